What follows belongs to an exercise in optimizing a design on an open flow for a short achievable clock period and few clock cycles; a production flow would make more cautious choices.
At most, simulation tests tie the RTL to the original design; equivalence was not proved.
Runs are listed by start time; runs that overlapped did not see each other's results, and the first one shown may already differ from the original design.
Some runs may be left out. An edit can pass the tests and still lose a function that they never use.
For runs 1 to 18, 22, 23, 26, 29, 30, 33, 36 and 43 to 46, only the layout was checked, not whether the RTL still works.
In runs 11 to 46 the design's own scripts or RTL, not TritonCTS, make the clock network.
No driver is modelled on the clock port, so clock power and skew are understated where the tree is cut down; a real chip needs a root buffer or a tree.

File: flow/design.v
`timescale 1ns / 1ps
module prio_support_2(
    input clk,
    input [5:0] initial_count,   
    input init,                  
    input setup,                 
    input sel,                   
    output reg [5:0] addr,       
    output reg has_dat,          
    output reg valid             
);
reg [5:0] item_cntr;
wire not_zero, count_en;
assign not_zero = (item_cntr[5:0] != 6'b000000) ? 1'b1 : 1'b0;
assign count_en = ~setup & not_zero & sel;
always @ (posedge clk) begin
    if (init) begin                     
        item_cntr[5:0] <= initial_count;
    end
    else if (count_en) begin        
        item_cntr[5:0] <= item_cntr[5:0] - 1'b000001;
    end
end
always @ (posedge clk) begin
    has_dat <= not_zero;
    valid <= count_en;
end
always @ (posedge clk) begin
    if (init)                      
        addr[5:0] <= 6'b000000;
    else if (count_en)             
        addr[5:0] <= addr[5:0] + 1'b000001;
end
endmodule
`timescale 1ns / 1ps
module prio_encoder_2(
    input clk,
    input first_dat,
    input has_dat00,
    input has_dat01,
    input has_dat02,
    input has_dat03,
    input has_dat04,
    input has_dat05,
    input has_dat06,
    input has_dat07,
    input has_dat08,
    input has_dat09,
    input has_dat10,
    input has_dat11,
    output reg sel00,
    output reg sel01,
    output reg sel02,
    output reg sel03,
    output reg sel04,
    output reg sel05,
    output reg sel06,
    output reg sel07,
    output reg sel08,
    output reg sel09,
    output reg sel10,
    output reg sel11,
    output reg [3:0] sel,    
    output reg none
);
reg first;
always @ (posedge clk) begin
    if (first_dat) begin
        first <= 1'b1;
        sel00 <= 1'b0;
        sel01 <= 1'b0;
        sel02 <= 1'b0;
        sel03 <= 1'b0;
        sel04 <= 1'b0;
        sel05 <= 1'b0;
        sel06 <= 1'b0;
        sel07 <= 1'b0;
        sel08 <= 1'b0;
        sel09 <= 1'b0;
        sel10 <= 1'b0;
        sel11 <= 1'b0;
        none <= 1'b0;
    end
    else begin
        first <= 1'b0;
        sel00 <= has_dat00;
        sel01 <= has_dat01 & !has_dat00;
        sel02 <= has_dat02 & !has_dat00 & !has_dat01;
        sel03 <= has_dat03 & !has_dat00 & !has_dat01 & !has_dat02;
        sel04 <= has_dat04 & !has_dat00 & !has_dat01 & !has_dat02 & !has_dat03;
        sel05 <= has_dat05 & !has_dat00 & !has_dat01 & !has_dat02 & !has_dat03 & !has_dat04;
        sel06 <= has_dat06 & !has_dat00 & !has_dat01 & !has_dat02 & !has_dat03 & !has_dat04 & !has_dat05;
        sel07 <= has_dat07 & !has_dat00 & !has_dat01 & !has_dat02 & !has_dat03 & !has_dat04 & !has_dat05 & !has_dat06;
        sel08 <= has_dat08 & !has_dat00 & !has_dat01 & !has_dat02 & !has_dat03 & !has_dat04 & !has_dat05 & !has_dat06 & !has_dat07;
        sel09 <= has_dat09 & !has_dat00 & !has_dat01 & !has_dat02 & !has_dat03 & !has_dat04 & !has_dat05 & !has_dat06 & !has_dat07 & !has_dat08;
        sel10 <= has_dat10 & !has_dat00 & !has_dat01 & !has_dat02 & !has_dat03 & !has_dat04 & !has_dat05 & !has_dat06 & !has_dat07 & !has_dat08 & !has_dat09;
        sel11 <= has_dat11 & !has_dat00 & !has_dat01 & !has_dat02 & !has_dat03 & !has_dat04 & !has_dat05 & !has_dat06 & !has_dat07 & !has_dat08 & !has_dat09 & !has_dat10;
        none <= !has_dat00 & !has_dat01 & !has_dat02 & !has_dat03 & !has_dat04 & !has_dat05 & !has_dat06 & !has_dat07 & !has_dat08 & !has_dat09 & !has_dat10 &!has_dat11;
    end
end 
always @ (posedge clk) begin
    if (first) sel <= 4'b1111;
    if (sel00) sel <= 4'b0001;
    if (sel01) sel <= 4'b0010;
    if (sel02) sel <= 4'b0011;
    if (sel03) sel <= 4'b0100;
    if (sel04) sel <= 4'b0101;
    if (sel05) sel <= 4'b0110;
    if (sel06) sel <= 4'b0111;
    if (sel07) sel <= 4'b1000;
    if (sel08) sel <= 4'b1001;
    if (sel09) sel <= 4'b1010;
    if (sel10) sel <= 4'b1011;
    if (sel11) sel <= 4'b1100;
end
endmodule
`timescale 1ns / 1ps
module mem_mux_2(
    input clk,
    input [2:0] BX,
    input [3:0] sel,    
    input [43:0] mem_dat00,
    input [43:0] mem_dat01,
    input [43:0] mem_dat02,
    input [43:0] mem_dat03,
    input [43:0] mem_dat04,
    input [43:0] mem_dat05,
    input [43:0] mem_dat06,
    input [43:0] mem_dat07,
    input [43:0] mem_dat08,
    input [43:0] mem_dat09,
    input [43:0] mem_dat10,
    input [43:0] mem_dat11,
    output reg [47:0] mem_dat_stream                     
);
always @ (posedge clk) begin
    case (sel[3:0])
        4'b1111: mem_dat_stream <= {sel,BX,41'b0};
        4'b0001: mem_dat_stream <= {sel,mem_dat00};
        4'b0010: mem_dat_stream <= {sel,mem_dat01};
        4'b0011: mem_dat_stream <= {sel,mem_dat02};
        4'b0100: mem_dat_stream <= {sel,mem_dat03};
        4'b0101: mem_dat_stream <= {sel,mem_dat04};
        4'b0110: mem_dat_stream <= {sel,mem_dat05};
        4'b0111: mem_dat_stream <= {sel,mem_dat06};
        4'b1000: mem_dat_stream <= {sel,mem_dat07};
        4'b1001: mem_dat_stream <= {sel,mem_dat08};
        4'b1010: mem_dat_stream <= {sel,mem_dat09};
        4'b1011: mem_dat_stream <= {sel,mem_dat10};
        4'b1100: mem_dat_stream <= {sel,mem_dat11};
        default  mem_dat_stream <= 48'b0;
    endcase
end
endmodule
`timescale 1ns / 1ps
module mem_readout_top_2(
    input clk,                      
    input reset,                    
    input wire [2:0] BX,            
    input [6:0] clk_cnt,            
    input [2:0] BX_pipe,            
    input [5:0] number_in1,           
    output [5:0] read_add1,           
    input [43:0] input_L1L2_1,        
    input [5:0] number_in2,           
    output [5:0] read_add2,           
    input [43:0] input_L1L2_2,        
    input [5:0] number_in3,           
    output [5:0] read_add3,           
    input [43:0] input_L1L2_3,        
    input [5:0] number_in4,           
    output [5:0] read_add4,           
    input [43:0] input_L1L2_4,        
    input [5:0] number_in5,           
    output [5:0] read_add5,           
    input [43:0] input_L3L4_1,        
    input [5:0] number_in6,           
    output [5:0] read_add6,           
    input [43:0] input_L3L4_2,        
    input [5:0] number_in7,           
    output [5:0] read_add7,           
    input [43:0] input_L3L4_3,        
    input [5:0] number_in8,           
    output [5:0] read_add8,           
    input [43:0] input_L3L4_4,        
    input [5:0] number_in9,           
    output [5:0] read_add9,           
    input [43:0] input_L5L6_1,        
    input [5:0] number_in10,           
    output [5:0] read_add10,           
    input [43:0] input_L5L6_2,        
    input [5:0] number_in11,           
    output [5:0] read_add11,           
    input [43:0] input_L5L6_3,        
    input [5:0] number_in12,           
    output [5:0] read_add12,           
    input [43:0] input_L5L6_4,        
    output [47:0] mem_dat_stream,  
    output reg valid,              
    output reg send_BX,            
    output none                    
);
wire has_dat00, has_dat01, has_dat02, has_dat03, has_dat04, has_dat05, has_dat06, has_dat07, has_dat08, has_dat09, has_dat10, has_dat11;
wire valid00, valid01, valid02, valid03, valid04, valid05, valid06, valid07, valid08, valid09, valid10, valid11;
wire [3:0] sel;
wire sel00, sel01, sel02, sel03, sel04, sel05, sel06, sel07, sel08, sel09, sel10, sel11;
wire setup;
reg hdr_done;                
reg new_event_dly1, new_event_dly2;
always @(posedge clk) begin
    new_event_dly1 <= reset;
    new_event_dly2 <= new_event_dly1;
end
assign setup = reset | new_event_dly1 | new_event_dly2;
prio_support_2 prio_support00(.clk(clk), .initial_count(number_in1), .init(reset), .sel(sel00), 
    .setup(setup), .addr(read_add1[5:0]), .has_dat(has_dat00), .valid(valid00));
prio_support_2 prio_support01(.clk(clk), .initial_count(number_in2), .init(reset), .sel(sel01), 
    .setup(setup), .addr(read_add2[5:0]), .has_dat(has_dat01), .valid(valid01));
prio_support_2 prio_support02(.clk(clk), .initial_count(number_in3), .init(reset), .sel(sel02), 
    .setup(setup), .addr(read_add3[5:0]), .has_dat(has_dat02), .valid(valid02));
prio_support_2 prio_support03(.clk(clk), .initial_count(number_in4), .init(reset), .sel(sel03), 
    .setup(setup), .addr(read_add4[5:0]), .has_dat(has_dat03), .valid(valid03));
prio_support_2 prio_support04(.clk(clk), .initial_count(number_in5), .init(reset), .sel(sel04), 
    .setup(setup), .addr(read_add5[5:0]), .has_dat(has_dat04), .valid(valid04));
prio_support_2 prio_support05(.clk(clk), .initial_count(number_in6), .init(reset), .sel(sel05), 
    .setup(setup), .addr(read_add6[5:0]), .has_dat(has_dat05), .valid(valid05));
prio_support_2 prio_support06(.clk(clk), .initial_count(number_in7), .init(reset), .sel(sel06), 
    .setup(setup), .addr(read_add7[5:0]), .has_dat(has_dat06), .valid(valid06));
prio_support_2 prio_support07(.clk(clk), .initial_count(number_in8), .init(reset), .sel(sel07), 
    .setup(setup), .addr(read_add8[5:0]), .has_dat(has_dat07), .valid(valid07));
prio_support_2 prio_support08(.clk(clk), .initial_count(number_in9), .init(reset), .sel(sel08), 
    .setup(setup), .addr(read_add9[5:0]), .has_dat(has_dat08), .valid(valid08));
prio_support_2 prio_support09(.clk(clk), .initial_count(number_in10), .init(reset), .sel(sel09), 
    .setup(setup), .addr(read_add10[5:0]), .has_dat(has_dat09), .valid(valid09));
prio_support_2 prio_support10(.clk(clk), .initial_count(number_in11), .init(reset), .sel(sel10), 
    .setup(setup), .addr(read_add11[5:0]), .has_dat(has_dat10), .valid(valid10));
prio_support_2 prio_support11(.clk(clk), .initial_count(number_in12), .init(reset), .sel(sel11), 
    .setup(setup), .addr(read_add12[5:0]), .has_dat(has_dat11), .valid(valid11));
prio_encoder_2 prio_encoder(
    .clk(clk),
    .first_dat(setup),
    .has_dat00(has_dat00),
    .has_dat01(has_dat01),
    .has_dat02(has_dat02),
    .has_dat03(has_dat03),
    .has_dat04(has_dat04),
    .has_dat05(has_dat05),
    .has_dat06(has_dat06),
    .has_dat07(has_dat07),
    .has_dat08(has_dat08),
    .has_dat09(has_dat09),
    .has_dat10(has_dat10),
    .has_dat11(has_dat11),
    .sel00(sel00),
    .sel01(sel01),
    .sel02(sel02),
    .sel03(sel03),
    .sel04(sel04),
    .sel05(sel05),
    .sel06(sel06),
    .sel07(sel07),
    .sel08(sel08),
    .sel09(sel09),
    .sel10(sel10),
    .sel11(sel11),
    .sel(sel[3:0]),    
    .none(none)        
);
mem_mux_2 mem_mux(
    .clk(clk),
    .BX(BX),
    .sel(sel[3:0]),    
    .mem_dat00(input_L1L2_1[43:0]),
    .mem_dat01(input_L1L2_2[43:0]),
    .mem_dat02(input_L1L2_3[43:0]),
    .mem_dat03(input_L1L2_4[43:0]),
    .mem_dat04(input_L3L4_1[43:0]),
    .mem_dat05(input_L3L4_2[43:0]),
    .mem_dat06(input_L3L4_3[43:0]),
    .mem_dat07(input_L3L4_4[43:0]),
    .mem_dat08(input_L5L6_1[43:0]),
    .mem_dat09(input_L5L6_2[43:0]),
    .mem_dat10(input_L5L6_3[43:0]),
    .mem_dat11(input_L5L6_4[43:0]),
    .mem_dat_stream(mem_dat_stream)
);
always @ (posedge clk) begin
    valid <= !setup & (valid00 | valid01 | valid02 | valid03 | valid04 | valid05 | valid06 | valid07 | valid08 | valid09 | valid10 | valid11);
    send_BX <= (!setup & !hdr_done & sel[3:0]==4'b1111)? 1'b1 : 1'b0;
    hdr_done <= setup ? 1'b0 : (hdr_done | (sel[3:0]==4'b1111));
end
endmodule
File: flow/run.sh
#!/bin/bash
# synth_recipe.tcl (not shown) runs the flow's synth.tcl, then flattens the netlist and writes it again
# the make line also repeats each setting of config.mk as NAME=value (left out here)
make -C /OpenROAD-flow-scripts/flow DESIGN_CONFIG=/design/flow/config.mk WORK_HOME=/design/flow/orfs CLKGATE_MAP_FILE= SYNTH_SCRIPT=/design/flow/synth_recipe.tcl finish
File: flow/constraint.sdc
create_clock -name core_clock -period 3.0 [get_ports {clk}]
set_input_delay 0.6000 -clock core_clock [delete_from_list [all_inputs] [get_ports {clk}]]
set_output_delay 0.6000 -clock core_clock [all_outputs]
set_load 0.01 [all_outputs]
File: flow/config.mk
export PLATFORM = sky130hd
export DESIGN_NAME = mem_readout_top_2
export DESIGN_NICKNAME = mem_readout_top_2
export VERILOG_FILES = /design/flow/design.v
export SDC_FILE = /design/flow/constraint.sdc
export NUM_CORES = 4
export LEC_CHECK = 0
export CAP_MARGIN = 20
export CORE_AREA = 10 10 290 290
export DIE_AREA = 0 0 300 300
export PLACE_DENSITY = 0.6
export SLEW_MARGIN = 20
==> out/metrics.yaml, run 1 <==
placement:
  portBuffers: 727
  place.gp.congestion: 0.9779
  dp_hpwl_mm: 77.08
  post-place-ws_ns: 0.5951
critical_path:
  cpPeakStageDelay_ns: 0.90
  cp.required_ns: 2.40
  r2r_slack_ns: 0.71
  r2r-start: "prio_support09.item_cntr[3]"
  critical_path.top_delay_family: "buffers and inverters"
  cpMaxStageDelayCell: "clkdlybuf4s50_1"
  path_max_fanout: 1
  reg2regPathDepth: 3
  crit_type: "reg -> out"
  cp.arrival_ns: 1.80
  worstPathCellList: "clkdlybuf4s50_1"
  path_buf_inv: 1
  start_kind: "flop"
  r2r_end: "prio_support09.item_cntr[0]"
  critPathCaptureType: "output pin"
floorplanning:
  die_y_microns: 300
  ioPinCount: 738
  die_w_microns: 300
  coreArea_sq_um: 77590
  dieArea_sq_um: 90000
  core.rowCount: 102
  initial_core_util: 0.1636
timing:
  worst_hold_slack_ns: 0.4193
  max_slew_margin: 0.4284
  rsz0062_at_grt: "no"
  finClkSkew_ns: 0.01044
  max_freq_ghz: 0.4164
  fin_crit_ns: 2.401
  max_slew.worst_pin.slew_ns: 0.8503
  fin_ws_ns: 0.5987
  setup_violations: 0
  setup_tns_ns: 0
  slew_viol_final: 0
  finalCritPeriodShare: 0.8004
  hold_viol: 0
cts:
  cts_tree: "done"
  cts_max_path_buffers: 3
  cts_hold_buf: 0
  root_buffer: "clkbuf_16"
  cts.sinks: 239
  cts_made_buffers: 31
  htree_num_levels: 1
  post_cts_buffers: 0
  insertion_delay_ns: 0.59
  cts_resized: 0
  path_clk_slew_ns: 0.06
grt:
  grt_antenna_before_repair: 56
  grt_pass1_wl_mm: 122.2
  grt_pass1_vias: 14500
  grt_start_max_net_pins: 198
  grt_use_total: 0.1926
  grt_overflow: 0
logic_synthesis:
  synth-compound-area-share: 0.2652
  synth_xor_area_frac: 0.05312
  muxShareOfSynthArea: 0.01035
  synth-async-reset-ratio: 0
  yosys-top-cells-area: "dfxtp_1 (26%), edfxtp_1 (17%), a221oi_1 (8.7%)"
  synthAdderAreaFrac: 0.03548
  synth_area_sq_um: 12690
  syn_nets: 1992
  ys_seq_elements: 239
  yosysSeqAreaShare: 0.4337
  yosys.area.top_type_share: 0.2634
  yosys.area.top_type: "dfxtp_1"
  synth_simple_gate_area_frac: 0.1569
  synthFlopType: "dfxtp_1"
  synth_cells: 1341
  synth_top_family_by_area: "compound AO/OA/AOI/OAI gates"
  ys_types: 62
  avgSynthCellArea_sq_um: 9.467
  synth_edf_count: 72
  synth-warning-count: 4
job:
  maxCapViolations: 0
route:
  drc: 0
  detail_route.wl_per_cell_microns: 29.26
  firstDrtPassIters: 5
  dr.first_iter.drc_count: 902
  via_per_inst: 4.610
  ant_nets: 0
  vias: 14540
  drt-total-wl_mm: 92.32
final_layout:
  most-common-layout-cells: "clkdlybuf4s50_1 (726), dfxtp_1 (167), nand2_1 (138), a221oi_1 (126), a22o_1 (125)"
  regMostFlops: "mem_mux.mem_dat_stream"
  area_growth_pct: 77.98
  largest_reg_flops: 48
  nNetsFinal: 2707
  layout.filler_cells: 8282
  final_common_cell: "clkdlybuf4s50_1"
  final_layout_size_suffix_gt1_frac: 0.06202
worst_hold_path:
  hold_class: "reg -> reg"
  min_to: "new_event_dly2"
  hp-start: "new_event_dly1"
  min_delay_path_depth: 0
run_status:
  status: "no timing/DRC/antenna violations"
per-layer routing:
metal,global-route usage,wire (microns),up-vias
met3,0.09701,11600,168
met5,0,226,-
met4,0.09859,4211,32
met1,0.2046,33260,6934
li1,-,-,6654
met2,0.3119,43020,755
Yosys cell counts (6+ instances only):
cell type  count
o211ai_1      20
or4_1          6
xor2_1        32
or2_2         12
nand3_1       55
mux2i_1       12
o31ai_1       12
nand4_1       12
a21oi_1       23
and4_1         7
clkbuf_1      68
edfxtp_1      72
ha_1          36
or3_1         14
nor4_1        10
nor3_1        26
a22o_1       125
o21ai_0       79
a221oi_1     126
xnor2_1       45
nand2_1      138
dfxtp_1      167
nor2b_1        6
inv_1         50
buf_2         21
a211oi_1       9
o41ai_1        6
nand2b_1       7
nor2_1        65
final cells by class:
type / count / area, sq um / area share
Antenna cell: 35 / 87.58 / 0.003876
Clock buffer: 42 / 847.1 / 0.03749
Clock inverter: 15 / 150.1 / 0.006645
Inverter: 52 / 195.2 / 0.008639
Multi-Input combinational cell: 956 / 6740 / 0.2983
Sequential cell: 239 / 5505 / 0.2437
Tap cell: 1040 / 1301 / 0.05759
Timing Repair Buffer: 776 / 7767 / 0.3438
cells by family after synthesis:
logic type / count (synthesis)
AOI/OAI and AO/OA: 435
and+or+nand+nor: 395
DFF: 239
buffers and inverters: 146
xor gates and xnor gates: 77
adders and majority gates: 36
muxes: 13
how the worst max path moves through the flow:
stage	start	endpoint	slack (ns)	cells past startpoint
floorplan	reset	prio_support05.addr[5]	0.97	5
finish	mem_mux.mem_dat_stream[36]	mem_dat_stream[36]	0.60	1
global route	mem_mux.mem_dat_stream[37]	mem_dat_stream[37]	0.47	1
global placement	reset	prio_support11.addr[5]	0.63	6
CTS	mem_mux.mem_dat_stream[39]	mem_dat_stream[39]	0.54	1
detailed placement	reset	prio_support11.addr[5]	0.60	6
through the flow:
stage / area, sq um / utilization / instances
finish: 22590 / 0.2912 / 3155
global route: 22570 / 0.2909 / 3145
CTS: 22510 / 0.2901 / 3120
detailed placement: 21510 / 0.2772 / 3063
global placement: 21510 / 0.2772 / 3063
floorplan: 12690 / - / 1341
Power of run 1 is not shown: the default activity estimate is doubtful for this run.
==> inputs of run 2 (changes only) <==
==> flow/design.v (replaced) <==
`timescale 1ns / 1ps
module mem_readout_top_2(
    input clk,
    input reset,
    input wire [2:0] BX,
    input [6:0] clk_cnt,
    input [2:0] BX_pipe,
    input [5:0] number_in1,
    output [5:0] read_add1,
    input [43:0] input_L1L2_1,
    input [5:0] number_in2,
    output [5:0] read_add2,
    input [43:0] input_L1L2_2,
    input [5:0] number_in3,
    output [5:0] read_add3,
    input [43:0] input_L1L2_3,
    input [5:0] number_in4,
    output [5:0] read_add4,
    input [43:0] input_L1L2_4,
    input [5:0] number_in5,
    output [5:0] read_add5,
    input [43:0] input_L3L4_1,
    input [5:0] number_in6,
    output [5:0] read_add6,
    input [43:0] input_L3L4_2,
    input [5:0] number_in7,
    output [5:0] read_add7,
    input [43:0] input_L3L4_3,
    input [5:0] number_in8,
    output [5:0] read_add8,
    input [43:0] input_L3L4_4,
    input [5:0] number_in9,
    output [5:0] read_add9,
    input [43:0] input_L5L6_1,
    input [5:0] number_in10,
    output [5:0] read_add10,
    input [43:0] input_L5L6_2,
    input [5:0] number_in11,
    output [5:0] read_add11,
    input [43:0] input_L5L6_3,
    input [5:0] number_in12,
    output [5:0] read_add12,
    input [43:0] input_L5L6_4,
    output reg [47:0] mem_dat_stream,
    output reg valid,
    output reg send_BX,
    output reg none
);
wire [5:0] num [0:11];
assign num[0] = number_in1;   assign num[1] = number_in2;
assign num[2] = number_in3;   assign num[3] = number_in4;
assign num[4] = number_in5;   assign num[5] = number_in6;
assign num[6] = number_in7;   assign num[7] = number_in8;
assign num[8] = number_in9;   assign num[9] = number_in10;
assign num[10] = number_in11; assign num[11] = number_in12;
wire [43:0] dat [0:11];
assign dat[0] = input_L1L2_1;  assign dat[1] = input_L1L2_2;
assign dat[2] = input_L1L2_3;  assign dat[3] = input_L1L2_4;
assign dat[4] = input_L3L4_1;  assign dat[5] = input_L3L4_2;
assign dat[6] = input_L3L4_3;  assign dat[7] = input_L3L4_4;
assign dat[8] = input_L5L6_1;  assign dat[9] = input_L5L6_2;
assign dat[10] = input_L5L6_3; assign dat[11] = input_L5L6_4;
reg [5:0] addr [0:11];           
assign read_add1 = addr[0];   assign read_add2 = addr[1];
assign read_add3 = addr[2];   assign read_add4 = addr[3];
assign read_add5 = addr[4];   assign read_add6 = addr[5];
assign read_add7 = addr[6];   assign read_add8 = addr[7];
assign read_add9 = addr[8];   assign read_add10 = addr[9];
assign read_add11 = addr[10]; assign read_add12 = addr[11];
function [11:0] lowest;
    input [11:0] m;
    integer j;
    reg seen;
    begin
        seen = 1'b0;
        for (j = 0; j < 12; j = j + 1) begin
            lowest[j] = m[j] & ~seen;
            seen = seen | m[j];
        end
    end
endfunction
function [3:0] code;
    input [11:0] s;
    integer j;
    begin
        code = 4'd0;
        for (j = 0; j < 12; j = j + 1)
            code = code | ({4{s[j]}} & (j[3:0] + 4'd1));
    end
endfunction
reg [11:0] act, pend;
reg [5:0]  rem [0:11];           
reg [11:0] last;                 
reg        idle;                 
wire [11:0] ne_in;
genvar g;
generate
    for (g = 0; g < 12; g = g + 1) begin : g_ne
        assign ne_in[g] = |num[g];
    end
endgenerate
wire        sw = |(act & last);              
wire [11:0] nxt = lowest(pend & ~act);       
integer n;
always @(posedge clk) begin
    if (reset) begin
        act  <= lowest(ne_in);
        pend <= ne_in;
        idle <= ~|ne_in;
    end else if (sw) begin
        act  <= nxt;
        pend <= pend & ~act;
        idle <= ~|nxt;
    end
    for (n = 0; n < 12; n = n + 1) begin
        if (reset) begin
            addr[n] <= 6'd0;
            rem[n]  <= num[n];
            last[n] <= (num[n] == 6'd1);
        end else if (act[n]) begin
            addr[n] <= addr[n] + 6'd1;
            rem[n]  <= rem[n] - 6'd1;
            last[n] <= (rem[n] == 6'd2);
        end
    end
end
reg [11:0] sel;                  
reg [3:0]  sel_code;             
reg [2:0]  hdr_bx;               
reg        dvalid;               
reg        hdr;                  
reg [43:0] mux;
integer k;
always @(*) begin
    mux = 44'd0;
    for (k = 0; k < 12; k = k + 1)
        mux = mux | ({44{sel[k]}} & dat[k]);
end
always @(posedge clk) begin
    sel      <= reset ? 12'd0 : act;
    sel_code <= reset ? 4'hF : code(act);
    hdr_bx   <= reset ? BX : 3'd0;
    hdr      <= reset;
    dvalid   <= ~reset & ~idle;
    mem_dat_stream <= {sel_code, mux[43:41] | hdr_bx, mux[40:0]};
    valid   <= ~reset & dvalid;
    send_BX <= ~reset & hdr;
    none    <= ~reset & ~hdr & idle;
end
endmodule
==> run 2 against run 1 <==
  * Via count increased by 2.0%
  * Flip-flop and latch count increased by 13
  * Critical path type is now in -> reg
  * Wire length grew 5.2%
  * Critical endpoint is now idle
==> out/metrics.yaml, run 2 <==
floorplanning:
  die_y_microns: 300  # unchanged
  coreArea_sq_um: 77590  # unchanged
  dieArea_sq_um: 90000  # unchanged
  ioPinCount: 738  # unchanged
  initial_core_util: 0.1724  # +0.008756
  die_w_microns: 300  # unchanged
  core.rowCount: 102  # unchanged
run_status:
  status: "no timing/DRC/antenna violations"
placement:
  placed_area_sq_um: 21940  # +2.0%
  dp_hpwl_mm: 81.50  # +5.7%
  place.gp.congestion: 0.9928  # +1.5%
  portBuffers: 727  # unchanged
  dp.cells: 3087  # +0.78%
logic_synthesis:
  ys_seq_elements: 252  # +5.4%
  yosysSeqAreaShare: 0.4580  # +0.02437
  synth_cells: 1380  # +2.9%
  synth-async-reset-ratio: 0  # unchanged
  yosys-top-cells-area: "edfxtp_1 (24%), dfxtp_1 (22%), a221oi_1 (8.6%)"
  syn_nets: 2031  # +2.0%
  synth_area_sq_um: 13370  # +5.4%
  ys_types: 45  # -27%
  synth-warning-count: 3  # -1
  synthFlopType: "dfxtp_1"
  yosys.area.top_type_share: 0.2425  # -0.02086
  yosys.area.top_type: "edfxtp_1"
  synth_edf_count: 108  # +50%
  yosys-top-cells-count: "dfxtp_1 (144), nand2_1 (137), a221oi_1 (131), a22o_1 (128), edfxtp_1 (108)"
  synth.most_common_cell: "dfxtp_1"
  avgSynthCellArea_sq_um: 9.691  # +2.4%
grt:
  grt_pass1_wl_mm: 128.8  # +5.4%
  grt_use_total: 0.2049  # +0.01229
  grt_antenna_before_repair: 69  # +23%
  grt_overflow: 0  # unchanged
  grt_start_max_net_pins: 112  # -43%
  grt_pass1_vias: 15050  # +3.8%
critical_path:
  cpPeakStageDelay_ns: 0.58  # -0.32 ns
  worstPathCellList: "clkdlybuf4s50_1, or4_4, or4_4, nor3_2, nand2_1, o41ai_1"
  worst_path_most_repeated_cell: "or4_4"
  crit_type: "in -> reg"
  critical_path.top_delay_family: "simple AND/OR/NAND/NOR gates"
  critPathCaptureType: "flop"
  cpMaxStageDelayCell: "or4_4"
  cp.required_ns: 3.34  # +0.94 ns
  cp.arrival_ns: 2.67  # +0.87 ns
  path_max_fanout: 3  # +2
  path_buf_inv: 1  # unchanged
  start_kind: "input pin"
route:
  detail_route.wl_per_cell_microns: 30.58  # +4.5%
  dr.first_iter.drc_count: 1036  # +15%
  ant_nets: 0  # unchanged
  via_per_inst: 4.670  # +1.3%
  drc: 0  # unchanged
  drt-total-wl_mm: 97.15  # +5.2%
  firstDrtPassIters: 5  # unchanged
  vias: 14840  # +2.0%
job:
  maxCapViolations: 0  # unchanged
timing:
  fin_crit_ns: 2.333  # -0.06855 ns
  setup_violations: 0  # unchanged
  max_slew.worst_pin.slew_ns: 1.198  # +0.3475 ns
  finClkSkew_ns: 0.01535  # +0.004912 ns
  hold_viol: 0  # unchanged
  rsz0062_at_grt: "no"
  max_slew_margin: 0.2015  # -0.2269
  worst_hold_slack_ns: 0.3282  # -0.09111 ns
  finalCritPeriodShare: 0.7776  # -0.02285
  max_freq_ghz: 0.4287  # +2.9%
  slew_viol_final: 0  # unchanged
  setup_tns_ns: 0  # unchanged
cts:
  cts_tree: "done"
  cts.sinks: 252  # +5.4%
  cts_max_path_buffers: 3  # unchanged
  cts_resized: 0  # unchanged
  insertion_delay_ns: 0.55  # -0.04 ns
  path_clk_slew_ns: 0.06  # about the same
  post_cts_buffers: 0  # unchanged
  cts_made_buffers: 35  # +13%
  cts_hold_buf: 0  # unchanged
  root_buffer: "clkbuf_16"
  htree_num_levels: 2  # +1
final_layout:
  finalInstanceArea_sq_um: 23130  # +2.4%
  nNetsFinal: 2735  # +1.0%
  instances_no_fill: 3177  # +0.70%
  largest_registers: "addr x72, rem x72, mem_dat_stream x48"
  final_layout_size_suffix_gt1_frac: 0.06632  # +0.004300
  final_common_cell: "clkdlybuf4s50_1"
  layout.filler_cells: 8221  # -0.74%
  most-common-layout-cells: "clkdlybuf4s50_1 (726), nand2_1 (137), dfxtp_1 (132), a221oi_1 (131), a22o_1 (128)"
  area_growth_pct: 72.98
worst_hold_path:
  hold_class: "reg -> reg"
## run 2: cell count changes after synthesis, moves of 20 or more
cell      before  now
edfxtp_1      72  108
clkbuf_1      68   89
o211ai_1      20    0
xor2_1        32   56
buf_2         21    0
nor2_1        65   99
dfxtp_1      167  144
## run 2: logic make-up after synthesis
| group | after synthesis | share of synthesized area |
|---|---|---|
| AOI/OAI and AO/OA | 378 | 0.2183 |
| DFF | 252 | 0.4580 |
| xor gates and xnor gates | 96 | 0.06287 |
| adders and majority gates | 36 | 0.03368 |
| and+or+nand+nor | 442 | 0.1594 |
| muxes | 35 | 0.02741 |
| buffers and inverters | 141 | 0.04032 |
## run 2: per-stage QoR
stage | utilization | setup WS, ns
after floorplan | - | 0.6023
after global placement | 0.2828 | 0.1679
after detailed placement | 0.2828 | 0.1203
after CTS | 0.2973 | 0.6107
after global routing | 0.2980 | 0.5655
final | 0.2981 | 0.6673
## run 2: layout make-up
cell class,count,area [sq um],share of cell area
tap,1040,1301,0.05625
clock buffer,47,960.9,0.04154
sequential,252,6141,0.2654
multi-input combinational,987,6709,0.2900
clock inverter,17,165.2,0.007139
antenna,26,65.06,0.002812
inverter,39,146.4,0.006328
timing repair buffer,769,7646,0.3305
## run 2: path summary, 6_finish.rpt
check	from	end	slack, ns	depth (start not counted)
min reg2reg	sel_code[0]	mem_dat_stream[44]	0.33	0
min	sel_code[0]	mem_dat_stream[44]	0.33	0
max reg2reg	sel[3]	mem_dat_stream[26]	0.97	4
max	number_in1[1]	idle	0.67	6
## run 2: per-layer routing
layer | vias up | global-route usage | wire length (microns)
met1 | 7100 | 0.2159 | 34640
met4 | 26 | 0.09205 | 4825
met3 | 215 | 0.08717 | 10670
met5 | - | 0 | 161
li1 | 6681 | - | -
met2 | 814 | 0.3519 | 46850
Power of run 2 is not shown: the default activity estimate is doubtful for this run.
==> inputs of run 3 (changes only) <==
--- a/flow/config.mk
+++ b/flow/config.mk
@@ -5,8 +5,10 @@
 export SDC_FILE = /design/flow/constraint.sdc
 export NUM_CORES = 4
 export LEC_CHECK = 0
+export ABC_CLOCK_PERIOD_IN_PS = 1400
 export CAP_MARGIN = 20
 export CORE_AREA = 10 10 290 290
 export DIE_AREA = 0 0 300 300
 export PLACE_DENSITY = 0.6
+export SETUP_SLACK_MARGIN = 1.6
 export SLEW_MARGIN = 20
==> run 3 against run 2 <==
  * Still clean on timing, DRC and antenna
  * Worst hold slack got worse by 0.0073 ns
  * Wire length increased by 12%
  * Register-to-register slack better by 0.34 ns
  * Synthesized cell count unchanged
  * Die area unchanged
  * Clock skew is 0.0043 ns higher
  * Cell area up 20%
  * Area after synthesis unchanged
  * Flip-flop and latch count did not move
  * Worst setup slack gained 0.44 ns
  * Largest cell class unchanged
==> out/metrics.yaml, run 3 <==
final_layout:
  final_util: 0.3567  # +0.05850
  layout.filler_cells: 7846  # -4.6%
  most-common-layout-cells: "clkdlybuf4s50_1 (558), buf_4 (173), buf_6 (158), nand2_1 (126), a22o_1 (117)"
  area_growth_pct: 106.9
  nNetsFinal: 2975  # +8.8%
  final_common_cell: "clkdlybuf4s50_1"
  seqCellArea_sq_um: 6359  # +3.5%
  finalInstanceArea_sq_um: 27670  # +20%
  largest_registers: "addr x72, rem x72, mem_dat_stream x48"
  multi_input_area_sq_um: 8170  # +22%
  final_layout_size_suffix_gt1_frac: 0.3579  # +0.2916
route:
  wl_met2_mm: 52.58  # +12%
  drc: 0  # unchanged
  vias: 16110  # +8.6%
  drt-total-wl_mm: 108.9  # +12%
  firstDrtPassIters: 5  # unchanged
  met1_length_mm: 37.52  # +8.3%
  routed-wl-met3_mm: 11.49  # +7.6%
  ant_nets: 0  # unchanged
  detail_route.wl_per_cell_microns: 31.77  # +3.9%
  routed.top_layer: "met5"
  via_per_inst: 4.700  # +0.64%
  dr.first_iter.drc_count: 1008  # -2.7%
logic_synthesis:
  synth_cells: 1380  # unchanged
  syn_nets: 2031  # unchanged
  ys_types: 45  # unchanged
  synth-warning-count: 3  # unchanged
  synth.most_common_cell: "dfxtp_1"
  yosys.area.top_type: "edfxtp_1"
  avgSynthCellArea_sq_um: 9.691  # unchanged
  yosys.area.top_type_share: 0.2425  # unchanged
  yosys-top-cells-area: "edfxtp_1 (24%), dfxtp_1 (22%), a221oi_1 (8.6%)"
  synth_area_sq_um: 13370  # unchanged
  yosysSeqAreaShare: 0.4580  # unchanged
  synthFlopType: "dfxtp_1"
  synth-async-reset-ratio: 0  # unchanged
  ys_seq_elements: 252  # unchanged
  synth_edf_count: 108  # unchanged
  yosys-top-cells-count: "dfxtp_1 (144), nand2_1 (137), a221oi_1 (131), a22o_1 (128), edfxtp_1 (108)"
timing:
  fin_crit_ns: 1.893  # -0.4395 ns
  max_freq_ghz: 0.5282  # +23%
  setup_tns_ns: 0  # unchanged
  hold_viol: 0  # unchanged
  finalCritPeriodShare: 0.6311  # -0.1465
  slew_viol_final: 0  # unchanged
  max_slew.worst_pin.slew_ns: 0.5947  # -0.6031 ns
  max_slew_margin: 0.6036  # +0.4021
  rsz0062_at_grt: "yes"
  setup_violations: 0  # unchanged
  fin_ws_ns: 1.107  # +0.4395 ns
  finClkSkew_ns: 0.01967  # +0.004319 ns
critical_path:
  cp.arrival_ns: 2.27  # -0.40 ns
  start_kind: "input pin"
  critPathCaptureType: "flop"
  cp.required_ns: 3.38  # +0.04 ns
  crit_type: "in -> reg"
  path_max_fanout: 3  # unchanged
placement:
  placed_area_sq_um: 22120  # +0.79%
  portBuffers: 727  # unchanged
  dp_hpwl_mm: 82.89  # +1.7%
  post-place-ws_ns: 0.1300  # +0.009653 ns
  place.gp.congestion: 0.9557  # -3.7%
cts:
  root_buffer: "clkbuf_16"
  path_clk_slew_ns: 0.06  # about the same
  cts_made_buffers: 35  # unchanged
  cts_max_path_buffers: 3  # unchanged
  insertion_delay_ns: 0.56  # about the same
  htree_num_levels: 2  # unchanged
  cts.sinks: 252  # unchanged
  cts_tree: "done"
floorplanning:
  initial_core_util: 0.1724  # unchanged
  coreArea_sq_um: 77590  # unchanged
  die_y_microns: 300  # unchanged
  core.rowCount: 102  # unchanged
  dieArea_sq_um: 90000  # unchanged
  ioPinCount: 738  # unchanged
  die_w_microns: 300  # unchanged
grt:
  grt_pass1_wl_mm: 140.1  # +8.8%
  grt_overflow: 0  # unchanged
  grt_start_max_net_pins: 86  # -23%
  grt_pass1_vias: 16340  # +8.6%
  grt_antenna_before_repair: 79  # +14%
  grt_use_total: 0.2261  # +0.02124
worst_hold_path:
  hold_class: "reg -> reg"
run_status:
  status: "no timing/DRC/antenna violations"
job:
  maxCapViolations: 0  # unchanged
## run 3: cell counts after synthesis
Identical to the previous run, type by type.
## run 3: final timing paths
kind,from,end,slack (ns),cells after the start
max,number_in1[5],idle,1.11,6
min,sel_code[1],mem_dat_stream[45],0.32,0
max reg2reg,act[8],act[11],1.31,6
min reg2reg,sel_code[1],mem_dat_stream[45],0.32,0
## run 3: critical path, cell delays in order
cell and delay [ns]:
buf_6 0.09, or4_4 0.55, or4_4 0.49, nor3_4 0.15, nand2_2 0.11, o41ai_2 0.27
## run 3: kinds of logic after synthesis
kind of cell,synth area share
flip-flops,0.4580
adder cells (fa/ha/maj),0.03368
multiplexers,0.02741
XOR/XNOR,0.06287
buffers and inverters,0.04032
AO/OA/AOI/OAI,0.2183
AND/OR/NAND/NOR,0.1594
## run 3: what timing repair did
action / 4_1_cts / 5_1_grt
cloned: 9 / 3
hold buffers: 0 / 0
endpoints found under the setup margin: 339 / 258
setup buffers: 155 / 73
pin swaps: 72 / 87
gates resized for setup: 1151 / 182
## run 3: area by class of cell
| type | instances | share of cell area |
|---|---|---|
| inverter | 39 | 0.005290 |
| clock inverter | 11 | 0.005199 |
| sequential | 252 | 0.2298 |
| clock buffer | 52 | 0.03653 |
| antenna | 38 | 0.003436 |
| tap | 1040 | 0.04702 |
| timing repair buffer | 1007 | 0.3775 |
| multi-input combinational | 989 | 0.2952 |
## run 3: per-layer routing
metal  track usage  up-vias
met4        0.1374       28
met5             0        -
met1        0.2258     7767
met2        0.3828      832
li1              -     7207
met3        0.1026      277
## run 3: per-stage QoR
step                instances  hold slack, ns
floorplan                1380          0.3096
global placement         3087          0.3117
detailed placement       3087          0.3164
CTS                      3314          0.2921
global route             3416          0.3239
finish                   3428          0.3209
Power of run 3 is not shown: the default activity estimate is doubtful for this run.
==> inputs of run 4 (changes only) <==
--- a/flow/config.mk
+++ b/flow/config.mk
@@ -7,8 +7,8 @@
 export LEC_CHECK = 0
 export ABC_CLOCK_PERIOD_IN_PS = 1400
 export CAP_MARGIN = 20
-export CORE_AREA = 10 10 290 290
-export DIE_AREA = 0 0 300 300
+export CORE_AREA = 8 8 192 192
+export DIE_AREA = 0 0 200 200
 export PLACE_DENSITY = 0.6
 export SETUP_SLACK_MARGIN = 1.6
 export SLEW_MARGIN = 20
==> run 4 against run 3 <==
  * The run now fails in 3_2_place_iop
  * Area after synthesis unchanged
  * Synthesized cell count unchanged
==> out/metrics.yaml, run 4 <==
logic_synthesis:
  ys_types: 45  # unchanged
  synth.most_common_cell: "dfxtp_1"
  yosys.area.top_type_share: 0.2425  # unchanged
  synth_area_sq_um: 13370  # unchanged
  synthFlopType: "dfxtp_1"
  ys_seq_elements: 252  # unchanged
  avgSynthCellArea_sq_um: 9.691  # unchanged
  synth_edf_count: 108  # unchanged
  yosysSeqAreaShare: 0.4580  # unchanged
  synth-warning-count: 3  # unchanged
  yosys.area.top_type: "edfxtp_1"
  yosys-top-cells-area: "edfxtp_1 (24%), dfxtp_1 (22%), a221oi_1 (8.6%)"
  synth_cells: 1380  # unchanged
  syn_nets: 2031  # unchanged
  yosys-top-cells-count: "dfxtp_1 (144), nand2_1 (137), a221oi_1 (131), a22o_1 (128), edfxtp_1 (108)"
  synth-async-reset-ratio: 0  # unchanged
run_status:
  toolErrorMsg: "[ERROR PPL-0024] Number of IO pins (738) exceeds maximum number of available positions (718). Increase the die perimeter from 800.00um to 1003.68um."
  haltStage: "3_2_place_iop"
  status: "aborted with a tool error"
floorplanning:
  initial_core_util: 0.3998  # +0.2275
  die_w_microns: 200  # -33%
  die_y_microns: 200  # -33%
  core.rowCount: 67  # -34%
-- run 4: cell counts after synthesis --
No cell type changed its count.
-- run 4: kinds of logic after synthesis --
kind of cell	Yosys count	share of synthesized area
compound gates	378	0.2183
xor+xnor	96	0.06287
flops	252	0.4580
mux	35	0.02741
buf+inv	141	0.04032
fa+ha+maj	36	0.03368
simple gates	442	0.1594
==> inputs of run 5 (changes only) <==
--- a/flow/design.v
+++ b/flow/design.v
@@ -88,39 +88,20 @@
             code = code | ({4{s[j]}} & (j[3:0] + 4'd1));
     end
 endfunction
-reg [11:0] act, pend;
-reg [5:0]  rem [0:11];           
+reg [11:0] pend;
 reg [11:0] last;                 
-reg        idle;                 
-wire [11:0] ne_in;
-genvar g;
-generate
-    for (g = 0; g < 12; g = g + 1) begin : g_ne
-        assign ne_in[g] = |num[g];
-    end
-endgenerate
-wire        sw = |(act & last);              
-wire [11:0] nxt = lowest(pend & ~act);       
+wire [11:0] act = lowest(pend);
 integer n;
 always @(posedge clk) begin
-    if (reset) begin
-        act  <= lowest(ne_in);
-        pend <= ne_in;
-        idle <= ~|ne_in;
-    end else if (sw) begin
-        act  <= nxt;
-        pend <= pend & ~act;
-        idle <= ~|nxt;
-    end
     for (n = 0; n < 12; n = n + 1) begin
         if (reset) begin
+            pend[n] <= |num[n];
             addr[n] <= 6'd0;
-            rem[n]  <= num[n];
             last[n] <= (num[n] == 6'd1);
         end else if (act[n]) begin
+            pend[n] <= ~last[n];
             addr[n] <= addr[n] + 6'd1;
-            rem[n]  <= rem[n] - 6'd1;
-            last[n] <= (rem[n] == 6'd2);
+            last[n] <= (addr[n] + 6'd2 == num[n]);
         end
     end
 end
@@ -141,10 +122,10 @@
     sel_code <= reset ? 4'hF : code(act);
     hdr_bx   <= reset ? BX : 3'd0;
     hdr      <= reset;
-    dvalid   <= ~reset & ~idle;
+    dvalid   <= ~reset & |pend;
     mem_dat_stream <= {sel_code, mux[43:41] | hdr_bx, mux[40:0]};
     valid   <= ~reset & dvalid;
     send_BX <= ~reset & hdr;
-    none    <= ~reset & ~hdr & idle;
+    none    <= ~reset & ~|pend;
 end
 endmodule
==> flow/config.mk (replaced) <==
export PLATFORM = sky130hd
export DESIGN_NAME = mem_readout_top_2
export DESIGN_NICKNAME = mem_readout_top_2
export VERILOG_FILES = /design/flow/design.v
export SDC_FILE = /design/flow/constraint.sdc
export NUM_CORES = 4
export LEC_CHECK = 0
export ABC_CLOCK_PERIOD_IN_PS = 1200
export CAP_MARGIN = 20
export CORE_AREA = 6 6 256 256
export CTS_CLUSTER_DIAMETER = 120
export CTS_CLUSTER_SIZE = 30
export DIE_AREA = 0 0 262 262
export PLACE_DENSITY = 0.6
export SETUP_SLACK_MARGIN = 1.8
export SLEW_MARGIN = 20
==> run 5 against run 4 <==
  * The run now finishes clean
  * Area after synthesis is 20% lower
  * Synthesized cell count is 13% lower
==> out/metrics.yaml, run 5 <==
logic_synthesis:
  synth_simple_gate_area_frac: 0.1913  # +0.03192
  synth_top_family_by_area: "compound AO/OA/AOI/OAI gates"
  yosys.area.top_type: "dfxtp_1"
  avgSynthCellArea_sq_um: 8.865  # -8.5%
  yosys-top-cells-area: "dfxtp_1 (27%), a22o_1 (11%), a221oi_1 (11%)"
  yosys.area.top_type_share: 0.2715  # +0.02901
  yosys-top-cells-count: "dfxtp_1 (145), a22o_1 (130), a221oi_1 (129), nor2_1 (119), xor2_1 (102)"
  synth_cells: 1206  # -13%
  muxShareOfSynthArea: 0.02715  # -0.0002610
  synth-async-reset-ratio: 0  # unchanged
  synthFlopType: "dfxtp_1"
  yosysSeqAreaShare: 0.3361  # -0.1219
  ys_seq_elements: 168  # -33%
  synth_area_sq_um: 10690  # -20%
  synth-compound-area-share: 0.2660  # +0.04774
  syn_nets: 1845  # -9.2%
  synth-warning-count: 2  # -1
  synth.most_common_cell: "dfxtp_1"
  synth_xor_area_frac: 0.1136  # +0.05077
  ys_types: 50  # +11%
  synth_edf_count: 23  # -79%
  synthAdderAreaFrac: 0.02809  # -0.005593
critical_path:
  critPathCaptureType: "flop"
  cp.arrival_ns: 2.34
  critical_path.top_delay_family: "simple AND/OR/NAND/NOR gates"
  start_kind: "flop"
  cpMaxStageDelayCell: "edfxtp_1"
  path_buf_inv: 3
  path_max_fanout: 5
  cpPeakStageDelay_ns: 0.49
  crit_type: "reg -> reg"
  worstPathCellList: "buf_6, nor4_4, buf_6, and2_4, buf_6, nand4_1, xor2_1, nor2_1"
  cp.required_ns: 3.38
  worst_path_most_repeated_cell: "buf_6"
final_layout:
  nNetsFinal: 2783
  multi_input_area_sq_um: 8956
  regMostFlops: "addr"
  most-common-layout-cells: "clkdlybuf4s50_1 (550), buf_6 (196), buf_4 (157), a22o_1 (125), a221oi_2 (119)"
  largest_registers: "addr x72, mem_dat_stream x48"
  layout.filler_cells: 5953
  area_growth_pct: 138.2
  finalInstanceArea_sq_um: 25470
  final_common_cell: "clkdlybuf4s50_1"
  largest_reg_flops: 72
  seqCellArea_sq_um: 3948
  final_layout_size_suffix_gt1_frac: 0.4358
run_status:
  status: "no timing/DRC/antenna violations"
placement:
  dp_hpwl_mm: 77.34
  portBuffers: 727
  placed_area_sq_um: 20060
  place.gp.congestion: 0.9558
  post-place-ws_ns: 0.6039
cts:
  path_clk_slew_ns: 0.08
  cts.sinks: 168
  insertion_delay_ns: 0.49
  cts_max_path_buffers: 2
  cts_tree: "done"
  htree_num_levels: 4
  cts_made_buffers: 17
  root_buffer: "clkbuf_16"
grt:
  use_met1: 0.3141
  grt_most_used_layer: "met2"
  grt_pass1_vias: 15610
  grt_antenna_before_repair: 96
  grt_pass1_wl_mm: 137.7
  grtUsageMet2: 0.4609
  grt_start_max_net_pins: 50
  grt_use_met3: 0.1655
  grt_use_total: 0.2964
  grt_overflow: 0
floorplanning:
  ioPinCount: 738
  initial_core_util: 0.1732  # -0.2266
  dieArea_sq_um: 68640
  coreArea_sq_um: 61710
  core.rowCount: 91  # +36%
  die_w_microns: 262  # +31%
  die_y_microns: 262  # +31%
timing:
  finClkSkew_ns: 0.01408
  hold_viol: 0
  fin_crit_ns: 1.958
  finalCritPeriodShare: 0.6526
  rsz0062_at_grt: "yes"
  setup_tns_ns: 0
  slew_viol_final: 0
  setup_violations: 0
  fin_ws_ns: 1.042
  max_slew.worst_pin.slew_ns: 0.9149
  max_slew_margin: 0.3900
  max_freq_ghz: 0.5107
worst_hold_path:
  hold_class: "reg -> reg"
route:
  firstDrtPassIters: 7
  ant_nets: 0
  drt-total-wl_mm: 107.8
  dr.first_iter.drc_count: 1187
  detail_route.wl_per_cell_microns: 35.36
  vias: 15340
  via_per_inst: 5.032
  drc: 0
job:
  maxCapViolations: 0
[run 5: cell count changes after synthesis, sizes merged, moves of 29 or more]
cell	change
edfxtp	-85
xor2	+46
nand2	-101
inv	-29
o21ai	-58
nand3	+40
[run 5: cell type report]
class,instances,area share
repair buffers,1015,0.4218
multi-input cells,932,0.3516
flip-flops and latches,168,0.1550
well taps,837,0.04112
clock buffers,17,0.01670
clock inverters,15,0.006926
diodes,54,0.005305
inverters,10,0.001572
[run 5: stage by stage]
stage / instances / util / hold slack (ns)
floorplan: 1206 / - / 0.3096
global placement: 2702 / 0.3251 / 0.3149
detailed placement: 2702 / 0.3251 / 0.3154
CTS: 2944 / 0.3948 / 0.3319
global route: 3031 / 0.4120 / 0.3330
finish: 3048 / 0.4127 / 0.3314
[run 5: kinds of logic after synthesis]
logic type,Yosys count
buffers and inverters,106
adders and majority gates,24
AOI/OAI and AO/OA,348
xor gates and xnor gates,134
muxes,29
and+or+nand+nor,397
DFF,168
[run 5: worst paths after layout]
kind	start	endpoint	slack (ns)	cells after the start
worst max register to register	pend[1]	addr[11][2]	1.04	8
worst max-delay path	pend[1]	addr[11][2]	1.04	8
worst min register to register	sel_code[1]	mem_dat_stream[45]	0.33	0
worst min-delay path	sel_code[1]	mem_dat_stream[45]	0.33	0
[run 5: layer usage]
| metal | part of all wire | wire length (microns) | vias up |
|---|---|---|---|
| met5 | 0.0032 | 346 | - |
| met4 | 0.061 | 6568 | 52 |
| met3 | 0.12 | 13100 | 291 |
| met2 | 0.46 | 49560 | 883 |
| met1 | 0.35 | 38210 | 7439 |
| li1 | - | - | 6673 |
[run 5: timing repair]
item / in CTS / in global routing
pin swaps: 143 / 107
hold buffers: 0 / 0
buffers inserted: 200 / 50
setup endpoints to repair: 298 / 297
resized for setup: 1302 / 137
cloned: 10 / 0
Power of run 5 is not shown: the default activity estimate is doubtful for this run.
==> inputs of run 6 (changes only) <==
--- a/flow/config.mk
+++ b/flow/config.mk
@@ -7,10 +7,8 @@
 export LEC_CHECK = 0
 export ABC_CLOCK_PERIOD_IN_PS = 1200
 export CAP_MARGIN = 20
-export CORE_AREA = 6 6 256 256
-export CTS_CLUSTER_DIAMETER = 120
-export CTS_CLUSTER_SIZE = 30
-export DIE_AREA = 0 0 262 262
+export CORE_AREA = 10 10 290 290
+export DIE_AREA = 0 0 300 300
 export PLACE_DENSITY = 0.6
 export SETUP_SLACK_MARGIN = 1.8
 export SLEW_MARGIN = 20
==> run 6 against run 5 <==
  * Wire length up 1.6%
  * Count of clock-buffer cells in the layout increased by 3
  * Critical path depth fell by 2
  * Cell area rose by 2.0%
  * Worst setup slack lost 0.039 ns
  * Die area grew 31%
  * Register-to-register slack lost 0.04 ns
  * Sequential share of layout area decreased by 0.31 points
  * First-iteration DRC count is 8.3% lower
  * Via count decreased by 1.1%
  * Clock skew up 0.015 ns
  * Critical endpoint is now addr[6][4]
==> out/metrics.yaml, run 6 <==
critical_path:
  crit_type: "reg -> reg"
  cp.arrival_ns: 2.41  # +0.07 ns
  cp.required_ns: 3.42  # +0.04 ns
  r2r_slack_ns: 1.00  # -0.04 ns
  r2r-start: "pend[3]"
  critPathCaptureType: "flop"
  path_max_fanout: 7  # +2
  start_kind: "flop"
  crit_start: "pend[3]"
placement:
  place.gp.congestion: 0.9541  # -0.18%
  dp_hpwl_mm: 76.55  # -1.0%
  portBuffers: 727  # unchanged
run_status:
  status: "no timing/DRC/antenna violations"
logic_synthesis:
  ys_seq_elements: 168  # unchanged
  yosys.area.top_type_share: 0.2715  # unchanged
  synth-async-reset-ratio: 0  # unchanged
  yosys.area.top_type: "dfxtp_1"
  avgSynthCellArea_sq_um: 8.865  # unchanged
  yosys-top-cells-count: "dfxtp_1 (145), a22o_1 (130), a221oi_1 (129), nor2_1 (119), xor2_1 (102)"
  synth_cells: 1206  # unchanged
  synth_area_sq_um: 10690  # unchanged
  synth_edf_count: 23  # unchanged
  yosysSeqAreaShare: 0.3361  # unchanged
  ys_types: 50  # unchanged
  synth-warning-count: 2  # unchanged
  synth.most_common_cell: "dfxtp_1"
  yosys-top-cells-area: "dfxtp_1 (27%), a22o_1 (11%), a221oi_1 (11%)"
  synthFlopType: "dfxtp_1"
  syn_nets: 1845  # unchanged
timing:
  setup_violations: 0  # unchanged
  max_slew_margin: 0.4449  # +0.05485
  finClkSkew_ns: 0.02869  # +0.01461 ns
  hold_viol: 0  # unchanged
  rsz0062_at_grt: "yes"
  setup_tns_ns: 0  # unchanged
  max_slew.worst_pin.slew_ns: 0.8327  # -0.08227 ns
  fin_crit_ns: 1.997  # +0.03878 ns
  max_freq_ghz: 0.5008  # -1.9%
  finalCritPeriodShare: 0.6656  # +0.01293
  slew_viol_final: 0  # unchanged
final_layout:
  largest_reg_flops: 72  # unchanged
  nNetsFinal: 2793  # +0.36%
  final_layout_size_suffix_gt1_frac: 0.4407  # +0.004911
  area_growth_pct: 142.9
  most-common-layout-cells: "clkdlybuf4s50_1 (549), buf_6 (183), buf_4 (167), a22o_1 (123), a221oi_2 (116)"
  final_common_cell: "clkdlybuf4s50_1"
  regMostFlops: "addr"
  largest_registers: "addr x72, mem_dat_stream x48"
cts:
  path_clk_slew_ns: 0.07  # about the same
  root_buffer: "clkbuf_16"
  insertion_delay_ns: 0.51  # +0.02 ns
  cts.sinks: 168  # unchanged
  cts_hold_buf: 0  # unchanged
  cts_tree: "done"
  cts_made_buffers: 17  # unchanged
  htree_num_levels: 4  # unchanged
  cts_max_path_buffers: 2  # unchanged
grt:
  grt_start_max_net_pins: 56  # +12%
  grt_use_total: 0.2291  # -0.06730
  grt_pass1_wl_mm: 139.9  # +1.6%
  grt_antenna_before_repair: 75  # -22%
  grt_overflow: 0  # unchanged
  grt_pass1_vias: 15410  # -1.3%
job:
  maxCapViolations: 0  # unchanged
worst_hold_path:
  hp-start: "sel_code[2]"
  hold_class: "reg -> reg"
route:
  firstDrtPassIters: 5  # -2
  via_per_inst: 4.673  # -7.1%
  drc: 0  # unchanged
  vias: 15170  # -1.1%
  dr.first_iter.drc_count: 1089  # -8.3%
  detail_route.wl_per_cell_microns: 33.75  # -4.6%
  drt-total-wl_mm: 109.6  # +1.6%
  ant_nets: 0  # unchanged
floorplanning:
  coreArea_sq_um: 77590  # +26%
  ioPinCount: 738  # unchanged
  die_w_microns: 300  # +15%
  initial_core_util: 0.1378  # -0.03546
  dieArea_sq_um: 90000  # +31%
  die_y_microns: 300  # +15%
  core.rowCount: 102  # +12%
-- run 6: kinds of logic (layout without fill, tap and decap cells) --
kind of cell / count (synthesis) / count (layout) / synth area share
and+or+nand+nor: 397 / 398 / 0.1913
AOI/OAI and AO/OA: 348 / 348 / 0.2660
DFF: 168 / 168 / 0.3361
xor gates and xnor gates: 134 / 134 / 0.1136
buffers and inverters: 106 / 1066 / 0.03768
muxes: 29 / 29 / 0.02715
adders and majority gates: 24 / 24 / 0.02809
other: 0 / 39 / 0
-- run 6: layout make-up --
type	instances	area, sq um
flip-flops and latches	168	3945
inverters	10	40.04
well taps	1040	1301
fillers	7933	51620
clock buffers	20	446.7
multi-input cells	933	9109
repair buffers	1024	10880
diodes	39	97.59
clock inverters	12	155.1
-- run 6: through the flow --
step           cell area [sq um]  hold slack [ns]  instances  setup slack, ns  utilization
2_1_floorplan              12290           0.3096       1206            1.064            -
3_3_place_gp               20400           0.3130       2909           0.6054       0.2629
3_5_place_dp               20400           0.3146       2909           0.5962       0.2629
4_1_cts                    24790           0.3282       3148            1.011       0.3195
5_1_grt                    25950           0.3395       3237           0.9312       0.3344
6_report                   25970           0.3262       3246            1.003       0.3347
-- run 6: worst paths after layout --
kind / endpoint / depth (start not counted)
max: addr[6][4] / 6
min: mem_dat_stream[46] / 0
max reg2reg: addr[6][4] / 6
min reg2reg: mem_dat_stream[46] / 0
-- run 6: metal layers --
layer / track usage / wire (microns) / up-vias / share of wire
li1: - / - / 6655 / -
met1: 0.2433 / 39160 / 7328 / 0.36
met2: 0.3791 / 52260 / 900 / 0.48
met3: 0.09996 / 11960 / 246 / 0.11
met4: 0.1256 / 5944 / 38 / 0.054
met5: 0 / 233 / - / 0.0021
-- run 6: critical path, cell delays in order (launching register included) --
cell and delay [ns]:
edfxtp_1 0.46, or4_4 0.62, nor4b_4 0.30, buf_6 0.17, nand4_1 0.10, xor2_1 0.16
nor2_1 0.13
-- run 6: what timing repair did --
item | CTS | global route
pin swaps | 165 | 126
cloned | 9 | 4
resized for setup | 1290 | 135
endpoints found under the setup margin | 300 | 295
setup buffers | 198 | 55
Power of run 6 is not shown: the default activity estimate is doubtful for this run.
==> inputs of run 7 (changes only) <==
--- a/flow/design.v
+++ b/flow/design.v
@@ -67,18 +67,6 @@
 assign read_add7 = addr[6];   assign read_add8 = addr[7];
 assign read_add9 = addr[8];   assign read_add10 = addr[9];
 assign read_add11 = addr[10]; assign read_add12 = addr[11];
-function [11:0] lowest;
-    input [11:0] m;
-    integer j;
-    reg seen;
-    begin
-        seen = 1'b0;
-        for (j = 0; j < 12; j = j + 1) begin
-            lowest[j] = m[j] & ~seen;
-            seen = seen | m[j];
-        end
-    end
-endfunction
 function [3:0] code;
     input [11:0] s;
     integer j;
@@ -88,18 +76,53 @@
             code = code | ({4{s[j]}} & (j[3:0] + 4'd1));
     end
 endfunction
-reg [11:0] pend;
+wire [11:0] ne_in;               
+genvar g;
+generate
+    for (g = 0; g < 12; g = g + 1) begin : g_ne
+        assign ne_in[g] = |num[g];
+    end
+endgenerate
+reg [11:0] act;
 reg [11:0] last;                 
-wire [11:0] act = lowest(pend);
+reg [11:0] succ [0:11];
+wire [11:0] leave = act & last;  
+integer i, j;
+reg [11:0] act_nxt;
+always @(*) begin
+    for (j = 0; j < 12; j = j + 1) begin
+        act_nxt[j] = act[j] & ~last[j];
+        for (i = 0; i < j; i = i + 1)
+            act_nxt[j] = act_nxt[j] | (leave[i] & succ[i][j]);
+    end
+end
+reg [11:0] first_in;             
+reg [11:0] succ_in [0:11];
+reg        seen;
+always @(*) begin
+    seen = 1'b0;
+    for (j = 0; j < 12; j = j + 1) begin
+        first_in[j] = ne_in[j] & ~seen;
+        seen = seen | ne_in[j];
+    end
+    for (i = 0; i < 12; i = i + 1) begin
+        seen = 1'b0;
+        for (j = 0; j < 12; j = j + 1) begin
+            succ_in[i][j] = (j > i) & ne_in[j] & ~seen;
+            if (j > i) seen = seen | ne_in[j];
+        end
+    end
+end
 integer n;
 always @(posedge clk) begin
+    act <= reset ? first_in : act_nxt;
     for (n = 0; n < 12; n = n + 1) begin
+        if (reset)
+            succ[n] <= succ_in[n];
         if (reset) begin
-            pend[n] <= |num[n];
             addr[n] <= 6'd0;
             last[n] <= (num[n] == 6'd1);
         end else if (act[n]) begin
-            pend[n] <= ~last[n];
             addr[n] <= addr[n] + 6'd1;
             last[n] <= (addr[n] + 6'd2 == num[n]);
         end
@@ -122,10 +145,10 @@
     sel_code <= reset ? 4'hF : code(act);
     hdr_bx   <= reset ? BX : 3'd0;
     hdr      <= reset;
-    dvalid   <= ~reset & |pend;
+    dvalid   <= ~reset & |act;
     mem_dat_stream <= {sel_code, mux[43:41] | hdr_bx, mux[40:0]};
     valid   <= ~reset & dvalid;
     send_BX <= ~reset & hdr;
-    none    <= ~reset & ~|pend;
+    none    <= ~reset & ~|act;
 end
 endmodule
--- a/flow/config.mk
+++ b/flow/config.mk
@@ -5,10 +5,10 @@
 export SDC_FILE = /design/flow/constraint.sdc
 export NUM_CORES = 4
 export LEC_CHECK = 0
-export ABC_CLOCK_PERIOD_IN_PS = 1200
+export ABC_CLOCK_PERIOD_IN_PS = 1300
 export CAP_MARGIN = 20
 export CORE_AREA = 10 10 290 290
 export DIE_AREA = 0 0 300 300
 export PLACE_DENSITY = 0.6
-export SETUP_SLACK_MARGIN = 1.8
+export SETUP_SLACK_MARGIN = 1.6
 export SLEW_MARGIN = 20
==> run 7 against run 6 <==
  * Global-route usage increased by 1.8 points
  * Cell area rose by 10%
  * Synthesized cell count increased by 18%
  * Clock skew shrank 0.00095 ns
  * Die area did not move
  * Sequential share of layout area grew 5.2 points
  * Count of clock-buffer cells in the layout increased by 27
  * Highest routed layer unchanged
  * Wire length increased by 7.4%
  * Still clean
  * Largest cell class unchanged
  * Utilization up 3.5 points
==> out/metrics.yaml, run 7 <==
logic_synthesis:
  synthFlopType: "dfxtp_1"
  synth-async-reset-ratio: 0  # unchanged
  avgSynthCellArea_sq_um: 9.373  # +5.7%
  syn_nets: 2067  # +12%
  synth_area_sq_um: 13380  # +25%
  yosys-top-cells-area: "dfxtp_1 (23%), edfxtp_1 (18%), a221oi_1 (8.8%)"
  yosysSeqAreaShare: 0.4083  # +0.07224
  yosys.area.top_type: "dfxtp_1"
  yosys.area.top_type_share: 0.2333  # -0.03817
  synth-warning-count: 4  # +2
  ys_types: 61  # +22%
  yosys-top-cells-count: "dfxtp_1 (156), nor2_1 (142), a221oi_1 (135), a22o_1 (135), xor2_1 (101)"
  synth.most_common_cell: "dfxtp_1"
  ys_seq_elements: 234  # +39%
  synth_edf_count: 78  # +240%
  synth_cells: 1428  # +18%
critical_path:
  path_max_fanout: 4  # -3
  cpMaxStageDelayCell: "dfxtp_4"
  critPathCaptureType: "output pin"
  start_kind: "flop"
  cp.required_ns: 2.40  # -1.02 ns
  worstPathCellList: "buf_6, buf_6"
  worst_path_most_repeated_cell: "buf_6"
  cpPeakStageDelay_ns: 0.37  # -0.25 ns
  cp.arrival_ns: 1.14  # -1.27 ns
  crit_type: "reg -> out"
route:
  via_per_inst: 4.834  # +3.5%
  drt-total-wl_mm: 117.7  # +7.4%
  dr.first_iter.drc_count: 1307  # +20%
  detail_route.wl_per_cell_microns: 33.63  # -0.37%
  vias: 16920  # +12%
  drc: 0  # unchanged
  ant_nets: 0  # unchanged
  firstDrtPassIters: 5  # unchanged
cts:
  cts_max_path_buffers: 3  # +1
  cts.sinks: 234  # +39%
  insertion_delay_ns: 0.56  # +0.05 ns
  cts_tree: "done"
  cts_made_buffers: 34  # +17
  path_clk_slew_ns: 0.06  # about the same
  root_buffer: "clkbuf_16"
  htree_num_levels: 2  # -2
  cts_hold_buf: 0  # unchanged
grt:
  grt_use_total: 0.2473  # +0.01812
  grt_overflow: 0  # unchanged
  grt_antenna_before_repair: 85  # +13%
  grt_pass1_wl_mm: 152.4  # +8.9%
  grt_pass1_vias: 16890  # +9.6%
  grt_start_max_net_pins: 60  # +7.1%
timing:
  max_slew_margin: 0.6556  # +0.2108
  max_slew.worst_pin.slew_ns: 0.5158  # -0.3168 ns
  finClkSkew_ns: 0.02773  # -0.0009548 ns
  setup_violations: 0  # unchanged
  setup_tns_ns: 0  # unchanged
  fin_crit_ns: 1.738  # -0.2591 ns
  hold_viol: 0  # unchanged
  finalCritPeriodShare: 0.5792  # -0.08637
  rsz0062_at_grt: "yes"
  max_freq_ghz: 0.5755  # +15%
  slew_viol_final: 0  # unchanged
final_layout:
  nNetsFinal: 3020  # +8.1%
  regMostFlops: "addr"
  layout.filler_cells: 7761  # -2.2%
  most-common-layout-cells: "clkdlybuf4s50_1 (531), buf_4 (213), buf_6 (140), a22o_1 (123), nor2_1 (114)"
  final_common_cell: "clkdlybuf4s50_1"
  largest_reg_flops: 72  # unchanged
  largest_registers: "addr x72, succ x66, mem_dat_stream x48"
  final_layout_size_suffix_gt1_frac: 0.4038  # -0.03688
  area_growth_pct: 114.4
floorplanning:
  core.rowCount: 102  # unchanged
  die_y_microns: 300  # unchanged
  coreArea_sq_um: 77590  # unchanged
  dieArea_sq_um: 90000  # unchanged
  initial_core_util: 0.1725  # +0.03470
  ioPinCount: 738  # unchanged
  die_w_microns: 300  # unchanged
worst_hold_path:
  hold_class: "reg -> reg"
placement:
  place.gp.congestion: 1.062  # +11%
  portBuffers: 727  # unchanged
  dp_hpwl_mm: 88.09  # +15%
run_status:
  status: "no timing/DRC/antenna violations"
job:
  maxCapViolations: 0  # unchanged
## run 7: changes by cell type after synthesis, moves of 14 or more
cell	delta
edfxtp_1	+55
a21oi_1	+14
a32oi_1	+18
inv_1	+27
nor2_1	+23
nand2_1	+26
## run 7: area by class of cell
class	count	area, sq um	area share
Inverter	39	181.4	0.006322
Multi-Input combinational cell	1047	9497	0.3309
Antenna cell	53	132.6	0.004622
Sequential cell	234	5861	0.2042
Tap cell	1040	1301	0.04535
Clock buffer	47	991.0	0.03453
Clock inverter	15	257.7	0.008982
Timing Repair Buffer	1025	10470	0.3650
## run 7: metrics by stage
stage	instance area, sq um	util	hold slack [ns]	setup slack, ns	std cells
after CTS	27490	0.3543	0.3280	1.198	3402
final	28700	0.3698	0.3268	1.262	3500
after floorplan	14020	-	0.3096	1.142	1428
after global routing	28670	0.3695	0.3349	1.214	3489
after global placement	22440	0.2891	0.3125	0.2652	3129
after detailed placement	22440	0.2891	0.3153	0.2579	3129
## run 7: cell families after synthesis
| kind of cell | Yosys count | synth area share |
|---|---|---|
| and+or+nand+nor | 463 | 0.1779 |
| AOI/OAI and AO/OA | 407 | 0.2440 |
| DFF | 234 | 0.4083 |
| buffers and inverters | 147 | 0.04300 |
| xor gates and xnor gates | 130 | 0.08713 |
| adders and majority gates | 24 | 0.02244 |
| muxes | 23 | 0.01720 |
## run 7: what timing repair did
action                                   CTS  global route
resized for setup                       1356           212
gates cloned                               8             1
endpoints found under the setup margin   275           224
buffers inserted                         203            44
pin swaps                                125           116
## run 7: final timing paths
path	startpoint	endpoint	slack, ns	cells past startpoint
worst max-delay path	addr[7][1]	read_add8[1]	1.26	2
worst min-delay path	sel_code[3]	mem_dat_stream[47]	0.33	0
worst max register to register	addr[7][4]	last[7]	1.27	4
worst min register to register	sel_code[3]	mem_dat_stream[47]	0.33	0
## run 7: routing by layer
metal | up-vias | part of all wire | global-route usage | wire length, microns
li1 | 7493 | - | - | -
met3 | 252 | 0.096 | 0.09105 | 11320
met2 | 903 | 0.50 | 0.4264 | 58610
met1 | 8258 | 0.34 | 0.2510 | 40220
met5 | - | 0.00078 | 0 | 92
met4 | 14 | 0.063 | 0.1571 | 7445
## run 7: critical path: cells and delay by family, from the launching register on
family | cells | cell delay, ns
buffers and inverters | 2 | 0.23
DFF | 1 | 0.37
Power of run 7 is not shown: the default activity estimate is doubtful for this run.
==> inputs of run 8 (changes only) <==
--- a/flow/design.v
+++ b/flow/design.v
@@ -85,6 +85,7 @@
 endgenerate
 reg [11:0] act;
 reg [11:0] last;                 
+reg [5:0]  rem [0:11];           
 reg [11:0] succ [0:11];
 wire [11:0] leave = act & last;  
 integer i, j;
@@ -121,10 +122,12 @@
             succ[n] <= succ_in[n];
         if (reset) begin
             addr[n] <= 6'd0;
+            rem[n]  <= num[n];
             last[n] <= (num[n] == 6'd1);
         end else if (act[n]) begin
             addr[n] <= addr[n] + 6'd1;
-            last[n] <= (addr[n] + 6'd2 == num[n]);
+            rem[n]  <= rem[n] - 6'd1;
+            last[n] <= (rem[n] == 6'd2);
         end
     end
 end
--- a/flow/config.mk
+++ b/flow/config.mk
@@ -7,8 +7,10 @@
 export LEC_CHECK = 0
 export ABC_CLOCK_PERIOD_IN_PS = 1300
 export CAP_MARGIN = 20
-export CORE_AREA = 10 10 290 290
-export DIE_AREA = 0 0 300 300
+export CORE_AREA = 6 6 264 264
+export CTS_CLUSTER_DIAMETER = 80
+export CTS_CLUSTER_SIZE = 20
+export DIE_AREA = 0 0 270 270
 export PLACE_DENSITY = 0.6
 export SETUP_SLACK_MARGIN = 1.6
 export SLEW_MARGIN = 20
==> run 8 against run 7 <==
  * Clock skew shrank 0.0040 ns
  * Worst hold slack got worse by 0.041 ns
  * Still clean
  * Critical path depth up 11
  * Area after synthesis grew 15%
  * Via count up 5.8%
  * Count of clock-buffer cells in the layout decreased by 11
==> out/metrics.yaml, run 8 <==
run_status:
  status: "no timing/DRC/antenna violations"
logic_synthesis:
  synthAdderAreaFrac: 0.02938  # +0.006944
  synth_xor_area_frac: 0.05484  # -0.03228
  yosys-top-cells-count: "dfxtp_1 (156), edfxtp_1 (150), nand2_1 (140), a221oi_1 (134), nor2_1 (131)"
  synth_simple_gate_area_frac: 0.1547  # -0.02316
  synth_edf_count: 150  # +92%
  synth_cells: 1523  # +6.7%
  yosys-top-cells-area: "edfxtp_1 (29%), dfxtp_1 (20%), a221oi_1 (7.7%)"
  muxShareOfSynthArea: 0.01241  # -0.004796
  ys_types: 56  # -8.2%
  synth-compound-area-share: 0.2107  # -0.03327
  synth.most_common_cell: "dfxtp_1"
  synth_top_family_by_area: "compound AO/OA/AOI/OAI gates"
  yosysSeqAreaShare: 0.4975  # +0.08917
  yosys.area.top_type_share: 0.2938  # +0.06047
  synthFlopType: "dfxtp_1"
  synth-warning-count: 5  # +1
  yosys.area.top_type: "edfxtp_1"
  ys_seq_elements: 306  # +31%
  syn_nets: 2174  # +5.2%
  synth-async-reset-ratio: 0  # unchanged
  synth_area_sq_um: 15330  # +15%
  avgSynthCellArea_sq_um: 10.07  # +7.4%
job:
  maxCapViolations: 0  # unchanged
timing:
  max_freq_ghz: 0.4715  # -18%
  max_slew.worst_pin.slew_ns: 0.4441  # -0.07177 ns
  slew_viol_final: 0  # unchanged
  max_slew_margin: 0.7040  # +0.04832
  finClkSkew_ns: 0.02373  # -0.004003 ns
  finalCritPeriodShare: 0.7069  # +0.1277
  setup_violations: 0  # unchanged
  rsz0062_at_grt: "yes"
  fin_crit_ns: 2.121  # +0.3831 ns
  hold_viol: 0  # unchanged
worst_hold_path:
  hold_class: "in -> reg"
route:
  dr.first_iter.drc_count: 1428  # +9.3%
  via_per_inst: 5.260  # +8.8%
  drc: 0  # unchanged
  vias: 17900  # +5.8%
  drt-total-wl_mm: 120.6  # +2.4%
  ant_nets: 0  # unchanged
  detail_route.wl_per_cell_microns: 35.43  # +5.4%
  firstDrtPassIters: 5  # unchanged
grt:
  grt_use_total: 0.3075  # +0.06028
  grt_antenna_before_repair: 116  # +36%
  grt_overflow: 0  # unchanged
  grt_start_max_net_pins: 100  # +67%
  grt_pass1_wl_mm: 156.6  # +2.8%
  grt_pass1_vias: 18240  # +7.9%
placement:
  place.gp.congestion: 0.9748  # -8.2%
  portBuffers: 727  # unchanged
  dp_hpwl_mm: 94.33  # +7.1%
  dp.cells: 3063  # -2.1%
cts:
  cts_hold_buf: 0  # unchanged
  root_buffer: "clkbuf_16"
  htree_num_levels: 1  # -1
  cts_made_buffers: 27  # -21%
  insertion_delay_ns: 0.58  # +0.02 ns
  cts_tree: "done"
  cts_max_path_buffers: 3  # unchanged
  cts.sinks: 306  # +31%
  path_clk_slew_ns: 0.09  # +0.03 ns
floorplanning:
  initial_core_util: 0.2332  # +0.06070
  core.rowCount: 94  # -7.8%
  dieArea_sq_um: 72900  # -19%
  coreArea_sq_um: 65750  # -15%
  ioPinCount: 738  # unchanged
  die_y_microns: 270  # -10%
  die_w_microns: 270  # -10%
final_layout:
  nNetsFinal: 3104  # +2.8%
  area_growth_pct: 92.52
  final_common_cell: "clkdlybuf4s50_1"
  final_layout_size_suffix_gt1_frac: 0.3684  # -0.03544
  most-common-layout-cells: "clkdlybuf4s50_1 (548), buf_6 (187), buf_4 (162), edfxtp_1 (150), nand2_1 (122)"
  instances_no_fill: 3403  # -2.8%
  largest_registers: "addr x72, rem x72, succ x66"
critical_path:
  cp.required_ns: 3.35  # +0.95 ns
  cp.arrival_ns: 2.47  # +1.33 ns
  crit_type: "in -> reg"
  path_max_fanout: 3  # -1
  critPathCaptureType: "flop"
  start_kind: "input pin"
run 8: cell count changes after synthesis, sizes merged, moves of 17 or more:
cell / previous run / this run
a21oi: 39 / 22
edfxtp: 78 / 150
nand2: 61 / 143
nand3: 100 / 54
o21ai: 37 / 86
xor2: 101 / 58
run 8: worst max-delay path: stages:
cell and delay [ns]:
buf_6 0.09, or4_4 0.55, nor3_4 0.23, clkinv_2 0.10, buf_6 0.12, buf_6 0.10, buf_6 0.10, buf_6 0.10
buf_6 0.10, buf_8 0.11, nand3_4 0.09, buf_6 0.11, nor2_1 0.04
run 8: what timing repair did:
item / in CTS / in global routing
cloned: 4 / 2
gates resized for setup: 1287 / 166
setup endpoints to repair: 329 / 295
setup buffers: 175 / 44
pin swaps: 88 / 77
run 8: cells by family after synthesis:
group | Yosys count
mux | 19
fa+ha+maj | 36
xor+xnor | 96
simple gates | 484
buf+inv | 163
compound gates | 419
flops | 306
run 8: final timing paths:
kind / slack [ns] / endpoint / start / cells past startpoint
worst max-delay path: 0.88 / succ[1][6] / number_in7[3] / 13
worst min-delay path: 0.29 / rem[5][3] / number_in6[3] / 3
worst max register to register: 1.22 / act[8] / last[5] / 5
worst min register to register: 0.33 / mem_dat_stream[47] / sel_code[3] / 0
run 8: per-stage QoR:
stage | hold WS, ns | setup TNS, ns | setup slack (ns) | instance area [sq um] | utilization
2_1_floorplan | 0.3096 | 0 | 0.4358 | 15900 | -
3_3_place_gp | 0.3186 | -0.02803 | -0.007981 | 24110 | 0.3667
3_5_place_dp | 0.3168 | -0.07476 | -0.02194 | 24110 | 0.3667
4_1_cts | 0.2652 | 0 | 0.8304 | 28250 | 0.4296
5_1_grt | 0.2752 | 0 | 0.8718 | 29460 | 0.4482
6_report | 0.2853 | 0 | 0.8793 | 29510 | 0.4489
run 8: per-layer routing:
layer	routed length [microns]	vias to the layer above	track usage
met5	246	-	0
met4	8661	38	0.1872
met3	14190	314	0.1412
met2	55970	1008	0.4955
met1	41500	8778	0.3290
li1	-	7762	-
run 8: layout make-up:
type | instances | area [sq um]
Sequential cell | 306 | 7884
Clock inverter | 13 | 190.2
Timing Repair Buffer | 1010 | 10510
Multi-Input combinational cell | 1054 | 8726
Clock buffer | 36 | 744.5
Fill cell | 6181 | 36230
Tap cell | 864 | 1081
Antenna cell | 66 | 165.2
Inverter | 54 | 214.0
Power of run 8 is not shown: the default activity estimate is doubtful for this run.
==> inputs of run 9 (changes only) <==
--- a/flow/config.mk
+++ b/flow/config.mk
@@ -8,8 +8,8 @@
 export ABC_CLOCK_PERIOD_IN_PS = 1300
 export CAP_MARGIN = 20
 export CORE_AREA = 6 6 264 264
-export CTS_CLUSTER_DIAMETER = 80
-export CTS_CLUSTER_SIZE = 20
+export CTS_CLUSTER_DIAMETER = 60
+export CTS_CLUSTER_SIZE = 28
 export DIE_AREA = 0 0 270 270
 export PLACE_DENSITY = 0.6
 export SETUP_SLACK_MARGIN = 1.6
==> run 9 against run 8 <==
  * Final cell count rose by 1.2%
  * First-iteration DRC count shrank 0.98%
  * Worst setup slack improved by 0.031 ns
  * Global-route usage about the same
  * Wire length rose by 0.70%
  * Clock skew increased by 0.016 ns
  * Critical path type unchanged
==> out/metrics.yaml, run 9 <==
final_layout:
  most-common-layout-cells: "clkdlybuf4s50_1 (548), buf_4 (180), buf_6 (171), edfxtp_1 (150), nand2_1 (121)"
  final_common_cell: "clkdlybuf4s50_1"
  largest_registers: "addr x72, rem x72, succ x66"
  area_growth_pct: 96.96
  finalInstanceArea_sq_um: 30200  # +2.3%
  nNetsFinal: 3125  # +0.68%
  layout.filler_cells: 6124  # -0.92%
  final_layout_size_suffix_gt1_frac: 0.3799  # +0.01151
timing:
  setup_tns_ns: 0  # unchanged
  hold_viol: 0  # unchanged
  max_slew_margin: 0.6150  # -0.08893
  setup_violations: 0  # unchanged
  max_freq_ghz: 0.4786  # +1.5%
  fin_ws_ns: 0.9104  # +0.03112 ns
  fin_crit_ns: 2.090  # -0.03112 ns
  slew_viol_final: 0  # unchanged
  max_slew.worst_pin.slew_ns: 0.5775  # +0.1334 ns
  finClkSkew_ns: 0.03928  # +0.01554 ns
  rsz0062_at_grt: "yes"
  finalCritPeriodShare: 0.6965  # -0.01037
placement:
  place.gp.congestion: 0.9748  # unchanged
  placed_area_sq_um: 24110  # unchanged
  post-place-ws_ns: -0.02194  # unchanged
  portBuffers: 727  # unchanged
  dp_hpwl_mm: 94.33  # unchanged
route:
  firstDrtPassIters: 7  # +2
  ant_nets: 0  # unchanged
  drc: 0  # unchanged
  dr.first_iter.drc_count: 1414  # -0.98%
  via_per_inst: 5.227  # -0.62%
  detail_route.wl_per_cell_microns: 35.26  # -0.47%
  drt-total-wl_mm: 121.4  # +0.70%
  vias: 18000  # +0.55%
floorplanning:
  ioPinCount: 738  # unchanged
  die_y_microns: 270  # unchanged
  coreArea_sq_um: 65750  # unchanged
  initial_core_util: 0.2332  # unchanged
  core.rowCount: 94  # unchanged
  dieArea_sq_um: 72900  # unchanged
  die_w_microns: 270  # unchanged
cts:
  cts_max_path_buffers: 3  # unchanged
  insertion_delay_ns: 0.60  # +0.02 ns
  root_buffer: "clkbuf_16"
  htree_num_levels: 2  # +1
  cts_tree: "done"
  cts.sinks: 306  # unchanged
  cts_made_buffers: 40  # +48%
  path_clk_slew_ns: 0.08  # about the same
critical_path:
  worstPathCellList: "buf_6, or4_4, nor3_4, clkinv_2, or4_4, or3_4, nor2_2"
  r2r_slack_ns: 1.21  # about the same
  cpPeakStageDelay_ns: 0.55  # about the same
  critPathCaptureType: "flop"
  cp.arrival_ns: 2.55  # +0.08 ns
  path_max_fanout: 4  # +1
  critical_path.top_delay_family: "simple AND/OR/NAND/NOR gates"
  crit_start: "number_in7[1]"
  crit_type: "in -> reg"
  cp.required_ns: 3.47  # +0.12 ns
  path_buf_inv: 2  # -7
  reg2regPathDepth: 5  # unchanged
  cpMaxStageDelayCell: "or4_4"
  worst_path_most_repeated_cell: "or4_4"
  cp.depth: 7  # -6
  start_kind: "input pin"
  r2r-start: "last[4]"
logic_synthesis:
  yosys.area.top_type: "edfxtp_1"
  yosysSeqAreaShare: 0.4975  # unchanged
  synthFlopType: "dfxtp_1"
  synth_cells: 1523  # unchanged
  synth-async-reset-ratio: 0  # unchanged
  ys_seq_elements: 306  # unchanged
  ys_types: 56  # unchanged
  synth.most_common_cell: "dfxtp_1"
  yosys.area.top_type_share: 0.2938  # unchanged
  yosys-top-cells-area: "edfxtp_1 (29%), dfxtp_1 (20%), a221oi_1 (7.7%)"
  syn_nets: 2174  # unchanged
  avgSynthCellArea_sq_um: 10.07  # unchanged
  synth_edf_count: 150  # unchanged
  yosys-top-cells-count: "dfxtp_1 (156), edfxtp_1 (150), nand2_1 (140), a221oi_1 (134), nor2_1 (131)"
  synth_area_sq_um: 15330  # unchanged
  synth-warning-count: 5  # unchanged
grt:
  grt_overflow: 0  # unchanged
  grt_antenna_before_repair: 127  # +9.5%
  grt_pass1_vias: 18060  # -0.98%
  grt_pass1_wl_mm: 156.0  # -0.41%
  grt_start_max_net_pins: 100  # unchanged
  grt_use_total: 0.3078  # about the same
worst_hold_path:
  hold_class: "in -> reg"
  hp-start: "number_in6[3]"
  min_delay_path_depth: 3  # unchanged
run_status:
  status: "no timing/DRC/antenna violations"
job:
  maxCapViolations: 0  # unchanged
-- run 9: area by class of cell --
type / instances / area [sq um] / share of cell area
repair buffers: 1018 / 10610 / 0.3512
multi-input cells: 1054 / 8787 / 0.2910
flip-flops and latches: 306 / 7881 / 0.2610
clock buffers: 49 / 1117 / 0.03700
well taps: 864 / 1081 / 0.03580
clock inverters: 25 / 329.1 / 0.01090
inverters: 54 / 211.5 / 0.007003
diodes: 73 / 182.7 / 0.006050
-- run 9: worst min-delay path: cells and delay by family --
| family | cells | cell delay, ns |
|---|---|---|
| simple gates | 1 | 0.04 |
| compound gates | 1 | 0.06 |
| buf+inv | 1 | 0.07 |
-- run 9: kinds of logic after synthesis --
group                    share of synthesized area
XOR/XNOR                                   0.05484
adder cells (fa/ha/maj)                    0.02938
buffers and inverters                      0.04040
AND/OR/NAND/NOR                             0.1547
multiplexers                               0.01240
AO/OA/AOI/OAI                               0.2107
flip-flops                                  0.4975
-- run 9: per-layer routing --
layer,wire length [microns],GRT usage
met4,9250,0.1853
met1,40910,0.3220
met2,56350,0.5013
met5,277,0
met3,14620,0.1472
-- run 9: final timing paths --
check | to
hold reg to reg | mem_dat_stream[47]
setup / recovery | succ[0][8]
hold / removal | rem[5][3]
setup reg to reg | act[8]
-- run 9: through the flow --
step / utilization / cells / hold slack [ns]
floorplan: - / 1523 / 0.3096
global placement: 0.3667 / 3063 / 0.3186
detailed placement: 0.3667 / 3063 / 0.3168
CTS: 0.4329 / 3285 / 0.2403
global route: 0.4582 / 3415 / 0.2808
finish: 0.4593 / 3443 / 0.2864
-- run 9: timing repair --
item	in CTS	in global routing
buffers inserted	141	81
setup endpoints to repair	325	300
resized for setup	1207	216
cloned	7	4
hold buffers	0	0
pin swaps	78	80
Power of run 9 is not shown: the default activity estimate is doubtful for this run.
==> inputs of run 10 (changes only) <==
==> flow/flow/run.sh (new file) <==
#!/bin/bash
# Standard layout; every tool's output goes to standard.log.
bash standard.sh > standard.log 2>&1
==> flow/standard.sh (new file) <==
#!/bin/bash
# synth_recipe.tcl (not shown) runs the flow's synth.tcl, then flattens the netlist and writes it again
# the make line also repeats each setting of config.mk as NAME=value (left out here)
make -C /OpenROAD-flow-scripts/flow DESIGN_CONFIG=/design/flow/config.mk WORK_HOME=/design/flow/orfs CLKGATE_MAP_FILE= SYNTH_SCRIPT=/design/flow/synth_recipe.tcl "${@:-finish}"
--- a/flow/config.mk
+++ b/flow/config.mk
@@ -8,9 +8,7 @@
 export ABC_CLOCK_PERIOD_IN_PS = 1300
 export CAP_MARGIN = 20
 export CORE_AREA = 6 6 264 264
-export CTS_CLUSTER_DIAMETER = 60
-export CTS_CLUSTER_SIZE = 28
 export DIE_AREA = 0 0 270 270
 export PLACE_DENSITY = 0.6
-export SETUP_SLACK_MARGIN = 1.6
+export SETUP_SLACK_MARGIN = 1.3
 export SLEW_MARGIN = 20
removed: flow/run.sh
==> run 10 against run 9 <==
  * Sequential share of layout area increased by 3.7 points
  * Worst hold slack improved by 0.039 ns
  * Largest cell class unchanged
  * Critical endpoint is now succ[0][7]
  * Still clean on timing, DRC and antenna
  * Cell area decreased by 13%
==> out/metrics.yaml, run 10 <==
critical_path:
  critPathCaptureType: "flop"
  worst_path_most_repeated_cell: "or4_4"
  worstPathCellList: "buf_6, or4_4, nor3_4, buf_12, inv_6, or4_4, or3_4, nor2_2"
  cp.arrival_ns: 2.55  # about the same
  cpMaxStageDelayCell: "or4_4"
  start_kind: "input pin"
  cp.required_ns: 3.44  # -0.03 ns
  cpPeakStageDelay_ns: 0.54  # about the same
  crit_type: "in -> reg"
  path_max_fanout: 4  # unchanged
run_status:
  status: "no timing/DRC/antenna violations"
route:
  dr.first_iter.drc_count: 1487  # +5.2%
  drc: 0  # unchanged
  firstDrtPassIters: 7  # unchanged
  vias: 17070  # -5.2%
  detail_route.wl_per_cell_microns: 34.80  # -1.3%
  via_per_inst: 5.220  # -0.14%
  ant_nets: 0  # unchanged
  drt-total-wl_mm: 113.8  # -6.3%
floorplanning:
  die_y_microns: 270  # unchanged
  coreArea_sq_um: 65750  # unchanged
  initial_core_util: 0.2332  # unchanged
  die_w_microns: 270  # unchanged
  dieArea_sq_um: 72900  # unchanged
  ioPinCount: 738  # unchanged
  core.rowCount: 94  # unchanged
final_layout:
  final_common_cell: "clkdlybuf4s50_1"
  largest_registers: "addr x72, rem x72, succ x66"
  most-common-layout-cells: "clkdlybuf4s50_1 (563), edfxtp_1 (150), nand2_1 (134), buf_4 (127), a22o_1 (126)"
  area_growth_pct: 71.39
  nNetsFinal: 2968  # -5.0%
  final_util: 0.3997  # -0.05962
  multi_input_area_sq_um: 7546  # -14%
  final_layout_size_suffix_gt1_frac: 0.2372  # -0.1427
  seqCellArea_sq_um: 7830  # -0.65%
  instances_no_fill: 3269  # -5.1%
  layout.filler_cells: 6438  # +5.1%
cts:
  cts_tree: "done"
  cts_made_buffers: 39  # -2.5%
  root_buffer: "clkbuf_16"
  cts_max_path_buffers: 3  # unchanged
  insertion_delay_ns: 0.57  # -0.03 ns
  htree_num_levels: 2  # unchanged
  cts_hold_buf: 0  # unchanged
  cts.sinks: 306  # unchanged
  path_clk_slew_ns: 0.06  # -0.02 ns
worst_hold_path:
  hold_class: "in -> reg"
logic_synthesis:
  synth_simple_gate_area_frac: 0.1547  # unchanged
  muxShareOfSynthArea: 0.01241  # unchanged
  yosys.area.top_type: "edfxtp_1"
  yosys-top-cells-area: "edfxtp_1 (29%), dfxtp_1 (20%), a221oi_1 (7.7%)"
  synth_cells: 1523  # unchanged
  synth-compound-area-share: 0.2107  # unchanged
  avgSynthCellArea_sq_um: 10.07  # unchanged
  ys_types: 56  # unchanged
  synthAdderAreaFrac: 0.02938  # unchanged
  synth-warning-count: 5  # unchanged
  yosysSeqAreaShare: 0.4975  # unchanged
  synthFlopType: "dfxtp_1"
  yosys.area.top_type_share: 0.2938  # unchanged
  synth-async-reset-ratio: 0  # unchanged
  synth_edf_count: 150  # unchanged
  yosys-top-cells-count: "dfxtp_1 (156), edfxtp_1 (150), nand2_1 (140), a221oi_1 (134), nor2_1 (131)"
  syn_nets: 2174  # unchanged
  synth.most_common_cell: "dfxtp_1"
  synth_area_sq_um: 15330  # unchanged
  synth_top_family_by_area: "compound AO/OA/AOI/OAI gates"
  synth_xor_area_frac: 0.05484  # unchanged
  ys_seq_elements: 306  # unchanged
placement:
  portBuffers: 727  # unchanged
  place.gp.congestion: 0.9958  # +2.2%
  dp_hpwl_mm: 93.11  # -1.3%
  dp.cells: 3060  # -0.098%
grt:
  grt_use_total: 0.2927  # -0.01505
  grt_start_max_net_pins: 97  # -3.0%
  grt_antenna_before_repair: 124  # -2.4%
  grt_pass1_vias: 17120  # -5.2%
  grt_overflow: 0  # unchanged
  grt_pass1_wl_mm: 148.9  # -4.5%
timing:
  fin_crit_ns: 2.119  # +0.02917 ns
  setup_violations: 0  # unchanged
  hold_viol: 0  # unchanged
  rsz0062_at_grt: "yes"
  finalCritPeriodShare: 0.7063  # +0.009722
  max_slew.worst_pin.slew_ns: 0.8151  # +0.2377 ns
  max_slew_margin: 0.4566  # -0.1584
  max_freq_ghz: 0.4720  # -1.4%
  slew_viol_final: 0  # unchanged
  finClkSkew_ns: 0.02341  # -0.01587 ns
job:
  maxCapViolations: 0  # unchanged
-- run 10: metal layers --
metal / GRT usage / share of wire
met5: 0 / 0.0021
met4: 0.1270 / 0.054
met3: 0.1352 / 0.12
met2: 0.4869 / 0.47
met1: 0.3210 / 0.35
-- run 10: final timing paths --
kind                      start                 end  slack [ns]  cells past startpoint
setup / recovery  number_in6[3]          succ[0][7]        0.88                      8
hold / removal    number_in9[3]           rem[8][3]        0.33                      3
setup reg to reg         act[2]              act[8]        1.16                      6
hold reg to reg     sel_code[2]  mem_dat_stream[46]        0.33                      0
-- run 10: timing repair --
item                       4_1_cts  5_1_grt
setup endpoints to repair      230      107
setup buffers                   54       26
gates resized for setup        862       97
pin swaps                       35       38
-- run 10: layout make-up --
type / instances / area share
antenna: 57 / 0.005429
clock buffer: 55 / 0.04138
clock inverter: 17 / 0.008333
inverter: 54 / 0.008048
multi-input combinational: 1054 / 0.2872
sequential: 306 / 0.2980
tap: 864 / 0.04114
timing repair buffer: 862 / 0.3105
-- run 10: per-stage QoR --
stage	setup WS, ns	hold slack, ns	instance area, sq um	TNS (ns)
detailed placement	-0.06672	0.3143	23880	-0.2481
CTS	0.7500	0.3048	25660	0
finish	0.8812	0.3256	26280	0
global route	0.8467	0.3170	26210	0
floorplan	0.4355	0.3096	15500	0
global placement	-0.04459	0.3161	23880	-0.1713
-- run 10: worst max-delay path, delay by kind of cell --
kind                   cells  cell delay (ns)
buffers and inverters      3             0.26
and+or+nand+nor            5             1.68
-- run 10: cells by family (layout without fill, tap and decap cells) --
kind of cell	after synthesis	in the layout
and+or+nand+nor	484	484
AOI/OAI and AO/OA	419	419
DFF	306	306
buffers and inverters	163	988
xor gates and xnor gates	96	96
adders and majority gates	36	36
muxes	19	19
other	0	57
Power of run 10 is not shown: the default activity estimate is doubtful for this run.
==> inputs of run 11 (changes only) <==
--- a/flow/design.v
+++ b/flow/design.v
@@ -77,57 +77,71 @@
     end
 endfunction
 wire [11:0] ne_in;               
+wire [11:0] pre_in;              
 genvar g;
 generate
     for (g = 0; g < 12; g = g + 1) begin : g_ne
         assign ne_in[g] = |num[g];
+        if (g == 0) begin : g_p0
+            assign pre_in[g] = 1'b0;
+        end else begin : g_pn
+            assign pre_in[g] = |ne_in[g-1:0];
+        end
     end
 endgenerate
-reg [11:0] act;
+reg [11:0] ne;                   
+reg [11:0] act, mask;
+reg        first;                
+reg        ghost;                
 reg [11:0] last;                 
 reg [5:0]  rem [0:11];           
 reg [11:0] succ [0:11];
-wire [11:0] leave = act & last;  
+wire [11:0] cur = act & ~mask;   
+wire [11:0] leave = act & (last | {12{ghost}});
 integer i, j;
 reg [11:0] act_nxt;
 always @(*) begin
     for (j = 0; j < 12; j = j + 1) begin
-        act_nxt[j] = act[j] & ~last[j];
+        act_nxt[j] = act[j] & ~last[j] & ~ghost;
         for (i = 0; i < j; i = i + 1)
             act_nxt[j] = act_nxt[j] | (leave[i] & succ[i][j]);
     end
 end
-reg [11:0] first_in;             
-reg [11:0] succ_in [0:11];
+reg [11:0] succ_nxt [0:11];
 reg        seen;
 always @(*) begin
-    seen = 1'b0;
-    for (j = 0; j < 12; j = j + 1) begin
-        first_in[j] = ne_in[j] & ~seen;
-        seen = seen | ne_in[j];
-    end
     for (i = 0; i < 12; i = i + 1) begin
         seen = 1'b0;
         for (j = 0; j < 12; j = j + 1) begin
-            succ_in[i][j] = (j > i) & ne_in[j] & ~seen;
-            if (j > i) seen = seen | ne_in[j];
+            succ_nxt[i][j] = (j > i) & ne[j] & ~seen;
+            if (j > i) seen = seen | ne[j];
         end
     end
 end
 integer n;
 always @(posedge clk) begin
-    act <= reset ? first_in : act_nxt;
+    if (reset) begin
+        ne    <= ne_in;
+        act   <= ne_in;
+        mask  <= pre_in;
+        first <= 1'b1;
+        ghost <= 1'b0;
+    end else begin
+        act   <= first ? cur : act_nxt;
+        mask  <= 12'd0;
+        first <= 1'b0;
+        ghost <= first & |(cur & last);
+    end
     for (n = 0; n < 12; n = n + 1) begin
-        if (reset)
-            succ[n] <= succ_in[n];
+        succ[n] <= succ_nxt[n];
         if (reset) begin
             addr[n] <= 6'd0;
             rem[n]  <= num[n];
             last[n] <= (num[n] == 6'd1);
-        end else if (act[n]) begin
+        end else if (cur[n]) begin
             addr[n] <= addr[n] + 6'd1;
             rem[n]  <= rem[n] - 6'd1;
-            last[n] <= (rem[n] == 6'd2);
+            last[n] <= (rem[n] == 6'd2) | (first & last[n]);
         end
     end
 end
@@ -144,11 +158,11 @@
         mux = mux | ({44{sel[k]}} & dat[k]);
 end
 always @(posedge clk) begin
-    sel      <= reset ? 12'd0 : act;
-    sel_code <= reset ? 4'hF : code(act);
+    sel      <= reset ? 12'd0 : cur;
+    sel_code <= reset ? 4'hF : code(cur);
     hdr_bx   <= reset ? BX : 3'd0;
     hdr      <= reset;
-    dvalid   <= ~reset & |act;
+    dvalid   <= ~reset & ~ghost & |act;
     mem_dat_stream <= {sel_code, mux[43:41] | hdr_bx, mux[40:0]};
     valid   <= ~reset & dvalid;
     send_BX <= ~reset & hdr;
==> flow/flow/run.sh (replaced) <==
#!/bin/bash
# Standard ORFS layout with two changes: the ports get plain buffers that
# the resizer may size freely (instead of delay cells of a fixed footprint),
# and the clock tree is built by flow/mytree.tcl, hooked in before ORFS's CTS
# step. Tool output goes to standard.log.
bash standard.sh PRE_CTS_TCL="$PWD/flow/pre_cts.tcl" \
  BUFFER_PORTS_ARGS="-buffer_cell sky130_fd_sc_hd__buf_4" \
  MATCH_CELL_FOOTPRINT=0 finish > standard.log 2>&1
==> flow/flow/mytree.tcl (new file) <==
# Two-level clock tree: the clock port drives NROOT root buffers, each root
# drives the leaf buffers of its part of the die, each leaf a cluster of
# nearby flip-flops. Sinks are split into equal clusters by k-means.
proc mt_env {name default} {
  if {[info exists ::env($name)] && $::env($name) ne ""} { return $::env($name) }
  return $default
}
set mt_nroot [mt_env MT_NROOT 4]
set mt_nleaf [mt_env MT_NLEAF 12]
set mt_buf   [mt_env MT_BUF sky130_fd_sc_hd__clkbuf_16]
set mt_rbuf  [mt_env MT_RBUF sky130_fd_sc_hd__clkbuf_16]

set block [ord::get_db_block]
set db [ord::get_db]
set clk_port [$block findBTerm clk]
set clk_net [$clk_port getNet]
set bmaster [$db findMaster $mt_buf]
set rmaster [$db findMaster $mt_rbuf]

set sinks {}
foreach it [$clk_net getITerms] {
  set inst [$it getInst]
  set box [$inst getBBox]
  set x [expr {([$box xMin] + [$box xMax]) / 2.0}]
  set y [expr {([$box yMin] + [$box yMax]) / 2.0}]
  lappend sinks [list $it $x $y]
}
set n [llength $sinks]
puts "mytree: $n sinks, $mt_nroot roots, $mt_nleaf leaves"

# balanced k-means: assign points to centers with a capacity limit
proc mt_kmeans {pts k iters} {
  set n [llength $pts]
  set cap [expr {int(ceil(double($n) / $k))}]
  # initial centers: sort by angle around the centroid
  set cx 0; set cy 0
  foreach p $pts { set cx [expr {$cx + [lindex $p 1]}]; set cy [expr {$cy + [lindex $p 2]}] }
  set cx [expr {$cx / $n}]; set cy [expr {$cy / $n}]
  set ang {}
  set i 0
  foreach p $pts { lappend ang [list $i [expr {atan2([lindex $p 2]-$cy, [lindex $p 1]-$cx)}]]; incr i }
  set ang [lsort -real -index 1 $ang]
  set centers {}
  for {set c 0} {$c < $k} {incr c} {
    set sx 0; set sy 0; set m 0
    for {set j [expr {$c * $n / $k}]} {$j < ($c + 1) * $n / $k} {incr j} {
      set p [lindex $pts [lindex $ang $j 0]]
      set sx [expr {$sx + [lindex $p 1]}]; set sy [expr {$sy + [lindex $p 2]}]; incr m
    }
    lappend centers [list [expr {$sx / $m}] [expr {$sy / $m}]]
  }
  for {set it 0} {$it < $iters} {incr it} {
    # all (point, center) distances, greedy by distance with capacity
    set pairs {}
    set i 0
    foreach p $pts {
      set c 0
      foreach ctr $centers {
        lappend pairs [list $i $c [expr {abs([lindex $p 1]-[lindex $ctr 0]) + abs([lindex $p 2]-[lindex $ctr 1])}]]
        incr c
      }
      incr i
    }
    set pairs [lsort -real -index 2 $pairs]
    set assign [lrepeat $n -1]
    set count [lrepeat $k 0]
    foreach pr $pairs {
      lassign $pr i c d
      if {[lindex $assign $i] >= 0} continue
      if {[lindex $count $c] >= $cap} continue
      lset assign $i $c
      lset count $c [expr {[lindex $count $c] + 1}]
    }
    set sums {}
    for {set c 0} {$c < $k} {incr c} { lappend sums [list 0 0 0] }
    set i 0
    foreach p $pts {
      set c [lindex $assign $i]
      lassign [lindex $sums $c] sx sy m
      lset sums $c [list [expr {$sx + [lindex $p 1]}] [expr {$sy + [lindex $p 2]}] [expr {$m + 1}]]
      incr i
    }
    set centers {}
    foreach s $sums {
      lassign $s sx sy m
      if {$m == 0} { set m 1 }
      lappend centers [list [expr {$sx / $m}] [expr {$sy / $m}]]
    }
  }
  return [list $assign $centers]
}

lassign [mt_kmeans $sinks $mt_nleaf 12] assign lcenters
set lpts {}
set c 0
foreach ctr $lcenters { lappend lpts [list $c [lindex $ctr 0] [lindex $ctr 1]]; incr c }
lassign [mt_kmeans $lpts $mt_nroot 12] rassign rcenters

proc mt_place {inst x y} {
  set m [$inst getMaster]
  set w [$m getWidth]; set h [$m getHeight]
  $inst setLocation [expr {int($x - $w / 2)}] [expr {int($y - $h / 2)}]
  $inst setPlacementStatus PLACED
}

# root buffers on the clock port's net
set rnets {}
for {set r 0} {$r < $mt_nroot} {incr r} {
  set inst [odb::dbInst_create $block $rmaster "mt_root_$r"]
  mt_place $inst [lindex $rcenters $r 0] [lindex $rcenters $r 1]
  set net [odb::dbNet_create $block "mt_rootnet_$r"]
  $net setSigType CLOCK
  [$inst findITerm A] connect $clk_net
  [$inst findITerm X] connect $net
  lappend rnets $net
}
set lnets {}
for {set l 0} {$l < $mt_nleaf} {incr l} {
  set inst [odb::dbInst_create $block $bmaster "mt_leaf_$l"]
  mt_place $inst [lindex $lcenters $l 0] [lindex $lcenters $l 1]
  set net [odb::dbNet_create $block "mt_leafnet_$l"]
  $net setSigType CLOCK
  [$inst findITerm A] connect [lindex $rnets [lindex $rassign $l]]
  [$inst findITerm X] connect $net
  lappend lnets $net
}
set i 0
foreach s $sinks {
  set it [lindex $s 0]
  $it disconnect
  $it connect [lindex $lnets [lindex $assign $i]]
  incr i
}
$clk_net setSigType CLOCK
puts "mytree: done"
==> flow/flow/pre_cts.tcl (new file) <==
# Replaces ORFS's clock tree synthesis with the two-level tree of mytree.tcl:
# clock port -> 4 root buffers -> 24 leaf buffers -> flip-flops.
set ::env(MT_NROOT) 4
set ::env(MT_NLEAF) 24
source [file join [file dirname [info script]] mytree.tcl]
proc clock_tree_synthesis {args} {
  puts "clock_tree_synthesis skipped: the tree was built by mytree.tcl"
}
set_propagated_clock [all_clocks]
==> run 11 against run 10 <==
  * Area after synthesis grew 1.8%
  * Utilization is 3.9 points lower
  * Global-route usage is 0.91 points higher
  * Via count grew 1.9%
  * Final cell count shrank 0.28%
==> out/metrics.yaml, run 11 <==
route:
  firstDrtPassIters: 6  # -1
  dr.first_iter.drc_count: 1643  # +10%
  drt-total-wl_mm: 118.4  # +4.1%
  ant_nets: 0  # unchanged
  via_per_inst: 5.335  # +2.2%
  detail_route.wl_per_cell_microns: 36.31  # +4.3%
  vias: 17390  # +1.9%
  drc: 0  # unchanged
floorplanning:
  initial_core_util: 0.2374  # +0.004263
  dieArea_sq_um: 72900  # unchanged
  coreArea_sq_um: 65750  # unchanged
  die_y_microns: 270  # unchanged
  ioPinCount: 738  # unchanged
  die_w_microns: 270  # unchanged
  core.rowCount: 94  # unchanged
placement:
  placed_area_sq_um: 22130  # -7.3%
  place.gp.congestion: 0.9723  # -2.4%
  dp_hpwl_mm: 98.73  # +6.0%
  portBuffers: 727  # unchanged
grt:
  grt_use_total: 0.3018  # +0.009062
  grt_pass1_wl_mm: 154.5  # +3.7%
  grt_pass1_vias: 17100  # -0.12%
  grt_antenna_before_repair: 102  # -18%
  grt_overflow: 0  # unchanged
  grt_start_max_net_pins: 81  # -16%
logic_synthesis:
  synthAdderAreaFrac: 0.02885  # -0.0005275
  yosys-top-cells-area: "dfxtp_1 (30%), edfxtp_1 (18%), a221oi_1 (8.9%)"
  synth_area_sq_um: 15610  # +1.8%
  synth_simple_gate_area_frac: 0.1527  # -0.002057
  avgSynthCellArea_sq_um: 9.702  # -3.6%
  muxShareOfSynthArea: 0.01250  # +0.00009788
  synth_top_family_by_area: "compound AO/OA/AOI/OAI gates"
  syn_nets: 2260  # +4.0%
  synth-async-reset-ratio: 0  # unchanged
  ys_types: 52  # -7.1%
  yosys-top-cells-count: "dfxtp_1 (233), a221oi_1 (159), nand2_1 (142), nor2_1 (141), a22o_1 (133)"
  ys_seq_elements: 329  # +7.5%
  synth_cells: 1609  # +5.6%
  yosysSeqAreaShare: 0.4834  # -0.01406
  synth-warning-count: 5  # unchanged
  yosys.area.top_type_share: 0.2988  # +0.004984
  yosys.area.top_type: "dfxtp_1"
  synth_xor_area_frac: 0.05386  # -0.0009846
  synth_edf_count: 96  # -36%
  synth.most_common_cell: "dfxtp_1"
  synth-compound-area-share: 0.2285  # +0.01778
  synthFlopType: "dfxtp_1"
critical_path:
  reg2regPathDepth: 6  # unchanged
  crit_type: "in -> reg"
  r2r-start: "ghost"
  r2r_end: "act[4]"
  cp.required_ns: 3.21  # -0.23 ns
  r2r_slack_ns: 1.17  # about the same
  start_kind: "input pin"
  path_max_fanout: 4  # unchanged
  cp.arrival_ns: 2.40  # -0.15 ns
  critPathCaptureType: "flop"
timing:
  max_freq_ghz: 0.4568  # -3.2%
  rsz0062_at_grt: "yes"
  max_slew_margin: 0.5871  # +0.1305
  setup_tns_ns: 0  # unchanged
  max_slew.worst_pin.slew_ns: 0.6193  # -0.1958 ns
  slew_viol_final: 0  # unchanged
  setup_violations: 0  # unchanged
  fin_crit_ns: 2.189  # +0.07037 ns
  finClkSkew_ns: 0.04266  # +0.01926 ns
  hold_viol: 0  # unchanged
  finalCritPeriodShare: 0.7297  # +0.02346
final_layout:
  final_layout_size_suffix_gt1_frac: 0.3920  # +0.1548
  most-common-layout-cells: "buf_4 (791), dfxtp_1 (215), a221oi_1 (148), nand2_1 (142), nor2_1 (141)"
  largest_registers: "addr x72, rem x72, succ x66"
  final_common_cell: "buf_4"
  finalInstanceArea_sq_um: 23700  # -9.8%
  nNetsFinal: 2987  # +0.64%
  area_growth_pct: 51.80
cts:
  insertion_delay_ns: 0.36  # -0.21 ns
  path_clk_slew_ns: 0.07  # about the same
  cts_hold_buf: 0  # unchanged
run_status:
  status: "no timing/DRC/antenna violations"
job:
  maxCapViolations: 0  # unchanged
worst_hold_path:
  hold_class: "reg -> reg"
  hp-start: "sel_code[2]"
  min_delay_path_depth: 0  # -3
  min_to: "mem_dat_stream[46]"
[run 11: cell count changes after synthesis, moves of 8 or more]
cell,change
dfxtp_1,+77
edfxtp_1,-54
a221oi_1,+25
nand2b_1,+19
a21oi_1,+16
o21ai_0,-14
nor4b_1,-12
o21a_1,+12
nor2_1,+10
nor4_1,+10
o31ai_1,-10
nor2b_1,+9
a22oi_1,+8
[run 11: cell type report]
class | count | area [sq um]
inverters | 54 | 202.7
diodes | 62 | 155.1
plain buffers | 28 | 700.7
fillers | 6733 | 42050
flip-flops and latches | 329 | 7595
repair buffers | 810 | 6262
multi-input cells | 1113 | 7701
well taps | 864 | 1081
[run 11: layer usage]
layer	up-vias	track usage	routed length (microns)
met1	8463	0.3477	43370
met2	1106	0.5008	55260
met4	10	0.1574	8053
met5	-	0	62
met3	260	0.09630	11620
li1	7554	-	-
[run 11: repair_timing]
action | CTS | global route
setup buffers | 15 | 25
cloned | 1 | 1
setup endpoints to repair | 103 | 32
pin swaps | 7 | 18
resized for setup | 42 | 42
[run 11: per-stage QoR]
| step | util | setup slack [ns] | cells | hold WS (ns) |
|---|---|---|---|---|
| after floorplan | - | 0.7175 | 1609 | 0.3096 |
| after global placement | 0.3366 | 0.3278 | 3128 | 0.3181 |
| after CTS | 0.3517 | 0.8346 | 3172 | 0.3302 |
| after global routing | 0.3595 | 0.7623 | 3236 | 0.3365 |
| final | 0.3604 | 0.8109 | 3260 | 0.3331 |
| after detailed placement | 0.3366 | 0.3221 | 3128 | 0.3200 |
[run 11: cells by family after synthesis]
logic type                 after synthesis
buffers and inverters                  167
adders and majority gates               36
DFF                                    329
xor gates and xnor gates                96
and+or+nand+nor                        504
AOI/OAI and AO/OA                      458
muxes                                   19
[run 11: worst max-delay path by stage]
| stage | to | from | depth (start not counted) |
|---|---|---|---|
| after detailed placement | mask[11] | number_in3[1] | 6 |
| after CTS | mask[7] | number_in4[2] | 7 |
| after global routing | mask[7] | number_in4[2] | 7 |
| final | mask[7] | number_in4[2] | 7 |
| after global placement | mask[11] | number_in3[1] | 6 |
| after floorplan | mask[7] | number_in3[1] | 5 |
[run 11: worst max-delay path: stages]
cell and delay, ns:
buf_6 0.09, or4_4 0.54, or3_4 0.37, nor4_4 0.28, buf_6 0.17, nand3_4 0.08
o31a_1 0.25
Power of run 11 is not shown: the default activity estimate is doubtful for this run.
==> inputs of run 12 (changes only) <==
--- a/flow/config.mk
+++ b/flow/config.mk
@@ -10,5 +10,5 @@
 export CORE_AREA = 6 6 264 264
 export DIE_AREA = 0 0 270 270
 export PLACE_DENSITY = 0.6
-export SETUP_SLACK_MARGIN = 1.3
+export SETUP_SLACK_MARGIN = 1.0
 export SLEW_MARGIN = 20
==> run 12 against run 11 <==
  * Critical path depth unchanged
  * First-iteration DRC count shrank 8.8%
  * Area after synthesis did not move
  * Cell area is 2.5% lower
  * Global-route usage shrank 1.1 points
  * Die area unchanged
  * Sequential share of layout area increased by 0.68 points
  * Worst setup slack worse by 0.035 ns
  * Critical path type unchanged
==> out/metrics.yaml, run 12 <==
route:
  via_per_inst: 5.355  # +0.36%
  ant_nets: 0  # unchanged
  firstDrtPassIters: 5  # -1
  drc: 0  # unchanged
  dr.first_iter.drc_count: 1498  # -8.8%
  vias: 17230  # -0.96%
  drt-total-wl_mm: 113.5  # -4.1%
  detail_route.wl_per_cell_microns: 35.29  # -2.8%
worst_hold_path:
  min_delay_path_depth: 0  # unchanged
  hold_class: "reg -> reg"
  min_to: "mem_dat_stream[46]"
  hp-start: "sel_code[2]"
grt:
  grt_overflow: 0  # unchanged
  grt_antenna_before_repair: 91  # -11%
  grt_pass1_wl_mm: 150.1  # -2.8%
  grt_start_max_net_pins: 104  # +28%
  grt_pass1_vias: 17000  # -0.58%
  grtUsageMet2: 0.4755  # -0.02533
  grt_most_used_layer: "met2"
  grt_use_met3: 0.08294  # -0.01337
  grt_use_total: 0.2909  # -0.01088
  use_met1: 0.3439  # -0.003728
critical_path:
  cp.arrival_ns: 2.46  # +0.06 ns
  r2r_end: "mem_dat_stream[25]"
  cp.required_ns: 3.24  # +0.03 ns
  crit_type: "in -> reg"
  r2r_slack_ns: 1.01  # -0.16 ns
  start_kind: "input pin"
  r2r-start: "sel[1]"
  reg2regPathDepth: 3  # -3
  critPathCaptureType: "flop"
  path_max_fanout: 4  # unchanged
floorplanning:
  coreArea_sq_um: 65750  # unchanged
  ioPinCount: 738  # unchanged
  dieArea_sq_um: 72900  # unchanged
  die_w_microns: 270  # unchanged
  die_y_microns: 270  # unchanged
  core.rowCount: 94  # unchanged
  initial_core_util: 0.2374  # unchanged
cts:
  cts_hold_buf: 0  # unchanged
  insertion_delay_ns: 0.36  # about the same
  path_clk_slew_ns: 0.06  # about the same
logic_synthesis:
  yosys.area.top_type_share: 0.2988  # unchanged
  yosys.area.top_type: "dfxtp_1"
  synth_area_sq_um: 15610  # unchanged
  yosysSeqAreaShare: 0.4834  # unchanged
  synth-warning-count: 5  # unchanged
  synthFlopType: "dfxtp_1"
  synth_edf_count: 96  # unchanged
  yosys-top-cells-area: "dfxtp_1 (30%), edfxtp_1 (18%), a221oi_1 (8.9%)"
  yosys-top-cells-count: "dfxtp_1 (233), a221oi_1 (159), nand2_1 (142), nor2_1 (141), a22o_1 (133)"
  syn_nets: 2260  # unchanged
  synth.most_common_cell: "dfxtp_1"
  avgSynthCellArea_sq_um: 9.702  # unchanged
  synth-async-reset-ratio: 0  # unchanged
  ys_types: 52  # unchanged
  synth_cells: 1609  # unchanged
  ys_seq_elements: 329  # unchanged
timing:
  slew_viol_final: 0  # unchanged
  setup_violations: 0  # unchanged
  max_freq_ghz: 0.4496  # -1.6%
  fin_crit_ns: 2.224  # +0.03487 ns
  hold_viol: 0  # unchanged
  rsz0062_at_grt: "yes"
  finalCritPeriodShare: 0.7413  # +0.01162
  max_slew.worst_pin.slew_ns: 1.138  # +0.5183 ns
  finClkSkew_ns: 0.03519  # -0.007472 ns
  setup_tns_ns: 0  # unchanged
  max_slew_margin: 0.2416  # -0.3455
placement:
  place.gp.congestion: 1.055  # +8.5%
  portBuffers: 727  # unchanged
  dp_hpwl_mm: 96.14  # -2.6%
final_layout:
  nNetsFinal: 2954  # -1.1%
  most-common-layout-cells: "buf_4 (766), dfxtp_1 (221), a221oi_1 (158), nand2_1 (142), nor2_1 (141)"
  largest_registers: "addr x72, rem x72, succ x66"
  final_layout_size_suffix_gt1_frac: 0.3698  # -0.02219
  area_growth_pct: 48.02
  final_common_cell: "buf_4"
run_status:
  status: "no timing/DRC/antenna violations"
job:
  maxCapViolations: 0  # unchanged
run 12: cell counts after synthesis:
No cell type changed its count.
run 12: how the worst max path moves through the flow:
stage	startpoint	to	slack, ns	cells after the start
final	number_in3[1]	mask[7]	0.78	7
after global routing	number_in3[1]	mask[7]	0.73	7
after CTS	number_in1[3]	mask[7]	0.75	7
after detailed placement	number_in1[3]	mask[7]	0.33	6
after global placement	number_in1[3]	mask[7]	0.35	6
after floorplan	number_in3[1]	mask[7]	0.72	5
run 12: cell type report:
class	count	area [sq um]
Tap cell	864	1081
Inverter	54	202.7
Antenna cell	52	130.1
Timing Repair Buffer	777	5903
Multi-Input combinational cell	1113	7527
Sequential cell	329	7562
Fill cell	6789	42640
Buffer	28	700.7
run 12: what timing repair did:
item                       4_1_cts  5_1_grt
resized for setup               12       16
setup endpoints to repair        9       18
setup buffers                    4        1
pin swaps                        6        3
run 12: per-layer routing:
metal,routed length [microns],up-vias
li1,-,7470
met1,43240,8451
met2,52420,1056
met3,10250,239
met4,7555,10
met5,69,-
run 12: critical path, cell delays in order:
cell     delay [ns]
buf_6          0.09
or4_4          0.52
or3_4          0.39
nor4_4         0.31
buf_4          0.17
nand3_4        0.09
o31a_1         0.30
run 12: stage by stage:
stage | instances | utilization | setup slack, ns | hold slack [ns] | instance area (sq um)
after CTS | 3164 | 0.3485 | 0.7501 | 0.3316 | 22910
after floorplan | 1609 | - | 0.7171 | 0.3096 | 15620
final | 3217 | 0.3515 | 0.7760 | 0.3297 | 23110
after global routing | 3207 | 0.3511 | 0.7329 | 0.3373 | 23080
after global placement | 3132 | 0.3366 | 0.3499 | 0.3126 | 22130
after detailed placement | 3132 | 0.3366 | 0.3310 | 0.3171 | 22130
run 12: cell families (layout without fill, tap and decap cells):
| group | count (synthesis) | in the layout | share of synthesized area |
|---|---|---|---|
| adders and majority gates | 36 | 36 | 0.02885 |
| buffers and inverters | 167 | 859 | 0.04015 |
| AOI/OAI and AO/OA | 458 | 458 | 0.2285 |
| muxes | 19 | 19 | 0.01250 |
| xor gates and xnor gates | 96 | 96 | 0.05386 |
| and+or+nand+nor | 504 | 504 | 0.1527 |
| other | 0 | 52 | 0 |
| DFF | 329 | 329 | 0.4834 |
Power of run 12 is not shown: the default activity estimate is doubtful for this run.
==> inputs of run 13 (changes only) <==
--- a/flow/config.mk
+++ b/flow/config.mk
@@ -5,10 +5,10 @@
 export SDC_FILE = /design/flow/constraint.sdc
 export NUM_CORES = 4
 export LEC_CHECK = 0
-export ABC_CLOCK_PERIOD_IN_PS = 1300
+export ABC_CLOCK_PERIOD_IN_PS = 600
 export CAP_MARGIN = 20
 export CORE_AREA = 6 6 264 264
 export DIE_AREA = 0 0 270 270
 export PLACE_DENSITY = 0.6
-export SETUP_SLACK_MARGIN = 1.0
+export SETUP_SLACK_MARGIN = 1.8
 export SLEW_MARGIN = 20
==> run 13 against run 12 <==
  * Register-to-register slack gained 0.28 ns
  * Die area is the same
  * Synthesized cell count is the same
  * Clock skew grew 0.027 ns
  * Critical path type unchanged
  * Largest cell class is now non-clock buffers
  * Highest routed layer unchanged
==> out/metrics.yaml, run 13 <==
logic_synthesis:
  synthFlopType: "dfxtp_1"
  ys_types: 52  # unchanged
  synth_simple_gate_area_frac: 0.1527  # unchanged
  yosys-top-cells-count: "dfxtp_1 (233), a221oi_1 (159), nand2_1 (142), nor2_1 (141), a22o_1 (133)"
  synth_xor_area_frac: 0.05386  # unchanged
  synth_top_family_by_area: "compound AO/OA/AOI/OAI gates"
  yosys-top-cells-area: "dfxtp_1 (30%), edfxtp_1 (18%), a221oi_1 (8.9%)"
  synth_cells: 1609  # unchanged
  synth.most_common_cell: "dfxtp_1"
  synth-warning-count: 5  # unchanged
  synth-async-reset-ratio: 0  # unchanged
  yosysSeqAreaShare: 0.4834  # unchanged
  synth_edf_count: 96  # unchanged
  syn_nets: 2260  # unchanged
  synthAdderAreaFrac: 0.02885  # unchanged
  yosys.area.top_type: "dfxtp_1"
  muxShareOfSynthArea: 0.01250  # unchanged
  yosys.area.top_type_share: 0.2988  # unchanged
  avgSynthCellArea_sq_um: 9.702  # unchanged
  ys_seq_elements: 329  # unchanged
  synth-compound-area-share: 0.2285  # unchanged
  synth_area_sq_um: 15610  # unchanged
route:
  dr.first_iter.drc_count: 1616  # +7.9%
  drc: 0  # unchanged
  vias: 19010  # +10%
  drt-total-wl_mm: 128.2  # +13%
  via_per_inst: 5.365  # +0.19%
  ant_nets: 0  # unchanged
  firstDrtPassIters: 7  # +2
  detail_route.wl_per_cell_microns: 36.19  # +2.5%
floorplanning:
  die_y_microns: 270  # unchanged
  ioPinCount: 738  # unchanged
  die_w_microns: 270  # unchanged
  coreArea_sq_um: 65750  # unchanged
  dieArea_sq_um: 72900  # unchanged
  initial_core_util: 0.2374  # unchanged
  core.rowCount: 94  # unchanged
worst_hold_path:
  min_to: "mem_dat_stream[47]"
  min_delay_path_depth: 0  # unchanged
  hold_class: "reg -> reg"
  hp-start: "sel_code[3]"
grt:
  grt_use_total: 0.3227  # +0.03176
  grt_overflow: 0  # unchanged
  grt_start_max_net_pins: 45  # -57%
  grt_pass1_wl_mm: 165.6  # +10%
  grt_pass1_vias: 18600  # +9.4%
  grt_antenna_before_repair: 68  # -25%
timing:
  slew_viol_final: 0  # unchanged
  rsz0062_at_grt: "yes"
  hold_viol: 0  # unchanged
  setup_tns_ns: 0  # unchanged
  max_slew.worst_pin.slew_ns: 0.6171  # -0.5206 ns
  max_slew_margin: 0.5886  # +0.3470
  max_freq_ghz: 0.4306  # -4.2%
  finClkSkew_ns: 0.06242  # +0.02722 ns
  finalCritPeriodShare: 0.7742  # +0.03286
  setup_violations: 0  # unchanged
  fin_crit_ns: 2.323  # +0.09857 ns
critical_path:
  path_max_fanout: 4  # unchanged
  worstPathCellList: "buf_6, or4_4, or3_4, nor4_4, nand3_2, o31a_1"
  r2r-start: "last[6]"
  cpMaxStageDelayCell: "or4_4"
  r2r_slack_ns: 1.29  # +0.28 ns
  start_kind: "input pin"
  reg2regPathDepth: 5  # +2
  cp.required_ns: 3.21  # -0.03 ns
  cpPeakStageDelay_ns: 0.55  # +0.03 ns
  critPathCaptureType: "flop"
  crit_type: "in -> reg"
  cp.arrival_ns: 2.53  # +0.07 ns
  r2r_end: "act[7]"
cts:
  path_clk_slew_ns: 0.07  # about the same
  cts_hold_buf: 0  # unchanged
  insertion_delay_ns: 0.38  # +0.02 ns
placement:
  portBuffers: 727  # unchanged
  place.gp.congestion: 0.9923  # -6.0%
  dp_hpwl_mm: 96.57  # +0.44%
final_layout:
  area_growth_pct: 91.24
  largest_registers: "addr x72, rem x72, succ x66"
  most-common-layout-cells: "buf_4 (831), buf_6 (205), a22o_1 (129), a221oi_2 (127), nand2_1 (120)"
  final_layout_size_suffix_gt1_frac: 0.6407  # +0.2708
  nNetsFinal: 3283  # +11%
  final_common_cell: "buf_4"
job:
  maxCapViolations: 0  # unchanged
run_status:
  status: "no timing/DRC/antenna violations"
[run 13: routing by layer]
layer,up-vias,part of all wire,global-route usage,routed length (microns)
met3,265,0.081,0.08984,10400
met4,20,0.055,0.1391,7010
met1,9467,0.38,0.3785,48730
met5,-,0.0010,0,132
met2,1073,0.48,0.5514,61930
li1,8182,-,-,-
[run 13: worst max-delay path by stage]
stage,depth (start not counted),endpoint,start
3_5_place_dp,6,mask[11],number_in3[1]
3_3_place_gp,6,mask[11],number_in3[1]
2_1_floorplan,5,mask[11],number_in3[1]
5_1_grt,6,mask[11],number_in4[2]
6_report,6,mask[11],number_in4[2]
4_1_cts,6,mask[11],number_in3[1]
[run 13: final cells by class]
type	count	area (sq um)
Antenna cell	49	122.6
Buffer	28	700.7
Fill cell	6120	35890
Inverter	54	210.2
Multi-Input combinational cell	1115	9945
Sequential cell	329	7838
Tap cell	864	1081
Timing Repair Buffer	1104	9958
[run 13: critical path: cells and delay by family]
family                 cells  cell delay, ns
buffers and inverters      1            0.09
AOI/OAI and AO/OA          1            0.30
and+or+nand+nor            4            1.55
[run 13: cell families (layout without fill, tap and decap cells)]
| family | count (synthesis) | after routing |
|---|---|---|
| AND/OR/NAND/NOR | 504 | 505 |
| AO/OA/AOI/OAI | 458 | 459 |
| flip-flops | 329 | 329 |
| buffers and inverters | 167 | 1186 |
| XOR/XNOR | 96 | 96 |
| adder cells (fa/ha/maj) | 36 | 36 |
| multiplexers | 19 | 19 |
| other | 0 | 49 |
[run 13: per-stage QoR]
stage          instances  hold WS, ns  setup slack (ns)  area, sq um  utilization
6_report            3543       0.3321            0.6774        29850       0.4541
5_1_grt             3531       0.3417            0.6598        29820       0.4536
4_1_cts             3393       0.3330            0.7753        27940       0.4249
3_5_place_dp        3127       0.3168            0.3408        23220       0.3533
3_3_place_gp        3127       0.3174            0.3810        23220       0.3533
2_1_floorplan       1609       0.3096            0.7233        17100            -
[run 13: repair_timing]
item / 4_1_cts / 5_1_grt
endpoints found under the setup margin: 478 / 367
setup buffers: 221 / 98
gates resized for setup: 528 / 210
gates cloned: 17 / 3
pin swaps: 124 / 150
Power of run 13 is not shown: the default activity estimate is doubtful for this run.
==> inputs of run 14 (changes only) <==
--- a/flow/config.mk
+++ b/flow/config.mk
@@ -10,5 +10,5 @@
 export CORE_AREA = 6 6 264 264
 export DIE_AREA = 0 0 270 270
 export PLACE_DENSITY = 0.6
-export SETUP_SLACK_MARGIN = 1.8
+export SETUP_SLACK_MARGIN = 1.6
 export SLEW_MARGIN = 20
==> run 14 against run 13 <==
  * First-iteration DRC count is 15% lower
  * Critical endpoint is now mask[7]
  * Maximum frequency is 6.6% higher
  * Still clean
  * Cell area is 8.9% lower
  * Area after synthesis stayed put
  * Synthesized cell count stayed put
  * Die area stayed put
  * Critical path depth is 1 higher
  * Clock skew is 0.0062 ns lower
==> out/metrics.yaml, run 14 <==
final_layout:
  final_common_cell: "buf_4"
  final_util: 0.4136  # -0.04054
  layout.filler_cells: 6424  # +5.0%
  largest_registers: "addr x72, rem x72, succ x66"
  area_growth_pct: 74.17
  nNetsFinal: 3172  # -3.4%
  final_layout_size_suffix_gt1_frac: 0.5510  # -0.08967
  most-common-layout-cells: "buf_4 (801), buf_6 (150), nand2_1 (142), nor2_1 (134), a22o_1 (127)"
placement:
  post-place-ws_ns: 0.2874  # -0.05339 ns
  place.gp.congestion: 0.9451  # -4.8%
  dp_hpwl_mm: 97.09  # +0.53%
  portBuffers: 727  # unchanged
logic_synthesis:
  yosys-top-cells-area: "dfxtp_1 (30%), edfxtp_1 (18%), a221oi_1 (8.9%)"
  synth_edf_count: 96  # unchanged
  synth_area_sq_um: 15610  # unchanged
  synth_xor_area_frac: 0.05386  # unchanged
  synth_cells: 1609  # unchanged
  yosys-top-cells-count: "dfxtp_1 (233), a221oi_1 (159), nand2_1 (142), nor2_1 (141), a22o_1 (133)"
  synth_simple_gate_area_frac: 0.1527  # unchanged
  synth-compound-area-share: 0.2285  # unchanged
  ys_types: 52  # unchanged
  yosys.area.top_type_share: 0.2988  # unchanged
  synth_top_family_by_area: "compound AO/OA/AOI/OAI gates"
  synth.most_common_cell: "dfxtp_1"
  synthFlopType: "dfxtp_1"
  synth-async-reset-ratio: 0  # unchanged
  synth-warning-count: 5  # unchanged
  avgSynthCellArea_sq_um: 9.702  # unchanged
  synthAdderAreaFrac: 0.02885  # unchanged
  yosys.area.top_type: "dfxtp_1"
  yosysSeqAreaShare: 0.4834  # unchanged
  syn_nets: 2260  # unchanged
  muxShareOfSynthArea: 0.01250  # unchanged
  ys_seq_elements: 329  # unchanged
critical_path:
  cp.required_ns: 3.22  # about the same
  critPathCaptureType: "flop"
  crit_type: "in -> reg"
  path_max_fanout: 4  # unchanged
  start_kind: "input pin"
  cp.arrival_ns: 2.40  # -0.13 ns
route:
  drc: 0  # unchanged
  drt-total-wl_mm: 124.2  # -3.1%
  via_per_inst: 5.275  # -1.7%
  dr.first_iter.drc_count: 1378  # -15%
  vias: 18150  # -4.5%
  detail_route.wl_per_cell_microns: 36.10  # -0.25%
  ant_nets: 0  # unchanged
  firstDrtPassIters: 5  # -2
timing:
  fin_ws_ns: 0.8214  # +0.1440 ns
  max_slew_margin: 0.5296  # -0.05900
  setup_tns_ns: 0  # unchanged
  rsz0062_at_grt: "yes"
  finClkSkew_ns: 0.05618  # -0.006238 ns
  max_slew.worst_pin.slew_ns: 0.7056  # +0.08850 ns
  hold_viol: 0  # unchanged
  setup_violations: 0  # unchanged
  slew_viol_final: 0  # unchanged
  finalCritPeriodShare: 0.7262  # -0.04799
  max_freq_ghz: 0.4590  # +6.6%
  fin_crit_ns: 2.179  # -0.1440 ns
cts:
  cts_hold_buf: 0  # unchanged
  insertion_delay_ns: 0.38  # about the same
  path_clk_slew_ns: 0.07  # about the same
floorplanning:
  dieArea_sq_um: 72900  # unchanged
  ioPinCount: 738  # unchanged
  core.rowCount: 94  # unchanged
  initial_core_util: 0.2374  # unchanged
  die_w_microns: 270  # unchanged
  coreArea_sq_um: 65750  # unchanged
  die_y_microns: 270  # unchanged
grt:
  grt_use_met3: 0.1414  # +0.05160
  use_met1: 0.3458  # -0.03274
  grt_use_total: 0.3149  # -0.007783
  grt_antenna_before_repair: 116  # +71%
  grt_pass1_wl_mm: 160.9  # -2.9%
  grtUsageMet2: 0.5085  # -0.04292
  grt_start_max_net_pins: 50  # +11%
  grt_pass1_vias: 18410  # -1.0%
  grt_most_used_layer: "met2"
  grt_overflow: 0  # unchanged
worst_hold_path:
  hold_class: "reg -> reg"
run_status:
  status: "no timing/DRC/antenna violations"
job:
  maxCapViolations: 0  # unchanged
run 14: cell counts after synthesis:
No cell type changed its count.
run 14: final timing paths:
kind | startpoint | end | slack [ns] | cells past startpoint
max reg2reg | ghost | act[10] | 1.31 | 6
min | sel_code[3] | mem_dat_stream[47] | 0.33 | 0
min reg2reg | sel_code[3] | mem_dat_stream[47] | 0.33 | 0
max | number_in4[2] | mask[7] | 0.82 | 7
run 14: final cells by class:
| type | instances | area [sq um] | area share |
|---|---|---|---|
| Buffer | 28 | 700.7 | 0.02577 |
| Antenna cell | 57 | 142.6 | 0.005246 |
| Inverter | 54 | 202.7 | 0.007455 |
| Timing Repair Buffer | 994 | 8523 | 0.3135 |
| Tap cell | 864 | 1081 | 0.03976 |
| Sequential cell | 329 | 7825 | 0.2878 |
| Multi-Input combinational cell | 1114 | 8715 | 0.3205 |
run 14: kinds of logic (layout without fill, tap and decap cells):
| logic type | Yosys count | in the layout |
|---|---|---|
| other | 0 | 57 |
| XOR/XNOR | 96 | 96 |
| buffers and inverters | 167 | 1076 |
| flip-flops | 329 | 329 |
| AO/OA/AOI/OAI | 458 | 458 |
| multiplexers | 19 | 19 |
| AND/OR/NAND/NOR | 504 | 505 |
| adder cells (fa/ha/maj) | 36 | 36 |
run 14: timing repair:
item,4_1_cts,5_1_grt
pin swaps,51,66
cloned,4,1
buffers inserted,151,71
gates resized for setup,423,145
setup endpoints to repair,359,239
run 14: through the flow:
step,cells,hold slack [ns],instance area [sq um]
final,3440,0.3334,27190
after global routing,3422,0.3391,27140
after CTS,3311,0.3314,25780
after detailed placement,3128,0.3143,22250
after global placement,3128,0.3174,22250
after floorplan,1609,0.3096,15880
run 14: metal layers:
layer,wire length [microns],up-vias
met5,210,-
met4,8588,30
met3,14780,297
met2,56530,1018
met1,44050,8881
li1,-,7921
run 14: worst max-delay path: stages:
cell	delay, ns
buf_6	0.09
or4_4	0.52
or3_4	0.38
nor4_4	0.29
buf_6	0.17
nand3_4	0.09
o31a_1	0.25
Power of run 14 is not shown: the default activity estimate is doubtful for this run.
==> inputs of run 15 (changes only) <==
--- a/flow/design.v
+++ b/flow/design.v
@@ -67,6 +67,18 @@
 assign read_add7 = addr[6];   assign read_add8 = addr[7];
 assign read_add9 = addr[8];   assign read_add10 = addr[9];
 assign read_add11 = addr[10]; assign read_add12 = addr[11];
+function [11:0] lowest;
+    input [11:0] m;
+    integer j;
+    reg seen;
+    begin
+        seen = 1'b0;
+        for (j = 0; j < 12; j = j + 1) begin
+            lowest[j] = m[j] & ~seen;
+            seen = seen | m[j];
+        end
+    end
+endfunction
 function [3:0] code;
     input [11:0] s;
     integer j;
@@ -76,27 +88,15 @@
             code = code | ({4{s[j]}} & (j[3:0] + 4'd1));
     end
 endfunction
-wire [11:0] ne_in;               
-wire [11:0] pre_in;              
-genvar g;
-generate
-    for (g = 0; g < 12; g = g + 1) begin : g_ne
-        assign ne_in[g] = |num[g];
-        if (g == 0) begin : g_p0
-            assign pre_in[g] = 1'b0;
-        end else begin : g_pn
-            assign pre_in[g] = |ne_in[g-1:0];
-        end
-    end
-endgenerate
 reg [11:0] ne;                   
-reg [11:0] act, mask;
 reg        first;                
 reg        ghost;                
+reg [11:0] act;
 reg [11:0] last;                 
-reg [5:0]  rem [0:11];           
+reg [5:0]  nm2 [0:11];           
 reg [11:0] succ [0:11];
-wire [11:0] cur = act & ~mask;   
+wire [11:0] fst = lowest(ne);    
+wire [11:0] cur = first ? fst : act;    
 wire [11:0] leave = act & (last | {12{ghost}});
 integer i, j;
 reg [11:0] act_nxt;
@@ -121,27 +121,27 @@
 integer n;
 always @(posedge clk) begin
     if (reset) begin
-        ne    <= ne_in;
-        act   <= ne_in;
-        mask  <= pre_in;
         first <= 1'b1;
         ghost <= 1'b0;
     end else begin
-        act   <= first ? cur : act_nxt;
-        mask  <= 12'd0;
+        act   <= first ? fst : act_nxt;
         first <= 1'b0;
-        ghost <= first & |(cur & last);
+        ghost <= first & |(fst & last);
     end
     for (n = 0; n < 12; n = n + 1) begin
         succ[n] <= succ_nxt[n];
         if (reset) begin
+            ne[n]   <= |num[n];
+            nm2[n]  <= num[n] - 6'd2;
             addr[n] <= 6'd0;
-            rem[n]  <= num[n];
             last[n] <= (num[n] == 6'd1);
-        end else if (cur[n]) begin
+        end else if (first) begin
+            addr[n] <= {5'd0, fst[n]};
+            if (fst[n])
+                last[n] <= last[n] | (nm2[n] == 6'd0);
+        end else if (act[n]) begin
             addr[n] <= addr[n] + 6'd1;
-            rem[n]  <= rem[n] - 6'd1;
-            last[n] <= (rem[n] == 6'd2) | (first & last[n]);
+            last[n] <= (addr[n] == nm2[n]);
         end
     end
 end
@@ -162,10 +162,10 @@
     sel_code <= reset ? 4'hF : code(cur);
     hdr_bx   <= reset ? BX : 3'd0;
     hdr      <= reset;
-    dvalid   <= ~reset & ~ghost & |act;
+    dvalid   <= ~reset & (first ? |ne : ~ghost & |act);
     mem_dat_stream <= {sel_code, mux[43:41] | hdr_bx, mux[40:0]};
     valid   <= ~reset & dvalid;
     send_BX <= ~reset & hdr;
-    none    <= ~reset & ~|act;
+    none    <= ~reset & (first ? ~|ne : ~|act);
 end
 endmodule
--- a/flow/config.mk
+++ b/flow/config.mk
@@ -5,10 +5,10 @@
 export SDC_FILE = /design/flow/constraint.sdc
 export NUM_CORES = 4
 export LEC_CHECK = 0
-export ABC_CLOCK_PERIOD_IN_PS = 600
+export ABC_CLOCK_PERIOD_IN_PS = 1300
 export CAP_MARGIN = 20
 export CORE_AREA = 6 6 264 264
 export DIE_AREA = 0 0 270 270
 export PLACE_DENSITY = 0.6
-export SETUP_SLACK_MARGIN = 1.6
+export SETUP_SLACK_MARGIN = 1.8
 export SLEW_MARGIN = 20
==> run 15 against run 14 <==
  * Cell area up 10%
  * Wire length up 2.4%
  * Register-to-register slack lost 0.04 ns
  * Die area unchanged
  * Maximum frequency up 26%
  * First-iteration DRC count fell by 11%
  * Worst hold slack better by 0.025 ns
  * Utilization up 4.2 points
  * Global-route usage up 1.0 points
  * Critical path depth fell by 1
  * Final cell count rose by 0.23%
==> out/metrics.yaml, run 15 <==
floorplanning:
  ioPinCount: 738  # unchanged
  core.rowCount: 94  # unchanged
  die_y_microns: 270  # unchanged
  dieArea_sq_um: 72900  # unchanged
  initial_core_util: 0.2350  # -0.002474
  coreArea_sq_um: 65750  # unchanged
  die_w_microns: 270  # unchanged
grt:
  grt_use_total: 0.3251  # +0.01017
  grt_pass1_vias: 19140  # +3.9%
  grt_pass1_wl_mm: 166.3  # +3.4%
  grt_antenna_before_repair: 96  # -17%
  grt_start_max_net_pins: 52  # +4.0%
  grt_overflow: 0  # unchanged
placement:
  post-place-ws_ns: 0.6678  # +0.3804 ns
  dp_hpwl_mm: 91.33  # -5.9%
  place.gp.congestion: 1.017  # +7.6%
  portBuffers: 727  # unchanged
route:
  detail_route.wl_per_cell_microns: 36.86  # +2.1%
  dr.first_iter.drc_count: 1227  # -11%
  via_per_inst: 5.339  # +1.2%
  vias: 18410  # +1.4%
  drc: 0  # unchanged
  drt-total-wl_mm: 127.1  # +2.4%
  ant_nets: 0  # unchanged
  firstDrtPassIters: 7  # +2
final_layout:
  layout.filler_cells: 6107  # -4.9%
  seqCellArea_sq_um: 7816  # -0.11%
  most-common-layout-cells: "buf_4 (773), buf_6 (205), a221oi_2 (130), a22o_1 (113), edfxtp_1 (108)"
  nNetsFinal: 3175  # +0.095%
  largest_registers: "addr x72, nm2 x72, succ x66"
  final_layout_size_suffix_gt1_frac: 0.6504  # +0.09934
  multi_input_area_sq_um: 9874  # +13%
  area_growth_pct: 94.09
  final_common_cell: "buf_4"
timing:
  fin_ws_ns: 1.273  # +0.4520 ns
  max_freq_ghz: 0.5792  # +26%
  fin_crit_ns: 1.727  # -0.4520 ns
  setup_violations: 0  # unchanged
  max_slew.worst_pin.slew_ns: 0.4781  # -0.2275 ns
  slew_viol_final: 0  # unchanged
  setup_tns_ns: 0  # unchanged
  finalCritPeriodShare: 0.5755  # -0.1507
  max_slew_margin: 0.6812  # +0.1516
  hold_viol: 0  # unchanged
  worst_hold_slack_ns: 0.3581  # +0.02472 ns
  finClkSkew_ns: 0.03938  # -0.01680 ns
  rsz0062_at_grt: "yes"
run_status:
  status: "no timing/DRC/antenna violations"
logic_synthesis:
  yosys.area.top_type: "dfxtp_1"
  synth.most_common_cell: "dfxtp_1"
  synth-async-reset-ratio: 0  # unchanged
  synth_area_sq_um: 15450  # -1.0%
  ys_seq_elements: 319  # -3.0%
  yosys.area.top_type_share: 0.2734  # -0.02536
  synth_cells: 1526  # -5.2%
  yosys-top-cells-area: "dfxtp_1 (27%), edfxtp_1 (21%), a221oi_1 (8.0%)"
  syn_nets: 2165  # -4.2%
  synthFlopType: "dfxtp_1"
  synth-warning-count: 5  # unchanged
  avgSynthCellArea_sq_um: 10.12  # +4.3%
  synth_edf_count: 108  # +13%
  yosysSeqAreaShare: 0.4834  # about the same
  yosys-top-cells-count: "dfxtp_1 (211), a221oi_1 (141), a22o_1 (135), nor2_1 (122), edfxtp_1 (108)"
  ys_types: 64  # +23%
worst_hold_path:
  hold_class: "reg -> reg"
critical_path:
  r2r_slack_ns: 1.27  # -0.04 ns
  crit_type: "reg -> reg"
  path_max_fanout: 7  # +3
  cp.arrival_ns: 1.79  # -0.61 ns
  start_kind: "flop"
  cp.required_ns: 3.06  # -0.16 ns
  critPathCaptureType: "flop"
cts:
  path_clk_slew_ns: 0.07  # about the same
  insertion_delay_ns: 0.35  # -0.03 ns
  cts_hold_buf: 0  # unchanged
job:
  maxCapViolations: 0  # unchanged
-- run 15: cell types whose count changed after synthesis, sizes merged, moves of 16 or more --
cell,delta
a221oi,-18
nand4,+17
dfxtp,-22
o21ai,-38
nand2b,-16
clkbuf,-20
nand2,-59
or4,+19
nor2,-19
xor2,+35
-- run 15: area by class of cell --
cell class / instances / area share
inverters: 53 / 0.007845
plain buffers: 28 / 0.02337
flip-flops and latches: 319 / 0.2607
well taps: 864 / 0.03605
multi-input cells: 1052 / 0.3293
diodes: 50 / 0.004173
repair buffers: 1082 / 0.3385
-- run 15: timing repair --
action,CTS,global route
pin swaps,127,86
hold endpoints to repair,0,0
setup buffers,269,31
cloned,24,2
endpoints found under the setup margin,443,349
resized for setup,626,161
-- run 15: per-layer routing --
layer | vias up | part of all wire | GRT usage
li1 | 7947 | - | -
met1 | 9017 | 0.35 | 0.3481
met2 | 1062 | 0.46 | 0.5245
met3 | 332 | 0.13 | 0.1722
met4 | 52 | 0.060 | 0.1606
met5 | - | 0.0027 | 0
-- run 15: through the flow --
stage,utilization,std cells,cell area (sq um)
3_5_place_dp,0.3517,3044,23120
4_1_cts,0.4401,3365,28930
2_1_floorplan,-,1526,16990
3_3_place_gp,0.3517,3044,23120
6_report,0.4561,3448,29980
5_1_grt,0.4553,3429,29940
-- run 15: kinds of logic after synthesis --
group,synth area share
AO/OA/AOI/OAI,0.2167
XOR/XNOR,0.08277
adder cells (fa/ha/maj),0.01944
buffers and inverters,0.04147
flip-flops,0.4834
multiplexers,0.007775
AND/OR/NAND/NOR,0.1485
-- run 15: path summary, 6_finish.rpt --
kind,from,end,cells after the start
hold reg to reg,sel_code[1],mem_dat_stream[45],0
setup reg to reg,ne[1],last[6],6
hold / removal,sel_code[1],mem_dat_stream[45],0
setup / recovery,ne[1],last[6],6
-- run 15: worst max-delay path, cell delays in order, from the launching register on --
cell and delay (ns):
edfxtp_1 0.51, nor4_4 0.28, buf_4 0.19, buf_12 0.16, a311oi_4 0.10, buf_4 0.17, inv_2 0.04
Power of run 15 is not shown: the default activity estimate is doubtful for this run.
==> inputs of run 16 (changes only) <==
--- a/flow/config.mk
+++ b/flow/config.mk
@@ -10,5 +10,5 @@
 export CORE_AREA = 6 6 264 264
 export DIE_AREA = 0 0 270 270
 export PLACE_DENSITY = 0.6
-export SETUP_SLACK_MARGIN = 1.8
+export SETUP_SLACK_MARGIN = 1.6
 export SLEW_MARGIN = 20
==> run 16 against run 15 <==
  * Via count increased by 1.8%
  * Wire length increased by 1.5%
  * Cell area decreased by 3.7%
  * Worst setup slack got worse by 0.020 ns
  * Worst hold slack improved by 0.017 ns
  * Die area unchanged
  * Critical path depth unchanged
  * Register-to-register slack got worse by 0.02 ns
  * Global-route usage increased by 0.28 points
  * Synthesized cell count unchanged
  * First-iteration DRC count increased by 20%
  * Critical path type unchanged
  * Largest cell class unchanged
==> out/metrics.yaml, run 16 <==
final_layout:
  final_common_cell: "buf_4"
  layout.filler_cells: 6290  # +3.0%
  seqCellArea_sq_um: 7843  # +0.34%
  final_util: 0.4392  # -0.01682
  final_layout_size_suffix_gt1_frac: 0.6134  # -0.03692
  most-common-layout-cells: "buf_4 (823), buf_6 (189), a22o_1 (122), edfxtp_1 (108), xor2_1 (94)"
  finalInstanceArea_sq_um: 28880  # -3.7%
  area_growth_pct: 86.93
  instances_no_fill: 3467  # +0.55%
  nNetsFinal: 3171  # -0.13%
  largest_registers: "addr x72, nm2 x72, succ x66"
  multi_input_area_sq_um: 9238  # -6.4%
logic_synthesis:
  synth-warning-count: 5  # unchanged
  synth-async-reset-ratio: 0  # unchanged
  yosys-top-cells-area: "dfxtp_1 (27%), edfxtp_1 (21%), a221oi_1 (8.0%)"
  synth_area_sq_um: 15450  # unchanged
  yosys-top-cells-count: "dfxtp_1 (211), a221oi_1 (141), a22o_1 (135), nor2_1 (122), edfxtp_1 (108)"
  synthFlopType: "dfxtp_1"
  ys_types: 64  # unchanged
  yosys.area.top_type: "dfxtp_1"
  avgSynthCellArea_sq_um: 10.12  # unchanged
  yosys.area.top_type_share: 0.2734  # unchanged
  syn_nets: 2165  # unchanged
  synth.most_common_cell: "dfxtp_1"
  yosysSeqAreaShare: 0.4834  # unchanged
  synth_cells: 1526  # unchanged
  synth_edf_count: 108  # unchanged
  ys_seq_elements: 319  # unchanged
floorplanning:
  die_y_microns: 270  # unchanged
  dieArea_sq_um: 72900  # unchanged
  core.rowCount: 94  # unchanged
  ioPinCount: 738  # unchanged
  initial_core_util: 0.2350  # unchanged
  coreArea_sq_um: 65750  # unchanged
  die_w_microns: 270  # unchanged
critical_path:
  path_max_fanout: 8  # +1
  r2r_slack_ns: 1.25  # -0.02 ns
  crit_type: "reg -> reg"
  cp.required_ns: 3.05  # about the same
  start_kind: "flop"
  cp.arrival_ns: 1.80  # about the same
  crit_start: "ne[5]"
  critPathCaptureType: "flop"
  r2r-start: "ne[5]"
placement:
  dp_hpwl_mm: 100.1  # +9.6%
  place.gp.congestion: 1.003  # -1.4%
  placed_area_sq_um: 22200  # -4.0%
  portBuffers: 727  # unchanged
  dp.cells: 3058  # +0.46%
route:
  vias: 18730  # +1.8%
  firstDrtPassIters: 5  # -2
  drt-total-wl_mm: 129.0  # +1.5%
  ant_nets: 0  # unchanged
  via_per_inst: 5.403  # +1.2%
  dr.first_iter.drc_count: 1471  # +20%
  drc: 0  # unchanged
  detail_route.wl_per_cell_microns: 37.22  # +0.96%
cts:
  insertion_delay_ns: 0.37  # +0.02 ns
  path_clk_slew_ns: 0.07  # about the same
  cts_hold_buf: 0  # unchanged
grt:
  grt_antenna_before_repair: 130  # +35%
  grt_pass1_wl_mm: 166.6  # +0.15%
  grt_start_max_net_pins: 57  # +9.6%
  grt_pass1_vias: 18910  # -1.2%
  grt_overflow: 0  # unchanged
  grt_use_total: 0.3278  # +0.002753
timing:
  hold_viol: 0  # unchanged
  setup_tns_ns: 0  # unchanged
  max_freq_ghz: 0.5726  # -1.1%
  max_slew_margin: 0.4473  # -0.2340
  finClkSkew_ns: 0.03750  # -0.001883 ns
  setup_violations: 0  # unchanged
  max_slew.worst_pin.slew_ns: 0.8291  # +0.3509 ns
  slew_viol_final: 0  # unchanged
  rsz0062_at_grt: "yes"
  fin_crit_ns: 1.747  # +0.01995 ns
  finalCritPeriodShare: 0.5822  # +0.006650
run_status:
  status: "no timing/DRC/antenna violations"
worst_hold_path:
  hold_class: "reg -> reg"
  hp-start: "sel_code[2]"
job:
  maxCapViolations: 0  # unchanged
-- run 16: area by class of cell --
| class | instances | share of cell area |
|---|---|---|
| multi-input cells | 1048 | 0.3199 |
| flip-flops and latches | 319 | 0.2716 |
| diodes | 73 | 0.006326 |
| plain buffers | 28 | 0.02426 |
| repair buffers | 1082 | 0.3329 |
| inverters | 53 | 0.007582 |
| well taps | 864 | 0.03744 |
-- run 16: routing by layer --
metal	part of all wire	track usage
met3	0.12	0.1511
met1	0.33	0.3431
met4	0.065	0.1843
met2	0.48	0.5445
met5	0.00099	0
-- run 16: final timing paths --
check / to / cells after the start
setup / recovery: last[9] / 6
hold / removal: mem_dat_stream[46] / 0
setup reg to reg: last[9] / 6
hold reg to reg: mem_dat_stream[46] / 0
-- run 16: stage by stage --
step / setup slack, ns / hold slack (ns)
floorplan: 1.288 / 0.3096
finish: 1.253 / 0.3751
global route: 1.242 / 0.3702
CTS: 1.253 / 0.3664
global placement: 0.8149 / 0.3689
detailed placement: 0.8051 / 0.3742
-- run 16: worst max-delay path, stage by stage (launching register included) --
cell       delay, ns
edfxtp_1        0.48
buf_6           0.18
nor4_4          0.26
buf_6           0.24
nand2_8         0.08
a2bb2oi_4       0.15
nand2_1         0.08
-- run 16: kinds of logic after synthesis --
group,Yosys count,share of synthesized area
buf+inv,160,0.04147
fa+ha+maj,24,0.01944
flops,319,0.4834
xor+xnor,146,0.08277
mux,12,0.007775
simple gates,453,0.1485
compound gates,412,0.2167
-- run 16: repair_timing --
| item | CTS | global route |
|---|---|---|
| gates resized for setup | 585 | 230 |
| cloned | 5 | 1 |
| pin swaps | 96 | 111 |
| endpoints found under the setup margin | 372 | 261 |
| buffers inserted | 234 | 68 |
Power of run 16 is not shown: the default activity estimate is doubtful for this run.
==> inputs of run 17 (changes only) <==
--- a/flow/design.v
+++ b/flow/design.v
@@ -67,18 +67,6 @@
 assign read_add7 = addr[6];   assign read_add8 = addr[7];
 assign read_add9 = addr[8];   assign read_add10 = addr[9];
 assign read_add11 = addr[10]; assign read_add12 = addr[11];
-function [11:0] lowest;
-    input [11:0] m;
-    integer j;
-    reg seen;
-    begin
-        seen = 1'b0;
-        for (j = 0; j < 12; j = j + 1) begin
-            lowest[j] = m[j] & ~seen;
-            seen = seen | m[j];
-        end
-    end
-endfunction
 function [3:0] code;
     input [11:0] s;
     integer j;
@@ -89,14 +77,33 @@
     end
 endfunction
 reg [11:0] ne;                   
+reg [12:0] none_before;          
+reg [11:0] one, two;             
+reg [5:0]  nm2 [0:11];           
+reg [12:0] nb_in;                
+integer m;
+always @(*) begin
+    nb_in[0] = 1'b1;
+    for (m = 0; m < 12; m = m + 1)
+        nb_in[m+1] = nb_in[m] & ~|num[m];
+end
+integer n;
+always @(posedge clk) begin
+    for (n = 0; n < 12; n = n + 1) begin
+        ne[n]  <= |num[n];
+        one[n] <= (num[n] == 6'd1);
+        two[n] <= (num[n] == 6'd2);
+        nm2[n] <= num[n] - 6'd2;
+    end
+    none_before <= nb_in;
+end
 reg        first;                
 reg        ghost;                
 reg [11:0] act;
 reg [11:0] last;                 
-reg [5:0]  nm2 [0:11];           
 reg [11:0] succ [0:11];
-wire [11:0] fst = lowest(ne);    
-wire [11:0] cur = first ? fst : act;    
+wire [11:0] fst = ne & none_before[11:0];   
+wire [11:0] cur = first ? fst : act;        
 wire [11:0] leave = act & (last | {12{ghost}});
 integer i, j;
 reg [11:0] act_nxt;
@@ -118,7 +125,6 @@
         end
     end
 end
-integer n;
 always @(posedge clk) begin
     if (reset) begin
         first <= 1'b1;
@@ -126,23 +132,20 @@
     end else begin
         act   <= first ? fst : act_nxt;
         first <= 1'b0;
-        ghost <= first & |(fst & last);
+        ghost <= first & |(fst & one);
     end
     for (n = 0; n < 12; n = n + 1) begin
         succ[n] <= succ_nxt[n];
-        if (reset) begin
-            ne[n]   <= |num[n];
-            nm2[n]  <= num[n] - 6'd2;
+        if (first)
+            last[n] <= one[n] | (fst[n] & two[n]);
+        else if (act[n])
+            last[n] <= (addr[n] == nm2[n]);
+        if (reset)
             addr[n] <= 6'd0;
-            last[n] <= (num[n] == 6'd1);
-        end else if (first) begin
+        else if (first)
             addr[n] <= {5'd0, fst[n]};
-            if (fst[n])
-                last[n] <= last[n] | (nm2[n] == 6'd0);
-        end else if (act[n]) begin
+        else if (act[n])
             addr[n] <= addr[n] + 6'd1;
-            last[n] <= (addr[n] == nm2[n]);
-        end
     end
 end
 reg [11:0] sel;                  
@@ -162,10 +165,10 @@
     sel_code <= reset ? 4'hF : code(cur);
     hdr_bx   <= reset ? BX : 3'd0;
     hdr      <= reset;
-    dvalid   <= ~reset & (first ? |ne : ~ghost & |act);
+    dvalid   <= ~reset & (first ? ~none_before[12] : ~ghost & |act);
     mem_dat_stream <= {sel_code, mux[43:41] | hdr_bx, mux[40:0]};
     valid   <= ~reset & dvalid;
     send_BX <= ~reset & hdr;
-    none    <= ~reset & (first ? ~|ne : ~|act);
+    none    <= ~reset & (first ? none_before[12] : ~|act);
 end
 endmodule
==> run 17 against run 16 <==
  * Global-route usage is 3.7 points lower
  * Critical endpoint is now none_before[11]
  * Area after synthesis is 0.79% lower
  * Still clean on timing, DRC and antenna
  * Flip-flop and latch count is 36 higher
  * Worst setup slack worse by 0.26 ns
  * Clock skew is 0.0016 ns higher
  * Utilization is 2.9 points lower
  * Cell area is 6.6% lower
  * First-iteration DRC count is 18% lower
  * Worst hold slack worse by 0.034 ns
  * Sequential share of layout area is 1.4 points higher
  * Final cell count is 2.6% lower
  * Maximum frequency is 13% lower
==> out/metrics.yaml, run 17 <==
run_status:
  status: "no timing/DRC/antenna violations"
timing:
  hold_viol: 0  # unchanged
  fin_crit_ns: 2.009  # +0.2625 ns
  setup_violations: 0  # unchanged
  rsz0062_at_grt: "yes"
  max_slew.worst_pin.slew_ns: 0.6458  # -0.1833 ns
  finClkSkew_ns: 0.03912  # +0.001623 ns
  setup_tns_ns: 0  # unchanged
  fin_ws_ns: 0.9909  # -0.2625 ns
  max_slew_margin: 0.5695  # +0.1222
  slew_viol_final: 0  # unchanged
  max_freq_ghz: 0.4977  # -13%
  finalCritPeriodShare: 0.6697  # +0.08751
logic_synthesis:
  synth_edf_count: 24  # -78%
  synth_xor_area_frac: 0.08914  # +0.006370
  synth_simple_gate_area_frac: 0.1509  # +0.002319
  synth_cells: 1566  # +2.6%
  synth_area_sq_um: 15330  # -0.79%
  yosys.area.top_type: "dfxtp_1"
  syn_nets: 2205  # +1.8%
  synth-compound-area-share: 0.2133  # -0.003346
  yosys.area.top_type_share: 0.4323  # +0.1589
  synth.most_common_cell: "dfxtp_1"
  yosysSeqAreaShare: 0.4793  # -0.004009
  synthFlopType: "dfxtp_1"
  synth_top_family_by_area: "compound AO/OA/AOI/OAI gates"
  synth-async-reset-ratio: 0  # unchanged
  yosys-top-cells-area: "dfxtp_1 (43%), a221oi_1 (8.1%), a22o_1 (7.4%)"
  avgSynthCellArea_sq_um: 9.787  # -3.3%
  muxShareOfSynthArea: 0.007837  # +0.00006157
  ys_seq_elements: 355  # +11%
  yosys-top-cells-count: "dfxtp_1 (331), a221oi_1 (141), a22o_1 (129), nor2_1 (127), clkbuf_1 (96)"
  synthAdderAreaFrac: 0.01959  # +0.0001539
  synth-warning-count: 5  # unchanged
  ys_types: 55  # -14%
route:
  dr.first_iter.drc_count: 1212  # -18%
  via_per_inst: 5.203  # -3.7%
  drt-total-wl_mm: 116.0  # -10%
  ant_nets: 0  # unchanged
  drc: 0  # unchanged
  detail_route.wl_per_cell_microns: 34.35  # -7.7%
  vias: 17570  # -6.2%
  firstDrtPassIters: 7  # +2
floorplanning:
  coreArea_sq_um: 65750  # unchanged
  ioPinCount: 738  # unchanged
  die_y_microns: 270  # unchanged
  dieArea_sq_um: 72900  # unchanged
  die_w_microns: 270  # unchanged
  initial_core_util: 0.2331  # -0.001846
  core.rowCount: 94  # unchanged
final_layout:
  layout.filler_cells: 6383  # +1.5%
  final_layout_size_suffix_gt1_frac: 0.5497  # -0.06378
  most-common-layout-cells: "buf_4 (771), dfxtp_1 (194), buf_6 (143), a22o_1 (122), nor2_1 (93)"
  finalInstanceArea_sq_um: 26980  # -6.6%
  final_common_cell: "buf_4"
  nNetsFinal: 3108  # -2.0%
  area_growth_pct: 76.06
  largest_registers: "addr x72, nm2 x72, succ x66"
critical_path:
  cp.arrival_ns: 2.26  # +0.46 ns
  critPathCaptureType: "flop"
  path_max_fanout: 6  # -2
  start_kind: "input pin"
  cp.required_ns: 3.25  # +0.20 ns
  crit_type: "in -> reg"
worst_hold_path:
  hold_class: "reg -> reg"
grt:
  grt_use_total: 0.2909  # -0.03693
  grt_pass1_wl_mm: 150.7  # -9.5%
  grt_start_max_net_pins: 41  # -28%
  grt_overflow: 0  # unchanged
  grt_pass1_vias: 17850  # -5.6%
  grt_antenna_before_repair: 83  # -36%
cts:
  path_clk_slew_ns: 0.07  # about the same
  insertion_delay_ns: 0.37  # about the same
placement:
  portBuffers: 727  # unchanged
  place.gp.congestion: 0.9859  # -1.7%
  placed_area_sq_um: 21920  # -1.3%
  post-place-ws_ns: 0.6323  # -0.1728 ns
  dp_hpwl_mm: 88.67  # -11%
job:
  maxCapViolations: 0  # unchanged
## run 17: cell count changes after synthesis, sizes merged, moves of 18 or more
cell,before,now
xor2,94,65
dfxtp,211,331
edfxtp,108,24
o21ai,31,13
nor3,19,42
xnor2,52,91
## run 17: cells by family after synthesis
family | Yosys count
AO/OA/AOI/OAI | 407
buffers and inverters | 162
XOR/XNOR | 156
adder cells (fa/ha/maj) | 24
multiplexers | 12
AND/OR/NAND/NOR | 450
flip-flops | 355
## run 17: path summary, 6_finish.rpt
| kind | cells after the start | start | endpoint | slack [ns] |
|---|---|---|---|---|
| setup / recovery | 6 | number_in1[0] | none_before[11] | 0.99 |
| setup reg to reg | 6 | ghost | act[6] | 1.36 |
| hold reg to reg | 0 | sel_code[3] | mem_dat_stream[47] | 0.34 |
| hold / removal | 0 | sel_code[3] | mem_dat_stream[47] | 0.34 |
## run 17: repair_timing
action                     in CTS  in global routing
cloned                          6                 12
pin swaps                      49                 79
buffers inserted              165                 34
gates resized for setup       465                159
hold buffers                    0                  0
setup endpoints to repair     314                254
## run 17: metrics by stage
step	instances	util	hold WS, ns
after floorplan	1566	-	0.3096
after global placement	3086	0.3334	0.3174
after detailed placement	3086	0.3334	0.3229
after CTS	3285	0.3891	0.3309
after global routing	3359	0.4098	0.3408
final	3376	0.4104	0.3412
## run 17: worst max-delay path: stages
cell,delay (ns)
buf_6,0.09
or4_4,0.57
nor4_4,0.37
nand4_4,0.26
buf_4,0.22
nor4_2,0.14
## run 17: per-layer routing
layer / share of wire / track usage
met5: 0.0026 / 0
met4: 0.041 / 0.1019
met3: 0.13 / 0.1529
met2: 0.47 / 0.4869
met1: 0.35 / 0.3148
## run 17: layout make-up
type,count,area (sq um),share of cell area
diodes,45,112.6,0.004173
plain buffers,28,700.7,0.02597
well taps,864,1081,0.04006
flip-flops and latches,355,7711,0.2858
multi-input cells,1052,8578,0.3179
repair buffers,977,8587,0.3182
inverters,55,214.0,0.007929
Power of run 17 is not shown: the default activity estimate is doubtful for this run.
==> inputs of run 18 (changes only) <==
--- a/flow/config.mk
+++ b/flow/config.mk
@@ -10,5 +10,5 @@
 export CORE_AREA = 6 6 264 264
 export DIE_AREA = 0 0 270 270
 export PLACE_DENSITY = 0.6
-export SETUP_SLACK_MARGIN = 1.6
+export SETUP_SLACK_MARGIN = 1.8
 export SLEW_MARGIN = 20
==> run 18 against run 17 <==
  * Still clean
  * Cell area grew 11%
  * Critical path depth is the same
  * Maximum frequency shrank 2.1%
  * First-iteration DRC count grew 29%
  * Worst hold slack lost 0.014 ns
  * Final cell count grew 3.2%
  * Sequential share of layout area shrank 2.9 points
  * Register-to-register slack gained 0.05 ns
  * Via count grew 5.9%
  * Wire length grew 11%
  * Area after synthesis is the same
  * Clock skew grew 0.025 ns
  * Critical path type unchanged
==> out/metrics.yaml, run 18 <==
final_layout:
  nNetsFinal: 3211  # +3.3%
  multi_input_area_sq_um: 9853  # +15%
  instances_no_fill: 3485  # +3.2%
  final_util: 0.4576  # +0.04720
  area_growth_pct: 96.30
  final_layout_size_suffix_gt1_frac: 0.6455  # +0.09587
  final_common_cell: "buf_4"
  finalInstanceArea_sq_um: 30090  # +11%
  largest_registers: "addr x72, nm2 x72, succ x66"
  layout.filler_cells: 6046  # -5.3%
  seqCellArea_sq_um: 7734  # +0.29%
  most-common-layout-cells: "buf_4 (759), buf_6 (199), dfxtp_1 (184), a221oi_2 (123), a22o_1 (116)"
timing:
  max_freq_ghz: 0.4874  # -2.1%
  max_slew_margin: 0.4896  # -0.07985
  finalCritPeriodShare: 0.6839  # +0.01422
  slew_viol_final: 0  # unchanged
  max_slew.worst_pin.slew_ns: 0.7656  # +0.1198 ns
  setup_violations: 0  # unchanged
  rsz0062_at_grt: "yes"
  hold_viol: 0  # unchanged
  finClkSkew_ns: 0.06405  # +0.02493 ns
  setup_tns_ns: 0  # unchanged
  fin_crit_ns: 2.052  # +0.04265 ns
floorplanning:
  die_w_microns: 270  # unchanged
  core.rowCount: 94  # unchanged
  coreArea_sq_um: 65750  # unchanged
  initial_core_util: 0.2331  # unchanged
  ioPinCount: 738  # unchanged
  dieArea_sq_um: 72900  # unchanged
  die_y_microns: 270  # unchanged
route:
  via_per_inst: 5.339  # +2.6%
  dr.first_iter.drc_count: 1564  # +29%
  drt-total-wl_mm: 128.8  # +11%
  vias: 18610  # +5.9%
  ant_nets: 0  # unchanged
  detail_route.wl_per_cell_microns: 36.96  # +7.6%
  firstDrtPassIters: 7  # unchanged
  drc: 0  # unchanged
critical_path:
  path_max_fanout: 6  # unchanged
  crit_start: "number_in2[4]"
  r2r_end: "act[10]"
  crit_path_end: "none_before[11]"
  cp.required_ns: 3.22  # -0.03 ns
  crit_type: "in -> reg"
  start_kind: "input pin"
  r2r_slack_ns: 1.41  # +0.05 ns
  r2r-start: "ghost"
  reg2regPathDepth: 5  # -1
  critPathCaptureType: "flop"
  cp.arrival_ns: 2.27  # about the same
logic_synthesis:
  yosys.area.top_type_share: 0.4323  # unchanged
  syn_nets: 2205  # unchanged
  synth.most_common_cell: "dfxtp_1"
  synth-async-reset-ratio: 0  # unchanged
  synth_cells: 1566  # unchanged
  avgSynthCellArea_sq_um: 9.787  # unchanged
  yosys-top-cells-area: "dfxtp_1 (43%), a221oi_1 (8.1%), a22o_1 (7.4%)"
  synthFlopType: "dfxtp_1"
  ys_types: 55  # unchanged
  synth-warning-count: 5  # unchanged
  synth_area_sq_um: 15330  # unchanged
  ys_seq_elements: 355  # unchanged
  synth_edf_count: 24  # unchanged
  yosys.area.top_type: "dfxtp_1"
  yosys-top-cells-count: "dfxtp_1 (331), a221oi_1 (141), a22o_1 (129), nor2_1 (127), clkbuf_1 (96)"
  yosysSeqAreaShare: 0.4793  # unchanged
grt:
  grt_start_max_net_pins: 32  # -22%
  grt_antenna_before_repair: 91  # +9.6%
  grt_overflow: 0  # unchanged
  grt_pass1_vias: 19180  # +7.4%
  grt_pass1_wl_mm: 167.3  # +11%
  grt_use_total: 0.3263  # +0.03544
job:
  maxCapViolations: 0  # unchanged
cts:
  insertion_delay_ns: 0.39  # +0.02 ns
  cts_hold_buf: 0  # unchanged
  path_clk_slew_ns: 0.07  # about the same
placement:
  place.gp.congestion: 0.9583  # -2.8%
  portBuffers: 727  # unchanged
  dp.cells: 3067  # -0.62%
  dp_hpwl_mm: 88.83  # +0.18%
  placed_area_sq_um: 22680  # +3.5%
worst_hold_path:
  hold_class: "reg -> reg"
  hp-start: "sel_code[0]"
run_status:
  status: "no timing/DRC/antenna violations"
run 18: cell counts after synthesis:
Identical to the previous run, type by type.
run 18: worst min path at each step:
stage	to	slack, ns	cells past startpoint
6_report	mem_dat_stream[44]	0.33	0
5_1_grt	nm2[8][0]	0.33	1
4_1_cts	mem_dat_stream[44]	0.33	0
3_5_place_dp	mem_dat_stream[44]	0.31	0
3_3_place_gp	mem_dat_stream[45]	0.32	0
2_1_floorplan	mem_dat_stream[44]	0.31	0
run 18: metal layers:
layer	share of wire	global-route usage
met3	0.13	0.1657
met1	0.35	0.3549
met2	0.46	0.5322
met4	0.058	0.1472
met5	0.0020	0
run 18: repair_timing:
item / 4_1_cts / 5_1_grt
gates cloned: 33 / 4
setup endpoints to repair: 357 / 352
pin swaps: 132 / 81
buffers inserted: 256 / 46
resized for setup: 633 / 177
run 18: logic make-up (layout without fill, tap and decap cells):
kind of cell,after synthesis,in the layout,share of synthesized area
buffers and inverters,162,1163,0.03992
adders and majority gates,24,24,0.01959
xor gates and xnor gates,156,156,0.08914
muxes,12,12,0.007837
AOI/OAI and AO/OA,407,408,0.2133
other,0,51,0
DFF,355,355,0.4793
and+or+nand+nor,450,452,0.1509
run 18: cell type report:
class | count | area share
timing repair buffer | 1080 | 0.3448
multi-input combinational | 1052 | 0.3275
sequential | 355 | 0.2570
tap | 864 | 0.03593
buffer | 28 | 0.02329
inverter | 55 | 0.007236
antenna | 51 | 0.004242
run 18: stage by stage:
step | setup slack (ns) | hold slack [ns]
after floorplan | 0.9138 | 0.3096
after global routing | 0.9114 | 0.3288
final | 0.9483 | 0.3273
after CTS | 1.042 | 0.3286
after detailed placement | 0.4012 | 0.3146
after global placement | 0.4266 | 0.3185
run 18: critical path: stages:
cell     delay, ns
buf_6         0.11
or4_4         0.53
nor4_4        0.29
buf_6         0.17
nand4_4       0.20
nor4_2        0.37
Power of run 18 is not shown: the default activity estimate is doubtful for this run.
==> inputs of run 19 (changes only) <==
--- a/flow/design.v
+++ b/flow/design.v
@@ -67,6 +67,18 @@
 assign read_add7 = addr[6];   assign read_add8 = addr[7];
 assign read_add9 = addr[8];   assign read_add10 = addr[9];
 assign read_add11 = addr[10]; assign read_add12 = addr[11];
+function [11:0] lowest;
+    input [11:0] m;
+    integer j;
+    reg seen;
+    begin
+        seen = 1'b0;
+        for (j = 0; j < 12; j = j + 1) begin
+            lowest[j] = m[j] & ~seen;
+            seen = seen | m[j];
+        end
+    end
+endfunction
 function [3:0] code;
     input [11:0] s;
     integer j;
@@ -77,16 +89,8 @@
     end
 endfunction
 reg [11:0] ne;                   
-reg [12:0] none_before;          
 reg [11:0] one, two;             
 reg [5:0]  nm2 [0:11];           
-reg [12:0] nb_in;                
-integer m;
-always @(*) begin
-    nb_in[0] = 1'b1;
-    for (m = 0; m < 12; m = m + 1)
-        nb_in[m+1] = nb_in[m] & ~|num[m];
-end
 integer n;
 always @(posedge clk) begin
     for (n = 0; n < 12; n = n + 1) begin
@@ -95,21 +99,18 @@
         two[n] <= (num[n] == 6'd2);
         nm2[n] <= num[n] - 6'd2;
     end
-    none_before <= nb_in;
 end
-reg        first;                
-reg        ghost;                
+reg        first, second;
 reg [11:0] act;
 reg [11:0] last;                 
 reg [11:0] succ [0:11];
-wire [11:0] fst = ne & none_before[11:0];   
-wire [11:0] cur = first ? fst : act;        
-wire [11:0] leave = act & (last | {12{ghost}});
+wire [11:0] fst = lowest(ne);
+wire [11:0] leave = act & last;
 integer i, j;
 reg [11:0] act_nxt;
 always @(*) begin
     for (j = 0; j < 12; j = j + 1) begin
-        act_nxt[j] = act[j] & ~last[j] & ~ghost;
+        act_nxt[j] = act[j] & ~last[j];
         for (i = 0; i < j; i = i + 1)
             act_nxt[j] = act_nxt[j] | (leave[i] & succ[i][j]);
     end
@@ -126,33 +127,34 @@
     end
 end
 always @(posedge clk) begin
-    if (reset) begin
-        first <= 1'b1;
-        ghost <= 1'b0;
-    end else begin
-        act   <= first ? fst : act_nxt;
-        first <= 1'b0;
-        ghost <= first & |(fst & one);
-    end
+    first  <= reset;
+    second <= ~reset & first;
+    if (first)
+        act <= fst;
+    else
+        act <= act_nxt;
     for (n = 0; n < 12; n = n + 1) begin
         succ[n] <= succ_nxt[n];
         if (first)
-            last[n] <= one[n] | (fst[n] & two[n]);
+            last[n] <= one[n] | two[n];
         else if (act[n])
             last[n] <= (addr[n] == nm2[n]);
+        else if (second)
+            last[n] <= one[n];
         if (reset)
             addr[n] <= 6'd0;
         else if (first)
-            addr[n] <= {5'd0, fst[n]};
+            addr[n] <= 6'd1;
         else if (act[n])
             addr[n] <= addr[n] + 6'd1;
+        else if (second)
+            addr[n] <= 6'd0;
     end
 end
 reg [11:0] sel;                  
 reg [3:0]  sel_code;             
 reg [2:0]  hdr_bx;               
 reg        dvalid;               
-reg        hdr;                  
 reg [43:0] mux;
 integer k;
 always @(*) begin
@@ -161,14 +163,13 @@
         mux = mux | ({44{sel[k]}} & dat[k]);
 end
 always @(posedge clk) begin
-    sel      <= reset ? 12'd0 : cur;
-    sel_code <= reset ? 4'hF : code(cur);
+    sel      <= reset ? 12'd0 : first ? fst : act;
+    sel_code <= reset ? 4'hF : first ? code(fst) : code(act);
     hdr_bx   <= reset ? BX : 3'd0;
-    hdr      <= reset;
-    dvalid   <= ~reset & (first ? ~none_before[12] : ~ghost & |act);
+    dvalid   <= ~reset & (first ? |ne : |act & ~(second & |(act & one)));
     mem_dat_stream <= {sel_code, mux[43:41] | hdr_bx, mux[40:0]};
     valid   <= ~reset & dvalid;
-    send_BX <= ~reset & hdr;
-    none    <= ~reset & (first ? none_before[12] : ~|act);
+    send_BX <= ~reset & first;
+    none    <= ~reset & (first ? ~|ne : ~|act);
 end
 endmodule
--- a/flow/config.mk
+++ b/flow/config.mk
@@ -10,5 +10,5 @@
 export CORE_AREA = 6 6 264 264
 export DIE_AREA = 0 0 270 270
 export PLACE_DENSITY = 0.6
-export SETUP_SLACK_MARGIN = 1.8
+export SETUP_SLACK_MARGIN = 1.6
 export SLEW_MARGIN = 20
==> run 19 against run 18 <==
  * Still clean on timing, DRC and antenna
  * First-iteration DRC count rose by 0.77%
  * Worst hold slack improved by 0.0015 ns
  * Synthesized cell count increased by 6.1%
  * Final cell count down 0.92%
  * Wire length shrank 4.4%
  * Area after synthesis grew 1.4%
  * Highest routed layer unchanged
==> out/metrics.yaml, run 19 <==
critical_path:
  cpMaxStageDelayCell: "or4_4"
  r2r-start: "act[3]"
  r2r_slack_ns: 1.39  # -0.02 ns
  crit_type: "reg -> reg"
  r2r_end: "none"
  path_max_fanout: 5  # -1
  reg2regPathDepth: 5  # unchanged
  critPathCaptureType: "flop"
  start_kind: "flop"
  cpPeakStageDelay_ns: 0.55  # +0.02 ns
  path_buf_inv: 1  # -1
  cp.arrival_ns: 1.89  # -0.38 ns
  worstPathCellList: "buf_12, or4_4, nor4_4, a41o_1, and2b_1"
  critical_path.top_delay_family: "simple AND/OR/NAND/NOR gates"
  cp.required_ns: 3.28  # +0.06 ns
logic_synthesis:
  synth_edf_count: 12  # -50%
  synth-async-reset-ratio: 0  # unchanged
  synthAdderAreaFrac: 0.01933  # -0.0002635
  yosysSeqAreaShare: 0.4484  # -0.03093
  yosys-top-cells-area: "dfxtp_1 (43%), a221oi_1 (7.4%), a22o_1 (7.3%)"
  synthFlopType: "dfxtp_1"
  synth.most_common_cell: "dfxtp_1"
  synth_xor_area_frac: 0.06145  # -0.02769
  ys_seq_elements: 342  # -3.7%
  avgSynthCellArea_sq_um: 9.348  # -4.5%
  synth_cells: 1662  # +6.1%
  synth_simple_gate_area_frac: 0.1742  # +0.02334
  syn_nets: 2301  # +4.4%
  synth-warning-count: 5  # unchanged
  muxShareOfSynthArea: 0  # -0.007837
  synth_area_sq_um: 15540  # +1.4%
  yosys.area.top_type: "dfxtp_1"
  synth_top_family_by_area: "compound AO/OA/AOI/OAI gates"
  ys_types: 61  # +11%
  synth-compound-area-share: 0.2509  # +0.03756
  yosys.area.top_type_share: 0.4252  # -0.007103
  yosys-top-cells-count: "dfxtp_1 (330), a221oi_1 (132), a22o_1 (130), clkbuf_1 (106), nand3_1 (96)"
timing:
  setup_violations: 0  # unchanged
  finalCritPeriodShare: 0.5361  # -0.1478
  finClkSkew_ns: 0.06001  # -0.004040 ns
  worst_hold_slack_ns: 0.3288  # +0.001465 ns
  slew_viol_final: 0  # unchanged
  max_freq_ghz: 0.6218  # +28%
  hold_viol: 0  # unchanged
  max_slew.worst_pin.slew_ns: 0.7793  # +0.01376 ns
  rsz0062_at_grt: "yes"
  max_slew_margin: 0.4804  # -0.009174
  setup_tns_ns: 0  # unchanged
  fin_crit_ns: 1.608  # -0.4434 ns
floorplanning:
  initial_core_util: 0.2363  # +0.003178
  die_y_microns: 270  # unchanged
  ioPinCount: 738  # unchanged
  die_w_microns: 270  # unchanged
  coreArea_sq_um: 65750  # unchanged
  dieArea_sq_um: 72900  # unchanged
  core.rowCount: 94  # unchanged
placement:
  dp_hpwl_mm: 93.80  # +5.6%
  portBuffers: 727  # unchanged
  dp.cells: 3169  # +3.3%
  place.gp.congestion: 0.9908  # +3.4%
final_layout:
  seqCellArea_sq_um: 7396  # -4.4%
  instances_no_fill: 3453  # -0.92%
  final_common_cell: "buf_4"
  most-common-layout-cells: "buf_4 (773), dfxtp_1 (173), buf_6 (140), a22o_1 (122), dfxtp_4 (93)"
  layout.filler_cells: 6505  # +7.6%
  multi_input_area_sq_um: 8867  # -10%
  area_growth_pct: 72.76
  final_layout_size_suffix_gt1_frac: 0.5296  # -0.1160
  largest_registers: "addr x72, nm2 x72, succ x66"
  nNetsFinal: 3177  # -1.1%
cts:
  insertion_delay_ns: 0.39  # about the same
  cts_hold_buf: 0  # unchanged
  path_clk_slew_ns: 0.07  # about the same
grt:
  grt_use_total: 0.3080  # -0.01830
  grt_use_met3: 0.1774  # +0.01168
  grt_most_used_layer: "met2"
  grt_start_max_net_pins: 30  # -6.3%
  use_met1: 0.3255  # -0.02933
  grtUsageMet2: 0.4914  # -0.04080
  grt_overflow: 0  # unchanged
  grt_pass1_vias: 18600  # -3.0%
  grt_pass1_wl_mm: 158.9  # -5.0%
  grt_antenna_before_repair: 111  # +22%
worst_hold_path:
  min_to: "mem_dat_stream[44]"
  min_delay_path_depth: 0  # unchanged
  hold_class: "reg -> reg"
  hp-start: "sel_code[0]"
route:
  drt-total-wl_mm: 123.1  # -4.4%
  drc: 0  # unchanged
  detail_route.wl_per_cell_microns: 35.66  # -3.5%
  dr.first_iter.drc_count: 1576  # +0.77%
  ant_nets: 0  # unchanged
  vias: 18660  # +0.30%
  firstDrtPassIters: 5  # -2
  via_per_inst: 5.404  # +1.2%
run_status:
  status: "no timing/DRC/antenna violations"
job:
  maxCapViolations: 0  # unchanged
-- run 19: per-stage QoR --
step           cell area, sq um  worst slack [ns]  utilization
2_1_floorplan             15620             1.456            -
3_3_place_gp              21960            0.9668       0.3340
3_5_place_dp              21960            0.9293       0.3340
4_1_cts                   25390             1.389       0.3861
5_1_grt                   26800             1.344       0.4076
6_report                  26840             1.392       0.4083
-- run 19: worst max-delay path by stage --
| stage | start | to | slack [ns] | cells past startpoint |
|---|---|---|---|---|
| 2_1_floorplan | number_in11[2] | ne[10] | 1.46 | 2 |
| 3_3_place_gp | reset | addr[8][4] | 0.97 | 4 |
| 3_5_place_dp | reset | addr[0][5] | 0.93 | 4 |
| 4_1_cts | act[3] | none | 1.39 | 5 |
| 5_1_grt | act[3] | none | 1.34 | 5 |
| 6_report | act[3] | none | 1.39 | 5 |
-- run 19: kinds of logic after synthesis --
family	Yosys count
and+or+nand+nor	507
AOI/OAI and AO/OA	498
adders and majority gates	24
xor gates and xnor gates	109
DFF	342
buffers and inverters	182
-- run 19: area by class of cell --
class,count,area share
well taps,864,0.04028
repair buffers,971,0.3145
flip-flops and latches,342,0.2755
inverters,56,0.008298
multi-input cells,1139,0.3304
plain buffers,28,0.02610
diodes,53,0.004941
-- run 19: worst register-to-register path, stage by stage (launching register included) --
cell	delay, ns
dfxtp_4	0.35
buf_12	0.13
or4_4	0.55
nor4_4	0.23
a41o_1	0.17
and2b_1	0.13
-- run 19: routing by layer --
layer | up-vias | share of wire
met3 | 299 | 0.14
met5 | - | 0.0036
li1 | 8115 | -
met4 | 66 | 0.053
met1 | 9116 | 0.35
met2 | 1064 | 0.46
-- run 19: timing repair --
action	CTS	global route
gates resized for setup	460	166
setup buffers	152	42
pin swaps	33	57
endpoints found under the hold margin	0	0
cloned	2	7
endpoints found under the setup margin	308	251
Testbench counts for the RTL of run 19, summed over its fixed seeds: cycles 29,813.
Power of run 19 is not shown: the default activity estimate is doubtful for this run.
==> inputs of run 20 (changes only) <==
--- a/flow/config.mk
+++ b/flow/config.mk
@@ -10,5 +10,5 @@
 export CORE_AREA = 6 6 264 264
 export DIE_AREA = 0 0 270 270
 export PLACE_DENSITY = 0.6
-export SETUP_SLACK_MARGIN = 1.6
+export SETUP_SLACK_MARGIN = 1.8
 export SLEW_MARGIN = 20
==> run 20 against run 19 <==
  * Sequential share of layout area decreased by 2.3 points
  * Cell area rose by 9.6%
  * Via count up 2.0%
  * Largest cell class unchanged
  * Clock skew decreased by 0.023 ns
==> out/metrics.yaml, run 20 <==
run_status:
  status: "no timing/DRC/antenna violations"
timing:
  worst_hold_slack_ns: 0.3507  # +0.02192 ns
  setup_violations: 0  # unchanged
  fin_ws_ns: 1.421  # +0.02979 ns
  setup_tns_ns: 0  # unchanged
  finClkSkew_ns: 0.03674  # -0.02327 ns
  fin_crit_ns: 1.579  # -0.02979 ns
  max_freq_ghz: 0.6335  # +1.9%
  slew_viol_final: 0  # unchanged
  max_slew.worst_pin.slew_ns: 0.6044  # -0.1749 ns
  hold_viol: 0  # unchanged
  rsz0062_at_grt: "yes"
  max_slew_margin: 0.5920  # +0.1115
  finalCritPeriodShare: 0.5262  # -0.009930
grt:
  grt_start_max_net_pins: 27  # -10%
  grt_antenna_before_repair: 116  # +4.5%
  grt_overflow: 0  # unchanged
  grt_use_total: 0.3241  # +0.01606
  grt_pass1_vias: 19030  # +2.3%
  grt_pass1_wl_mm: 166.1  # +4.5%
placement:
  post-place-ws_ns: 0.9764  # +0.04708 ns
  place.gp.congestion: 0.9688  # -2.2%
  portBuffers: 727  # unchanged
  dp.cells: 3156  # -0.41%
  dp_hpwl_mm: 93.92  # +0.14%
critical_path:
  path_max_fanout: 7  # +2
  cp.arrival_ns: 1.85  # -0.04 ns
  cp.required_ns: 3.27  # about the same
  crit_type: "reg -> reg"
  worstPathCellList: "or4_4, nor4_4, a41o_1, and2b_1"
  cpMaxStageDelayCell: "or4_4"
  cpPeakStageDelay_ns: 0.56  # about the same
  critPathCaptureType: "flop"
  start_kind: "flop"
route:
  via_per_inst: 5.389  # -0.28%
  dr.first_iter.drc_count: 1677  # +6.4%
  ant_nets: 0  # unchanged
  firstDrtPassIters: 8  # +3
  detail_route.wl_per_cell_microns: 36.33  # +1.9%
  vias: 19030  # +2.0%
  drt-total-wl_mm: 128.3  # +4.2%
  drc: 0  # unchanged
floorplanning:
  dieArea_sq_um: 72900  # unchanged
  coreArea_sq_um: 65750  # unchanged
  die_w_microns: 270  # unchanged
  ioPinCount: 738  # unchanged
  die_y_microns: 270  # unchanged
  initial_core_util: 0.2363  # unchanged
  core.rowCount: 94  # unchanged
final_layout:
  final_common_cell: "buf_4"
  layout.filler_cells: 6196  # -4.8%
  instances_no_fill: 3532  # +2.3%
  seqCellArea_sq_um: 7420  # +0.32%
  multi_input_area_sq_um: 10170  # +15%
  nNetsFinal: 3253  # +2.4%
  largest_registers: "addr x72, nm2 x72, succ x66"
  final_layout_size_suffix_gt1_frac: 0.6179  # +0.08834
  most-common-layout-cells: "buf_4 (771), buf_6 (176), dfxtp_1 (172), a221oi_2 (119), a22o_1 (114)"
  area_growth_pct: 89.27
worst_hold_path:
  hold_class: "reg -> reg"
cts:
  insertion_delay_ns: 0.37  # -0.02 ns
  path_clk_slew_ns: 0.06  # about the same
  cts_hold_buf: 0  # unchanged
logic_synthesis:
  yosysSeqAreaShare: 0.4484  # unchanged
  yosys-top-cells-area: "dfxtp_1 (43%), a221oi_1 (7.4%), a22o_1 (7.3%)"
  synth-warning-count: 5  # unchanged
  synth_cells: 1662  # unchanged
  synth.most_common_cell: "dfxtp_1"
  synth_edf_count: 12  # unchanged
  synth-async-reset-ratio: 0  # unchanged
  syn_nets: 2301  # unchanged
  ys_seq_elements: 342  # unchanged
  ys_types: 61  # unchanged
  yosys.area.top_type_share: 0.4252  # unchanged
  avgSynthCellArea_sq_um: 9.348  # unchanged
  yosys-top-cells-count: "dfxtp_1 (330), a221oi_1 (132), a22o_1 (130), clkbuf_1 (106), nand3_1 (96)"
  synthFlopType: "dfxtp_1"
  synth_area_sq_um: 15540  # unchanged
  yosys.area.top_type: "dfxtp_1"
job:
  maxCapViolations: 0  # unchanged
[run 20: layout make-up]
| type | instances | area share |
|---|---|---|
| timing repair buffer | 1043 | 0.3281 |
| buffer | 28 | 0.02383 |
| sequential | 342 | 0.2523 |
| multi-input combinational | 1141 | 0.3458 |
| inverter | 56 | 0.007574 |
| timing repair inverter | 2 | 0.0008510 |
| antenna | 56 | 0.004766 |
| tap | 864 | 0.03676 |
[run 20: cell families (layout without fill, tap and decap cells)]
| family | Yosys count | after routing | synth area share |
|---|---|---|---|
| fa+ha+maj | 24 | 24 | 0.01933 |
| buf+inv | 182 | 1129 | 0.04574 |
| simple gates | 507 | 510 | 0.1742 |
| compound gates | 498 | 498 | 0.2509 |
| other cells | 0 | 56 | 0 |
| xor+xnor | 109 | 109 | 0.06145 |
| flops | 342 | 342 | 0.4484 |
[run 20: timing repair]
item                       4_1_cts  5_1_grt
setup endpoints to repair      331      322
gates cloned                    19        3
gates resized for setup        562      233
pin swaps                      105      115
buffers inserted               209       61
[run 20: worst max-delay path: cells and delay by family, from the launching register on]
| family | cells | cell delay (ns) |
|---|---|---|
| AO/OA/AOI/OAI | 1 | 0.15 |
| AND/OR/NAND/NOR | 3 | 0.97 |
| flip-flops | 1 | 0.38 |
[run 20: final timing paths]
| check | start | end | slack [ns] | cells past startpoint |
|---|---|---|---|---|
| setup / recovery | act[2] | none | 1.42 | 4 |
| hold / removal | sel_code[3] | mem_dat_stream[47] | 0.35 | 0 |
| setup reg to reg | act[2] | none | 1.42 | 4 |
| hold reg to reg | sel_code[3] | mem_dat_stream[47] | 0.35 | 0 |
[run 20: stage by stage]
stage	util	cell area, sq um
floorplan	-	16830
global placement	0.3482	22890
detailed placement	0.3482	22890
CTS	0.4212	27690
global route	0.4466	29360
finish	0.4473	29410
[run 20: layer usage]
| metal | up-vias | global-route usage | wire, microns |
|---|---|---|---|
| met1 | 9268 | 0.3424 | 44130 |
| met3 | 340 | 0.1653 | 16480 |
| met5 | - | 0 | 313 |
| li1 | 8288 | - | - |
| met4 | 50 | 0.1457 | 7115 |
| met2 | 1087 | 0.5403 | 60290 |
Power of run 20 is not shown: the default activity estimate is doubtful for this run.
==> inputs of run 21 (changes only) <==
==> flow/flow/run.sh (replaced) <==
#!/bin/bash
# Standard ORFS layout with three changes:
# - synthesis and the resizer do not use the slow 3- and 4-input OR and
#   4-input NOR cells (added to the platform's don't-use list);
# - the ports get plain buffers that the resizer may size freely (instead
#   of delay cells of a fixed footprint);
# - the clock tree is built by flow/mytree.tcl, hooked in before ORFS's CTS
#   step.
# Tool output goes to standard.log.
DONT_USE="$(cat flow/dont_use.txt)"
bash standard.sh PRE_CTS_TCL="$PWD/flow/pre_cts.tcl" \
  BUFFER_PORTS_ARGS="-buffer_cell sky130_fd_sc_hd__buf_4" \
  MATCH_CELL_FOOTPRINT=0 DONT_USE_CELLS="$DONT_USE" finish > standard.log 2>&1
==> flow/flow/dont_use.txt (new file) <==
sky130_fd_sc_hd__probe_p_8 sky130_fd_sc_hd__probec_p_8 sky130_fd_sc_hd__lpflow_bleeder_1 sky130_fd_sc_hd__lpflow_clkbufkapwr_1 sky130_fd_sc_hd__lpflow_clkbufkapwr_16 sky130_fd_sc_hd__lpflow_clkbufkapwr_2 sky130_fd_sc_hd__lpflow_clkbufkapwr_4 sky130_fd_sc_hd__lpflow_clkbufkapwr_8 sky130_fd_sc_hd__lpflow_clkinvkapwr_1 sky130_fd_sc_hd__lpflow_clkinvkapwr_16 sky130_fd_sc_hd__lpflow_clkinvkapwr_2 sky130_fd_sc_hd__lpflow_clkinvkapwr_4 sky130_fd_sc_hd__lpflow_clkinvkapwr_8 sky130_fd_sc_hd__lpflow_decapkapwr_12 sky130_fd_sc_hd__lpflow_decapkapwr_3 sky130_fd_sc_hd__lpflow_decapkapwr_4 sky130_fd_sc_hd__lpflow_decapkapwr_6 sky130_fd_sc_hd__lpflow_decapkapwr_8 sky130_fd_sc_hd__lpflow_inputiso0n_1 sky130_fd_sc_hd__lpflow_inputiso0p_1 sky130_fd_sc_hd__lpflow_inputiso1n_1 sky130_fd_sc_hd__lpflow_inputiso1p_1 sky130_fd_sc_hd__lpflow_inputisolatch_1 sky130_fd_sc_hd__lpflow_isobufsrc_1 sky130_fd_sc_hd__lpflow_isobufsrc_16 sky130_fd_sc_hd__lpflow_isobufsrc_2 sky130_fd_sc_hd__lpflow_isobufsrc_4 sky130_fd_sc_hd__lpflow_isobufsrc_8 sky130_fd_sc_hd__lpflow_isobufsrckapwr_16 sky130_fd_sc_hd__lpflow_lsbuf_lh_hl_isowell_tap_1 sky130_fd_sc_hd__lpflow_lsbuf_lh_hl_isowell_tap_2 sky130_fd_sc_hd__lpflow_lsbuf_lh_hl_isowell_tap_4 sky130_fd_sc_hd__lpflow_lsbuf_lh_isowell_4 sky130_fd_sc_hd__lpflow_lsbuf_lh_isowell_tap_1 sky130_fd_sc_hd__lpflow_lsbuf_lh_isowell_tap_2 sky130_fd_sc_hd__lpflow_lsbuf_lh_isowell_tap_4 sky130_fd_sc_hd__nor4_1 sky130_fd_sc_hd__nor4_2 sky130_fd_sc_hd__nor4_4 sky130_fd_sc_hd__nor4b_1 sky130_fd_sc_hd__nor4b_2 sky130_fd_sc_hd__nor4b_4 sky130_fd_sc_hd__nor4bb_1 sky130_fd_sc_hd__nor4bb_2 sky130_fd_sc_hd__nor4bb_4 sky130_fd_sc_hd__or3_1 sky130_fd_sc_hd__or3_2 sky130_fd_sc_hd__or3_4 sky130_fd_sc_hd__or3b_1 sky130_fd_sc_hd__or3b_2 sky130_fd_sc_hd__or3b_4 sky130_fd_sc_hd__or4_1 sky130_fd_sc_hd__or4_2 sky130_fd_sc_hd__or4_4 sky130_fd_sc_hd__or4b_1 sky130_fd_sc_hd__or4b_2 sky130_fd_sc_hd__or4b_4 sky130_fd_sc_hd__or4bb_1 sky130_fd_sc_hd__or4bb_2 sky130_fd_sc_hd__or4bb_4
==> run 21 against run 20 <==
  * Still clean on timing, DRC and antenna
  * Utilization increased by 0.36 points
  * Clock skew increased by 0.013 ns
  * Via count rose by 1.2%
  * Sequential share of layout area fell by 0.21 points
  * Cell area grew 0.81%
  * First-iteration DRC count rose by 6.3%
  * Critical path depth is 2 lower
  * Flip-flop and latch count unchanged
  * Area after synthesis grew 0.41%
  * Register-to-register slack improved by 0.06 ns
  * Largest cell class unchanged
  * Highest routed layer unchanged
==> out/metrics.yaml, run 21 <==
cts:
  path_clk_slew_ns: 0.07  # about the same
  insertion_delay_ns: 0.37  # about the same
  cts_hold_buf: 0  # unchanged
grt:
  grt_antenna_before_repair: 94  # -19%
  grt_start_max_net_pins: 36  # +33%
  grt_overflow: 0  # unchanged
  grt_use_total: 0.3267  # +0.002618
  grt_pass1_wl_mm: 167.7  # +1.0%
  grt_pass1_vias: 19210  # +0.94%
final_layout:
  most-common-layout-cells: "buf_4 (767), dfxtp_1 (173), buf_6 (168), a221oi_2 (121), a22o_1 (111)"
  final_layout_size_suffix_gt1_frac: 0.6093  # -0.008626
  multi_input_area_sq_um: 10300  # +1.3%
  area_growth_pct: 90.02
  layout.filler_cells: 6098  # -1.6%
  seqCellArea_sq_um: 7418  # about the same
  largest_registers: "addr x72, nm2 x72, succ x66"
  finalInstanceArea_sq_um: 29640  # +0.81%
  final_common_cell: "buf_4"
  nNetsFinal: 3267  # +0.43%
route:
  firstDrtPassIters: 5  # -3
  drc: 0  # unchanged
  detail_route.wl_per_cell_microns: 36.74  # +1.1%
  vias: 19250  # +1.2%
  dr.first_iter.drc_count: 1783  # +6.3%
  via_per_inst: 5.439  # +0.93%
  ant_nets: 0  # unchanged
  drt-total-wl_mm: 130.1  # +1.3%
timing:
  finClkSkew_ns: 0.04970  # +0.01296 ns
  hold_viol: 0  # unchanged
  finalCritPeriodShare: 0.5230  # -0.003177
  setup_tns_ns: 0  # unchanged
  rsz0062_at_grt: "yes"
  setup_violations: 0  # unchanged
  max_slew.worst_pin.slew_ns: 0.7264  # +0.1220 ns
  max_freq_ghz: 0.6373  # +0.61%
  fin_crit_ns: 1.569  # -0.009530 ns
  max_slew_margin: 0.5157  # -0.07623
  slew_viol_final: 0  # unchanged
floorplanning:
  die_y_microns: 270  # unchanged
  ioPinCount: 738  # unchanged
  core.rowCount: 94  # unchanged
  initial_core_util: 0.2373  # +0.0009706
  coreArea_sq_um: 65750  # unchanged
  dieArea_sq_um: 72900  # unchanged
  die_w_microns: 270  # unchanged
critical_path:
  cp.required_ns: 2.40  # -0.87 ns
  r2r-start: "sel[5]"
  crit_type: "reg -> out"
  critPathCaptureType: "output pin"
  start_kind: "flop"
  cp.arrival_ns: 0.97  # -0.88 ns
  path_max_fanout: 2  # -5
  reg2regPathDepth: 6  # +2
  r2r_end: "mem_dat_stream[25]"
  r2r_slack_ns: 1.48  # +0.06 ns
worst_hold_path:
  min_delay_path_depth: 0  # unchanged
  hold_class: "reg -> reg"
  hp-start: "sel_code[0]"
  min_to: "mem_dat_stream[44]"
logic_synthesis:
  synth-warning-count: 5  # unchanged
  synth-async-reset-ratio: 0  # unchanged
  yosys.area.top_type: "dfxtp_1"
  yosys-top-cells-count: "dfxtp_1 (330), a221oi_1 (132), a22o_1 (130), nor2_1 (107), clkbuf_1 (88)"
  synthFlopType: "dfxtp_1"
  yosysSeqAreaShare: 0.4466  # -0.001834
  syn_nets: 2314  # +0.56%
  ys_seq_elements: 342  # unchanged
  synth.most_common_cell: "dfxtp_1"
  synth_cells: 1675  # +0.78%
  ys_types: 58  # -4.9%
  synth_area_sq_um: 15600  # +0.41%
  yosys-top-cells-area: "dfxtp_1 (42%), a221oi_1 (7.4%), a22o_1 (7.3%)"
  synth_edf_count: 12  # unchanged
  avgSynthCellArea_sq_um: 9.313  # -0.37%
  yosys.area.top_type_share: 0.4235  # -0.001739
placement:
  place.gp.congestion: 0.9592  # -0.99%
  placed_area_sq_um: 22720  # -0.73%
  portBuffers: 727  # unchanged
  dp_hpwl_mm: 91.25  # -2.8%
run_status:
  status: "no timing/DRC/antenna violations"
job:
  maxCapViolations: 0  # unchanged
## run 21: changes by cell type in the layout (fill, tap and decap cells not counted), moves of 10 or more
cell	change
and3_1	+17
nand2_2	-13
xnor2_1	+13
nand2b_4	+11
or3_1	-11
nor2b_1	+10
or3_4	-10
## run 21: worst max-delay path by stage
| stage | start | end | slack (ns) | cells past startpoint |
|---|---|---|---|---|
| floorplan | reset | addr[10][4] | 1.53 | 5 |
| global placement | first | last[6] | 0.77 | 3 |
| finish | send_BX | send_BX | 1.43 | 2 |
| detailed placement | reset | addr[0][4] | 0.90 | 4 |
| CTS | send_BX | send_BX | 1.43 | 2 |
| global route | send_BX | send_BX | 1.42 | 2 |
## run 21: through the flow
step	instances	setup slack (ns)	hold WS (ns)	utilization
5_1_grt	3520	1.421	0.3480	0.4501
2_1_floorplan	1675	1.527	0.3096	-
4_1_cts	3440	1.433	0.3407	0.4285
3_3_place_gp	3172	0.7681	0.3197	0.3456
3_5_place_dp	3172	0.9035	0.3153	0.3456
6_report	3540	1.431	0.3396	0.4509
## run 21: kinds of logic (layout without fill, tap and decap cells)
kind of cell,Yosys count,in the layout,share of synthesized area
other,0,50,0
AO/OA/AOI/OAI,501,501,0.2511
flip-flops,342,342,0.4466
buffers and inverters,176,1123,0.04764
adder cells (fa/ha/maj),24,24,0.01925
AND/OR/NAND/NOR,523,527,0.1742
XOR/XNOR,109,109,0.06120
## run 21: timing repair
action	4_1_cts	5_1_grt
buffers inserted	214	47
pin swaps	129	124
resized for setup	663	195
gates cloned	26	3
setup endpoints to repair	311	310
## run 21: critical path, cell delays in order, from the launching register on
cell,delay (ns)
dfxtp_4,0.36
buf_12,0.13
buf_6,0.11
## run 21: layer usage
layer / track usage / share of wire / up-vias
li1: - / - / 8288
met1: 0.3530 / 0.35 / 9465
met2: 0.5407 / 0.46 / 1123
met3: 0.1573 / 0.13 / 336
met4: 0.1497 / 0.059 / 42
met5: 0 / 0.0021 / -
## run 21: final cells by class
class                           instances  share of cell area
Buffer                                 28             0.02364
Antenna cell                           50            0.004221
Multi-Input combinational cell       1161              0.3474
Timing Repair Buffer                 1044              0.3314
Inverter                               51            0.006669
Sequential cell                       342              0.2503
Tap cell                              864             0.03647
Power of run 21 is not shown: the default activity estimate is doubtful for this run.
==> inputs of run 22 (changes only) <==
--- a/flow/design.v
+++ b/flow/design.v
@@ -104,10 +104,13 @@
 reg [11:0] act;
 reg [11:0] last;                 
 reg [11:0] succ [0:11];
+reg [11:0] nosucc;               
+reg        busy;                 
 wire [11:0] fst = lowest(ne);
 wire [11:0] leave = act & last;
 integer i, j;
 reg [11:0] act_nxt;
+reg [11:0] nosucc_nxt;
 always @(*) begin
     for (j = 0; j < 12; j = j + 1) begin
         act_nxt[j] = act[j] & ~last[j];
@@ -124,15 +127,20 @@
             succ_nxt[i][j] = (j > i) & ne[j] & ~seen;
             if (j > i) seen = seen | ne[j];
         end
+        nosucc_nxt[i] = ~seen;
     end
 end
 always @(posedge clk) begin
     first  <= reset;
     second <= ~reset & first;
-    if (first)
-        act <= fst;
-    else
-        act <= act_nxt;
+    nosucc <= nosucc_nxt;
+    if (first) begin
+        act  <= fst;
+        busy <= |ne;
+    end else begin
+        act  <= act_nxt;
+        busy <= busy & ~|(leave & nosucc);
+    end
     for (n = 0; n < 12; n = n + 1) begin
         succ[n] <= succ_nxt[n];
         if (first)
@@ -166,10 +174,10 @@
     sel      <= reset ? 12'd0 : first ? fst : act;
     sel_code <= reset ? 4'hF : first ? code(fst) : code(act);
     hdr_bx   <= reset ? BX : 3'd0;
-    dvalid   <= ~reset & (first ? |ne : |act & ~(second & |(act & one)));
+    dvalid   <= ~reset & (first ? |ne : busy & ~(second & |(act & one)));
     mem_dat_stream <= {sel_code, mux[43:41] | hdr_bx, mux[40:0]};
     valid   <= ~reset & dvalid;
     send_BX <= ~reset & first;
-    none    <= ~reset & (first ? ~|ne : ~|act);
+    none    <= ~reset & (first ? ~|ne : ~busy);
 end
 endmodule
==> run 22 against run 21 <==
  * Still clean on timing, DRC and antenna
  * First-iteration DRC count down 8.9%
  * Worst hold slack got worse by 0.012 ns
  * Clock skew increased by 0.0070 ns
  * Sequential share of layout area rose by 0.34 points
  * Maximum frequency increased by 2.6%
  * Area after synthesis grew 2.5%
  * Critical path type unchanged
  * Critical endpoint unchanged
  * Highest routed layer unchanged
==> out/metrics.yaml, run 22 <==
critical_path:
  cp.arrival_ns: 0.93  # -0.04 ns
  critPathCaptureType: "output pin"
  cp.required_ns: 2.40  # about the same
  start_kind: "flop"
  crit_type: "reg -> out"
  path_max_fanout: 2  # unchanged
floorplanning:
  ioPinCount: 738  # unchanged
  core.rowCount: 94  # unchanged
  die_y_microns: 270  # unchanged
  die_w_microns: 270  # unchanged
  coreArea_sq_um: 65750  # unchanged
  initial_core_util: 0.2432  # +0.005919
  dieArea_sq_um: 72900  # unchanged
route:
  firstDrtPassIters: 5  # unchanged
  drc: 0  # unchanged
  dr.first_iter.drc_count: 1625  # -8.9%
  detail_route.wl_per_cell_microns: 35.07  # -4.5%
  vias: 19370  # +0.60%
  via_per_inst: 5.355  # -1.5%
  ant_nets: 0  # unchanged
  drt-total-wl_mm: 126.8  # -2.5%
worst_hold_path:
  hold_class: "reg -> reg"
cts:
  path_clk_slew_ns: 0.07  # about the same
  cts_hold_buf: 0  # unchanged
  insertion_delay_ns: 0.38  # about the same
logic_synthesis:
  yosys-top-cells-count: "dfxtp_1 (342), a221oi_1 (132), a22o_1 (129), nor2_1 (122), clkbuf_1 (100)"
  synth_cells: 1737  # +3.7%
  synth-async-reset-ratio: 0  # unchanged
  yosys-top-cells-area: "dfxtp_1 (43%), a221oi_1 (7.2%), a22o_1 (7.1%)"
  ys_types: 49  # -16%
  synth.most_common_cell: "dfxtp_1"
  synthFlopType: "dfxtp_1"
  synth_area_sq_um: 15990  # +2.5%
  yosysSeqAreaShare: 0.4507  # +0.004156
  avgSynthCellArea_sq_um: 9.205  # -1.2%
  synth-warning-count: 5  # unchanged
  yosys.area.top_type_share: 0.4282  # +0.004718
  syn_nets: 2376  # +2.7%
  ys_seq_elements: 354  # +3.5%
  yosys.area.top_type: "dfxtp_1"
  synth_edf_count: 12  # unchanged
timing:
  finClkSkew_ns: 0.05674  # +0.007040 ns
  fin_crit_ns: 1.529  # -0.03966 ns
  setup_tns_ns: 0  # unchanged
  finalCritPeriodShare: 0.5098  # -0.01322
  setup_violations: 0  # unchanged
  max_slew.worst_pin.slew_ns: 0.5055  # -0.2209 ns
  slew_viol_final: 0  # unchanged
  hold_viol: 0  # unchanged
  max_freq_ghz: 0.6539  # +2.6%
  rsz0062_at_grt: "yes"
  max_slew_margin: 0.6630  # +0.1473
final_layout:
  nNetsFinal: 3340  # +2.2%
  largest_registers: "addr x72, nm2 x72, succ x66"
  final_layout_size_suffix_gt1_frac: 0.5987  # -0.01055
  layout.filler_cells: 6092  # -0.098%
  final_common_cell: "buf_4"
  multi_input_area_sq_um: 10480  # +1.8%
  most-common-layout-cells: "buf_4 (777), dfxtp_1 (183), buf_6 (175), a221oi_2 (118), a22o_1 (113)"
  area_growth_pct: 88.69
  seqCellArea_sq_um: 7654  # +3.2%
placement:
  portBuffers: 727  # unchanged
  dp_hpwl_mm: 90.25  # -1.1%
  place.gp.congestion: 0.9921  # +3.4%
job:
  maxCapViolations: 0  # unchanged
grt:
  grt_overflow: 0  # unchanged
  grt_pass1_wl_mm: 166.2  # -0.91%
  grt_start_max_net_pins: 26  # -28%
  grt_antenna_before_repair: 92  # -2.1%
  grt_use_total: 0.3216  # -0.005070
  grt_pass1_vias: 19440  # +1.2%
run_status:
  status: "no timing/DRC/antenna violations"
[run 22: routing by layer]
layer	up-vias	global-route usage	part of all wire	routed length [microns]
met3	304	0.1730	0.13	16690
met1	9488	0.3481	0.35	44570
met2	1058	0.5234	0.46	58600
met5	-	0	0.0025	323
li1	8468	-	-	-
met4	52	0.1367	0.052	6654
[run 22: critical path, cell delays in order, from the launching register on]
cell and delay, ns:
dfxtp_4 0.36, buf_12 0.13, buf_6 0.11
[run 22: area by class of cell]
| cell class | instances | share of cell area |
|---|---|---|
| buffer | 28 | 0.02322 |
| tap | 864 | 0.03583 |
| timing repair buffer | 1059 | 0.3270 |
| antenna | 54 | 0.004479 |
| multi-input combinational | 1199 | 0.3474 |
| sequential | 354 | 0.2537 |
| inverter | 59 | 0.008377 |
[run 22: logic make-up after synthesis]
kind of cell / after synthesis / share of synthesized area
flip-flops: 354 / 0.4507
AO/OA/AOI/OAI: 513 / 0.2393
AND/OR/NAND/NOR: 540 / 0.1791
XOR/XNOR: 120 / 0.06573
buffers and inverters: 186 / 0.04633
adder cells (fa/ha/maj): 24 / 0.01878
[run 22: per-stage QoR]
| stage | cells | utilization | instance area (sq um) | setup slack (ns) | hold slack [ns] |
|---|---|---|---|---|---|
| 2_1_floorplan | 1737 | - | 17230 | 1.650 | 0.3096 |
| 3_3_place_gp | 3232 | 0.3549 | 23330 | 1.092 | 0.3195 |
| 3_5_place_dp | 3232 | 0.3549 | 23330 | 1.052 | 0.3136 |
| 4_1_cts | 3511 | 0.4370 | 28730 | 1.473 | 0.3263 |
| 5_1_grt | 3598 | 0.4582 | 30120 | 1.451 | 0.3410 |
| 6_report | 3617 | 0.4589 | 30170 | 1.471 | 0.3273 |
[run 22: worst paths after layout]
kind	startpoint	end	slack (ns)	cells past startpoint
worst max register to register	sel[5]	mem_dat_stream[18]	1.52	5
worst min-delay path	sel_code[3]	mem_dat_stream[47]	0.33	0
worst min register to register	sel_code[3]	mem_dat_stream[47]	0.33	0
worst max-delay path	send_BX	send_BX	1.47	2
[run 22: repair_timing]
item | 4_1_cts | 5_1_grt
resized for setup | 629 | 200
buffers inserted | 224 | 52
cloned | 27 | 0
endpoints found under the setup margin | 335 | 306
pin swaps | 143 | 114
Power of run 22 is not shown: the default activity estimate is doubtful for this run.
==> inputs of run 23 (changes only) <==
--- a/flow/config.mk
+++ b/flow/config.mk
@@ -10,5 +10,5 @@
 export CORE_AREA = 6 6 264 264
 export DIE_AREA = 0 0 270 270
 export PLACE_DENSITY = 0.6
-export SETUP_SLACK_MARGIN = 1.8
+export SETUP_SLACK_MARGIN = 2.0
 export SLEW_MARGIN = 20
==> run 23 against run 22 <==
  * Still clean
  * Die area unchanged
  * Utilization rose by 1.3 points
  * Area after synthesis did not move
  * Synthesized cell count unchanged
  * First-iteration DRC count fell by 2.8%
  * Sequential share of layout area decreased by 0.69 points
  * Flip-flop and latch count unchanged
  * Via count shrank 0.39%
  * Register-to-register slack worse by 0.03 ns
  * Worst hold slack gained 0.0035 ns
  * Critical endpoint is now act[8]
  * Largest cell class is now multi-input gates
==> out/metrics.yaml, run 23 <==
logic_synthesis:
  synth.most_common_cell: "dfxtp_1"
  synth_cells: 1737  # unchanged
  synth_edf_count: 12  # unchanged
  syn_nets: 2376  # unchanged
  avgSynthCellArea_sq_um: 9.205  # unchanged
  yosys.area.top_type: "dfxtp_1"
  yosys.area.top_type_share: 0.4282  # unchanged
  yosysSeqAreaShare: 0.4507  # unchanged
  yosys-top-cells-count: "dfxtp_1 (342), a221oi_1 (132), a22o_1 (129), nor2_1 (122), clkbuf_1 (100)"
  ys_types: 49  # unchanged
  synth-warning-count: 5  # unchanged
  synth-async-reset-ratio: 0  # unchanged
  synthFlopType: "dfxtp_1"
  synth_area_sq_um: 15990  # unchanged
  yosys-top-cells-area: "dfxtp_1 (43%), a221oi_1 (7.2%), a22o_1 (7.1%)"
  ys_seq_elements: 354  # unchanged
floorplanning:
  core.rowCount: 94  # unchanged
  die_y_microns: 270  # unchanged
  ioPinCount: 738  # unchanged
  initial_core_util: 0.2432  # unchanged
  coreArea_sq_um: 65750  # unchanged
  die_w_microns: 270  # unchanged
  dieArea_sq_um: 72900  # unchanged
timing:
  max_freq_ghz: 0.6610  # +1.1%
  fin_crit_ns: 1.513  # -0.01646 ns
  setup_violations: 0  # unchanged
  finClkSkew_ns: 0.05672  # -0.00001930 ns
  slew_viol_final: 0  # unchanged
  max_slew_margin: 0.4927  # -0.1703
  hold_viol: 0  # unchanged
  finalCritPeriodShare: 0.5043  # -0.005487
  rsz0062_at_grt: "yes"
  setup_tns_ns: 0  # unchanged
  max_slew.worst_pin.slew_ns: 0.7610  # +0.2555 ns
critical_path:
  cp.required_ns: 3.24  # +0.84 ns
  path_max_fanout: 4  # +2
  cp.arrival_ns: 1.75  # +0.82 ns
  start_kind: "flop"
  r2r_slack_ns: 1.49  # -0.03 ns
  crit_path_end: "act[8]"
  crit_start: "last[7]"
  critPathCaptureType: "flop"
  crit_type: "reg -> reg"
  r2r-start: "last[7]"
  reg2regPathDepth: 4  # -1
  r2r_end: "act[8]"
cts:
  cts_hold_buf: 0  # unchanged
  path_clk_slew_ns: 0.07  # about the same
  insertion_delay_ns: 0.38  # about the same
route:
  drt-total-wl_mm: 128.6  # +1.4%
  firstDrtPassIters: 5  # unchanged
  routed.top_layer: "met5"
  ant_nets: 0  # unchanged
  vias: 19290  # -0.39%
  detail_route.wl_per_cell_microns: 35.98  # +2.6%
  dr.first_iter.drc_count: 1580  # -2.8%
  via_per_inst: 5.400  # +0.83%
  wl_met2_mm: 61.12  # +4.3%
  drc: 0  # unchanged
  routed-wl-met3_mm: 17.92  # +7.4%
  met1_length_mm: 43.77  # -1.8%
grt:
  grt_overflow: 0  # unchanged
  grt_use_total: 0.3239  # +0.002288
  grt_start_max_net_pins: 33  # +27%
  grt_antenna_before_repair: 90  # -2.2%
  grt_pass1_wl_mm: 167.1  # +0.54%
  grt_pass1_vias: 19750  # +1.6%
placement:
  portBuffers: 727  # unchanged
  dp_hpwl_mm: 89.65  # -0.66%
  place.gp.congestion: 0.9770  # -1.5%
final_layout:
  final_layout_size_suffix_gt1_frac: 0.6489  # +0.05012
  multi_input_area_sq_um: 11140  # +6.3%
  nNetsFinal: 3318  # -0.66%
  seqCellArea_sq_um: 7652  # about the same
  area_growth_pct: 93.92
  final_common_cell: "buf_4"
  most-common-layout-cells: "buf_4 (755), dfxtp_1 (182), buf_6 (172), a221oi_2 (125), a22o_1 (123)"
  layout.filler_cells: 6006  # -1.4%
  largest_registers: "addr x72, nm2 x72, succ x66"
worst_hold_path:
  hp-start: "sel_code[3]"
  hold_class: "reg -> reg"
job:
  maxCapViolations: 0  # unchanged
run_status:
  status: "no timing/DRC/antenna violations"
[run 23: cell counts after synthesis]
Identical to the previous run, type by type.
[run 23: cells by family (layout without fill, tap and decap cells)]
family	after synthesis	after routing	share of synthesized area
and+or+nand+nor	540	544	0.1791
AOI/OAI and AO/OA	513	513	0.2393
DFF	354	354	0.4507
buffers and inverters	186	1122	0.04633
xor gates and xnor gates	120	120	0.06573
adders and majority gates	24	24	0.01878
other	0	32	0
[run 23: worst max-delay path: stages (launching register included)]
cell,delay (ns)
edfxtp_1,0.52
and3_4,0.24
a2111oi_4,0.29
nand3_1,0.15
a32o_1,0.23
[run 23: worst min-delay path by stage]
stage	end	slack [ns]	depth (start not counted)
2_1_floorplan	mem_dat_stream[44]	0.31	0
3_3_place_gp	mem_dat_stream[47]	0.32	0
3_5_place_dp	mem_dat_stream[46]	0.31	0
4_1_cts	mem_dat_stream[47]	0.33	0
5_1_grt	mem_dat_stream[47]	0.33	0
6_report	mem_dat_stream[47]	0.33	0
[run 23: timing repair]
action | CTS | global route
setup endpoints to repair | 341 | 339
endpoints found under the hold margin | 0 | 0
pin swaps | 152 | 123
gates resized for setup | 634 | 238
gates cloned | 29 | 7
buffers inserted | 201 | 46
[run 23: final cells by class]
cell class                      count  share of cell area
Multi-Input combinational cell   1201              0.3593
Timing Repair Buffer             1035              0.3155
Sequential cell                   354              0.2468
Tap cell                          864             0.03487
Buffer                             28             0.02260
Inverter                           59             0.01836
Antenna cell                       32            0.002583
[run 23: metal layers]
metal	global-route usage	up-vias
met2	0.5444	1024
met1	0.3411	9448
met4	0.1045	88
met3	0.1884	326
met5	0	-
li1	-	8408
[run 23: stage by stage]
step	std cells	hold WS, ns	setup slack, ns	utilization	instance area, sq um
2_1_floorplan	1737	0.3096	1.650	-	18350
3_3_place_gp	3230	0.3165	1.034	0.3674	24160
3_5_place_dp	3230	0.3147	0.9900	0.3674	24160
4_1_cts	3488	0.3285	1.489	0.4468	29380
5_1_grt	3560	0.3348	1.434	0.4711	30970
6_report	3573	0.3308	1.487	0.4716	31010
Power of run 23 is not shown: the default activity estimate is doubtful for this run.
==> inputs of run 24 (changes only) <==
--- a/flow/design.v
+++ b/flow/design.v
@@ -100,7 +100,8 @@
         nm2[n] <= num[n] - 6'd2;
     end
 end
-reg        first, second;
+reg        first;
+reg [11:0] first_m, second_m;
 reg [11:0] act;
 reg [11:0] last;                 
 reg [11:0] succ [0:11];
@@ -132,7 +133,6 @@
 end
 always @(posedge clk) begin
     first  <= reset;
-    second <= ~reset & first;
     nosucc <= nosucc_nxt;
     if (first) begin
         act  <= fst;
@@ -143,19 +143,21 @@
     end
     for (n = 0; n < 12; n = n + 1) begin
         succ[n] <= succ_nxt[n];
-        if (first)
+        first_m[n]  <= reset & |num[n];
+        second_m[n] <= ~reset & first_m[n];
+        if (first_m[n])
             last[n] <= one[n] | two[n];
         else if (act[n])
             last[n] <= (addr[n] == nm2[n]);
-        else if (second)
+        else if (second_m[n])
             last[n] <= one[n];
         if (reset)
             addr[n] <= 6'd0;
-        else if (first)
+        else if (first_m[n])
             addr[n] <= 6'd1;
         else if (act[n])
             addr[n] <= addr[n] + 6'd1;
-        else if (second)
+        else if (second_m[n])
             addr[n] <= 6'd0;
     end
 end
@@ -174,7 +176,7 @@
     sel      <= reset ? 12'd0 : first ? fst : act;
     sel_code <= reset ? 4'hF : first ? code(fst) : code(act);
     hdr_bx   <= reset ? BX : 3'd0;
-    dvalid   <= ~reset & (first ? |ne : busy & ~(second & |(act & one)));
+    dvalid   <= ~reset & (first ? |ne : busy & ~|(act & one & second_m));
     mem_dat_stream <= {sel_code, mux[43:41] | hdr_bx, mux[40:0]};
     valid   <= ~reset & dvalid;
     send_BX <= ~reset & first;
--- a/flow/config.mk
+++ b/flow/config.mk
@@ -7,8 +7,8 @@
 export LEC_CHECK = 0
 export ABC_CLOCK_PERIOD_IN_PS = 1300
 export CAP_MARGIN = 20
-export CORE_AREA = 6 6 264 264
-export DIE_AREA = 0 0 270 270
+export CORE_AREA = 6 6 250 250
+export DIE_AREA = 0 0 256 256
 export PLACE_DENSITY = 0.6
-export SETUP_SLACK_MARGIN = 2.0
+export SETUP_SLACK_MARGIN = 1.8
 export SLEW_MARGIN = 20
==> run 24 against run 23 <==
  * Critical path depth down 2
  * Maximum frequency down 2.8%
  * Utilization up 6.5 points
  * Final cell count up 0.84%
  * Area after synthesis up 5.0%
  * Synthesized cell count up 4.0%
  * Highest routed layer unchanged
  * Die area down 10%
  * Worst hold slack better by 0.0032 ns
  * Register-to-register slack worse by 0.04 ns
==> out/metrics.yaml, run 24 <==
logic_synthesis:
  syn_nets: 2445  # +2.9%
  synthFlopType: "dfxtp_1"
  synth-warning-count: 5  # unchanged
  synth_area_sq_um: 16780  # +5.0%
  yosys-top-cells-count: "dfxtp_1 (366), a221oi_1 (133), a22o_1 (126), nor2_1 (126), nand3_1 (115)"
  synth_edf_count: 12  # unchanged
  synth.most_common_cell: "dfxtp_1"
  ys_types: 53  # +8.2%
  synth-async-reset-ratio: 0  # unchanged
  yosys.area.top_type: "dfxtp_1"
  yosys-top-cells-area: "dfxtp_1 (44%), a221oi_1 (6.9%), a22o_1 (6.6%)"
  synth_cells: 1806  # +4.0%
  yosysSeqAreaShare: 0.4581  # +0.007358
  avgSynthCellArea_sq_um: 9.292  # +0.94%
  yosys.area.top_type_share: 0.4366  # +0.008421
  ys_seq_elements: 378  # +6.8%
floorplanning:
  core.rowCount: 88  # -6.4%
  die_y_microns: 256  # -5.2%
  ioPinCount: 738  # unchanged
  die_w_microns: 256  # -5.2%
  dieArea_sq_um: 65540  # -10%
  coreArea_sq_um: 58250  # -11%
  initial_core_util: 0.2881  # +0.04491
final_layout:
  most-common-layout-cells: "buf_4 (746), buf_6 (243), dfxtp_1 (210), a221oi_2 (118), a22o_1 (108)"
  final_layout_size_suffix_gt1_frac: 0.6024  # -0.04642
  nNetsFinal: 3423  # +3.2%
  area_growth_pct: 86.41
  finalInstanceArea_sq_um: 31280  # +0.89%
  final_common_cell: "buf_4"
  largest_registers: "addr x72, nm2 x72, succ x66"
grt:
  grt_use_total: 0.3641  # +0.04013
  grt_pass1_wl_mm: 168.5  # +0.85%
  grt_pass1_vias: 19820  # +0.31%
  grt_start_max_net_pins: 53  # +61%
  grt_antenna_before_repair: 97  # +7.8%
  grt_overflow: 0  # unchanged
route:
  vias: 20230  # +4.8%
  ant_nets: 0  # unchanged
  drc: 0  # unchanged
  drt-total-wl_mm: 130.8  # +1.8%
  firstDrtPassIters: 5  # unchanged
  via_per_inst: 5.614  # +4.0%
  dr.first_iter.drc_count: 1862  # +18%
  detail_route.wl_per_cell_microns: 36.32  # +0.93%
critical_path:
  r2r_slack_ns: 1.44  # -0.04 ns
  path_max_fanout: 5  # +1
  crit_start: "sel[0]"
  cp.arrival_ns: 1.76  # about the same
  cp.required_ns: 3.20  # -0.04 ns
  critPathCaptureType: "flop"
  r2r-start: "sel[0]"
  crit_type: "reg -> reg"
  start_kind: "flop"
worst_hold_path:
  hold_class: "reg -> reg"
  hp-start: "sel_code[0]"
placement:
  portBuffers: 727  # unchanged
  place.gp.congestion: 1.014  # +3.8%
  placed_area_sq_um: 23960  # -0.81%
  dp_hpwl_mm: 92.29  # +2.9%
  post-place-ws_ns: 0.8962  # -0.09378 ns
timing:
  worst_hold_slack_ns: 0.3340  # +0.003193 ns
  rsz0062_at_grt: "yes"
  finClkSkew_ns: 0.03323  # -0.02349 ns
  finalCritPeriodShare: 0.5187  # +0.01439
  slew_viol_final: 0  # unchanged
  hold_viol: 0  # unchanged
  setup_tns_ns: 0  # unchanged
  setup_violations: 0  # unchanged
  max_freq_ghz: 0.6426  # -2.8%
  fin_crit_ns: 1.556  # +0.04318 ns
  max_slew.worst_pin.slew_ns: 0.9135  # +0.1525 ns
  fin_ws_ns: 1.444  # -0.04318 ns
  max_slew_margin: 0.3910  # -0.1017
cts:
  insertion_delay_ns: 0.36  # -0.02 ns
  path_clk_slew_ns: 0.09  # +0.02 ns
run_status:
  status: "no timing/DRC/antenna violations"
job:
  maxCapViolations: 0  # unchanged
[run 24: cell families after synthesis]
| kind of cell | Yosys count | share of synthesized area |
|---|---|---|
| AO/OA/AOI/OAI | 482 | 0.2272 |
| XOR/XNOR | 115 | 0.06002 |
| buffers and inverters | 198 | 0.04817 |
| AND/OR/NAND/NOR | 609 | 0.1886 |
| adder cells (fa/ha/maj) | 24 | 0.01789 |
| flip-flops | 378 | 0.4581 |
[run 24: area by class of cell]
cell class | instances | area, sq um
Sequential cell | 378 | 8128
Multi-Input combinational cell | 1231 | 10970
Buffer | 28 | 700.7
Timing Repair Buffer | 1078 | 10120
Timing Repair inverter | 1 | 7.507
Tap cell | 765 | 957.2
Antenna cell | 56 | 140.1
Fill cell | 5120 | 26960
Inverter | 66 | 260.3
[run 24: repair_timing]
| item | CTS | global route |
|---|---|---|
| setup endpoints to repair | 341 | 275 |
| gates resized for setup | 600 | 236 |
| cloned | 9 | 5 |
| hold buffers | 0 | 0 |
| pin swaps | 184 | 150 |
| buffers inserted | 241 | 72 |
[run 24: final timing paths]
path | end | cells after the start
min reg2reg | mem_dat_stream[44] | 0
max | mem_dat_stream[42] | 2
max reg2reg | mem_dat_stream[42] | 2
min | mem_dat_stream[44] | 0
[run 24: per-stage QoR]
step / cells / utilization
6_report: 3603 / 0.5371
5_1_grt: 3590 / 0.5365
4_1_cts: 3470 / 0.5024
3_5_place_dp: 3192 / 0.4114
3_3_place_gp: 3192 / 0.4114
2_1_floorplan: 1806 / -
[run 24: layer usage]
metal	share of wire	wire length [microns]	global-route usage
met2	0.45	58890	0.5764
met1	0.34	44600	0.3888
met4	0.074	9676	0.2087
met5	0.0028	366	0
met3	0.13	17310	0.1905
[run 24: worst max-delay path: stages (launching register included)]
cell	delay [ns]
dfxtp_4	0.42
a222oi_1	0.83
nand3_1	0.16
Testbench counts for the RTL of run 24, summed over its fixed seeds: cycles 29,813.
Power of run 24 is not shown: the default activity estimate is doubtful for this run.
==> inputs of run 25 (changes only) <==
--- a/flow/config.mk
+++ b/flow/config.mk
@@ -7,8 +7,8 @@
 export LEC_CHECK = 0
 export ABC_CLOCK_PERIOD_IN_PS = 1300
 export CAP_MARGIN = 20
-export CORE_AREA = 6 6 250 250
-export DIE_AREA = 0 0 256 256
+export CORE_AREA = 6 6 264 264
+export DIE_AREA = 0 0 270 270
 export PLACE_DENSITY = 0.6
 export SETUP_SLACK_MARGIN = 1.8
 export SLEW_MARGIN = 20
==> run 25 against run 24 <==
  * Still clean on timing, DRC and antenna
  * Wire length rose by 1.8%
  * Sequential share of layout area shrank 0.20 points
  * Maximum frequency increased by 2.7%
  * Clock skew rose by 0.030 ns
  * Via count barely moved
  * Critical path depth shrank 1
  * Worst hold slack lost 0.0060 ns
  * Die area rose by 11%
  * Global-route usage fell by 2.9 points
  * First-iteration DRC count shrank 12%
  * Cell area grew 0.80%
  * Largest cell class unchanged
  * Highest routed layer unchanged
==> out/metrics.yaml, run 25 <==
run_status:
  status: "no timing/DRC/antenna violations"
logic_synthesis:
  synth_cells: 1806  # unchanged
  yosysSeqAreaShare: 0.4581  # unchanged
  synth_top_family_by_area: "compound AO/OA/AOI/OAI gates"
  yosys.area.top_type_share: 0.4366  # unchanged
  yosys-top-cells-area: "dfxtp_1 (44%), a221oi_1 (6.9%), a22o_1 (6.6%)"
  syn_nets: 2445  # unchanged
  synth_edf_count: 12  # unchanged
  synth.most_common_cell: "dfxtp_1"
  synth-warning-count: 5  # unchanged
  avgSynthCellArea_sq_um: 9.292  # unchanged
  synth-async-reset-ratio: 0  # unchanged
  synth_simple_gate_area_frac: 0.1886  # unchanged
  muxShareOfSynthArea: 0  # unchanged
  yosys.area.top_type: "dfxtp_1"
  synth-compound-area-share: 0.2272  # unchanged
  synthFlopType: "dfxtp_1"
  yosys-top-cells-count: "dfxtp_1 (366), a221oi_1 (133), a22o_1 (126), nor2_1 (126), nand3_1 (115)"
  ys_types: 53  # unchanged
  synthAdderAreaFrac: 0.01789  # unchanged
  ys_seq_elements: 378  # unchanged
  synth_area_sq_um: 16780  # unchanged
  synth_xor_area_frac: 0.06002  # unchanged
floorplanning:
  coreArea_sq_um: 65750  # +13%
  core.rowCount: 94  # +6.8%
  ioPinCount: 738  # unchanged
  initial_core_util: 0.2552  # -0.03286
  die_y_microns: 270  # +5.5%
  die_w_microns: 270  # +5.5%
  dieArea_sq_um: 72900  # +11%
route:
  firstDrtPassIters: 6  # +1
  via_per_inst: 5.453  # -2.9%
  ant_nets: 0  # unchanged
  dr.first_iter.drc_count: 1632  # -12%
  drt-total-wl_mm: 133.3  # +1.8%
  vias: 20210  # -0.084%
  detail_route.wl_per_cell_microns: 35.96  # -0.98%
  drc: 0  # unchanged
final_layout:
  largest_registers: "addr x72, nm2 x72, succ x66"
  nNetsFinal: 3438  # +0.44%
  final_layout_size_suffix_gt1_frac: 0.6117  # +0.009283
  most-common-layout-cells: "buf_4 (785), dfxtp_1 (209), buf_6 (209), a221oi_2 (127), a22o_1 (112)"
  seqCellArea_sq_um: 8129  # about the same
  multi_input_area_sq_um: 10970  # about the same
  final_common_cell: "buf_4"
  layout.filler_cells: 6002  # +17%
  area_growth_pct: 87.90
grt:
  grt_use_total: 0.3350  # -0.02902
  grt_antenna_before_repair: 96  # -1.0%
  grt_start_max_net_pins: 34  # -36%
  grt_pass1_vias: 20200  # +2.0%
  grt_pass1_wl_mm: 172.4  # +2.3%
  grt_overflow: 0  # unchanged
critical_path:
  critPathCaptureType: "output pin"
  cp.depth: 1  # -1
  crit_type: "reg -> out"
  r2r_slack_ns: 1.58  # +0.14 ns
  cpMaxStageDelayCell: "dfxtp_2"
  worstPathCellList: "buf_8"
  crit_path_end: "mem_dat_stream[26]"
  reg2regPathDepth: 4  # +2
  r2r_end: "act[5]"
  path_buf_inv: 1  # +1
  cpPeakStageDelay_ns: 0.37  # -0.46 ns
  cp.arrival_ns: 0.91  # -0.85 ns
  cp.required_ns: 2.40  # -0.80 ns
  path_max_fanout: 1  # -4
  r2r-start: "last[3]"
  critical_path.top_delay_family: "flip-flops"
  crit_start: "mem_dat_stream[26]"
  start_kind: "flop"
timing:
  fin_crit_ns: 1.515  # -0.04147 ns
  hold_viol: 0  # unchanged
  worst_hold_slack_ns: 0.3279  # -0.006045 ns
  setup_tns_ns: 0  # unchanged
  setup_violations: 0  # unchanged
  max_slew.worst_pin.slew_ns: 0.5933  # -0.3201 ns
  finalCritPeriodShare: 0.5049  # -0.01382
  max_slew_margin: 0.6045  # +0.2134
  finClkSkew_ns: 0.06306  # +0.02983 ns
  rsz0062_at_grt: "yes"
  max_freq_ghz: 0.6602  # +2.7%
  slew_viol_final: 0  # unchanged
placement:
  portBuffers: 727  # unchanged
  place.gp.congestion: 0.9840  # -3.0%
  dp_hpwl_mm: 92.74  # +0.49%
cts:
  cts_hold_buf: 0  # unchanged
  path_clk_slew_ns: 0.09  # about the same
  insertion_delay_ns: 0.39  # +0.03 ns
worst_hold_path:
  hold_class: "reg -> reg"
job:
  maxCapViolations: 0  # unchanged
-- run 25: cell counts after synthesis --
No cell type changed its count.
-- run 25: worst min-delay path by stage --
| stage | slack [ns] | depth (start not counted) | startpoint | end |
|---|---|---|---|---|
| 2_1_floorplan | 0.31 | 0 | sel_code[0] | mem_dat_stream[44] |
| 3_3_place_gp | 0.31 | 0 | sel_code[0] | mem_dat_stream[44] |
| 3_5_place_dp | 0.32 | 0 | sel_code[0] | mem_dat_stream[44] |
| 4_1_cts | 0.33 | 0 | sel_code[0] | mem_dat_stream[44] |
| 5_1_grt | 0.34 | 1 | number_in6[0] | nm2[5][0] |
| 6_report | 0.33 | 0 | sel_code[2] | mem_dat_stream[46] |
-- run 25: cell type report --
type | instances | share of cell area
diodes | 45 | 0.003571
flip-flops and latches | 378 | 0.2578
repair buffers | 1094 | 0.3256
well taps | 864 | 0.03428
multi-input cells | 1230 | 0.3480
inverters | 66 | 0.008254
plain buffers | 28 | 0.02222
repair inverters | 1 | 0.0002381
-- run 25: timing repair --
action / in CTS / in global routing
pin swaps: 154 / 178
buffers inserted: 250 / 76
resized for setup: 574 / 244
gates cloned: 13 / 3
endpoints found under the hold margin: 0 / 0
endpoints found under the setup margin: 328 / 282
-- run 25: per-layer routing --
layer | up-vias | part of all wire | track usage | routed length [microns]
met4 | 48 | 0.057 | 0.1507 | 7659
met5 | - | 0.0023 | 0 | 310
li1 | 8740 | - | - | -
met2 | 1114 | 0.47 | 0.5574 | 62630
met1 | 9988 | 0.35 | 0.3643 | 46400
met3 | 319 | 0.12 | 0.1559 | 16270
-- run 25: through the flow --
step | utilization | area [sq um] | worst slack [ns] | cells
2_1_floorplan | - | 18160 | 1.556 | 1806
3_3_place_gp | 0.3668 | 24110 | 1.087 | 3291
3_5_place_dp | 0.3668 | 24110 | 1.051 | 3291
4_1_cts | 0.4492 | 29530 | 1.465 | 3582
5_1_grt | 0.4790 | 31490 | 1.461 | 3691
6_report | 0.4796 | 31530 | 1.485 | 3706
-- run 25: logic make-up after synthesis --
family | count (synthesis)
XOR/XNOR | 115
AND/OR/NAND/NOR | 609
AO/OA/AOI/OAI | 482
buffers and inverters | 198
adder cells (fa/ha/maj) | 24
flip-flops | 378
Power of run 25 is not shown: the default activity estimate is doubtful for this run.
==> inputs of run 26 (changes only) <==
--- a/flow/design.v
+++ b/flow/design.v
@@ -90,20 +90,24 @@
 endfunction
 reg [11:0] ne;                   
 reg [11:0] one, two;             
-reg [5:0]  nm2 [0:11];           
+reg [5:0]  nm1 [0:11];           
 integer n;
+always @(*) begin
+    for (n = 0; n < 12; n = n + 1) begin
+        one[n] = (num[n] == 6'd1);
+        two[n] = (num[n] == 6'd2);
+        nm1[n] = num[n] - 6'd1;
+    end
+end
 always @(posedge clk) begin
-    for (n = 0; n < 12; n = n + 1) begin
-        ne[n]  <= |num[n];
-        one[n] <= (num[n] == 6'd1);
-        two[n] <= (num[n] == 6'd2);
-        nm2[n] <= num[n] - 6'd2;
-    end
+    for (n = 0; n < 12; n = n + 1)
+        ne[n] <= |num[n];
 end
 reg        first;
 reg [11:0] first_m, second_m;
 reg [11:0] act;
 reg [11:0] last;                 
+reg [5:0]  ap1 [0:11];           
 reg [11:0] succ [0:11];
 reg [11:0] nosucc;               
 reg        busy;                 
@@ -148,17 +152,19 @@
         if (first_m[n])
             last[n] <= one[n] | two[n];
         else if (act[n])
-            last[n] <= (addr[n] == nm2[n]);
+            last[n] <= (ap1[n] == nm1[n]);
         else if (second_m[n])
             last[n] <= one[n];
-        if (reset)
+        if (reset) begin
             addr[n] <= 6'd0;
-        else if (first_m[n])
-            addr[n] <= 6'd1;
-        else if (act[n])
-            addr[n] <= addr[n] + 6'd1;
-        else if (second_m[n])
+            ap1[n]  <= 6'd1;
+        end else if (first_m[n] | act[n]) begin
+            addr[n] <= ap1[n];
+            ap1[n]  <= ap1[n] + 6'd1;
+        end else if (second_m[n]) begin
             addr[n] <= 6'd0;
+            ap1[n]  <= 6'd1;
+        end
     end
 end
 reg [11:0] sel;                  
==> run 26 against run 25 <==
  * Flip-flop and latch count is 24 lower
  * Wire length is 4.3% lower
  * Critical path depth is 5 higher
  * Via count is 4.6% higher
  * Clock skew is 0.00079 ns higher
  * Sequential share of layout area is 1.7 points lower
  * Register-to-register slack worse by 0.08 ns
  * Maximum frequency is 6.8% lower
  * Synthesized cell count is 12% higher
  * Die area stayed put
  * Cell area is 0.72% higher
  * Utilization is 0.34 points higher
  * Critical path type is now in -> reg
==> out/metrics.yaml, run 26 <==
floorplanning:
  initial_core_util: 0.2678  # +0.01252
  die_y_microns: 270  # unchanged
  ioPinCount: 738  # unchanged
  dieArea_sq_um: 72900  # unchanged
  core.rowCount: 94  # unchanged
  coreArea_sq_um: 65750  # unchanged
  die_w_microns: 270  # unchanged
route:
  drc: 0  # unchanged
  dr.first_iter.drc_count: 1581  # -3.1%
  firstDrtPassIters: 7  # +1
  via_per_inst: 5.498  # +0.83%
  vias: 21140  # +4.6%
  detail_route.wl_per_cell_microns: 33.17  # -7.7%
  drt-total-wl_mm: 127.6  # -4.3%
  ant_nets: 0  # unchanged
grt:
  grt_pass1_vias: 21040  # +4.1%
  grt_antenna_before_repair: 63  # -34%
  grt_overflow: 0  # unchanged
  grt_start_max_net_pins: 58  # +71%
  grt_use_total: 0.3185  # -0.01659
  grt_pass1_wl_mm: 168.1  # -2.5%
timing:
  worst_hold_slack_ns: 0.3357  # +0.007795 ns
  fin_crit_ns: 1.626  # +0.1109 ns
  setup_tns_ns: 0  # unchanged
  hold_viol: 0  # unchanged
  rsz0062_at_grt: "yes"
  finClkSkew_ns: 0.06384  # +0.0007857 ns
  max_slew.worst_pin.slew_ns: 0.4850  # -0.1083 ns
  max_freq_ghz: 0.6152  # -6.8%
  setup_violations: 0  # unchanged
  finalCritPeriodShare: 0.5418  # +0.03697
  fin_ws_ns: 1.374  # -0.1109 ns
  slew_viol_final: 0  # unchanged
  max_slew_margin: 0.6766  # +0.07219
critical_path:
  path_max_fanout: 3  # +2
  cpPeakStageDelay_ns: 0.38  # about the same
  r2r_slack_ns: 1.50  # -0.08 ns
  cp.required_ns: 3.21  # +0.81 ns
  cpMaxStageDelayCell: "nand4_1"
  critPathCaptureType: "flop"
  crit_type: "in -> reg"
  path_buf_inv: 1  # unchanged
  r2r-start: "last[1]"
  start_kind: "input pin"
  r2r_end: "act[2]"
  critical_path.top_delay_family: "simple AND/OR/NAND/NOR gates"
  reg2regPathDepth: 6  # +2
  cp.arrival_ns: 1.84  # +0.93 ns
  worst_path_most_repeated_cell: "nand4_1"
  worstPathCellList: "buf_8, or2_4, nor3_4, nand4_1, nand4_1, o32ai_1"
final_layout:
  most-common-layout-cells: "buf_4 (757), nand2_1 (167), buf_6 (159), dfxtp_2 (145), a22o_1 (129)"
  final_layout_size_suffix_gt1_frac: 0.5883  # -0.02339
  final_common_cell: "buf_4"
  nNetsFinal: 3614  # +5.1%
  layout.filler_cells: 6074  # +1.2%
  area_growth_pct: 80.40
  largest_registers: "addr x72, ap1 x72, succ x66"
placement:
  place.gp.congestion: 0.9976  # +1.4%
  post-place-ws_ns: 0.8668  # -0.1840 ns
  portBuffers: 727  # unchanged
  dp_hpwl_mm: 91.78  # -1.0%
logic_synthesis:
  synth-warning-count: 6  # +1
  syn_nets: 2693  # +10%
  synth_edf_count: 12  # unchanged
  yosys-top-cells-area: "dfxtp_1 (39%), a22o_1 (6.7%), a221oi_1 (6.5%)"
  yosys-top-cells-count: "dfxtp_1 (342), nand2_1 (190), nor2_1 (163), a22o_1 (134), a21oi_1 (132)"
  yosysSeqAreaShare: 0.4094  # -0.04872
  ys_types: 59  # +11%
  yosys.area.top_type: "dfxtp_1"
  synthFlopType: "dfxtp_1"
  synth-async-reset-ratio: 0  # unchanged
  synth.most_common_cell: "dfxtp_1"
  synth_area_sq_um: 17600  # +4.9%
  yosys.area.top_type_share: 0.3889  # -0.04771
  ys_seq_elements: 354  # -6.3%
  synth_cells: 2030  # +12%
  avgSynthCellArea_sq_um: 8.672  # -6.7%
worst_hold_path:
  hold_class: "reg -> reg"
  min_delay_path_depth: 0  # unchanged
  min_to: "mem_dat_stream[44]"
  hp-start: "sel_code[0]"
cts:
  insertion_delay_ns: 0.38  # about the same
  path_clk_slew_ns: 0.07  # -0.02 ns
job:
  maxCapViolations: 0  # unchanged
run_status:
  status: "no timing/DRC/antenna violations"
-- run 26: changes by cell type after synthesis, sizes merged, moves of 21 or more --
| cell | delta |
|---|---|
| nand2 | +119 |
| a21oi | +64 |
| nand3b | +64 |
| xor2 | -51 |
| nor3 | -46 |
| o21ai | +39 |
| nor2 | +33 |
| nor2b | -33 |
| nand2b | +30 |
| xnor2 | +27 |
| dfxtp | -24 |
| ha | +24 |
| nand3 | -21 |
-- run 26: final cells by class --
| cell class | instances | area, sq um | area share |
|---|---|---|---|
| Buffer | 28 | 700.7 | 0.02206 |
| Tap cell | 864 | 1081 | 0.03404 |
| Sequential cell | 354 | 7651 | 0.2409 |
| Inverter | 71 | 491.7 | 0.01548 |
| Antenna cell | 32 | 80.08 | 0.002521 |
| Timing Repair Buffer | 1026 | 9603 | 0.3024 |
| Multi-Input combinational cell | 1470 | 12150 | 0.3826 |
-- run 26: cells by family (layout without fill, tap and decap cells) --
logic type,Yosys count,after routing,synth area share
AND/OR/NAND/NOR,747,751,0.2138
AO/OA/AOI/OAI,578,578,0.2476
flip-flops,354,354,0.4094
buffers and inverters,210,1125,0.04876
XOR/XNOR,91,91,0.04527
adder cells (fa/ha/maj),48,48,0.03412
multiplexers,2,2,0.001137
other,0,32,0
-- run 26: worst register-to-register path: stages (launching register included) --
cell	delay (ns)
edfxtp_1	0.41
buf_6	0.14
and2_4	0.17
buf_4	0.15
buf_6	0.11
a222oi_1	0.31
o21ai_1	0.10
-- run 26: metal layers --
| metal | up-vias | share of wire | global-route usage |
|---|---|---|---|
| met5 | - | 0.0023 | 0 |
| met4 | 44 | 0.046 | 0.1162 |
| met3 | 287 | 0.12 | 0.1584 |
| met2 | 1009 | 0.46 | 0.5217 |
| met1 | 10440 | 0.37 | 0.3574 |
| li1 | 9357 | - | - |
-- run 26: timing repair --
item	CTS	global route
pin swaps	152	161
setup endpoints to repair	417	323
hold buffers	0	0
cloned	12	6
gates resized for setup	629	249
setup buffers	173	86
-- run 26: how the worst max path moves through the flow --
stage                    to  depth (start not counted)  slack [ns]          start
detailed placement   dvalid                          6        0.87  number_in8[3]
finish               dvalid                          6        1.37  number_in8[2]
global placement    last[8]                          8        0.88  number_in9[0]
global route        last[6]                          8        1.40  number_in7[1]
floorplan           last[0]                          6        1.29  number_in1[1]
CTS                  dvalid                          6        1.30  number_in8[2]
-- run 26: stage by stage --
stage / util / cell area [sq um] / std cells
floorplan: - / 19250 / 2030
global placement: 0.3840 / 25250 / 3508
detailed placement: 0.3840 / 25250 / 3508
CTS: 0.4542 / 29860 / 3721
global route: 0.4826 / 31730 / 3833
finish: 0.4830 / 31760 / 3845
Power of run 26 is not shown: the default activity estimate is doubtful for this run.
==> inputs of run 27 (changes only) <==
--- a/flow/design.v
+++ b/flow/design.v
@@ -90,24 +90,20 @@
 endfunction
 reg [11:0] ne;                   
 reg [11:0] one, two;             
-reg [5:0]  nm1 [0:11];           
+reg [5:0]  nm2 [0:11];           
 integer n;
-always @(*) begin
+always @(posedge clk) begin
     for (n = 0; n < 12; n = n + 1) begin
-        one[n] = (num[n] == 6'd1);
-        two[n] = (num[n] == 6'd2);
-        nm1[n] = num[n] - 6'd1;
+        ne[n]  <= |num[n];
+        one[n] <= (num[n] == 6'd1);
+        two[n] <= (num[n] == 6'd2);
+        nm2[n] <= num[n] - 6'd2;
     end
-end
-always @(posedge clk) begin
-    for (n = 0; n < 12; n = n + 1)
-        ne[n] <= |num[n];
 end
 reg        first;
 reg [11:0] first_m, second_m;
 reg [11:0] act;
 reg [11:0] last;                 
-reg [5:0]  ap1 [0:11];           
 reg [11:0] succ [0:11];
 reg [11:0] nosucc;               
 reg        busy;                 
@@ -152,19 +148,17 @@
         if (first_m[n])
             last[n] <= one[n] | two[n];
         else if (act[n])
-            last[n] <= (ap1[n] == nm1[n]);
+            last[n] <= (addr[n] == nm2[n]);
         else if (second_m[n])
             last[n] <= one[n];
-        if (reset) begin
+        if (reset)
             addr[n] <= 6'd0;
-            ap1[n]  <= 6'd1;
-        end else if (first_m[n] | act[n]) begin
-            addr[n] <= ap1[n];
-            ap1[n]  <= ap1[n] + 6'd1;
-        end else if (second_m[n]) begin
+        else if (first_m[n])
+            addr[n] <= 6'd1;
+        else if (act[n])
+            addr[n] <= addr[n] + 6'd1;
+        else if (second_m[n])
             addr[n] <= 6'd0;
-            ap1[n]  <= 6'd1;
-        end
     end
 end
 reg [11:0] sel;                  
--- a/flow/config.mk
+++ b/flow/config.mk
@@ -9,6 +9,6 @@
 export CAP_MARGIN = 20
 export CORE_AREA = 6 6 264 264
 export DIE_AREA = 0 0 270 270
-export PLACE_DENSITY = 0.6
+export PLACE_DENSITY = 0.8
 export SETUP_SLACK_MARGIN = 1.8
 export SLEW_MARGIN = 20
==> run 27 against run 26 <==
  * Sequential share of layout area rose by 1.8 points
  * Flip-flop and latch count rose by 24
  * Final cell count fell by 4.0%
  * First-iteration DRC count rose by 27%
  * Maximum frequency rose by 7.8%
  * Critical path depth fell by 5
  * Worst setup slack improved by 0.12 ns
==> out/metrics.yaml, run 27 <==
critical_path:
  cp.required_ns: 2.40  # -0.81 ns
  start_kind: "flop"
  path_max_fanout: 1  # -2
  crit_type: "reg -> out"
  path_buf_inv: 1  # unchanged
  cpMaxStageDelayCell: "dfxtp_2"
  cp.depth: 1  # -5
  critPathCaptureType: "output pin"
  cp.arrival_ns: 0.91  # -0.93 ns
  critical_path.top_delay_family: "flip-flops"
  worstPathCellList: "buf_8"
  reg2regPathDepth: 4  # -2
  cpPeakStageDelay_ns: 0.35  # -0.03 ns
logic_synthesis:
  yosys-top-cells-area: "dfxtp_1 (44%), a221oi_1 (6.9%), a22o_1 (6.6%)"
  avgSynthCellArea_sq_um: 9.292  # +7.1%
  yosysSeqAreaShare: 0.4581  # +0.04872
  synth-warning-count: 5  # -1
  synth_area_sq_um: 16780  # -4.7%
  yosys-top-cells-count: "dfxtp_1 (366), a221oi_1 (133), a22o_1 (126), nor2_1 (126), nand3_1 (115)"
  syn_nets: 2445  # -9.2%
  yosys.area.top_type: "dfxtp_1"
  yosys.area.top_type_share: 0.4366  # +0.04771
  ys_types: 53  # -10%
  ys_seq_elements: 378  # +6.8%
  synth.most_common_cell: "dfxtp_1"
  synth_cells: 1806  # -11%
  synth-async-reset-ratio: 0  # unchanged
  synth_edf_count: 12  # unchanged
  synthFlopType: "dfxtp_1"
timing:
  rsz0062_at_grt: "yes"
  setup_violations: 0  # unchanged
  max_slew_margin: 0.6142  # -0.06245
  finClkSkew_ns: 0.05452  # -0.009318 ns
  worst_hold_slack_ns: 0.3308  # -0.004904 ns
  max_slew.worst_pin.slew_ns: 0.5787  # +0.09368 ns
  setup_tns_ns: 0  # unchanged
  hold_viol: 0  # unchanged
  fin_crit_ns: 1.509  # -0.1170 ns
  finalCritPeriodShare: 0.5028  # -0.03899
  slew_viol_final: 0  # unchanged
  max_freq_ghz: 0.6629  # +7.8%
final_layout:
  final_layout_size_suffix_gt1_frac: 0.6046  # +0.01622
  final_common_cell: "buf_4"
  largest_registers: "addr x72, nm2 x72, succ x66"
  finalInstanceArea_sq_um: 31410  # -1.1%
  nNetsFinal: 3410  # -5.6%
  most-common-layout-cells: "buf_4 (762), dfxtp_1 (205), buf_6 (205), a221oi_2 (120), a22o_1 (102)"
  area_growth_pct: 87.18
  final_util: 0.4778  # -0.005290
route:
  drt-total-wl_mm: 137.8  # +8.0%
  ant_nets: 0  # unchanged
  dr.first_iter.drc_count: 2013  # +27%
  via_per_inst: 5.620  # +2.2%
  drc: 0  # unchanged
  detail_route.wl_per_cell_microns: 37.33  # +13%
  firstDrtPassIters: 6  # -1
  vias: 20740  # -1.9%
cts:
  cts_hold_buf: 0  # unchanged
  path_clk_slew_ns: 0.11  # +0.04 ns
  insertion_delay_ns: 0.40  # +0.02 ns
grt:
  grt_pass1_wl_mm: 173.8  # +3.4%
  grt_antenna_before_repair: 106  # +68%
  grt_use_total: 0.3404  # +0.02190
  grt_pass1_vias: 20150  # -4.2%
  grt_start_max_net_pins: 63  # +8.6%
  grt_overflow: 0  # unchanged
floorplanning:
  dieArea_sq_um: 72900  # unchanged
  die_w_microns: 270  # unchanged
  die_y_microns: 270  # unchanged
  initial_core_util: 0.2552  # -0.01252
  ioPinCount: 738  # unchanged
  coreArea_sq_um: 65750  # unchanged
  core.rowCount: 94  # unchanged
placement:
  placed_area_sq_um: 24070  # -4.7%
  dp_hpwl_mm: 92.47  # +0.75%
  portBuffers: 727  # unchanged
  place.gp.congestion: 0.9796  # -1.8%
job:
  maxCapViolations: 0  # unchanged
run_status:
  status: "no timing/DRC/antenna violations"
worst_hold_path:
  hold_class: "reg -> reg"
  min_delay_path_depth: 0  # unchanged
run 27: changes by cell type in the layout (fill, tap and decap cells not counted), moves of 27 or more:
cell / before / now
a21oi_1: 116 / 53
a22o_1: 129 / 102
buf_6: 159 / 205
dfxtp_1: 127 / 205
dfxtp_2: 145 / 62
dfxtp_4: 70 / 99
inv_1: 22 / 59
nand2_1: 167 / 61
nand3b_1: 79 / 15
nor2b_1: 25 / 62
nor3_1: 17 / 55
xor2_1: 39 / 68
run 27: layout make-up:
type	count	area [sq um]
Tap cell	864	1081
Timing Repair Buffer	1065	10010
Sequential cell	378	8137
Fill cell	5771	34340
Timing Repair inverter	2	15.01
Inverter	66	261.5
Buffer	28	700.7
Antenna cell	58	145.1
Multi-Input combinational cell	1230	11060
run 27: layer usage:
layer	GRT usage	vias to the layer above	part of all wire
met5	0	-	0.0034
met1	0.3628	10130	0.34
li1	-	8721	-
met3	0.1768	498	0.13
met2	0.5488	1336	0.45
met4	0.1783	58	0.073
run 27: path summary, 6_finish.rpt:
| check | end | start | slack (ns) |
|---|---|---|---|
| min reg2reg | mem_dat_stream[44] | sel_code[0] | 0.33 |
| max | mem_dat_stream[38] | mem_dat_stream[38] | 1.49 |
| max reg2reg | act[4] | last[0] | 1.50 |
| min | mem_dat_stream[44] | sel_code[0] | 0.33 |
run 27: metrics by stage:
step	cells	worst slack [ns]
3_3_place_gp	3287	1.088
5_1_grt	3671	1.430
6_report	3691	1.491
2_1_floorplan	1806	1.556
4_1_cts	3572	1.476
3_5_place_dp	3287	1.068
run 27: what timing repair did:
action | in CTS | in global routing
setup endpoints to repair | 341 | 266
buffers inserted | 235 | 58
gates cloned | 22 | 3
pin swaps | 143 | 169
gates resized for setup | 596 | 237
run 27: cells by family after synthesis:
logic type	count (synthesis)	synth area share
AOI/OAI and AO/OA	482	0.2272
xor gates and xnor gates	115	0.06002
adders and majority gates	24	0.01789
buffers and inverters	198	0.04817
DFF	378	0.4581
and+or+nand+nor	609	0.1886
Testbench counts for the RTL of run 27, summed over its fixed seeds: cycles 29,813.
Power of run 27 is not shown: the default activity estimate is doubtful for this run.
==> inputs of run 28 (changes only) <==
--- a/flow/config.mk
+++ b/flow/config.mk
@@ -9,6 +9,6 @@
 export CAP_MARGIN = 20
 export CORE_AREA = 6 6 264 264
 export DIE_AREA = 0 0 270 270
-export PLACE_DENSITY = 0.8
+export PLACE_DENSITY = 0.45
 export SETUP_SLACK_MARGIN = 1.8
 export SLEW_MARGIN = 20
==> run 28 against run 27 <==
  * Still clean on timing, DRC and antenna
  * Utilization shrank 0.13 points
  * Worst hold slack got worse by 0.0031 ns
  * Cell area decreased by 0.26%
  * Largest cell class is now non-clock buffers
==> out/metrics.yaml, run 28 <==
floorplanning:
  dieArea_sq_um: 72900  # unchanged
  coreArea_sq_um: 65750  # unchanged
  die_w_microns: 270  # unchanged
  ioPinCount: 738  # unchanged
  core.rowCount: 94  # unchanged
  die_y_microns: 270  # unchanged
  initial_core_util: 0.2552  # unchanged
grt:
  grt_most_used_layer: "met2"
  use_met1: 0.3770  # +0.01427
  grt_overflow: 0  # unchanged
  grt_use_total: 0.3202  # -0.02014
  grtUsageMet2: 0.5240  # -0.02480
  grt_start_max_net_pins: 26  # -59%
  grt_pass1_vias: 19910  # -1.2%
  grt_pass1_wl_mm: 167.0  # -3.9%
  grt_antenna_before_repair: 70  # -34%
  grt_use_met3: 0.1244  # -0.05240
final_layout:
  final_common_cell: "buf_4"
  final_layout_size_suffix_gt1_frac: 0.6019  # -0.002605
  area_growth_pct: 86.68
  largest_registers: "addr x72, nm2 x72, succ x66"
  most-common-layout-cells: "buf_4 (746), buf_6 (221), dfxtp_1 (206), a221oi_2 (128), a22o_1 (119)"
  nNetsFinal: 3417  # +0.21%
  layout.filler_cells: 6213  # +7.7%
timing:
  max_slew.worst_pin.slew_ns: 0.5460  # -0.03267 ns
  slew_viol_final: 0  # unchanged
  max_slew_margin: 0.6360  # +0.02178
  hold_viol: 0  # unchanged
  worst_hold_slack_ns: 0.3278  # -0.003054 ns
  rsz0062_at_grt: "yes"
  setup_violations: 0  # unchanged
  fin_crit_ns: 1.520  # +0.01110 ns
  setup_tns_ns: 0  # unchanged
  max_freq_ghz: 0.6581  # -0.73%
  finalCritPeriodShare: 0.5065  # +0.003700
  finClkSkew_ns: 0.05940  # +0.004878 ns
job:
  maxCapViolations: 0  # unchanged
critical_path:
  cp.arrival_ns: 0.92  # about the same
  cp.required_ns: 2.40  # about the same
  start_kind: "flop"
  path_max_fanout: 1  # unchanged
  critPathCaptureType: "output pin"
  cpPeakStageDelay_ns: 0.41  # +0.06 ns
  critical_path.top_delay_family: "flip-flops"
  crit_type: "reg -> out"
  worstPathCellList: "buf_6"
  cpMaxStageDelayCell: "dfxtp_4"
  path_buf_inv: 1  # unchanged
cts:
  insertion_delay_ns: 0.39  # about the same
  cts_hold_buf: 0  # unchanged
  path_clk_slew_ns: 0.09  # -0.02 ns
route:
  detail_route.wl_per_cell_microns: 34.19  # -8.4%
  ant_nets: 0  # unchanged
  drt-total-wl_mm: 126.0  # -8.6%
  drc: 0  # unchanged
  dr.first_iter.drc_count: 1608  # -20%
  firstDrtPassIters: 5  # -1
  via_per_inst: 5.350  # -4.8%
  vias: 19710  # -5.0%
placement:
  dp_hpwl_mm: 87.88  # -5.0%
  portBuffers: 727  # unchanged
  place.gp.congestion: 0.9446  # -3.6%
run_status:
  status: "no timing/DRC/antenna violations"
logic_synthesis:
  ys_types: 53  # unchanged
  synth.most_common_cell: "dfxtp_1"
  synth-warning-count: 5  # unchanged
  yosysSeqAreaShare: 0.4581  # unchanged
  synthFlopType: "dfxtp_1"
  yosys.area.top_type: "dfxtp_1"
  synth-async-reset-ratio: 0  # unchanged
  synth_edf_count: 12  # unchanged
  yosys.area.top_type_share: 0.4366  # unchanged
  syn_nets: 2445  # unchanged
  synth_cells: 1806  # unchanged
  yosys-top-cells-area: "dfxtp_1 (44%), a221oi_1 (6.9%), a22o_1 (6.6%)"
  avgSynthCellArea_sq_um: 9.292  # unchanged
  ys_seq_elements: 378  # unchanged
  yosys-top-cells-count: "dfxtp_1 (366), a221oi_1 (133), a22o_1 (126), nor2_1 (126), nand3_1 (115)"
  synth_area_sq_um: 16780  # unchanged
worst_hold_path:
  hold_class: "reg -> reg"
==> run 28: cell counts after synthesis <==
No cell type changed its count.
==> run 28: layout make-up <==
type	count	area (sq um)	share of cell area
well taps	864	1081	0.03451
inverters	66	257.7	0.008227
repair buffers	1074	10240	0.3270
diodes	44	110.1	0.003515
plain buffers	28	700.7	0.02237
flip-flops and latches	378	8160	0.2605
multi-input cells	1230	10770	0.3439
==> run 28: what timing repair did <==
item                                    4_1_cts  5_1_grt
endpoints found under the setup margin      341      285
resized for setup                           597      223
cloned                                       19        2
buffers inserted                            236       66
pin swaps                                   157      168
==> run 28: final timing paths <==
path | from | endpoint | slack [ns] | cells after the start
max | mem_dat_stream[29] | mem_dat_stream[29] | 1.48 | 1
min | sel_code[0] | mem_dat_stream[44] | 0.33 | 0
max reg2reg | last[4] | act[11] | 1.57 | 4
min reg2reg | sel_code[0] | mem_dat_stream[44] | 0.33 | 0
==> run 28: kinds of logic (layout without fill, tap and decap cells) <==
family,Yosys count,count (layout),share of synthesized area
other,0,44,0
and+or+nand+nor,609,609,0.1886
xor gates and xnor gates,115,115,0.06002
AOI/OAI and AO/OA,482,482,0.2272
DFF,378,378,0.4581
buffers and inverters,198,1168,0.04817
adders and majority gates,24,24,0.01789
==> run 28: routing by layer <==
layer  up-vias  wire length, microns
met5         -                   161
met4        26                  5720
met3       239                 13710
met2       965                 59070
met1      9778                 47290
li1       8702                     -
==> run 28: worst register-to-register path, cell delays in order, from the launching register on <==
cell and delay (ns):
edfxtp_1 0.54, and3_1 0.28, a2111oi_4 0.19, nand4_1 0.14, a21o_1 0.17
==> run 28: per-stage QoR <==
step                      instance area [sq um]  std cells    util  setup slack (ns)
after floorplan                           18160       1806       -             1.556
after global routing                      31290       3667  0.4759             1.480
final                                     31330       3684  0.4765             1.480
after detailed placement                  24070       3289  0.3661             1.002
after CTS                                 29570       3572  0.4498             1.487
after global placement                    24070       3289  0.3661            0.9526
Power of run 28 is not shown: the default activity estimate is doubtful for this run.
==> inputs of run 29 (changes only) <==
--- a/flow/design.v
+++ b/flow/design.v
@@ -88,30 +88,62 @@
             code = code | ({4{s[j]}} & (j[3:0] + 4'd1));
     end
 endfunction
-reg [11:0] ne;                   
-reg [11:0] one, two;             
+wire [11:0] ne_in;               
+wire [11:0] one_in, two_in;      
+reg  [11:0] succ_in [0:11];      
+reg  [11:0] nosucc_in;           
+wire [11:0] fst_in = lowest(ne_in);      
+genvar g;
+generate
+    for (g = 0; g < 12; g = g + 1) begin : g_cnt
+        assign ne_in[g]  = |num[g];
+        assign one_in[g] = (num[g] == 6'd1);
+        assign two_in[g] = (num[g] == 6'd2);
+    end
+endgenerate
+integer i, j;
+reg seen;
+always @(*) begin
+    for (i = 0; i < 12; i = i + 1) begin
+        seen = 1'b0;
+        for (j = 0; j < 12; j = j + 1) begin
+            succ_in[i][j] = (j > i) & ne_in[j] & ~seen;
+            if (j > i) seen = seen | ne_in[j];
+        end
+        nosucc_in[i] = ~seen;
+    end
+end
+reg [11:0] one, two;
 reg [5:0]  nm2 [0:11];           
+reg [11:0] succ [0:11];
+reg [11:0] nosucc;
 integer n;
 always @(posedge clk) begin
+    one    <= one_in;
+    two    <= two_in;
+    nosucc <= nosucc_in;
     for (n = 0; n < 12; n = n + 1) begin
-        ne[n]  <= |num[n];
-        one[n] <= (num[n] == 6'd1);
-        two[n] <= (num[n] == 6'd2);
-        nm2[n] <= num[n] - 6'd2;
-    end
-end
-reg        first;
+        nm2[n]  <= num[n] - 6'd2;
+        succ[n] <= succ_in[n];
+    end
+end
+reg        idle;                 
+reg        fchk;                 
+reg        trust;                
+reg        retry;                
+reg        first;                
+reg        hdr_slow;             
 reg [11:0] first_m, second_m;
 reg [11:0] act;
+reg        busy;
 reg [11:0] last;                 
-reg [11:0] succ [0:11];
-reg [11:0] nosucc;               
-reg        busy;                 
-wire [11:0] fst = lowest(ne);
+reg [11:0] sel;                  
+reg [3:0]  sel_code;             
+reg [2:0]  hdr_bx;               
+wire fast = reset & idle & ~|sel & ~|sel_code & ~|hdr_bx;
+wire rst  = reset | retry;       
 wire [11:0] leave = act & last;
-integer i, j;
 reg [11:0] act_nxt;
-reg [11:0] nosucc_nxt;
 always @(*) begin
     for (j = 0; j < 12; j = j + 1) begin
         act_nxt[j] = act[j] & ~last[j];
@@ -119,67 +151,66 @@
             act_nxt[j] = act_nxt[j] | (leave[i] & succ[i][j]);
     end
 end
-reg [11:0] succ_nxt [0:11];
-reg        seen;
-always @(*) begin
-    for (i = 0; i < 12; i = i + 1) begin
-        seen = 1'b0;
-        for (j = 0; j < 12; j = j + 1) begin
-            succ_nxt[i][j] = (j > i) & ne[j] & ~seen;
-            if (j > i) seen = seen | ne[j];
-        end
-        nosucc_nxt[i] = ~seen;
-    end
+reg served;
+integer k;
+always @(*) begin
+    served = 1'b0;
+    for (k = 0; k < 12; k = k + 1)
+        served = served | (|dat[k][3:0]);
 end
 always @(posedge clk) begin
-    first  <= reset;
-    nosucc <= nosucc_nxt;
-    if (first) begin
-        act  <= fst;
-        busy <= |ne;
-    end else begin
+    idle     <= ~rst & ~first & ~busy;
+    fchk     <= reset;
+    trust    <= fast;
+    retry    <= ~reset & fchk & busy & ~(trust & served);
+    first    <= retry;
+    hdr_slow <= reset & ~fast;
+    if (rst) begin
+        act  <= fst_in;
+        busy <= |ne_in;
+    end else if (~first) begin
         act  <= act_nxt;
         busy <= busy & ~|(leave & nosucc);
     end
     for (n = 0; n < 12; n = n + 1) begin
-        succ[n] <= succ_nxt[n];
-        first_m[n]  <= reset & |num[n];
-        second_m[n] <= ~reset & first_m[n];
-        if (first_m[n])
+        first_m[n]  <= retry & ne_in[n];
+        second_m[n] <= (fast & ne_in[n]) | (~rst & first_m[n]);
+        if (rst)
+            last[n] <= one_in[n] | two_in[n];
+        else if (first_m[n])
             last[n] <= one[n] | two[n];
         else if (act[n])
             last[n] <= (addr[n] == nm2[n]);
         else if (second_m[n])
             last[n] <= one[n];
-        if (reset)
-            addr[n] <= 6'd0;
+        if (rst)
+            addr[n] <= {5'd0, fast & ne_in[n]};
         else if (first_m[n])
             addr[n] <= 6'd1;
         else if (act[n])
-            addr[n] <= addr[n] + 6'd1;
+            addr[n] <= last[n] ? 6'd0 : addr[n] + 6'd1;
         else if (second_m[n])
             addr[n] <= 6'd0;
     end
 end
-reg [11:0] sel;                  
-reg [3:0]  sel_code;             
-reg [2:0]  hdr_bx;               
 reg        dvalid;               
 reg [43:0] mux;
-integer k;
 always @(*) begin
     mux = 44'd0;
     for (k = 0; k < 12; k = k + 1)
         mux = mux | ({44{sel[k]}} & dat[k]);
 end
 always @(posedge clk) begin
-    sel      <= reset ? 12'd0 : first ? fst : act;
-    sel_code <= reset ? 4'hF : first ? code(fst) : code(act);
-    hdr_bx   <= reset ? BX : 3'd0;
-    dvalid   <= ~reset & (first ? |ne : busy & ~|(act & one & second_m));
-    mem_dat_stream <= {sel_code, mux[43:41] | hdr_bx, mux[40:0]};
-    valid   <= ~reset & dvalid;
-    send_BX <= ~reset & first;
-    none    <= ~reset & (first ? ~|ne : ~busy);
+    sel      <= rst ? (fast ? fst_in : 12'd0) : act;
+    sel_code <= rst ? (fast ? code(fst_in) : {4{reset}}) : code(act);
+    hdr_bx   <= (reset & ~fast) ? BX : 3'd0;
+    dvalid   <= rst ? fast & |ne_in
+                    : (first ? busy : busy & ~|(act & one & second_m));
+    mem_dat_stream <= {sel_code | {4{fast}},
+                       mux[43:41] | hdr_bx | (BX & {3{fast}}),
+                       mux[40:0]};
+    valid   <= ~rst & dvalid & (~fchk | (trust & served));
+    send_BX <= fast | hdr_slow;
+    none    <= ~rst & ~busy;
 end
 endmodule
--- a/flow/config.mk
+++ b/flow/config.mk
@@ -9,6 +9,6 @@
 export CAP_MARGIN = 20
 export CORE_AREA = 6 6 264 264
 export DIE_AREA = 0 0 270 270
-export PLACE_DENSITY = 0.45
-export SETUP_SLACK_MARGIN = 1.8
+export PLACE_DENSITY = 0.6
+export SETUP_SLACK_MARGIN = 2.0
 export SLEW_MARGIN = 20
==> run 29 against run 28 <==
  * Global-route usage up 2.1 points
  * Critical path depth up 6
  * Clock skew down 0.033 ns
  * Still clean on timing, DRC and antenna
  * Final cell count up 5.8%
  * Wire length up 7.6%
  * Via count up 8.2%
==> out/metrics.yaml, run 29 <==
run_status:
  status: "no timing/DRC/antenna violations"
critical_path:
  path_buf_inv: 2  # +1
  cp.arrival_ns: 2.05  # +1.13 ns
  critPathCaptureType: "flop"
  cpMaxStageDelayCell: "o31ai_1"
  r2r_slack_ns: 1.22  # -0.35 ns
  start_kind: "input pin"
  cp.required_ns: 3.14  # +0.74 ns
  crit_type: "in -> reg"
  cpPeakStageDelay_ns: 0.30  # -0.11 ns
  path_max_fanout: 4  # +3
  critical_path.top_delay_family: "simple AND/OR/NAND/NOR gates"
  worstPathCellList: "buf_8, nor2_4, and3_4, clkinvlp_4, nor2_2, nand2_1, o31ai_1"
final_layout:
  nNetsFinal: 3615  # +5.8%
  largest_registers: "addr x72, nm2 x72, succ x66"
  final_util: 0.5181  # +0.04164
  most-common-layout-cells: "buf_4 (766), buf_6 (262), dfxtp_1 (208), nor2_1 (128), a22o_1 (119)"
  final_layout_size_suffix_gt1_frac: 0.6436  # +0.04163
  area_growth_pct: 100.0
  instances_no_fill: 3899  # +5.8%
  final_common_cell: "buf_4"
timing:
  fin_crit_ns: 1.908  # +0.3883 ns
  setup_tns_ns: 0  # unchanged
  worst_hold_slack_ns: 0.3708  # +0.04306 ns
  setup_violations: 0  # unchanged
  rsz0062_at_grt: "yes"
  finClkSkew_ns: 0.02625  # -0.03315 ns
  max_slew_margin: 0.6788  # +0.04280
  max_slew.worst_pin.slew_ns: 0.4819  # -0.06419 ns
  slew_viol_final: 0  # unchanged
  max_freq_ghz: 0.5241  # -20%
  finalCritPeriodShare: 0.6360  # +0.1294
  hold_viol: 0  # unchanged
route:
  drt-total-wl_mm: 135.5  # +7.6%
  dr.first_iter.drc_count: 1771  # +10%
  via_per_inst: 5.471  # +2.3%
  firstDrtPassIters: 5  # unchanged
  vias: 21330  # +8.2%
  drc: 0  # unchanged
  detail_route.wl_per_cell_microns: 34.76  # +1.7%
  ant_nets: 0  # unchanged
floorplanning:
  core.rowCount: 94  # unchanged
  die_y_microns: 270  # unchanged
  dieArea_sq_um: 72900  # unchanged
  initial_core_util: 0.2590  # +0.003787
  die_w_microns: 270  # unchanged
  coreArea_sq_um: 65750  # unchanged
  ioPinCount: 738  # unchanged
logic_synthesis:
  yosys-top-cells-area: "dfxtp_1 (39%), a22o_1 (6.8%), a221oi_1 (6.6%)"
  synth_simple_gate_area_frac: 0.1868  # -0.001803
  yosys-top-cells-count: "dfxtp_1 (334), nor2_1 (201), a22o_1 (132), a221oi_1 (128), nand2_1 (122)"
  synth.most_common_cell: "dfxtp_1"
  synth_edf_count: 37  # +25
  synth_xor_area_frac: 0.06120  # +0.001180
  yosys.area.top_type_share: 0.3926  # -0.04400
  synthFlopType: "dfxtp_1"
  ys_seq_elements: 371  # -1.9%
  synth-async-reset-ratio: 0  # unchanged
  muxShareOfSynthArea: 0.0005878  # +0.0005878
  ys_types: 58  # +9.4%
  synth-warning-count: 5  # unchanged
  syn_nets: 2532  # +3.6%
  synth_area_sq_um: 17030  # +1.5%
  avgSynthCellArea_sq_um: 8.996  # -3.2%
  synth_top_family_by_area: "compound AO/OA/AOI/OAI gates"
  synth-compound-area-share: 0.2326  # +0.005421
  yosysSeqAreaShare: 0.4579  # about the same
  synthAdderAreaFrac: 0.01763  # -0.0002616
  synth_cells: 1893  # +4.8%
  yosys.area.top_type: "dfxtp_1"
cts:
  path_clk_slew_ns: 0.07  # -0.02 ns
  cts_hold_buf: 0  # unchanged
  insertion_delay_ns: 0.35  # -0.04 ns
grt:
  grt_start_max_net_pins: 45  # +73%
  grt_pass1_wl_mm: 177.4  # +6.2%
  grt_use_total: 0.3414  # +0.02120
  use_met1: 0.3610  # -0.01604
  grt_most_used_layer: "met2"
  grt_use_met3: 0.1621  # +0.03771
  grt_overflow: 0  # unchanged
  grt_antenna_before_repair: 123  # +76%
  grtUsageMet2: 0.5712  # +0.04715
  grt_pass1_vias: 21220  # +6.6%
placement:
  dp.cells: 3415  # +3.8%
  dp_hpwl_mm: 101.1  # +15%
  place.gp.congestion: 0.9896  # +4.8%
  portBuffers: 727  # unchanged
worst_hold_path:
  hold_class: "in -> reg"
job:
  maxCapViolations: 0  # unchanged
[run 29: cell count changes after synthesis, sizes merged, moves of 31 or more]
cell,delta
xnor2,+73
nor2b,-60
dfxtp,-32
xor2,-69
o21ai,+91
nand2,+53
a311oi,-31
nor2,+73
[run 29: final timing paths]
path | startpoint | to | cells after the start
setup / recovery | number_in3[4] | act[6] | 7
hold / removal | number_in10[0] | nm2[9][0] | 1
setup reg to reg | act[0] | act[10] | 5
hold reg to reg | dvalid | valid | 2
[run 29: cell type report]
type | instances | area, sq um
repair buffers | 1158 | 11230
diodes | 61 | 152.6
inverters | 86 | 698.2
multi-input cells | 1331 | 12070
plain buffers | 28 | 700.7
well taps | 864 | 1081
fillers | 5783 | 31680
flip-flops and latches | 371 | 8133
[run 29: through the flow]
stage / setup WS, ns / instance area (sq um)
after global placement: 0.5678 / 25670
after detailed placement: 0.5225 / 25670
after floorplan: 1.059 / 19630
final: 1.092 / 34070
after CTS: 1.161 / 31500
after global routing: 1.106 / 34010
[run 29: cells by family after synthesis]
group / count (synthesis)
adders and majority gates: 24
muxes: 1
xor gates and xnor gates: 119
DFF: 371
and+or+nand+nor: 652
AOI/OAI and AO/OA: 534
buffers and inverters: 192
[run 29: routing by layer]
layer  share of wire  up-vias
li1                -     9285
met5          0.0027        -
met2            0.47     1191
met3            0.13      399
met4           0.064       54
met1            0.33    10400
[run 29: repair_timing]
item	CTS	global route
pin swaps	188	187
gates resized for setup	679	342
gates cloned	24	8
setup buffers	257	106
endpoints found under the setup margin	433	443
[run 29: worst reg2reg max path, delay by kind of cell, from the launching register on]
| family | cells | cell delay (ns) |
|---|---|---|
| buffers and inverters | 1 | 0.19 |
| AOI/OAI and AO/OA | 2 | 0.44 |
| and+or+nand+nor | 2 | 0.46 |
| DFF | 1 | 0.41 |
Power of run 29 is not shown: the default activity estimate is doubtful for this run.
==> inputs of run 30 (changes only) <==
--- a/flow/config.mk
+++ b/flow/config.mk
@@ -10,5 +10,5 @@
 export CORE_AREA = 6 6 264 264
 export DIE_AREA = 0 0 270 270
 export PLACE_DENSITY = 0.6
-export SETUP_SLACK_MARGIN = 2.0
+export SETUP_SLACK_MARGIN = 1.8
 export SLEW_MARGIN = 20
==> run 30 against run 29 <==
  * Still clean
  * Sequential share of layout area is 0.50 points higher
  * Final cell count hardly changed
  * Global-route usage is 0.38 points higher
  * Critical path depth is 1 higher
  * Wire length is 1.8% higher
  * Clock skew is 0.010 ns higher
  * Maximum frequency is 6.8% higher
  * Utilization is 0.99 points lower
  * Die area stayed put
  * Flip-flop and latch count stayed put
  * Critical endpoint is now busy
==> out/metrics.yaml, run 30 <==
run_status:
  status: "no timing/DRC/antenna violations"
floorplanning:
  core.rowCount: 94  # unchanged
  die_y_microns: 270  # unchanged
  ioPinCount: 738  # unchanged
  coreArea_sq_um: 65750  # unchanged
  initial_core_util: 0.2590  # unchanged
  die_w_microns: 270  # unchanged
  dieArea_sq_um: 72900  # unchanged
route:
  ant_nets: 0  # unchanged
  firstDrtPassIters: 6  # +1
  dr.first_iter.drc_count: 1839  # +3.8%
  vias: 21830  # +2.3%
  via_per_inst: 5.596  # +2.3%
  detail_route.wl_per_cell_microns: 35.38  # +1.8%
  drc: 0  # unchanged
  drt-total-wl_mm: 138.0  # +1.8%
critical_path:
  r2r_slack_ns: 1.29  # +0.07 ns
  path_max_fanout: 9  # +5
  critPathCaptureType: "flop"
  path_buf_inv: 3  # +1
  cpPeakStageDelay_ns: 0.26  # -0.04 ns
  critical_path.top_delay_family: "simple AND/OR/NAND/NOR gates"
  cp.arrival_ns: 1.90  # -0.15 ns
  worstPathCellList: "buf_4, nor2_4, and3_4, inv_6, nor3_4, buf_12, and4_4, a21oi_2"
  cpMaxStageDelayCell: "nor3_4"
  start_kind: "input pin"
  crit_type: "in -> reg"
  cp.required_ns: 3.11  # -0.03 ns
timing:
  setup_violations: 0  # unchanged
  slew_viol_final: 0  # unchanged
  max_slew_margin: 0.6549  # -0.02387
  hold_viol: 0  # unchanged
  rsz0062_at_grt: "yes"
  max_slew.worst_pin.slew_ns: 0.5170  # +0.03510 ns
  setup_tns_ns: 0  # unchanged
  fin_crit_ns: 1.786  # -0.1215 ns
  max_freq_ghz: 0.5598  # +6.8%
  finClkSkew_ns: 0.03658  # +0.01033 ns
  finalCritPeriodShare: 0.5955  # -0.04049
final_layout:
  nNetsFinal: 3624  # +0.25%
  final_layout_size_suffix_gt1_frac: 0.6185  # -0.02507
  final_common_cell: "buf_4"
  area_growth_pct: 96.22
  seqCellArea_sq_um: 8145  # +0.15%
  multi_input_area_sq_um: 11620  # -3.7%
  largest_registers: "addr x72, nm2 x72, succ x66"
  layout.filler_cells: 5865  # +1.4%
  most-common-layout-cells: "buf_4 (776), buf_6 (245), dfxtp_1 (206), nor2_1 (128), a22o_1 (125)"
logic_synthesis:
  synth_edf_count: 37  # unchanged
  synth_cells: 1893  # unchanged
  yosys-top-cells-count: "dfxtp_1 (334), nor2_1 (201), a22o_1 (132), a221oi_1 (128), nand2_1 (122)"
  yosysSeqAreaShare: 0.4579  # unchanged
  ys_seq_elements: 371  # unchanged
  synth-async-reset-ratio: 0  # unchanged
  synth.most_common_cell: "dfxtp_1"
  ys_types: 58  # unchanged
  syn_nets: 2532  # unchanged
  synthFlopType: "dfxtp_1"
  yosys.area.top_type: "dfxtp_1"
  synth_area_sq_um: 17030  # unchanged
  yosys.area.top_type_share: 0.3926  # unchanged
  yosys-top-cells-area: "dfxtp_1 (39%), a22o_1 (6.8%), a221oi_1 (6.6%)"
  avgSynthCellArea_sq_um: 8.996  # unchanged
  synth-warning-count: 5  # unchanged
placement:
  place.gp.congestion: 1.036  # +4.7%
  dp_hpwl_mm: 98.41  # -2.6%
  portBuffers: 727  # unchanged
cts:
  path_clk_slew_ns: 0.08  # about the same
  insertion_delay_ns: 0.36  # about the same
  cts_hold_buf: 0  # unchanged
grt:
  grtUsageMet2: 0.5664  # -0.004762
  grt_pass1_wl_mm: 178.9  # +0.82%
  grt_overflow: 0  # unchanged
  grt_start_max_net_pins: 26  # -42%
  grt_use_total: 0.3452  # +0.003828
  grt_pass1_vias: 21780  # +2.6%
  grt_antenna_before_repair: 92  # -25%
  grt_most_used_layer: "met2"
  grt_use_met3: 0.1649  # +0.002832
  use_met1: 0.3655  # +0.004520
worst_hold_path:
  hold_class: "in -> reg"
job:
  maxCapViolations: 0  # unchanged
==> run 30: cell counts after synthesis <==
Identical to the previous run, type by type.
==> run 30: path summary, 6_finish.rpt <==
| path | start | to | depth (start not counted) |
|---|---|---|---|
| min | number_in2[0] | nm2[1][0] | 1 |
| max reg2reg | last[1] | act[8] | 5 |
| max | number_in6[3] | busy | 8 |
| min reg2reg | retry | first | 0 |
==> run 30: what timing repair did <==
action | 4_1_cts | 5_1_grt
endpoints found under the setup margin | 413 | 421
cloned | 35 | 7
buffers inserted | 272 | 93
gates resized for setup | 741 | 280
pin swaps | 155 | 141
==> run 30: per-layer routing <==
| layer | routed length, microns | up-vias |
|---|---|---|
| met2 | 63950 | 1379 |
| met4 | 9474 | 54 |
| li1 | - | 9297 |
| met1 | 46830 | 10660 |
| met5 | 343 | - |
| met3 | 17390 | 437 |
==> run 30: logic make-up after synthesis <==
kind of cell               Yosys count  share of synthesized area
muxes                                1                  0.0005878
buffers and inverters              192                    0.04327
AOI/OAI and AO/OA                  534                     0.2326
DFF                                371                     0.4579
adders and majority gates           24                    0.01763
and+or+nand+nor                    652                     0.1868
xor gates and xnor gates           119                    0.06120
==> run 30: layout make-up <==
class / count / share of cell area
Inverter: 86 / 0.01198
Multi-Input combinational cell: 1336 / 0.3479
Tap cell: 864 / 0.03235
Timing Repair Buffer: 1162 / 0.3391
Antenna cell: 53 / 0.003969
Sequential cell: 371 / 0.2437
Buffer: 28 / 0.02097
==> run 30: through the flow <==
step / cell area [sq um] / std cells / worst slack, ns / hold slack [ns] / util
3_3_place_gp: 25020 / 3412 / 0.5263 / 0.4530 / 0.3806
4_1_cts: 31180 / 3747 / 1.146 / 0.3441 / 0.4742
2_1_floorplan: 18910 / 1893 / 1.059 / 0.3863 / -
5_1_grt: 33380 / 3884 / 1.198 / 0.3486 / 0.5077
6_report: 33420 / 3900 / 1.214 / 0.3493 / 0.5083
3_5_place_dp: 25020 / 3412 / 0.4938 / 0.4321 / 0.3806
==> run 30: worst register-to-register path, delay by kind of cell, from the launching register on <==
kind | cells | cell delay (ns)
AO/OA/AOI/OAI | 3 | 0.65
buffers and inverters | 1 | 0.18
flip-flops | 1 | 0.42
AND/OR/NAND/NOR | 1 | 0.21
Power of run 30 is not shown: the default activity estimate is doubtful for this run.
==> inputs of run 31 (changes only) <==
==> flow/design.v: back to that of run 24 <==
==> flow/flow/pre_cts.tcl (replaced) <==
# Replaces ORFS's clock tree synthesis with the two-level tree of mytree.tcl:
# clock port -> 4 root buffers -> 30 leaf buffers -> flip-flops.
set ::env(MT_NROOT) 4
set ::env(MT_NLEAF) 30
source [file join [file dirname [info script]] mytree.tcl]
proc clock_tree_synthesis {args} {
  puts "clock_tree_synthesis skipped: the tree was built by mytree.tcl"
}
set_propagated_clock [all_clocks]
==> run 31 against run 30 <==
  * Synthesized cell count is 4.6% lower
  * First-iteration DRC count fell by 15%
  * Flip-flop and latch count is 7 higher
  * Still clean on timing, DRC and antenna
  * Highest routed layer unchanged
  * Global-route usage fell by 1.6 points
==> out/metrics.yaml, run 31 <==
timing:
  hold_viol: 0  # unchanged
  rsz0062_at_grt: "yes"
  setup_violations: 0  # unchanged
  finClkSkew_ns: 0.05302  # +0.01644 ns
  max_freq_ghz: 0.6529  # +17%
  max_slew_margin: 0.5382  # -0.1167
  slew_viol_final: 0  # unchanged
  finalCritPeriodShare: 0.5105  # -0.08498
  fin_crit_ns: 1.532  # -0.2549 ns
  max_slew.worst_pin.slew_ns: 0.6927  # +0.1757 ns
  setup_tns_ns: 0  # unchanged
critical_path:
  worstPathCellList: "buf_8"
  r2r_slack_ns: 1.48  # +0.19 ns
  start_kind: "flop"
  r2r-start: "last[7]"
  path_max_fanout: 1  # -8
  reg2regPathDepth: 4  # -1
  path_buf_inv: 1  # -2
  critical_path.top_delay_family: "flip-flops"
  cpMaxStageDelayCell: "dfxtp_2"
  crit_type: "reg -> out"
  cpPeakStageDelay_ns: 0.37  # +0.11 ns
  r2r_end: "act[11]"
  cp.required_ns: 2.40  # -0.71 ns
  critPathCaptureType: "output pin"
  cp.arrival_ns: 0.93  # -0.97 ns
logic_synthesis:
  yosys-top-cells-count: "dfxtp_1 (366), a221oi_1 (133), a22o_1 (126), nor2_1 (126), nand3_1 (115)"
  synth.most_common_cell: "dfxtp_1"
  synthAdderAreaFrac: 0.01789  # +0.0002616
  avgSynthCellArea_sq_um: 9.292  # +3.3%
  synth_edf_count: 12  # -68%
  ys_types: 53  # -8.6%
  synth_area_sq_um: 16780  # -1.5%
  ys_seq_elements: 378  # +1.9%
  synth_simple_gate_area_frac: 0.1886  # +0.001803
  synth_top_family_by_area: "compound AO/OA/AOI/OAI gates"
  synth_cells: 1806  # -4.6%
  synthFlopType: "dfxtp_1"
  yosys-top-cells-area: "dfxtp_1 (44%), a221oi_1 (6.9%), a22o_1 (6.6%)"
  synth-warning-count: 5  # unchanged
  syn_nets: 2445  # -3.4%
  yosys.area.top_type: "dfxtp_1"
  synth-compound-area-share: 0.2272  # -0.005421
  synth_xor_area_frac: 0.06002  # -0.001180
  synth-async-reset-ratio: 0  # unchanged
  yosysSeqAreaShare: 0.4581  # about the same
  muxShareOfSynthArea: 0  # -0.0005878
  yosys.area.top_type_share: 0.4366  # +0.04400
final_layout:
  final_common_cell: "buf_4"
  most-common-layout-cells: "buf_4 (799), buf_6 (219), dfxtp_1 (206), a221oi_2 (125), a22o_1 (107)"
  largest_registers: "addr x72, nm2 x72, succ x66"
  area_growth_pct: 88.20
  final_util: 0.4804  # -0.02790
  instances_no_fill: 3729  # -4.4%
  nNetsFinal: 3461  # -4.5%
  final_layout_size_suffix_gt1_frac: 0.6067  # -0.01177
  finalInstanceArea_sq_um: 31580  # -5.5%
worst_hold_path:
  min_delay_path_depth: 0  # -1
  hp-start: "sel_code[1]"
  hold_class: "reg -> reg"
  min_to: "mem_dat_stream[45]"
run_status:
  status: "no timing/DRC/antenna violations"
route:
  firstDrtPassIters: 6  # unchanged
  ant_nets: 0  # unchanged
  drt-total-wl_mm: 131.6  # -4.7%
  drc: 0  # unchanged
  vias: 20210  # -7.4%
  detail_route.wl_per_cell_microns: 35.28  # -0.28%
  via_per_inst: 5.419  # -3.2%
  dr.first_iter.drc_count: 1564  # -15%
cts:
  cts_hold_buf: 0  # unchanged
  path_clk_slew_ns: 0.08  # about the same
  insertion_delay_ns: 0.39  # +0.03 ns
placement:
  portBuffers: 727  # unchanged
  place.gp.congestion: 0.9840  # -5.0%
  dp.cells: 3291  # -3.5%
  placed_area_sq_um: 24110  # -3.6%
  dp_hpwl_mm: 92.74  # -5.8%
floorplanning:
  core.rowCount: 94  # unchanged
  initial_core_util: 0.2552  # -0.003787
  die_w_microns: 270  # unchanged
  coreArea_sq_um: 65750  # unchanged
  die_y_microns: 270  # unchanged
  ioPinCount: 738  # unchanged
  dieArea_sq_um: 72900  # unchanged
job:
  maxCapViolations: 0  # unchanged
grt:
  grt_most_used_layer: "met2"
  grt_use_met3: 0.1529  # -0.01195
  use_met1: 0.3588  # -0.006758
  grt_use_total: 0.3295  # -0.01579
  grt_pass1_wl_mm: 170.2  # -4.9%
  grt_overflow: 0  # unchanged
  grt_start_max_net_pins: 44  # +69%
  grt_pass1_vias: 20250  # -7.0%
  grt_antenna_before_repair: 98  # +6.5%
  grtUsageMet2: 0.5524  # -0.01402
[run 31: cell count changes after synthesis, moves of 32 or more]
cell / change
xor2_1: +69
nor2_1: -75
xnor2_1: -73
nor2b_1: +60
nand2_1: -50
o21ai_0: -90
dfxtp_1: +32
[run 31: how the worst max path moves through the flow]
stage                            start            endpoint  slack [ns]  cells past startpoint
floorplan                        ne[3]              dvalid        1.56                      7
global placement                act[2]              act[8]        1.09                      4
detailed placement              act[2]              act[8]        1.05                      4
CTS                 mem_dat_stream[28]  mem_dat_stream[28]        1.47                      1
global route                   last[7]             act[11]        1.42                      4
finish              mem_dat_stream[28]  mem_dat_stream[28]        1.47                      1
[run 31: cells by family after synthesis]
family	Yosys count
AND/OR/NAND/NOR	609
AO/OA/AOI/OAI	482
flip-flops	378
buffers and inverters	198
XOR/XNOR	115
adder cells (fa/ha/maj)	24
[run 31: timing repair]
action | CTS | global route
pin swaps | 184 | 176
gates cloned | 8 | 3
setup endpoints to repair | 333 | 281
endpoints found under the hold margin | 0 | 0
buffers inserted | 245 | 103
resized for setup | 602 | 207
[run 31: area by class of cell]
type                    instances  area, sq um
fillers                      6023        34160
flip-flops and latches        378         8135
well taps                     864         1081
repair inverters                1        7.507
repair buffers               1111        10290
diodes                         45        112.6
inverters                      66        256.5
plain buffers                  34        850.8
multi-input cells            1230        10850
[run 31: metal layers]
metal / vias up / part of all wire
met5: - / 0.0022
met4: 46 / 0.056
met3: 337 / 0.12
met2: 1092 / 0.47
met1: 9934 / 0.36
li1: 8798 / -
[run 31: through the flow]
stage / worst slack [ns] / hold slack (ns)
after floorplan: 1.556 / 0.3096
after global placement: 1.087 / 0.3141
after detailed placement: 1.051 / 0.3184
after CTS: 1.467 / 0.3157
after global routing: 1.416 / 0.3322
final: 1.468 / 0.3212
Testbench counts for the RTL of run 31, summed over its fixed seeds: cycles 29,813.
Power of run 31 is not shown: the default activity estimate is doubtful for this run.
==> inputs of run 32 (changes only) <==
==> flow/flow/run.sh (replaced) <==
#!/bin/bash
# Standard ORFS layout with four changes:
# - synthesis and the resizer do not use the slow 3- and 4-input OR and
#   4-input NOR cells (added to the platform's don't-use list);
# - the ports get plain buffers that the resizer may size freely (instead
#   of delay cells of a fixed footprint);
# - the output word's pins are kept together on the top edge
#   (flow/pre_io.tcl, hooked in before ORFS's pin placement);
# - the clock tree is built by flow/mytree.tcl, hooked in before ORFS's CTS
#   step.
# Tool output goes to standard.log.
DONT_USE="$(cat flow/dont_use.txt)"
bash standard.sh PRE_CTS_TCL="$PWD/flow/pre_cts.tcl" \
  PRE_IO_PLACEMENT_TCL="$PWD/flow/pre_io.tcl" \
  BUFFER_PORTS_ARGS="-buffer_cell sky130_fd_sc_hd__buf_4" \
  MATCH_CELL_FOOTPRINT=0 DONT_USE_CELLS="$DONT_USE" finish > standard.log 2>&1
==> flow/flow/pre_cts.tcl (replaced) <==
# Replaces ORFS's clock tree synthesis with the two-level tree of mytree.tcl:
# clock port -> 4 root buffers -> 24 leaf buffers -> flip-flops.
set ::env(MT_NROOT) 4
set ::env(MT_NLEAF) 24
source [file join [file dirname [info script]] mytree.tcl]
proc clock_tree_synthesis {args} {
  puts "clock_tree_synthesis skipped: the tree was built by mytree.tcl"
}
set_propagated_clock [all_clocks]
==> flow/flow/pre_io.tcl (new file) <==
# Keeps the output word's pins together on the top edge, so that the output
# registers and their port buffers sit next to their pins.
set names {valid none send_BX}
for {set b 0} {$b < 48} {incr b} { lappend names "mem_dat_stream\[$b\]" }
set_io_pin_constraint -pin_names $names -region top:40-230
==> run 32 against run 31 <==
  * Still clean on timing, DRC and antenna
  * Utilization grew 0.082 points
  * Flip-flop and latch count is the same
  * Sequential share of layout area is essentially flat
  * Synthesized cell count is the same
  * Area after synthesis is the same
  * First-iteration DRC count grew 15%
  * Worst hold slack lost 0.025 ns
  * Die area is the same
  * Maximum frequency grew 3.4%
  * Critical path type unchanged
==> out/metrics.yaml, run 32 <==
logic_synthesis:
  synth_xor_area_frac: 0.06002  # unchanged
  yosys.area.top_type: "dfxtp_1"
  synth-async-reset-ratio: 0  # unchanged
  ys_seq_elements: 378  # unchanged
  synth_cells: 1806  # unchanged
  synth-compound-area-share: 0.2272  # unchanged
  synthFlopType: "dfxtp_1"
  avgSynthCellArea_sq_um: 9.292  # unchanged
  yosys-top-cells-area: "dfxtp_1 (44%), a221oi_1 (6.9%), a22o_1 (6.6%)"
  yosys.area.top_type_share: 0.4366  # unchanged
  synthAdderAreaFrac: 0.01789  # unchanged
  synth-warning-count: 5  # unchanged
  ys_types: 53  # unchanged
  synth_top_family_by_area: "compound AO/OA/AOI/OAI gates"
  synth.most_common_cell: "dfxtp_1"
  synth_area_sq_um: 16780  # unchanged
  yosys-top-cells-count: "dfxtp_1 (366), a221oi_1 (133), a22o_1 (126), nor2_1 (126), nand3_1 (115)"
  yosysSeqAreaShare: 0.4581  # unchanged
  synth_edf_count: 12  # unchanged
  muxShareOfSynthArea: 0  # unchanged
  synth_simple_gate_area_frac: 0.1886  # unchanged
  syn_nets: 2445  # unchanged
final_layout:
  area_growth_pct: 88.53
  layout.filler_cells: 5978  # -0.75%
  nNetsFinal: 3432  # -0.84%
  largest_registers: "addr x72, nm2 x72, succ x66"
  seqCellArea_sq_um: 8140  # about the same
  final_common_cell: "buf_4"
  most-common-layout-cells: "buf_4 (767), buf_6 (231), dfxtp_1 (206), a221oi_2 (123), nor2_1 (109)"
  multi_input_area_sq_um: 11080  # +2.1%
  final_layout_size_suffix_gt1_frac: 0.6084  # +0.001647
floorplanning:
  die_y_microns: 270  # unchanged
  ioPinCount: 738  # unchanged
  coreArea_sq_um: 65750  # unchanged
  die_w_microns: 270  # unchanged
  initial_core_util: 0.2552  # unchanged
  core.rowCount: 94  # unchanged
  dieArea_sq_um: 72900  # unchanged
critical_path:
  worstPathCellList: "buf_6"
  cp.arrival_ns: 0.88  # -0.05 ns
  path_max_fanout: 1  # unchanged
  path_buf_inv: 1  # unchanged
  cpPeakStageDelay_ns: 0.35  # -0.02 ns
  crit_type: "reg -> out"
  start_kind: "flop"
  cp.required_ns: 2.40  # about the same
  cpMaxStageDelayCell: "dfxtp_2"
  critical_path.top_delay_family: "flip-flops"
  critPathCaptureType: "output pin"
cts:
  cts_hold_buf: 0  # unchanged
  insertion_delay_ns: 0.40  # about the same
  path_clk_slew_ns: 0.11  # +0.03 ns
timing:
  finalCritPeriodShare: 0.4939  # -0.01658
  max_freq_ghz: 0.6749  # +3.4%
  fin_crit_ns: 1.482  # -0.04974 ns
  max_slew.worst_pin.slew_ns: 0.6725  # -0.02017 ns
  setup_violations: 0  # unchanged
  slew_viol_final: 0  # unchanged
  setup_tns_ns: 0  # unchanged
  hold_viol: 0  # unchanged
  finClkSkew_ns: 0.07434  # +0.02132 ns
  rsz0062_at_grt: "yes"
  max_slew_margin: 0.5517  # +0.01344
route:
  detail_route.wl_per_cell_microns: 35.76  # +1.4%
  vias: 20200  # -0.035%
  firstDrtPassIters: 6  # unchanged
  drt-total-wl_mm: 132.3  # +0.55%
  ant_nets: 0  # unchanged
  dr.first_iter.drc_count: 1798  # +15%
  drc: 0  # unchanged
  via_per_inst: 5.461  # +0.78%
job:
  maxCapViolations: 0  # unchanged
grt:
  grt_overflow: 0  # unchanged
  grt_pass1_vias: 20380  # +0.63%
  grt_antenna_before_repair: 99  # +1.0%
  grt_start_max_net_pins: 31  # -30%
  grt_use_total: 0.3349  # +0.005462
  grt_pass1_wl_mm: 173.2  # +1.7%
placement:
  place.gp.congestion: 1.013  # +3.0%
  portBuffers: 727  # unchanged
  dp_hpwl_mm: 93.20  # +0.50%
worst_hold_path:
  hold_class: "reg -> reg"
run_status:
  status: "no timing/DRC/antenna violations"
[run 32: cell types whose count changed in the layout (fill, tap and decap cells not counted), moves of 6 or more]
| cell | previous run | this run |
|---|---|---|
| buf_6 | 219 | 231 |
| nor2_1 | 103 | 109 |
| nor2_4 | 18 | 9 |
| a311oi_2 | 14 | 23 |
| buf_4 | 799 | 767 |
| nand3_4 | 5 | 13 |
| buf_8 | 26 | 11 |
| a311oi_1 | 18 | 9 |
[run 32: through the flow]
stage | cells | instance area, sq um | utilization | hold WS, ns | setup slack, ns
floorplan | 1806 | 18160 | - | 0.3096 | 1.556
global placement | 3294 | 24140 | 0.3672 | 0.3164 | 1.023
detailed placement | 3294 | 24140 | 0.3672 | 0.3128 | 0.9747
CTS | 3577 | 29760 | 0.4527 | 0.2897 | 1.505
global route | 3675 | 31580 | 0.4803 | 0.3039 | 1.499
finish | 3699 | 31640 | 0.4812 | 0.2960 | 1.518
[run 32: metal layers]
layer | GRT usage | vias to the layer above | part of all wire
li1 | - | 8754 | -
met3 | 0.1459 | 330 | 0.12
met5 | 0 | - | 0.0027
met1 | 0.3721 | 9917 | 0.35
met2 | 0.5550 | 1145 | 0.46
met4 | 0.1505 | 54 | 0.061
[run 32: path summary, 6_finish.rpt]
kind / endpoint / from / slack, ns / depth (start not counted)
hold reg to reg: mem_dat_stream[47] / sel_code[3] / 0.30 / 0
hold / removal: mem_dat_stream[47] / sel_code[3] / 0.30 / 0
setup reg to reg: sel[10] / ne[3] / 1.54 / 6
setup / recovery: mem_dat_stream[38] / mem_dat_stream[38] / 1.52 / 1
[run 32: logic make-up after synthesis]
family / count (synthesis)
buffers and inverters: 198
flip-flops: 378
AO/OA/AOI/OAI: 482
AND/OR/NAND/NOR: 609
XOR/XNOR: 115
adder cells (fa/ha/maj): 24
[run 32: cell type report]
cell class	count	area share
antenna	44	0.003480
buffer	28	0.02215
inverter	66	0.008028
multi-input combinational	1230	0.3501
sequential	378	0.2573
tap	864	0.03417
timing repair buffer	1089	0.3248
[run 32: timing repair]
item	CTS	global route
gates cloned	16	2
buffers inserted	239	76
endpoints found under the setup margin	339	268
gates resized for setup	608	216
pin swaps	171	186
Power of run 32 is not shown: the default activity estimate is doubtful for this run.
==> inputs of run 33 (changes only) <==
--- a/flow/design.v
+++ b/flow/design.v
@@ -89,12 +89,23 @@
     end
 endfunction
 reg [11:0] ne;                   
+reg [11:0] fst;                  
+reg        any;                  
 reg [11:0] one, two;             
 reg [5:0]  nm2 [0:11];           
+wire [11:0] ne_in;
+genvar g;
+generate
+    for (g = 0; g < 12; g = g + 1) begin : g_ne
+        assign ne_in[g] = |num[g];
+    end
+endgenerate
 integer n;
 always @(posedge clk) begin
+    fst <= lowest(ne_in);
+    any <= |ne_in;
     for (n = 0; n < 12; n = n + 1) begin
-        ne[n]  <= |num[n];
+        ne[n]  <= ne_in[n];
         one[n] <= (num[n] == 6'd1);
         two[n] <= (num[n] == 6'd2);
         nm2[n] <= num[n] - 6'd2;
@@ -107,7 +118,6 @@
 reg [11:0] succ [0:11];
 reg [11:0] nosucc;               
 reg        busy;                 
-wire [11:0] fst = lowest(ne);
 wire [11:0] leave = act & last;
 integer i, j;
 reg [11:0] act_nxt;
@@ -136,7 +146,7 @@
     nosucc <= nosucc_nxt;
     if (first) begin
         act  <= fst;
-        busy <= |ne;
+        busy <= any;
     end else begin
         act  <= act_nxt;
         busy <= busy & ~|(leave & nosucc);
@@ -176,10 +186,10 @@
     sel      <= reset ? 12'd0 : first ? fst : act;
     sel_code <= reset ? 4'hF : first ? code(fst) : code(act);
     hdr_bx   <= reset ? BX : 3'd0;
-    dvalid   <= ~reset & (first ? |ne : busy & ~|(act & one & second_m));
+    dvalid   <= ~reset & (first ? any : busy & ~|(act & one & second_m));
     mem_dat_stream <= {sel_code, mux[43:41] | hdr_bx, mux[40:0]};
     valid   <= ~reset & dvalid;
     send_BX <= ~reset & first;
-    none    <= ~reset & (first ? ~|ne : ~busy);
+    none    <= ~reset & (first ? ~any : ~busy);
 end
 endmodule
--- a/flow/config.mk
+++ b/flow/config.mk
@@ -10,5 +10,5 @@
 export CORE_AREA = 6 6 264 264
 export DIE_AREA = 0 0 270 270
 export PLACE_DENSITY = 0.6
-export SETUP_SLACK_MARGIN = 1.8
+export SETUP_SLACK_MARGIN = 2.0
 export SLEW_MARGIN = 20
==> run 33 against run 32 <==
  * Maximum frequency down 3.4%
  * Worst setup slack worse by 0.053 ns
  * Global-route usage grew 0.88 points
  * Critical path depth is 4 higher
  * First-iteration DRC count shrank 15%
  * Still clean
  * Wire length grew 3.3%
  * Register-to-register slack worse by 0.07 ns
  * Area after synthesis up 1.9%
  * Worst hold slack better by 0.013 ns
  * Critical path type is now reg -> reg
  * Via count is 1.8% higher
  * Cell area up 9.5%
==> out/metrics.yaml, run 33 <==
worst_hold_path:
  hp-start: "sel_code[1]"
  min_delay_path_depth: 0  # unchanged
  hold_class: "reg -> reg"
  min_to: "mem_dat_stream[45]"
logic_synthesis:
  synth_cells: 1809  # +0.17%
  synth_edf_count: 12  # unchanged
  syn_nets: 2448  # +0.12%
  ys_types: 54  # +1.9%
  yosys.area.top_type: "dfxtp_1"
  yosys-top-cells-area: "dfxtp_1 (44%), a221oi_1 (7.0%), a22o_1 (6.6%)"
  synth_area_sq_um: 17110  # +1.9%
  synthFlopType: "dfxtp_1"
  synth-async-reset-ratio: 0  # unchanged
  ys_seq_elements: 390  # +3.2%
  synth-warning-count: 5  # unchanged
  yosysSeqAreaShare: 0.4635  # +0.005366
  avgSynthCellArea_sq_um: 9.456  # +1.8%
  yosys.area.top_type_share: 0.4424  # +0.005772
  yosys-top-cells-count: "dfxtp_1 (378), nor2_1 (153), a221oi_1 (137), a22o_1 (128), nand3_1 (102)"
  synth.most_common_cell: "dfxtp_1"
route:
  ant_nets: 0  # unchanged
  drt-total-wl_mm: 136.7  # +3.3%
  drc: 0  # unchanged
  dr.first_iter.drc_count: 1529  # -15%
  firstDrtPassIters: 5  # -1
  vias: 20560  # +1.8%
  detail_route.wl_per_cell_microns: 36.17  # +1.1%
  via_per_inst: 5.440  # -0.38%
timing:
  fin_ws_ns: 1.466  # -0.05255 ns
  setup_tns_ns: 0  # unchanged
  max_freq_ghz: 0.6517  # -3.4%
  slew_viol_final: 0  # unchanged
  setup_violations: 0  # unchanged
  rsz0062_at_grt: "yes"
  finClkSkew_ns: 0.03851  # -0.03583 ns
  max_slew.worst_pin.slew_ns: 0.5701  # -0.1024 ns
  fin_crit_ns: 1.534  # +0.05255 ns
  hold_viol: 0  # unchanged
  max_slew_margin: 0.6200  # +0.06828
  finalCritPeriodShare: 0.5115  # +0.01752
  worst_hold_slack_ns: 0.3087  # +0.01269 ns
floorplanning:
  die_y_microns: 270  # unchanged
  ioPinCount: 738  # unchanged
  die_w_microns: 270  # unchanged
  initial_core_util: 0.2602  # +0.004929
  core.rowCount: 94  # unchanged
  coreArea_sq_um: 65750  # unchanged
  dieArea_sq_um: 72900  # unchanged
final_layout:
  instances_no_fill: 3780  # +2.2%
  final_layout_size_suffix_gt1_frac: 0.6965  # +0.08809
  area_growth_pct: 102.5
  nNetsFinal: 3504  # +2.1%
  largest_registers: "addr x72, nm2 x72, succ x66"
  most-common-layout-cells: "buf_4 (763), buf_6 (265), dfxtp_1 (209), a221oi_2 (118), a22o_1 (116)"
  final_common_cell: "buf_4"
cts:
  cts_hold_buf: 0  # unchanged
  path_clk_slew_ns: 0.08  # -0.03 ns
  insertion_delay_ns: 0.36  # -0.04 ns
placement:
  dp.cells: 3303  # +0.27%
  portBuffers: 727  # unchanged
  post-place-ws_ns: 1.110  # +0.1356 ns
  place.gp.congestion: 1.020  # +0.64%
  dp_hpwl_mm: 99.49  # +6.7%
critical_path:
  path_max_fanout: 3  # +2
  r2r-start: "last[6]"
  critPathCaptureType: "flop"
  r2r_end: "act[11]"
  start_kind: "flop"
  cp.arrival_ns: 1.78  # +0.90 ns
  cp.required_ns: 3.24  # +0.84 ns
  r2r_slack_ns: 1.47  # -0.07 ns
  crit_type: "reg -> reg"
  reg2regPathDepth: 5  # -1
grt:
  grt_use_total: 0.3437  # +0.008772
  grt_pass1_wl_mm: 177.6  # +2.6%
  grt_start_max_net_pins: 25  # -19%
  grt_antenna_before_repair: 77  # -22%
  grt_overflow: 0  # unchanged
  grt_pass1_vias: 20390  # +0.079%
run_status:
  status: "no timing/DRC/antenna violations"
job:
  maxCapViolations: 0  # unchanged
[run 33: cell count changes after synthesis, sizes merged, moves of 12 or more]
| cell | change |
|---|---|
| a311oi | -24 |
| a41oi | -15 |
| and3 | -16 |
| dfxtp | +12 |
| nand2 | -17 |
| nand3 | -15 |
| nor2 | +25 |
| nor3b | +12 |
| xnor2 | +58 |
| xor2 | -55 |
[run 33: cells by family (layout without fill, tap and decap cells)]
logic type	Yosys count	count (layout)	share of synthesized area
AO/OA/AOI/OAI	467	467	0.2160
XOR/XNOR	118	118	0.06042
adder cells (fa/ha/maj)	24	24	0.01756
buffers and inverters	195	1249	0.04733
flip-flops	390	390	0.4635
multiplexers	15	15	0.009070
other	0	53	0
AND/OR/NAND/NOR	600	600	0.1862
[run 33: worst max-delay path by stage]
| stage | cells past startpoint | to | startpoint | slack (ns) |
|---|---|---|---|---|
| 4_1_cts | 5 | act[11] | last[6] | 1.45 |
| 6_report | 5 | act[11] | last[6] | 1.47 |
| 5_1_grt | 5 | act[11] | last[6] | 1.42 |
| 3_5_place_dp | 6 | any | number_in2[1] | 1.11 |
| 2_1_floorplan | 5 | any | number_in3[1] | 1.44 |
| 3_3_place_gp | 6 | any | number_in3[1] | 1.12 |
[run 33: layout make-up]
cell class / count / area, sq um
Fill cell: 5615 / 31110
Sequential cell: 390 / 8379
Timing Repair Buffer: 1152 / 11150
Multi-Input combinational cell: 1224 / 12620
Inverter: 69 / 569.3
Buffer: 28 / 700.7
Antenna cell: 53 / 132.6
Tap cell: 864 / 1081
[run 33: metrics by stage]
stage | util | cell area [sq um]
after detailed placement | 0.3900 | 25640
after global routing | 0.5262 | 34590
after CTS | 0.4912 | 32290
final | 0.5268 | 34640
after global placement | 0.3900 | 25640
after floorplan | - | 19900
[run 33: metal layers]
layer,global-route usage,vias up,share of wire
met5,0,-,0.00097
met4,0.1815,20,0.069
met3,0.08665,331,0.079
met2,0.5908,1128,0.49
met1,0.3922,10190,0.36
li1,-,8891,-
[run 33: timing repair]
| item | CTS | global route |
|---|---|---|
| gates resized for setup | 767 | 283 |
| endpoints found under the setup margin | 381 | 360 |
| pin swaps | 297 | 237 |
| gates cloned | 21 | 1 |
| buffers inserted | 273 | 101 |
[run 33: worst max-delay path, stage by stage (launching register included)]
cell,delay [ns]
edfxtp_1,0.44
and2_4,0.19
a221o_1,0.30
a221oi_2,0.17
and4_1,0.23
a32oi_1,0.09
Power of run 33 is not shown: the default activity estimate is doubtful for this run.
==> inputs of run 34 (changes only) <==
--- a/flow/design.v
+++ b/flow/design.v
@@ -89,23 +89,12 @@
     end
 endfunction
 reg [11:0] ne;                   
-reg [11:0] fst;                  
-reg        any;                  
 reg [11:0] one, two;             
 reg [5:0]  nm2 [0:11];           
-wire [11:0] ne_in;
-genvar g;
-generate
-    for (g = 0; g < 12; g = g + 1) begin : g_ne
-        assign ne_in[g] = |num[g];
-    end
-endgenerate
 integer n;
 always @(posedge clk) begin
-    fst <= lowest(ne_in);
-    any <= |ne_in;
     for (n = 0; n < 12; n = n + 1) begin
-        ne[n]  <= ne_in[n];
+        ne[n]  <= |num[n];
         one[n] <= (num[n] == 6'd1);
         two[n] <= (num[n] == 6'd2);
         nm2[n] <= num[n] - 6'd2;
@@ -118,6 +107,7 @@
 reg [11:0] succ [0:11];
 reg [11:0] nosucc;               
 reg        busy;                 
+wire [11:0] fst = lowest(ne);
 wire [11:0] leave = act & last;
 integer i, j;
 reg [11:0] act_nxt;
@@ -146,7 +136,7 @@
     nosucc <= nosucc_nxt;
     if (first) begin
         act  <= fst;
-        busy <= any;
+        busy <= |ne;
     end else begin
         act  <= act_nxt;
         busy <= busy & ~|(leave & nosucc);
@@ -186,10 +176,10 @@
     sel      <= reset ? 12'd0 : first ? fst : act;
     sel_code <= reset ? 4'hF : first ? code(fst) : code(act);
     hdr_bx   <= reset ? BX : 3'd0;
-    dvalid   <= ~reset & (first ? any : busy & ~|(act & one & second_m));
+    dvalid   <= ~reset & (first ? |ne : busy & ~|(act & one & second_m));
     mem_dat_stream <= {sel_code, mux[43:41] | hdr_bx, mux[40:0]};
     valid   <= ~reset & dvalid;
     send_BX <= ~reset & first;
-    none    <= ~reset & (first ? ~any : ~busy);
+    none    <= ~reset & (first ? ~|ne : ~busy);
 end
 endmodule
==> run 34 against run 33 <==
  * Clock skew rose by 0.0056 ns
  * Global-route usage down 1.5 points
  * Critical path depth shrank 4
  * Via count is 1.2% lower
  * Final cell count fell by 1.2%
  * Largest cell class unchanged
  * Area after synthesis is 1.9% lower
  * Synthesized cell count decreased by 0.17%
  * Cell area down 3.8%
  * Utilization shrank 2.0 points
  * Still clean on timing, DRC and antenna
  * Highest routed layer unchanged
==> out/metrics.yaml, run 34 <==
placement:
  place.gp.congestion: 1.028  # +0.75%
  dp_hpwl_mm: 90.87  # -8.7%
  portBuffers: 727  # unchanged
worst_hold_path:
  hold_class: "reg -> reg"
  min_delay_path_depth: 0  # unchanged
logic_synthesis:
  avgSynthCellArea_sq_um: 9.292  # -1.7%
  synth_xor_area_frac: 0.06002  # -0.0003990
  ys_types: 53  # -1.9%
  synth_edf_count: 12  # unchanged
  yosys-top-cells-area: "dfxtp_1 (44%), a221oi_1 (6.9%), a22o_1 (6.6%)"
  yosysSeqAreaShare: 0.4581  # -0.005366
  yosys.area.top_type_share: 0.4366  # -0.005772
  synth_area_sq_um: 16780  # -1.9%
  ys_seq_elements: 378  # -3.1%
  syn_nets: 2445  # -0.12%
  synthFlopType: "dfxtp_1"
  yosys.area.top_type: "dfxtp_1"
  synth-compound-area-share: 0.2272  # +0.01118
  synth_cells: 1806  # -0.17%
  synthAdderAreaFrac: 0.01789  # +0.0003390
  muxShareOfSynthArea: 0  # -0.009070
  yosys-top-cells-count: "dfxtp_1 (366), a221oi_1 (133), a22o_1 (126), nor2_1 (126), nand3_1 (115)"
  synth-async-reset-ratio: 0  # unchanged
  synth-warning-count: 5  # unchanged
  synth_top_family_by_area: "compound AO/OA/AOI/OAI gates"
  synth.most_common_cell: "dfxtp_1"
  synth_simple_gate_area_frac: 0.1886  # +0.002477
timing:
  setup_tns_ns: 0  # unchanged
  finalCritPeriodShare: 0.4854  # -0.02609
  max_slew.worst_pin.slew_ns: 0.4822  # -0.08783 ns
  worst_hold_slack_ns: 0.3148  # +0.006126 ns
  setup_violations: 0  # unchanged
  slew_viol_final: 0  # unchanged
  finClkSkew_ns: 0.04414  # +0.005631 ns
  max_slew_margin: 0.6785  # +0.05856
  fin_crit_ns: 1.456  # -0.07826 ns
  max_freq_ghz: 0.6868  # +5.4%
  rsz0062_at_grt: "yes"
  hold_viol: 0  # unchanged
critical_path:
  cp.arrival_ns: 0.86  # -0.92 ns
  critical_path.top_delay_family: "flip-flops"
  crit_type: "reg -> out"
  cpMaxStageDelayCell: "dfxtp_2"
  critPathCaptureType: "output pin"
  cp.depth: 1  # -4
  worstPathCellList: "buf_6"
  path_buf_inv: 1  # +1
  start_kind: "flop"
  reg2regPathDepth: 4  # -1
  path_max_fanout: 1  # -2
  cpPeakStageDelay_ns: 0.38  # -0.06 ns
  cp.required_ns: 2.40  # -0.84 ns
grt:
  grt_antenna_before_repair: 94  # +22%
  grt_overflow: 0  # unchanged
  grt_use_total: 0.3289  # -0.01476
  grt_pass1_vias: 20700  # +1.5%
  grt_start_max_net_pins: 26  # +4.0%
  grt_pass1_wl_mm: 171.4  # -3.5%
floorplanning:
  die_w_microns: 270  # unchanged
  die_y_microns: 270  # unchanged
  dieArea_sq_um: 72900  # unchanged
  coreArea_sq_um: 65750  # unchanged
  ioPinCount: 738  # unchanged
  initial_core_util: 0.2552  # -0.004929
  core.rowCount: 94  # unchanged
final_layout:
  largest_registers: "addr x72, nm2 x72, succ x66"
  final_layout_size_suffix_gt1_frac: 0.6799  # -0.01661
  most-common-layout-cells: "buf_4 (764), buf_6 (265), dfxtp_1 (194), a221oi_2 (121), a22o_1 (111)"
  final_common_cell: "buf_4"
  nNetsFinal: 3471  # -0.94%
  area_growth_pct: 98.53
route:
  vias: 20330  # -1.2%
  dr.first_iter.drc_count: 1575  # +3.0%
  ant_nets: 0  # unchanged
  via_per_inst: 5.442  # about the same
  drc: 0  # unchanged
  firstDrtPassIters: 6  # +1
  detail_route.wl_per_cell_microns: 34.65  # -4.2%
  drt-total-wl_mm: 129.4  # -5.3%
cts:
  insertion_delay_ns: 0.38  # +0.02 ns
  path_clk_slew_ns: 0.10  # +0.02 ns
job:
  maxCapViolations: 0  # unchanged
run_status:
  status: "no timing/DRC/antenna violations"
## run 34: cell count changes after synthesis, sizes merged, moves of 16 or more
| cell | delta |
|---|---|
| xor2 | +55 |
| xnor2 | -58 |
| nor2 | -25 |
| and3 | +16 |
| nand2 | +17 |
| a311oi | +24 |
## run 34: per-stage QoR
| step | cells | setup WS (ns) | util | cell area, sq um |
|---|---|---|---|---|
| floorplan | 1806 | 1.556 | - | 19560 |
| detailed placement | 3286 | 0.9769 | 0.3830 | 25180 |
| global placement | 3286 | 0.9777 | 0.3830 | 25180 |
| CTS | 3626 | 1.526 | 0.4792 | 31510 |
| finish | 3735 | 1.544 | 0.5067 | 33320 |
| global route | 3714 | 1.517 | 0.5059 | 33260 |
## run 34: final timing paths
path,start,endpoint,slack (ns)
worst min register to register,sel_code[1],mem_dat_stream[45],0.31
worst max-delay path,mem_dat_stream[7],mem_dat_stream[7],1.54
worst max register to register,last[4],act[11],1.55
worst min-delay path,sel_code[1],mem_dat_stream[45],0.31
## run 34: timing repair
| action | in CTS | in global routing |
|---|---|---|
| hold endpoints to repair | 0 | 0 |
| cloned | 18 | 2 |
| buffers inserted | 294 | 66 |
| pin swaps | 250 | 263 |
| hold buffers | 0 | 0 |
| setup endpoints to repair | 373 | 347 |
| gates resized for setup | 661 | 242 |
## run 34: cell families after synthesis
| family | Yosys count |
|---|---|
| compound gates | 482 |
| xor+xnor | 115 |
| fa+ha+maj | 24 |
| buf+inv | 198 |
| flops | 378 |
| simple gates | 609 |
## run 34: layout make-up
class | count | area (sq um)
Antenna cell | 41 | 102.6
Sequential cell | 378 | 8160
Timing Repair Buffer | 1127 | 10690
Fill cell | 5761 | 32430
Multi-Input combinational cell | 1230 | 12010
Tap cell | 864 | 1081
Buffer | 28 | 700.7
Inverter | 66 | 568.0
Timing Repair inverter | 1 | 7.507
## run 34: per-layer routing
metal	part of all wire	vias to the layer above	track usage
li1	-	8833	-
met1	0.35	9928	0.3638
met2	0.45	1130	0.5298
met3	0.13	360	0.1677
met4	0.063	74	0.1457
met5	0.0038	-	0
Testbench counts for the RTL of run 34, summed over its fixed seeds: cycles 29,813.
Power of run 34 is not shown: the default activity estimate is doubtful for this run.
==> inputs of run 35 (changes only) <==
--- a/flow/config.mk
+++ b/flow/config.mk
@@ -10,5 +10,5 @@
 export CORE_AREA = 6 6 264 264
 export DIE_AREA = 0 0 270 270
 export PLACE_DENSITY = 0.6
-export SETUP_SLACK_MARGIN = 2.0
+export SETUP_SLACK_MARGIN = 2.2
 export SLEW_MARGIN = 20
==> run 35 against run 34 <==
  * Still clean on timing, DRC and antenna
  * Wire length increased by 4.3%
  * Die area unchanged
  * Clock skew rose by 0.010 ns
  * Worst setup slack worse by 0.041 ns
  * Cell area is 6.5% higher
  * Via count grew 4.6%
  * Utilization grew 3.3 points
  * Critical path depth stayed put
  * Sequential share of layout area shrank 1.4 points
  * Flip-flop and latch count unchanged
  * Maximum frequency down 2.7%
  * Area after synthesis did not move
  * Critical endpoint is now mem_dat_stream[26]
  * Largest cell class is now non-clock buffers
  * Highest routed layer unchanged
==> out/metrics.yaml, run 35 <==
run_status:
  status: "no timing/DRC/antenna violations"
cts:
  path_clk_slew_ns: 0.11  # about the same
  insertion_delay_ns: 0.39  # about the same
  cts_hold_buf: 0  # unchanged
timing:
  fin_crit_ns: 1.497  # +0.04099 ns
  hold_viol: 0  # unchanged
  finalCritPeriodShare: 0.4990  # +0.01366
  setup_violations: 0  # unchanged
  finClkSkew_ns: 0.05456  # +0.01042 ns
  rsz0062_at_grt: "yes"
  max_freq_ghz: 0.6680  # -2.7%
  setup_tns_ns: 0  # unchanged
  slew_viol_final: 0  # unchanged
  max_slew.worst_pin.slew_ns: 0.4790  # -0.003258 ns
  max_slew_margin: 0.6807  # +0.002172
final_layout:
  final_common_cell: "buf_4"
  nNetsFinal: 3582  # +3.2%
  seqCellArea_sq_um: 8189  # +0.35%
  area_growth_pct: 111.4
  multi_input_area_sq_um: 12540  # +4.5%
  most-common-layout-cells: "buf_4 (770), buf_6 (322), dfxtp_1 (193), a221oi_2 (125), dfxtp_4 (114)"
  layout.filler_cells: 5522  # -4.1%
  final_layout_size_suffix_gt1_frac: 0.7239  # +0.04404
  largest_registers: "addr x72, nm2 x72, succ x66"
placement:
  place.gp.congestion: 1.032  # +0.41%
  dp_hpwl_mm: 91.66  # +0.88%
  portBuffers: 727  # unchanged
job:
  maxCapViolations: 0  # unchanged
floorplanning:
  ioPinCount: 738  # unchanged
  die_y_microns: 270  # unchanged
  die_w_microns: 270  # unchanged
  core.rowCount: 94  # unchanged
  initial_core_util: 0.2552  # unchanged
  coreArea_sq_um: 65750  # unchanged
  dieArea_sq_um: 72900  # unchanged
critical_path:
  crit_start: "mem_dat_stream[26]"
  r2r_slack_ns: 1.53  # -0.02 ns
  worstPathCellList: "buf_6"
  crit_type: "reg -> out"
  cpMaxStageDelayCell: "dfxtp_4"
  path_max_fanout: 1  # unchanged
  path_buf_inv: 1  # unchanged
  critical_path.top_delay_family: "flip-flops"
  r2r-start: "last[4]"
  start_kind: "flop"
  cpPeakStageDelay_ns: 0.40  # +0.02 ns
  cp.arrival_ns: 0.90  # +0.04 ns
  critPathCaptureType: "output pin"
  cp.required_ns: 2.40  # about the same
logic_synthesis:
  ys_types: 53  # unchanged
  yosys-top-cells-count: "dfxtp_1 (366), a221oi_1 (133), a22o_1 (126), nor2_1 (126), nand3_1 (115)"
  synth_edf_count: 12  # unchanged
  synth-async-reset-ratio: 0  # unchanged
  ys_seq_elements: 378  # unchanged
  synth_area_sq_um: 16780  # unchanged
  yosys-top-cells-area: "dfxtp_1 (44%), a221oi_1 (6.9%), a22o_1 (6.6%)"
  synthFlopType: "dfxtp_1"
  synth.most_common_cell: "dfxtp_1"
  yosys.area.top_type: "dfxtp_1"
  synth_cells: 1806  # unchanged
  yosysSeqAreaShare: 0.4581  # unchanged
  avgSynthCellArea_sq_um: 9.292  # unchanged
  synth-warning-count: 5  # unchanged
  syn_nets: 2445  # unchanged
  yosys.area.top_type_share: 0.4366  # unchanged
route:
  vias: 21260  # +4.6%
  dr.first_iter.drc_count: 1790  # +14%
  drt-total-wl_mm: 134.9  # +4.3%
  ant_nets: 0  # unchanged
  detail_route.wl_per_cell_microns: 34.99  # +1.0%
  firstDrtPassIters: 6  # unchanged
  via_per_inst: 5.513  # +1.3%
  drc: 0  # unchanged
grt:
  grt_pass1_vias: 21170  # +2.3%
  grt_start_max_net_pins: 27  # +3.8%
  grt_antenna_before_repair: 90  # -4.3%
  grt_overflow: 0  # unchanged
  grt_use_total: 0.3338  # +0.004904
  grt_pass1_wl_mm: 174.5  # +1.8%
worst_hold_path:
  hp-start: "sel_code[0]"
  hold_class: "reg -> reg"
run 35: cell counts after synthesis:
Identical to the previous run, type by type.
run 35: path summary, 6_finish.rpt:
check	to	cells after the start
worst min register to register	mem_dat_stream[44]	0
worst max register to register	act[8]	4
worst min-delay path	mem_dat_stream[44]	0
worst max-delay path	mem_dat_stream[26]	1
run 35: cells by family (layout without fill, tap and decap cells):
logic type      Yosys count  after routing  share of synthesized area
flops                   378            378                     0.4581
xor+xnor                115            115                    0.06002
fa+ha+maj                24             24                    0.01789
simple gates            609            609                     0.1886
compound gates          482            482                     0.2272
other cells               0             51                          0
buf+inv                 198           1333                    0.04817
run 35: timing repair:
action,CTS,global route
gates cloned,30,1
setup buffers,340,116
resized for setup,756,361
pin swaps,353,303
setup endpoints to repair,468,438
run 35: per-layer routing:
metal	share of wire	track usage	up-vias
li1	-	-	9073
met1	0.35	0.3671	10410
met2	0.46	0.5444	1286
met3	0.13	0.1644	416
met4	0.062	0.1483	68
met5	0.0031	0	-
run 35: through the flow:
step	cell area, sq um	instances	util	setup WS (ns)	hold WS (ns)
final	35480	3856	0.5396	1.503	0.3346
after global routing	35410	3828	0.5385	1.489	0.3467
after CTS	32740	3688	0.4980	1.501	0.3370
after detailed placement	25520	3290	0.3882	1.129	0.3179
after global placement	25520	3290	0.3882	1.152	0.3172
after floorplan	19920	1806	-	1.557	0.3095
run 35: layout make-up:
type,instances,share of cell area
Multi-Input combinational cell,1230,0.3536
Timing Repair Buffer,1238,0.3456
Sequential cell,378,0.2308
Tap cell,864,0.03047
Buffer,28,0.01975
Inverter,66,0.01598
Antenna cell,51,0.003597
Timing Repair inverter,1,0.0002116
Power of run 35 is not shown: the default activity estimate is doubtful for this run.
==> inputs of run 36 (changes only) <==
--- a/flow/design.v
+++ b/flow/design.v
@@ -88,26 +88,43 @@
             code = code | ({4{s[j]}} & (j[3:0] + 4'd1));
     end
 endfunction
+wire [11:0] ne_in;               
+genvar g;
+generate
+    for (g = 0; g < 12; g = g + 1) begin : g_ne
+        assign ne_in[g] = |num[g];
+    end
+endgenerate
+wire [11:0] fst_in = lowest(ne_in);      
 reg [11:0] ne;                   
 reg [11:0] one, two;             
 reg [5:0]  nm2 [0:11];           
 integer n;
 always @(posedge clk) begin
     for (n = 0; n < 12; n = n + 1) begin
-        ne[n]  <= |num[n];
+        ne[n]  <= ne_in[n];
         one[n] <= (num[n] == 6'd1);
         two[n] <= (num[n] == 6'd2);
         nm2[n] <= num[n] - 6'd2;
     end
 end
-reg        first;
+reg        idle;                 
+reg        fchk;                 
+reg        trust;                
+reg        retry;                
+reg        first;                
+reg        hdr_slow;             
+reg        ghost;                
 reg [11:0] first_m, second_m;
 reg [11:0] act;
 reg [11:0] last;                 
 reg [11:0] succ [0:11];
 reg [11:0] nosucc;               
 reg        busy;                 
-wire [11:0] fst = lowest(ne);
+reg [11:0] sel;                  
+reg        dvalid;               
+wire fast = reset & idle & ~|sel;
+wire rst  = reset | retry;       
 wire [11:0] leave = act & last;
 integer i, j;
 reg [11:0] act_nxt;
@@ -131,55 +148,68 @@
         nosucc_nxt[i] = ~seen;
     end
 end
+reg served;
+integer k;
+always @(*) begin
+    served = 1'b0;
+    for (k = 0; k < 12; k = k + 1)
+        served = served | (|dat[k][3:0]);
+end
 always @(posedge clk) begin
-    first  <= reset;
-    nosucc <= nosucc_nxt;
-    if (first) begin
-        act  <= fst;
-        busy <= |ne;
-    end else begin
+    idle     <= ~rst & ~first & ~busy;
+    fchk     <= reset;
+    trust    <= fast;
+    retry    <= ~reset & fchk & busy & ~(trust & served);
+    first    <= retry;
+    hdr_slow <= reset & ~fast;
+    ghost    <= ~rst & fchk & |(act & (one | two));
+    nosucc   <= nosucc_nxt;
+    if (rst) begin
+        act  <= fst_in;
+        busy <= |ne_in;
+    end else if (~first) begin
         act  <= act_nxt;
         busy <= busy & ~|(leave & nosucc);
     end
     for (n = 0; n < 12; n = n + 1) begin
-        succ[n] <= succ_nxt[n];
-        first_m[n]  <= reset & |num[n];
-        second_m[n] <= ~reset & first_m[n];
-        if (first_m[n])
+        succ[n]     <= succ_nxt[n];
+        first_m[n]  <= retry & ne[n];
+        second_m[n] <= (fast & ne_in[n]) | (~rst & first_m[n]);
+        if (rst)
+            last[n] <= 1'b0;
+        else if (first_m[n])
             last[n] <= one[n] | two[n];
         else if (act[n])
-            last[n] <= (addr[n] == nm2[n]);
+            last[n] <= (addr[n] == nm2[n]) | (fchk & (one[n] | two[n]));
         else if (second_m[n])
             last[n] <= one[n];
-        if (reset)
-            addr[n] <= 6'd0;
+        if (rst)
+            addr[n] <= {5'd0, fast & ne_in[n]};
         else if (first_m[n])
             addr[n] <= 6'd1;
         else if (act[n])
-            addr[n] <= addr[n] + 6'd1;
+            addr[n] <= last[n] ? 6'd0 : addr[n] + 6'd1;
         else if (second_m[n])
             addr[n] <= 6'd0;
     end
 end
-reg [11:0] sel;                  
-reg [3:0]  sel_code;             
-reg [2:0]  hdr_bx;               
-reg        dvalid;               
 reg [43:0] mux;
-integer k;
 always @(*) begin
     mux = 44'd0;
     for (k = 0; k < 12; k = k + 1)
         mux = mux | ({44{sel[k]}} & dat[k]);
 end
+wire hdr = fast | hdr_slow;
 always @(posedge clk) begin
-    sel      <= reset ? 12'd0 : first ? fst : act;
-    sel_code <= reset ? 4'hF : first ? code(fst) : code(act);
-    hdr_bx   <= reset ? BX : 3'd0;
-    dvalid   <= ~reset & (first ? |ne : busy & ~|(act & one & second_m));
-    mem_dat_stream <= {sel_code, mux[43:41] | hdr_bx, mux[40:0]};
-    valid   <= ~reset & dvalid;
-    send_BX <= ~reset & first;
-    none    <= ~reset & (first ? ~|ne : ~busy);
+    sel    <= rst ? (fast ? fst_in : 12'd0) : act;
+    dvalid <= rst ? fast & |ne_in
+                  : (first ? busy
+                           : busy & ~ghost & ~|(act & one & second_m));
+    mem_dat_stream <= {code(sel) | {4{hdr}},
+                       mux[43:41] | (BX & {3{hdr}}),
+                       mux[40:0]};
+    valid   <= ~rst & dvalid & (~fchk | (trust & served));
+    send_BX <= hdr;
+    none    <= ~rst & ~busy;
 end
 endmodule
--- a/flow/config.mk
+++ b/flow/config.mk
@@ -10,5 +10,5 @@
 export CORE_AREA = 6 6 264 264
 export DIE_AREA = 0 0 270 270
 export PLACE_DENSITY = 0.6
-export SETUP_SLACK_MARGIN = 2.2
+export SETUP_SLACK_MARGIN = 2.0
 export SLEW_MARGIN = 20
==> run 36 against run 35 <==
  * Synthesized cell count grew 5.1%
  * Worst setup slack lost 0.34 ns
  * Die area is the same
  * Wire length shrank 4.3%
  * Register-to-register slack lost 0.30 ns
  * Highest routed layer unchanged
==> out/metrics.yaml, run 36 <==
final_layout:
  layout.filler_cells: 5983  # +8.3%
  largest_registers: "addr x72, nm2 x72, succ x66"
  multi_input_area_sq_um: 11590  # -7.6%
  nNetsFinal: 3553  # -0.81%
  final_util: 0.4944  # -0.04514
  area_growth_pct: 89.82
  seqCellArea_sq_um: 8154  # -0.43%
  final_layout_size_suffix_gt1_frac: 0.6137  # -0.1102
  most-common-layout-cells: "buf_4 (758), buf_6 (247), dfxtp_1 (219), a221oi_2 (121), a22o_1 (120)"
  final_common_cell: "buf_4"
  finalInstanceArea_sq_um: 32510  # -8.4%
floorplanning:
  die_w_microns: 270  # unchanged
  die_y_microns: 270  # unchanged
  core.rowCount: 94  # unchanged
  dieArea_sq_um: 72900  # unchanged
  coreArea_sq_um: 65750  # unchanged
  ioPinCount: 738  # unchanged
  initial_core_util: 0.2605  # +0.005234
route:
  ant_nets: 0  # unchanged
  via_per_inst: 5.399  # -2.1%
  dr.first_iter.drc_count: 1620  # -9.5%
  vias: 20640  # -2.9%
  drt-total-wl_mm: 129.2  # -4.3%
  drc: 0  # unchanged
  firstDrtPassIters: 6  # unchanged
  detail_route.wl_per_cell_microns: 33.79  # -3.5%
logic_synthesis:
  synth-async-reset-ratio: 0  # unchanged
  synth_edf_count: 25  # +13
  ys_types: 62  # +17%
  synth_area_sq_um: 17130  # +2.1%
  yosys-top-cells-count: "dfxtp_1 (352), nor2_1 (180), nand2_1 (138), a221oi_1 (129), a22o_1 (127)"
  yosys-top-cells-area: "dfxtp_1 (41%), a221oi_1 (6.6%), a22o_1 (6.5%)"
  synthFlopType: "dfxtp_1"
  yosys.area.top_type_share: 0.4115  # -0.02514
  syn_nets: 2537  # +3.8%
  yosysSeqAreaShare: 0.4553  # -0.002775
  ys_seq_elements: 377  # -0.26%
  yosys.area.top_type: "dfxtp_1"
  synth_cells: 1898  # +5.1%
  synth.most_common_cell: "dfxtp_1"
  avgSynthCellArea_sq_um: 9.023  # -2.9%
  synth-warning-count: 5  # unchanged
grt:
  grt_start_max_net_pins: 46  # +70%
  grt_antenna_before_repair: 99  # +10%
  grt_pass1_vias: 20660  # -2.4%
  grt_pass1_wl_mm: 169.5  # -2.9%
  grt_use_total: 0.3238  # -0.01005
  grt_overflow: 0  # unchanged
timing:
  slew_viol_final: 0  # unchanged
  max_freq_ghz: 0.5455  # -18%
  finalCritPeriodShare: 0.6111  # +0.1121
  rsz0062_at_grt: "yes"
  fin_ws_ns: 1.167  # -0.3362 ns
  setup_violations: 0  # unchanged
  max_slew_margin: 0.6224  # -0.05831
  setup_tns_ns: 0  # unchanged
  fin_crit_ns: 1.833  # +0.3362 ns
  hold_viol: 0  # unchanged
  finClkSkew_ns: 0.05458  # +0.00002280 ns
  max_slew.worst_pin.slew_ns: 0.5605  # +0.08154 ns
critical_path:
  cp.required_ns: 3.09  # +0.69 ns
  reg2regPathDepth: 6  # +2
  cpMaxStageDelayCell: "and3_4"
  start_kind: "input pin"
  cpPeakStageDelay_ns: 0.27  # -0.13 ns
  critical_path.top_delay_family: "simple AND/OR/NAND/NOR gates"
  worst_path_most_repeated_cell: "and3_4"
  path_buf_inv: 2  # +1
  cp.depth: 8  # +7
  path_max_fanout: 6  # +5
  crit_type: "in -> reg"
  critPathCaptureType: "flop"
  cp.arrival_ns: 1.93  # +1.03 ns
  worstPathCellList: "buf_4, nor2_4, and3_4, nand4_4, nor3_4, buf_12, and3_4, a21oi_2"
cts:
  insertion_delay_ns: 0.38  # about the same
  path_clk_slew_ns: 0.09  # -0.02 ns
  cts_hold_buf: 0  # unchanged
placement:
  placed_area_sq_um: 25610  # +0.34%
  dp_hpwl_mm: 94.96  # +3.6%
  portBuffers: 727  # unchanged
  post-place-ws_ns: 0.6408  # -0.4882 ns
  place.gp.congestion: 0.9894  # -4.1%
job:
  maxCapViolations: 0  # unchanged
worst_hold_path:
  hold_class: "in -> reg"
  min_delay_path_depth: 1  # +1
run_status:
  status: "no timing/DRC/antenna violations"
run 36: logic make-up after synthesis:
| kind of cell | share of synthesized area |
|---|---|
| adder cells (fa/ha/maj) | 0.01754 |
| flip-flops | 0.4553 |
| XOR/XNOR | 0.06137 |
| AND/OR/NAND/NOR | 0.1895 |
| AO/OA/AOI/OAI | 0.2334 |
| buffers and inverters | 0.04289 |
run 36: path summary, 6_finish.rpt:
path                 to     startpoint  slack, ns
max                busy  number_in2[3]       1.17
min           nm2[0][0]  number_in1[0]       0.35
max reg2reg     act[10]         act[3]       1.23
min reg2reg  succ[5][6]          ne[6]       0.41
run 36: through the flow:
stage | std cells | hold slack, ns
floorplan | 1898 | 0.3421
global placement | 3416 | 0.4055
detailed placement | 3416 | 0.4080
CTS | 3696 | 0.3208
global route | 3799 | 0.3445
finish | 3823 | 0.3540
run 36: layout make-up:
type | instances | area share
Multi-Input combinational cell | 1332 | 0.3566
Timing Repair Buffer | 1091 | 0.3145
Antenna cell | 47 | 0.003618
Inverter | 84 | 0.01959
Buffer | 28 | 0.02155
Tap cell | 864 | 0.03326
Sequential cell | 377 | 0.2508
run 36: what timing repair did:
item,in CTS,in global routing
cloned,24,7
pin swaps,180,146
resized for setup,600,234
endpoints found under the setup margin,380,383
setup buffers,228,73
run 36: worst reg2reg max path, cell delays in order (launching register included):
cell and delay [ns]:
edfxtp_1 0.46, and2_4 0.20, a32o_1 0.21, a221oi_2 0.22, nand4_1 0.18, o21ai_2 0.18, o31ai_2 0.09
run 36: per-layer routing:
layer / global-route usage / share of wire / vias to the layer above
li1: - / - / 9134
met1: 0.3516 / 0.35 / 10070
met2: 0.5283 / 0.46 / 1061
met3: 0.1629 / 0.13 / 314
met4: 0.1492 / 0.058 / 58
met5: 0 / 0.0030 / -
Power of run 36 is not shown: the default activity estimate is doubtful for this run.
==> inputs of run 37 (changes only) <==
==> flow/design.v: back to that of run 24 <==
==> flow/flow/pre_io.tcl (replaced) <==
# Keeps the output word's pins together on the top edge, so that the output
# registers and their port buffers sit next to their pins.
set names {valid none send_BX}
for {set b 0} {$b < 48} {incr b} { lappend names "mem_dat_stream\[$b\]" }
set_io_pin_constraint -pin_names $names -region top:35-225
--- a/flow/config.mk
+++ b/flow/config.mk
@@ -7,8 +7,8 @@
 export LEC_CHECK = 0
 export ABC_CLOCK_PERIOD_IN_PS = 1300
 export CAP_MARGIN = 20
-export CORE_AREA = 6 6 264 264
-export DIE_AREA = 0 0 270 270
+export CORE_AREA = 6 6 254 254
+export DIE_AREA = 0 0 260 260
 export PLACE_DENSITY = 0.6
 export SETUP_SLACK_MARGIN = 2.0
 export SLEW_MARGIN = 20
==> run 37 against run 36 <==
  * Still clean
  * Highest routed layer unchanged
  * Via count increased by 0.44%
  * Final cell count decreased by 4.1%
  * Utilization increased by 6.1 points
==> out/metrics.yaml, run 37 <==
route:
  dr.first_iter.drc_count: 1700  # +4.9%
  vias: 20730  # +0.44%
  firstDrtPassIters: 7  # +1
  ant_nets: 0  # unchanged
  via_per_inst: 5.653  # +4.7%
  drc: 0  # unchanged
  detail_route.wl_per_cell_microns: 35.60  # +5.4%
  drt-total-wl_mm: 130.5  # +1.1%
logic_synthesis:
  synthFlopType: "dfxtp_1"
  ys_types: 53  # -15%
  syn_nets: 2445  # -3.6%
  yosysSeqAreaShare: 0.4581  # +0.002775
  avgSynthCellArea_sq_um: 9.292  # +3.0%
  yosys.area.top_type: "dfxtp_1"
  yosys-top-cells-count: "dfxtp_1 (366), a221oi_1 (133), a22o_1 (126), nor2_1 (126), nand3_1 (115)"
  ys_seq_elements: 378  # +0.27%
  synth_edf_count: 12  # -52%
  synth-warning-count: 5  # unchanged
  synth-async-reset-ratio: 0  # unchanged
  synth_area_sq_um: 16780  # -2.0%
  synth.most_common_cell: "dfxtp_1"
  yosys-top-cells-area: "dfxtp_1 (44%), a221oi_1 (6.9%), a22o_1 (6.6%)"
  synth_cells: 1806  # -4.8%
  yosys.area.top_type_share: 0.4366  # +0.02514
floorplanning:
  ioPinCount: 738  # unchanged
  dieArea_sq_um: 67600  # -7.3%
  coreArea_sq_um: 60580  # -7.9%
  core.rowCount: 90  # -4.3%
  die_w_microns: 260  # -3.7%
  initial_core_util: 0.2770  # +0.01652
  die_y_microns: 260  # -3.7%
critical_path:
  reg2regPathDepth: 4  # -2
  cpMaxStageDelayCell: "edfxtp_1"
  path_buf_inv: 0  # -2
  critPathCaptureType: "flop"
  path_max_fanout: 2  # -4
  r2r-start: "last[9]"
  critical_path.top_delay_family: "flip-flops"
  cpPeakStageDelay_ns: 0.52  # +0.25 ns
  cp.arrival_ns: 1.74  # -0.19 ns
  crit_start: "last[9]"
  start_kind: "flop"
  worstPathCellList: "and3_4, a2111oi_4, nand4_1, a21o_1"
  cp.required_ns: 3.23  # +0.14 ns
  cp.depth: 4  # -4
  crit_type: "reg -> reg"
grt:
  grt_start_max_net_pins: 24  # -48%
  grt_use_total: 0.3504  # +0.02658
  grt_overflow: 0  # unchanged
  grt_antenna_before_repair: 104  # +5.1%
  grt_pass1_vias: 20440  # -1.0%
  grt_pass1_wl_mm: 166.8  # -1.6%
placement:
  place.gp.congestion: 1.018  # +2.9%
  portBuffers: 727  # unchanged
  dp.cells: 3208  # -6.1%
  dp_hpwl_mm: 91.29  # -3.9%
  post-place-ws_ns: 1.112  # +0.4716 ns
timing:
  finalCritPeriodShare: 0.5010  # -0.1100
  fin_ws_ns: 1.497  # +0.3301 ns
  finClkSkew_ns: 0.06881  # +0.01422 ns
  fin_crit_ns: 1.503  # -0.3301 ns
  hold_viol: 0  # unchanged
  slew_viol_final: 0  # unchanged
  max_freq_ghz: 0.6653  # +22%
  max_slew_margin: 0.7165  # +0.09410
  rsz0062_at_grt: "yes"
  max_slew.worst_pin.slew_ns: 0.4253  # -0.1352 ns
  setup_tns_ns: 0  # unchanged
  setup_violations: 0  # unchanged
final_layout:
  seqCellArea_sq_um: 8158  # about the same
  multi_input_area_sq_um: 12190  # +5.2%
  largest_registers: "addr x72, nm2 x72, succ x66"
  nNetsFinal: 3481  # -2.0%
  most-common-layout-cells: "buf_4 (752), buf_6 (290), dfxtp_1 (196), a221oi_2 (126), a22o_1 (108)"
  instances_no_fill: 3667  # -4.1%
  final_layout_size_suffix_gt1_frac: 0.6908  # +0.07718
  layout.filler_cells: 5052  # -16%
  area_growth_pct: 100.4
  final_util: 0.5551  # +0.06062
  final_common_cell: "buf_4"
worst_hold_path:
  hold_class: "reg -> reg"
  hp-start: "sel_code[3]"
  min_delay_path_depth: 0  # -1
cts:
  path_clk_slew_ns: 0.07  # -0.02 ns
  cts_hold_buf: 0  # unchanged
  insertion_delay_ns: 0.39  # about the same
run_status:
  status: "no timing/DRC/antenna violations"
job:
  maxCapViolations: 0  # unchanged
==> run 37: cell types whose count changed in the layout (fill, tap and decap cells not counted), moves of 26 or more <==
cell | before | now
nand2_1 | 94 | 36
xnor2_1 | 71 | 18
buf_6 | 247 | 290
nor2_1 | 115 | 84
nor2b_1 | 22 | 53
o21ai_0 | 34 | 3
dfxtp_4 | 76 | 103
o21ai_1 | 41 | 15
o21ai_2 | 33 | 7
==> run 37: through the flow <==
stage	area [sq um]	hold slack, ns
finish	33630	0.3282
global route	33560	0.3415
CTS	31230	0.3292
detailed placement	25130	0.3147
global placement	25130	0.3183
floorplan	19560	0.3096
==> run 37: cells by family (layout without fill, tap and decap cells) <==
group,after synthesis,after routing,share of synthesized area
AOI/OAI and AO/OA,482,482,0.2272
buffers and inverters,198,1232,0.04817
adders and majority gates,24,24,0.01789
DFF,378,378,0.4581
and+or+nand+nor,609,609,0.1886
xor gates and xnor gates,115,115,0.06002
other,0,45,0
==> run 37: worst paths after layout <==
check                             to  slack, ns
setup / recovery             act[11]       1.50
hold / removal    mem_dat_stream[47]       0.33
setup reg to reg             act[11]       1.50
hold reg to reg   mem_dat_stream[47]       0.33
==> run 37: timing repair <==
item                                    4_1_cts  5_1_grt
gates cloned                                 21        6
endpoints found under the setup margin      371      351
pin swaps                                   293      266
gates resized for setup                     656      311
setup buffers                               261       98
==> run 37: final cells by class <==
| class | count | area share |
|---|---|---|
| Multi-Input combinational cell | 1230 | 0.3626 |
| Inverter | 66 | 0.01700 |
| Antenna cell | 45 | 0.003349 |
| Timing Repair Buffer | 1138 | 0.3246 |
| Buffer | 28 | 0.02084 |
| Sequential cell | 378 | 0.2426 |
| Tap cell | 782 | 0.02910 |
==> run 37: per-layer routing <==
metal  global-route usage  vias to the layer above  part of all wire
li1                     -                     8871                 -
met4               0.1575                       80             0.053
met3               0.2051                      393              0.15
met1               0.3885                    10130              0.35
met5                    0                        -            0.0040
met2               0.5425                     1257              0.44
Testbench counts for the RTL of run 37, summed over its fixed seeds: cycles 29,813.
Power of run 37 is not shown: the default activity estimate is doubtful for this run.
==> inputs of run 38 (changes only) <==
==> flow/flow/pre_io.tcl (replaced) <==
# Keeps the output word's pins together on the top edge, so that the output
# registers and their port buffers sit next to their pins.
set names {valid none send_BX}
for {set b 0} {$b < 48} {incr b} { lappend names "mem_dat_stream\[$b\]" }
set_io_pin_constraint -pin_names $names -region top:40-230
--- a/flow/config.mk
+++ b/flow/config.mk
@@ -7,8 +7,8 @@
 export LEC_CHECK = 0
 export ABC_CLOCK_PERIOD_IN_PS = 1300
 export CAP_MARGIN = 20
-export CORE_AREA = 6 6 254 254
-export DIE_AREA = 0 0 260 260
-export PLACE_DENSITY = 0.6
+export CORE_AREA = 6 6 264 264
+export DIE_AREA = 0 0 270 270
+export PLACE_DENSITY = 0.7
 export SETUP_SLACK_MARGIN = 2.0
 export SLEW_MARGIN = 20
==> run 38 against run 37 <==
  * Synthesized cell count unchanged
  * Critical path type unchanged
  * Largest cell class unchanged
  * Clock skew decreased by 0.0010 ns
  * Area after synthesis unchanged
  * First-iteration DRC count increased by 28%
  * Die area increased by 7.8%
  * Critical path depth increased by 2
  * Worst hold slack got worse by 0.018 ns
  * Maximum frequency decreased by 2.6%
  * Worst setup slack got worse by 0.040 ns
  * Still clean on timing, DRC and antenna
  * Via count increased by 3.5%
  * Cell area increased by 0.61%
  * Register-to-register slack got worse by 0.04 ns
==> out/metrics.yaml, run 38 <==
final_layout:
  largest_registers: "addr x72, nm2 x72, succ x66"
  most-common-layout-cells: "buf_4 (756), buf_6 (301), dfxtp_1 (196), a221oi_2 (126), a22o_1 (109)"
  final_common_cell: "buf_4"
  nNetsFinal: 3498  # +0.49%
  final_layout_size_suffix_gt1_frac: 0.6895  # -0.001311
  area_growth_pct: 101.6
  instances_no_fill: 3796  # +3.5%
  layout.filler_cells: 5613  # +11%
  finalInstanceArea_sq_um: 33830  # +0.61%
logic_synthesis:
  synth-warning-count: 5  # unchanged
  avgSynthCellArea_sq_um: 9.292  # unchanged
  synth_xor_area_frac: 0.06002  # unchanged
  synthAdderAreaFrac: 0.01789  # unchanged
  ys_types: 53  # unchanged
  synth_area_sq_um: 16780  # unchanged
  synthFlopType: "dfxtp_1"
  ys_seq_elements: 378  # unchanged
  synth.most_common_cell: "dfxtp_1"
  yosysSeqAreaShare: 0.4581  # unchanged
  yosys.area.top_type_share: 0.4366  # unchanged
  muxShareOfSynthArea: 0  # unchanged
  yosys-top-cells-area: "dfxtp_1 (44%), a221oi_1 (6.9%), a22o_1 (6.6%)"
  synth_top_family_by_area: "compound AO/OA/AOI/OAI gates"
  synth-compound-area-share: 0.2272  # unchanged
  syn_nets: 2445  # unchanged
  yosys-top-cells-count: "dfxtp_1 (366), a221oi_1 (133), a22o_1 (126), nor2_1 (126), nand3_1 (115)"
  synth_edf_count: 12  # unchanged
  synth_cells: 1806  # unchanged
  synth_simple_gate_area_frac: 0.1886  # unchanged
  synth-async-reset-ratio: 0  # unchanged
  yosys.area.top_type: "dfxtp_1"
floorplanning:
  die_y_microns: 270  # +3.8%
  initial_core_util: 0.2552  # -0.02175
  die_w_microns: 270  # +3.8%
  core.rowCount: 94  # +4.4%
  coreArea_sq_um: 65750  # +8.5%
  dieArea_sq_um: 72900  # +7.8%
  ioPinCount: 738  # unchanged
critical_path:
  path_max_fanout: 5  # +3
  critPathCaptureType: "flop"
  cp.arrival_ns: 1.76  # +0.02 ns
  cpMaxStageDelayCell: "dfxtp_4"
  path_buf_inv: 2  # +2
  critical_path.top_delay_family: "flip-flops"
  cp.required_ns: 3.22  # about the same
  worstPathCellList: "nor2_4, buf_6, nand4_4, inv_2, a21oi_2, a211oi_2"
  crit_type: "reg -> reg"
  start_kind: "flop"
  cpPeakStageDelay_ns: 0.41  # -0.11 ns
timing:
  rsz0062_at_grt: "yes"
  max_slew.worst_pin.slew_ns: 0.5318  # +0.1065 ns
  slew_viol_final: 0  # unchanged
  fin_crit_ns: 1.543  # +0.04018 ns
  setup_tns_ns: 0  # unchanged
  finalCritPeriodShare: 0.5144  # +0.01339
  finClkSkew_ns: 0.06780  # -0.001006 ns
  hold_viol: 0  # unchanged
  max_slew_margin: 0.6455  # -0.07101
  max_freq_ghz: 0.6480  # -2.6%
  setup_violations: 0  # unchanged
placement:
  dp_hpwl_mm: 94.08  # +3.1%
  place.gp.congestion: 0.9755  # -4.2%
  dp.cells: 3286  # +2.4%
  placed_area_sq_um: 25180  # +0.17%
  portBuffers: 727  # unchanged
route:
  detail_route.wl_per_cell_microns: 37.61  # +5.6%
  vias: 21450  # +3.5%
  via_per_inst: 5.651  # about the same
  ant_nets: 0  # unchanged
  drt-total-wl_mm: 142.7  # +9.4%
  dr.first_iter.drc_count: 2169  # +28%
  drc: 0  # unchanged
  firstDrtPassIters: 7  # unchanged
run_status:
  status: "no timing/DRC/antenna violations"
cts:
  path_clk_slew_ns: 0.09  # +0.02 ns
  cts_hold_buf: 0  # unchanged
  insertion_delay_ns: 0.40  # about the same
grt:
  grt_pass1_vias: 20660  # +1.0%
  grt_use_total: 0.3463  # -0.004024
  grt_pass1_wl_mm: 176.9  # +6.0%
  grt_antenna_before_repair: 131  # +26%
  grt_start_max_net_pins: 31  # +29%
  grt_overflow: 0  # unchanged
worst_hold_path:
  hold_class: "reg -> reg"
job:
  maxCapViolations: 0  # unchanged
[run 38: cell types whose count changed in the layout (fill, tap and decap cells not counted), sizes merged]
cell	change
buf	+20
clkbuf	-3
clkinv	-1
clkinvlp	-1
diode	+30
inv	+2
[run 38: cell families (layout without fill, tap and decap cells)]
logic type | Yosys count | after routing
flip-flops | 378 | 378
AND/OR/NAND/NOR | 609 | 609
adder cells (fa/ha/maj) | 24 | 24
AO/OA/AOI/OAI | 482 | 482
XOR/XNOR | 115 | 115
other | 0 | 75
buffers and inverters | 198 | 1249
[run 38: path summary, 6_finish.rpt]
kind | slack (ns) | cells after the start | to | startpoint
setup reg to reg | 1.46 | 6 | none | ne[4]
hold / removal | 0.31 | 0 | mem_dat_stream[45] | sel_code[1]
setup / recovery | 1.46 | 6 | none | ne[4]
hold reg to reg | 0.31 | 0 | mem_dat_stream[45] | sel_code[1]
[run 38: layer usage]
| layer | routed length, microns | part of all wire | track usage |
|---|---|---|---|
| met5 | 634 | 0.0044 | 0 |
| met4 | 10870 | 0.076 | 0.1762 |
| met3 | 21020 | 0.15 | 0.2052 |
| met2 | 63160 | 0.44 | 0.5501 |
| met1 | 47060 | 0.33 | 0.3626 |
[run 38: area by class of cell]
type,count,area [sq um],area share
plain buffers,28,700.7,0.02071
diodes,75,187.7,0.005547
repair buffers,1155,11040,0.3263
multi-input cells,1230,12110,0.3578
well taps,864,1081,0.03195
flip-flops and latches,378,8155,0.2411
inverters,66,563.0,0.01664
[run 38: repair_timing]
action                                  CTS  global route
gates cloned                             15             7
gates resized for setup                 630           332
endpoints found under the setup margin  374           349
pin swaps                               284           244
buffers inserted                        294            91
[run 38: per-stage QoR]
step / setup WS [ns] / hold slack, ns / utilization
6_report: 1.457 / 0.3104 / 0.5146
5_1_grt: 1.491 / 0.3266 / 0.5130
4_1_cts: 1.500 / 0.3097 / 0.4754
3_5_place_dp: 1.098 / 0.3132 / 0.3829
3_3_place_gp: 1.056 / 0.3127 / 0.3829
2_1_floorplan: 1.556 / 0.3096 / -
[run 38: worst register-to-register path, cell delays in order (launching register included)]
cell	delay (ns)
dfxtp_4	0.41
nor2_4	0.24
buf_6	0.16
nand4_4	0.11
inv_2	0.12
a21oi_2	0.07
a211oi_2	0.30
Power of run 38 is not shown: the default activity estimate is doubtful for this run.
==> inputs of run 39 (changes only) <==
==> flow/flow/run.sh (replaced) <==
#!/bin/bash
# Standard ORFS layout with five changes:
# - synthesis and the resizer do not use the slow 3- and 4-input OR and
#   4-input NOR cells (added to the platform's don't-use list);
# - the ports get plain buffers that the resizer may size freely (instead
#   of delay cells of a fixed footprint);
# - the output word's pins are kept together on the top edge
#   (flow/pre_io.tcl, hooked in before ORFS's pin placement);
# - registers that drive only an output port's buffer are moved next to it
#   before detailed placement (flow/pre_dpl.tcl);
# - the clock tree is built by flow/mytree.tcl, hooked in before ORFS's CTS
#   step.
# Tool output goes to standard.log.
DONT_USE="$(cat flow/dont_use.txt)"
bash standard.sh PRE_CTS_TCL="$PWD/flow/pre_cts.tcl" \
  PRE_IO_PLACEMENT_TCL="$PWD/flow/pre_io.tcl" \
  PRE_DETAIL_PLACE_TCL="$PWD/flow/pre_dpl.tcl" \
  BUFFER_PORTS_ARGS="-buffer_cell sky130_fd_sc_hd__buf_4" \
  MATCH_CELL_FOOTPRINT=0 DONT_USE_CELLS="$DONT_USE" finish > standard.log 2>&1
==> flow/flow/pre_dpl.tcl (new file) <==
# Moves each register that drives only an output port's buffer next to
# that buffer (detailed placement then legalizes it).
set block [ord::get_db_block]
set moved 0
foreach bt [$block getBTerms] {
  if {[$bt getIoType] != "OUTPUT"} continue
  set net [$bt getNet]
  set buf ""
  foreach it [$net getITerms] { if {[$it isOutputSignal]} { set buf [$it getInst] } }
  if {$buf eq ""} continue
  set a [$buf findITerm A]
  if {$a eq "NULL"} continue
  set n2 [$a getNet]
  if {$n2 eq "NULL" || [llength [$n2 getITerms]] != 2} continue
  set ff ""
  foreach it [$n2 getITerms] { if {[$it isOutputSignal]} { set ff [$it getInst] } }
  if {$ff eq "" || ![[$ff getMaster] isSequential]} continue
  lassign [$buf getLocation] bx by
  $ff setLocation $bx $by
  incr moved
}
puts "pre_dpl: moved $moved output registers next to their port buffers"
--- a/flow/config.mk
+++ b/flow/config.mk
@@ -9,6 +9,6 @@
 export CAP_MARGIN = 20
 export CORE_AREA = 6 6 264 264
 export DIE_AREA = 0 0 270 270
-export PLACE_DENSITY = 0.7
+export PLACE_DENSITY = 0.6
 export SETUP_SLACK_MARGIN = 2.0
 export SLEW_MARGIN = 20
==> run 39 against run 38 <==
  * Global-route usage decreased by 1.7 points
  * Maximum frequency rose by 4.9%
  * Worst setup slack improved by 0.072 ns
  * Clock skew about the same
  * Worst hold slack better by 0.0088 ns
==> out/metrics.yaml, run 39 <==
logic_synthesis:
  yosys-top-cells-count: "dfxtp_1 (366), a221oi_1 (133), a22o_1 (126), nor2_1 (126), nand3_1 (115)"
  muxShareOfSynthArea: 0  # unchanged
  synthFlopType: "dfxtp_1"
  synth_edf_count: 12  # unchanged
  ys_seq_elements: 378  # unchanged
  avgSynthCellArea_sq_um: 9.292  # unchanged
  synth_xor_area_frac: 0.06002  # unchanged
  synth-warning-count: 5  # unchanged
  yosysSeqAreaShare: 0.4581  # unchanged
  yosys.area.top_type_share: 0.4366  # unchanged
  yosys.area.top_type: "dfxtp_1"
  synth.most_common_cell: "dfxtp_1"
  synth_area_sq_um: 16780  # unchanged
  ys_types: 53  # unchanged
  synth-compound-area-share: 0.2272  # unchanged
  synthAdderAreaFrac: 0.01789  # unchanged
  synth-async-reset-ratio: 0  # unchanged
  syn_nets: 2445  # unchanged
  synth_simple_gate_area_frac: 0.1886  # unchanged
  synth_top_family_by_area: "compound AO/OA/AOI/OAI gates"
  synth_cells: 1806  # unchanged
  yosys-top-cells-area: "dfxtp_1 (44%), a221oi_1 (6.9%), a22o_1 (6.6%)"
placement:
  dp_hpwl_mm: 90.84  # -3.4%
  placed_area_sq_um: 25180  # about the same
  post-place-ws_ns: 0.9448  # -0.1528 ns
  portBuffers: 727  # unchanged
  dp.cells: 3286  # unchanged
  place.gp.congestion: 1.028  # +5.3%
timing:
  finalCritPeriodShare: 0.4906  # -0.02387
  setup_violations: 0  # unchanged
  rsz0062_at_grt: "yes"
  fin_crit_ns: 1.472  # -0.07160 ns
  fin_ws_ns: 1.528  # +0.07160 ns
  finClkSkew_ns: 0.06785  # +0.00004640 ns
  setup_tns_ns: 0  # unchanged
  max_freq_ghz: 0.6795  # +4.9%
  max_slew.worst_pin.slew_ns: 0.4459  # -0.08589 ns
  max_slew_margin: 0.7027  # +0.05726
  slew_viol_final: 0  # unchanged
  hold_viol: 0  # unchanged
final_layout:
  finalInstanceArea_sq_um: 33580  # -0.76%
  nNetsFinal: 3495  # -0.086%
  largest_registers: "addr x72, nm2 x72, succ x66"
  final_common_cell: "buf_4"
  instances_no_fill: 3777  # -0.50%
  area_growth_pct: 100.1
  most-common-layout-cells: "buf_4 (788), buf_6 (268), dfxtp_1 (197), a221oi_2 (125), a22o_1 (110)"
  final_layout_size_suffix_gt1_frac: 0.6875  # -0.002078
critical_path:
  crit_path_end: "read_add8[5]"
  reg2regPathDepth: 5  # -1
  cpPeakStageDelay_ns: 0.38  # -0.03 ns
  r2r-start: "act[11]"
  cp.depth: 1  # -5
  path_buf_inv: 1  # -1
  cpMaxStageDelayCell: "dfxtp_4"
  r2r_slack_ns: 1.56  # +0.10 ns
  critPathCaptureType: "output pin"
  cp.required_ns: 2.40  # -0.82 ns
  r2r_end: "act[11]"
  critical_path.top_delay_family: "flip-flops"
  crit_type: "reg -> out"
  crit_start: "addr[7][5]"
  start_kind: "flop"
  path_max_fanout: 4  # -1
  cp.arrival_ns: 0.87  # -0.89 ns
  worstPathCellList: "buf_6"
route:
  drc: 0  # unchanged
  drt-total-wl_mm: 130.0  # -9.0%
  dr.first_iter.drc_count: 1599  # -26%
  via_per_inst: 5.434  # -3.8%
  firstDrtPassIters: 5  # -2
  detail_route.wl_per_cell_microns: 34.41  # -8.5%
  vias: 20520  # -4.3%
  ant_nets: 0  # unchanged
floorplanning:
  initial_core_util: 0.2552  # unchanged
  die_y_microns: 270  # unchanged
  die_w_microns: 270  # unchanged
  dieArea_sq_um: 72900  # unchanged
  core.rowCount: 94  # unchanged
  coreArea_sq_um: 65750  # unchanged
  ioPinCount: 738  # unchanged
cts:
  path_clk_slew_ns: 0.10  # about the same
  insertion_delay_ns: 0.39  # about the same
grt:
  grt_overflow: 0  # unchanged
  grt_antenna_before_repair: 95  # -27%
  grt_pass1_wl_mm: 172.0  # -2.8%
  grt_start_max_net_pins: 26  # -16%
  grt_pass1_vias: 20840  # +0.87%
  grt_use_total: 0.3297  # -0.01659
worst_hold_path:
  hold_class: "reg -> reg"
job:
  maxCapViolations: 0  # unchanged
run_status:
  status: "no timing/DRC/antenna violations"
[run 39: cell counts after synthesis]
Identical to the previous run, type by type.
[run 39: cells by family after synthesis]
kind of cell / Yosys count
AOI/OAI and AO/OA: 482
DFF: 378
buffers and inverters: 198
and+or+nand+nor: 609
adders and majority gates: 24
xor gates and xnor gates: 115
[run 39: worst min-delay path by stage]
stage	from	cells after the start	endpoint
2_1_floorplan	sel_code[0]	0	mem_dat_stream[44]
3_3_place_gp	sel_code[2]	0	mem_dat_stream[46]
3_5_place_dp	sel_code[3]	0	mem_dat_stream[47]
4_1_cts	sel_code[1]	0	mem_dat_stream[45]
5_1_grt	sel_code[1]	0	mem_dat_stream[45]
6_report	sel_code[1]	0	mem_dat_stream[45]
[run 39: metrics by stage]
stage / hold slack (ns) / util
4_1_cts: 0.3184 / 0.4777
3_5_place_dp: 0.3230 / 0.3830
6_report: 0.3192 / 0.5107
3_3_place_gp: 0.3174 / 0.3830
2_1_floorplan: 0.3096 / -
5_1_grt: 0.3300 / 0.5093
[run 39: timing repair]
action                                  CTS  global route
pin swaps                               254           268
gates resized for setup                 650           268
endpoints found under the setup margin  373           338
setup buffers                           284            98
hold buffers                              0             0
cloned                                   22             0
[run 39: routing by layer]
| metal | part of all wire | vias to the layer above | GRT usage |
|---|---|---|---|
| met2 | 0.45 | 1180 | 0.5195 |
| met1 | 0.35 | 10050 | 0.3659 |
| met5 | 0.0023 | - | 0 |
| met3 | 0.13 | 347 | 0.1684 |
| met4 | 0.063 | 48 | 0.1662 |
| li1 | - | 8903 | - |
[run 39: cell type report]
type | count | area, sq um
repair inverters | 1 | 7.507
multi-input cells | 1230 | 12060
flip-flops and latches | 378 | 8154
diodes | 59 | 147.6
well taps | 864 | 1081
fillers | 5736 | 32170
plain buffers | 28 | 700.7
inverters | 66 | 564.3
repair buffers | 1151 | 10860
Power of run 39 is not shown: the default activity estimate is doubtful for this run.
==> inputs of run 40 (changes only) <==
--- a/flow/flow/run.sh
+++ b/flow/flow/run.sh
@@ -6,14 +6,16 @@
 #   of delay cells of a fixed footprint);
 # - the output word's pins are kept together on the top edge
 #   (flow/pre_io.tcl, hooked in before ORFS's pin placement);
-# - registers that drive only an output port's buffer are moved next to it
-#   before detailed placement (flow/pre_dpl.tcl);
+# - registers that drive only an output port are placed at its pin before
+#   global placement and released before detailed placement
+#   (flow/pre_gpl.tcl, flow/pre_dpl.tcl);
 # - the clock tree is built by flow/mytree.tcl, hooked in before ORFS's CTS
 #   step.
 # Tool output goes to standard.log.
 DONT_USE="$(cat flow/dont_use.txt)"
 bash standard.sh PRE_CTS_TCL="$PWD/flow/pre_cts.tcl" \
   PRE_IO_PLACEMENT_TCL="$PWD/flow/pre_io.tcl" \
+  PRE_GLOBAL_PLACE_TCL="$PWD/flow/pre_gpl.tcl" \
   PRE_DETAIL_PLACE_TCL="$PWD/flow/pre_dpl.tcl" \
   BUFFER_PORTS_ARGS="-buffer_cell sky130_fd_sc_hd__buf_4" \
   MATCH_CELL_FOOTPRINT=0 DONT_USE_CELLS="$DONT_USE" finish > standard.log 2>&1
==> flow/flow/pre_dpl.tcl (replaced) <==
# Lets detailed placement legalize the output registers that
# flow/pre_gpl.tcl kept in place during global placement.
set n 0
foreach inst [[ord::get_db_block] getInsts] {
  if {[$inst getPlacementStatus] eq "FIRM" && [[$inst getMaster] isSequential]} {
    $inst setPlacementStatus PLACED
    incr n
  }
}
puts "pre_dpl: released $n output registers"
==> flow/flow/pre_gpl.tcl (new file) <==
# Places each register that drives only an output port next to that port's
# pin and keeps it there during global placement, so that the register, its
# port buffer and the pin are close together.
set block [ord::get_db_block]
set core [$block getCoreArea]
set cx0 [$core xMin]; set cy0 [$core yMin]; set cx1 [$core xMax]; set cy1 [$core yMax]
set moved 0
foreach bt [$block getBTerms] {
  if {[$bt getIoType] != "OUTPUT"} continue
  set net [$bt getNet]
  if {$net eq "NULL" || [llength [$net getITerms]] != 1} continue
  set it [lindex [$net getITerms] 0]
  set ff [$it getInst]
  if {![[$ff getMaster] isSequential]} continue
  set bb [$bt getBBox]
  set px [expr {([$bb xMin] + [$bb xMax]) / 2}]
  set py [expr {([$bb yMin] + [$bb yMax]) / 2}]
  set w [[$ff getMaster] getWidth]; set h [[$ff getMaster] getHeight]
  set x [expr {min(max($px - $w / 2, $cx0), $cx1 - $w)}]
  set y [expr {min(max($py - $h / 2, $cy0), $cy1 - $h)}]
  $ff setLocation $x $y
  $ff setPlacementStatus FIRM
  incr moved
}
puts "pre_gpl: placed $moved output registers at their pins"
==> run 40 against run 39 <==
  * Still clean
  * Worst setup slack got worse by 0.065 ns
  * Worst hold slack improved by 0.038 ns
  * Final cell count fell by 0.69%
  * Cell area fell by 0.16%
  * Maximum frequency fell by 4.2%
  * Utilization fell by 0.084 points
  * Area after synthesis did not move
  * First-iteration DRC count fell by 3.8%
  * Clock skew fell by 0.032 ns
==> out/metrics.yaml, run 40 <==
route:
  vias: 20590  # +0.30%
  drc: 0  # unchanged
  detail_route.wl_per_cell_microns: 35.03  # +1.8%
  drt-total-wl_mm: 131.4  # +1.1%
  firstDrtPassIters: 5  # unchanged
  ant_nets: 0  # unchanged
  dr.first_iter.drc_count: 1539  # -3.8%
  via_per_inst: 5.488  # +0.99%
logic_synthesis:
  synth_edf_count: 12  # unchanged
  yosys.area.top_type_share: 0.4366  # unchanged
  synth-warning-count: 5  # unchanged
  ys_seq_elements: 378  # unchanged
  synth-async-reset-ratio: 0  # unchanged
  ys_types: 53  # unchanged
  avgSynthCellArea_sq_um: 9.292  # unchanged
  yosys-top-cells-area: "dfxtp_1 (44%), a221oi_1 (6.9%), a22o_1 (6.6%)"
  synth_area_sq_um: 16780  # unchanged
  synth.most_common_cell: "dfxtp_1"
  yosys.area.top_type: "dfxtp_1"
  yosys-top-cells-count: "dfxtp_1 (366), a221oi_1 (133), a22o_1 (126), nor2_1 (126), nand3_1 (115)"
  yosysSeqAreaShare: 0.4581  # unchanged
  synthFlopType: "dfxtp_1"
  syn_nets: 2445  # unchanged
  synth_cells: 1806  # unchanged
grt:
  grt_start_max_net_pins: 23  # -12%
  grt_antenna_before_repair: 87  # -8.4%
  grt_pass1_wl_mm: 171.3  # -0.45%
  grt_use_total: 0.3286  # -0.001173
  grt_pass1_vias: 20480  # -1.7%
  grt_overflow: 0  # unchanged
timing:
  hold_viol: 0  # unchanged
  max_slew.worst_pin.slew_ns: 0.4677  # +0.02174 ns
  slew_viol_final: 0  # unchanged
  setup_violations: 0  # unchanged
  rsz0062_at_grt: "yes"
  max_slew_margin: 0.6882  # -0.01449
  setup_tns_ns: 0  # unchanged
  finalCritPeriodShare: 0.5123  # +0.02168
  max_freq_ghz: 0.6507  # -4.2%
  finClkSkew_ns: 0.03563  # -0.03222 ns
  fin_crit_ns: 1.537  # +0.06504 ns
floorplanning:
  initial_core_util: 0.2552  # unchanged
  coreArea_sq_um: 65750  # unchanged
  ioPinCount: 738  # unchanged
  die_w_microns: 270  # unchanged
  core.rowCount: 94  # unchanged
  dieArea_sq_um: 72900  # unchanged
  die_y_microns: 270  # unchanged
final_layout:
  area_growth_pct: 99.75
  final_common_cell: "buf_4"
  largest_registers: "addr x72, nm2 x72, succ x66"
  nNetsFinal: 3483  # -0.34%
  layout.filler_cells: 5685  # -0.89%
  most-common-layout-cells: "buf_4 (790), buf_6 (256), dfxtp_1 (196), a221oi_2 (116), a22o_1 (111)"
  final_layout_size_suffix_gt1_frac: 0.6914  # +0.003958
placement:
  place.gp.congestion: 1.005  # -2.2%
  portBuffers: 727  # unchanged
  dp_hpwl_mm: 92.13  # +1.4%
worst_hold_path:
  hold_class: "reg -> reg"
job:
  maxCapViolations: 0  # unchanged
cts:
  cts_hold_buf: 0  # unchanged
  insertion_delay_ns: 0.36  # -0.03 ns
  path_clk_slew_ns: 0.08  # -0.02 ns
run_status:
  status: "no timing/DRC/antenna violations"
critical_path:
  r2r_slack_ns: 1.46  # -0.10 ns
  crit_type: "reg -> reg"
  cp.required_ns: 3.16  # +0.76 ns
  start_kind: "flop"
  path_max_fanout: 8  # +4
  cp.arrival_ns: 1.69  # +0.82 ns
  critPathCaptureType: "flop"
==> run 40: per-stage QoR <==
step	setup WS (ns)	instance area (sq um)	utilization	hold WS, ns	instances
3_5_place_dp	0.8560	25170	0.3829	0.3903	3285
2_1_floorplan	1.556	19560	-	0.3096	1806
6_report	1.463	33520	0.5099	0.3568	3751
3_3_place_gp	0.9017	25170	0.3829	0.4042	3285
5_1_grt	1.441	33450	0.5088	0.3574	3724
4_1_cts	1.455	31300	0.4761	0.3627	3614
==> run 40: layer usage <==
layer	up-vias	track usage	wire length (microns)
met5	-	0	408
met4	58	0.1385	7658
met3	359	0.1620	17190
met2	1159	0.5347	60190
met1	10140	0.3652	45930
li1	8869	-	-
==> run 40: cell type report <==
type	instances	area (sq um)	area share
Buffer	28	700.7	0.02090
Antenna cell	45	112.6	0.003359
Inverter	66	564.3	0.01683
Tap cell	864	1081	0.03225
Sequential cell	378	8155	0.2433
Timing Repair Buffer	1139	10720	0.3198
Multi-Input combinational cell	1231	12190	0.3636
==> run 40: cell families (layout without fill, tap and decap cells) <==
group,after synthesis,in the layout,synth area share
other,0,45,0
AO/OA/AOI/OAI,482,482,0.2272
XOR/XNOR,115,115,0.06002
adder cells (fa/ha/maj),24,24,0.01789
flip-flops,378,378,0.4581
buffers and inverters,198,1233,0.04817
AND/OR/NAND/NOR,609,610,0.1886
==> run 40: critical path, stage by stage (launching register included) <==
cell       delay (ns)
dfxtp_4          0.43
clkbuf_16        0.21
a22o_4           0.27
a221oi_2         0.19
nand3_2          0.24
==> run 40: what timing repair did <==
item	in CTS	in global routing
cloned	14	5
gates resized for setup	664	276
setup endpoints to repair	376	351
setup buffers	287	87
pin swaps	241	241
==> run 40: worst paths after layout <==
| kind | endpoint | cells past startpoint | startpoint |
|---|---|---|---|
| worst min-delay path | mem_dat_stream[47] | 0 | sel_code[3] |
| worst max register to register | mem_dat_stream[23] | 4 | sel[5] |
| worst min register to register | mem_dat_stream[47] | 0 | sel_code[3] |
| worst max-delay path | mem_dat_stream[23] | 4 | sel[5] |
Power of run 40 is not shown: the default activity estimate is doubtful for this run.
==> inputs of run 41 (changes only) <==
==> flow/flow/run.sh (replaced) <==
#!/bin/bash
# Standard ORFS layout with four changes:
# - synthesis and the resizer do not use the slow 3- and 4-input OR and
#   4-input NOR cells (added to the platform's don't-use list);
# - the ports get plain buffers that the resizer may size freely (instead
#   of delay cells of a fixed footprint);
# - the output word's pins are kept together on the top edge
#   (flow/pre_io.tcl, hooked in before ORFS's pin placement);
# - the clock tree is built by flow/mytree.tcl, hooked in before ORFS's CTS
#   step.
# Tool output goes to standard.log.
DONT_USE="$(cat flow/dont_use.txt)"
bash standard.sh PRE_CTS_TCL="$PWD/flow/pre_cts.tcl" \
  PRE_IO_PLACEMENT_TCL="$PWD/flow/pre_io.tcl" \
  BUFFER_PORTS_ARGS="-buffer_cell sky130_fd_sc_hd__buf_4" \
  MATCH_CELL_FOOTPRINT=0 DONT_USE_CELLS="$DONT_USE" finish > standard.log 2>&1
--- a/flow/config.mk
+++ b/flow/config.mk
@@ -5,7 +5,7 @@
 export SDC_FILE = /design/flow/constraint.sdc
 export NUM_CORES = 4
 export LEC_CHECK = 0
-export ABC_CLOCK_PERIOD_IN_PS = 1300
+export ABC_CLOCK_PERIOD_IN_PS = 1000
 export CAP_MARGIN = 20
 export CORE_AREA = 6 6 264 264
 export DIE_AREA = 0 0 270 270
removed: flow/flow/pre_dpl.tcl
removed: flow/flow/pre_gpl.tcl
==> run 41 against run 40 <==
  * Area after synthesis unchanged
  * Clock skew is 0.0085 ns higher
  * Synthesized cell count did not move
  * Maximum frequency grew 5.5%
  * Via count is 1.3% lower
  * Sequential share of layout area up 0.16 points
  * Critical path type is now reg -> out
==> out/metrics.yaml, run 41 <==
critical_path:
  start_kind: "flop"
  cp.required_ns: 2.40  # -0.76 ns
  crit_type: "reg -> out"
  path_buf_inv: 1  # unchanged
  cpPeakStageDelay_ns: 0.38  # -0.05 ns
  critPathCaptureType: "output pin"
  critical_path.top_delay_family: "flip-flops"
  cpMaxStageDelayCell: "dfxtp_2"
  path_max_fanout: 1  # -7
  worstPathCellList: "buf_6"
  cp.arrival_ns: 0.86  # -0.83 ns
timing:
  slew_viol_final: 0  # unchanged
  max_slew.worst_pin.slew_ns: 0.4822  # +0.01458 ns
  max_freq_ghz: 0.6868  # +5.5%
  max_slew_margin: 0.6785  # -0.009720
  setup_violations: 0  # unchanged
  finalCritPeriodShare: 0.4854  # -0.02688
  hold_viol: 0  # unchanged
  finClkSkew_ns: 0.04414  # +0.008512 ns
  fin_crit_ns: 1.456  # -0.08065 ns
  rsz0062_at_grt: "yes"
  setup_tns_ns: 0  # unchanged
route:
  detail_route.wl_per_cell_microns: 34.65  # -1.1%
  dr.first_iter.drc_count: 1575  # +2.3%
  drc: 0  # unchanged
  firstDrtPassIters: 6  # +1
  vias: 20330  # -1.3%
  ant_nets: 0  # unchanged
  via_per_inst: 5.442  # -0.84%
  drt-total-wl_mm: 129.4  # -1.5%
placement:
  dp.cells: 3286  # +0.030%
  portBuffers: 727  # unchanged
  place.gp.congestion: 1.028  # +2.3%
  dp_hpwl_mm: 90.87  # -1.4%
final_layout:
  area_growth_pct: 98.53
  final_layout_size_suffix_gt1_frac: 0.6799  # -0.01156
  most-common-layout-cells: "buf_4 (764), buf_6 (265), dfxtp_1 (194), a221oi_2 (121), a22o_1 (111)"
  nNetsFinal: 3471  # -0.34%
  largest_registers: "addr x72, nm2 x72, succ x66"
  final_common_cell: "buf_4"
  instances_no_fill: 3735  # -0.43%
logic_synthesis:
  synth_cells: 1806  # unchanged
  synth_area_sq_um: 16780  # unchanged
  ys_seq_elements: 378  # unchanged
  yosys-top-cells-area: "dfxtp_1 (44%), a221oi_1 (6.9%), a22o_1 (6.6%)"
  avgSynthCellArea_sq_um: 9.292  # unchanged
  synth_edf_count: 12  # unchanged
  yosys.area.top_type: "dfxtp_1"
  synth-async-reset-ratio: 0  # unchanged
  yosysSeqAreaShare: 0.4581  # unchanged
  synth-warning-count: 5  # unchanged
  synthFlopType: "dfxtp_1"
  ys_types: 53  # unchanged
  syn_nets: 2445  # unchanged
  yosys-top-cells-count: "dfxtp_1 (366), a221oi_1 (133), a22o_1 (126), nor2_1 (126), nand3_1 (115)"
  synth.most_common_cell: "dfxtp_1"
  yosys.area.top_type_share: 0.4366  # unchanged
floorplanning:
  ioPinCount: 738  # unchanged
  die_w_microns: 270  # unchanged
  coreArea_sq_um: 65750  # unchanged
  core.rowCount: 94  # unchanged
  die_y_microns: 270  # unchanged
  dieArea_sq_um: 72900  # unchanged
  initial_core_util: 0.2552  # unchanged
grt:
  grt_pass1_vias: 20700  # +1.1%
  grt_overflow: 0  # unchanged
  grt_use_total: 0.3289  # +0.0003535
  grt_pass1_wl_mm: 171.4  # +0.11%
  grt_start_max_net_pins: 26  # +13%
  grt_antenna_before_repair: 94  # +8.0%
worst_hold_path:
  hold_class: "reg -> reg"
run_status:
  status: "no timing/DRC/antenna violations"
cts:
  path_clk_slew_ns: 0.10  # +0.02 ns
  insertion_delay_ns: 0.38  # +0.02 ns
  cts_hold_buf: 0  # unchanged
job:
  maxCapViolations: 0  # unchanged
-- run 41: changes by cell type in the layout (fill, tap and decap cells not counted), moves of 5 or more --
cell,previous run,this run
a221oi_2,116,121
nor2_1,84,89
buf_4,790,764
nand3_2,57,30
buf_12,47,54
nor2_2,17,10
buf_6,256,265
nand3_1,49,77
-- run 41: layer usage --
metal,vias to the layer above,global-route usage,part of all wire
li1,8833,-,-
met1,9928,0.3638,0.35
met2,1130,0.5298,0.45
met3,360,0.1677,0.13
met4,74,0.1457,0.063
met5,-,0,0.0038
-- run 41: cell type report --
type                       instances  area [sq um]
fill                            5761         32430
multi-input combinational       1230         12010
timing repair buffer            1127         10690
sequential                       378          8160
tap                              864          1081
buffer                            28         700.7
inverter                          66         568.0
antenna                           41         102.6
timing repair inverter             1         7.507
-- run 41: repair_timing --
action / in CTS / in global routing
pin swaps: 250 / 263
buffers inserted: 294 / 66
gates resized for setup: 661 / 242
gates cloned: 18 / 2
setup endpoints to repair: 373 / 347
-- run 41: worst register-to-register path, cell delays in order, from the launching register on --
cell and delay (ns):
edfxtp_1 0.53, and3_4 0.25, a2111oi_4 0.20, nand4_1 0.15, a21o_1 0.19
-- run 41: logic make-up (layout without fill, tap and decap cells) --
logic type | count (synthesis) | after routing | share of synthesized area
simple gates | 609 | 609 | 0.1886
compound gates | 482 | 482 | 0.2272
flops | 378 | 378 | 0.4581
buf+inv | 198 | 1222 | 0.04817
xor+xnor | 115 | 115 | 0.06002
fa+ha+maj | 24 | 24 | 0.01789
other cells | 0 | 41 | 0
-- run 41: stage by stage --
stage | cell area [sq um] | setup WS [ns] | hold WS, ns | util
CTS | 31510 | 1.526 | 0.3011 | 0.4792
detailed placement | 25180 | 0.9769 | 0.3150 | 0.3830
global route | 33260 | 1.517 | 0.3132 | 0.5059
floorplan | 19560 | 1.556 | 0.3096 | -
global placement | 25180 | 0.9777 | 0.3174 | 0.3830
finish | 33320 | 1.544 | 0.3148 | 0.5067
-- run 41: worst paths after layout --
check	from	end	cells past startpoint	slack, ns
worst min register to register	sel_code[1]	mem_dat_stream[45]	0	0.31
worst min-delay path	sel_code[1]	mem_dat_stream[45]	0	0.31
worst max-delay path	mem_dat_stream[7]	mem_dat_stream[7]	1	1.54
worst max register to register	last[4]	act[11]	4	1.55
Power of run 41 is not shown: the default activity estimate is doubtful for this run.
==> inputs of run 42 (changes only) <==
==> flow/flow/pre_cts.tcl (replaced) <==
# Replaces ORFS's clock tree synthesis with the two-level tree of mytree.tcl:
# clock port -> 4 root buffers (buf_16) -> 24 leaf buffers -> flip-flops.
set ::env(MT_NROOT) 4
set ::env(MT_NLEAF) 24
set ::env(MT_RBUF) sky130_fd_sc_hd__buf_16
source [file join [file dirname [info script]] mytree.tcl]
proc clock_tree_synthesis {args} {
  puts "clock_tree_synthesis skipped: the tree was built by mytree.tcl"
}
set_propagated_clock [all_clocks]
--- a/flow/config.mk
+++ b/flow/config.mk
@@ -5,7 +5,7 @@
 export SDC_FILE = /design/flow/constraint.sdc
 export NUM_CORES = 4
 export LEC_CHECK = 0
-export ABC_CLOCK_PERIOD_IN_PS = 1000
+export ABC_CLOCK_PERIOD_IN_PS = 1300
 export CAP_MARGIN = 20
 export CORE_AREA = 6 6 264 264
 export DIE_AREA = 0 0 270 270
==> run 42 against run 41 <==
  * Area after synthesis did not move
  * Highest routed layer unchanged
  * First-iteration DRC count up 7.0%
  * Via count up 1.4%
  * Wire length is 1.1% higher
  * Critical path depth rose by 5
==> out/metrics.yaml, run 42 <==
run_status:
  status: "no timing/DRC/antenna violations"
critical_path:
  crit_type: "reg -> reg"
  cp.required_ns: 3.24  # +0.84 ns
  crit_start: "ne[5]"
  reg2regPathDepth: 6  # +2
  start_kind: "flop"
  critPathCaptureType: "flop"
  crit_path_end: "sel_code[0]"
  r2r-start: "ne[5]"
  r2r_end: "sel_code[0]"
  cp.arrival_ns: 1.71  # +0.85 ns
  r2r_slack_ns: 1.54  # about the same
  path_max_fanout: 5  # +4
logic_synthesis:
  synth_edf_count: 12  # unchanged
  ys_seq_elements: 378  # unchanged
  yosysSeqAreaShare: 0.4581  # unchanged
  synth.most_common_cell: "dfxtp_1"
  yosys-top-cells-count: "dfxtp_1 (366), a221oi_1 (133), a22o_1 (126), nor2_1 (126), nand3_1 (115)"
  ys_types: 53  # unchanged
  yosys.area.top_type_share: 0.4366  # unchanged
  synthFlopType: "dfxtp_1"
  synth_area_sq_um: 16780  # unchanged
  synth-warning-count: 5  # unchanged
  syn_nets: 2445  # unchanged
  synth-async-reset-ratio: 0  # unchanged
  avgSynthCellArea_sq_um: 9.292  # unchanged
  yosys.area.top_type: "dfxtp_1"
  synth_cells: 1806  # unchanged
  yosys-top-cells-area: "dfxtp_1 (44%), a221oi_1 (6.9%), a22o_1 (6.6%)"
timing:
  setup_tns_ns: 0  # unchanged
  rsz0062_at_grt: "yes"
  hold_viol: 0  # unchanged
  finalCritPeriodShare: 0.4876  # +0.002260
  finClkSkew_ns: 0.04411  # -0.00002880 ns
  fin_crit_ns: 1.463  # +0.006780 ns
  max_freq_ghz: 0.6836  # -0.46%
  slew_viol_final: 0  # unchanged
  max_slew.worst_pin.slew_ns: 0.4700  # -0.01222 ns
  max_slew_margin: 0.6867  # +0.008145
  setup_violations: 0  # unchanged
grt:
  grt_use_total: 0.3313  # +0.002346
  grt_start_max_net_pins: 26  # unchanged
  grt_antenna_before_repair: 92  # -2.1%
  grt_overflow: 0  # unchanged
  grt_pass1_wl_mm: 172.6  # +0.67%
  grt_pass1_vias: 20840  # +0.68%
placement:
  portBuffers: 727  # unchanged
  dp_hpwl_mm: 90.87  # unchanged
  place.gp.congestion: 1.028  # unchanged
cts:
  insertion_delay_ns: 0.35  # -0.03 ns
  path_clk_slew_ns: 0.10  # about the same
route:
  firstDrtPassIters: 8  # +2
  ant_nets: 0  # unchanged
  vias: 20610  # +1.4%
  dr.first_iter.drc_count: 1685  # +7.0%
  drt-total-wl_mm: 130.8  # +1.1%
  drc: 0  # unchanged
  via_per_inst: 5.461  # +0.36%
  detail_route.wl_per_cell_microns: 34.68  # about the same
floorplanning:
  die_y_microns: 270  # unchanged
  core.rowCount: 94  # unchanged
  coreArea_sq_um: 65750  # unchanged
  ioPinCount: 738  # unchanged
  initial_core_util: 0.2552  # unchanged
  die_w_microns: 270  # unchanged
  dieArea_sq_um: 72900  # unchanged
final_layout:
  area_growth_pct: 101.3
  most-common-layout-cells: "buf_4 (761), buf_6 (294), dfxtp_1 (194), a221oi_2 (123), a22o_1 (110)"
  final_layout_size_suffix_gt1_frac: 0.6900  # +0.01011
  final_common_cell: "buf_4"
  layout.filler_cells: 5706  # -0.95%
  nNetsFinal: 3502  # +0.89%
  largest_registers: "addr x72, nm2 x72, succ x66"
job:
  maxCapViolations: 0  # unchanged
worst_hold_path:
  hold_class: "reg -> reg"
  min_delay_path_depth: 0  # unchanged
[run 42: cell counts after synthesis]
No cell type changed its count.
[run 42: stage by stage]
step	cells	utilization	hold slack, ns	worst slack, ns	area [sq um]
5_1_grt	3745	0.5128	0.3135	1.512	33710
3_5_place_dp	3286	0.3830	0.3150	0.9769	25180
4_1_cts	3642	0.4814	0.3012	1.552	31650
2_1_floorplan	1806	-	0.3096	1.556	19560
6_report	3773	0.5138	0.3087	1.537	33780
3_3_place_gp	3286	0.3830	0.3174	0.9777	25180
[run 42: worst min-delay path by stage]
stage | startpoint | endpoint | slack (ns)
after floorplan | sel_code[0] | mem_dat_stream[44] | 0.31
after global placement | sel_code[2] | mem_dat_stream[46] | 0.32
after detailed placement | sel_code[3] | mem_dat_stream[47] | 0.31
after CTS | sel_code[1] | mem_dat_stream[45] | 0.30
after global routing | sel_code[1] | mem_dat_stream[45] | 0.31
final | sel_code[1] | mem_dat_stream[45] | 0.31
[run 42: cell families (layout without fill, tap and decap cells)]
kind of cell / Yosys count / count (layout) / share of synthesized area
and+or+nand+nor: 609 / 609 / 0.1886
AOI/OAI and AO/OA: 482 / 482 / 0.2272
DFF: 378 / 378 / 0.4581
buffers and inverters: 198 / 1253 / 0.04817
xor gates and xnor gates: 115 / 115 / 0.06002
adders and majority gates: 24 / 24 / 0.01789
other: 0 / 48 / 0
[run 42: worst max-delay path, stage by stage (launching register included)]
cell,delay [ns]
dfxtp_4,0.39
nor2_4,0.24
buf_6,0.15
buf_12,0.09
nand3_4,0.12
a31oi_1,0.19
a211o_1,0.19
[run 42: layer usage]
metal | vias up | wire (microns) | global-route usage
li1 | 8905 | - | -
met1 | 10070 | 45910 | 0.3671
met2 | 1200 | 59270 | 0.5310
met3 | 367 | 17030 | 0.1664
met4 | 62 | 8197 | 0.1540
met5 | - | 421 | 0
[run 42: area by class of cell]
cell class / instances / area, sq um / share of cell area
buffer: 28 / 710.7 / 0.02104
tap: 864 / 1081 / 0.03200
inverter: 66 / 568.0 / 0.01682
sequential: 378 / 8158 / 0.2415
multi-input combinational: 1230 / 12060 / 0.3570
timing repair inverter: 1 / 7.507 / 0.0002222
antenna: 48 / 120.1 / 0.003556
timing repair buffer: 1158 / 11080 / 0.3279
[run 42: repair_timing]
item	in CTS	in global routing
hold buffers	0	0
setup endpoints to repair	375	351
gates resized for setup	675	296
gates cloned	19	0
buffers inserted	309	83
pin swaps	263	286
Power of run 42 is not shown: the default activity estimate is doubtful for this run.
==> inputs of run 43 (changes only) <==
--- a/flow/design.v
+++ b/flow/design.v
@@ -89,12 +89,23 @@
     end
 endfunction
 reg [11:0] ne;                   
+reg [11:0] fst;                  
+reg        any;                  
 reg [11:0] one, two;             
 reg [5:0]  nm2 [0:11];           
+wire [11:0] ne_in;
+genvar g;
+generate
+    for (g = 0; g < 12; g = g + 1) begin : g_ne
+        assign ne_in[g] = |num[g];
+    end
+endgenerate
 integer n;
 always @(posedge clk) begin
+    fst <= lowest(ne_in);
+    any <= |ne_in;
     for (n = 0; n < 12; n = n + 1) begin
-        ne[n]  <= |num[n];
+        ne[n]  <= ne_in[n];
         one[n] <= (num[n] == 6'd1);
         two[n] <= (num[n] == 6'd2);
         nm2[n] <= num[n] - 6'd2;
@@ -107,7 +118,7 @@
 reg [11:0] succ [0:11];
 reg [11:0] nosucc;               
 reg        busy;                 
-wire [11:0] fst = lowest(ne);
+reg        ghost;                
 wire [11:0] leave = act & last;
 integer i, j;
 reg [11:0] act_nxt;
@@ -133,10 +144,11 @@
 end
 always @(posedge clk) begin
     first  <= reset;
+    ghost  <= first & |(fst & one);
     nosucc <= nosucc_nxt;
     if (first) begin
         act  <= fst;
-        busy <= |ne;
+        busy <= any;
     end else begin
         act  <= act_nxt;
         busy <= busy & ~|(leave & nosucc);
@@ -145,12 +157,10 @@
         succ[n] <= succ_nxt[n];
         first_m[n]  <= reset & |num[n];
         second_m[n] <= ~reset & first_m[n];
-        if (first_m[n])
-            last[n] <= one[n] | two[n];
-        else if (act[n])
-            last[n] <= (addr[n] == nm2[n]);
-        else if (second_m[n])
-            last[n] <= one[n];
+        last[n] <= (first_m[n] & (one[n] | two[n]))
+                 | (~first_m[n] & act[n] & (addr[n] == nm2[n]))
+                 | (~first_m[n] & ~act[n] & second_m[n] & one[n])
+                 | (~first_m[n] & ~act[n] & ~second_m[n] & last[n]);
         if (reset)
             addr[n] <= 6'd0;
         else if (first_m[n])
@@ -176,10 +186,10 @@
     sel      <= reset ? 12'd0 : first ? fst : act;
     sel_code <= reset ? 4'hF : first ? code(fst) : code(act);
     hdr_bx   <= reset ? BX : 3'd0;
-    dvalid   <= ~reset & (first ? |ne : busy & ~|(act & one & second_m));
+    dvalid   <= ~reset & (first ? any : busy & ~ghost);
     mem_dat_stream <= {sel_code, mux[43:41] | hdr_bx, mux[40:0]};
     valid   <= ~reset & dvalid;
     send_BX <= ~reset & first;
-    none    <= ~reset & (first ? ~|ne : ~busy);
+    none    <= ~reset & (first ? ~any : ~busy);
 end
 endmodule
==> flow/flow/pre_cts.tcl (replaced) <==
# Replaces ORFS's clock tree synthesis with the two-level tree of mytree.tcl:
# clock port -> 4 root buffers -> 24 leaf buffers -> flip-flops.
set ::env(MT_NROOT) 4
set ::env(MT_NLEAF) 24
source [file join [file dirname [info script]] mytree.tcl]
proc clock_tree_synthesis {args} {
  puts "clock_tree_synthesis skipped: the tree was built by mytree.tcl"
}
set_propagated_clock [all_clocks]
==> run 43 against run 42 <==
  * Still clean
  * Final cell count grew 0.85%
  * Worst setup slack lost 0.056 ns
  * Utilization shrank 0.25 points
  * Register-to-register slack is essentially flat
==> out/metrics.yaml, run 43 <==
run_status:
  status: "no timing/DRC/antenna violations"
critical_path:
  reg2regPathDepth: 2  # -4
  cp.required_ns: 2.40  # -0.84 ns
  worstPathCellList: "buf_6"
  start_kind: "flop"
  path_buf_inv: 1  # -1
  crit_path_end: "mem_dat_stream[38]"
  r2r-start: "sel[0]"
  path_max_fanout: 1  # -4
  cp.depth: 1  # -5
  cpMaxStageDelayCell: "dfxtp_4"
  critPathCaptureType: "output pin"
  cp.arrival_ns: 0.92  # -0.79 ns
  critical_path.top_delay_family: "flip-flops"
  r2r_slack_ns: 1.55  # about the same
  crit_type: "reg -> out"
  r2r_end: "mem_dat_stream[43]"
  cpPeakStageDelay_ns: 0.42  # +0.03 ns
  crit_start: "mem_dat_stream[38]"
logic_synthesis:
  syn_nets: 2482  # +1.5%
  synth-async-reset-ratio: 0  # unchanged
  ys_types: 51  # -3.8%
  synth.most_common_cell: "dfxtp_1"
  synth-warning-count: 5  # unchanged
  synth_area_sq_um: 17050  # +1.6%
  yosys.area.top_type_share: 0.4590  # +0.02240
  synth_cells: 1843  # +2.0%
  synth_edf_count: 0  # -12
  yosysSeqAreaShare: 0.4590  # +0.0009240
  yosys.area.top_type: "dfxtp_1"
  synthFlopType: "dfxtp_1"
  yosys-top-cells-count: "dfxtp_1 (391), nor2_1 (177), a221oi_1 (138), a22o_1 (130), nand3_1 (83)"
  avgSynthCellArea_sq_um: 9.253  # -0.42%
  yosys-top-cells-area: "dfxtp_1 (46%), a221oi_1 (7.1%), a22o_1 (6.7%)"
  ys_seq_elements: 391  # +3.4%
grt:
  grt_most_used_layer: "met2"
  grt_use_met3: 0.1523  # -0.01407
  grt_start_max_net_pins: 44  # +69%
  grt_pass1_wl_mm: 179.1  # +3.8%
  grt_antenna_before_repair: 110  # +20%
  grt_use_total: 0.3484  # +0.01711
  grtUsageMet2: 0.5741  # +0.04312
  grt_overflow: 0  # unchanged
  use_met1: 0.3669  # about the same
  grt_pass1_vias: 20750  # -0.44%
timing:
  max_freq_ghz: 0.6585  # -3.7%
  hold_viol: 0  # unchanged
  finClkSkew_ns: 0.04777  # +0.003658 ns
  fin_crit_ns: 1.519  # +0.05566 ns
  max_slew_margin: 0.4472  # -0.2395
  max_slew.worst_pin.slew_ns: 0.8292  # +0.3592 ns
  slew_viol_final: 0  # unchanged
  rsz0062_at_grt: "yes"
  setup_tns_ns: 0  # unchanged
  finalCritPeriodShare: 0.5062  # +0.01855
  setup_violations: 0  # unchanged
final_layout:
  layout.filler_cells: 5773  # +1.2%
  area_growth_pct: 97.13
  most-common-layout-cells: "buf_4 (754), buf_6 (266), dfxtp_1 (210), a221oi_2 (131), nor2_1 (127)"
  final_common_cell: "buf_4"
  largest_registers: "addr x72, nm2 x72, succ x66"
  final_layout_size_suffix_gt1_frac: 0.6698  # -0.02017
  nNetsFinal: 3512  # +0.29%
worst_hold_path:
  hold_class: "reg -> reg"
  hp-start: "sel_code[2]"
floorplanning:
  die_w_microns: 270  # unchanged
  dieArea_sq_um: 72900  # unchanged
  initial_core_util: 0.2594  # +0.004130
  ioPinCount: 738  # unchanged
  die_y_microns: 270  # unchanged
  core.rowCount: 94  # unchanged
  coreArea_sq_um: 65750  # unchanged
route:
  vias: 20820  # +1.1%
  drc: 0  # unchanged
  firstDrtPassIters: 5  # -3
  drt-total-wl_mm: 138.1  # +5.6%
  ant_nets: 0  # unchanged
  via_per_inst: 5.473  # +0.21%
  dr.first_iter.drc_count: 1739  # +3.2%
  detail_route.wl_per_cell_microns: 36.29  # +4.7%
cts:
  insertion_delay_ns: 0.38  # +0.03 ns
  path_clk_slew_ns: 0.09  # about the same
placement:
  dp_hpwl_mm: 97.39  # +7.2%
  place.gp.congestion: 0.9854  # -4.1%
  portBuffers: 727  # unchanged
job:
  maxCapViolations: 0  # unchanged
## run 43: final cells by class
type	instances	area, sq um	share of cell area
buffer	28	700.7	0.02084
antenna	70	175.2	0.005211
multi-input combinational	1248	11970	0.3560
sequential	391	8332	0.2479
timing repair buffer	1125	10760	0.3200
tap	864	1081	0.03216
inverter	79	601.8	0.01790
## run 43: layer usage
layer | vias to the layer above | share of wire
li1 | 9002 | -
met1 | 10240 | 0.34
met2 | 1133 | 0.46
met3 | 407 | 0.12
met4 | 40 | 0.080
met5 | - | 0.0018
## run 43: timing repair
action | in CTS | in global routing
cloned | 22 | 5
setup endpoints to repair | 370 | 357
pin swaps | 230 | 209
hold buffers | 0 | 0
endpoints found under the hold margin | 0 | 0
buffers inserted | 263 | 94
gates resized for setup | 713 | 236
## run 43: cells by family (layout without fill, tap and decap cells)
| kind of cell | after synthesis | count (layout) | share of synthesized area |
|---|---|---|---|
| and+or+nand+nor | 597 | 600 | 0.1790 |
| AOI/OAI and AO/OA | 494 | 494 | 0.2259 |
| DFF | 391 | 391 | 0.4590 |
| buffers and inverters | 207 | 1232 | 0.05099 |
| xor gates and xnor gates | 120 | 120 | 0.06163 |
| adders and majority gates | 24 | 24 | 0.01761 |
| muxes | 10 | 10 | 0.005870 |
| other | 0 | 70 | 0 |
## run 43: worst min path at each step
stage	to	slack [ns]	depth (start not counted)
2_1_floorplan	mem_dat_stream[44]	0.31	0
3_5_place_dp	mem_dat_stream[46]	0.31	0
5_1_grt	mem_dat_stream[46]	0.30	0
6_report	mem_dat_stream[46]	0.30	0
3_3_place_gp	mem_dat_stream[45]	0.32	0
4_1_cts	mem_dat_stream[46]	0.30	0
## run 43: metrics by stage
stage          cells  worst slack, ns  cell area (sq um)  hold WS (ns)    util
2_1_floorplan   1843            1.621              19920        0.3096       -
3_3_place_gp    3323            1.118              25680        0.3184  0.3906
3_5_place_dp    3323            1.129              25680        0.3135  0.3906
4_1_cts         3636            1.483              31550        0.2972  0.4798
5_1_grt         3770            1.481              33530        0.3018  0.5100
6_report        3805            1.481              33620        0.2987  0.5113
Power of run 43 is not shown: the default activity estimate is doubtful for this run.
==> inputs of run 44 (changes only) <==
==> flow/flow/run.sh (replaced) <==
#!/bin/bash
# Standard ORFS layout with five changes:
# - synthesis and the resizer do not use the slow 3- and 4-input OR and
#   4-input NOR cells (added to the platform's don't-use list);
# - the ports get plain buffers that the resizer may size freely (instead
#   of delay cells of a fixed footprint);
# - the output word's pins are kept together on the top edge
#   (flow/pre_io.tcl, hooked in before ORFS's pin placement);
# - registers that drive only an output port's buffer are moved next to it
#   before detailed placement (flow/pre_dpl.tcl);
# - the clock tree is built by flow/mytree.tcl, hooked in before ORFS's CTS
#   step.
# Tool output goes to standard.log.
DONT_USE="$(cat flow/dont_use.txt)"
bash standard.sh PRE_CTS_TCL="$PWD/flow/pre_cts.tcl" \
  PRE_IO_PLACEMENT_TCL="$PWD/flow/pre_io.tcl" \
  PRE_DETAIL_PLACE_TCL="$PWD/flow/pre_dpl.tcl" \
  BUFFER_PORTS_ARGS="-buffer_cell sky130_fd_sc_hd__buf_4" \
  MATCH_CELL_FOOTPRINT=0 DONT_USE_CELLS="$DONT_USE" finish > standard.log 2>&1
==> flow/flow/pre_dpl.tcl (new file) <==
# Moves each register that drives only an output port's buffer next to
# that buffer (detailed placement then legalizes it).
set block [ord::get_db_block]
set moved 0
foreach bt [$block getBTerms] {
  if {[$bt getIoType] != "OUTPUT"} continue
  set net [$bt getNet]
  set buf ""
  foreach it [$net getITerms] { if {[$it isOutputSignal]} { set buf [$it getInst] } }
  if {$buf eq ""} continue
  set a [$buf findITerm A]
  if {$a eq "NULL"} continue
  set n2 [$a getNet]
  if {$n2 eq "NULL" || [llength [$n2 getITerms]] != 2} continue
  set ff ""
  foreach it [$n2 getITerms] { if {[$it isOutputSignal]} { set ff [$it getInst] } }
  if {$ff eq "" || ![[$ff getMaster] isSequential]} continue
  lassign [$buf getLocation] bx by
  $ff setLocation $bx $by
  incr moved
}
puts "pre_dpl: moved $moved output registers next to their port buffers"
==> run 44 against run 43 <==
  * Via count rose by 0.69%
  * Worst hold slack better by 0.036 ns
  * Area after synthesis is the same
  * Utilization up 0.91 points
  * Final cell count grew 0.16%
  * Critical path depth rose by 1
  * Register-to-register slack worse by 0.07 ns
  * Maximum frequency grew 0.11%
  * Wire length rose by 2.1%
  * Clock skew rose by 0.0083 ns
  * Critical path type is now reg -> reg
  * Critical endpoint is now mem_dat_stream[43]
==> out/metrics.yaml, run 44 <==
logic_synthesis:
  ys_types: 51  # unchanged
  synth-warning-count: 5  # unchanged
  yosysSeqAreaShare: 0.4590  # unchanged
  synthFlopType: "dfxtp_1"
  avgSynthCellArea_sq_um: 9.253  # unchanged
  synth-async-reset-ratio: 0  # unchanged
  yosys.area.top_type: "dfxtp_1"
  syn_nets: 2482  # unchanged
  synth_edf_count: 0  # unchanged
  synth_area_sq_um: 17050  # unchanged
  yosys.area.top_type_share: 0.4590  # unchanged
  ys_seq_elements: 391  # unchanged
  yosys-top-cells-area: "dfxtp_1 (46%), a221oi_1 (7.1%), a22o_1 (6.7%)"
  yosys-top-cells-count: "dfxtp_1 (391), nor2_1 (177), a221oi_1 (138), a22o_1 (130), nand3_1 (83)"
  synth_cells: 1843  # unchanged
  synth.most_common_cell: "dfxtp_1"
timing:
  fin_crit_ns: 1.517  # -0.001600 ns
  finClkSkew_ns: 0.05608  # +0.008308 ns
  slew_viol_final: 0  # unchanged
  max_freq_ghz: 0.6592  # +0.11%
  max_slew_margin: 0.4110  # -0.03615
  max_slew.worst_pin.slew_ns: 0.8834  # +0.05422 ns
  setup_violations: 0  # unchanged
  rsz0062_at_grt: "yes"
  finalCritPeriodShare: 0.5056  # -0.0005333
  setup_tns_ns: 0  # unchanged
  hold_viol: 0  # unchanged
critical_path:
  critPathCaptureType: "flop"
  start_kind: "flop"
  path_buf_inv: 0  # -1
  path_max_fanout: 4  # +3
  critical_path.top_delay_family: "compound AO/OA/AOI/OAI gates"
  cp.arrival_ns: 1.73  # +0.81 ns
  worstPathCellList: "a222oi_1, nand3_1"
  cp.required_ns: 3.21  # +0.81 ns
  cpPeakStageDelay_ns: 0.80  # +0.38 ns
  cpMaxStageDelayCell: "a222oi_1"
  r2r_slack_ns: 1.48  # -0.07 ns
  reg2regPathDepth: 2  # unchanged
  cp.depth: 2  # +1
  crit_type: "reg -> reg"
  r2r_end: "mem_dat_stream[43]"
  r2r-start: "sel[0]"
final_layout:
  final_common_cell: "buf_4"
  instances_no_fill: 3811  # +0.16%
  final_util: 0.5204  # +0.009116
  final_layout_size_suffix_gt1_frac: 0.6764  # +0.006557
  nNetsFinal: 3530  # +0.51%
  layout.filler_cells: 5665  # -1.9%
  area_growth_pct: 100.6
  most-common-layout-cells: "buf_4 (757), buf_6 (268), dfxtp_1 (210), a221oi_2 (126), nor2_1 (126)"
  largest_registers: "addr x72, nm2 x72, succ x66"
grt:
  grt_start_max_net_pins: 44  # unchanged
  grt_pass1_wl_mm: 182.2  # +1.7%
  grt_pass1_vias: 21080  # +1.6%
  grt_overflow: 0  # unchanged
  grt_use_total: 0.3547  # +0.006308
  grt_antenna_before_repair: 107  # -2.7%
floorplanning:
  coreArea_sq_um: 65750  # unchanged
  ioPinCount: 738  # unchanged
  die_w_microns: 270  # unchanged
  die_y_microns: 270  # unchanged
  dieArea_sq_um: 72900  # unchanged
  core.rowCount: 94  # unchanged
  initial_core_util: 0.2594  # unchanged
route:
  drt-total-wl_mm: 140.9  # +2.1%
  ant_nets: 0  # unchanged
  detail_route.wl_per_cell_microns: 36.98  # +1.9%
  drc: 0  # unchanged
  via_per_inst: 5.502  # +0.53%
  dr.first_iter.drc_count: 1811  # +4.1%
  firstDrtPassIters: 5  # unchanged
  vias: 20970  # +0.69%
job:
  maxCapViolations: 0  # unchanged
placement:
  place.gp.congestion: 0.9854  # unchanged
  portBuffers: 727  # unchanged
  dp_hpwl_mm: 97.91  # +0.54%
  dp.cells: 3323  # unchanged
run_status:
  status: "no timing/DRC/antenna violations"
worst_hold_path:
  min_delay_path_depth: 0  # unchanged
  hp-start: "sel_code[3]"
  hold_class: "reg -> reg"
  min_to: "mem_dat_stream[47]"
cts:
  insertion_delay_ns: 0.38  # about the same
  cts_hold_buf: 0  # unchanged
  path_clk_slew_ns: 0.08  # about the same
[run 44: area by class of cell]
| type | instances | area [sq um] | share of cell area |
|---|---|---|---|
| Multi-Input combinational cell | 1247 | 12200 | 0.3566 |
| Antenna cell | 58 | 145.1 | 0.004242 |
| Timing Repair inverter | 2 | 32.53 | 0.0009508 |
| Buffer | 28 | 700.7 | 0.02048 |
| Tap cell | 864 | 1081 | 0.03160 |
| Sequential cell | 391 | 8307 | 0.2428 |
| Inverter | 79 | 618.1 | 0.01806 |
| Timing Repair Buffer | 1142 | 11130 | 0.3253 |
[run 44: worst max-delay path by stage]
stage / to / slack (ns) / startpoint
3_3_place_gp: mem_dat_stream[40] / 1.12 / sel[4]
2_1_floorplan: any / 1.62 / number_in6[1]
3_5_place_dp: mem_dat_stream[37] / 0.92 / sel[4]
4_1_cts: mem_dat_stream[43] / 1.50 / sel[0]
6_report: mem_dat_stream[43] / 1.48 / sel[0]
5_1_grt: mem_dat_stream[43] / 1.47 / sel[3]
[run 44: per-stage QoR]
step                      cell area (sq um)  hold WS [ns]  setup WS [ns]
after floorplan                       19920        0.3096          1.621
after global placement                25680        0.3184          1.118
after detailed placement              25680        0.3184         0.9244
after CTS                             32070        0.3386          1.504
after global routing                  34150        0.3473          1.471
final                                 34220        0.3346          1.483
[run 44: routing by layer]
layer | GRT usage | share of wire | vias up
met5 | 0 | 0.0021 | -
met4 | 0.2190 | 0.082 | 44
met3 | 0.1537 | 0.11 | 405
met2 | 0.5820 | 0.46 | 1214
met1 | 0.3750 | 0.34 | 10290
li1 | - | - | 9016
[run 44: timing repair]
| action | 4_1_cts | 5_1_grt |
|---|---|---|
| endpoints found under the setup margin | 371 | 362 |
| buffers inserted | 283 | 85 |
| gates resized for setup | 732 | 255 |
| pin swaps | 265 | 215 |
| gates cloned | 26 | 8 |
[run 44: logic make-up (layout without fill, tap and decap cells)]
| family | count (synthesis) | after routing | synth area share |
|---|---|---|---|
| and+or+nand+nor | 597 | 599 | 0.1790 |
| other | 0 | 58 | 0 |
| muxes | 10 | 10 | 0.005870 |
| xor gates and xnor gates | 120 | 120 | 0.06163 |
| DFF | 391 | 391 | 0.4590 |
| adders and majority gates | 24 | 24 | 0.01761 |
| buffers and inverters | 207 | 1251 | 0.05099 |
| AOI/OAI and AO/OA | 494 | 494 | 0.2259 |
Power of run 44 is not shown: the default activity estimate is doubtful for this run.
==> inputs of run 45 (changes only) <==
==> flow/flow/run.sh (replaced) <==
#!/bin/bash
# Standard ORFS layout with four changes:
# - synthesis and the resizer do not use the slow 3- and 4-input OR and
#   4-input NOR cells (added to the platform's don't-use list);
# - the ports get plain buffers that the resizer may size freely (instead
#   of delay cells of a fixed footprint);
# - the output word's pins are kept together on the top edge
#   (flow/pre_io.tcl, hooked in before ORFS's pin placement);
# - the clock tree is built by flow/mytree.tcl, hooked in before ORFS's CTS
#   step.
# Tool output goes to standard.log.
DONT_USE="$(cat flow/dont_use.txt)"
bash standard.sh PRE_CTS_TCL="$PWD/flow/pre_cts.tcl" \
  PRE_IO_PLACEMENT_TCL="$PWD/flow/pre_io.tcl" \
  BUFFER_PORTS_ARGS="-buffer_cell sky130_fd_sc_hd__buf_4" \
  MATCH_CELL_FOOTPRINT=0 DONT_USE_CELLS="$DONT_USE" finish > standard.log 2>&1
--- a/flow/config.mk
+++ b/flow/config.mk
@@ -6,9 +6,9 @@
 export NUM_CORES = 4
 export LEC_CHECK = 0
 export ABC_CLOCK_PERIOD_IN_PS = 1300
-export CAP_MARGIN = 20
+export CAP_MARGIN = 50
 export CORE_AREA = 6 6 264 264
 export DIE_AREA = 0 0 270 270
 export PLACE_DENSITY = 0.6
 export SETUP_SLACK_MARGIN = 2.0
-export SLEW_MARGIN = 20
+export SLEW_MARGIN = 70
removed: flow/flow/pre_dpl.tcl
==> run 45 against run 44 <==
  * Still clean on timing, DRC and antenna
  * Critical path depth shrank 1
  * Sequential share of layout area increased by 0.14 points
  * Via count decreased by 1.3%
  * Critical path type is now reg -> out
  * Largest cell class unchanged
  * Highest routed layer unchanged
==> out/metrics.yaml, run 45 <==
run_status:
  status: "no timing/DRC/antenna violations"
job:
  maxCapViolations: 0  # unchanged
critical_path:
  cpMaxStageDelayCell: "dfxtp_4"
  path_max_fanout: 1  # -3
  start_kind: "flop"
  cpPeakStageDelay_ns: 0.42  # -0.38 ns
  worstPathCellList: "buf_6"
  path_buf_inv: 1  # +1
  cp.required_ns: 2.40  # -0.81 ns
  cp.arrival_ns: 0.93  # -0.80 ns
  critical_path.top_delay_family: "flip-flops"
  crit_type: "reg -> out"
  critPathCaptureType: "output pin"
floorplanning:
  coreArea_sq_um: 65750  # unchanged
  ioPinCount: 738  # unchanged
  dieArea_sq_um: 72900  # unchanged
  die_w_microns: 270  # unchanged
  die_y_microns: 270  # unchanged
  core.rowCount: 94  # unchanged
  initial_core_util: 0.2594  # unchanged
route:
  drc: 0  # unchanged
  drt-total-wl_mm: 132.2  # -6.2%
  vias: 20690  # -1.3%
  firstDrtPassIters: 5  # unchanged
  detail_route.wl_per_cell_microns: 34.72  # -6.1%
  via_per_inst: 5.434  # -1.2%
  ant_nets: 0  # unchanged
  dr.first_iter.drc_count: 1683  # -7.1%
final_layout:
  largest_registers: "addr x72, nm2 x72, succ x66"
  final_layout_size_suffix_gt1_frac: 0.6750  # -0.001385
  area_growth_pct: 100.1
  final_common_cell: "buf_4"
  nNetsFinal: 3530  # unchanged
  most-common-layout-cells: "buf_4 (748), buf_6 (275), dfxtp_1 (207), a221oi_2 (128), a22o_1 (122)"
timing:
  finalCritPeriodShare: 0.5096  # +0.003957
  max_slew_margin: 0.7045  # +0.2935
  setup_violations: 0  # unchanged
  fin_ws_ns: 1.471  # -0.01187 ns
  hold_viol: 0  # unchanged
  max_freq_ghz: 0.6541  # -0.78%
  setup_tns_ns: 0  # unchanged
  fin_crit_ns: 1.529  # +0.01187 ns
  slew_viol_final: 0  # unchanged
  rsz0062_at_grt: "yes"
  finClkSkew_ns: 0.05058  # -0.005494 ns
  max_slew.worst_pin.slew_ns: 0.4426  # -0.4408 ns
logic_synthesis:
  yosysSeqAreaShare: 0.4590  # unchanged
  syn_nets: 2482  # unchanged
  yosys.area.top_type: "dfxtp_1"
  synthAdderAreaFrac: 0.01761  # unchanged
  avgSynthCellArea_sq_um: 9.253  # unchanged
  synth_simple_gate_area_frac: 0.1790  # unchanged
  yosys-top-cells-area: "dfxtp_1 (46%), a221oi_1 (7.1%), a22o_1 (6.7%)"
  synth-compound-area-share: 0.2259  # unchanged
  synth_area_sq_um: 17050  # unchanged
  synth_cells: 1843  # unchanged
  yosys.area.top_type_share: 0.4590  # unchanged
  synth_edf_count: 0  # unchanged
  ys_seq_elements: 391  # unchanged
  synthFlopType: "dfxtp_1"
  synth_top_family_by_area: "compound AO/OA/AOI/OAI gates"
  muxShareOfSynthArea: 0.005870  # unchanged
  synth-warning-count: 5  # unchanged
  synth_xor_area_frac: 0.06163  # unchanged
  synth.most_common_cell: "dfxtp_1"
  synth-async-reset-ratio: 0  # unchanged
  yosys-top-cells-count: "dfxtp_1 (391), nor2_1 (177), a221oi_1 (138), a22o_1 (130), nand3_1 (83)"
  ys_types: 51  # unchanged
cts:
  insertion_delay_ns: 0.38  # about the same
  path_clk_slew_ns: 0.10  # +0.02 ns
  cts_hold_buf: 0  # unchanged
placement:
  dp_hpwl_mm: 99.99  # +2.1%
  post-place-ws_ns: 1.156  # +0.2320 ns
  portBuffers: 727  # unchanged
  place.gp.congestion: 0.9854  # unchanged
worst_hold_path:
  hold_class: "reg -> reg"
grt:
  grt_pass1_wl_mm: 174.2  # -4.4%
  grt_pass1_vias: 20810  # -1.3%
  grt_antenna_before_repair: 112  # +4.7%
  grt_start_max_net_pins: 45  # +2.3%
  grt_use_total: 0.3346  # -0.02006
  grt_overflow: 0  # unchanged
## run 45: final timing paths
check / from / to / slack [ns] / cells past startpoint
worst max-delay path: mem_dat_stream[38] / mem_dat_stream[38] / 1.47 / 1
worst min-delay path: sel_code[3] / mem_dat_stream[47] / 0.30 / 0
worst max register to register: sel[1] / mem_dat_stream[24] / 1.53 / 6
worst min register to register: sel_code[3] / mem_dat_stream[47] / 0.30 / 0
## run 45: timing repair
action,4_1_cts,5_1_grt
pin swaps,281,192
gates resized for setup,711,248
endpoints found under the hold margin,0,0
setup endpoints to repair,357,361
buffers inserted,278,70
gates cloned,25,1
## run 45: logic make-up (layout without fill, tap and decap cells)
kind of cell | Yosys count | in the layout
AND/OR/NAND/NOR | 597 | 600
adder cells (fa/ha/maj) | 24 | 24
XOR/XNOR | 120 | 120
flip-flops | 391 | 391
multiplexers | 10 | 10
AO/OA/AOI/OAI | 494 | 494
buffers and inverters | 207 | 1250
other | 0 | 54
## run 45: cell type report
class                      instances  area, sq um
multi-input combinational       1248        12100
fill                            5691        31620
sequential                       391         8333
tap                              864         1081
inverter                          79        605.6
timing repair inverter             1        8.758
antenna                           54        135.1
buffer                            28        700.7
timing repair buffer            1142        11160
## run 45: per-layer routing
metal | up-vias | GRT usage | wire length [microns]
met4 | 56 | 0.1665 | 8912
met5 | - | 0 | 395
li1 | 9011 | - | -
met3 | 332 | 0.1429 | 14440
met1 | 10260 | 0.3573 | 45970
met2 | 1033 | 0.5662 | 62440
## run 45: through the flow
step | instance area [sq um] | cells | util | hold WS [ns]
floorplan | 19920 | 1843 | - | 0.3096
global placement | 25680 | 3323 | 0.3906 | 0.3184
detailed placement | 26350 | 3351 | 0.4008 | 0.3121
CTS | 32400 | 3682 | 0.4929 | 0.2978
global route | 34070 | 3784 | 0.5182 | 0.3210
finish | 34130 | 3807 | 0.5191 | 0.3008
Power of run 45 is not shown: the default activity estimate is doubtful for this run.
==> inputs of run 46 (changes only) <==
==> flow/flow/run.sh (replaced) <==
#!/bin/bash
# Standard ORFS layout with five changes:
# - synthesis and the resizer do not use the slow 3- and 4-input OR and
#   4-input NOR cells (added to the platform's don't-use list);
# - the ports get plain buffers that the resizer may size freely (instead
#   of delay cells of a fixed footprint);
# - the output word's pins are kept together on the top edge
#   (flow/pre_io.tcl, hooked in before ORFS's pin placement);
# - registers that drive only an output port's buffer are moved next to it
#   before detailed placement (flow/pre_dpl.tcl);
# - the clock tree is built by flow/mytree.tcl, hooked in before ORFS's CTS
#   step.
# Tool output goes to standard.log.
DONT_USE="$(cat flow/dont_use.txt)"
bash standard.sh PRE_CTS_TCL="$PWD/flow/pre_cts.tcl" \
  PRE_IO_PLACEMENT_TCL="$PWD/flow/pre_io.tcl" \
  PRE_DETAIL_PLACE_TCL="$PWD/flow/pre_dpl.tcl" \
  BUFFER_PORTS_ARGS="-buffer_cell sky130_fd_sc_hd__buf_4" \
  MATCH_CELL_FOOTPRINT=0 DONT_USE_CELLS="$DONT_USE" finish > standard.log 2>&1
==> flow/flow/pre_dpl.tcl (new file) <==
# Moves each register that drives only an output port's buffer next to
# that buffer (detailed placement then legalizes it).
set block [ord::get_db_block]
set moved 0
foreach bt [$block getBTerms] {
  if {[$bt getIoType] != "OUTPUT"} continue
  set net [$bt getNet]
  set buf ""
  foreach it [$net getITerms] { if {[$it isOutputSignal]} { set buf [$it getInst] } }
  if {$buf eq ""} continue
  set a [$buf findITerm A]
  if {$a eq "NULL"} continue
  set n2 [$a getNet]
  if {$n2 eq "NULL" || [llength [$n2 getITerms]] != 2} continue
  set ff ""
  foreach it [$n2 getITerms] { if {[$it isOutputSignal]} { set ff [$it getInst] } }
  if {$ff eq "" || ![[$ff getMaster] isSequential]} continue
  lassign [$buf getLocation] bx by
  $ff setLocation $bx $by
  incr moved
}
puts "pre_dpl: moved $moved output registers next to their port buffers"
==> run 46 against run 45 <==
  * Sequential share of layout area down 0.43 points
  * Critical endpoint is now mem_dat_stream[38]
  * Clock skew up 0.0076 ns
  * Critical path type is now reg -> reg
  * Die area is the same
  * Flip-flop and latch count unchanged
==> out/metrics.yaml, run 46 <==
critical_path:
  r2r_slack_ns: 1.47  # -0.06 ns
  reg2regPathDepth: 5  # -1
  r2r_end: "mem_dat_stream[38]"
  crit_type: "reg -> reg"
  cp.required_ns: 3.19  # +0.79 ns
  critPathCaptureType: "flop"
  start_kind: "flop"
  path_max_fanout: 5  # +4
  r2r-start: "sel[10]"
  cp.arrival_ns: 1.72  # +0.79 ns
placement:
  dp_hpwl_mm: 100.0  # about the same
  portBuffers: 727  # unchanged
  post-place-ws_ns: 1.155  # -0.0009500 ns
  place.gp.congestion: 0.9854  # unchanged
  placed_area_sq_um: 26350  # unchanged
timing:
  finClkSkew_ns: 0.05819  # +0.007609 ns
  finalCritPeriodShare: 0.5113  # +0.001733
  rsz0062_at_grt: "yes"
  hold_viol: 0  # unchanged
  max_freq_ghz: 0.6519  # -0.34%
  setup_tns_ns: 0  # unchanged
  slew_viol_final: 0  # unchanged
  fin_crit_ns: 1.534  # +0.005200 ns
  max_slew.worst_pin.slew_ns: 0.4073  # -0.03538 ns
  max_slew_margin: 0.7281  # +0.02362
  setup_violations: 0  # unchanged
  fin_ws_ns: 1.466  # -0.005200 ns
grt:
  grt_pass1_wl_mm: 175.4  # +0.69%
  grt_overflow: 0  # unchanged
  grt_start_max_net_pins: 29  # -36%
  grt_antenna_before_repair: 111  # -0.89%
  grt_pass1_vias: 20850  # +0.19%
  grt_use_total: 0.3382  # +0.003518
floorplanning:
  initial_core_util: 0.2594  # unchanged
  ioPinCount: 738  # unchanged
  core.rowCount: 94  # unchanged
  dieArea_sq_um: 72900  # unchanged
  die_y_microns: 270  # unchanged
  coreArea_sq_um: 65750  # unchanged
  die_w_microns: 270  # unchanged
route:
  firstDrtPassIters: 9  # +4
  dr.first_iter.drc_count: 1789  # +6.3%
  drc: 0  # unchanged
  ant_nets: 0  # unchanged
  drt-total-wl_mm: 133.3  # +0.86%
  vias: 20830  # +0.71%
  detail_route.wl_per_cell_microns: 34.59  # -0.37%
  via_per_inst: 5.406  # -0.52%
logic_synthesis:
  synth_edf_count: 0  # unchanged
  ys_types: 51  # unchanged
  synthFlopType: "dfxtp_1"
  syn_nets: 2482  # unchanged
  ys_seq_elements: 391  # unchanged
  synth-warning-count: 5  # unchanged
  synth_area_sq_um: 17050  # unchanged
  synth_cells: 1843  # unchanged
  synth-async-reset-ratio: 0  # unchanged
  yosys-top-cells-area: "dfxtp_1 (46%), a221oi_1 (7.1%), a22o_1 (6.7%)"
  avgSynthCellArea_sq_um: 9.253  # unchanged
  yosys.area.top_type: "dfxtp_1"
  yosys.area.top_type_share: 0.4590  # unchanged
  yosysSeqAreaShare: 0.4590  # unchanged
  yosys-top-cells-count: "dfxtp_1 (391), nor2_1 (177), a221oi_1 (138), a22o_1 (130), nand3_1 (83)"
  synth.most_common_cell: "dfxtp_1"
worst_hold_path:
  hold_class: "in -> reg"
  hp-start: "number_in7[0]"
  min_delay_path_depth: 1  # +1
  min_to: "nm2[6][0]"
final_layout:
  nNetsFinal: 3566  # +1.0%
  largest_registers: "addr x72, nm2 x72, succ x66"
  finalInstanceArea_sq_um: 34680  # +1.6%
  final_common_cell: "buf_4"
  seqCellArea_sq_um: 8318  # -0.18%
  multi_input_area_sq_um: 12200  # +0.81%
  final_layout_size_suffix_gt1_frac: 0.6834  # +0.008445
  area_growth_pct: 103.4
  most-common-layout-cells: "buf_4 (763), buf_6 (292), dfxtp_1 (203), a221oi_2 (124), nor2_1 (121)"
  layout.filler_cells: 5649  # -0.74%
cts:
  insertion_delay_ns: 0.39  # about the same
  path_clk_slew_ns: 0.07  # -0.03 ns
run_status:
  status: "no timing/DRC/antenna violations"
job:
  maxCapViolations: 0  # unchanged
-- run 46: worst max-delay path, cell delays in order (launching register included) --
cell      delay, ns
dfxtp_4        0.38
buf_16         0.15
buf_16         0.14
a22o_4         0.25
a221oi_2       0.20
nand3_2        0.25
-- run 46: logic make-up (layout without fill, tap and decap cells) --
kind of cell    Yosys count  in the layout  synth area share
mux                      10             10          0.005870
xor+xnor                120            120           0.06163
flops                   391            391            0.4590
simple gates            597            599            0.1790
fa+ha+maj                24             24           0.01761
other cells               0             65                 0
compound gates          494            494            0.2259
buf+inv                 207           1287           0.05099
-- run 46: worst max path at each step --
stage,endpoint,startpoint,depth (start not counted)
after floorplan,any,number_in6[1],5
after global routing,mem_dat_stream[2],sel[3],5
after CTS,mem_dat_stream[38],sel[10],5
after detailed placement,fst[9],number_in6[1],5
after global placement,mem_dat_stream[40],sel[4],4
final,mem_dat_stream[38],sel[10],5
-- run 46: layout make-up --
class	instances	share of cell area
multi-input cells	1247	0.3518
repair buffers	1180	0.3350
flip-flops and latches	391	0.2399
well taps	864	0.03117
plain buffers	28	0.02020
inverters	79	0.01728
diodes	65	0.004690
-- run 46: routing by layer --
metal,track usage,share of wire,vias to the layer above
met5,0,0.0022,-
li1,-,-,9110
met3,0.1329,0.12,370
met4,0.2069,0.082,40
met2,0.5500,0.46,1087
met1,0.3706,0.34,10230
-- run 46: stage by stage --
step / cells / util / hold slack [ns]
6_report: 3854 / 0.5275 / 0.3245
5_1_grt: 3822 / 0.5262 / 0.3055
4_1_cts: 3704 / 0.4962 / 0.3115
3_5_place_dp: 3351 / 0.4008 / 0.3175
3_3_place_gp: 3323 / 0.3906 / 0.3184
2_1_floorplan: 1843 / - / 0.3096
-- run 46: repair_timing --
| item | CTS | global route |
|---|---|---|
| cloned | 30 | 3 |
| pin swaps | 280 | 203 |
| hold buffers | 0 | 0 |
| buffers inserted | 295 | 82 |
| endpoints found under the setup margin | 357 | 360 |
| resized for setup | 697 | 288 |
Power of run 46 is not shown: the default activity estimate is doubtful for this run.

==> afterwards: timing with drivers on the ports <==
The results above use ideal ports. As a check the final layouts listed here were re-extracted and re-timed, cells and wires unchanged. Step 1 sets driving cells, clkbuf_16 on the clock port and buf_2 on the other inputs (assumed; they add their load-dependent delay and slew). Step 2 adds t to the input delays and takes it off the output delays; t is the mean of the earliest and latest rising clock arrival at the registers after step 1. Input paths then give back, and output paths get back, about the clock's delay inside the block. a / b / c = no drivers / after step 1 / after step 2; a / b = the first two.
| run | t (ns) | setup slack, ns | hold slack, ns | latest minus earliest clock arrival (ns) | worst register clock-pin slew, ns |
|---|---|---|---|---|---|
| run 1 | 0.642 | 0.599 / 0.539 / 0.558 | 0.419 / 0.419 / 0.419 | 0.012 / 0.012 | 0.07 / 0.07 |
| run 2 | 0.599 | 0.667 / 0.625 / 0.099 | 0.328 / 0.328 / 0.328 | 0.016 / 0.015 | 0.06 / 0.06 |
| run 3 | 0.613 | 1.107 / 1.135 / 0.523 | 0.321 / 0.314 / 0.321 | 0.021 / 0.021 | 0.06 / 0.06 |
| run 5 | 0.534 | 1.042 / 1.042 / 0.842 | 0.331 / 0.331 / 0.331 | 0.017 / 0.017 | 0.09 / 0.09 |
| run 6 | 0.553 | 1.003 / 1.003 / 0.896 | 0.326 / 0.326 / 0.326 | 0.034 / 0.035 | 0.10 / 0.10 |
| run 7 | 0.605 | 1.262 / 1.202 / 0.597 | 0.327 / 0.327 / 0.327 | 0.029 / 0.028 | 0.06 / 0.06 |
| run 8 | 0.633 | 0.879 / 0.902 / 0.269 | 0.285 / 0.267 / 0.334 | 0.031 / 0.031 | 0.09 / 0.09 |
| run 9 | 0.641 | 0.910 / 0.940 / 0.299 | 0.286 / 0.265 / 0.332 | 0.049 / 0.049 | 0.09 / 0.09 |
| run 10 | 0.618 | 0.881 / 0.909 / 0.291 | 0.326 / 0.304 / 0.331 | 0.024 / 0.024 | 0.06 / 0.06 |
| run 11 | 0.461 | 0.811 / 0.901 / 0.440 | 0.333 / 0.333 / 0.333 | 0.046 / 0.045 | 0.09 / 0.09 |
| run 12 | 0.473 | 0.776 / 0.871 / 0.399 | 0.330 / 0.330 / 0.330 | 0.043 / 0.043 | 0.10 / 0.10 |
| run 13 | 0.464 | 0.677 / 0.758 / 0.294 | 0.332 / 0.332 / 0.332 | 0.066 / 0.066 | 0.11 / 0.11 |
| run 14 | 0.493 | 0.821 / 0.926 / 0.434 | 0.333 / 0.325 / 0.333 | 0.060 / 0.061 | 0.09 / 0.09 |
| run 15 | 0.479 | 1.273 / 1.274 / 1.053 | 0.358 / 0.340 / 0.358 | 0.053 / 0.053 | 0.09 / 0.09 |
| run 16 | 0.484 | 1.253 / 1.253 / 1.071 | 0.375 / 0.352 / 0.375 | 0.054 / 0.054 | 0.09 / 0.09 |
| run 17 | 0.480 | 0.991 / 1.074 / 0.594 | 0.341 / 0.248 / 0.341 | 0.047 / 0.046 | 0.09 / 0.09 |
| run 18 | 0.486 | 0.948 / 1.041 / 0.555 | 0.327 / 0.251 / 0.327 | 0.070 / 0.070 | 0.10 / 0.10 |
| run 19 | 0.482 | 1.392 / 1.355 / 1.157 | 0.329 / 0.260 / 0.329 | 0.066 / 0.067 | 0.09 / 0.09 |
| run 20 | 0.488 | 1.421 / 1.356 / 1.200 | 0.351 / 0.269 / 0.351 | 0.049 / 0.049 | 0.09 / 0.09 |
| run 21 | 0.480 | 1.431 / 1.301 / 1.273 | 0.340 / 0.266 / 0.340 | 0.063 / 0.062 | 0.09 / 0.09 |
| run 22 | 0.462 | 1.471 / 1.360 / 1.293 | 0.327 / 0.282 / 0.327 | 0.058 / 0.057 | 0.10 / 0.10 |
| run 23 | 0.464 | 1.487 / 1.389 / 1.268 | 0.331 / 0.298 / 0.331 | 0.061 / 0.061 | 0.10 / 0.10 |
| run 24 | 0.464 | 1.444 / 1.370 / 1.147 | 0.334 / 0.285 / 0.334 | 0.037 / 0.037 | 0.09 / 0.09 |
| run 25 | 0.470 | 1.485 / 1.372 / 1.322 | 0.328 / 0.273 / 0.328 | 0.066 / 0.065 | 0.09 / 0.09 |
| run 26 | 0.453 | 1.374 / 1.408 / 0.984 | 0.336 / 0.336 / 0.336 | 0.065 / 0.065 | 0.09 / 0.09 |
| run 27 | 0.502 | 1.491 / 1.355 / 1.321 | 0.331 / 0.258 / 0.331 | 0.071 / 0.072 | 0.12 / 0.12 |
| run 28 | 0.459 | 1.480 / 1.372 / 1.308 | 0.328 / 0.267 / 0.328 | 0.069 / 0.069 | 0.09 / 0.09 |
| run 29 | 0.472 | 1.092 / 1.146 / 0.674 | 0.371 / 0.284 / 0.420 | 0.039 / 0.039 | 0.09 / 0.09 |
| run 30 | 0.461 | 1.214 / 1.249 / 0.837 | 0.349 / 0.278 / 0.460 | 0.037 / 0.038 | 0.08 / 0.08 |
| run 31 | 0.481 | 1.468 / 1.353 / 1.276 | 0.321 / 0.262 / 0.321 | 0.053 / 0.053 | 0.08 / 0.08 |
| run 32 | 0.469 | 1.518 / 1.407 / 1.264 | 0.296 / 0.270 / 0.296 | 0.082 / 0.082 | 0.11 / 0.11 |
| run 33 | 0.461 | 1.466 / 1.417 / 1.215 | 0.309 / 0.301 / 0.309 | 0.042 / 0.042 | 0.09 / 0.09 |
| run 34 | 0.463 | 1.544 / 1.434 / 1.328 | 0.315 / 0.292 / 0.315 | 0.045 / 0.046 | 0.10 / 0.10 |
| run 35 | 0.476 | 1.503 / 1.386 / 1.361 | 0.335 / 0.282 / 0.335 | 0.062 / 0.061 | 0.11 / 0.11 |
| run 36 | 0.476 | 1.167 / 1.228 / 0.781 | 0.354 / 0.274 / 0.414 | 0.056 / 0.056 | 0.09 / 0.09 |
| run 37 | 0.472 | 1.497 / 1.404 / 1.287 | 0.328 / 0.265 / 0.328 | 0.075 / 0.074 | 0.11 / 0.11 |
| run 38 | 0.502 | 1.457 / 1.369 / 1.377 | 0.310 / 0.250 / 0.310 | 0.071 / 0.072 | 0.11 / 0.11 |
| run 39 | 0.468 | 1.528 / 1.419 / 1.293 | 0.319 / 0.292 / 0.319 | 0.069 / 0.068 | 0.10 / 0.10 |
| run 40 | 0.463 | 1.463 / 1.433 / 1.253 | 0.357 / 0.288 / 0.357 | 0.041 / 0.042 | 0.09 / 0.09 |
| run 41 | 0.463 | 1.544 / 1.434 / 1.328 | 0.315 / 0.292 / 0.315 | 0.045 / 0.046 | 0.10 / 0.10 |
| run 42 | 0.455 | 1.537 / 1.438 / 1.305 | 0.309 / 0.299 / 0.309 | 0.045 / 0.046 | 0.10 / 0.10 |
| run 43 | 0.464 | 1.481 / 1.370 / 1.185 | 0.299 / 0.282 / 0.299 | 0.058 / 0.059 | 0.10 / 0.10 |
| run 44 | 0.468 | 1.483 / 1.427 / 1.110 | 0.335 / 0.304 / 0.335 | 0.060 / 0.060 | 0.10 / 0.10 |
| run 45 | 0.472 | 1.471 / 1.355 / 1.353 | 0.301 / 0.259 / 0.301 | 0.054 / 0.054 | 0.10 / 0.10 |
| run 46 | 0.475 | 1.466 / 1.423 / 1.255 | 0.324 / 0.263 / 0.330 | 0.060 / 0.060 | 0.08 / 0.08 |
After both steps every run listed still meets setup and hold. The setup slack of run 7, which loses most, moves by -0.060 ns with the drivers and by -0.665 ns with both steps.
